This is an optimization exercise on Yosys and OpenROAD, whose aim is small area, not a production implementation.
At most, simulation tests tie the RTL to the original design; equivalence was not proved.
The runs stand in the order in which they began. Some may have run side by side, so a run need not build on the results above it, and the first need not be the original design.
Some runs may be left out. An edit can pass the tests and still lose a function that they never use.
Only the layout flow was run in runs 3 to 8 and 12; the RTL was not checked for function there.
Power figures rest on the tool's default switching activity, not on a simulated workload.

**design.v**
```verilog
`timescale 1ns / 1ps
module pulse_generator(
    input clk,
    input reset,
    input src,
    output pulse
);
parameter INIT = 2'b00,
            GEN = 2'b01,
            WAIT = 2'b11;
reg [1:0] current_state;
reg [1:0] next_state;
assign pulse = (current_state == GEN) ? 1'b1 : 1'b0;
always @ (*)
begin
    if (src == 1) begin
        case (current_state)
        INIT :
            next_state = GEN;
        GEN :
            next_state = WAIT;
        WAIT :
            next_state = WAIT;
        default :
            next_state = INIT;
        endcase
    end else begin
        next_state = INIT;
    end
end
always @ (posedge clk or posedge reset)
begin
    if (reset) begin
        current_state <= INIT;
    end else begin
        current_state <= next_state;
    end
end
endmodule
`timescale 1ns / 1ps
module uart_byte_tx (
    input clk,
    input reset,
    input [19:0] speed,
    input [7:0] tx_data,
    input pulse,
    output reg tx,
    output reg tx_busy
);
localparam DATA_BIT = 4'd8;
reg [3:0] i;
reg [19:0] counter;
reg [DATA_BIT + 1:0] frame;
wire [19:0] COUNT_VALUE = 1000_000_00 / speed;
always @ (*)
begin
    frame = {1'b1, tx_data, 1'b0};
end
always @ (posedge clk or posedge reset)
begin
    if (reset) begin
        counter <= 1'b0;
        tx <= 1'b1;
        i <= 0;
        tx_busy <= 0;        
    end else begin
        if (pulse) begin
            tx_busy <= 1'b1;
        end else if (i == DATA_BIT + 3) begin
           tx_busy <= 1'b0;
           tx <= 1'b1;
           counter <= 0;
        end    
        if (tx_busy) begin
            if (counter == 0) begin
                if (i <= DATA_BIT + 1) begin
                    tx <= frame[i];
                end
                i <= i + 1;
                counter <= counter + 1;
            end else if (counter == COUNT_VALUE) begin
                counter <= 0;
            end else begin
                counter <= counter + 1;
            end
        end else begin
            i <= 0;
        end
    end
end
endmodule
`timescale 1ns / 1ps
module uart_rx (
    input clk,
    input reset,
    input [19:0] speed,
    input rx,
    input clr_buffer,
    output [7:0] rx_data,
    output reg rx_busy
);
localparam DATA_BIT = 4'd8;
reg [DATA_BIT:0] frame;
reg [19:0] counter;
reg [4:0] i;
wire [19:0] COUNT_VALUE = 1000_000_00 / speed;
assign rx_data = frame[DATA_BIT:1];
always @ (posedge clk or posedge reset)
begin
    if (reset) begin
        frame <= 0;
        counter <= 0;
        i <= 0;
        rx_busy <= 1'b0;
    end else begin
        if (clr_buffer) begin
            frame <= 0;
            counter <= 0;
            i <= 0;
            rx_busy <= 0;
        end else begin        
            if (rx_busy == 1'b0 && rx == 0) begin
                rx_busy <= 1'b1;
            end else if (rx_busy == 1'b1) begin
                if (counter == COUNT_VALUE / 2) begin
                    if (i <= DATA_BIT) frame[i] <= rx;    
                    i <= i + 1;
                    counter <= counter + 1;
                end else if (counter == COUNT_VALUE) begin
                    counter <= 0;
                    if (i == DATA_BIT + 1) begin
                        rx_busy <= 1'b0;
                        i <= 0;
                    end
                end else begin
                    counter <= counter + 1;
                end
            end
        end
    end
end
endmodule
`timescale 1ns / 1ps
module uart_8bytes_tx(
    input clk,
    input reset,
    input [19:0] speed,
    input [63:0] bytes2send,
    input [3:0] bytes_num,
    input pulse,
    output tx,
    output reg tx_busy_8bytes
);
localparam IDLE = 3'd0;
localparam READY = 3'd1;
localparam TRIGGER = 3'd2;
localparam XMIT = 3'd3;
reg send_byte;
reg [2:0] state, next_state;
reg [63:0] fifo;
reg signed [7:0] ptr;
reg [7:0] byte2send;
wire tx_busy_1byte;
reg [1:0] tx_busy_r;
uart_byte_tx uart_byte_tx(.clk(clk), .reset(reset), .speed(speed), .tx_data(byte2send), .pulse(send_byte), .tx(tx), .tx_busy(tx_busy_1byte));
always @ (*)
begin
    if (state == IDLE) begin
        if (pulse) begin
            next_state = READY;
        end else begin
            next_state = state;
        end
    end else if (state == READY) begin
        next_state = TRIGGER;
    end else if (state == TRIGGER) begin
        next_state = XMIT;
    end else if (state == XMIT) begin                
        if (tx_busy_r == 2'b10 && ptr > 0) begin
            next_state = TRIGGER;
        end else if (ptr == -1) begin
            next_state = IDLE;
        end else begin
            next_state = state;
        end
    end else begin
        next_state = IDLE;
    end
end
always @ (posedge clk or posedge reset)
begin
    if (reset) begin
        state <= IDLE;
    end else begin
        state <= next_state;
    end
end
always @ (posedge clk)
begin
    tx_busy_r <= {tx_busy_r[0], tx_busy_1byte};
end
always @ (posedge clk or posedge reset)
begin
    if (reset) begin
        send_byte <= 0;
        fifo <= 0;
        ptr <= 63;
        tx_busy_8bytes <= 0;
        byte2send <= 0;
    end else begin
        if (state == IDLE) begin
            send_byte <= 0;
            fifo <= 0;
            ptr <= 8 * bytes_num - 1;
            if (pulse) 
                tx_busy_8bytes <= 1;
            else
                tx_busy_8bytes <= 0;
        end else if (state == READY) begin
            fifo <= bytes2send;
        end else if (state == TRIGGER) begin
            if (ptr >= 7) 
                byte2send <= fifo[ptr -: 8];
            send_byte <= 1;
            ptr <= ptr - 8;
        end else if (state == XMIT) begin
            send_byte <= 0;
        end
    end
end
endmodule
`timescale 1ns / 1ps
module uart(
    input clk,
    input reset,
    input send,
    input [19:0] speed,  
    input [7:0] tx_data,
    input rx,
    output tx,
    output [7:0] rx_data
);
wire pulse;
pulse_generator pulse_generator(.clk(clk), .reset(reset), .src(send), .pulse(pulse));
uart_rx uart_rx(.clk(clk), .reset(reset), .speed(speed), .rx(rx), .rx_data(rx_data), .rx_busy(), .clr_buffer(1'b0));
uart_byte_tx uart_byte_tx(.clk(clk), .reset(reset), .speed(speed), .tx_data(tx_data), .pulse(pulse), .tx(tx));
endmodule
`timescale 1ns / 1ps
module console(
    input clk,
    input reset,
    input rx,
    output tx,
    output reg [1:0] mode,
    output reg [19:0] uart_speed,
    output reg [27:0] spi_speed,
    output reg spi_mode,
    output reg spi_cpol,
    output reg spi_cpha,
    output reg i2c_mode,
    output reg [23:0] i2c_speed
);
parameter UART = 2'd0;
parameter SPI = 2'd1;
parameter I2C = 2'd2;
parameter [19:0] SERIAL_SPEED = 115200;
localparam STANDBY = 2'd0;
localparam RESPOND = 2'd1;
localparam WAIT = 2'd2;
localparam CR = 8'h0d;
localparam LF = 8'h0a;
localparam [31:0] OK_RESPONSE = {"ok", CR, LF};
localparam [55:0] ERROR_RESPONSE = {"error", CR, LF};
localparam MAX_CMD_BITS = 8*20;
localparam SLAVE = 1'b0;
localparam MASTER = 1'b1;
reg clear_buffer;
wire rx_busy;
reg [1:0] rx_busy_r; 
always @ (posedge clk or posedge reset) 
begin 
    if (reset) begin
        rx_busy_r <= 0; 
    end else begin 
        rx_busy_r <= {rx_busy_r[0], rx_busy}; 
    end
end
wire rx_busy_fedge = (rx_busy_r == 2'b10);
wire [7:0] received_byte;
reg send;
reg [63:0] response;
reg [3:0] response_chars_num;
wire tx_busy;
reg [1:0] tx_busy_r;
wire tx_busy_fedge = (tx_busy_r == 2'b10);
always @ (posedge clk or posedge reset)
begin
    if (reset) begin
        tx_busy_r <= 0;
    end else begin
        tx_busy_r <= {tx_busy_r[0], tx_busy};
    end
end
reg [MAX_CMD_BITS:1] command;
uart_rx console_rx(.clk(clk), .reset(reset), .speed(SERIAL_SPEED), .rx(rx), .rx_data(received_byte), .rx_busy(rx_busy), .clr_buffer(clear_buffer));
uart_8bytes_tx console_tx(.clk(clk), .reset(reset), .speed(SERIAL_SPEED), .bytes2send(response), .bytes_num(response_chars_num), .pulse(send), .tx(tx), .tx_busy_8bytes(tx_busy));
reg [3:0] state, next_state;
always @ (*)
begin
    if (state == STANDBY) begin
        if (rx_busy_fedge && (received_byte == "\n"))
            next_state = RESPOND;
        else
            next_state = state;
    end else if (state == RESPOND) begin
        next_state = WAIT;
    end else if (state == WAIT) begin
        if (tx_busy_fedge)
            next_state = STANDBY;
        else
            next_state = state;        
    end else begin
        next_state = STANDBY;
    end
end
always @ (posedge clk or posedge reset)
begin
    if (reset) begin
        state <= STANDBY;
    end else begin
        state <= next_state;
    end
end
always @ (posedge clk or posedge reset)
begin
    if (reset) begin
        response <= 0;
        command <= 0;
        send <= 0;
        mode <= SPI;
        uart_speed <= 9600;
        spi_speed <= 1_000_000;
        i2c_speed <= 100_000; 
        spi_mode <= SLAVE;
        spi_cpol <= 0;
        spi_cpha <= 0;
        i2c_mode <= SLAVE;        
        response_chars_num <= 0;
        clear_buffer <= 0;
    end else begin
        if (state == STANDBY) begin
            send <= 0;
            if (rx_busy_fedge) begin
                command <= {command, received_byte};    
                clear_buffer <= 1;
            end else begin
                clear_buffer <= 0;
            end
        end else if (state == RESPOND) begin
            send <= 1;
            command <= 0;
            clear_buffer <= 0;            
            if (command == {"AT", CR, LF}) begin
                response <= OK_RESPONSE;
                response_chars_num <= 4;
            end else if (command == {"AT+MODE=UART", CR, LF}) begin
                response <= OK_RESPONSE;
                response_chars_num <= 4;
                mode <= UART;
            end else if (command == {"AT+MODE=SPI", CR, LF}) begin
                response <= OK_RESPONSE;
                response_chars_num <= 4;
                mode <= SPI;                    
            end else if (command == {"AT+MODE=I2C", CR, LF}) begin
                response <= OK_RESPONSE;
                response_chars_num <= 4;
                mode <= I2C;                
            end else if (command == {"AT+SPI=MASTER", CR, LF}) begin
                spi_mode <= MASTER;
                response <= OK_RESPONSE;
                response_chars_num <= 4;                
            end else if (command == {"AT+SPI=SLAVE", CR, LF}) begin
                spi_mode <= SLAVE;
                response <= OK_RESPONSE;
                response_chars_num <= 4;                
            end else if (command == {"AT+CPOL=1", CR, LF}) begin
                spi_cpol <= 1;
                response <= OK_RESPONSE;
                response_chars_num <= 4;                
            end else if (command == {"AT+CPOL=0", CR, LF}) begin
                spi_cpol <= 0;
                response <= OK_RESPONSE;
                response_chars_num <= 4;                
            end else if (command == {"AT+CPHA=1", CR, LF}) begin
                spi_cpha <= 1;
                response <= OK_RESPONSE;
                response_chars_num <= 4;                
            end else if (command == {"AT+CPHA=0", CR, LF}) begin
                spi_cpha <= 0;
                response <= OK_RESPONSE;
                response_chars_num <= 4;                           
            end else if (command == {"AT+I2C=MASTER", CR, LF}) begin
                i2c_mode <= MASTER;
                response <= OK_RESPONSE;
                response_chars_num <= 4;                
            end else if (command == {"AT+I2C=SLAVE", CR, LF}) begin
                i2c_mode <= SLAVE;
                response <= OK_RESPONSE;
                response_chars_num <= 4;                
            end else if (command[128 : 25] == "AT+UARTSPEED=") begin
                case (command[24 : 1])  
                    {"1", CR, LF} : begin
                        response <= OK_RESPONSE;
                        response_chars_num <= 4;
                        uart_speed <= 1200;     
                    end               
                    {"2", CR, LF} : begin
                        response <= OK_RESPONSE;
                        response_chars_num <= 4;
                        uart_speed <= 4800;
                    end
                    {"3", CR, LF} : begin
                        response <= OK_RESPONSE;
                        response_chars_num <= 4;
                        uart_speed <= 9600;                    
                    end
                    {"4", CR, LF} : begin
                        response <= OK_RESPONSE;
                        response_chars_num <= 4;
                        uart_speed <= 115200;                    
                    end
                    {"5", CR, LF} : begin
                        response <= OK_RESPONSE;
                        response_chars_num <= 4;
                        uart_speed <= 921600;
                    end
                    default : begin
                        response <= ERROR_RESPONSE;
                        response_chars_num <= 7;
                    end
                endcase
            end else if (command[120 : 25] == "AT+SPISPEED=") begin     
                case (command[24 : 1])  
                    {"1", CR, LF} : begin
                        response <= OK_RESPONSE;
                        response_chars_num <= 4;
                        spi_speed <= 100_000;
                    end
                    {"2", CR, LF} : begin
                        response <= OK_RESPONSE;
                        response_chars_num <= 4;       
                        spi_speed <= 500_000;     
                    end               
                    {"3", CR, LF} : begin
                        response <= OK_RESPONSE;
                        response_chars_num <= 4;   
                        spi_speed <= 1_000_000;                    
                    end
                    {"4", CR, LF} : begin
                        response <= OK_RESPONSE;
                        response_chars_num <= 4;       
                        spi_speed <= 10_000_000;
                    end
                    {"5", CR, LF} : begin
                        response <= OK_RESPONSE;
                        response_chars_num <= 4;   
                        spi_speed <= 50_000_000;
                    end
                    default : begin
                        response <= ERROR_RESPONSE;
                        response_chars_num <= 7;
                    end
                endcase                
            end else if (command[120 : 25] == "AT+I2CSPEED=") begin           
                case (command[24 : 1])  
                    {"1", CR, LF} : begin
                        response <= OK_RESPONSE;
                        response_chars_num <= 4;
                        i2c_speed <= 100_000;
                    end
                    {"2", CR, LF} : begin
                        response <= OK_RESPONSE;
                        response_chars_num <= 4;
                        i2c_speed <= 100_000;                    
                    end
                    {"3", CR, LF} : begin
                        response <= OK_RESPONSE;
                        response_chars_num <= 4;
                        i2c_speed <= 100_000;                    
                    end
                    {"4", CR, LF}: begin
                        response <= OK_RESPONSE;
                        response_chars_num <= 4;
                        i2c_speed <= 400_000; 
                    end
                   {"5", CR, LF} : begin
                        response <= OK_RESPONSE;
                        response_chars_num <= 4;       
                        i2c_speed <= 3_400_000;
                    end
                    default : begin
                        response <= ERROR_RESPONSE;
                        response_chars_num <= 7;
                    end
                endcase  
            end else begin
                response <= ERROR_RESPONSE;
                response_chars_num <= 7;
            end
        end else if (state == WAIT) begin
            send <= 0;
        end
    end
end     
endmodule
`timescale 1ns / 1ps
module spi_master(
    input clk,
    input reset,
    input pulse1,
    input pulse2,
    input [27:0] speed,
    input [7:0] data2send,
    input cpol,
    input cpha,
    input miso,
    output reg sclk,
    output reg cs1,
    output reg cs2,
    output reg mosi,
    output reg [7:0] data_received
);
localparam IDLE = 3'd0;
localparam CHIP1SELECT = 3'd1;
localparam CHIP2SELECT = 3'd2;
localparam CPHA0DELAY = 3'd3;
localparam CPHA1DELAY = 3'd4;
localparam CPHA0_DATA_PHASE = 3'd5;
localparam CPHA1_DATA_PHASE = 3'd6;
reg [7:0] counter;
reg signed [4:0] bit4tx;
reg signed [4:0] bit4rx;
reg [3:0] state, next_state;
reg activate_counter;
wire [11:0] COUNT_VALUE = (100_000_000 / speed) - 1;
wire [10:0] HALF_COUNT_VALUE = (COUNT_VALUE + 1) / 2 - 1;
wire full_counted = (counter == COUNT_VALUE);
wire half_counted = (counter == HALF_COUNT_VALUE);
always @ (*)
begin
    case (state)
        IDLE : begin
            if (pulse1)
                next_state = CHIP1SELECT;
            else if (pulse2)                
                next_state = CHIP2SELECT;                                      
            else
                next_state = state;
        end
        CHIP1SELECT, CHIP2SELECT : begin
            if (cpha == 0)
                next_state = CPHA0_DATA_PHASE;
            else
                next_state = CPHA1DELAY;
        end
        CPHA1DELAY : begin
            if (half_counted)
                next_state = CPHA1_DATA_PHASE;
            else 
                next_state = state;
        end
        CPHA0_DATA_PHASE, CPHA1_DATA_PHASE: begin
            if (bit4tx == -1) begin
                if (cpha == 0)
                    next_state = CPHA0DELAY;
                else if (cpha == 1)
                    next_state = IDLE;
                else
                    next_state = IDLE;
            end else begin
                next_state = state;
            end
        end
        CPHA0DELAY : begin
            if (half_counted)
                next_state = IDLE;
            else
                next_state = state;
        end
        default : begin
            next_state = IDLE;
        end
    endcase
end
always @ (posedge clk or posedge reset)
begin : COUNTING_PROGRAM
    if (reset) begin
        counter <= 0;
    end else begin
        if (activate_counter) begin
            if (counter == COUNT_VALUE)
                counter <= 0;
            else
                counter <= counter + 1;
         end else begin
            counter <= 0;
         end
    end
end
always @ (posedge clk or posedge reset)
begin : STATE_FF
    if (reset) begin
        state <= IDLE;
    end else begin
        state <= next_state;
    end
end
always @ (posedge clk or posedge reset)
begin : SCLK_GENERATOR
    if (reset) begin
        sclk <= 1'b0;
    end else begin
        if (state == IDLE) begin
            sclk <= cpol;
        end else if (state == CPHA0_DATA_PHASE && bit4tx >=0) begin
            if(half_counted || full_counted) begin
                sclk <= ~sclk;
            end
        end else if (state == CPHA1_DATA_PHASE && bit4tx >= 0) begin
            if (counter == 0 || half_counted) begin
                sclk <= ~ sclk;
            end
        end else begin
            sclk <= 0;
        end
    end
end
always @ (posedge clk or posedge reset)
begin : CS_MOSI_GENERATOR
    if (reset) begin
        bit4tx <= 7;
        cs1 <= 1;
        cs2 <= 1;
        activate_counter <= 0;
        mosi <= 1'b0;
    end else begin
        if (state == IDLE) begin
            cs1 <= 1;
            cs2 <= 1;
            mosi <= 1'b0;
            bit4tx <= 7;           
            activate_counter <= 0;
        end else if (state == CHIP1SELECT) begin
            cs1 <= 0;        
        end else if (state == CHIP2SELECT) begin
            cs2 <= 0;           
        end else if (state == CPHA1DELAY) begin
            mosi <= 0;
            activate_counter <= 1;
            if (half_counted)
                activate_counter <= 0; 
        end else if (state == CPHA0_DATA_PHASE || state == CPHA1_DATA_PHASE) begin
            activate_counter <= 1;
            if (counter == 0) begin
                if (bit4tx >= 0) begin
                    mosi <= data2send[bit4tx];                    
                end 
            end else if (full_counted) begin
                bit4tx <= bit4tx - 1;
                if (bit4tx == -1)
                    activate_counter <= 0;
            end            
        end else if (state == CPHA0DELAY) begin
            mosi <= 1'b0;
            activate_counter <= 1;
        end
    end
end
always @ (posedge clk or posedge reset)
begin
    if (reset) begin
        data_received <= 0;
        bit4rx <= 7;
    end else begin
        if (bit4rx != -1) begin
            if (state == CPHA0_DATA_PHASE || state == CPHA1_DATA_PHASE) begin
                if (half_counted) begin
                    data_received[bit4rx] <= miso;
                    bit4rx <= bit4rx - 1;
                end 
            end
        end else begin
            bit4rx <= 7;
        end         
    end
end
endmodule
`timescale 1ns / 1ps
module spi_slave(
    input clk,
    input reset,
    input cpol,
    input cpha,
    input sclk,
    input cs,
    input mosi,
    input [7:0] data2send,
    output reg miso,
    output reg [7:0] data_received
);
reg [1:0] sclkr;
reg [1:0] csr;
reg signed [4:0] bit4tx;
wire cs_fedge = (csr == 2'b10);
wire cs_redge = (csr == 2'b01);
wire time2sample = (cpha == 0) ? (sclkr == {cpol, !cpol}) : (sclkr == {!cpol, cpol});
wire time2send = (bit4tx != -1) && (cpha == 0 ? ((sclkr == {!cpol, cpol}) || cs_fedge) : (sclkr == {cpol, !cpol}));
reg [3:0] state, next_state;
localparam IDLE = 2'd0;
localparam DATA_PHASE = 2'd1;
always @ (posedge clk or posedge reset)
begin : DETECT_CS
    if (reset) begin
        csr <= 2'b11;
    end else begin
        csr <= {csr[0], cs};
    end
end
always @ (posedge clk or posedge reset)
begin : DETECT_EDGE
    if (reset) begin
        sclkr <= 2'b00;
    end else begin
        sclkr <= {sclkr[0], sclk};
    end
end
always @ (*)
begin : NEXT_STATE_TABLE
    case (state)
        IDLE : begin
            if (cs_fedge) begin
                next_state = DATA_PHASE;
            end else begin
                next_state = state;
            end
        end
        DATA_PHASE : begin
            if (cs_redge) begin
                next_state = IDLE;
            end else begin
                next_state = state;
            end
        end
        default : begin
            next_state = IDLE;
        end
    endcase
end
always @ (posedge clk or posedge reset)
begin : STATE_FF
    if (reset) begin
        state <= IDLE;
    end else begin
        state <= next_state;        
    end
end
always @ (posedge clk or posedge reset)
begin : SLAVE_MOSI
    if (reset) begin
        data_received <= 0;
    end else begin
        if (state == DATA_PHASE) begin
            if (time2sample ) begin
                data_received <= {data_received[6:0], mosi};
            end
        end
    end
end
always @ (posedge clk or posedge reset)
begin : SLAVE_MISO
    if (reset) begin
        bit4tx <= 7;
    end else begin
        if (state == IDLE) begin
            if (time2send) begin
                miso <= data2send[bit4tx];
                bit4tx <= bit4tx - 1;
            end else begin
                miso <= 1'b0; 
                bit4tx <= 7;
            end       
        end else if (state == DATA_PHASE) begin
            if (time2send) begin
                miso <=  data2send[bit4tx];
                bit4tx <= bit4tx - 1;
            end
        end
    end
end
endmodule
`timescale 1ns / 1ps
module spi(
    input clk, 
    input reset, 
    input mode,  
    input [27:0] speed,
    input cpol,
    input cpha,
    input [7:0] data2send, 
    input send1, 
    input send2, 
    input master_miso, 
    input slave_mosi, 
    input slave_sclk, 
    input slave_cs, 
    output [7:0] data_received, 
    output master_sclk, 
    output master_mosi, 
    output slave_miso, 
    output master_cs1, 
    output master_cs2 
);
localparam SLAVE = 1'b0;
localparam MASTER = 1'b1;
wire [7:0] slave_data_received, master_data_received;
wire pulse1, pulse2;
assign data_received = (mode == SLAVE ? slave_data_received : master_data_received);
pulse_generator pulse_generator1(.clk(clk), .reset(reset), .src(send1), .pulse(pulse1));
pulse_generator pulse_generator2(.clk(clk), .reset(reset), .src(send2), .pulse(pulse2));
spi_master spi_master(.clk(clk), .reset(reset), .pulse1(pulse1), .pulse2(pulse2), .data2send(data2send), .speed(speed), .cpol(cpol), .cpha(cpha),
                      .sclk(master_sclk), .cs1(master_cs1), .cs2(master_cs2), .mosi(master_mosi), .miso(master_miso), .data_received(master_data_received));
spi_slave spi_slave(.clk(clk), .reset(reset), .cpol(cpol), .cpha(cpha), .sclk(slave_sclk), .cs(slave_cs), .mosi(slave_mosi),
                    .miso(slave_miso), .data2send(data2send), .data_received(slave_data_received));
endmodule
`timescale 1ns / 1ps
module i2c_master #(parameter NUM_OF_FRAMES = 2) (
    input clk,
    input reset,
    input [23:0] speed,
    input [6:0] addr2send,
    input [7:0] data2send,
    input pulse,
    output scl,
    input sda_i,
    output sda_o,
    output sda_oe
);
parameter [6:0] SLAVE_ADDRESS = 7'h33;
parameter [3:0] IDLE = 0;
parameter [3:0] START = 1;
parameter [3:0] ADDR = 2;
parameter [3:0] RW = 3;
parameter [3:0] ADDR_ACK = 4;
parameter [3:0] DATA1 = 5;
parameter [3:0] DATA1_ACK = 6;
parameter [3:0] DATA2 = 7;
parameter [3:0] DATA2_ACK = 8;
parameter [3:0] STOP = 9;
wire [9:0] COUNT_VALUE = (100_000_000 / speed) - 1; 
wire [9:0] PERIOD_4Q = COUNT_VALUE;
wire [9:0] PERIOD_3Q =  3 * COUNT_VALUE / 4;
wire [8:0] PERIOD_2Q =   COUNT_VALUE / 2;
wire [7:0] PERIOD_1Q =  COUNT_VALUE / 4;
reg reg_sda;
reg reg_scl;
wire sda_in;
reg sda_driving;
reg scl_driving;
reg [11:0] counter;
reg [3:0] state, next_state;
reg signed [4:0] bit_idx;
reg addr_acknowledged;
reg data_acknowledged;
assign sda_o = reg_sda;
assign sda_oe = sda_driving;
assign scl = scl_driving ? reg_scl : 1'b1;
assign sda_in = sda_i;
always @ (*)
begin
    if (state == IDLE) begin
        if (pulse) begin
            next_state = START;
        end else begin
            next_state = state;
        end
    end else if (state == START) begin
        if (counter == PERIOD_4Q) begin
            next_state = ADDR;
        end else begin
            next_state = state;
        end
    end else if (state == ADDR) begin
        if (bit_idx == -1 && counter == PERIOD_4Q) begin
            next_state = RW;
        end else begin
            next_state =  state;
        end
    end else if (state == RW) begin
        if (counter == PERIOD_4Q) begin
            next_state = ADDR_ACK;
        end else begin
            next_state = state;
        end    
    end else if (state == ADDR_ACK) begin
        if (counter == PERIOD_4Q) begin
            if (addr_acknowledged == 1 && (NUM_OF_FRAMES > 1)) begin
                next_state = DATA1;
            end else begin
                next_state = STOP;
            end
        end else begin
            next_state = state;
        end
    end else if (state == DATA1) begin
        if (bit_idx == -1 && counter == PERIOD_4Q) begin
            next_state = DATA1_ACK;
        end else begin
            next_state = state;
        end    
    end else if (state == DATA1_ACK) begin
        if (counter == PERIOD_4Q) begin
            next_state = STOP;            
        end else begin
            next_state = state;
        end
    end else if (state == STOP) begin
        if (counter == PERIOD_4Q) begin
            next_state = IDLE;
        end else begin
            next_state = state;
        end
    end else begin
        next_state = IDLE;
    end
end
always @ (posedge clk or posedge reset)
begin
    if (reset) begin
        state <= IDLE;
    end else begin
        state <= next_state;
    end
end
always @ (posedge clk or posedge reset)
begin : COUNTER
    if (reset) begin
        counter <= 0;    
    end else begin
        if (state != IDLE) begin
            if (counter == PERIOD_4Q) begin
                counter <= 0;
            end else begin
                counter <= counter + 1;
            end
        end
    end
end
always @ (posedge clk or posedge reset)
begin : SCL_GENERATOR
    if (reset) begin
        reg_scl <= 0;
        scl_driving <= 0;
    end else begin
            if (state == IDLE) begin
                scl_driving <= 0;
            end else begin             
                if (state == START) begin
                    scl_driving <= 1;               
                    if (counter == 0) begin
                        reg_scl <= 1;
                    end else if (counter == PERIOD_2Q) begin
                        reg_scl <= 0;
                    end
                end else if (state ==  STOP) begin
                    scl_driving <= 0;
                end else begin
                    if (counter == PERIOD_1Q) begin
                        reg_scl <= 1;
                    end else if (counter == PERIOD_3Q) begin
                        reg_scl <= 0;
                    end
                end
            end
    end
end
always @ (posedge clk or posedge reset)
begin : SDA_GENERATOR
    if (reset) begin
        bit_idx <= 6;
        addr_acknowledged <= 0;
        data_acknowledged <= 0;
        sda_driving <= 0;
        reg_sda <= 0;
    end else begin        
        if (state == IDLE) begin
            sda_driving <= 0;
            reg_sda <= 0;
            addr_acknowledged <= 0;
            data_acknowledged <= 0;            
            bit_idx <= 6;
        end else if (state == START) begin
            sda_driving <= 1;
            if (counter == 0) begin
                reg_sda <= 0;
            end else if (counter == PERIOD_4Q) begin
                reg_sda <= addr2send[bit_idx];
                bit_idx <= bit_idx - 1;
            end
        end else if (state == ADDR) begin
            if (counter == PERIOD_4Q) begin
                reg_sda <= (bit_idx >= 0 ? addr2send[bit_idx] : 1'b0);  
                bit_idx <= bit_idx - 1;    
            end
        end else if (state == RW) begin
            if (counter == PERIOD_4Q) begin
                sda_driving <= 0;            
            end
        end else if (state == ADDR_ACK) begin
            if (counter == PERIOD_1Q) begin
                bit_idx <= 7;            
                if (sda_in == 0) begin
                    addr_acknowledged <= 1;
                end else begin
                    addr_acknowledged <= 0;
                end
            end else if (counter == PERIOD_4Q) begin
                sda_driving <= 1;
                reg_sda <= 1;
                reg_sda <= data2send[bit_idx];
                bit_idx <= bit_idx - 1;                
            end
        end else if (state == DATA1) begin
            sda_driving <= 1;
            if (counter == PERIOD_4Q) begin
                if (bit_idx >= 0) begin
                    reg_sda <= data2send[bit_idx];
                    bit_idx <= bit_idx - 1;
                end else begin
                    sda_driving <= 0;
                end
            end
        end else if (state == DATA1_ACK) begin
            if (counter == PERIOD_1Q) begin
                if (sda_in == 0) begin
                    data_acknowledged <= 1;
                end else begin
                    data_acknowledged <= 0;
                end
            end else if (counter == PERIOD_3Q) begin
                sda_driving <= 1;
                reg_sda <= 0;
            end
        end else if (state == STOP) begin
            if (counter == 0) begin
                reg_sda <= 0;
            end else if (counter == PERIOD_4Q) begin
                sda_driving <= 0;
            end
        end
    end
end    
endmodule
`timescale 1ns / 1ps
module i2c_slave(
    input clk,
    input reset,
    input scl,
    input sda_i,
    output sda_o,
    output sda_oe,
    output reg [7:0] data_received
);
parameter [6:0] SLAVE_ADDRESS = 7'h33;
parameter [3:0] IDLE = 0;
parameter [3:0] START = 1;
parameter [3:0] ADDR = 2;
parameter [3:0] RW = 3;
parameter [3:0] ADDR_ACK = 4;
parameter [3:0] DATA1 = 5;
parameter [3:0] DATA1_ACK = 6;
parameter [3:0] DATA2 = 7;
parameter [3:0] DATA2_ACK = 8;
parameter [3:0] STOP = 9;
localparam [3:0] MAX_BIT = 8;
reg [6:0] received_address;
reg r_or_w;
reg [1:0] sclr, sdar;
reg [3:0] state, next_state;
reg signed [4:0] bit_count;
wire scl_redge = (sclr == 2'b01);
wire scl_fedge = (sclr == 2'b10);
wire sda_redge = (sdar == 2'b01);
wire sda_fedge = (sdar == 2'b10);
wire addr_match = (received_address == SLAVE_ADDRESS);
reg sda_driving;
wire sda_in;
reg sda_out;
wire sda = sda_i;
assign sda_o = sda_out;
assign sda_oe = sda_driving;
assign sda_in = sda_i;
task toIdleState;
begin
    bit_count <= 7;     
    sda_driving <= 0;
    sda_out <= 0;
    received_address <= 0;
    r_or_w <= 0;
end
endtask
always @ (*)
begin
    if (scl && sda_redge) begin
        next_state = IDLE;
    end else begin
        if (state == IDLE) begin
            if (scl && sda_fedge)
                next_state = START;
            else
                next_state = state;
        end else if (state == START) begin
            if (scl_redge)
                next_state = ADDR;
            else
                next_state = state;
        end else if (state == ADDR) begin
            if (scl_redge && bit_count == 0)
                next_state = RW;
            else 
                next_state = state;
        end else if (state == RW) begin
            if (scl_redge && bit_count == -1)
                next_state = ADDR_ACK;
            else 
                next_state = state;        
        end else if (state == ADDR_ACK) begin
            if (scl_redge)
                next_state = DATA1;
            else
                next_state = state;
        end else if (state == DATA1) begin
            if (scl_redge && bit_count == 0)
                next_state = DATA1_ACK;
            else
                next_state = state;
        end else if (state == DATA1_ACK) begin
            if (scl && sda_redge)
                next_state = IDLE;
            else
                next_state = state;
        end else begin
            next_state = IDLE;
        end
    end
end
always @ (posedge clk or posedge reset)
begin
    if (reset) begin
        sclr <= 2'b11;
        sdar <= 2'b11;
    end else begin
        sclr <= {sclr[0], scl};
        sdar <= {sdar[0], sda};
    end
end
always @ (posedge clk or posedge reset)
begin
    if (reset) begin
        state <= IDLE; 
    end else begin
        state <= next_state;
    end
end
always @ (posedge clk or posedge reset)
begin
    if (reset) begin
        toIdleState;
        data_received <= 0;    
    end else begin
        if (state == IDLE) begin
            toIdleState;
        end else if (state == ADDR) begin
            if (scl_fedge) begin
                if (bit_count >= 0) begin
                    if (bit_count > 0) begin
                        received_address <= {received_address[6:0], sda};
                    end
                    bit_count <= bit_count - 1;
                end
            end
        end else if (state == RW) begin
            if (scl_fedge) begin
                r_or_w <= sda_in;
                bit_count <= bit_count - 1;
                sda_driving <= 1;
                sda_out <= ~addr_match;
            end
        end else if (state == ADDR_ACK) begin
            bit_count <= 8;
            if (scl_fedge) begin
                sda_driving <= 0;        
            end
        end else if (state == DATA1) begin
            if (scl_fedge) begin
                if (bit_count > 0) begin
                    if (bit_count == 1) begin
                        sda_driving <= 1;
                        sda_out <= 0;
                    end
                    data_received <= {data_received[6:0], sda};                       
                    bit_count <= bit_count - 1;
                end
            end
        end else if (state == DATA1_ACK) begin
            if (scl_fedge) begin
                sda_driving <= 0;
            end
        end   
    end
end
endmodule
`timescale 1ns / 1ps
module i2c(
    input clk,
    input reset,
    input [23:0] speed,
    input mode,
    input [6:0] addr2send,
    input [7:0] data2send,
    input send,
    input slave_scl,
    input slave_sda_i,
    output slave_sda_o,
    output slave_sda_oe,
    output master_scl,
    input master_sda_i,
    output master_sda_o,
    output master_sda_oe,
    output [7:0] data_received
);
parameter [6:0] SLAVE_ADDRESS = 7'h33;
parameter [3:0] IDLE = 0;
parameter [3:0] START = 1;
parameter [3:0] ADDR = 2;
parameter [3:0] RW = 3;
parameter [3:0] ADDR_ACK = 4;
parameter [3:0] DATA1 = 5;
parameter [3:0] DATA1_ACK = 6;
parameter [3:0] DATA2 = 7;
parameter [3:0] DATA2_ACK = 8;
parameter [3:0] STOP = 9;
wire pulse;
pulse_generator pulse_generator1(.clk(clk), .reset(reset), .src(send), .pulse(pulse));
i2c_master i2c_master(.clk(clk), .reset(reset), .speed(speed), .addr2send(addr2send), .data2send(data2send), .pulse(pulse), .scl(master_scl), .sda_i(master_sda_i), .sda_o(master_sda_o), .sda_oe(master_sda_oe));
i2c_slave i2c_slave(.clk(clk), .reset(reset), .scl(slave_scl), .sda_i(slave_sda_i), .sda_o(slave_sda_o), .sda_oe(slave_sda_oe), .data_received(data_received));
endmodule
`timescale 1ns / 1ps
module comms(
    input clk,
    input BTNC,
    input BTNU,
    input BTND,
    input BTNR,
    input BTNL,
    input[7:0] D_SW,
    output [7:0] LED,    
    output JA1,
    input JA2,
    output JA3,
    input JA4,
    output JB1,
    input JB2,
    output JB3,
    output JB7,
    output JB8,
    input JA7,
    output JA8,
    input JA9,
    input JA10,
    output JB9,
    input JB10_I,
    output JB10_O,
    output JB10_OE,
    input JC1_N,
    input JC1_P_I,
    output JC1_P_O,
    output JC1_P_OE
);
parameter UART = 2'd0;
parameter SPI = 2'd1;
parameter I2C = 2'd2;
parameter [19:0] SERIAL_SPEED = 115200;
localparam STANDBY = 2'd0;
localparam RESPOND = 2'd1;
localparam WAIT = 2'd2;
localparam CR = 8'h0d;
localparam LF = 8'h0a;
localparam [31:0] OK_RESPONSE = {"ok", CR, LF};
localparam [55:0] ERROR_RESPONSE = {"error", CR, LF};
localparam MAX_CMD_BITS = 8*20;
parameter [6:0] SLAVE_ADDRESS = 7'h33;
parameter [3:0] IDLE = 0;
parameter [3:0] START = 1;
parameter [3:0] ADDR = 2;
parameter [3:0] RW = 3;
parameter [3:0] ADDR_ACK = 4;
parameter [3:0] DATA1 = 5;
parameter [3:0] DATA1_ACK = 6;
parameter [3:0] DATA2 = 7;
parameter [3:0] DATA2_ACK = 8;
parameter [3:0] STOP = 9;
wire [1:0] mode;
wire [7:0] uart_data_received;
wire [19:0] uart_speed;
wire [7:0] spi_data_received;
wire spi_mode, cpol, cpha;
wire [27:0] spi_speed;
wire [7:0] i2c_data_received;
wire i2c_mode;
wire [23:0] i2c_speed;
assign LED = (mode == UART ? uart_data_received : (mode == SPI ? spi_data_received : i2c_data_received));
console console(.clk(clk), .reset(BTNC), .tx(JA1), .rx(JA2), .mode(mode), .uart_speed(uart_speed), .spi_speed(spi_speed), 
                 .spi_mode(spi_mode), .spi_cpol(cpol), .spi_cpha(cpha),
                 .i2c_mode(i2c_mode), .i2c_speed(i2c_speed));   
uart uart(.clk(clk), .reset(BTNC), .speed(uart_speed), .send(BTND), .tx_data(D_SW), .rx(JA4), .tx(JA3), .rx_data(uart_data_received));
spi spi(.clk(clk), .reset(BTNC), .mode(spi_mode), .speed(spi_speed), .cpol(cpol), .cpha(cpha), .data2send(D_SW), .data_received(spi_data_received), 
        .send1(BTNR), .send2(BTNL), .master_sclk(JB1), .master_miso(JB2), .master_mosi(JB3), .master_cs1(JB7), .master_cs2(JB8),
         .slave_sclk(JA7), .slave_miso(JA8), .slave_mosi(JA9), .slave_cs(JA10));
i2c i2c(.clk(clk), .reset(BTNC), .speed(i2c_speed), .mode(i2c_mode), .addr2send(D_SW[6:0]), .data2send(D_SW), .send(BTNU),
        .master_scl(JB9), .master_sda_i(JB10_I), .master_sda_o(JB10_O), .master_sda_oe(JB10_OE),
        .slave_scl(JC1_N), .slave_sda_i(JC1_P_I), .slave_sda_o(JC1_P_O), .slave_sda_oe(JC1_P_OE), .data_received(i2c_data_received));
endmodule
```
**run.sh**
```bash
#!/bin/bash
# synth_recipe.tcl (not shown) runs the flow's synth.tcl, then flattens the netlist and writes it again
# the make line also repeats each setting of config.mk as NAME=value (left out here)
make -C /OpenROAD-flow-scripts/flow DESIGN_CONFIG=/design/flow/config.mk WORK_HOME=/design/flow/orfs CLKGATE_MAP_FILE= SYNTH_SCRIPT=/design/flow/synth_recipe.tcl finish
```
**config.mk**
```make
export PLATFORM = sky130hd
export DESIGN_NAME = comms
export DESIGN_NICKNAME = comms
export VERILOG_FILES = /design/flow/design.v
export SDC_FILE = /design/flow/constraint.sdc
export NUM_CORES = 4
export LEC_CHECK = 0
export CAP_MARGIN = 20
export CORE_MARGIN = 2
export CORE_UTILIZATION = 40
export SLEW_MARGIN = 20
```
**constraint.sdc**
```tcl
create_clock -name core_clock -period 80.0 [get_ports {clk}]
set_input_delay 16.0000 -clock core_clock [delete_from_list [all_inputs] [get_ports {clk}]]
set_output_delay 16.0000 -clock core_clock [all_outputs]
set_load 0.01 [all_outputs]
```
==> impl_results.html, run 1 <==
<table>
<tr><th>Metric</th><th>Value</th></tr>
<tr><th colspan="2">Run status</th></tr>
<tr><td>Run status</td><td>timing/DRC/antenna clean</td></tr>
<tr><th colspan="2">Timing</th></tr>
<tr><td>Minimum clock period</td><td>73.85 ns</td></tr>
<tr><td>Number of setup violations in the final report</td><td>0</td></tr>
<tr><td>Fin Hold WS</td><td>0.361 ns</td></tr>
<tr><td>Final Max Slew Viols</td><td>0</td></tr>
<tr><td>Slew HR</td><td>17.7%</td></tr>
<tr><td>Layout Skew</td><td>0.0391 ns</td></tr>
<tr><td>Portion of the clock cycle consumed by the worst path in the final layout</td><td>92.3%</td></tr>
<tr><td>Maximum clock frequency</td><td>0.0135 GHz</td></tr>
<tr><td>Worst-Margin Slew</td><td>1.22 ns</td></tr>
<tr><td>Final count of hold timing violations</td><td>0</td></tr>
<tr><th colspan="2">Clock tree</th></tr>
<tr><td>Maximum clock path buffer count</td><td>3</td></tr>
<tr><td>Num CTS Buffers</td><td>53</td></tr>
<tr><td>Htree depth</td><td>2</td></tr>
<tr><td>Clock root cell</td><td>sky130_fd_sc_hd__clkbuf_16</td></tr>
<tr><td>Hold bufs inserted after CTS</td><td>0</td></tr>
<tr><td>Clock net sink count</td><td>465</td></tr>
<tr><td>CTS tree</td><td>yes</td></tr>
<tr><td>Clock latency on the worst-skew pair</td><td>0.66 ns</td></tr>
<tr><td>Clock-pin slew on the worst setup and hold paths</td><td>0.06 ns</td></tr>
<tr><th colspan="2">Floorplan</th></tr>
<tr><td>Row cnt</td><td>164</td></tr>
<tr><td>Effective utilization at floorplan</td><td>40.2%</td></tr>
<tr><td>Die Y-Extent</td><td>452 um</td></tr>
<tr><td>Placeable core region</td><td>199000 um^2</td></tr>
<tr><td>Number of top-level pins</td><td>43</td></tr>
<tr><td>Chip width</td><td>452 um</td></tr>
<tr><td>Die ar.</td><td>204000 um^2</td></tr>
<tr><th colspan="2">Synthesis</th></tr>
<tr><td>Most instantiated flip-flop cell in the synthesis netlist</td><td>sky130_fd_sc_hd__dfrtp_1</td></tr>
<tr><td>Synth Area per Inst</td><td>7.30 um^2</td></tr>
<tr><td>Asr flop ratio synth</td><td>99.4%</td></tr>
<tr><td>Number of flops mapped to enable cells by yosys</td><td>1</td></tr>
<tr><td>Synth Register Bits</td><td>465</td></tr>
<tr><td>Yosys warnings</td><td>9</td></tr>
<tr><td>Area of the mapped netlist</td><td>80100 um^2</td></tr>
<tr><td>Unique masters post-synth</td><td>133</td></tr>
<tr><td>Share of the yosys chip area belonging to registers</td><td>14.6%</td></tr>
<tr><td>Cells after synthesis</td><td>11000</td></tr>
<tr><th colspan="2">Setup path</th></tr>
<tr><td>Crit path DAT</td><td>74.40 ns</td></tr>
<tr><td>Crit-path max FO</td><td>25</td></tr>
<tr><td>Largest delay share family, worst path</td><td>compound AO/OA/AOI/OAI gates</td></tr>
<tr><td>Class of the most critical setup path</td><td>flip-flop to flip-flop</td></tr>
<tr><td>Capturing element type of the critical path</td><td>flip-flop</td></tr>
<tr><td>Max incr delay on CP</td><td>0.70 ns</td></tr>
<tr><td>Cell with the biggest individual delay on the critical path</td><td>sky130_fd_sc_hd__dfstp_4</td></tr>
<tr><td>CP startpoint kind</td><td>flip-flop</td></tr>
<tr><td>Number of buffers and inverters on the critical path</td><td>12</td></tr>
<tr><td>Critical path data required time</td><td>80.55 ns</td></tr>
<tr><th colspan="2">Cells and area</th></tr>
<tr><td>Net count, final</td><td>11800</td></tr>
<tr><td>Area growth from synthesis to layout</td><td>7.35%</td></tr>
<tr><td>Most common library cell in the layout ignoring fill and taps</td><td>sky130_fd_sc_hd__nand2_1</td></tr>
<tr><td>Top library cells by usage in the layout, fill and taps aside</td><td>sky130_fd_sc_hd__nand2_1, sky130_fd_sc_hd__nor2_1, sky130_fd_sc_hd__ha_1</td></tr>
<tr><td>Proportion of layout cells with a drive suffix above 1</td><td>7.34%</td></tr>
<tr><th colspan="2">Detailed routing</th></tr>
<tr><td>Met2 Wirelength</td><td>115 mm</td></tr>
<tr><td>Total wirelength of the detailed-routed design</td><td>246 mm</td></tr>
<tr><td>Post-DRT Antenna Nets</td><td>0</td></tr>
<tr><td>First-pass iteration count of the detailed router</td><td>6</td></tr>
<tr><td>Via count</td><td>80400</td></tr>
<tr><td>Routed len/inst</td><td>18.2 um</td></tr>
<tr><td>Post-route DRC violation count</td><td>0</td></tr>
<tr><td>Met3 wirelength from detailed routing</td><td>9.11 mm</td></tr>
<tr><td>Wl on met1</td><td>115 mm</td></tr>
<tr><td>Number of DRC violations after detailed-routing iteration 0</td><td>6006</td></tr>
<tr><td>Drt via density</td><td>5.93</td></tr>
<tr><td>Highest metal used</td><td>met4</td></tr>
<tr><th colspan="2">Place</th></tr>
<tr><td>Count of port buffers added during placement</td><td>42</td></tr>
<tr><td>Final RePlAce weighted congestion</td><td>0.915</td></tr>
<tr><td>Final HPWL from detailed placement</td><td>189 mm</td></tr>
<tr><th colspan="2">Global routing</th></tr>
<tr><td>Number of global-route vias before repair</td><td>76100</td></tr>
<tr><td>Wire length of the first global-routing pass</td><td>398 mm</td></tr>
<tr><td>Grt ovf</td><td>0</td></tr>
<tr><td>Global-route total usage across every layer</td><td>23.0%</td></tr>
<tr><td>Pin count of the biggest net entering global routing</td><td>274</td></tr>
<tr><td>Antenna violations before repair</td><td>4</td></tr>
<tr><th colspan="2">Worst hold path</th></tr>
<tr><td>Worst hold path type</td><td>flip-flop to flip-flop</td></tr>
<tr><th colspan="2">Flow run</th></tr>
<tr><td>Maxcap violations</td><td>0</td></tr>
</table>
[cell families (layout without fill, tap and decap cells)]
logic type	after synthesis	after routing	share of synthesized area, %
DFF	465	465	14.6
AOI/OAI and AO/OA	3463	3463	28.1
buffers and inverters	823	743	3.94
other	1	10	0.00468
and+or+nand+nor	4141	4142	25.2
adders and majority gates	914	914	14.3
muxes	368	368	5.10
xor gates and xnor gates	801	801	8.81
[flip-flops by register name (all words and copies together) (netlist names), 6 cells and up]
register                                 cells
console.uart_speed                           9
i2c.i2c_master.counter                      12
uart.uart_rx.counter                        20
uart.uart_byte_tx.counter                   20
console.console_tx.uart_byte_tx.counter     20
console.command                            160
console.console_tx.byte2send                 8
spi.spi_master.counter                       8
console.console_rx.frame                     8
uart.uart_rx.frame                           8
console.i2c_speed                            6
console.spi_speed                           15
spi.spi_slave.data_received                  8
console.console_rx.counter                  20
console.console_tx.ptr                       6
i2c.i2c_slave.received_address               7
spi.spi_master.data_received                 8
i2c.i2c_slave.data_received                  8
[final cells by class]
| cell class | count | area, um^2 |
|---|---|---|
| Tap cell | 2656 | 3320 |
| Fill cell | 20300 | 113000 |
| Multi-Input combinational cell | 9696 | 65800 |
| Timing Repair Buffer | 199 | 1700 |
| Clock inverter | 28 | 367 |
| Antenna cell | 2 | 5.00 |
| Sequential cell | 465 | 11700 |
| Clock buffer | 72 | 1470 |
| Inverter | 444 | 1680 |
[worst paths after layout]
check	start	depth (start not counted)	slack [ns]	end
worst max-delay path	console.i2c_speed[10]	420	6.15	i2c.i2c_master.sda_driving
worst min-delay path	console.console_tx.tx_busy_r[0]	0	0.36	console.console_tx.tx_busy_r[1]
worst max register to register	console.i2c_speed[10]	420	6.15	i2c.i2c_master.sda_driving
worst min register to register	console.console_tx.tx_busy_r[0]	0	0.36	console.console_tx.tx_busy_r[1]
max in group asynchronous	BTNC	5	61.39	i2c.i2c_slave.data_received[2]
min in group asynchronous	BTNC	2	15.96	console.console_tx.uart_byte_tx.tx_busy
[routing by layer]
layer,vias up,global-route usage (%)
li1,40000,-
met1,38400,31.2
met3,307,1.44
met5,-,0
met2,1701,39.2
met4,0,6.66
[cell usage after synthesis, types with 86 or more instances]
cell type                     n  area, um^2
sky130_fd_sc_hd__nand2_1   1267        4760
sky130_fd_sc_hd__nor2_1     969        3640
sky130_fd_sc_hd__ha_1       911       11400
sky130_fd_sc_hd__o21ai_0    898        4490
sky130_fd_sc_hd__a21oi_1    805        4030
sky130_fd_sc_hd__xnor2_1    483        4230
sky130_fd_sc_hd__inv_1      439        1650
sky130_fd_sc_hd__dfrtp_1    420       10500
sky130_fd_sc_hd__a21o_1     397        2980
sky130_fd_sc_hd__xor2_1     314        2750
sky130_fd_sc_hd__clkbuf_1   308        1160
sky130_fd_sc_hd__nor3_1     291        1460
sky130_fd_sc_hd__nand3_1    278        1390
sky130_fd_sc_hd__nand2b_1   262        1640
sky130_fd_sc_hd__o21a_1     238        1790
sky130_fd_sc_hd__mux2_2     219        2470
sky130_fd_sc_hd__o31ai_1    177        1330
sky130_fd_sc_hd__nor2b_1    156         976
sky130_fd_sc_hd__and3_1     154         963
sky130_fd_sc_hd__nand4_1    142         888
sky130_fd_sc_hd__mux2i_1    133        1330
sky130_fd_sc_hd__a31oi_1    121         757
sky130_fd_sc_hd__and2_1     120         751
sky130_fd_sc_hd__nor4_1     103         644
sky130_fd_sc_hd__a211oi_1    86         646
[metrics by stage]
step	instance area, um^2	TNS [ns]	setup slack [ns]	cells	utilization [%]
finish	86000	0	6.15	13600	43.1
detailed placement	83400	-8.55	-1.69	13400	41.8
CTS	85300	0	0.0700	13500	42.8
floorplan	80100	0	1.34	11000	-
global placement	83400	0	0.173	13400	41.8
global route	86000	-0.251	-0.251	13600	43.1
[repair_timing]
action / CTS / global route
endpoints found under the setup margin: 24 / 24
gates resized for setup: 19 / 115
cloned: 0 / 3
pin swaps: 2 / 19
buffers inserted: 7 / 35
Power of run 1 is left out: the tool's default activity adds up to more than one toggle a clock period on the data nets, which glitch-free logic cannot reach.
==> run 2, diff against run 1 <==
==> design.v (replaced) <==
module pulse_generator(
    input clk,
    input reset,
    input src,
    output pulse
);
reg q1, q2;
assign pulse = q1 & ~q2;
always @ (posedge clk or posedge reset)
begin
    if (reset) begin
        q1 <= 1'b0;
        q2 <= 1'b0;
    end else begin
        q1 <= src;
        q2 <= q1;
    end
end
endmodule
module uart_byte_tx #(parameter FIXED = 0, parameter CW = 20) (
    input clk,
    input reset,
    input [2:0] spd,
    input [7:0] tx_data,
    input pulse,
    output reg tx,
    output reg tx_busy
);
reg [3:0] i;
reg [CW-1:0] counter;
wire [9:0] frame = {1'b1, tx_data, 1'b0};
reg [16:0] cv;
always @ (*)
begin
    if (FIXED) cv = 17'd868;
    else case (spd)
        3'd1: cv = 17'd83333;
        3'd2: cv = 17'd20833;
        3'd3: cv = 17'd10416;
        3'd4: cv = 17'd868;
        default: cv = 17'd108;
    endcase
end
always @ (posedge clk or posedge reset)
begin
    if (reset) begin
        counter <= 0;
        tx <= 1'b1;
        i <= 0;
        tx_busy <= 0;
    end else begin
        if (pulse) begin
            tx_busy <= 1'b1;
        end else if (i == 4'd11) begin
           tx_busy <= 1'b0;
           tx <= 1'b1;
           counter <= 0;
        end
        if (tx_busy) begin
            if (counter == 0) begin
                if (i <= 4'd9) begin
                    tx <= frame[i];
                end
                i <= i + 1'b1;
                counter <= counter + 1'b1;
            end else if (counter == cv) begin
                counter <= 0;
            end else begin
                counter <= counter + 1'b1;
            end
        end else begin
            i <= 0;
        end
    end
end
endmodule
module uart_rx #(parameter FIXED = 0, parameter CW = 20, parameter IW = 5) (
    input clk,
    input reset,
    input [2:0] spd,
    input rx,
    input clr_buffer,
    output reg [7:0] rx_data,
    output reg rx_busy
);
reg [CW-1:0] counter;
reg [IW-1:0] i;
reg [16:0] cv, hv;
always @ (*)
begin
    if (FIXED) begin
        cv = 17'd868; hv = 17'd434;
    end else case (spd)
        3'd1: begin cv = 17'd83333; hv = 17'd41666; end
        3'd2: begin cv = 17'd20833; hv = 17'd10416; end
        3'd3: begin cv = 17'd10416; hv = 17'd5208; end
        3'd4: begin cv = 17'd868; hv = 17'd434; end
        default: begin cv = 17'd108; hv = 17'd54; end
    endcase
end
integer k;
always @ (posedge clk or posedge reset)
begin
    if (reset) begin
        rx_data <= 0;
        counter <= 0;
        i <= 0;
        rx_busy <= 1'b0;
    end else begin
        if (clr_buffer) begin
            rx_data <= 0;
            counter <= 0;
            i <= 0;
            rx_busy <= 0;
        end else begin
            if (rx_busy == 1'b0 && rx == 0) begin
                rx_busy <= 1'b1;
            end else if (rx_busy == 1'b1) begin
                if (counter == hv) begin
                    for (k = 1; k <= 8; k = k + 1)
                        if (i == k) rx_data[k-1] <= rx;
                    i <= i + 1'b1;
                    counter <= counter + 1'b1;
                end else if (counter == cv) begin
                    counter <= 0;
                    if (i == 9) begin
                        rx_busy <= 1'b0;
                        i <= 0;
                    end
                end else begin
                    counter <= counter + 1'b1;
                end
            end
        end
    end
end
endmodule
module uart_8bytes_tx(
    input clk,
    input reset,
    input err,
    input pulse,
    output tx,
    output reg tx_busy_8bytes
);
localparam IDLE = 2'd0;
localparam READY = 2'd1;
localparam TRIGGER = 2'd2;
localparam XMIT = 2'd3;
reg send_byte;
reg [1:0] state, next_state;
reg [2:0] k;
reg [2:0] code;
reg [7:0] byte2send;
reg [2:0] next_code;
wire tx_busy_1byte;
reg [1:0] tx_busy_r;
always @ (*)
begin
    case (code)
        3'd1: byte2send = 8'h0a;
        3'd2: byte2send = 8'h0d;
        3'd3: byte2send = "k";
        3'd4: byte2send = "o";
        3'd5: byte2send = "r";
        3'd6: byte2send = "e";
        default: byte2send = 8'h00;
    endcase
end
always @ (*)
begin
    case (k)
        3'd1: next_code = 3'd1;
        3'd2: next_code = 3'd2;
        3'd3: next_code = err ? 3'd5 : 3'd3;
        3'd4: next_code = 3'd4;
        3'd5, 3'd6: next_code = 3'd5;
        default: next_code = 3'd6;
    endcase
end
uart_byte_tx #(.FIXED(1), .CW(10)) uart_byte_tx(.clk(clk), .reset(reset), .spd(3'd0), .tx_data(byte2send), .pulse(send_byte), .tx(tx), .tx_busy(tx_busy_1byte));
always @ (*)
begin
    case (state)
        IDLE: next_state = pulse ? READY : IDLE;
        READY: next_state = TRIGGER;
        TRIGGER: next_state = XMIT;
        default: begin
            if (tx_busy_r == 2'b10 && k != 0)
                next_state = TRIGGER;
            else if (k == 0)
                next_state = IDLE;
            else
                next_state = XMIT;
        end
    endcase
end
always @ (posedge clk or posedge reset)
begin
    if (reset) begin
        state <= IDLE;
    end else begin
        state <= next_state;
    end
end
always @ (posedge clk)
begin
    tx_busy_r <= {tx_busy_r[0], tx_busy_1byte};
end
always @ (posedge clk or posedge reset)
begin
    if (reset) begin
        send_byte <= 0;
        k <= 0;
        tx_busy_8bytes <= 0;
        code <= 0;
    end else begin
        if (state == IDLE) begin
            send_byte <= 0;
            k <= err ? 3'd7 : 3'd4;
            tx_busy_8bytes <= pulse;
        end else if (state == READY) begin
        end else if (state == TRIGGER) begin
            if (k != 0)
                code <= next_code;
            send_byte <= 1;
            k <= k - 1'b1;
        end else begin
            send_byte <= 0;
        end
    end
end
endmodule
module uart(
    input clk,
    input reset,
    input send,
    input [2:0] spd,
    input [7:0] tx_data,
    input rx,
    output tx,
    output [7:0] rx_data
);
wire pulse;
pulse_generator pulse_generator(.clk(clk), .reset(reset), .src(send), .pulse(pulse));
uart_rx #(.FIXED(0), .CW(20), .IW(5)) uart_rx(.clk(clk), .reset(reset), .spd(spd), .rx(rx), .rx_data(rx_data), .rx_busy(), .clr_buffer(1'b0));
uart_byte_tx #(.FIXED(0), .CW(20)) uart_byte_tx(.clk(clk), .reset(reset), .spd(spd), .tx_data(tx_data), .pulse(pulse), .tx(tx), .tx_busy());
endmodule
module console(
    input clk,
    input reset,
    input rx,
    output tx,
    output reg [1:0] mode,
    output reg [2:0] uart_spd,
    output reg [2:0] spi_spd,
    output reg spi_mode,
    output reg spi_cpol,
    output reg spi_cpha,
    output reg i2c_mode,
    output reg [1:0] i2c_spd
);
localparam UART = 2'd0;
localparam SPI = 2'd1;
localparam I2C = 2'd2;
localparam STANDBY = 2'd0;
localparam RESPOND = 2'd1;
localparam WAIT = 2'd2;
localparam SLAVE = 1'b0;
localparam MASTER = 1'b1;
reg clear_buffer;
wire rx_busy;
reg [1:0] rx_busy_r;
always @ (posedge clk or posedge reset)
begin
    if (reset) begin
        rx_busy_r <= 0;
    end else begin
        rx_busy_r <= {rx_busy_r[0], rx_busy};
    end
end
wire rx_busy_fedge = (rx_busy_r == 2'b10);
wire [7:0] received_byte;
reg send;
reg resp_err;
wire tx_busy;
reg [1:0] tx_busy_r;
wire tx_busy_fedge = (tx_busy_r == 2'b10);
always @ (posedge clk or posedge reset)
begin
    if (reset) begin
        tx_busy_r <= 0;
    end else begin
        tx_busy_r <= {tx_busy_r[0], tx_busy};
    end
end
uart_rx #(.FIXED(1), .CW(10), .IW(4)) console_rx(.clk(clk), .reset(reset), .spd(3'd0), .rx(rx), .rx_data(received_byte), .rx_busy(rx_busy), .clr_buffer(clear_buffer));
uart_8bytes_tx console_tx(.clk(clk), .reset(reset), .err(resp_err), .pulse(send), .tx(tx), .tx_busy_8bytes(tx_busy));
reg [1:0] state, next_state;
reg [3:0] act;
localparam NW = 7;
localparam [NW-1:0] N_ROOT = 7'd0;
localparam [NW-1:0] N_A = 7'd1;
localparam [NW-1:0] N_AT = 7'd2;
localparam [NW-1:0] N_AT_CR = 7'd3;
localparam [NW-1:0] N_AT_ = 7'd4;
localparam [NW-1:0] N_AT_M = 7'd5;
localparam [NW-1:0] N_AT_MO = 7'd6;
localparam [NW-1:0] N_AT_MOD = 7'd7;
localparam [NW-1:0] N_AT_MODE = 7'd8;
localparam [NW-1:0] N_AT_MODE_ = 7'd9;
localparam [NW-1:0] N_AT_MODE_U = 7'd10;
localparam [NW-1:0] N_AT_MODE_UA = 7'd11;
localparam [NW-1:0] N_AT_MODE_UAR = 7'd12;
localparam [NW-1:0] N_AT_MODE_UART = 7'd13;
localparam [NW-1:0] N_AT_MODE_UART_CR = 7'd14;
localparam [NW-1:0] N_AT_MODE_S = 7'd15;
localparam [NW-1:0] N_AT_MODE_SP = 7'd16;
localparam [NW-1:0] N_AT_MODE_SPI = 7'd17;
localparam [NW-1:0] N_AT_MODE_SPI_CR = 7'd18;
localparam [NW-1:0] N_AT_MODE_I = 7'd19;
localparam [NW-1:0] N_AT_MODE_I2 = 7'd20;
localparam [NW-1:0] N_AT_MODE_I2C = 7'd21;
localparam [NW-1:0] N_AT_MODE_I2C_CR = 7'd22;
localparam [NW-1:0] N_AT_S = 7'd23;
localparam [NW-1:0] N_AT_SP = 7'd24;
localparam [NW-1:0] N_AT_SPI = 7'd25;
localparam [NW-1:0] N_AT_SPI_ = 7'd26;
localparam [NW-1:0] N_AT_SPI_M = 7'd27;
localparam [NW-1:0] N_AT_SPI_MA = 7'd28;
localparam [NW-1:0] N_AT_SPI_MAS = 7'd29;
localparam [NW-1:0] N_AT_SPI_MAST = 7'd30;
localparam [NW-1:0] N_AT_SPI_MASTE = 7'd31;
localparam [NW-1:0] N_AT_SPI_MASTER = 7'd32;
localparam [NW-1:0] N_AT_SPI_MASTER_CR = 7'd33;
localparam [NW-1:0] N_AT_SPI_S = 7'd34;
localparam [NW-1:0] N_AT_SPI_SL = 7'd35;
localparam [NW-1:0] N_AT_SPI_SLA = 7'd36;
localparam [NW-1:0] N_AT_SPI_SLAV = 7'd37;
localparam [NW-1:0] N_AT_SPI_SLAVE = 7'd38;
localparam [NW-1:0] N_AT_SPI_SLAVE_CR = 7'd39;
localparam [NW-1:0] N_AT_C = 7'd40;
localparam [NW-1:0] N_AT_CP = 7'd41;
localparam [NW-1:0] N_AT_CPO = 7'd42;
localparam [NW-1:0] N_AT_CPOL = 7'd43;
localparam [NW-1:0] N_AT_CPOL_ = 7'd44;
localparam [NW-1:0] N_AT_CPOL_V = 7'd45;
localparam [NW-1:0] N_AT_CPOL_V_CR = 7'd46;
localparam [NW-1:0] N_AT_CPH = 7'd47;
localparam [NW-1:0] N_AT_CPHA = 7'd48;
localparam [NW-1:0] N_AT_CPHA_ = 7'd49;
localparam [NW-1:0] N_AT_CPHA_V = 7'd50;
localparam [NW-1:0] N_AT_CPHA_V_CR = 7'd51;
localparam [NW-1:0] N_AT_I = 7'd52;
localparam [NW-1:0] N_AT_I2 = 7'd53;
localparam [NW-1:0] N_AT_I2C = 7'd54;
localparam [NW-1:0] N_AT_I2C_ = 7'd55;
localparam [NW-1:0] N_AT_I2C_M = 7'd56;
localparam [NW-1:0] N_AT_I2C_MA = 7'd57;
localparam [NW-1:0] N_AT_I2C_MAS = 7'd58;
localparam [NW-1:0] N_AT_I2C_MAST = 7'd59;
localparam [NW-1:0] N_AT_I2C_MASTE = 7'd60;
localparam [NW-1:0] N_AT_I2C_MASTER = 7'd61;
localparam [NW-1:0] N_AT_I2C_MASTER_CR = 7'd62;
localparam [NW-1:0] N_AT_I2C_S = 7'd63;
localparam [NW-1:0] N_AT_I2C_SL = 7'd64;
localparam [NW-1:0] N_AT_I2C_SLA = 7'd65;
localparam [NW-1:0] N_AT_I2C_SLAV = 7'd66;
localparam [NW-1:0] N_AT_I2C_SLAVE = 7'd67;
localparam [NW-1:0] N_AT_I2C_SLAVE_CR = 7'd68;
localparam [NW-1:0] N_AT_U = 7'd69;
localparam [NW-1:0] N_AT_UA = 7'd70;
localparam [NW-1:0] N_AT_UAR = 7'd71;
localparam [NW-1:0] N_AT_UART = 7'd72;
localparam [NW-1:0] N_AT_UARTS = 7'd73;
localparam [NW-1:0] N_AT_UARTSP = 7'd74;
localparam [NW-1:0] N_AT_UARTSPE = 7'd75;
localparam [NW-1:0] N_AT_UARTSPEE = 7'd76;
localparam [NW-1:0] N_AT_UARTSPEED = 7'd77;
localparam [NW-1:0] N_AT_UARTSPEED_ = 7'd78;
localparam [NW-1:0] N_AT_UARTSPEED_D = 7'd79;
localparam [NW-1:0] N_AT_UARTSPEED_D_CR = 7'd80;
localparam [NW-1:0] N_AT_SPIS = 7'd81;
localparam [NW-1:0] N_AT_SPISP = 7'd82;
localparam [NW-1:0] N_AT_SPISPE = 7'd83;
localparam [NW-1:0] N_AT_SPISPEE = 7'd84;
localparam [NW-1:0] N_AT_SPISPEED = 7'd85;
localparam [NW-1:0] N_AT_SPISPEED_ = 7'd86;
localparam [NW-1:0] N_AT_SPISPEED_D = 7'd87;
localparam [NW-1:0] N_AT_SPISPEED_D_CR = 7'd88;
localparam [NW-1:0] N_AT_I2CS = 7'd89;
localparam [NW-1:0] N_AT_I2CSP = 7'd90;
localparam [NW-1:0] N_AT_I2CSPE = 7'd91;
localparam [NW-1:0] N_AT_I2CSPEE = 7'd92;
localparam [NW-1:0] N_AT_I2CSPEED = 7'd93;
localparam [NW-1:0] N_AT_I2CSPEED_ = 7'd94;
localparam [NW-1:0] N_AT_I2CSPEED_D = 7'd95;
localparam [NW-1:0] N_AT_I2CSPEED_D_CR = 7'd96;
reg [NW-1:0] node, nn;
reg [4:0] zl, nz;
reg [2:0] val, nv;
reg hit, ends_a;
wire [7:0] c = received_byte;
always @ (*)
begin
    nn = N_ROOT; nz = zl; nv = val; hit = 1'b0; ends_a = 1'b0;
    case (node)
        N_ROOT: begin
            if (c == "A") begin nn = N_A; hit = 1'b1; end
        end
        N_A: begin
            if (c == "T") begin nn = N_AT; hit = 1'b1; end
        end
        N_AT: begin
            if (c == 8'h0d) begin nn = N_AT_CR; hit = 1'b1; end
            else if (c == "+") begin nn = N_AT_; hit = 1'b1; end
        end
        N_AT_: begin
            if (c == "M") begin nn = N_AT_M; hit = 1'b1; end
            else if (c == "S") begin nn = N_AT_S; hit = 1'b1; end
            else if (c == "C") begin nn = N_AT_C; hit = 1'b1; end
            else if (c == "I") begin nn = N_AT_I; hit = 1'b1; end
            else if (c == "U") begin nn = N_AT_U; hit = 1'b1; end
        end
        N_AT_M: begin
            if (c == "O") begin nn = N_AT_MO; hit = 1'b1; end
        end
        N_AT_MO: begin
            if (c == "D") begin nn = N_AT_MOD; hit = 1'b1; end
        end
        N_AT_MOD: begin
            if (c == "E") begin nn = N_AT_MODE; hit = 1'b1; end
        end
        N_AT_MODE: begin
            if (c == "=") begin nn = N_AT_MODE_; hit = 1'b1; end
        end
        N_AT_MODE_: begin
            if (c == "U") begin nn = N_AT_MODE_U; hit = 1'b1; end
            else if (c == "S") begin nn = N_AT_MODE_S; hit = 1'b1; end
            else if (c == "I") begin nn = N_AT_MODE_I; hit = 1'b1; end
        end
        N_AT_MODE_U: begin
            if (c == "A") begin nn = N_AT_MODE_UA; hit = 1'b1; end
        end
        N_AT_MODE_UA: begin
            ends_a = 1'b1;
            if (c == "R") begin nn = N_AT_MODE_UAR; hit = 1'b1; end
        end
        N_AT_MODE_UAR: begin
            if (c == "T") begin nn = N_AT_MODE_UART; hit = 1'b1; end
        end
        N_AT_MODE_UART: begin
            if (c == 8'h0d) begin nn = N_AT_MODE_UART_CR; hit = 1'b1; end
        end
        N_AT_MODE_S: begin
            if (c == "P") begin nn = N_AT_MODE_SP; hit = 1'b1; end
        end
        N_AT_MODE_SP: begin
            if (c == "I") begin nn = N_AT_MODE_SPI; hit = 1'b1; end
        end
        N_AT_MODE_SPI: begin
            if (c == 8'h0d) begin nn = N_AT_MODE_SPI_CR; hit = 1'b1; end
        end
        N_AT_MODE_I: begin
            if (c == "2") begin nn = N_AT_MODE_I2; hit = 1'b1; end
        end
        N_AT_MODE_I2: begin
            if (c == "C") begin nn = N_AT_MODE_I2C; hit = 1'b1; end
        end
        N_AT_MODE_I2C: begin
            if (c == 8'h0d) begin nn = N_AT_MODE_I2C_CR; hit = 1'b1; end
        end
        N_AT_S: begin
            if (c == "P") begin nn = N_AT_SP; hit = 1'b1; end
        end
        N_AT_SP: begin
            if (c == "I") begin nn = N_AT_SPI; hit = 1'b1; end
        end
        N_AT_SPI: begin
            if (c == "=") begin nn = N_AT_SPI_; hit = 1'b1; end
            else if (c == "S") begin nn = N_AT_SPIS; hit = 1'b1; end
        end
        N_AT_SPI_: begin
            if (c == "M") begin nn = N_AT_SPI_M; hit = 1'b1; end
            else if (c == "S") begin nn = N_AT_SPI_S; hit = 1'b1; end
        end
        N_AT_SPI_M: begin
            if (c == "A") begin nn = N_AT_SPI_MA; hit = 1'b1; end
        end
        N_AT_SPI_MA: begin
            ends_a = 1'b1;
            if (c == "S") begin nn = N_AT_SPI_MAS; hit = 1'b1; end
        end
        N_AT_SPI_MAS: begin
            if (c == "T") begin nn = N_AT_SPI_MAST; hit = 1'b1; end
        end
        N_AT_SPI_MAST: begin
            if (c == "E") begin nn = N_AT_SPI_MASTE; hit = 1'b1; end
        end
        N_AT_SPI_MASTE: begin
            if (c == "R") begin nn = N_AT_SPI_MASTER; hit = 1'b1; end
        end
        N_AT_SPI_MASTER: begin
            if (c == 8'h0d) begin nn = N_AT_SPI_MASTER_CR; hit = 1'b1; end
        end
        N_AT_SPI_S: begin
            if (c == "L") begin nn = N_AT_SPI_SL; hit = 1'b1; end
        end
        N_AT_SPI_SL: begin
            if (c == "A") begin nn = N_AT_SPI_SLA; hit = 1'b1; end
        end
        N_AT_SPI_SLA: begin
            ends_a = 1'b1;
            if (c == "V") begin nn = N_AT_SPI_SLAV; hit = 1'b1; end
        end
        N_AT_SPI_SLAV: begin
            if (c == "E") begin nn = N_AT_SPI_SLAVE; hit = 1'b1; end
        end
        N_AT_SPI_SLAVE: begin
            if (c == 8'h0d) begin nn = N_AT_SPI_SLAVE_CR; hit = 1'b1; end
        end
        N_AT_C: begin
            if (c == "P") begin nn = N_AT_CP; hit = 1'b1; end
        end
        N_AT_CP: begin
            if (c == "O") begin nn = N_AT_CPO; hit = 1'b1; end
            else if (c == "H") begin nn = N_AT_CPH; hit = 1'b1; end
        end
        N_AT_CPO: begin
            if (c == "L") begin nn = N_AT_CPOL; hit = 1'b1; end
        end
        N_AT_CPOL: begin
            if (c == "=") begin nn = N_AT_CPOL_; hit = 1'b1; end
        end
        N_AT_CPOL_: begin
            if (c == "0" || c == "1") begin nn = N_AT_CPOL_V; hit = 1'b1; nv = c[2:0]; end
        end
        N_AT_CPOL_V: begin
            if (c == 8'h0d) begin nn = N_AT_CPOL_V_CR; hit = 1'b1; end
        end
        N_AT_CPH: begin
            if (c == "A") begin nn = N_AT_CPHA; hit = 1'b1; end
        end
        N_AT_CPHA: begin
            ends_a = 1'b1;
            if (c == "=") begin nn = N_AT_CPHA_; hit = 1'b1; end
        end
        N_AT_CPHA_: begin
            if (c == "0" || c == "1") begin nn = N_AT_CPHA_V; hit = 1'b1; nv = c[2:0]; end
        end
        N_AT_CPHA_V: begin
            if (c == 8'h0d) begin nn = N_AT_CPHA_V_CR; hit = 1'b1; end
        end
        N_AT_I: begin
            if (c == "2") begin nn = N_AT_I2; hit = 1'b1; end
        end
        N_AT_I2: begin
            if (c == "C") begin nn = N_AT_I2C; hit = 1'b1; end
        end
        N_AT_I2C: begin
            if (c == "=") begin nn = N_AT_I2C_; hit = 1'b1; end
            else if (c == "S") begin nn = N_AT_I2CS; hit = 1'b1; end
        end
        N_AT_I2C_: begin
            if (c == "M") begin nn = N_AT_I2C_M; hit = 1'b1; end
            else if (c == "S") begin nn = N_AT_I2C_S; hit = 1'b1; end
        end
        N_AT_I2C_M: begin
            if (c == "A") begin nn = N_AT_I2C_MA; hit = 1'b1; end
        end
        N_AT_I2C_MA: begin
            ends_a = 1'b1;
            if (c == "S") begin nn = N_AT_I2C_MAS; hit = 1'b1; end
        end
        N_AT_I2C_MAS: begin
            if (c == "T") begin nn = N_AT_I2C_MAST; hit = 1'b1; end
        end
        N_AT_I2C_MAST: begin
            if (c == "E") begin nn = N_AT_I2C_MASTE; hit = 1'b1; end
        end
        N_AT_I2C_MASTE: begin
            if (c == "R") begin nn = N_AT_I2C_MASTER; hit = 1'b1; end
        end
        N_AT_I2C_MASTER: begin
            if (c == 8'h0d) begin nn = N_AT_I2C_MASTER_CR; hit = 1'b1; end
        end
        N_AT_I2C_S: begin
            if (c == "L") begin nn = N_AT_I2C_SL; hit = 1'b1; end
        end
        N_AT_I2C_SL: begin
            if (c == "A") begin nn = N_AT_I2C_SLA; hit = 1'b1; end
        end
        N_AT_I2C_SLA: begin
            ends_a = 1'b1;
            if (c == "V") begin nn = N_AT_I2C_SLAV; hit = 1'b1; end
        end
        N_AT_I2C_SLAV: begin
            if (c == "E") begin nn = N_AT_I2C_SLAVE; hit = 1'b1; end
        end
        N_AT_I2C_SLAVE: begin
            if (c == 8'h0d) begin nn = N_AT_I2C_SLAVE_CR; hit = 1'b1; end
        end
        N_AT_U: begin
            if (c == "A") begin nn = N_AT_UA; hit = 1'b1; end
        end
        N_AT_UA: begin
            ends_a = 1'b1;
            if (c == "R") begin nn = N_AT_UAR; hit = 1'b1; end
        end
        N_AT_UAR: begin
            if (c == "T") begin nn = N_AT_UART; hit = 1'b1; end
        end
        N_AT_UART: begin
            if (c == "S") begin nn = N_AT_UARTS; hit = 1'b1; end
        end
        N_AT_UARTS: begin
            if (c == "P") begin nn = N_AT_UARTSP; hit = 1'b1; end
        end
        N_AT_UARTSP: begin
            if (c == "E") begin nn = N_AT_UARTSPE; hit = 1'b1; end
        end
        N_AT_UARTSPE: begin
            if (c == "E") begin nn = N_AT_UARTSPEE; hit = 1'b1; end
        end
        N_AT_UARTSPEE: begin
            if (c == "D") begin nn = N_AT_UARTSPEED; hit = 1'b1; end
        end
        N_AT_UARTSPEED: begin
            if (c == "=") begin nn = N_AT_UARTSPEED_; hit = 1'b1; end
        end
        N_AT_UARTSPEED_: begin
            if (c >= "1" && c <= "5") begin nn = N_AT_UARTSPEED_D; hit = 1'b1; nv = c[2:0]; end
        end
        N_AT_UARTSPEED_D: begin
            if (c == 8'h0d) begin nn = N_AT_UARTSPEED_D_CR; hit = 1'b1; end
        end
        N_AT_SPIS: begin
            if (c == "P") begin nn = N_AT_SPISP; hit = 1'b1; end
        end
        N_AT_SPISP: begin
            if (c == "E") begin nn = N_AT_SPISPE; hit = 1'b1; end
        end
        N_AT_SPISPE: begin
            if (c == "E") begin nn = N_AT_SPISPEE; hit = 1'b1; end
        end
        N_AT_SPISPEE: begin
            if (c == "D") begin nn = N_AT_SPISPEED; hit = 1'b1; end
        end
        N_AT_SPISPEED: begin
            if (c == "=") begin nn = N_AT_SPISPEED_; hit = 1'b1; end
        end
        N_AT_SPISPEED_: begin
            if (c >= "1" && c <= "5") begin nn = N_AT_SPISPEED_D; hit = 1'b1; nv = c[2:0]; end
        end
        N_AT_SPISPEED_D: begin
            if (c == 8'h0d) begin nn = N_AT_SPISPEED_D_CR; hit = 1'b1; end
        end
        N_AT_I2CS: begin
            if (c == "P") begin nn = N_AT_I2CSP; hit = 1'b1; end
        end
        N_AT_I2CSP: begin
            if (c == "E") begin nn = N_AT_I2CSPE; hit = 1'b1; end
        end
        N_AT_I2CSPE: begin
            if (c == "E") begin nn = N_AT_I2CSPEE; hit = 1'b1; end
        end
        N_AT_I2CSPEE: begin
            if (c == "D") begin nn = N_AT_I2CSPEED; hit = 1'b1; end
        end
        N_AT_I2CSPEED: begin
            if (c == "=") begin nn = N_AT_I2CSPEED_; hit = 1'b1; end
        end
        N_AT_I2CSPEED_: begin
            if (c >= "1" && c <= "5") begin nn = N_AT_I2CSPEED_D; hit = 1'b1; nv = c[2:0]; end
        end
        N_AT_I2CSPEED_D: begin
            if (c == 8'h0d) begin nn = N_AT_I2CSPEED_D_CR; hit = 1'b1; end
        end
        default: ;
    endcase
    if (c == 8'h00) begin
        nn = N_ROOT;
        nz = (node == N_ROOT) ? (zl[4] ? zl : zl + 1'b1) : 5'd1;
    end else if (!hit) begin
        nz = 5'd0;
        if (c == "A") nn = N_A;
        else if (c == "T" && ends_a) nn = N_AT;
        else nn = N_ROOT;
    end
end
always @ (*)
begin
    act = 4'd0;
    case (node)
        N_AT_CR: if (zl[4]) act = 4'd1;  
        N_AT_MODE_UART_CR: if ((zl >= 5'd6)) act = 4'd2;  
        N_AT_MODE_SPI_CR: if ((zl >= 5'd7)) act = 4'd3;  
        N_AT_MODE_I2C_CR: if ((zl >= 5'd7)) act = 4'd4;  
        N_AT_SPI_MASTER_CR: if ((zl >= 5'd5)) act = 4'd5;  
        N_AT_SPI_SLAVE_CR: if ((zl >= 5'd6)) act = 4'd6;  
        N_AT_CPOL_V_CR: if ((zl >= 5'd9)) act = 4'd7;  
        N_AT_CPHA_V_CR: if ((zl >= 5'd9)) act = 4'd8;  
        N_AT_I2C_MASTER_CR: if ((zl >= 5'd5)) act = 4'd9;  
        N_AT_I2C_SLAVE_CR: if ((zl >= 5'd6)) act = 4'd10;  
        N_AT_UARTSPEED_D_CR: if (1'b1) act = 4'd11;  
        N_AT_SPISPEED_D_CR: if (1'b1) act = 4'd12;  
        N_AT_I2CSPEED_D_CR: if (1'b1) act = 4'd13;  
        default: ;
    endcase
end
localparam [3:0] A_AT = 4'd1;
localparam [3:0] A_MODE_UART = 4'd2;
localparam [3:0] A_MODE_SPI = 4'd3;
localparam [3:0] A_MODE_I2C = 4'd4;
localparam [3:0] A_SPI_MASTER = 4'd5;
localparam [3:0] A_SPI_SLAVE = 4'd6;
localparam [3:0] A_CPOL = 4'd7;
localparam [3:0] A_CPHA = 4'd8;
localparam [3:0] A_I2C_MASTER = 4'd9;
localparam [3:0] A_I2C_SLAVE = 4'd10;
localparam [3:0] A_UART_SPEED = 4'd11;
localparam [3:0] A_SPI_SPEED = 4'd12;
localparam [3:0] A_I2C_SPEED = 4'd13;
always @ (*)
begin
    case (state)
        STANDBY: next_state = (rx_busy_fedge && received_byte == 8'h0a) ? RESPOND : STANDBY;
        RESPOND: next_state = WAIT;
        WAIT: next_state = tx_busy_fedge ? STANDBY : WAIT;
        default: next_state = STANDBY;
    endcase
end
always @ (posedge clk or posedge reset)
begin
    if (reset) begin
        state <= STANDBY;
    end else begin
        state <= next_state;
    end
end
always @ (posedge clk or posedge reset)
begin
    if (reset) begin
        node <= N_ROOT;
        zl <= 5'd16;
        val <= 3'd0;
    end else begin
        if (state == STANDBY) begin
            if (rx_busy_fedge && received_byte != 8'h0a) begin
                node <= nn;
                zl <= nz;
                val <= nv;
            end
        end else if (state == RESPOND) begin
            node <= N_ROOT;
            zl <= 5'd16;
        end
    end
end
always @ (posedge clk or posedge reset)
begin
    if (reset) begin
        resp_err <= 0;
        send <= 0;
        mode <= SPI;
        uart_spd <= 3'd3;
        spi_spd <= 3'd3;
        i2c_spd <= 2'd0;
        spi_mode <= SLAVE;
        spi_cpol <= 0;
        spi_cpha <= 0;
        i2c_mode <= SLAVE;
        clear_buffer <= 0;
    end else begin
        if (state == STANDBY) begin
            send <= 0;
            clear_buffer <= rx_busy_fedge;
        end else if (state == RESPOND) begin
            send <= 1;
            clear_buffer <= 0;
            resp_err <= (act == 4'd0);
            case (act)
                A_MODE_UART: mode <= UART;
                A_MODE_SPI: mode <= SPI;
                A_MODE_I2C: mode <= I2C;
                A_SPI_MASTER: spi_mode <= MASTER;
                A_SPI_SLAVE: spi_mode <= SLAVE;
                A_CPOL: spi_cpol <= val[0];
                A_CPHA: spi_cpha <= val[0];
                A_I2C_MASTER: i2c_mode <= MASTER;
                A_I2C_SLAVE: i2c_mode <= SLAVE;
                A_UART_SPEED: uart_spd <= val;
                A_SPI_SPEED: spi_spd <= val;
                A_I2C_SPEED: i2c_spd <= (val == 3'd5) ? 2'd2 : (val == 3'd4) ? 2'd1 : 2'd0;
                default: ;
            endcase
        end else if (state == WAIT) begin
            send <= 0;
        end
    end
end
endmodule
module spi_master(
    input clk,
    input reset,
    input pulse1,
    input pulse2,
    input [2:0] spd,
    input [7:0] data2send,
    input cpol,
    input cpha,
    input miso,
    output reg sclk,
    output reg cs1,
    output reg cs2,
    output reg mosi,
    output reg [7:0] data_received
);
localparam IDLE = 3'd0;
localparam CHIP1SELECT = 3'd1;
localparam CHIP2SELECT = 3'd2;
localparam CPHA0DELAY = 3'd3;
localparam CPHA1DELAY = 3'd4;
localparam CPHA0_DATA_PHASE = 3'd5;
localparam CPHA1_DATA_PHASE = 3'd6;
reg [7:0] counter;
reg signed [3:0] bit4tx;
reg signed [3:0] bit4rx;
reg [2:0] state, next_state;
reg activate_counter;
reg full_counted, half_counted;
always @ (*)
begin
    case (spd)
        3'd2: begin full_counted = (counter == 8'd199); half_counted = (counter == 8'd99); end
        3'd3: begin full_counted = (counter == 8'd99); half_counted = (counter == 8'd49); end
        3'd4: begin full_counted = (counter == 8'd9); half_counted = (counter == 8'd4); end
        3'd5: begin full_counted = (counter == 8'd1); half_counted = (counter == 8'd0); end
        default: begin full_counted = 1'b0; half_counted = 1'b0; end
    endcase
end
wire data_phase = (state == CPHA0_DATA_PHASE) || (state == CPHA1_DATA_PHASE);
always @ (*)
begin
    case (state)
        IDLE : begin
            if (pulse1)
                next_state = CHIP1SELECT;
            else if (pulse2)
                next_state = CHIP2SELECT;
            else
                next_state = state;
        end
        CHIP1SELECT, CHIP2SELECT : begin
            if (cpha == 0)
                next_state = CPHA0_DATA_PHASE;
            else
                next_state = CPHA1DELAY;
        end
        CPHA1DELAY : begin
            if (half_counted)
                next_state = CPHA1_DATA_PHASE;
            else
                next_state = state;
        end
        CPHA0_DATA_PHASE, CPHA1_DATA_PHASE: begin
            if (bit4tx == -1) begin
                if (cpha == 0)
                    next_state = CPHA0DELAY;
                else
                    next_state = IDLE;
            end else begin
                next_state = state;
            end
        end
        CPHA0DELAY : begin
            if (half_counted)
                next_state = IDLE;
            else
                next_state = state;
        end
        default : begin
            next_state = IDLE;
        end
    endcase
end
always @ (posedge clk or posedge reset)
begin
    if (reset) begin
        counter <= 0;
    end else begin
        if (activate_counter) begin
            if (full_counted)
                counter <= 0;
            else
                counter <= counter + 1'b1;
         end else begin
            counter <= 0;
         end
    end
end
always @ (posedge clk or posedge reset)
begin
    if (reset) begin
        state <= IDLE;
    end else begin
        state <= next_state;
    end
end
always @ (posedge clk or posedge reset)
begin
    if (reset) begin
        sclk <= 1'b0;
    end else begin
        if (state == IDLE) begin
            sclk <= cpol;
        end else if (state == CPHA0_DATA_PHASE && bit4tx >= 0) begin
            if (half_counted || full_counted) begin
                sclk <= ~sclk;
            end
        end else if (state == CPHA1_DATA_PHASE && bit4tx >= 0) begin
            if (counter == 0 || half_counted) begin
                sclk <= ~sclk;
            end
        end else begin
            sclk <= 0;
        end
    end
end
always @ (posedge clk or posedge reset)
begin
    if (reset) begin
        bit4tx <= 7;
        cs1 <= 1;
        cs2 <= 1;
        activate_counter <= 0;
        mosi <= 1'b0;
    end else begin
        if (state == IDLE) begin
            cs1 <= 1;
            cs2 <= 1;
            mosi <= 1'b0;
            bit4tx <= 7;
            activate_counter <= 0;
        end else if (state == CHIP1SELECT) begin
            cs1 <= 0;
        end else if (state == CHIP2SELECT) begin
            cs2 <= 0;
        end else if (state == CPHA1DELAY) begin
            mosi <= 0;
            activate_counter <= !half_counted;
        end else if (data_phase) begin
            activate_counter <= 1;
            if (counter == 0) begin
                if (bit4tx >= 0) begin
                    mosi <= data2send[bit4tx[2:0]];
                end
            end else if (full_counted) begin
                bit4tx <= bit4tx - 1'b1;
                if (bit4tx == -1)
                    activate_counter <= 0;
            end
        end else if (state == CPHA0DELAY) begin
            mosi <= 1'b0;
            activate_counter <= 1;
        end
    end
end
always @ (posedge clk or posedge reset)
begin
    if (reset) begin
        data_received <= 0;
        bit4rx <= 7;
    end else begin
        if (bit4rx != -1) begin
            if (data_phase) begin
                if (half_counted) begin
                    data_received[bit4rx[2:0]] <= miso;
                    bit4rx <= bit4rx - 1'b1;
                end
            end
        end else begin
            bit4rx <= 7;
        end
    end
end
endmodule
module spi_slave(
    input clk,
    input reset,
    input cpol,
    input cpha,
    input sclk,
    input cs,
    input mosi,
    input [7:0] data2send,
    output reg miso,
    output reg [7:0] data_received
);
reg [1:0] sclkr;
reg [1:0] csr;
reg signed [3:0] bit4tx;
wire cs_fedge = (csr == 2'b10);
wire cs_redge = (csr == 2'b01);
wire time2sample = (cpha == 0) ? (sclkr == {cpol, !cpol}) : (sclkr == {!cpol, cpol});
wire time2send = (bit4tx != -1) && (cpha == 0 ? ((sclkr == {!cpol, cpol}) || cs_fedge) : (sclkr == {cpol, !cpol}));
reg state;
always @ (posedge clk or posedge reset)
begin
    if (reset) begin
        csr <= 2'b11;
        sclkr <= 2'b00;
        state <= 1'b0;
    end else begin
        csr <= {csr[0], cs};
        sclkr <= {sclkr[0], sclk};
        if (state == 1'b0)
            state <= cs_fedge;
        else
            state <= !cs_redge;
    end
end
always @ (posedge clk or posedge reset)
begin
    if (reset) begin
        data_received <= 0;
    end else begin
        if (state && time2sample)
            data_received <= {data_received[6:0], mosi};
    end
end
always @ (posedge clk)
begin
    if (time2send)
        miso <= data2send[bit4tx[2:0]];
    else if (!state)
        miso <= 1'b0;
end
always @ (posedge clk or posedge reset)
begin
    if (reset) begin
        bit4tx <= 7;
    end else begin
        if (time2send)
            bit4tx <= bit4tx - 1'b1;
        else if (!state)
            bit4tx <= 7;
    end
end
endmodule
module spi(
    input clk,
    input reset,
    input mode,  
    input [2:0] spd,
    input cpol,
    input cpha,
    input [7:0] data2send,
    input send1,
    input send2,
    input master_miso,
    input slave_mosi,
    input slave_sclk,
    input slave_cs,
    output [7:0] data_received,
    output master_sclk,
    output master_mosi,
    output slave_miso,
    output master_cs1,
    output master_cs2
);
localparam SLAVE = 1'b0;
wire [7:0] slave_data_received, master_data_received;
wire pulse1, pulse2;
assign data_received = (mode == SLAVE ? slave_data_received : master_data_received);
pulse_generator pulse_generator1(.clk(clk), .reset(reset), .src(send1), .pulse(pulse1));
pulse_generator pulse_generator2(.clk(clk), .reset(reset), .src(send2), .pulse(pulse2));
spi_master spi_master(.clk(clk), .reset(reset), .pulse1(pulse1), .pulse2(pulse2), .data2send(data2send), .spd(spd), .cpol(cpol), .cpha(cpha),
                      .sclk(master_sclk), .cs1(master_cs1), .cs2(master_cs2), .mosi(master_mosi), .miso(master_miso), .data_received(master_data_received));
spi_slave spi_slave(.clk(clk), .reset(reset), .cpol(cpol), .cpha(cpha), .sclk(slave_sclk), .cs(slave_cs), .mosi(slave_mosi),
                    .miso(slave_miso), .data2send(data2send), .data_received(slave_data_received));
endmodule
module i2c_master(
    input clk,
    input reset,
    input [1:0] spd,
    input [6:0] addr2send,
    input [7:0] data2send,
    input pulse,
    output scl,
    input sda_i,
    output sda_o,
    output sda_oe
);
localparam [2:0] IDLE = 0;
localparam [2:0] START = 1;
localparam [2:0] ADDR = 2;
localparam [2:0] RW = 3;
localparam [2:0] ADDR_ACK = 4;
localparam [2:0] DATA1 = 5;
localparam [2:0] DATA1_ACK = 6;
localparam [2:0] STOP = 7;
reg reg_sda;
reg reg_scl;
reg sda_driving;
reg scl_driving;
reg [11:0] counter;
reg [2:0] state, next_state;
reg signed [4:0] bit_idx;
reg addr_acknowledged;
reg is4q, is3q, is2q, is1q;
always @ (*)
begin
    case (spd)
        2'd0: begin is4q = counter == 12'd999; is3q = counter == 12'd749; is2q = counter == 12'd499; is1q = counter == 12'd249; end
        2'd1: begin is4q = counter == 12'd249; is3q = counter == 12'd186; is2q = counter == 12'd124; is1q = counter == 12'd62; end
        default: begin is4q = counter == 12'd28; is3q = counter == 12'd21; is2q = counter == 12'd14; is1q = counter == 12'd7; end
    endcase
end
assign sda_o = reg_sda;
assign sda_oe = sda_driving;
assign scl = scl_driving ? reg_scl : 1'b1;
always @ (*)
begin
    next_state = state;
    case (state)
        IDLE: if (pulse) next_state = START;
        START: if (is4q) next_state = ADDR;
        ADDR: if (bit_idx == -1 && is4q) next_state = RW;
        RW: if (is4q) next_state = ADDR_ACK;
        ADDR_ACK: if (is4q) next_state = addr_acknowledged ? DATA1 : STOP;
        DATA1: if (bit_idx == -1 && is4q) next_state = DATA1_ACK;
        DATA1_ACK: if (is4q) next_state = STOP;
        default: if (is4q) next_state = IDLE;
    endcase
end
always @ (posedge clk or posedge reset)
begin
    if (reset) begin
        state <= IDLE;
    end else begin
        state <= next_state;
    end
end
always @ (posedge clk or posedge reset)
begin
    if (reset) begin
        counter <= 0;
    end else begin
        if (state != IDLE) begin
            if (is4q) begin
                counter <= 0;
            end else begin
                counter <= counter + 1'b1;
            end
        end
    end
end
always @ (posedge clk or posedge reset)
begin
    if (reset) begin
        reg_scl <= 0;
        scl_driving <= 0;
    end else begin
        if (state == IDLE) begin
            scl_driving <= 0;
        end else if (state == START) begin
            scl_driving <= 1;
            if (counter == 0) begin
                reg_scl <= 1;
            end else if (is2q) begin
                reg_scl <= 0;
            end
        end else if (state == STOP) begin
            scl_driving <= 0;
        end else begin
            if (is1q) begin
                reg_scl <= 1;
            end else if (is3q) begin
                reg_scl <= 0;
            end
        end
    end
end
always @ (posedge clk or posedge reset)
begin
    if (reset) begin
        bit_idx <= 6;
        addr_acknowledged <= 0;
        sda_driving <= 0;
        reg_sda <= 0;
    end else begin
        case (state)
        IDLE: begin
            sda_driving <= 0;
            reg_sda <= 0;
            addr_acknowledged <= 0;
            bit_idx <= 6;
        end
        START: begin
            sda_driving <= 1;
            if (counter == 0) begin
                reg_sda <= 0;
            end else if (is4q) begin
                reg_sda <= addr2send[bit_idx];
                bit_idx <= bit_idx - 1'b1;
            end
        end
        ADDR: begin
            if (is4q) begin
                reg_sda <= (bit_idx >= 0 ? addr2send[bit_idx] : 1'b0);
                bit_idx <= bit_idx - 1'b1;
            end
        end
        RW: begin
            if (is4q) begin
                sda_driving <= 0;
            end
        end
        ADDR_ACK: begin
            if (is1q) begin
                bit_idx <= 7;
                addr_acknowledged <= (sda_i == 0);
            end else if (is4q) begin
                sda_driving <= 1;
                reg_sda <= data2send[bit_idx];
                bit_idx <= bit_idx - 1'b1;
            end
        end
        DATA1: begin
            sda_driving <= 1;
            if (is4q) begin
                if (bit_idx >= 0) begin
                    reg_sda <= data2send[bit_idx];
                    bit_idx <= bit_idx - 1'b1;
                end else begin
                    sda_driving <= 0;
                end
            end
        end
        DATA1_ACK: begin
            if (is1q) begin
            end else if (is3q) begin
                sda_driving <= 1;
                reg_sda <= 0;
            end
        end
        default: begin  
            if (counter == 0) begin
                reg_sda <= 0;
            end else if (is4q) begin
                sda_driving <= 0;
            end
        end
        endcase
    end
end
endmodule
module i2c_slave(
    input clk,
    input reset,
    input scl,
    input sda_i,
    output sda_o,
    output sda_oe,
    output reg [7:0] data_received
);
localparam [6:0] SLAVE_ADDRESS = 7'h33;
localparam [2:0] IDLE = 0;
localparam [2:0] START = 1;
localparam [2:0] ADDR = 2;
localparam [2:0] RW = 3;
localparam [2:0] ADDR_ACK = 4;
localparam [2:0] DATA1 = 5;
localparam [2:0] DATA1_ACK = 6;
reg [6:0] received_address;
reg [1:0] sclr, sdar;
reg [2:0] state, next_state;
reg signed [4:0] bit_count;
wire scl_redge = (sclr == 2'b01);
wire scl_fedge = (sclr == 2'b10);
wire sda_redge = (sdar == 2'b01);
wire sda_fedge = (sdar == 2'b10);
wire addr_match = (received_address == SLAVE_ADDRESS);
reg sda_driving;
reg sda_out;
assign sda_o = sda_out;
assign sda_oe = sda_driving;
always @ (*)
begin
    next_state = state;
    if (scl && sda_redge) begin
        next_state = IDLE;
    end else begin
        case (state)
            IDLE: if (scl && sda_fedge) next_state = START;
            START: if (scl_redge) next_state = ADDR;
            ADDR: if (scl_redge && bit_count == 0) next_state = RW;
            RW: if (scl_redge && bit_count == -1) next_state = ADDR_ACK;
            ADDR_ACK: if (scl_redge) next_state = DATA1;
            DATA1: if (scl_redge && bit_count == 0) next_state = DATA1_ACK;
            DATA1_ACK: ;
            default: next_state = IDLE;
        endcase
    end
end
always @ (posedge clk or posedge reset)
begin
    if (reset) begin
        sclr <= 2'b11;
        sdar <= 2'b11;
        state <= IDLE;
    end else begin
        sclr <= {sclr[0], scl};
        sdar <= {sdar[0], sda_i};
        state <= next_state;
    end
end
always @ (posedge clk or posedge reset)
begin
    if (reset) begin
        bit_count <= 7;
        sda_driving <= 0;
        sda_out <= 0;
        received_address <= 0;
        data_received <= 0;
    end else begin
        case (state)
        IDLE: begin
            bit_count <= 7;
            sda_driving <= 0;
            sda_out <= 0;
            received_address <= 0;
        end
        ADDR: begin
            if (scl_fedge) begin
                if (bit_count >= 0) begin
                    if (bit_count > 0) begin
                        received_address <= {received_address[5:0], sda_i};
                    end
                    bit_count <= bit_count - 1'b1;
                end
            end
        end
        RW: begin
            if (scl_fedge) begin
                bit_count <= bit_count - 1'b1;
                sda_driving <= 1;
                sda_out <= ~addr_match;
            end
        end
        ADDR_ACK: begin
            bit_count <= 8;
            if (scl_fedge) begin
                sda_driving <= 0;
            end
        end
        DATA1: begin
            if (scl_fedge) begin
                if (bit_count > 0) begin
                    if (bit_count == 1) begin
                        sda_driving <= 1;
                        sda_out <= 0;
                    end
                    data_received <= {data_received[6:0], sda_i};
                    bit_count <= bit_count - 1'b1;
                end
            end
        end
        DATA1_ACK: begin
            if (scl_fedge) begin
                sda_driving <= 0;
            end
        end
        default: ;
        endcase
    end
end
endmodule
module i2c(
    input clk,
    input reset,
    input [1:0] spd,
    input mode,
    input [6:0] addr2send,
    input [7:0] data2send,
    input send,
    input slave_scl,
    input slave_sda_i,
    output slave_sda_o,
    output slave_sda_oe,
    output master_scl,
    input master_sda_i,
    output master_sda_o,
    output master_sda_oe,
    output [7:0] data_received
);
wire pulse;
pulse_generator pulse_generator1(.clk(clk), .reset(reset), .src(send), .pulse(pulse));
i2c_master i2c_master(.clk(clk), .reset(reset), .spd(spd), .addr2send(addr2send), .data2send(data2send), .pulse(pulse), .scl(master_scl), .sda_i(master_sda_i), .sda_o(master_sda_o), .sda_oe(master_sda_oe));
i2c_slave i2c_slave(.clk(clk), .reset(reset), .scl(slave_scl), .sda_i(slave_sda_i), .sda_o(slave_sda_o), .sda_oe(slave_sda_oe), .data_received(data_received));
endmodule
module comms(
    input clk,
    input BTNC,
    input BTNU,
    input BTND,
    input BTNR,
    input BTNL,
    input[7:0] D_SW,
    output [7:0] LED,
    output JA1,
    input JA2,
    output JA3,
    input JA4,
    output JB1,
    input JB2,
    output JB3,
    output JB7,
    output JB8,
    input JA7,
    output JA8,
    input JA9,
    input JA10,
    output JB9,
    input JB10_I,
    output JB10_O,
    output JB10_OE,
    input JC1_N,
    input JC1_P_I,
    output JC1_P_O,
    output JC1_P_OE
);
localparam UART = 2'd0;
localparam SPI = 2'd1;
wire [1:0] mode;
wire [7:0] uart_data_received;
wire [2:0] uart_spd;
wire [7:0] spi_data_received;
wire spi_mode, cpol, cpha;
wire [2:0] spi_spd;
wire [7:0] i2c_data_received;
wire i2c_mode;
wire [1:0] i2c_spd;
assign LED = (mode == UART ? uart_data_received : (mode == SPI ? spi_data_received : i2c_data_received));
console console(.clk(clk), .reset(BTNC), .tx(JA1), .rx(JA2), .mode(mode), .uart_spd(uart_spd), .spi_spd(spi_spd),
                .spi_mode(spi_mode), .spi_cpol(cpol), .spi_cpha(cpha),
                .i2c_mode(i2c_mode), .i2c_spd(i2c_spd));
uart uart(.clk(clk), .reset(BTNC), .spd(uart_spd), .send(BTND), .tx_data(D_SW), .rx(JA4), .tx(JA3), .rx_data(uart_data_received));
spi spi(.clk(clk), .reset(BTNC), .mode(spi_mode), .spd(spi_spd), .cpol(cpol), .cpha(cpha), .data2send(D_SW), .data_received(spi_data_received),
        .send1(BTNR), .send2(BTNL), .master_sclk(JB1), .master_miso(JB2), .master_mosi(JB3), .master_cs1(JB7), .master_cs2(JB8),
        .slave_sclk(JA7), .slave_miso(JA8), .slave_mosi(JA9), .slave_cs(JA10));
i2c i2c(.clk(clk), .reset(BTNC), .spd(i2c_spd), .mode(i2c_mode), .addr2send(D_SW[6:0]), .data2send(D_SW), .send(BTNU),
        .master_scl(JB9), .master_sda_i(JB10_I), .master_sda_o(JB10_O), .master_sda_oe(JB10_OE),
        .slave_scl(JC1_N), .slave_sda_i(JC1_P_I), .slave_sda_o(JC1_P_O), .slave_sda_oe(JC1_P_OE), .data_received(i2c_data_received));
endmodule
==> impl_results.html, run 2 <==
<table>
<tr><th>Metric</th><th>Value</th></tr>
<tr><th colspan="2">Synthesis</th></tr>
<tr><td>Top post-synthesis cells by count</td><td>sky130_fd_sc_hd__dfrtp_1, sky130_fd_sc_hd__nor2_1, sky130_fd_sc_hd__nand2_1</td></tr>
<tr><td>Area of the mapped netlist</td><td>18000 um^2</td></tr>
<tr><td>Most instantiated flip-flop cell in the synthesis netlist</td><td>sky130_fd_sc_hd__dfrtp_1</td></tr>
<tr><td>Cells after synthesis</td><td>2147</td></tr>
<tr><td>Share of the yosys chip area belonging to registers</td><td>36.3%</td></tr>
<tr><td>Most repeated cell in the gate-level netlist after synthesis</td><td>sky130_fd_sc_hd__dfrtp_1</td></tr>
<tr><td>Synth Area per Inst</td><td>8.38 um^2</td></tr>
<tr><td>Asr flop ratio synth</td><td>98.8%</td></tr>
<tr><td>Synth Register Bits</td><td>260</td></tr>
<tr><td>Yosys warnings</td><td>11</td></tr>
<tr><td>Number of flops mapped to enable cells by yosys</td><td>1</td></tr>
<tr><td>Area share of the largest cell type after synthesis</td><td>31.6%</td></tr>
<tr><td>Cell type with the highest aggregate area in the netlist</td><td>sky130_fd_sc_hd__dfrtp_1</td></tr>
<tr><td>Most area-consuming cells after synthesis</td><td>sky130_fd_sc_hd__dfrtp_1, sky130_fd_sc_hd__o21ai_0, sky130_fd_sc_hd__nor2_1</td></tr>
<tr><td>Unique masters post-synth</td><td>90</td></tr>
<tr><th colspan="2">Detailed routing</th></tr>
<tr><td>Routed len/inst</td><td>19.2 um</td></tr>
<tr><td>First-pass iteration count of the detailed router</td><td>6</td></tr>
<tr><td>Post-DRT Antenna Nets</td><td>0</td></tr>
<tr><td>Drt via density</td><td>6.04</td></tr>
<tr><td>Total wirelength of the detailed-routed design</td><td>52.3 mm</td></tr>
<tr><td>Number of DRC violations after detailed-routing iteration 0</td><td>1665</td></tr>
<tr><td>Via count</td><td>16500</td></tr>
<tr><td>Post-route DRC violation count</td><td>0</td></tr>
<tr><th colspan="2">Setup path</th></tr>
<tr><td>Capturing element type of the critical path</td><td>async pin</td></tr>
<tr><td>Critical path data required time</td><td>80.54 ns</td></tr>
<tr><td>Worst reg2reg path endpoint</td><td>console.node[0]</td></tr>
<tr><td>Reg-to-reg critical path startpoint</td><td>console.node[2]</td></tr>
<tr><td>Setup slack of the worst register-to-register path</td><td>76.33 ns</td></tr>
<tr><td>CP startpoint kind</td><td>input port</td></tr>
<tr><td>Origin of the worst setup path</td><td>BTNC</td></tr>
<tr><td>Timing endpoint of the critical path</td><td>console.console_tx.tx_busy_8bytes</td></tr>
<tr><td>Crit-path max FO</td><td>112</td></tr>
<tr><td>Path depth of the worst reg2reg path</td><td>9</td></tr>
<tr><td>Crit path DAT</td><td>18.89 ns</td></tr>
<tr><td>Class of the most critical setup path</td><td>input port to async pin</td></tr>
<tr><th colspan="2">Timing</th></tr>
<tr><td>Portion of the clock cycle consumed by the worst path in the final layout</td><td>22.9%</td></tr>
<tr><td>Maximum clock frequency</td><td>0.0545 GHz</td></tr>
<tr><td>Slew HR</td><td>34.0%</td></tr>
<tr><td>Final Max Slew Viols</td><td>0</td></tr>
<tr><td>Worst-Margin Slew</td><td>0.977 ns</td></tr>
<tr><td>Unrepaired setup endpoints after global routing</td><td>no</td></tr>
<tr><td>Layout Skew</td><td>0.0198 ns</td></tr>
<tr><td>Setup TNS Final</td><td>0 ns</td></tr>
<tr><td>Minimum clock period</td><td>18.35 ns</td></tr>
<tr><td>Number of setup violations in the final report</td><td>0</td></tr>
<tr><td>Final count of hold timing violations</td><td>0</td></tr>
<tr><th colspan="2">Cells and area</th></tr>
<tr><td>Footprint of the flip-flops and latches</td><td>6540 um^2</td></tr>
<tr><td>Proportion of layout cells with a drive suffix above 1</td><td>9.47%</td></tr>
<tr><td>Area growth from synthesis to layout</td><td>10.5%</td></tr>
<tr><td>Most common library cell in the layout ignoring fill and taps</td><td>sky130_fd_sc_hd__dfrtp_1</td></tr>
<tr><td>Net count, final</td><td>2187</td></tr>
<tr><td>Multi-input logic area</td><td>10600 um^2</td></tr>
<tr><td>Filler cells</td><td>4285</td></tr>
<tr><td>Final cell count without fillers</td><td>2726</td></tr>
<tr><td>Top library cells by usage in the layout, fill and taps aside</td><td>sky130_fd_sc_hd__dfrtp_1, sky130_fd_sc_hd__nor2_1, sky130_fd_sc_hd__nand2_1</td></tr>
<tr><td>Largest registers in the final layout</td><td>uart.uart_byte_tx.counter: 20 flops, uart.uart_rx.counter: 20 flops, i2c.i2c_master.counter: 12 flops</td></tr>
<tr><td># diodes</td><td>0</td></tr>
<tr><th colspan="2">Place</th></tr>
<tr><td>Final RePlAce weighted congestion</td><td>1.01</td></tr>
<tr><td>Count of port buffers added during placement</td><td>42</td></tr>
<tr><td>Inst Count DP</td><td>2670</td></tr>
<tr><td>Final HPWL from detailed placement</td><td>37.3 mm</td></tr>
<tr><th colspan="2">Clock tree</th></tr>
<tr><td>CTS tree</td><td>yes</td></tr>
<tr><td>Clock-pin slew on the worst setup and hold paths</td><td>0.06 ns</td></tr>
<tr><td>Hold bufs inserted after CTS</td><td>0</td></tr>
<tr><td>Setup fix buffers added after clock tree synthesis</td><td>0</td></tr>
<tr><td>Clock latency on the worst-skew pair</td><td>0.56 ns</td></tr>
<tr><td>Clock root cell</td><td>sky130_fd_sc_hd__clkbuf_16</td></tr>
<tr><td>Clock net sink count</td><td>260</td></tr>
<tr><td>Htree depth</td><td>1</td></tr>
<tr><td>Maximum clock path buffer count</td><td>3</td></tr>
<tr><td>Num CTS Buffers</td><td>30</td></tr>
<tr><td>Resized cells post-CTS</td><td>0</td></tr>
<tr><th colspan="2">Floorplan</th></tr>
<tr><td>Die Y-Extent</td><td>216 um</td></tr>
<tr><td>Die ar.</td><td>46700 um^2</td></tr>
<tr><td>Effective utilization at floorplan</td><td>40.6%</td></tr>
<tr><td>Placeable core region</td><td>44300 um^2</td></tr>
<tr><td>Row cnt</td><td>77</td></tr>
<tr><td>Chip width</td><td>216 um</td></tr>
<tr><td>Number of top-level pins</td><td>43</td></tr>
<tr><th colspan="2">Pwr</th></tr>
<tr><td>Reported net switching power</td><td>169 uW</td></tr>
<tr><td>Peak supply drop</td><td>0.0174 mV</td></tr>
<tr><td>Sequential Power Share</td><td>41.6%</td></tr>
<tr><td>Clock share of power</td><td>31.6%</td></tr>
<tr><td>Switching part of the total</td><td>35.4%</td></tr>
<tr><td>Pwr per Cell Area</td><td>24.0 nW/um^2</td></tr>
<tr><td>Internal power consumption</td><td>308 uW</td></tr>
<tr><td>Part of the power in combinational logic</td><td>26.9%</td></tr>
<tr><td>Leakage power of the design</td><td>7.96 nW</td></tr>
<tr><th colspan="2">Global routing</th></tr>
<tr><td>Pin count of the biggest net entering global routing</td><td>113</td></tr>
<tr><td>Antenna violations before repair</td><td>0</td></tr>
<tr><td>Wire length of the first global-routing pass</td><td>84.6 mm</td></tr>
<tr><td>Global-route total usage across every layer</td><td>22.1%</td></tr>
<tr><td>Number of global-route vias before repair</td><td>15400</td></tr>
<tr><td>Grt ovf</td><td>0</td></tr>
<tr><th colspan="2">Worst hold path</th></tr>
<tr><td>Startpoint of the lowest-slack hold path</td><td>console.console_tx.tx_busy_r[0]</td></tr>
<tr><td>Worst hold path type</td><td>flip-flop to flip-flop</td></tr>
<tr><td>Number of instances on the worst hold path</td><td>0</td></tr>
<tr><th colspan="2">Flow run</th></tr>
<tr><td>Maxcap violations</td><td>0</td></tr>
<tr><th colspan="2">Run status</th></tr>
<tr><td>Run status</td><td>timing/DRC/antenna clean</td></tr>
</table>
==> run 2: cell types whose count changed after synthesis, sizes merged, moves of 388 or more <==
cell   delta
nand2  -1061
ha      -857
nor2    -750
o21ai   -747
a21oi   -705
xnor2   -451
a21o    -388
==> run 2: power by group through the flow <==
stage          combinational [mW]  sequential (mW)  clock (mW)
6_report                    0.128            0.198       0.150
5_1_grt                     0.147            0.204       0.161
4_1_cts                     0.129            0.198       0.154
3_5_place_dp                0.128            0.200           0
3_3_place_gp                0.125            0.199           0
2_1_floorplan               0.114            0.177           0
==> run 2: worst min-delay path by stage <==
stage                                            to  slack (ns)
finish              console.console_tx.tx_busy_r[1]        0.36
global route        console.console_tx.tx_busy_r[1]        0.38
CTS                 console.console_tx.tx_busy_r[1]        0.36
detailed placement  console.console_tx.tx_busy_r[1]        0.34
global placement    console.console_tx.tx_busy_r[1]        0.34
floorplan           console.console_tx.tx_busy_r[1]        0.33
==> run 2: final cells by class <==
cell class / instances / share of cell area [%]
Multi-Input combinational cell: 1668 / 53.2
Inverter: 87 / 1.68
Clock inverter: 19 / 1.28
Timing Repair Buffer: 63 / 2.91
Clock buffer: 37 / 4.27
Tap cell: 592 / 3.73
Sequential cell: 260 / 32.9
==> run 2: cell families (layout without fill, tap and decap cells) <==
group | after synthesis | after routing | synth area share [%]
simple gates | 934 | 934 | 27.1
compound gates | 527 | 527 | 19.0
flops | 260 | 260 | 36.3
buf+inv | 219 | 206 | 4.90
mux | 90 | 90 | 5.84
xor+xnor | 62 | 62 | 3.02
fa+ha+maj | 55 | 55 | 3.81
==> run 2: routing by layer <==
metal	vias to the layer above	share of wire, %	global-route usage [%]
li1	7793	-	-
met1	8035	45	30.4
met2	530	46	35.5
met3	113	5.7	3.00
met4	0	3.4	7.97
met5	-	0	0
==> run 2: critical path, stage by stage <==
cell	delay [ns]
sky130_fd_sc_hd__clkdlybuf4s50_1	0.49
sky130_fd_sc_hd__inv_8	0.54
sky130_fd_sc_hd__buf_4	0.81
sky130_fd_sc_hd__buf_4	0.89
==> run 2: through the flow <==
step / utilization [%] / total power [mW] / area [um^2] / setup slack, ns / hold WS [ns]
after detailed placement: 42.4 / 0.328 / 18800 / 60.87 / 0.343
after global routing: 44.9 / 0.511 / 19900 / 61.13 / 0.378
final: 44.9 / 0.477 / 19900 / 61.65 / 0.359
after global placement: 42.4 / 0.323 / 18800 / 60.92 / 0.342
after floorplan: - / 0.291 / 18000 / 56.98 / 0.326
after CTS: 44.9 / 0.481 / 19900 / 61.47 / 0.364
==> run 3, diff against run 2 <==
--- a/design.v
+++ b/design.v
@@ -18,5 +18,5 @@
 end
 endmodule
-module uart_byte_tx #(parameter FIXED = 0, parameter CW = 20) (
+module uart_byte_tx (
     input clk,
     input reset,
@@ -28,16 +28,16 @@
 );
 reg [3:0] i;
-reg [CW-1:0] counter;
+reg [19:0] counter;
 wire [9:0] frame = {1'b1, tx_data, 1'b0};
-reg [16:0] cv;
+reg [19:0] cv;
+wire [19:0] counter_inc = {counter[18:0], counter[19] ^ counter[2] ^ (counter[18:0] == 19'd0)};
 always @ (*)
 begin
-    if (FIXED) cv = 17'd868;
-    else case (spd)
-        3'd1: cv = 17'd83333;
-        3'd2: cv = 17'd20833;
-        3'd3: cv = 17'd10416;
-        3'd4: cv = 17'd868;
-        default: cv = 17'd108;
+    case (spd)
+        3'd1: cv = 20'h6acfe;    
+        3'd2: cv = 20'hd923f;    
+        3'd3: cv = 20'h2352e;    
+        3'd4: cv = 20'hc9fd5;    
+        default: cv = 20'hfc337;  
     endcase
 end
@@ -45,5 +45,5 @@
 begin
     if (reset) begin
-        counter <= 0;
+        counter <= 20'd0;
         tx <= 1'b1;
         i <= 0;
@@ -55,17 +55,64 @@
            tx_busy <= 1'b0;
            tx <= 1'b1;
-           counter <= 0;
+           counter <= 20'd0;
         end
         if (tx_busy) begin
-            if (counter == 0) begin
+            if (counter == 20'd0) begin
                 if (i <= 4'd9) begin
                     tx <= frame[i];
                 end
                 i <= i + 1'b1;
-                counter <= counter + 1'b1;
+                counter <= counter_inc;
             end else if (counter == cv) begin
-                counter <= 0;
+                counter <= 20'd0;
+            end else begin
+                counter <= counter_inc;
+            end
+        end else begin
+            i <= 0;
+        end
+    end
+end
+endmodule
+module uart_byte_tx_con (
+    input clk,
+    input reset,
+    input [7:0] tx_data,
+    input pulse,
+    output reg tx,
+    output reg tx_busy
+);
+localparam [9:0] C0 = 10'h001;
+localparam [9:0] C868 = 10'h280;
+reg [3:0] i;
+reg [9:0] counter;
+wire [9:0] frame = {1'b1, tx_data, 1'b0};
+wire [9:0] counter_inc = {counter[8:0], counter[9] ^ counter[2]};
+always @ (posedge clk or posedge reset)
+begin
+    if (reset) begin
+        counter <= C0;
+        tx <= 1'b1;
+        i <= 0;
+        tx_busy <= 0;
+    end else begin
+        if (pulse) begin
+            tx_busy <= 1'b1;
+        end else if (i == 4'd11) begin
+           tx_busy <= 1'b0;
+           tx <= 1'b1;
+           counter <= C0;
+        end
+        if (tx_busy) begin
+            if (counter == C0) begin
+                if (i <= 4'd9) begin
+                    tx <= frame[i];
+                end
+                i <= i + 1'b1;
+                counter <= counter_inc;
+            end else if (counter == C868) begin
+                counter <= C0;
             end else begin
-                counter <= counter + 1'b1;
+                counter <= counter_inc;
             end
         end else begin
@@ -75,26 +122,24 @@
 end
 endmodule
-module uart_rx #(parameter FIXED = 0, parameter CW = 20, parameter IW = 5) (
+module uart_rx (
     input clk,
     input reset,
     input [2:0] spd,
     input rx,
-    input clr_buffer,
-    output reg [7:0] rx_data,
-    output reg rx_busy
+    output reg [7:0] rx_data
 );
-reg [CW-1:0] counter;
-reg [IW-1:0] i;
-reg [16:0] cv, hv;
+reg [19:0] counter;
+reg [4:0] i;
+reg rx_busy;
+reg [19:0] cv, hv;
+wire [19:0] counter_inc = {counter[18:0], counter[19] ^ counter[2] ^ (counter[18:0] == 19'd0)};
 always @ (*)
 begin
-    if (FIXED) begin
-        cv = 17'd868; hv = 17'd434;
-    end else case (spd)
-        3'd1: begin cv = 17'd83333; hv = 17'd41666; end
-        3'd2: begin cv = 17'd20833; hv = 17'd10416; end
-        3'd3: begin cv = 17'd10416; hv = 17'd5208; end
-        3'd4: begin cv = 17'd868; hv = 17'd434; end
-        default: begin cv = 17'd108; hv = 17'd54; end
+    case (spd)
+        3'd1: begin cv = 20'h6acfe; hv = 20'h323df; end    
+        3'd2: begin cv = 20'hd923f; hv = 20'h2352e; end    
+        3'd3: begin cv = 20'h2352e; hv = 20'h688e5; end    
+        3'd4: begin cv = 20'hc9fd5; hv = 20'h91cff; end    
+        default: begin cv = 20'hfc337; hv = 20'h2ef2e; end  
     endcase
 end
@@ -104,5 +149,49 @@
     if (reset) begin
         rx_data <= 0;
-        counter <= 0;
+        counter <= 20'd0;
+        i <= 0;
+        rx_busy <= 1'b0;
+    end else begin
+        if (rx_busy == 1'b0 && rx == 0) begin
+            rx_busy <= 1'b1;
+        end else if (rx_busy == 1'b1) begin
+            if (counter == hv) begin
+                for (k = 1; k <= 8; k = k + 1)
+                    if (i == k) rx_data[k-1] <= rx;
+                i <= i + 1'b1;
+                counter <= counter_inc;
+            end else if (counter == cv) begin
+                counter <= 20'd0;
+                if (i == 9) begin
+                    rx_busy <= 1'b0;
+                    i <= 0;
+                end
+            end else begin
+                counter <= counter_inc;
+            end
+        end
+    end
+end
+endmodule
+module uart_rx_con (
+    input clk,
+    input reset,
+    input rx,
+    input clr_buffer,
+    output reg [7:0] rx_data,
+    output reg rx_busy
+);
+localparam [9:0] C0 = 10'h001;
+localparam [9:0] C434 = 10'h063;
+localparam [9:0] C868 = 10'h280;
+reg [9:0] counter;
+reg [3:0] i;
+wire [9:0] counter_inc = {counter[8:0], counter[9] ^ counter[2]};
+integer k;
+always @ (posedge clk or posedge reset)
+begin
+    if (reset) begin
+        rx_data <= 0;
+        counter <= C0;
         i <= 0;
         rx_busy <= 1'b0;
@@ -110,5 +199,5 @@
         if (clr_buffer) begin
             rx_data <= 0;
-            counter <= 0;
+            counter <= C0;
             i <= 0;
             rx_busy <= 0;
@@ -117,11 +206,11 @@
                 rx_busy <= 1'b1;
             end else if (rx_busy == 1'b1) begin
-                if (counter == hv) begin
+                if (counter == C434) begin
                     for (k = 1; k <= 8; k = k + 1)
                         if (i == k) rx_data[k-1] <= rx;
                     i <= i + 1'b1;
-                    counter <= counter + 1'b1;
-                end else if (counter == cv) begin
-                    counter <= 0;
+                    counter <= counter_inc;
+                end else if (counter == C868) begin
+                    counter <= C0;
                     if (i == 9) begin
                         rx_busy <= 1'b0;
@@ -129,5 +218,5 @@
                     end
                 end else begin
-                    counter <= counter + 1'b1;
+                    counter <= counter_inc;
                 end
             end
@@ -179,5 +268,5 @@
     endcase
 end
-uart_byte_tx #(.FIXED(1), .CW(10)) uart_byte_tx(.clk(clk), .reset(reset), .spd(3'd0), .tx_data(byte2send), .pulse(send_byte), .tx(tx), .tx_busy(tx_busy_1byte));
+uart_byte_tx_con uart_byte_tx(.clk(clk), .reset(reset), .tx_data(byte2send), .pulse(send_byte), .tx(tx), .tx_busy(tx_busy_1byte));
 always @ (*)
 begin
@@ -244,6 +333,6 @@
 wire pulse;
 pulse_generator pulse_generator(.clk(clk), .reset(reset), .src(send), .pulse(pulse));
-uart_rx #(.FIXED(0), .CW(20), .IW(5)) uart_rx(.clk(clk), .reset(reset), .spd(spd), .rx(rx), .rx_data(rx_data), .rx_busy(), .clr_buffer(1'b0));
-uart_byte_tx #(.FIXED(0), .CW(20)) uart_byte_tx(.clk(clk), .reset(reset), .spd(spd), .tx_data(tx_data), .pulse(pulse), .tx(tx), .tx_busy());
+uart_rx uart_rx(.clk(clk), .reset(reset), .spd(spd), .rx(rx), .rx_data(rx_data));
+uart_byte_tx uart_byte_tx(.clk(clk), .reset(reset), .spd(spd), .tx_data(tx_data), .pulse(pulse), .tx(tx), .tx_busy());
 endmodule
 module console(
@@ -295,396 +384,140 @@
     end
 end
-uart_rx #(.FIXED(1), .CW(10), .IW(4)) console_rx(.clk(clk), .reset(reset), .spd(3'd0), .rx(rx), .rx_data(received_byte), .rx_busy(rx_busy), .clr_buffer(clear_buffer));
+uart_rx_con console_rx(.clk(clk), .reset(reset), .rx(rx), .rx_data(received_byte), .rx_busy(rx_busy), .clr_buffer(clear_buffer));
 uart_8bytes_tx console_tx(.clk(clk), .reset(reset), .err(resp_err), .pulse(send), .tx(tx), .tx_busy_8bytes(tx_busy));
 reg [1:0] state, next_state;
 reg [3:0] act;
-localparam NW = 7;
-localparam [NW-1:0] N_ROOT = 7'd0;
-localparam [NW-1:0] N_A = 7'd1;
-localparam [NW-1:0] N_AT = 7'd2;
-localparam [NW-1:0] N_AT_CR = 7'd3;
-localparam [NW-1:0] N_AT_ = 7'd4;
-localparam [NW-1:0] N_AT_M = 7'd5;
-localparam [NW-1:0] N_AT_MO = 7'd6;
-localparam [NW-1:0] N_AT_MOD = 7'd7;
-localparam [NW-1:0] N_AT_MODE = 7'd8;
-localparam [NW-1:0] N_AT_MODE_ = 7'd9;
-localparam [NW-1:0] N_AT_MODE_U = 7'd10;
-localparam [NW-1:0] N_AT_MODE_UA = 7'd11;
-localparam [NW-1:0] N_AT_MODE_UAR = 7'd12;
-localparam [NW-1:0] N_AT_MODE_UART = 7'd13;
-localparam [NW-1:0] N_AT_MODE_UART_CR = 7'd14;
-localparam [NW-1:0] N_AT_MODE_S = 7'd15;
-localparam [NW-1:0] N_AT_MODE_SP = 7'd16;
-localparam [NW-1:0] N_AT_MODE_SPI = 7'd17;
-localparam [NW-1:0] N_AT_MODE_SPI_CR = 7'd18;
-localparam [NW-1:0] N_AT_MODE_I = 7'd19;
-localparam [NW-1:0] N_AT_MODE_I2 = 7'd20;
-localparam [NW-1:0] N_AT_MODE_I2C = 7'd21;
-localparam [NW-1:0] N_AT_MODE_I2C_CR = 7'd22;
-localparam [NW-1:0] N_AT_S = 7'd23;
-localparam [NW-1:0] N_AT_SP = 7'd24;
-localparam [NW-1:0] N_AT_SPI = 7'd25;
-localparam [NW-1:0] N_AT_SPI_ = 7'd26;
-localparam [NW-1:0] N_AT_SPI_M = 7'd27;
-localparam [NW-1:0] N_AT_SPI_MA = 7'd28;
-localparam [NW-1:0] N_AT_SPI_MAS = 7'd29;
-localparam [NW-1:0] N_AT_SPI_MAST = 7'd30;
-localparam [NW-1:0] N_AT_SPI_MASTE = 7'd31;
-localparam [NW-1:0] N_AT_SPI_MASTER = 7'd32;
-localparam [NW-1:0] N_AT_SPI_MASTER_CR = 7'd33;
-localparam [NW-1:0] N_AT_SPI_S = 7'd34;
-localparam [NW-1:0] N_AT_SPI_SL = 7'd35;
-localparam [NW-1:0] N_AT_SPI_SLA = 7'd36;
-localparam [NW-1:0] N_AT_SPI_SLAV = 7'd37;
-localparam [NW-1:0] N_AT_SPI_SLAVE = 7'd38;
-localparam [NW-1:0] N_AT_SPI_SLAVE_CR = 7'd39;
-localparam [NW-1:0] N_AT_C = 7'd40;
-localparam [NW-1:0] N_AT_CP = 7'd41;
-localparam [NW-1:0] N_AT_CPO = 7'd42;
-localparam [NW-1:0] N_AT_CPOL = 7'd43;
-localparam [NW-1:0] N_AT_CPOL_ = 7'd44;
-localparam [NW-1:0] N_AT_CPOL_V = 7'd45;
-localparam [NW-1:0] N_AT_CPOL_V_CR = 7'd46;
-localparam [NW-1:0] N_AT_CPH = 7'd47;
-localparam [NW-1:0] N_AT_CPHA = 7'd48;
-localparam [NW-1:0] N_AT_CPHA_ = 7'd49;
-localparam [NW-1:0] N_AT_CPHA_V = 7'd50;
-localparam [NW-1:0] N_AT_CPHA_V_CR = 7'd51;
-localparam [NW-1:0] N_AT_I = 7'd52;
-localparam [NW-1:0] N_AT_I2 = 7'd53;
-localparam [NW-1:0] N_AT_I2C = 7'd54;
-localparam [NW-1:0] N_AT_I2C_ = 7'd55;
-localparam [NW-1:0] N_AT_I2C_M = 7'd56;
-localparam [NW-1:0] N_AT_I2C_MA = 7'd57;
-localparam [NW-1:0] N_AT_I2C_MAS = 7'd58;
-localparam [NW-1:0] N_AT_I2C_MAST = 7'd59;
-localparam [NW-1:0] N_AT_I2C_MASTE = 7'd60;
-localparam [NW-1:0] N_AT_I2C_MASTER = 7'd61;
-localparam [NW-1:0] N_AT_I2C_MASTER_CR = 7'd62;
-localparam [NW-1:0] N_AT_I2C_S = 7'd63;
-localparam [NW-1:0] N_AT_I2C_SL = 7'd64;
-localparam [NW-1:0] N_AT_I2C_SLA = 7'd65;
-localparam [NW-1:0] N_AT_I2C_SLAV = 7'd66;
-localparam [NW-1:0] N_AT_I2C_SLAVE = 7'd67;
-localparam [NW-1:0] N_AT_I2C_SLAVE_CR = 7'd68;
-localparam [NW-1:0] N_AT_U = 7'd69;
-localparam [NW-1:0] N_AT_UA = 7'd70;
-localparam [NW-1:0] N_AT_UAR = 7'd71;
-localparam [NW-1:0] N_AT_UART = 7'd72;
-localparam [NW-1:0] N_AT_UARTS = 7'd73;
-localparam [NW-1:0] N_AT_UARTSP = 7'd74;
-localparam [NW-1:0] N_AT_UARTSPE = 7'd75;
-localparam [NW-1:0] N_AT_UARTSPEE = 7'd76;
-localparam [NW-1:0] N_AT_UARTSPEED = 7'd77;
-localparam [NW-1:0] N_AT_UARTSPEED_ = 7'd78;
-localparam [NW-1:0] N_AT_UARTSPEED_D = 7'd79;
-localparam [NW-1:0] N_AT_UARTSPEED_D_CR = 7'd80;
-localparam [NW-1:0] N_AT_SPIS = 7'd81;
-localparam [NW-1:0] N_AT_SPISP = 7'd82;
-localparam [NW-1:0] N_AT_SPISPE = 7'd83;
-localparam [NW-1:0] N_AT_SPISPEE = 7'd84;
-localparam [NW-1:0] N_AT_SPISPEED = 7'd85;
-localparam [NW-1:0] N_AT_SPISPEED_ = 7'd86;
-localparam [NW-1:0] N_AT_SPISPEED_D = 7'd87;
-localparam [NW-1:0] N_AT_SPISPEED_D_CR = 7'd88;
-localparam [NW-1:0] N_AT_I2CS = 7'd89;
-localparam [NW-1:0] N_AT_I2CSP = 7'd90;
-localparam [NW-1:0] N_AT_I2CSPE = 7'd91;
-localparam [NW-1:0] N_AT_I2CSPEE = 7'd92;
-localparam [NW-1:0] N_AT_I2CSPEED = 7'd93;
-localparam [NW-1:0] N_AT_I2CSPEED_ = 7'd94;
-localparam [NW-1:0] N_AT_I2CSPEED_D = 7'd95;
-localparam [NW-1:0] N_AT_I2CSPEED_D_CR = 7'd96;
-reg [NW-1:0] node, nn;
+localparam CW = 4;
+localparam PW = 4;
+reg [CW-1:0] cand, ncand;
+reg [PW-1:0] p, np;
 reg [4:0] zl, nz;
 reg [2:0] val, nv;
-reg hit, ends_a;
+reg [7:0] e;       
+reg wild01, wild15, ends_a;
 wire [7:0] c = received_byte;
 always @ (*)
 begin
-    nn = N_ROOT; nz = zl; nv = val; hit = 1'b0; ends_a = 1'b0;
-    case (node)
-        N_ROOT: begin
-            if (c == "A") begin nn = N_A; hit = 1'b1; end
-        end
-        N_A: begin
-            if (c == "T") begin nn = N_AT; hit = 1'b1; end
-        end
-        N_AT: begin
-            if (c == 8'h0d) begin nn = N_AT_CR; hit = 1'b1; end
-            else if (c == "+") begin nn = N_AT_; hit = 1'b1; end
-        end
-        N_AT_: begin
-            if (c == "M") begin nn = N_AT_M; hit = 1'b1; end
-            else if (c == "S") begin nn = N_AT_S; hit = 1'b1; end
-            else if (c == "C") begin nn = N_AT_C; hit = 1'b1; end
-            else if (c == "I") begin nn = N_AT_I; hit = 1'b1; end
-            else if (c == "U") begin nn = N_AT_U; hit = 1'b1; end
-        end
-        N_AT_M: begin
-            if (c == "O") begin nn = N_AT_MO; hit = 1'b1; end
-        end
-        N_AT_MO: begin
-            if (c == "D") begin nn = N_AT_MOD; hit = 1'b1; end
-        end
-        N_AT_MOD: begin
-            if (c == "E") begin nn = N_AT_MODE; hit = 1'b1; end
-        end
-        N_AT_MODE: begin
-            if (c == "=") begin nn = N_AT_MODE_; hit = 1'b1; end
-        end
-        N_AT_MODE_: begin
-            if (c == "U") begin nn = N_AT_MODE_U; hit = 1'b1; end
-            else if (c == "S") begin nn = N_AT_MODE_S; hit = 1'b1; end
-            else if (c == "I") begin nn = N_AT_MODE_I; hit = 1'b1; end
-        end
-        N_AT_MODE_U: begin
-            if (c == "A") begin nn = N_AT_MODE_UA; hit = 1'b1; end
-        end
-        N_AT_MODE_UA: begin
-            ends_a = 1'b1;
-            if (c == "R") begin nn = N_AT_MODE_UAR; hit = 1'b1; end
-        end
-        N_AT_MODE_UAR: begin
-            if (c == "T") begin nn = N_AT_MODE_UART; hit = 1'b1; end
-        end
-        N_AT_MODE_UART: begin
-            if (c == 8'h0d) begin nn = N_AT_MODE_UART_CR; hit = 1'b1; end
-        end
-        N_AT_MODE_S: begin
-            if (c == "P") begin nn = N_AT_MODE_SP; hit = 1'b1; end
-        end
-        N_AT_MODE_SP: begin
-            if (c == "I") begin nn = N_AT_MODE_SPI; hit = 1'b1; end
-        end
-        N_AT_MODE_SPI: begin
-            if (c == 8'h0d) begin nn = N_AT_MODE_SPI_CR; hit = 1'b1; end
-        end
-        N_AT_MODE_I: begin
-            if (c == "2") begin nn = N_AT_MODE_I2; hit = 1'b1; end
-        end
-        N_AT_MODE_I2: begin
-            if (c == "C") begin nn = N_AT_MODE_I2C; hit = 1'b1; end
-        end
-        N_AT_MODE_I2C: begin
-            if (c == 8'h0d) begin nn = N_AT_MODE_I2C_CR; hit = 1'b1; end
-        end
-        N_AT_S: begin
-            if (c == "P") begin nn = N_AT_SP; hit = 1'b1; end
-        end
-        N_AT_SP: begin
-            if (c == "I") begin nn = N_AT_SPI; hit = 1'b1; end
-        end
-        N_AT_SPI: begin
-            if (c == "=") begin nn = N_AT_SPI_; hit = 1'b1; end
-            else if (c == "S") begin nn = N_AT_SPIS; hit = 1'b1; end
-        end
-        N_AT_SPI_: begin
-            if (c == "M") begin nn = N_AT_SPI_M; hit = 1'b1; end
-            else if (c == "S") begin nn = N_AT_SPI_S; hit = 1'b1; end
-        end
-        N_AT_SPI_M: begin
-            if (c == "A") begin nn = N_AT_SPI_MA; hit = 1'b1; end
-        end
-        N_AT_SPI_MA: begin
-            ends_a = 1'b1;
-            if (c == "S") begin nn = N_AT_SPI_MAS; hit = 1'b1; end
-        end
-        N_AT_SPI_MAS: begin
-            if (c == "T") begin nn = N_AT_SPI_MAST; hit = 1'b1; end
-        end
-        N_AT_SPI_MAST: begin
-            if (c == "E") begin nn = N_AT_SPI_MASTE; hit = 1'b1; end
-        end
-        N_AT_SPI_MASTE: begin
-            if (c == "R") begin nn = N_AT_SPI_MASTER; hit = 1'b1; end
-        end
-        N_AT_SPI_MASTER: begin
-            if (c == 8'h0d) begin nn = N_AT_SPI_MASTER_CR; hit = 1'b1; end
-        end
-        N_AT_SPI_S: begin
-            if (c == "L") begin nn = N_AT_SPI_SL; hit = 1'b1; end
-        end
-        N_AT_SPI_SL: begin
-            if (c == "A") begin nn = N_AT_SPI_SLA; hit = 1'b1; end
-        end
-        N_AT_SPI_SLA: begin
-            ends_a = 1'b1;
-            if (c == "V") begin nn = N_AT_SPI_SLAV; hit = 1'b1; end
-        end
-        N_AT_SPI_SLAV: begin
-            if (c == "E") begin nn = N_AT_SPI_SLAVE; hit = 1'b1; end
-        end
-        N_AT_SPI_SLAVE: begin
-            if (c == 8'h0d) begin nn = N_AT_SPI_SLAVE_CR; hit = 1'b1; end
-        end
-        N_AT_C: begin
-            if (c == "P") begin nn = N_AT_CP; hit = 1'b1; end
-        end
-        N_AT_CP: begin
-            if (c == "O") begin nn = N_AT_CPO; hit = 1'b1; end
-            else if (c == "H") begin nn = N_AT_CPH; hit = 1'b1; end
-        end
-        N_AT_CPO: begin
-            if (c == "L") begin nn = N_AT_CPOL; hit = 1'b1; end
-        end
-        N_AT_CPOL: begin
-            if (c == "=") begin nn = N_AT_CPOL_; hit = 1'b1; end
-        end
-        N_AT_CPOL_: begin
-            if (c == "0" || c == "1") begin nn = N_AT_CPOL_V; hit = 1'b1; nv = c[2:0]; end
-        end
-        N_AT_CPOL_V: begin
-            if (c == 8'h0d) begin nn = N_AT_CPOL_V_CR; hit = 1'b1; end
-        end
-        N_AT_CPH: begin
-            if (c == "A") begin nn = N_AT_CPHA; hit = 1'b1; end
-        end
-        N_AT_CPHA: begin
-            ends_a = 1'b1;
-            if (c == "=") begin nn = N_AT_CPHA_; hit = 1'b1; end
-        end
-        N_AT_CPHA_: begin
-            if (c == "0" || c == "1") begin nn = N_AT_CPHA_V; hit = 1'b1; nv = c[2:0]; end
-        end
-        N_AT_CPHA_V: begin
-            if (c == 8'h0d) begin nn = N_AT_CPHA_V_CR; hit = 1'b1; end
-        end
-        N_AT_I: begin
-            if (c == "2") begin nn = N_AT_I2; hit = 1'b1; end
-        end
-        N_AT_I2: begin
-            if (c == "C") begin nn = N_AT_I2C; hit = 1'b1; end
-        end
-        N_AT_I2C: begin
-            if (c == "=") begin nn = N_AT_I2C_; hit = 1'b1; end
-            else if (c == "S") begin nn = N_AT_I2CS; hit = 1'b1; end
-        end
-        N_AT_I2C_: begin
-            if (c == "M") begin nn = N_AT_I2C_M; hit = 1'b1; end
-            else if (c == "S") begin nn = N_AT_I2C_S; hit = 1'b1; end
-        end
-        N_AT_I2C_M: begin
-            if (c == "A") begin nn = N_AT_I2C_MA; hit = 1'b1; end
-        end
-        N_AT_I2C_MA: begin
-            ends_a = 1'b1;
-            if (c == "S") begin nn = N_AT_I2C_MAS; hit = 1'b1; end
-        end
-        N_AT_I2C_MAS: begin
-            if (c == "T") begin nn = N_AT_I2C_MAST; hit = 1'b1; end
-        end
-        N_AT_I2C_MAST: begin
-            if (c == "E") begin nn = N_AT_I2C_MASTE; hit = 1'b1; end
-        end
-        N_AT_I2C_MASTE: begin
-            if (c == "R") begin nn = N_AT_I2C_MASTER; hit = 1'b1; end
-        end
-        N_AT_I2C_MASTER: begin
-            if (c == 8'h0d) begin nn = N_AT_I2C_MASTER_CR; hit = 1'b1; end
-        end
-        N_AT_I2C_S: begin
-            if (c == "L") begin nn = N_AT_I2C_SL; hit = 1'b1; end
-        end
-        N_AT_I2C_SL: begin
-            if (c == "A") begin nn = N_AT_I2C_SLA; hit = 1'b1; end
-        end
-        N_AT_I2C_SLA: begin
-            ends_a = 1'b1;
-            if (c == "V") begin nn = N_AT_I2C_SLAV; hit = 1'b1; end
-        end
-        N_AT_I2C_SLAV: begin
-            if (c == "E") begin nn = N_AT_I2C_SLAVE; hit = 1'b1; end
-        end
-        N_AT_I2C_SLAVE: begin
-            if (c == 8'h0d) begin nn = N_AT_I2C_SLAVE_CR; hit = 1'b1; end
-        end
-        N_AT_U: begin
-            if (c == "A") begin nn = N_AT_UA; hit = 1'b1; end
-        end
-        N_AT_UA: begin
-            ends_a = 1'b1;
-            if (c == "R") begin nn = N_AT_UAR; hit = 1'b1; end
-        end
-        N_AT_UAR: begin
-            if (c == "T") begin nn = N_AT_UART; hit = 1'b1; end
-        end
-        N_AT_UART: begin
-            if (c == "S") begin nn = N_AT_UARTS; hit = 1'b1; end
-        end
-        N_AT_UARTS: begin
-            if (c == "P") begin nn = N_AT_UARTSP; hit = 1'b1; end
-        end
-        N_AT_UARTSP: begin
-            if (c == "E") begin nn = N_AT_UARTSPE; hit = 1'b1; end
-        end
-        N_AT_UARTSPE: begin
-            if (c == "E") begin nn = N_AT_UARTSPEE; hit = 1'b1; end
-        end
-        N_AT_UARTSPEE: begin
-            if (c == "D") begin nn = N_AT_UARTSPEED; hit = 1'b1; end
-        end
-        N_AT_UARTSPEED: begin
-            if (c == "=") begin nn = N_AT_UARTSPEED_; hit = 1'b1; end
-        end
-        N_AT_UARTSPEED_: begin
-            if (c >= "1" && c <= "5") begin nn = N_AT_UARTSPEED_D; hit = 1'b1; nv = c[2:0]; end
-        end
-        N_AT_UARTSPEED_D: begin
-            if (c == 8'h0d) begin nn = N_AT_UARTSPEED_D_CR; hit = 1'b1; end
-        end
-        N_AT_SPIS: begin
-            if (c == "P") begin nn = N_AT_SPISP; hit = 1'b1; end
-        end
-        N_AT_SPISP: begin
-            if (c == "E") begin nn = N_AT_SPISPE; hit = 1'b1; end
-        end
-        N_AT_SPISPE: begin
-            if (c == "E") begin nn = N_AT_SPISPEE; hit = 1'b1; end
-        end
-        N_AT_SPISPEE: begin
-            if (c == "D") begin nn = N_AT_SPISPEED; hit = 1'b1; end
-        end
-        N_AT_SPISPEED: begin
-            if (c == "=") begin nn = N_AT_SPISPEED_; hit = 1'b1; end
-        end
-        N_AT_SPISPEED_: begin
-            if (c >= "1" && c <= "5") begin nn = N_AT_SPISPEED_D; hit = 1'b1; nv = c[2:0]; end
-        end
-        N_AT_SPISPEED_D: begin
-            if (c == 8'h0d) begin nn = N_AT_SPISPEED_D_CR; hit = 1'b1; end
-        end
-        N_AT_I2CS: begin
-            if (c == "P") begin nn = N_AT_I2CSP; hit = 1'b1; end
-        end
-        N_AT_I2CSP: begin
-            if (c == "E") begin nn = N_AT_I2CSPE; hit = 1'b1; end
-        end
-        N_AT_I2CSPE: begin
-            if (c == "E") begin nn = N_AT_I2CSPEE; hit = 1'b1; end
-        end
-        N_AT_I2CSPEE: begin
-            if (c == "D") begin nn = N_AT_I2CSPEED; hit = 1'b1; end
-        end
-        N_AT_I2CSPEED: begin
-            if (c == "=") begin nn = N_AT_I2CSPEED_; hit = 1'b1; end
-        end
-        N_AT_I2CSPEED_: begin
-            if (c >= "1" && c <= "5") begin nn = N_AT_I2CSPEED_D; hit = 1'b1; nv = c[2:0]; end
-        end
-        N_AT_I2CSPEED_D: begin
-            if (c == 8'h0d) begin nn = N_AT_I2CSPEED_D_CR; hit = 1'b1; end
-        end
+    e = 8'h0a; wild01 = 1'b0; wild15 = 1'b0; ends_a = 1'b0;
+    case ({cand, p})
+        {4'd0, 4'd0}: begin e = "A"; end
+        {4'd0, 4'd1}: begin e = "T"; end
+        {4'd0, 4'd2}: begin e = 8'h0d; end
+        {4'd1, 4'd3}: begin e = "M"; end
+        {4'd1, 4'd4}: begin e = "O"; end
+        {4'd1, 4'd5}: begin e = "D"; end
+        {4'd1, 4'd6}: begin e = "E"; end
+        {4'd1, 4'd7}: begin e = "="; end
+        {4'd1, 4'd8}: begin e = "U"; end
+        {4'd1, 4'd9}: begin e = "A"; end
+        {4'd1, 4'd10}: begin e = "R"; ends_a = 1'b1; end
+        {4'd1, 4'd11}: begin e = "T"; end
+        {4'd1, 4'd12}: begin e = 8'h0d; end
+        {4'd2, 4'd9}: begin e = "P"; end
+        {4'd2, 4'd10}: begin e = "I"; end
+        {4'd2, 4'd11}: begin e = 8'h0d; end
+        {4'd3, 4'd9}: begin e = "2"; end
+        {4'd3, 4'd10}: begin e = "C"; end
+        {4'd3, 4'd11}: begin e = 8'h0d; end
+        {4'd4, 4'd4}: begin e = "P"; end
+        {4'd4, 4'd5}: begin e = "I"; end
+        {4'd4, 4'd6}: begin e = "="; end
+        {4'd4, 4'd7}: begin e = "M"; end
+        {4'd4, 4'd8}: begin e = "A"; end
+        {4'd4, 4'd9}: begin e = "S"; ends_a = 1'b1; end
+        {4'd4, 4'd10}: begin e = "T"; end
+        {4'd4, 4'd11}: begin e = "E"; end
+        {4'd4, 4'd12}: begin e = "R"; end
+        {4'd4, 4'd13}: begin e = 8'h0d; end
+        {4'd5, 4'd8}: begin e = "L"; end
+        {4'd5, 4'd9}: begin e = "A"; end
+        {4'd5, 4'd10}: begin e = "V"; ends_a = 1'b1; end
+        {4'd5, 4'd11}: begin e = "E"; end
+        {4'd5, 4'd12}: begin e = 8'h0d; end
+        {4'd6, 4'd4}: begin e = "P"; end
+        {4'd6, 4'd5}: begin e = "O"; end
+        {4'd6, 4'd6}: begin e = "L"; end
+        {4'd6, 4'd7}: begin e = "="; end
+        {4'd6, 4'd8}: wild01 = 1'b1;
+        {4'd6, 4'd9}: begin e = 8'h0d; end
+        {4'd7, 4'd6}: begin e = "A"; end
+        {4'd7, 4'd7}: begin e = "="; ends_a = 1'b1; end
+        {4'd7, 4'd8}: wild01 = 1'b1;
+        {4'd7, 4'd9}: begin e = 8'h0d; end
+        {4'd8, 4'd4}: begin e = "2"; end
+        {4'd8, 4'd5}: begin e = "C"; end
+        {4'd8, 4'd6}: begin e = "="; end
+        {4'd8, 4'd7}: begin e = "M"; end
+        {4'd8, 4'd8}: begin e = "A"; end
+        {4'd8, 4'd9}: begin e = "S"; ends_a = 1'b1; end
+        {4'd8, 4'd10}: begin e = "T"; end
+        {4'd8, 4'd11}: begin e = "E"; end
+        {4'd8, 4'd12}: begin e = "R"; end
+        {4'd8, 4'd13}: begin e = 8'h0d; end
+        {4'd9, 4'd8}: begin e = "L"; end
+        {4'd9, 4'd9}: begin e = "A"; end
+        {4'd9, 4'd10}: begin e = "V"; ends_a = 1'b1; end
+        {4'd9, 4'd11}: begin e = "E"; end
+        {4'd9, 4'd12}: begin e = 8'h0d; end
+        {4'd10, 4'd4}: begin e = "A"; end
+        {4'd10, 4'd5}: begin e = "R"; ends_a = 1'b1; end
+        {4'd10, 4'd6}: begin e = "T"; end
+        {4'd10, 4'd7}: begin e = "S"; end
+        {4'd10, 4'd8}: begin e = "P"; end
+        {4'd10, 4'd9}: begin e = "E"; end
+        {4'd10, 4'd10}: begin e = "E"; end
+        {4'd10, 4'd11}: begin e = "D"; end
+        {4'd10, 4'd12}: begin e = "="; end
+        {4'd10, 4'd13}: wild15 = 1'b1;
+        {4'd10, 4'd14}: begin e = 8'h0d; end
+        {4'd11, 4'd7}: begin e = "P"; end
+        {4'd11, 4'd8}: begin e = "E"; end
+        {4'd11, 4'd9}: begin e = "E"; end
+        {4'd11, 4'd10}: begin e = "D"; end
+        {4'd11, 4'd11}: begin e = "="; end
+        {4'd11, 4'd12}: wild15 = 1'b1;
+        {4'd11, 4'd13}: begin e = 8'h0d; end
+        {4'd12, 4'd7}: begin e = "P"; end
+        {4'd12, 4'd8}: begin e = "E"; end
+        {4'd12, 4'd9}: begin e = "E"; end
+        {4'd12, 4'd10}: begin e = "D"; end
+        {4'd12, 4'd11}: begin e = "="; end
+        {4'd12, 4'd12}: wild15 = 1'b1;
+        {4'd12, 4'd13}: begin e = 8'h0d; end
         default: ;
     endcase
+end
+reg brh; reg [CW-1:0] bcand;
+always @ (*)
+begin
+    brh = 1'b0; bcand = cand;
+    if (cand == 4'd0 && p == 4'd2 && c == "+") begin brh = 1'b1; bcand = 4'd1; end
+    if (cand == 4'd1 && p == 4'd8 && c == "S") begin brh = 1'b1; bcand = 4'd2; end
+    if (cand == 4'd1 && p == 4'd8 && c == "I") begin brh = 1'b1; bcand = 4'd3; end
+    if (cand == 4'd1 && p == 4'd3 && c == "S") begin brh = 1'b1; bcand = 4'd4; end
+    if (cand == 4'd4 && p == 4'd7 && c == "S") begin brh = 1'b1; bcand = 4'd5; end
+    if (cand == 4'd1 && p == 4'd3 && c == "C") begin brh = 1'b1; bcand = 4'd6; end
+    if (cand == 4'd6 && p == 4'd5 && c == "H") begin brh = 1'b1; bcand = 4'd7; end
+    if (cand == 4'd1 && p == 4'd3 && c == "I") begin brh = 1'b1; bcand = 4'd8; end
+    if (cand == 4'd8 && p == 4'd7 && c == "S") begin brh = 1'b1; bcand = 4'd9; end
+    if (cand == 4'd1 && p == 4'd3 && c == "U") begin brh = 1'b1; bcand = 4'd10; end
+    if (cand == 4'd4 && p == 4'd6 && c == "S") begin brh = 1'b1; bcand = 4'd11; end
+    if (cand == 4'd8 && p == 4'd6 && c == "S") begin brh = 1'b1; bcand = 4'd12; end
+end
+wire m_ok = (c == e) || (wild01 && (c == "0" || c == "1")) || (wild15 && c >= "1" && c <= "5");
+always @ (*)
+begin
+    ncand = cand; np = p + 1'b1; nz = zl; nv = val;
     if (c == 8'h00) begin
-        nn = N_ROOT;
-        nz = (node == N_ROOT) ? (zl[4] ? zl : zl + 1'b1) : 5'd1;
-    end else if (!hit) begin
-        nz = 5'd0;
-        if (c == "A") nn = N_A;
-        else if (c == "T" && ends_a) nn = N_AT;
-        else nn = N_ROOT;
+        ncand = 0; np = 0;
+        nz = (p == 0) ? (zl[4] ? zl : zl + 1'b1) : 5'd1;
+    end else if (m_ok || brh) begin
+        ncand = brh ? bcand : cand;
+        if (wild01 || wild15) nv = c[2:0];
+    end else begin
+        ncand = 0; nz = 5'd0;
+        if (c == "A") np = 1;
+        else if (c == "T" && ends_a) np = 2;
+        else np = 0;
     end
 end
@@ -692,18 +525,18 @@
 begin
     act = 4'd0;
-    case (node)
-        N_AT_CR: if (zl[4]) act = 4'd1;  
-        N_AT_MODE_UART_CR: if ((zl >= 5'd6)) act = 4'd2;  
-        N_AT_MODE_SPI_CR: if ((zl >= 5'd7)) act = 4'd3;  
-        N_AT_MODE_I2C_CR: if ((zl >= 5'd7)) act = 4'd4;  
-        N_AT_SPI_MASTER_CR: if ((zl >= 5'd5)) act = 4'd5;  
-        N_AT_SPI_SLAVE_CR: if ((zl >= 5'd6)) act = 4'd6;  
-        N_AT_CPOL_V_CR: if ((zl >= 5'd9)) act = 4'd7;  
-        N_AT_CPHA_V_CR: if ((zl >= 5'd9)) act = 4'd8;  
-        N_AT_I2C_MASTER_CR: if ((zl >= 5'd5)) act = 4'd9;  
-        N_AT_I2C_SLAVE_CR: if ((zl >= 5'd6)) act = 4'd10;  
-        N_AT_UARTSPEED_D_CR: if (1'b1) act = 4'd11;  
-        N_AT_SPISPEED_D_CR: if (1'b1) act = 4'd12;  
-        N_AT_I2CSPEED_D_CR: if (1'b1) act = 4'd13;  
+    case ({cand, p})
+        {4'd0, 4'd3}: if (zl[4]) act = 4'd1;  
+        {4'd1, 4'd13}: if ((zl >= 5'd6)) act = 4'd2;  
+        {4'd2, 4'd12}: if ((zl >= 5'd7)) act = 4'd3;  
+        {4'd3, 4'd12}: if ((zl >= 5'd7)) act = 4'd4;  
+        {4'd4, 4'd14}: if ((zl >= 5'd5)) act = 4'd5;  
+        {4'd5, 4'd13}: if ((zl >= 5'd6)) act = 4'd6;  
+        {4'd6, 4'd10}: if ((zl >= 5'd9)) act = 4'd7;  
+        {4'd7, 4'd10}: if ((zl >= 5'd9)) act = 4'd8;  
+        {4'd8, 4'd14}: if ((zl >= 5'd5)) act = 4'd9;  
+        {4'd9, 4'd13}: if ((zl >= 5'd6)) act = 4'd10;  
+        {4'd10, 4'd15}: if (1'b1) act = 4'd11;  
+        {4'd11, 4'd14}: if (1'b1) act = 4'd12;  
+        {4'd12, 4'd14}: if (1'b1) act = 4'd13;  
         default: ;
     endcase
@@ -742,5 +575,6 @@
 begin
     if (reset) begin
-        node <= N_ROOT;
+        cand <= 0;
+        p <= 0;
         zl <= 5'd16;
         val <= 3'd0;
@@ -748,10 +582,12 @@
         if (state == STANDBY) begin
             if (rx_busy_fedge && received_byte != 8'h0a) begin
-                node <= nn;
+                cand <= ncand;
+                p <= np;
                 zl <= nz;
                 val <= nv;
             end
         end else if (state == RESPOND) begin
-            node <= N_ROOT;
+            cand <= 0;
+            p <= 0;
             zl <= 5'd16;
         end
@@ -825,4 +661,5 @@
 localparam CPHA1_DATA_PHASE = 3'd6;
 reg [7:0] counter;
+wire [7:0] counter_inc = {counter[6:0], counter[7] ^ counter[6] ^ counter[1] ^ counter[0] ^ (counter[6:0] == 7'd0)};
 reg signed [3:0] bit4tx;
 reg signed [3:0] bit4rx;
@@ -833,8 +670,8 @@
 begin
     case (spd)
-        3'd2: begin full_counted = (counter == 8'd199); half_counted = (counter == 8'd99); end
-        3'd3: begin full_counted = (counter == 8'd99); half_counted = (counter == 8'd49); end
-        3'd4: begin full_counted = (counter == 8'd9); half_counted = (counter == 8'd4); end
-        3'd5: begin full_counted = (counter == 8'd1); half_counted = (counter == 8'd0); end
+        3'd2: begin full_counted = (counter == 8'h54); half_counted = (counter == 8'hff); end  
+        3'd3: begin full_counted = (counter == 8'hff); half_counted = (counter == 8'h38); end  
+        3'd4: begin full_counted = (counter == 8'hb5); half_counted = (counter == 8'h0d); end  
+        3'd5: begin full_counted = (counter == 8'h01); half_counted = (counter == 8'h00); end  
         default: begin full_counted = 1'b0; half_counted = 1'b0; end
     endcase
@@ -894,5 +731,5 @@
                 counter <= 0;
             else
-                counter <= counter + 1'b1;
+                counter <= counter_inc;
          end else begin
             counter <= 0;
@@ -1106,4 +943,5 @@
 reg scl_driving;
 reg [11:0] counter;
+wire [11:0] counter_inc = {counter[10:0], counter[11] ^ counter[7] ^ counter[1] ^ counter[0] ^ (counter[10:0] == 11'd0)};
 reg [2:0] state, next_state;
 reg signed [4:0] bit_idx;
@@ -1113,7 +951,7 @@
 begin
     case (spd)
-        2'd0: begin is4q = counter == 12'd999; is3q = counter == 12'd749; is2q = counter == 12'd499; is1q = counter == 12'd249; end
-        2'd1: begin is4q = counter == 12'd249; is3q = counter == 12'd186; is2q = counter == 12'd124; is1q = counter == 12'd62; end
-        default: begin is4q = counter == 12'd28; is3q = counter == 12'd21; is2q = counter == 12'd14; is1q = counter == 12'd7; end
+        2'd0: begin is4q = counter == 12'h468; is3q = counter == 12'h085; is2q = counter == 12'h946; is1q = counter == 12'h1a1; end
+        2'd1: begin is4q = counter == 12'h1a1; is3q = counter == 12'h8c4; is2q = counter == 12'ha8c; is1q = counter == 12'hb42; end
+        default: begin is4q = counter == 12'hfa3; is3q = counter == 12'h8bf; is2q = counter == 12'h6f1; is1q = counter == 12'h06d; end
     endcase
 end
@@ -1152,5 +990,5 @@
                 counter <= 0;
             end else begin
-                counter <= counter + 1'b1;
+                counter <= counter_inc;
             end
         end
--- a/config.mk
+++ b/config.mk
@@ -9,3 +9,4 @@
 export CORE_MARGIN = 2
 export CORE_UTILIZATION = 40
+export CTS_BUF_LIST = sky130_fd_sc_hd__clkbuf_4
 export SLEW_MARGIN = 20
==> impl_results.html, run 3 <==
<table>
<tr><th>Metric</th><th>Value</th></tr>
<tr><th colspan="2">Run status</th></tr>
<tr><td>Run status</td><td>timing/DRC/antenna clean</td></tr>
<tr><th colspan="2">Floorplan</th></tr>
<tr><td>Number of top-level pins</td><td>43</td></tr>
<tr><td>Placeable core region</td><td>42800 um^2</td></tr>
<tr><td>Chip width</td><td>212 um</td></tr>
<tr><td>Die ar.</td><td>44800 um^2</td></tr>
<tr><td>Row cnt</td><td>76</td></tr>
<tr><td>Effective utilization at floorplan</td><td>40.3%</td></tr>
<tr><td>Die Y-Extent</td><td>212 um</td></tr>
<tr><th colspan="2">Cells and area</th></tr>
<tr><td>Top library cells by usage in the layout, fill and taps aside</td><td>sky130_fd_sc_hd__nand2_1, sky130_fd_sc_hd__dfrtp_1, sky130_fd_sc_hd__o21ai_0</td></tr>
<tr><td>Largest registers in the final layout</td><td>uart.uart_byte_tx.counter: 20 flops, uart.uart_rx.counter: 20 flops, i2c.i2c_master.counter: 12 flops</td></tr>
<tr><td>Proportion of layout cells with a drive suffix above 1</td><td>12.8%</td></tr>
<tr><td>Filler cells</td><td>4212</td></tr>
<tr><td>Post-route cell area</td><td>18900 um^2</td></tr>
<tr><td>Area growth from synthesis to layout</td><td>9.76%</td></tr>
<tr><td>Most common library cell in the layout ignoring fill and taps</td><td>sky130_fd_sc_hd__nand2_1</td></tr>
<tr><td>Net count, final</td><td>2065</td></tr>
<tr><th colspan="2">Timing</th></tr>
<tr><td>Final Max Slew Viols</td><td>0</td></tr>
<tr><td>Worst-Margin Slew</td><td>1.10 ns</td></tr>
<tr><td>Setup TNS Final</td><td>0 ns</td></tr>
<tr><td>Minimum clock period</td><td>18.67 ns</td></tr>
<tr><td>Unrepaired setup endpoints after global routing</td><td>no</td></tr>
<tr><td>Final count of hold timing violations</td><td>0</td></tr>
<tr><td>Layout Skew</td><td>0.0771 ns</td></tr>
<tr><td>Slew HR</td><td>25.7%</td></tr>
<tr><td>Portion of the clock cycle consumed by the worst path in the final layout</td><td>23.3%</td></tr>
<tr><td>Maximum clock frequency</td><td>0.0536 GHz</td></tr>
<tr><td>Number of setup violations in the final report</td><td>0</td></tr>
<tr><th colspan="2">Detailed routing</th></tr>
<tr><td>Drt via density</td><td>5.80</td></tr>
<tr><td>First-pass iteration count of the detailed router</td><td>6</td></tr>
<tr><td>Number of DRC violations after detailed-routing iteration 0</td><td>1714</td></tr>
<tr><td>Routed len/inst</td><td>17.1 um</td></tr>
<tr><td>Post-route DRC violation count</td><td>0</td></tr>
<tr><td>Total wirelength of the detailed-routed design</td><td>44.2 mm</td></tr>
<tr><td>Post-DRT Antenna Nets</td><td>0</td></tr>
<tr><td>Via count</td><td>15000</td></tr>
<tr><th colspan="2">Global routing</th></tr>
<tr><td>Pin count of the biggest net entering global routing</td><td>110</td></tr>
<tr><td>Grt ovf</td><td>0</td></tr>
<tr><td>Wire length of the first global-routing pass</td><td>73.1 mm</td></tr>
<tr><td>Antenna violations before repair</td><td>2</td></tr>
<tr><td>Global-route total usage across every layer</td><td>19.8%</td></tr>
<tr><td>Number of global-route vias before repair</td><td>14300</td></tr>
<tr><th colspan="2">Clock tree</th></tr>
<tr><td>Hold bufs inserted after CTS</td><td>0</td></tr>
<tr><td>Clock latency on the worst-skew pair</td><td>0.83 ns</td></tr>
<tr><td>Setup fix buffers added after clock tree synthesis</td><td>0</td></tr>
<tr><td>Clock root cell</td><td>sky130_fd_sc_hd__clkbuf_4</td></tr>
<tr><td>Htree depth</td><td>3</td></tr>
<tr><td>Num CTS Buffers</td><td>75</td></tr>
<tr><td>Clock-pin slew on the worst setup and hold paths</td><td>0.06 ns</td></tr>
<tr><td>Resized cells post-CTS</td><td>0</td></tr>
<tr><td>CTS tree</td><td>yes</td></tr>
<tr><td>Maximum clock path buffer count</td><td>3</td></tr>
<tr><td>Clock net sink count</td><td>261</td></tr>
<tr><th colspan="2">Setup path</th></tr>
<tr><td>Path depth of the worst reg2reg path</td><td>12</td></tr>
<tr><td>Crit path DAT</td><td>2.67 ns</td></tr>
<tr><td>Reg-to-reg critical path startpoint</td><td>console.p[1]</td></tr>
<tr><td>CP startpoint kind</td><td>flip-flop</td></tr>
<tr><td>Cell with the biggest individual delay on the critical path</td><td>sky130_fd_sc_hd__dfrtp_1</td></tr>
<tr><td>Levels on crit path</td><td>5</td></tr>
<tr><td>Number of buffers and inverters on the critical path</td><td>1</td></tr>
<tr><td>Setup slack of the worst register-to-register path</td><td>75.37 ns</td></tr>
<tr><td>Critical path data required time</td><td>64.00 ns</td></tr>
<tr><td>Largest delay share family, worst path</td><td>flip-flops</td></tr>
<tr><td>Most prevalent standard cell on the critical path</td><td>sky130_fd_sc_hd__o21ai_0</td></tr>
<tr><td>Class of the most critical setup path</td><td>flip-flop to output pin</td></tr>
<tr><td>Timing endpoint of the critical path</td><td>LED[0]</td></tr>
<tr><td>Origin of the worst setup path</td><td>console.spi_mode</td></tr>
<tr><td>Max incr delay on CP</td><td>0.67 ns</td></tr>
<tr><td>Chain of cells forming the critical path</td><td>mux2i_1 &gt; nand2_1 &gt; o21ai_0 &gt; o21ai_0 &gt; clkdlybuf4s50_1</td></tr>
<tr><td>Capturing element type of the critical path</td><td>output pin</td></tr>
<tr><td>Worst reg2reg path endpoint</td><td>console.val[1]</td></tr>
<tr><td>Crit-path max FO</td><td>10</td></tr>
<tr><th colspan="2">Synthesis</th></tr>
<tr><td>Synth Area per Inst</td><td>8.70 um^2</td></tr>
<tr><td>Area share of the largest cell type after synthesis</td><td>32.8%</td></tr>
<tr><td>Most repeated cell in the gate-level netlist after synthesis</td><td>sky130_fd_sc_hd__nand2_1</td></tr>
<tr><td>Unique masters post-synth</td><td>106</td></tr>
<tr><td>Asr flop ratio synth</td><td>98.9%</td></tr>
<tr><td>Share of the yosys chip area belonging to registers</td><td>38.1%</td></tr>
<tr><td>Area of the mapped netlist</td><td>17200 um^2</td></tr>
<tr><td>Cells after synthesis</td><td>1982</td></tr>
<tr><td>Top post-synthesis cells by count</td><td>sky130_fd_sc_hd__nand2_1, sky130_fd_sc_hd__dfrtp_1, sky130_fd_sc_hd__o21ai_0</td></tr>
<tr><td>Synth Register Bits</td><td>261</td></tr>
<tr><td>Cell type with the highest aggregate area in the netlist</td><td>sky130_fd_sc_hd__dfrtp_1</td></tr>
<tr><td>Most area-consuming cells after synthesis</td><td>sky130_fd_sc_hd__dfrtp_1, sky130_fd_sc_hd__nand2_1, sky130_fd_sc_hd__dfstp_2</td></tr>
<tr><td>Number of flops mapped to enable cells by yosys</td><td>1</td></tr>
<tr><td>Yosys warnings</td><td>11</td></tr>
<tr><td>Most instantiated flip-flop cell in the synthesis netlist</td><td>sky130_fd_sc_hd__dfrtp_1</td></tr>
<tr><th colspan="2">Pwr</th></tr>
<tr><td>Peak supply drop</td><td>0.0104 mV</td></tr>
<tr><td>Pwr per Cell Area</td><td>21.9 nW/um^2</td></tr>
<tr><td>Leakage power of the design</td><td>7.80 nW</td></tr>
<tr><th colspan="2">Place</th></tr>
<tr><td>Count of port buffers added during placement</td><td>42</td></tr>
<tr><td>Final HPWL from detailed placement</td><td>29.6 mm</td></tr>
<tr><td>Final RePlAce weighted congestion</td><td>0.923</td></tr>
<tr><td>Placed instance area</td><td>17900 um^2</td></tr>
<tr><th colspan="2">Flow run</th></tr>
<tr><td>Maxcap violations</td><td>0</td></tr>
<tr><th colspan="2">Worst hold path</th></tr>
<tr><td>Worst hold path type</td><td>flip-flop to flip-flop</td></tr>
</table>
## run 3: how the worst min path moves through the flow
stage	cells after the start	slack, ns	endpoint	from
after floorplan	0	0.33	console.console_tx.tx_busy_r[1]	console.console_tx.tx_busy_r[0]
after global placement	0	0.34	console.console_tx.tx_busy_r[1]	console.console_tx.tx_busy_r[0]
after detailed placement	0	0.34	console.console_tx.tx_busy_r[1]	console.console_tx.tx_busy_r[0]
after CTS	0	0.35	console.console_tx.tx_busy_r[1]	console.console_tx.tx_busy_r[0]
after global routing	0	0.37	console.console_tx.tx_busy_r[1]	console.console_tx.tx_busy_r[0]
final	0	0.35	console.console_tx.tx_busy_r[1]	console.console_tx.tx_busy_r[0]
## run 3: cell families after synthesis
group,Yosys count,share of synthesized area [%]
DFF,261,38.1
AOI/OAI and AO/OA,526,20.5
adders and majority gates,60,4.33
buffers and inverters,227,5.49
muxes,95,6.42
xor gates and xnor gates,49,2.53
and+or+nand+nor,764,22.6
## run 3: cell type report
class | count | area [um^2] | area share [%]
Inverter | 96 | 369 | 1.95
Tap cell | 546 | 683 | 3.61
Multi-Input combinational cell | 1494 | 9730 | 51.4
Clock inverter | 21 | 160 | 0.846
Antenna cell | 4 | 10.0 | 0.0529
Sequential cell | 261 | 6570 | 34.7
Clock buffer | 114 | 856 | 4.52
Timing Repair Buffer | 56 | 546 | 2.88
## run 3: power breakdown
| part | total [mW] | leakage [nW] | switching (mW) | internal [mW] |
|---|---|---|---|---|
| clock | 0.133 | 0.599 | 0.0609 | 0.0719 |
| sequential | 0.188 | 3.19 | 0.0343 | 0.154 |
| combinational | 0.0940 | 4.01 | 0.0472 | 0.0468 |
## run 3: worst reg2reg max path: cells and delay by family, from the launching register on
kind | cells | cell delay [ns]
adders and majority gates | 2 | 0.98
DFF | 1 | 0.75
AOI/OAI and AO/OA | 4 | 1.14
muxes | 1 | 0.38
and+or+nand+nor | 3 | 0.87
xor gates and xnor gates | 1 | 0.30
buffers and inverters | 1 | 0.11
## run 3: routing by layer
layer  vias up  GRT usage, %  share of wire [%]
li1       7278             -                  -
met1      7192          26.6                 45
met2       470          30.9                 46
met3        85          4.32                6.2
met4         0          8.35                2.6
met5         -             0                  0
## run 3: metrics by stage
stage	util, %	power [mW]	setup slack [ns]	std cells	hold WS (ns)
3_5_place_dp	41.8	0.284	61.83	2452	0.340
5_1_grt	44.2	0.445	61.15	2590	0.366
6_report	44.2	0.415	61.33	2592	0.351
4_1_cts	44.1	0.420	61.27	2587	0.352
3_3_place_gp	41.8	0.282	61.85	2452	0.341
2_1_floorplan	-	0.258	56.95	1982	0.326
==> run 4, diff against run 3 <==
--- a/config.mk
+++ b/config.mk
@@ -9,4 +9,4 @@
 export CORE_MARGIN = 2
 export CORE_UTILIZATION = 40
-export CTS_BUF_LIST = sky130_fd_sc_hd__clkbuf_4
+export CTS_BUF_LIST = sky130_fd_sc_hd__clkbuf_2
 export SLEW_MARGIN = 20
==> impl_results.html, run 4 <==
<table>
<tr><th>Metric</th><th>Value</th></tr>
<tr><th colspan="2">Synthesis</th></tr>
<tr><td>Number of flops mapped to enable cells by yosys</td><td>1</td></tr>
<tr><td>Most repeated cell in the gate-level netlist after synthesis</td><td>sky130_fd_sc_hd__nand2_1</td></tr>
<tr><td>Unique masters post-synth</td><td>106</td></tr>
<tr><td>Area of the mapped netlist</td><td>17200 um^2</td></tr>
<tr><td>Yosys warnings</td><td>11</td></tr>
<tr><td>Share of the yosys chip area belonging to registers</td><td>38.1%</td></tr>
<tr><td>Top post-synthesis cells by count</td><td>sky130_fd_sc_hd__nand2_1, sky130_fd_sc_hd__dfrtp_1, sky130_fd_sc_hd__o21ai_0</td></tr>
<tr><td>Asr flop ratio synth</td><td>98.9%</td></tr>
<tr><td>Area share of the largest cell type after synthesis</td><td>32.8%</td></tr>
<tr><td>Most instantiated flip-flop cell in the synthesis netlist</td><td>sky130_fd_sc_hd__dfrtp_1</td></tr>
<tr><td>Cells after synthesis</td><td>1982</td></tr>
<tr><td>Cell type with the highest aggregate area in the netlist</td><td>sky130_fd_sc_hd__dfrtp_1</td></tr>
<tr><td>Most area-consuming cells after synthesis</td><td>sky130_fd_sc_hd__dfrtp_1, sky130_fd_sc_hd__nand2_1, sky130_fd_sc_hd__dfstp_2</td></tr>
<tr><td>Synth Area per Inst</td><td>8.70 um^2</td></tr>
<tr><td>Synth Register Bits</td><td>261</td></tr>
<tr><th colspan="2">Clock tree</th></tr>
<tr><td>Htree depth</td><td>3</td></tr>
<tr><td>Num CTS Buffers</td><td>72</td></tr>
<tr><td>Hold bufs inserted after CTS</td><td>0</td></tr>
<tr><td>Clock latency on the worst-skew pair</td><td>1.01 ns</td></tr>
<tr><td>CTS tree</td><td>yes</td></tr>
<tr><td>Resized cells post-CTS</td><td>0</td></tr>
<tr><td>Clock-pin slew on the worst setup and hold paths</td><td>0.10 ns</td></tr>
<tr><td>Clock net sink count</td><td>261</td></tr>
<tr><td>Setup fix buffers added after clock tree synthesis</td><td>0</td></tr>
<tr><td>Maximum clock path buffer count</td><td>3</td></tr>
<tr><td>Clock root cell</td><td>sky130_fd_sc_hd__clkbuf_2</td></tr>
<tr><th colspan="2">Setup path</th></tr>
<tr><td>Origin of the worst setup path</td><td>console.spi_mode</td></tr>
<tr><td>Cell with the biggest individual delay on the critical path</td><td>sky130_fd_sc_hd__dfrtp_1</td></tr>
<tr><td>Max incr delay on CP</td><td>0.68 ns</td></tr>
<tr><td>Most prevalent standard cell on the critical path</td><td>sky130_fd_sc_hd__o21ai_0</td></tr>
<tr><td>Crit path DAT</td><td>2.83 ns</td></tr>
<tr><td>Class of the most critical setup path</td><td>flip-flop to output pin</td></tr>
<tr><td>Number of buffers and inverters on the critical path</td><td>1</td></tr>
<tr><td>Chain of cells forming the critical path</td><td>mux2i_1 &gt; nand2_1 &gt; o21ai_0 &gt; o21ai_0 &gt; clkdlybuf4s50_1</td></tr>
<tr><td>Crit-path max FO</td><td>10</td></tr>
<tr><td>Largest delay share family, worst path</td><td>flip-flops</td></tr>
<tr><td>Critical path data required time</td><td>64.00 ns</td></tr>
<tr><td>CP startpoint kind</td><td>flip-flop</td></tr>
<tr><td>Reg-to-reg critical path startpoint</td><td>console.p[1]</td></tr>
<tr><td>Capturing element type of the critical path</td><td>output pin</td></tr>
<tr><th colspan="2">Timing</th></tr>
<tr><td>Unrepaired setup endpoints after global routing</td><td>no</td></tr>
<tr><td>Final count of hold timing violations</td><td>0</td></tr>
<tr><td>Number of setup violations in the final report</td><td>0</td></tr>
<tr><td>Worst-Margin Slew</td><td>1.11 ns</td></tr>
<tr><td>Maximum clock frequency</td><td>0.0531 GHz</td></tr>
<tr><td>Layout Skew</td><td>0.102 ns</td></tr>
<tr><td>Minimum clock period</td><td>18.83 ns</td></tr>
<tr><td>Portion of the clock cycle consumed by the worst path in the final layout</td><td>23.5%</td></tr>
<tr><td>Setup TNS Final</td><td>0 ns</td></tr>
<tr><td>Final Max Slew Viols</td><td>0</td></tr>
<tr><td>Slew HR</td><td>24.9%</td></tr>
<tr><th colspan="2">Floorplan</th></tr>
<tr><td>Chip width</td><td>212 um</td></tr>
<tr><td>Effective utilization at floorplan</td><td>40.3%</td></tr>
<tr><td>Die Y-Extent</td><td>212 um</td></tr>
<tr><td>Die ar.</td><td>44800 um^2</td></tr>
<tr><td>Row cnt</td><td>76</td></tr>
<tr><td>Placeable core region</td><td>42800 um^2</td></tr>
<tr><td>Number of top-level pins</td><td>43</td></tr>
<tr><th colspan="2">Cells and area</th></tr>
<tr><td>Final cell count without fillers</td><td>2585</td></tr>
<tr><td>Largest registers in the final layout</td><td>uart.uart_byte_tx.counter: 20 flops, uart.uart_rx.counter: 20 flops, i2c.i2c_master.counter: 12 flops</td></tr>
<tr><td>Fraction of the core area covered by cells at the end of the flow</td><td>43.4%</td></tr>
<tr><td>Footprint of the flip-flops and latches</td><td>6570 um^2</td></tr>
<tr><td>Top library cells by usage in the layout, fill and taps aside</td><td>sky130_fd_sc_hd__nand2_1, sky130_fd_sc_hd__dfrtp_1, sky130_fd_sc_hd__o21ai_0</td></tr>
<tr><td>Multi-input logic area</td><td>9730 um^2</td></tr>
<tr><td>Most common library cell in the layout ignoring fill and taps</td><td>sky130_fd_sc_hd__nand2_1</td></tr>
<tr><td>Filler cells</td><td>4261</td></tr>
<tr><td>Net count, final</td><td>2062</td></tr>
<tr><td>Proportion of layout cells with a drive suffix above 1</td><td>12.4%</td></tr>
<tr><td>Area growth from synthesis to layout</td><td>7.81%</td></tr>
<tr><th colspan="2">Detailed routing</th></tr>
<tr><td>Drt via density</td><td>5.82</td></tr>
<tr><td>Post-DRT Antenna Nets</td><td>0</td></tr>
<tr><td>Routed len/inst</td><td>17.1 um</td></tr>
<tr><td>First-pass iteration count of the detailed router</td><td>5</td></tr>
<tr><td>Total wirelength of the detailed-routed design</td><td>44.2 mm</td></tr>
<tr><td>Number of DRC violations after detailed-routing iteration 0</td><td>1689</td></tr>
<tr><td>Via count</td><td>15000</td></tr>
<tr><td>Post-route DRC violation count</td><td>0</td></tr>
<tr><th colspan="2">Pwr</th></tr>
<tr><td>Peak supply drop</td><td>0.00909 mV</td></tr>
<tr><td>Overall power</td><td>384 uW</td></tr>
<tr><td>Pwr per Cell Area</td><td>20.6 nW/um^2</td></tr>
<tr><td>Leakage power of the design</td><td>7.73 nW</td></tr>
<tr><th colspan="2">Worst hold path</th></tr>
<tr><td>Worst hold path type</td><td>flip-flop to flip-flop</td></tr>
<tr><td>Startpoint of the lowest-slack hold path</td><td>console.rx_busy_r[0]</td></tr>
<tr><th colspan="2">Global routing</th></tr>
<tr><td>Met1 Track Usage GR</td><td>26.5%</td></tr>
<tr><td>Wire length of the first global-routing pass</td><td>72.9 mm</td></tr>
<tr><td>Met3 global-route usage</td><td>4.32%</td></tr>
<tr><td>Busiest grt layer</td><td>met2</td></tr>
<tr><td>Grt ovf</td><td>0</td></tr>
<tr><td>Pin count of the biggest net entering global routing</td><td>110</td></tr>
<tr><td>Global-route total usage across every layer</td><td>19.8%</td></tr>
<tr><td>Fraction of met2 tracks used by global routing</td><td>30.8%</td></tr>
<tr><td>Number of global-route vias before repair</td><td>14300</td></tr>
<tr><td>Antenna violations before repair</td><td>1</td></tr>
<tr><th colspan="2">Place</th></tr>
<tr><td>Count of port buffers added during placement</td><td>42</td></tr>
<tr><td>Final HPWL from detailed placement</td><td>29.6 mm</td></tr>
<tr><td>Final RePlAce weighted congestion</td><td>0.923</td></tr>
<tr><td>Inst Count DP</td><td>2452</td></tr>
<tr><th colspan="2">Flow run</th></tr>
<tr><td>Maxcap violations</td><td>0</td></tr>
<tr><th colspan="2">Run status</th></tr>
<tr><td>Run status</td><td>timing/DRC/antenna clean</td></tr>
</table>
## run 4: cell count changes in the layout (fill, tap and decap cells not counted)
cell,change
sky130_fd_sc_hd__diode_2,-3
sky130_fd_sc_hd__inv_6,-1
sky130_fd_sc_hd__clkinv_4,-1
sky130_fd_sc_hd__clkinv_2,-4
sky130_fd_sc_hd__clkinv_1,+6
sky130_fd_sc_hd__clkinvlp_4,-2
sky130_fd_sc_hd__clkbuf_2,+109
sky130_fd_sc_hd__inv_2,+3
sky130_fd_sc_hd__clkbuf_4,-114
## run 4: routing by layer
layer,vias up,routed length (um)
li1,7279,-
met1,7182,19900
met2,488,20300
met3,98,2820
met4,0,1210
met5,-,0
## run 4: per-stage QoR
step	setup WS (ns)	hold slack, ns	area (um^2)
floorplan	56.95	0.326	17200
global placement	61.85	0.341	17900
detailed placement	61.83	0.340	17900
CTS	61.05	0.359	18600
global route	60.95	0.374	18600
finish	61.17	0.339	18600
## run 4: area by class of cell
| type | instances | share of cell area (%) |
|---|---|---|
| clock buffer | 109 | 2.93 |
| timing repair buffer | 56 | 2.93 |
| clock inverter | 22 | 0.761 |
| tap | 546 | 3.68 |
| inverter | 96 | 1.99 |
| multi-input combinational | 1494 | 52.4 |
| sequential | 261 | 35.3 |
| antenna | 1 | 0.0135 |
## run 4: worst paths after layout
path / end / slack (ns) / cells past startpoint
max in group asynchronous: uart.uart_rx.counter[10] / 62.92 / 3
worst max-delay path: LED[0] / 61.17 / 5
worst max register to register: console.val[1] / 75.35 / 12
min in group asynchronous: console.console_rx.rx_data[3] / 15.57 / 2
worst min-delay path: console.rx_busy_r[1] / 0.34 / 0
worst min register to register: console.rx_busy_r[1] / 0.34 / 0
## run 4: cell families (layout without fill, tap and decap cells)
group | count (synthesis) | in the layout | share of synthesized area (%)
DFF | 261 | 261 | 38.1
AOI/OAI and AO/OA | 526 | 526 | 20.5
xor gates and xnor gates | 49 | 49 | 2.53
muxes | 95 | 95 | 6.42
other | 0 | 1 | 0
adders and majority gates | 60 | 60 | 4.33
and+or+nand+nor | 764 | 764 | 22.6
buffers and inverters | 227 | 283 | 5.49
## run 4: power by group
| part | switching (mW) | total (mW) | leakage [nW] | internal (mW) |
|---|---|---|---|---|
| Sequential | 0.0340 | 0.188 | 3.19 | 0.154 |
| Clock | 0.0589 | 0.102 | 0.525 | 0.0428 |
| Combinational | 0.0473 | 0.0941 | 4.01 | 0.0468 |
==> run 5, diff against run 4 <==
--- a/design.v
+++ b/design.v
@@ -240,30 +240,16 @@
 reg [1:0] state, next_state;
 reg [2:0] k;
-reg [2:0] code;
 reg [7:0] byte2send;
-reg [2:0] next_code;
 wire tx_busy_1byte;
 reg [1:0] tx_busy_r;
 always @ (*)
 begin
-    case (code)
-        3'd1: byte2send = 8'h0a;
-        3'd2: byte2send = 8'h0d;
-        3'd3: byte2send = "k";
-        3'd4: byte2send = "o";
-        3'd5: byte2send = "r";
-        3'd6: byte2send = "e";
-        default: byte2send = 8'h00;
-    endcase
-end
-always @ (*)
-begin
     case (k)
-        3'd1: next_code = 3'd1;
-        3'd2: next_code = 3'd2;
-        3'd3: next_code = err ? 3'd5 : 3'd3;
-        3'd4: next_code = 3'd4;
-        3'd5, 3'd6: next_code = 3'd5;
-        default: next_code = 3'd6;
+        3'd0: byte2send = 8'h0a;
+        3'd1: byte2send = 8'h0d;
+        3'd2: byte2send = err ? "r" : "k";
+        3'd3: byte2send = "o";
+        3'd4, 3'd5: byte2send = "r";
+        default: byte2send = "e";
     endcase
 end
@@ -299,21 +285,21 @@
 always @ (posedge clk or posedge reset)
 begin
+    if (reset)
+        k <= 3'd0;
+    else if (state == TRIGGER)
+        k <= (k == 3'd0) ? (err ? 3'd6 : 3'd3) : k - 1'b1;
+end
+always @ (posedge clk or posedge reset)
+begin
     if (reset) begin
         send_byte <= 0;
-        k <= 0;
         tx_busy_8bytes <= 0;
-        code <= 0;
     end else begin
         if (state == IDLE) begin
             send_byte <= 0;
-            k <= err ? 3'd7 : 3'd4;
             tx_busy_8bytes <= pulse;
-        end else if (state == READY) begin
         end else if (state == TRIGGER) begin
-            if (k != 0)
-                code <= next_code;
             send_byte <= 1;
-            k <= k - 1'b1;
-        end else begin
+        end else if (state == XMIT) begin
             send_byte <= 0;
         end
@@ -356,4 +342,5 @@
 localparam RESPOND = 2'd1;
 localparam WAIT = 2'd2;
+localparam WAIT1 = 2'd3;    
 localparam SLAVE = 1'b0;
 localparam MASTER = 1'b1;
@@ -371,5 +358,5 @@
 wire rx_busy_fedge = (rx_busy_r == 2'b10);
 wire [7:0] received_byte;
-reg send;
+wire send;
 reg resp_err;
 wire tx_busy;
@@ -394,95 +381,95 @@
 reg [4:0] zl, nz;
 reg [2:0] val, nv;
-reg [7:0] e;       
+reg m_e;           
 reg wild01, wild15, ends_a;
 wire [7:0] c = received_byte;
 always @ (*)
 begin
-    e = 8'h0a; wild01 = 1'b0; wild15 = 1'b0; ends_a = 1'b0;
+    m_e = 1'b0; wild01 = 1'b0; wild15 = 1'b0; ends_a = 1'b0;
     case ({cand, p})
-        {4'd0, 4'd0}: begin e = "A"; end
-        {4'd0, 4'd1}: begin e = "T"; end
-        {4'd0, 4'd2}: begin e = 8'h0d; end
-        {4'd1, 4'd3}: begin e = "M"; end
-        {4'd1, 4'd4}: begin e = "O"; end
-        {4'd1, 4'd5}: begin e = "D"; end
-        {4'd1, 4'd6}: begin e = "E"; end
-        {4'd1, 4'd7}: begin e = "="; end
-        {4'd1, 4'd8}: begin e = "U"; end
-        {4'd1, 4'd9}: begin e = "A"; end
-        {4'd1, 4'd10}: begin e = "R"; ends_a = 1'b1; end
-        {4'd1, 4'd11}: begin e = "T"; end
-        {4'd1, 4'd12}: begin e = 8'h0d; end
-        {4'd2, 4'd9}: begin e = "P"; end
-        {4'd2, 4'd10}: begin e = "I"; end
-        {4'd2, 4'd11}: begin e = 8'h0d; end
-        {4'd3, 4'd9}: begin e = "2"; end
-        {4'd3, 4'd10}: begin e = "C"; end
-        {4'd3, 4'd11}: begin e = 8'h0d; end
-        {4'd4, 4'd4}: begin e = "P"; end
-        {4'd4, 4'd5}: begin e = "I"; end
-        {4'd4, 4'd6}: begin e = "="; end
-        {4'd4, 4'd7}: begin e = "M"; end
-        {4'd4, 4'd8}: begin e = "A"; end
-        {4'd4, 4'd9}: begin e = "S"; ends_a = 1'b1; end
-        {4'd4, 4'd10}: begin e = "T"; end
-        {4'd4, 4'd11}: begin e = "E"; end
-        {4'd4, 4'd12}: begin e = "R"; end
-        {4'd4, 4'd13}: begin e = 8'h0d; end
-        {4'd5, 4'd8}: begin e = "L"; end
-        {4'd5, 4'd9}: begin e = "A"; end
-        {4'd5, 4'd10}: begin e = "V"; ends_a = 1'b1; end
-        {4'd5, 4'd11}: begin e = "E"; end
-        {4'd5, 4'd12}: begin e = 8'h0d; end
-        {4'd6, 4'd4}: begin e = "P"; end
-        {4'd6, 4'd5}: begin e = "O"; end
-        {4'd6, 4'd6}: begin e = "L"; end
-        {4'd6, 4'd7}: begin e = "="; end
+        {4'd0, 4'd0}: begin m_e = (c == "A"); end
+        {4'd0, 4'd1}: begin m_e = (c == "T"); end
+        {4'd0, 4'd2}: begin m_e = (c == 8'h0d); end
+        {4'd1, 4'd3}: begin m_e = (c == "M"); end
+        {4'd1, 4'd4}: begin m_e = (c == "O"); end
+        {4'd1, 4'd5}: begin m_e = (c == "D"); end
+        {4'd1, 4'd6}: begin m_e = (c == "E"); end
+        {4'd1, 4'd7}: begin m_e = (c == "="); end
+        {4'd1, 4'd8}: begin m_e = (c == "U"); end
+        {4'd1, 4'd9}: begin m_e = (c == "A"); end
+        {4'd1, 4'd10}: begin m_e = (c == "R"); ends_a = 1'b1; end
+        {4'd1, 4'd11}: begin m_e = (c == "T"); end
+        {4'd1, 4'd12}: begin m_e = (c == 8'h0d); end
+        {4'd2, 4'd9}: begin m_e = (c == "P"); end
+        {4'd2, 4'd10}: begin m_e = (c == "I"); end
+        {4'd2, 4'd11}: begin m_e = (c == 8'h0d); end
+        {4'd3, 4'd9}: begin m_e = (c == "2"); end
+        {4'd3, 4'd10}: begin m_e = (c == "C"); end
+        {4'd3, 4'd11}: begin m_e = (c == 8'h0d); end
+        {4'd4, 4'd4}: begin m_e = (c == "P"); end
+        {4'd4, 4'd5}: begin m_e = (c == "I"); end
+        {4'd4, 4'd6}: begin m_e = (c == "="); end
+        {4'd4, 4'd7}: begin m_e = (c == "M"); end
+        {4'd4, 4'd8}: begin m_e = (c == "A"); end
+        {4'd4, 4'd9}: begin m_e = (c == "S"); ends_a = 1'b1; end
+        {4'd4, 4'd10}: begin m_e = (c == "T"); end
+        {4'd4, 4'd11}: begin m_e = (c == "E"); end
+        {4'd4, 4'd12}: begin m_e = (c == "R"); end
+        {4'd4, 4'd13}: begin m_e = (c == 8'h0d); end
+        {4'd5, 4'd8}: begin m_e = (c == "L"); end
+        {4'd5, 4'd9}: begin m_e = (c == "A"); end
+        {4'd5, 4'd10}: begin m_e = (c == "V"); ends_a = 1'b1; end
+        {4'd5, 4'd11}: begin m_e = (c == "E"); end
+        {4'd5, 4'd12}: begin m_e = (c == 8'h0d); end
+        {4'd6, 4'd4}: begin m_e = (c == "P"); end
+        {4'd6, 4'd5}: begin m_e = (c == "O"); end
+        {4'd6, 4'd6}: begin m_e = (c == "L"); end
+        {4'd6, 4'd7}: begin m_e = (c == "="); end
         {4'd6, 4'd8}: wild01 = 1'b1;
-        {4'd6, 4'd9}: begin e = 8'h0d; end
-        {4'd7, 4'd6}: begin e = "A"; end
-        {4'd7, 4'd7}: begin e = "="; ends_a = 1'b1; end
+        {4'd6, 4'd9}: begin m_e = (c == 8'h0d); end
+        {4'd7, 4'd6}: begin m_e = (c == "A"); end
+        {4'd7, 4'd7}: begin m_e = (c == "="); ends_a = 1'b1; end
         {4'd7, 4'd8}: wild01 = 1'b1;
-        {4'd7, 4'd9}: begin e = 8'h0d; end
-        {4'd8, 4'd4}: begin e = "2"; end
-        {4'd8, 4'd5}: begin e = "C"; end
-        {4'd8, 4'd6}: begin e = "="; end
-        {4'd8, 4'd7}: begin e = "M"; end
-        {4'd8, 4'd8}: begin e = "A"; end
-        {4'd8, 4'd9}: begin e = "S"; ends_a = 1'b1; end
-        {4'd8, 4'd10}: begin e = "T"; end
-        {4'd8, 4'd11}: begin e = "E"; end
-        {4'd8, 4'd12}: begin e = "R"; end
-        {4'd8, 4'd13}: begin e = 8'h0d; end
-        {4'd9, 4'd8}: begin e = "L"; end
-        {4'd9, 4'd9}: begin e = "A"; end
-        {4'd9, 4'd10}: begin e = "V"; ends_a = 1'b1; end
-        {4'd9, 4'd11}: begin e = "E"; end
-        {4'd9, 4'd12}: begin e = 8'h0d; end
-        {4'd10, 4'd4}: begin e = "A"; end
-        {4'd10, 4'd5}: begin e = "R"; ends_a = 1'b1; end
-        {4'd10, 4'd6}: begin e = "T"; end
-        {4'd10, 4'd7}: begin e = "S"; end
-        {4'd10, 4'd8}: begin e = "P"; end
-        {4'd10, 4'd9}: begin e = "E"; end
-        {4'd10, 4'd10}: begin e = "E"; end
-        {4'd10, 4'd11}: begin e = "D"; end
-        {4'd10, 4'd12}: begin e = "="; end
+        {4'd7, 4'd9}: begin m_e = (c == 8'h0d); end
+        {4'd8, 4'd4}: begin m_e = (c == "2"); end
+        {4'd8, 4'd5}: begin m_e = (c == "C"); end
+        {4'd8, 4'd6}: begin m_e = (c == "="); end
+        {4'd8, 4'd7}: begin m_e = (c == "M"); end
+        {4'd8, 4'd8}: begin m_e = (c == "A"); end
+        {4'd8, 4'd9}: begin m_e = (c == "S"); ends_a = 1'b1; end
+        {4'd8, 4'd10}: begin m_e = (c == "T"); end
+        {4'd8, 4'd11}: begin m_e = (c == "E"); end
+        {4'd8, 4'd12}: begin m_e = (c == "R"); end
+        {4'd8, 4'd13}: begin m_e = (c == 8'h0d); end
+        {4'd9, 4'd8}: begin m_e = (c == "L"); end
+        {4'd9, 4'd9}: begin m_e = (c == "A"); end
+        {4'd9, 4'd10}: begin m_e = (c == "V"); ends_a = 1'b1; end
+        {4'd9, 4'd11}: begin m_e = (c == "E"); end
+        {4'd9, 4'd12}: begin m_e = (c == 8'h0d); end
+        {4'd10, 4'd4}: begin m_e = (c == "A"); end
+        {4'd10, 4'd5}: begin m_e = (c == "R"); ends_a = 1'b1; end
+        {4'd10, 4'd6}: begin m_e = (c == "T"); end
+        {4'd10, 4'd7}: begin m_e = (c == "S"); end
+        {4'd10, 4'd8}: begin m_e = (c == "P"); end
+        {4'd10, 4'd9}: begin m_e = (c == "E"); end
+        {4'd10, 4'd10}: begin m_e = (c == "E"); end
+        {4'd10, 4'd11}: begin m_e = (c == "D"); end
+        {4'd10, 4'd12}: begin m_e = (c == "="); end
         {4'd10, 4'd13}: wild15 = 1'b1;
-        {4'd10, 4'd14}: begin e = 8'h0d; end
-        {4'd11, 4'd7}: begin e = "P"; end
-        {4'd11, 4'd8}: begin e = "E"; end
-        {4'd11, 4'd9}: begin e = "E"; end
-        {4'd11, 4'd10}: begin e = "D"; end
-        {4'd11, 4'd11}: begin e = "="; end
+        {4'd10, 4'd14}: begin m_e = (c == 8'h0d); end
+        {4'd11, 4'd7}: begin m_e = (c == "P"); end
+        {4'd11, 4'd8}: begin m_e = (c == "E"); end
+        {4'd11, 4'd9}: begin m_e = (c == "E"); end
+        {4'd11, 4'd10}: begin m_e = (c == "D"); end
+        {4'd11, 4'd11}: begin m_e = (c == "="); end
         {4'd11, 4'd12}: wild15 = 1'b1;
-        {4'd11, 4'd13}: begin e = 8'h0d; end
-        {4'd12, 4'd7}: begin e = "P"; end
-        {4'd12, 4'd8}: begin e = "E"; end
-        {4'd12, 4'd9}: begin e = "E"; end
-        {4'd12, 4'd10}: begin e = "D"; end
-        {4'd12, 4'd11}: begin e = "="; end
+        {4'd11, 4'd13}: begin m_e = (c == 8'h0d); end
+        {4'd12, 4'd7}: begin m_e = (c == "P"); end
+        {4'd12, 4'd8}: begin m_e = (c == "E"); end
+        {4'd12, 4'd9}: begin m_e = (c == "E"); end
+        {4'd12, 4'd10}: begin m_e = (c == "D"); end
+        {4'd12, 4'd11}: begin m_e = (c == "="); end
         {4'd12, 4'd12}: wild15 = 1'b1;
-        {4'd12, 4'd13}: begin e = 8'h0d; end
+        {4'd12, 4'd13}: begin m_e = (c == 8'h0d); end
         default: ;
     endcase
@@ -505,5 +492,5 @@
     if (cand == 4'd8 && p == 4'd6 && c == "S") begin brh = 1'b1; bcand = 4'd12; end
 end
-wire m_ok = (c == e) || (wild01 && (c == "0" || c == "1")) || (wild15 && c >= "1" && c <= "5");
+wire m_ok = m_e || (wild01 && (c == "0" || c == "1")) || (wild15 && c >= "1" && c <= "5");
 always @ (*)
 begin
@@ -559,7 +546,6 @@
     case (state)
         STANDBY: next_state = (rx_busy_fedge && received_byte == 8'h0a) ? RESPOND : STANDBY;
-        RESPOND: next_state = WAIT;
-        WAIT: next_state = tx_busy_fedge ? STANDBY : WAIT;
-        default: next_state = STANDBY;
+        RESPOND: next_state = WAIT1;
+        default: next_state = tx_busy_fedge ? STANDBY : WAIT;
     endcase
 end
@@ -572,4 +558,10 @@
     end
 end
+assign send = (state == WAIT1);
+always @ (posedge clk)
+begin
+    if (state == STANDBY && rx_busy_fedge && received_byte != 8'h0a)
+        val <= nv;
+end
 always @ (posedge clk or posedge reset)
 begin
@@ -578,5 +570,4 @@
         p <= 0;
         zl <= 5'd16;
-        val <= 3'd0;
     end else begin
         if (state == STANDBY) begin
@@ -585,5 +576,4 @@
                 p <= np;
                 zl <= nz;
-                val <= nv;
             end
         end else if (state == RESPOND) begin
@@ -598,5 +588,4 @@
     if (reset) begin
         resp_err <= 0;
-        send <= 0;
         mode <= SPI;
         uart_spd <= 3'd3;
@@ -610,8 +599,6 @@
     end else begin
         if (state == STANDBY) begin
-            send <= 0;
             clear_buffer <= rx_busy_fedge;
         end else if (state == RESPOND) begin
-            send <= 1;
             clear_buffer <= 0;
             resp_err <= (act == 4'd0);
@@ -631,6 +618,4 @@
                 default: ;
             endcase
-        end else if (state == WAIT) begin
-            send <= 0;
         end
     end
@@ -722,17 +707,13 @@
     endcase
 end
-always @ (posedge clk or posedge reset)
+always @ (posedge clk)
 begin
-    if (reset) begin
-        counter <= 0;
-    end else begin
-        if (activate_counter) begin
-            if (full_counted)
-                counter <= 0;
-            else
-                counter <= counter_inc;
-         end else begin
+    if (activate_counter) begin
+        if (full_counted)
             counter <= 0;
-         end
+        else
+            counter <= counter_inc;
+    end else begin
+        counter <= 0;
     end
 end
@@ -842,5 +823,5 @@
 wire time2sample = (cpha == 0) ? (sclkr == {cpol, !cpol}) : (sclkr == {!cpol, cpol});
 wire time2send = (bit4tx != -1) && (cpha == 0 ? ((sclkr == {!cpol, cpol}) || cs_fedge) : (sclkr == {cpol, !cpol}));
-reg state;
+wire state = !csr[1];
 always @ (posedge clk or posedge reset)
 begin
@@ -848,12 +829,7 @@
         csr <= 2'b11;
         sclkr <= 2'b00;
-        state <= 1'b0;
     end else begin
         csr <= {csr[0], cs};
         sclkr <= {sclkr[0], sclk};
-        if (state == 1'b0)
-            state <= cs_fedge;
-        else
-            state <= !cs_redge;
     end
 end
@@ -945,5 +921,5 @@
 wire [11:0] counter_inc = {counter[10:0], counter[11] ^ counter[7] ^ counter[1] ^ counter[0] ^ (counter[10:0] == 11'd0)};
 reg [2:0] state, next_state;
-reg signed [4:0] bit_idx;
+reg signed [3:0] bit_idx;    
 reg addr_acknowledged;
 reg is4q, is3q, is2q, is1q;
@@ -1112,13 +1088,14 @@
 localparam [2:0] DATA1 = 5;
 localparam [2:0] DATA1_ACK = 6;
-reg [6:0] received_address;
+reg addr_ok;
 reg [1:0] sclr, sdar;
 reg [2:0] state, next_state;
-reg signed [4:0] bit_count;
+reg [3:0] b;
 wire scl_redge = (sclr == 2'b01);
 wire scl_fedge = (sclr == 2'b10);
 wire sda_redge = (sdar == 2'b01);
 wire sda_fedge = (sdar == 2'b10);
-wire addr_match = (received_address == SLAVE_ADDRESS);
+wire addr_match = addr_ok;
+wire [2:0] abit = b[2:0] - 2'd2;
 reg sda_driving;
 reg sda_out;
@@ -1134,8 +1111,8 @@
             IDLE: if (scl && sda_fedge) next_state = START;
             START: if (scl_redge) next_state = ADDR;
-            ADDR: if (scl_redge && bit_count == 0) next_state = RW;
-            RW: if (scl_redge && bit_count == -1) next_state = ADDR_ACK;
+            ADDR: if (scl_redge && b == 4'd1) next_state = RW;
+            RW: if (scl_redge && b == 4'd0) next_state = ADDR_ACK;
             ADDR_ACK: if (scl_redge) next_state = DATA1;
-            DATA1: if (scl_redge && bit_count == 0) next_state = DATA1_ACK;
+            DATA1: if (scl_redge && b == 4'd1) next_state = DATA1_ACK;
             DATA1_ACK: ;
             default: next_state = IDLE;
@@ -1158,24 +1135,24 @@
 begin
     if (reset) begin
-        bit_count <= 7;
+        b <= 4'd8;
         sda_driving <= 0;
         sda_out <= 0;
-        received_address <= 0;
+        addr_ok <= 1'b1;
         data_received <= 0;
     end else begin
         case (state)
         IDLE: begin
-            bit_count <= 7;
+            b <= 4'd8;
             sda_driving <= 0;
             sda_out <= 0;
-            received_address <= 0;
+            addr_ok <= 1'b1;
         end
         ADDR: begin
             if (scl_fedge) begin
-                if (bit_count >= 0) begin
-                    if (bit_count > 0) begin
-                        received_address <= {received_address[5:0], sda_i};
+                if (b != 4'd0) begin
+                    if (b >= 4'd2) begin
+                        addr_ok <= addr_ok & (sda_i == SLAVE_ADDRESS[abit]);
                     end
-                    bit_count <= bit_count - 1'b1;
+                    b <= b - 1'b1;
                 end
             end
@@ -1183,5 +1160,5 @@
         RW: begin
             if (scl_fedge) begin
-                bit_count <= bit_count - 1'b1;
+                b <= b - 1'b1;
                 sda_driving <= 1;
                 sda_out <= ~addr_match;
@@ -1189,5 +1166,5 @@
         end
         ADDR_ACK: begin
-            bit_count <= 8;
+            b <= 4'd9;
             if (scl_fedge) begin
                 sda_driving <= 0;
@@ -1196,11 +1173,11 @@
         DATA1: begin
             if (scl_fedge) begin
-                if (bit_count > 0) begin
-                    if (bit_count == 1) begin
+                if (b >= 4'd2) begin
+                    if (b == 4'd2) begin
                         sda_driving <= 1;
                         sda_out <= 0;
                     end
                     data_received <= {data_received[6:0], sda_i};
-                    bit_count <= bit_count - 1'b1;
+                    b <= b - 1'b1;
                 end
             end
--- a/config.mk
+++ b/config.mk
@@ -9,4 +9,6 @@
 export CORE_MARGIN = 2
 export CORE_UTILIZATION = 40
-export CTS_BUF_LIST = sky130_fd_sc_hd__clkbuf_2
+export CTS_BUF_LIST = sky130_fd_sc_hd__clkbuf_4
+export CTS_CLUSTER_DIAMETER = 50
+export CTS_CLUSTER_SIZE = 10
 export SLEW_MARGIN = 20
==> impl_results.html, run 5 <==
<table>
<tr><th>Metric</th><th>Value</th></tr>
<tr><th colspan="2">Clock tree</th></tr>
<tr><td>Maximum clock path buffer count</td><td>3</td></tr>
<tr><td>CTS tree</td><td>yes</td></tr>
<tr><td>Clock-pin slew on the worst setup and hold paths</td><td>0.12 ns</td></tr>
<tr><td>Clock latency on the worst-skew pair</td><td>0.76 ns</td></tr>
<tr><td>Clock root cell</td><td>sky130_fd_sc_hd__clkbuf_4</td></tr>
<tr><td>Hold bufs inserted after CTS</td><td>0</td></tr>
<tr><td>Num CTS Buffers</td><td>38</td></tr>
<tr><td>Resized cells post-CTS</td><td>0</td></tr>
<tr><td>Htree depth</td><td>2</td></tr>
<tr><td>Setup fix buffers added after clock tree synthesis</td><td>0</td></tr>
<tr><td>Clock net sink count</td><td>248</td></tr>
<tr><th colspan="2">Timing</th></tr>
<tr><td>Layout Skew</td><td>0.0472 ns</td></tr>
<tr><td>Slew HR</td><td>28.4%</td></tr>
<tr><td>Worst-Margin Slew</td><td>1.07 ns</td></tr>
<tr><td>Unrepaired setup endpoints after global routing</td><td>no</td></tr>
<tr><td>Post-layout worst setup margin</td><td>61.52 ns</td></tr>
<tr><td>Final Max Slew Viols</td><td>0</td></tr>
<tr><td>Portion of the clock cycle consumed by the worst path in the final layout</td><td>23.1%</td></tr>
<tr><td>Setup TNS Final</td><td>0 ns</td></tr>
<tr><td>Final count of hold timing violations</td><td>0</td></tr>
<tr><td>Minimum clock period</td><td>18.48 ns</td></tr>
<tr><td>Maximum clock frequency</td><td>0.0541 GHz</td></tr>
<tr><td>Number of setup violations in the final report</td><td>0</td></tr>
<tr><th colspan="2">Global routing</th></tr>
<tr><td>Busiest grt layer</td><td>met2</td></tr>
<tr><td>Pin count of the biggest net entering global routing</td><td>87</td></tr>
<tr><td>Met1 Track Usage GR</td><td>27.1%</td></tr>
<tr><td>Number of global-route vias before repair</td><td>12300</td></tr>
<tr><td>Global-route total usage across every layer</td><td>18.9%</td></tr>
<tr><td>Grt ovf</td><td>0</td></tr>
<tr><td>Fraction of met2 tracks used by global routing</td><td>28.6%</td></tr>
<tr><td>Wire length of the first global-routing pass</td><td>63.8 mm</td></tr>
<tr><td>Antenna violations before repair</td><td>2</td></tr>
<tr><td>Met3 global-route usage</td><td>3.81%</td></tr>
<tr><th colspan="2">Pwr</th></tr>
<tr><td>Pwr per Cell Area</td><td>26.7 nW/um^2</td></tr>
<tr><td>Leakage power of the design</td><td>6.85 nW</td></tr>
<tr><td>Overall power</td><td>444 uW</td></tr>
<tr><td>Peak supply drop</td><td>0.0148 mV</td></tr>
<tr><th colspan="2">Setup path</th></tr>
<tr><td>Worst reg2reg path endpoint</td><td>console.val[0]</td></tr>
<tr><td>Largest delay share family, worst path</td><td>flip-flops</td></tr>
<tr><td>Cell with the biggest individual delay on the critical path</td><td>sky130_fd_sc_hd__dfrtp_1</td></tr>
<tr><td>Crit-path max FO</td><td>10</td></tr>
<tr><td>Number of buffers and inverters on the critical path</td><td>1</td></tr>
<tr><td>Setup slack of the worst register-to-register path</td><td>75.75 ns</td></tr>
<tr><td>Path depth of the worst reg2reg path</td><td>9</td></tr>
<tr><td>Most prevalent standard cell on the critical path</td><td>sky130_fd_sc_hd__o21ai_0</td></tr>
<tr><td>Reg-to-reg critical path startpoint</td><td>console.cand[1]</td></tr>
<tr><td>Max incr delay on CP</td><td>0.65 ns</td></tr>
<tr><td>CP startpoint kind</td><td>flip-flop</td></tr>
<tr><td>Crit path DAT</td><td>2.48 ns</td></tr>
<tr><td>Critical path data required time</td><td>64.00 ns</td></tr>
<tr><td>Class of the most critical setup path</td><td>flip-flop to output pin</td></tr>
<tr><td>Capturing element type of the critical path</td><td>output pin</td></tr>
<tr><td>Chain of cells forming the critical path</td><td>mux2i_1 &gt; nand2_1 &gt; o21ai_0 &gt; o21ai_0 &gt; clkdlybuf4s50_1</td></tr>
<tr><th colspan="2">Worst hold path</th></tr>
<tr><td>Worst hold path type</td><td>flip-flop to flip-flop</td></tr>
<tr><td>Startpoint of the lowest-slack hold path</td><td>spi.spi_slave.csr[0]</td></tr>
<tr><td>Number of instances on the worst hold path</td><td>0</td></tr>
<tr><td>Worst Hold Endpoint</td><td>spi.spi_slave.csr[1]</td></tr>
<tr><th colspan="2">Cells and area</th></tr>
<tr><td>Proportion of layout cells with a drive suffix above 1</td><td>10.5%</td></tr>
<tr><td>Most common library cell in the layout ignoring fill and taps</td><td>sky130_fd_sc_hd__dfrtp_1</td></tr>
<tr><td>Area growth from synthesis to layout</td><td>7.91%</td></tr>
<tr><td>Fraction of the core area covered by cells at the end of the flow</td><td>44.0%</td></tr>
<tr><td>Net count, final</td><td>1789</td></tr>
<tr><td>Largest registers in the final layout</td><td>uart.uart_byte_tx.counter: 20 flops, uart.uart_rx.counter: 20 flops, i2c.i2c_master.counter: 12 flops</td></tr>
<tr><td>Top library cells by usage in the layout, fill and taps aside</td><td>sky130_fd_sc_hd__dfrtp_1, sky130_fd_sc_hd__nand2_1, sky130_fd_sc_hd__nor2_1</td></tr>
<tr><th colspan="2">Floorplan</th></tr>
<tr><td>Chip width</td><td>200 um</td></tr>
<tr><td>Effective utilization at floorplan</td><td>40.7%</td></tr>
<tr><td>Die Y-Extent</td><td>200 um</td></tr>
<tr><td>Row cnt</td><td>71</td></tr>
<tr><td>Number of top-level pins</td><td>43</td></tr>
<tr><td>Placeable core region</td><td>37800 um^2</td></tr>
<tr><td>Die ar.</td><td>40100 um^2</td></tr>
<tr><th colspan="2">Detailed routing</th></tr>
<tr><td>Routed len/inst</td><td>16.9 um</td></tr>
<tr><td>Number of DRC violations after detailed-routing iteration 0</td><td>1095</td></tr>
<tr><td>Total wirelength of the detailed-routed design</td><td>38.3 mm</td></tr>
<tr><td>Drt via density</td><td>5.78</td></tr>
<tr><td>Post-DRT Antenna Nets</td><td>0</td></tr>
<tr><td>First-pass iteration count of the detailed router</td><td>5</td></tr>
<tr><td>Post-route DRC violation count</td><td>0</td></tr>
<tr><td>Via count</td><td>13100</td></tr>
<tr><th colspan="2">Synthesis</th></tr>
<tr><td>Area share of the largest cell type after synthesis</td><td>32.9%</td></tr>
<tr><td>Asr flop ratio synth</td><td>94.4%</td></tr>
<tr><td>Top post-synthesis cells by count</td><td>sky130_fd_sc_hd__dfrtp_1, sky130_fd_sc_hd__nand2_1, sky130_fd_sc_hd__nor2_1</td></tr>
<tr><td>Synth Area per Inst</td><td>8.89 um^2</td></tr>
<tr><td>Yosys warnings</td><td>11</td></tr>
<tr><td>Most area-consuming cells after synthesis</td><td>sky130_fd_sc_hd__dfrtp_1, sky130_fd_sc_hd__dfstp_2, sky130_fd_sc_hd__nand2_1</td></tr>
<tr><td>Most repeated cell in the gate-level netlist after synthesis</td><td>sky130_fd_sc_hd__dfrtp_1</td></tr>
<tr><td>Most instantiated flip-flop cell in the synthesis netlist</td><td>sky130_fd_sc_hd__dfrtp_1</td></tr>
<tr><td>Number of flops mapped to enable cells by yosys</td><td>4</td></tr>
<tr><td>Area of the mapped netlist</td><td>15400 um^2</td></tr>
<tr><td>Cells after synthesis</td><td>1734</td></tr>
<tr><td>Cell type with the highest aggregate area in the netlist</td><td>sky130_fd_sc_hd__dfrtp_1</td></tr>
<tr><td>Unique masters post-synth</td><td>93</td></tr>
<tr><td>Share of the yosys chip area belonging to registers</td><td>40.3%</td></tr>
<tr><td>Synth Register Bits</td><td>248</td></tr>
<tr><th colspan="2">Place</th></tr>
<tr><td>Final RePlAce weighted congestion</td><td>0.938</td></tr>
<tr><td>Final HPWL from detailed placement</td><td>26.5 mm</td></tr>
<tr><td>Setup slack after placement</td><td>61.00 ns</td></tr>
<tr><td>Count of port buffers added during placement</td><td>42</td></tr>
<tr><th colspan="2">Run status</th></tr>
<tr><td>Run status</td><td>timing/DRC/antenna clean</td></tr>
<tr><th colspan="2">Flow run</th></tr>
<tr><td>Maxcap violations</td><td>0</td></tr>
</table>
run 5: cell types whose count changed in the layout (fill, tap and decap cells not counted), moves of 9 or more:
cell	change
sky130_fd_sc_hd__dfrtp_1	-23
sky130_fd_sc_hd__nand2b_1	-13
sky130_fd_sc_hd__mux2_2	-11
sky130_fd_sc_hd__a21oi_1	-11
sky130_fd_sc_hd__nand3_1	-23
sky130_fd_sc_hd__nand2_1	-57
sky130_fd_sc_hd__clkbuf_2	-109
sky130_fd_sc_hd__o22ai_1	+9
sky130_fd_sc_hd__ha_1	-11
sky130_fd_sc_hd__o21ai_0	-29
sky130_fd_sc_hd__clkbuf_4	+48
sky130_fd_sc_hd__nand4b_1	-9
sky130_fd_sc_hd__clkinv_1	-10
run 5: cell families (layout without fill, tap and decap cells):
group           Yosys count  count (layout)  synth area share, %
fa+ha+maj                48              48                 3.88
compound gates          455             455                 19.6
simple gates            654             654                 21.8
xor+xnor                 48              48                 2.73
mux                      82              82                 6.39
other cells               0               3                    0
buf+inv                 199             213                 5.23
flops                   248             248                 40.3
run 5: worst max-delay path by stage:
stage | from | endpoint | cells after the start
detailed placement | BTNC | i2c.i2c_slave.data_received[2] | 4
CTS | console.spi_mode | LED[7] | 5
global route | console.spi_mode | LED[5] | 5
finish | console.spi_mode | LED[7] | 5
floorplan | BTNC | console.cand[0] | 1
global placement | BTNC | uart.uart_rx.counter[18] | 4
run 5: final cells by class:
class,instances,area (um^2)
antenna,3,7.51
clock buffer,48,360
clock inverter,21,148
fill,3780,21200
inverter,90,345
multi-input combinational,1287,8410
sequential,248,6210
tap,511,639
timing repair buffer,54,514
run 5: per-stage QoR:
step / instances / hold slack (ns) / cell area [um^2]
2_1_floorplan: 1734 / 0.332 / 15400
3_3_place_gp: 2190 / 0.341 / 16100
3_5_place_dp: 2190 / 0.345 / 16100
4_1_cts: 2259 / 0.362 / 16600
5_1_grt: 2262 / 0.366 / 16600
6_report: 2262 / 0.359 / 16600
run 5: metal layers:
layer | up-vias | share of wire (%)
met4 | 0 | 2.5
met2 | 402 | 44
met1 | 6302 | 47
li1 | 6306 | -
met5 | - | 0
met3 | 74 | 6.0
run 5: worst register-to-register path, delay by kind of cell, from the launching register on:
family / cells / cell delay [ns]
and+or+nand+nor: 5 / 1.54
DFF: 1 / 0.95
xor gates and xnor gates: 1 / 0.12
AOI/OAI and AO/OA: 3 / 1.38
run 5: power breakdown:
group | switching [mW] | internal [mW] | total (mW)
clock | 0.0509 | 0.0332 | 0.0841
sequential | 0.0575 | 0.161 | 0.219
combinational | 0.0712 | 0.0698 | 0.141
==> run 6, diff against run 5 <==
--- a/config.mk
+++ b/config.mk
@@ -9,6 +9,6 @@
 export CORE_MARGIN = 2
 export CORE_UTILIZATION = 40
-export CTS_BUF_LIST = sky130_fd_sc_hd__clkbuf_4
-export CTS_CLUSTER_DIAMETER = 50
-export CTS_CLUSTER_SIZE = 10
+export CTS_BUF_LIST = sky130_fd_sc_hd__clkbuf_8
+export CTS_CLUSTER_DIAMETER = 60
+export CTS_CLUSTER_SIZE = 20
 export SLEW_MARGIN = 20
==> impl_results.html, run 6 <==
<table>
<tr><th>Metric</th><th>Value</th></tr>
<tr><th colspan="2">Clock tree</th></tr>
<tr><td>Setup fix buffers added after clock tree synthesis</td><td>0</td></tr>
<tr><td>Clock root cell</td><td>sky130_fd_sc_hd__clkbuf_8</td></tr>
<tr><td>Maximum clock path buffer count</td><td>3</td></tr>
<tr><td>CTS tree</td><td>yes</td></tr>
<tr><td>Clock net sink count</td><td>248</td></tr>
<tr><td>Num CTS Buffers</td><td>27</td></tr>
<tr><td>Hold bufs inserted after CTS</td><td>0</td></tr>
<tr><td>Clock-pin slew on the worst setup and hold paths</td><td>0.11 ns</td></tr>
<tr><td>Resized cells post-CTS</td><td>0</td></tr>
<tr><td>Clock latency on the worst-skew pair</td><td>0.62 ns</td></tr>
<tr><td>Htree depth</td><td>1</td></tr>
<tr><th colspan="2">Setup path</th></tr>
<tr><td>Reg-to-reg critical path startpoint</td><td>console.cand[1]</td></tr>
<tr><td>Critical path data required time</td><td>64.00 ns</td></tr>
<tr><td>Origin of the worst setup path</td><td>console.spi_mode</td></tr>
<tr><td>Crit path DAT</td><td>2.37 ns</td></tr>
<tr><td>Crit-path max FO</td><td>10</td></tr>
<tr><td>Class of the most critical setup path</td><td>flip-flop to output pin</td></tr>
<tr><td>Capturing element type of the critical path</td><td>output pin</td></tr>
<tr><td>CP startpoint kind</td><td>flip-flop</td></tr>
<tr><th colspan="2">Worst hold path</th></tr>
<tr><td>Worst hold path type</td><td>flip-flop to flip-flop</td></tr>
<tr><td>Startpoint of the lowest-slack hold path</td><td>console.console_tx.tx_busy_r[0]</td></tr>
<tr><th colspan="2">Synthesis</th></tr>
<tr><td>Top post-synthesis cells by count</td><td>sky130_fd_sc_hd__dfrtp_1, sky130_fd_sc_hd__nand2_1, sky130_fd_sc_hd__nor2_1</td></tr>
<tr><td>Most instantiated flip-flop cell in the synthesis netlist</td><td>sky130_fd_sc_hd__dfrtp_1</td></tr>
<tr><td>Number of flops mapped to enable cells by yosys</td><td>4</td></tr>
<tr><td>Share of the yosys chip area belonging to registers</td><td>40.3%</td></tr>
<tr><td>Cell type with the highest aggregate area in the netlist</td><td>sky130_fd_sc_hd__dfrtp_1</td></tr>
<tr><td>Cells after synthesis</td><td>1734</td></tr>
<tr><td>Synth Area per Inst</td><td>8.89 um^2</td></tr>
<tr><td>Most area-consuming cells after synthesis</td><td>sky130_fd_sc_hd__dfrtp_1, sky130_fd_sc_hd__dfstp_2, sky130_fd_sc_hd__nand2_1</td></tr>
<tr><td>Yosys warnings</td><td>11</td></tr>
<tr><td>Unique masters post-synth</td><td>93</td></tr>
<tr><td>Area of the mapped netlist</td><td>15400 um^2</td></tr>
<tr><td>Synth Register Bits</td><td>248</td></tr>
<tr><td>Area share of the largest cell type after synthesis</td><td>32.9%</td></tr>
<tr><td>Most repeated cell in the gate-level netlist after synthesis</td><td>sky130_fd_sc_hd__dfrtp_1</td></tr>
<tr><td>Asr flop ratio synth</td><td>94.4%</td></tr>
<tr><th colspan="2">Cells and area</th></tr>
<tr><td>Most common library cell in the layout ignoring fill and taps</td><td>sky130_fd_sc_hd__dfrtp_1</td></tr>
<tr><td># diodes</td><td>0</td></tr>
<tr><td>Final cell count without fillers</td><td>2240</td></tr>
<tr><td>Proportion of layout cells with a drive suffix above 1</td><td>9.77%</td></tr>
<tr><td>Net count, final</td><td>1778</td></tr>
<tr><td>Largest registers in the final layout</td><td>uart.uart_byte_tx.counter: 20 flops, uart.uart_rx.counter: 20 flops, i2c.i2c_master.counter: 12 flops</td></tr>
<tr><td>Filler cells</td><td>3750</td></tr>
<tr><td>Top library cells by usage in the layout, fill and taps aside</td><td>sky130_fd_sc_hd__dfrtp_1, sky130_fd_sc_hd__nand2_1, sky130_fd_sc_hd__nor2_1</td></tr>
<tr><td>Area growth from synthesis to layout</td><td>8.59%</td></tr>
<tr><th colspan="2">Timing</th></tr>
<tr><td>Portion of the clock cycle consumed by the worst path in the final layout</td><td>23.0%</td></tr>
<tr><td>Final count of hold timing violations</td><td>0</td></tr>
<tr><td>Final Max Slew Viols</td><td>0</td></tr>
<tr><td>Unrepaired setup endpoints after global routing</td><td>no</td></tr>
<tr><td>Worst-Margin Slew</td><td>1.12 ns</td></tr>
<tr><td>Maximum clock frequency</td><td>0.0544 GHz</td></tr>
<tr><td>Slew HR</td><td>25.1%</td></tr>
<tr><td>Minimum clock period</td><td>18.37 ns</td></tr>
<tr><td>Setup TNS Final</td><td>0 ns</td></tr>
<tr><td>Post-layout worst setup margin</td><td>61.63 ns</td></tr>
<tr><td>Number of setup violations in the final report</td><td>0</td></tr>
<tr><td>Layout Skew</td><td>0.0359 ns</td></tr>
<tr><th colspan="2">Global routing</th></tr>
<tr><td>Pin count of the biggest net entering global routing</td><td>87</td></tr>
<tr><td>Wire length of the first global-routing pass</td><td>63.4 mm</td></tr>
<tr><td>Number of global-route vias before repair</td><td>12200</td></tr>
<tr><td>Antenna violations before repair</td><td>0</td></tr>
<tr><td>Grt ovf</td><td>0</td></tr>
<tr><td>Global-route total usage across every layer</td><td>18.5%</td></tr>
<tr><th colspan="2">Floorplan</th></tr>
<tr><td>Die ar.</td><td>40100 um^2</td></tr>
<tr><td>Die Y-Extent</td><td>200 um</td></tr>
<tr><td>Placeable core region</td><td>37800 um^2</td></tr>
<tr><td>Effective utilization at floorplan</td><td>40.7%</td></tr>
<tr><td>Row cnt</td><td>71</td></tr>
<tr><td>Number of top-level pins</td><td>43</td></tr>
<tr><td>Chip width</td><td>200 um</td></tr>
<tr><th colspan="2">Detailed routing</th></tr>
<tr><td>Routed len/inst</td><td>16.9 um</td></tr>
<tr><td>Number of DRC violations after detailed-routing iteration 0</td><td>1068</td></tr>
<tr><td>Post-DRT Antenna Nets</td><td>0</td></tr>
<tr><td>First-pass iteration count of the detailed router</td><td>5</td></tr>
<tr><td>Total wirelength of the detailed-routed design</td><td>37.9 mm</td></tr>
<tr><td>Drt via density</td><td>5.80</td></tr>
<tr><td>Post-route DRC violation count</td><td>0</td></tr>
<tr><td>Via count</td><td>13000</td></tr>
<tr><th colspan="2">Pwr</th></tr>
<tr><td>Sequential Power Share</td><td>48.1%</td></tr>
<tr><td>Pwr per Cell Area</td><td>27.2 nW/um^2</td></tr>
<tr><td>Peak supply drop</td><td>0.0170 mV</td></tr>
<tr><td>Internal power consumption</td><td>271 uW</td></tr>
<tr><td>Leakage power of the design</td><td>6.88 nW</td></tr>
<tr><td>Clock share of power</td><td>21.0%</td></tr>
<tr><td>Part of the power in combinational logic</td><td>31.0%</td></tr>
<tr><td>Switching part of the total</td><td>40.5%</td></tr>
<tr><td>Reported net switching power</td><td>184 uW</td></tr>
<tr><th colspan="2">Place</th></tr>
<tr><td>Inst Count DP</td><td>2190</td></tr>
<tr><td>Final RePlAce weighted congestion</td><td>0.938</td></tr>
<tr><td>Setup slack after placement</td><td>61.00 ns</td></tr>
<tr><td>Count of port buffers added during placement</td><td>42</td></tr>
<tr><td>Final HPWL from detailed placement</td><td>26.5 mm</td></tr>
<tr><th colspan="2">Run status</th></tr>
<tr><td>Run status</td><td>timing/DRC/antenna clean</td></tr>
<tr><th colspan="2">Flow run</th></tr>
<tr><td>Maxcap violations</td><td>0</td></tr>
</table>
## run 6: cell counts after synthesis
No cell type changed its count.
## run 6: worst max-delay path, stage by stage (launching register included)
cell and delay, ns:
sky130_fd_sc_hd__dfrtp_1 0.65, sky130_fd_sc_hd__mux2i_1 0.14, sky130_fd_sc_hd__nand2_1 0.07, sky130_fd_sc_hd__o21ai_0 0.10, sky130_fd_sc_hd__o21ai_0 0.21, sky130_fd_sc_hd__clkdlybuf4s50_1 0.57
## run 6: area by class of cell
class / count / area [um^2] / area share (%)
Multi-Input combinational cell: 1287 / 8410 / 50.2
Timing Repair Buffer: 54 / 514 / 3.07
Inverter: 90 / 345 / 2.06
Tap cell: 511 / 639 / 3.82
Clock inverter: 23 / 249 / 1.49
Clock buffer: 27 / 372 / 2.22
Sequential cell: 248 / 6210 / 37.1
## run 6: per-stage QoR
step	utilization [%]	power (mW)	hold WS (ns)	area, um^2
finish	44.3	0.455	0.357	16700
global route	44.3	0.492	0.349	16700
CTS	44.2	0.459	0.346	16700
detailed placement	42.6	0.361	0.345	16100
global placement	42.6	0.356	0.341	16100
floorplan	-	0.319	0.332	15400
## run 6: metal layers
| layer | wire, um | vias up | share of wire, % | GRT usage [%] |
|---|---|---|---|---|
| li1 | - | 6256 | - | - |
| met1 | 18200 | 6305 | 48 | 27.1 |
| met2 | 16800 | 358 | 44 | 28.5 |
| met3 | 2070 | 65 | 5.4 | 2.70 |
| met4 | 866 | 0 | 2.3 | 5.21 |
| met5 | 0 | - | 0 | 0 |
## run 6: kinds of logic (layout without fill, tap and decap cells)
group / Yosys count / in the layout / synth area share [%]
and+or+nand+nor: 654 / 654 / 21.8
buffers and inverters: 199 / 194 / 5.23
adders and majority gates: 48 / 48 / 3.88
DFF: 248 / 248 / 40.3
AOI/OAI and AO/OA: 455 / 455 / 19.6
xor gates and xnor gates: 48 / 48 / 2.73
muxes: 82 / 82 / 6.39
## run 6: power by group through the flow
stage               clock (mW)  sequential, mW  combinational, mW
floorplan                    0           0.188              0.131
global placement             0           0.219              0.137
detailed placement           0           0.220              0.141
CTS                     0.0998           0.218              0.142
global route             0.105           0.227              0.160
finish                  0.0954           0.219              0.141
## run 6: worst paths after layout
| check | to | slack, ns | cells past startpoint |
|---|---|---|---|
| min in group asynchronous | i2c.i2c_master.counter[0] | 15.87 | 2 |
| worst min register to register | console.console_tx.tx_busy_r[1] | 0.36 | 0 |
| worst min-delay path | console.console_tx.tx_busy_r[1] | 0.36 | 0 |
| worst max register to register | console.val[0] | 75.68 | 9 |
| max in group asynchronous | spi.spi_master.data_received[6] | 62.13 | 4 |
| worst max-delay path | LED[7] | 61.63 | 5 |
==> run 7, diff against run 6 <==
==> flow/run.sh (new file) <==
#!/bin/bash
# Layout flow: the standard ORFS flow (standard synthesis unchanged) with
# two changes to how the layout is made:
#  - ports are buffered with sky130_fd_sc_hd__buf_1 instead of the default
#    buffer_ports choice (every input and output port still gets a buffer);
#  - clock tree synthesis uses clkbuf_4 leaf clusters of at most 10 sinks
#    and inserts no dummy loads.
# ORFS writes each step's full log under orfs/logs/; make's own output goes
# to standard.log in this folder.
set -euo pipefail
export BUFFER_PORTS_ARGS="-buffer_cell sky130_fd_sc_hd__buf_1"
export CTS_ARGS="-sink_clustering_enable -repair_clock_nets -buf_list sky130_fd_sc_hd__clkbuf_4 -sink_clustering_size 10 -sink_clustering_max_diameter 50 -dont_use_dummy_load"
bash standard.sh finish > standard.log 2>&1
==> standard.sh (new file) <==
#!/bin/bash
# synth_recipe.tcl (not shown) runs the flow's synth.tcl, then flattens the netlist and writes it again
# the make line also repeats each setting of config.mk as NAME=value (left out here)
make -C /OpenROAD-flow-scripts/flow DESIGN_CONFIG=/design/flow/config.mk WORK_HOME=/design/flow/orfs CLKGATE_MAP_FILE= SYNTH_SCRIPT=/design/flow/synth_recipe.tcl "${@:-finish}"
--- a/config.mk
+++ b/config.mk
@@ -9,6 +9,6 @@
 export CORE_MARGIN = 2
 export CORE_UTILIZATION = 40
-export CTS_BUF_LIST = sky130_fd_sc_hd__clkbuf_8
-export CTS_CLUSTER_DIAMETER = 60
-export CTS_CLUSTER_SIZE = 20
+export CTS_BUF_LIST = sky130_fd_sc_hd__clkbuf_4
+export CTS_CLUSTER_DIAMETER = 50
+export CTS_CLUSTER_SIZE = 10
 export SLEW_MARGIN = 20
removed: run.sh
==> impl_results.html, run 7 <==
<table>
<tr><th>Metric</th><th>Value</th></tr>
<tr><th colspan="2">Timing</th></tr>
<tr><td>Layout Skew</td><td>0.0545 ns</td></tr>
<tr><td>Unrepaired setup endpoints after global routing</td><td>no</td></tr>
<tr><td>Worst-Margin Slew</td><td>1.06 ns</td></tr>
<tr><td>Final count of hold timing violations</td><td>0</td></tr>
<tr><td>Maximum clock frequency</td><td>0.0556 GHz</td></tr>
<tr><td>Setup TNS Final</td><td>0 ns</td></tr>
<tr><td>Final Max Slew Viols</td><td>0</td></tr>
<tr><td>Slew HR</td><td>28.8%</td></tr>
<tr><td>Minimum clock period</td><td>17.98 ns</td></tr>
<tr><td>Portion of the clock cycle consumed by the worst path in the final layout</td><td>22.5%</td></tr>
<tr><td>Number of setup violations in the final report</td><td>0</td></tr>
<tr><th colspan="2">Synthesis</th></tr>
<tr><td>Unique masters post-synth</td><td>93</td></tr>
<tr><td>Number of flops mapped to enable cells by yosys</td><td>4</td></tr>
<tr><td>Most area-consuming cells after synthesis</td><td>sky130_fd_sc_hd__dfrtp_1, sky130_fd_sc_hd__dfstp_2, sky130_fd_sc_hd__nand2_1</td></tr>
<tr><td>Most instantiated flip-flop cell in the synthesis netlist</td><td>sky130_fd_sc_hd__dfrtp_1</td></tr>
<tr><td>Post-synthesis share of cell area spent on and, or, nand and nor gates</td><td>21.8%</td></tr>
<tr><td>Synth Register Bits</td><td>248</td></tr>
<tr><td>Cells after synthesis</td><td>1734</td></tr>
<tr><td>Synthesized-area fraction occupied by ao, oa, aoi and oai cells</td><td>19.6%</td></tr>
<tr><td>Synth Area in Adders</td><td>3.88%</td></tr>
<tr><td>Post-synthesis share of cell area spent on xor and xnor gates</td><td>2.73%</td></tr>
<tr><td>Cell type with the highest aggregate area in the netlist</td><td>sky130_fd_sc_hd__dfrtp_1</td></tr>
<tr><td>Post-synthesis mux area share</td><td>6.39%</td></tr>
<tr><td>Asr flop ratio synth</td><td>94.4%</td></tr>
<tr><td>Synth Area per Inst</td><td>8.89 um^2</td></tr>
<tr><td>Most repeated cell in the gate-level netlist after synthesis</td><td>sky130_fd_sc_hd__dfrtp_1</td></tr>
<tr><td>Top post-synthesis cells by count</td><td>sky130_fd_sc_hd__dfrtp_1, sky130_fd_sc_hd__nand2_1, sky130_fd_sc_hd__nor2_1</td></tr>
<tr><td>Share of the yosys chip area belonging to registers</td><td>40.3%</td></tr>
<tr><td>Area share of the largest cell type after synthesis</td><td>32.9%</td></tr>
<tr><td>Largest family of logic cells by synthesized area</td><td>simple AND/OR/NAND/NOR gates</td></tr>
<tr><td>Yosys warnings</td><td>11</td></tr>
<tr><td>Area of the mapped netlist</td><td>15400 um^2</td></tr>
<tr><th colspan="2">Setup path</th></tr>
<tr><td>CP startpoint kind</td><td>flip-flop</td></tr>
<tr><td>Most prevalent standard cell on the critical path</td><td>sky130_fd_sc_hd__o21ai_0</td></tr>
<tr><td>Max incr delay on CP</td><td>0.64 ns</td></tr>
<tr><td>Crit path DAT</td><td>1.98 ns</td></tr>
<tr><td>Setup slack of the worst register-to-register path</td><td>75.73 ns</td></tr>
<tr><td>Critical path data required time</td><td>64.00 ns</td></tr>
<tr><td>Class of the most critical setup path</td><td>flip-flop to output pin</td></tr>
<tr><td>Cell with the biggest individual delay on the critical path</td><td>sky130_fd_sc_hd__dfrtp_1</td></tr>
<tr><td>Crit-path max FO</td><td>10</td></tr>
<tr><td>Chain of cells forming the critical path</td><td>mux2i_1 &gt; nand2_1 &gt; o21ai_0 &gt; o21ai_0 &gt; buf_1</td></tr>
<tr><td>Capturing element type of the critical path</td><td>output pin</td></tr>
<tr><th colspan="2">Cells and area</th></tr>
<tr><td>Net count, final</td><td>1787</td></tr>
<tr><td>Post-route cell area</td><td>16100 um^2</td></tr>
<tr><td>Proportion of layout cells with a drive suffix above 1</td><td>9.04%</td></tr>
<tr><td>Most common library cell in the layout ignoring fill and taps</td><td>sky130_fd_sc_hd__dfrtp_1</td></tr>
<tr><td>Top library cells by usage in the layout, fill and taps aside</td><td>sky130_fd_sc_hd__dfrtp_1, sky130_fd_sc_hd__nand2_1, sky130_fd_sc_hd__nor2_1</td></tr>
<tr><td>Largest registers in the final layout</td><td>uart.uart_byte_tx.counter: 20 flops, uart.uart_rx.counter: 20 flops, i2c.i2c_master.counter: 12 flops</td></tr>
<tr><td>Area growth from synthesis to layout</td><td>4.61%</td></tr>
<tr><th colspan="2">Clock tree</th></tr>
<tr><td>Clock net sink count</td><td>248</td></tr>
<tr><td>Clock root cell</td><td>sky130_fd_sc_hd__clkbuf_4</td></tr>
<tr><td>Setup fix buffers added after clock tree synthesis</td><td>0</td></tr>
<tr><td>Maximum clock path buffer count</td><td>3</td></tr>
<tr><td>CTS tree</td><td>yes</td></tr>
<tr><td>Num CTS Buffers</td><td>36</td></tr>
<tr><td>Hold bufs inserted after CTS</td><td>0</td></tr>
<tr><td>Clock-pin slew on the worst setup and hold paths</td><td>0.10 ns</td></tr>
<tr><td>Clock latency on the worst-skew pair</td><td>0.68 ns</td></tr>
<tr><td>Resized cells post-CTS</td><td>0</td></tr>
<tr><td>Htree depth</td><td>2</td></tr>
<tr><th colspan="2">Detailed routing</th></tr>
<tr><td>Via count</td><td>13100</td></tr>
<tr><td>Drt via density</td><td>5.86</td></tr>
<tr><td>Total wirelength of the detailed-routed design</td><td>37.9 mm</td></tr>
<tr><td>Number of DRC violations after detailed-routing iteration 0</td><td>1205</td></tr>
<tr><td>Routed len/inst</td><td>17.0 um</td></tr>
<tr><td>Post-DRT Antenna Nets</td><td>0</td></tr>
<tr><td>Post-route DRC violation count</td><td>0</td></tr>
<tr><td>First-pass iteration count of the detailed router</td><td>6</td></tr>
<tr><th colspan="2">Floorplan</th></tr>
<tr><td>Row cnt</td><td>71</td></tr>
<tr><td>Die ar.</td><td>40100 um^2</td></tr>
<tr><td>Die Y-Extent</td><td>200 um</td></tr>
<tr><td>Number of top-level pins</td><td>43</td></tr>
<tr><td>Chip width</td><td>200 um</td></tr>
<tr><td>Placeable core region</td><td>37800 um^2</td></tr>
<tr><td>Effective utilization at floorplan</td><td>40.7%</td></tr>
<tr><th colspan="2">Worst hold path</th></tr>
<tr><td>Worst hold path type</td><td>flip-flop to flip-flop</td></tr>
<tr><th colspan="2">Pwr</th></tr>
<tr><td>Overall power</td><td>417 uW</td></tr>
<tr><td>Peak supply drop</td><td>0.0147 mV</td></tr>
<tr><td>Pwr per Cell Area</td><td>25.9 nW/um^2</td></tr>
<tr><td>Leakage power of the design</td><td>6.61 nW</td></tr>
<tr><th colspan="2">Global routing</th></tr>
<tr><td>Met3 global-route usage</td><td>3.17%</td></tr>
<tr><td>Wire length of the first global-routing pass</td><td>63.5 mm</td></tr>
<tr><td>Met1 Track Usage GR</td><td>27.1%</td></tr>
<tr><td>Busiest grt layer</td><td>met2</td></tr>
<tr><td>Grt ovf</td><td>0</td></tr>
<tr><td>Fraction of met2 tracks used by global routing</td><td>28.4%</td></tr>
<tr><td>Global-route total usage across every layer</td><td>18.6%</td></tr>
<tr><td>Number of global-route vias before repair</td><td>12300</td></tr>
<tr><td>Antenna violations before repair</td><td>1</td></tr>
<tr><td>Pin count of the biggest net entering global routing</td><td>97</td></tr>
<tr><th colspan="2">Run status</th></tr>
<tr><td>Run status</td><td>timing/DRC/antenna clean</td></tr>
<tr><th colspan="2">Place</th></tr>
<tr><td>Placed instance area</td><td>15900 um^2</td></tr>
<tr><td>Final RePlAce weighted congestion</td><td>0.947</td></tr>
<tr><td>Count of port buffers added during placement</td><td>42</td></tr>
<tr><td>Final HPWL from detailed placement</td><td>26.5 mm</td></tr>
<tr><th colspan="2">Flow run</th></tr>
<tr><td>Maxcap violations</td><td>0</td></tr>
</table>
==> run 7: critical path, delay by kind of cell, from the launching register on <==
kind,cells,cell delay [ns]
flops,1,0.64
mux,1,0.24
compound gates,2,0.22
buf+inv,1,0.16
simple gates,1,0.06
==> run 7: layout make-up <==
type	count	area [um^2]
Fill cell	3750	21700
Antenna cell	2	5.00
Timing Repair Buffer	54	248
Clock buffer	36	270
Sequential cell	248	6210
Multi-Input combinational cell	1287	8410
Inverter	90	345
Tap cell	511	639
==> run 7: cells by family after synthesis <==
logic type,after synthesis
xor gates and xnor gates,48
buffers and inverters,199
AOI/OAI and AO/OA,455
DFF,248
muxes,82
and+or+nand+nor,654
adders and majority gates,48
==> run 7: stage by stage <==
stage	util [%]	hold WS, ns	worst slack (ns)	cells
2_1_floorplan	-	0.332	57.63	1734
3_3_place_gp	41.9	0.336	62.36	2190
3_5_place_dp	41.9	0.338	62.34	2190
4_1_cts	42.6	0.365	61.95	2226
5_1_grt	42.6	0.380	61.85	2228
6_report	42.6	0.364	62.02	2228
==> run 7: layer usage <==
layer,wire [um],vias up
li1,-,6266
met1,18100,6274
met2,16500,431
met3,2400,85
met4,918,0
met5,0,-
==> run 7: report_power, final <==
| group | internal, mW | total, mW | switching [mW] |
|---|---|---|---|
| combinational | 0.0656 | 0.136 | 0.0709 |
| clock | 0.0208 | 0.0626 | 0.0418 |
| sequential | 0.161 | 0.218 | 0.0572 |
| total | 0.248 | 0.417 | 0.170 |
==> run 7: worst paths after layout <==
check,from,endpoint,cells after the start
min in group asynchronous,BTNC,spi.spi_master.state[2],2
max,console.spi_mode,LED[7],5
min,i2c.i2c_slave.sdar[0],i2c.i2c_slave.sdar[1],0
min reg2reg,i2c.i2c_slave.sdar[0],i2c.i2c_slave.sdar[1],0
max reg2reg,console.cand[1],console.val[0],9
max in group asynchronous,BTNC,console.console_rx.i[0],3
==> run 8, diff against run 7 <==
--- a/flow/run.sh
+++ b/flow/run.sh
@@ -10,4 +10,4 @@
 set -euo pipefail
 export BUFFER_PORTS_ARGS="-buffer_cell sky130_fd_sc_hd__buf_1"
-export CTS_ARGS="-sink_clustering_enable -repair_clock_nets -buf_list sky130_fd_sc_hd__clkbuf_4 -sink_clustering_size 10 -sink_clustering_max_diameter 50 -dont_use_dummy_load"
+export CTS_ARGS="-sink_clustering_enable -repair_clock_nets -buf_list sky130_fd_sc_hd__clkbuf_2 -dont_use_dummy_load"
 bash standard.sh finish > standard.log 2>&1
==> impl_results.html, run 8 <==
<table>
<tr><th>Metric</th><th>Value</th></tr>
<tr><th colspan="2">Pwr</th></tr>
<tr><td>Peak supply drop</td><td>0.0151 mV</td></tr>
<tr><td>Pwr per Cell Area</td><td>26.2 nW/um^2</td></tr>
<tr><td>Leakage power of the design</td><td>6.73 nW</td></tr>
<tr><th colspan="2">Synthesis</th></tr>
<tr><td>Number of flops mapped to enable cells by yosys</td><td>4</td></tr>
<tr><td>Synth Area in Adders</td><td>3.88%</td></tr>
<tr><td>Most repeated cell in the gate-level netlist after synthesis</td><td>sky130_fd_sc_hd__dfrtp_1</td></tr>
<tr><td>Most instantiated flip-flop cell in the synthesis netlist</td><td>sky130_fd_sc_hd__dfrtp_1</td></tr>
<tr><td>Yosys warnings</td><td>11</td></tr>
<tr><td>Post-synthesis share of cell area spent on and, or, nand and nor gates</td><td>21.8%</td></tr>
<tr><td>Unique masters post-synth</td><td>93</td></tr>
<tr><td>Post-synthesis mux area share</td><td>6.39%</td></tr>
<tr><td>Share of the yosys chip area belonging to registers</td><td>40.3%</td></tr>
<tr><td>Area share of the largest cell type after synthesis</td><td>32.9%</td></tr>
<tr><td>Synth Register Bits</td><td>248</td></tr>
<tr><td>Area of the mapped netlist</td><td>15400 um^2</td></tr>
<tr><td>Asr flop ratio synth</td><td>94.4%</td></tr>
<tr><td>Top post-synthesis cells by count</td><td>sky130_fd_sc_hd__dfrtp_1, sky130_fd_sc_hd__nand2_1, sky130_fd_sc_hd__nor2_1</td></tr>
<tr><td>Post-synthesis share of cell area spent on xor and xnor gates</td><td>2.73%</td></tr>
<tr><td>Largest family of logic cells by synthesized area</td><td>simple AND/OR/NAND/NOR gates</td></tr>
<tr><td>Synth Area per Inst</td><td>8.89 um^2</td></tr>
<tr><td>Cell type with the highest aggregate area in the netlist</td><td>sky130_fd_sc_hd__dfrtp_1</td></tr>
<tr><td>Most area-consuming cells after synthesis</td><td>sky130_fd_sc_hd__dfrtp_1, sky130_fd_sc_hd__dfstp_2, sky130_fd_sc_hd__nand2_1</td></tr>
<tr><td>Cells after synthesis</td><td>1734</td></tr>
<tr><td>Synthesized-area fraction occupied by ao, oa, aoi and oai cells</td><td>19.6%</td></tr>
<tr><th colspan="2">Clock tree</th></tr>
<tr><td>Htree depth</td><td>3</td></tr>
<tr><td>CTS tree</td><td>yes</td></tr>
<tr><td>Resized cells post-CTS</td><td>0</td></tr>
<tr><td>Hold bufs inserted after CTS</td><td>0</td></tr>
<tr><td>Clock latency on the worst-skew pair</td><td>0.89 ns</td></tr>
<tr><td>Maximum clock path buffer count</td><td>3</td></tr>
<tr><td>Setup fix buffers added after clock tree synthesis</td><td>0</td></tr>
<tr><td>Clock root cell</td><td>sky130_fd_sc_hd__clkbuf_2</td></tr>
<tr><td>Num CTS Buffers</td><td>69</td></tr>
<tr><td>Clock-pin slew on the worst setup and hold paths</td><td>0.08 ns</td></tr>
<tr><td>Clock net sink count</td><td>248</td></tr>
<tr><th colspan="2">Setup path</th></tr>
<tr><td>Number of buffers and inverters on the critical path</td><td>1</td></tr>
<tr><td>Class of the most critical setup path</td><td>flip-flop to output pin</td></tr>
<tr><td>Largest delay share family, worst path</td><td>flip-flops</td></tr>
<tr><td>Crit-path max FO</td><td>10</td></tr>
<tr><td>Cell with the biggest individual delay on the critical path</td><td>sky130_fd_sc_hd__dfrtp_1</td></tr>
<tr><td>Most prevalent standard cell on the critical path</td><td>sky130_fd_sc_hd__o21ai_0</td></tr>
<tr><td>Origin of the worst setup path</td><td>console.spi_mode</td></tr>
<tr><td>Critical path data required time</td><td>64.00 ns</td></tr>
<tr><td>CP startpoint kind</td><td>flip-flop</td></tr>
<tr><td>Crit path DAT</td><td>2.17 ns</td></tr>
<tr><td>Capturing element type of the critical path</td><td>output pin</td></tr>
<tr><td>Max incr delay on CP</td><td>0.63 ns</td></tr>
<tr><td>Chain of cells forming the critical path</td><td>mux2i_1 &gt; nand2_1 &gt; o21ai_0 &gt; o21ai_0 &gt; buf_1</td></tr>
<tr><td>Reg-to-reg critical path startpoint</td><td>console.cand[3]</td></tr>
<tr><th colspan="2">Global routing</th></tr>
<tr><td>Met1 Track Usage GR</td><td>26.9%</td></tr>
<tr><td>Number of global-route vias before repair</td><td>12700</td></tr>
<tr><td>Busiest grt layer</td><td>met2</td></tr>
<tr><td>Antenna violations before repair</td><td>1</td></tr>
<tr><td>Wire length of the first global-routing pass</td><td>64.4 mm</td></tr>
<tr><td>Fraction of met2 tracks used by global routing</td><td>28.4%</td></tr>
<tr><td>Grt ovf</td><td>0</td></tr>
<tr><td>Global-route total usage across every layer</td><td>19.0%</td></tr>
<tr><td>Pin count of the biggest net entering global routing</td><td>97</td></tr>
<tr><td>Met3 global-route usage</td><td>3.81%</td></tr>
<tr><th colspan="2">Timing</th></tr>
<tr><td>Portion of the clock cycle consumed by the worst path in the final layout</td><td>22.7%</td></tr>
<tr><td>Final count of hold timing violations</td><td>0</td></tr>
<tr><td>Layout Skew</td><td>0.0887 ns</td></tr>
<tr><td>Worst-Margin Slew</td><td>1.07 ns</td></tr>
<tr><td>Slew HR</td><td>28.6%</td></tr>
<tr><td>Number of setup violations in the final report</td><td>0</td></tr>
<tr><td>Final Max Slew Viols</td><td>0</td></tr>
<tr><td>Unrepaired setup endpoints after global routing</td><td>no</td></tr>
<tr><td>Fin Hold WS</td><td>0.321 ns</td></tr>
<tr><td>Minimum clock period</td><td>18.17 ns</td></tr>
<tr><td>Setup TNS Final</td><td>0 ns</td></tr>
<tr><td>Maximum clock frequency</td><td>0.0550 GHz</td></tr>
<tr><th colspan="2">Detailed routing</th></tr>
<tr><td>First-pass iteration count of the detailed router</td><td>5</td></tr>
<tr><td>Total wirelength of the detailed-routed design</td><td>38.2 mm</td></tr>
<tr><td>Via count</td><td>13100</td></tr>
<tr><td>Number of DRC violations after detailed-routing iteration 0</td><td>1146</td></tr>
<tr><td>Drt via density</td><td>5.79</td></tr>
<tr><td>Routed len/inst</td><td>16.9 um</td></tr>
<tr><td>Post-DRT Antenna Nets</td><td>0</td></tr>
<tr><td>Post-route DRC violation count</td><td>0</td></tr>
<tr><th colspan="2">Cells and area</th></tr>
<tr><td>Most common library cell in the layout ignoring fill and taps</td><td>sky130_fd_sc_hd__dfrtp_1</td></tr>
<tr><td>Filler cells</td><td>3763</td></tr>
<tr><td>Top library cells by usage in the layout, fill and taps aside</td><td>sky130_fd_sc_hd__dfrtp_1, sky130_fd_sc_hd__nand2_1, sky130_fd_sc_hd__nor2_1</td></tr>
<tr><td>Net count, final</td><td>1820</td></tr>
<tr><td>Proportion of layout cells with a drive suffix above 1</td><td>10.8%</td></tr>
<tr><td>Area growth from synthesis to layout</td><td>5.08%</td></tr>
<tr><td>Largest registers in the final layout</td><td>uart.uart_byte_tx.counter: 20 flops, uart.uart_rx.counter: 20 flops, i2c.i2c_master.counter: 12 flops</td></tr>
<tr><th colspan="2">Place</th></tr>
<tr><td>Final HPWL from detailed placement</td><td>26.5 mm</td></tr>
<tr><td>Count of port buffers added during placement</td><td>42</td></tr>
<tr><td>Final RePlAce weighted congestion</td><td>0.947</td></tr>
<tr><th colspan="2">Floorplan</th></tr>
<tr><td>Number of top-level pins</td><td>43</td></tr>
<tr><td>Die ar.</td><td>40100 um^2</td></tr>
<tr><td>Row cnt</td><td>71</td></tr>
<tr><td>Effective utilization at floorplan</td><td>40.7%</td></tr>
<tr><td>Die Y-Extent</td><td>200 um</td></tr>
<tr><td>Placeable core region</td><td>37800 um^2</td></tr>
<tr><td>Chip width</td><td>200 um</td></tr>
<tr><th colspan="2">Worst hold path</th></tr>
<tr><td>Startpoint of the lowest-slack hold path</td><td>console.console_tx.tx_busy_r[0]</td></tr>
<tr><td>Worst hold path type</td><td>flip-flop to flip-flop</td></tr>
<tr><th colspan="2">Run status</th></tr>
<tr><td>Run status</td><td>timing/DRC/antenna clean</td></tr>
<tr><th colspan="2">Flow run</th></tr>
<tr><td>Maxcap violations</td><td>0</td></tr>
</table>
==> run 8: worst reg2reg max path, cell delays in order (launching register included) <==
cell and delay, ns:
sky130_fd_sc_hd__dfrtp_1 0.98, sky130_fd_sc_hd__xor2_1 0.62, sky130_fd_sc_hd__a31oi_1 0.19, sky130_fd_sc_hd__nor4_2 0.55, sky130_fd_sc_hd__nor3_1 0.15, sky130_fd_sc_hd__nand4_1 0.14, sky130_fd_sc_hd__a41oi_1 0.11, sky130_fd_sc_hd__nand4b_1 0.26
sky130_fd_sc_hd__o31ai_4 0.61, sky130_fd_sc_hd__o211a_1 0.33
==> run 8: cell type report <==
cell class / count / area [um^2] / area share, %
tap: 511 / 639 / 3.95
antenna: 1 / 2.50 / 0.0154
timing repair buffer: 54 / 248 / 1.53
sequential: 248 / 6210 / 38.4
multi-input combinational: 1287 / 8410 / 51.9
inverter: 90 / 345 / 2.13
clock buffer: 69 / 345 / 2.13
==> run 8: path summary, 6_finish.rpt <==
path,to,slack (ns),cells after the start
worst min-delay path,console.console_tx.tx_busy_r[1],0.32,0
worst max-delay path,LED[7],61.83,5
max in group asynchronous,console.console_tx.uart_byte_tx.counter[5],63.34,3
min in group asynchronous,spi.spi_slave.sclkr[1],15.22,2
worst min register to register,console.console_tx.tx_busy_r[1],0.32,0
worst max register to register,console.val[2],75.80,9
==> run 8: logic make-up after synthesis <==
| logic type | count (synthesis) |
|---|---|
| and+or+nand+nor | 654 |
| AOI/OAI and AO/OA | 455 |
| DFF | 248 |
| buffers and inverters | 199 |
| muxes | 82 |
| xor gates and xnor gates | 48 |
| adders and majority gates | 48 |
==> run 8: stage by stage <==
step	utilization (%)	std cells	power [mW]	setup WS (ns)	cell area [um^2]
floorplan	-	1734	0.319	57.63	15400
global placement	41.9	2190	0.352	62.36	15900
detailed placement	41.9	2190	0.357	62.34	15900
CTS	42.8	2259	0.430	61.70	16200
global route	42.8	2260	0.464	61.65	16200
finish	42.8	2260	0.425	61.83	16200
==> run 8: metal layers <==
layer	routed length (um)	vias to the layer above
met5	0	-
met4	1170	0
met3	2380	93
met2	16500	428
met1	18200	6242
li1	-	6328
==> run 8: power by group <==
| part | switching, mW | leakage [nW] | internal, mW |
|---|---|---|---|
| logic | 0.0708 | 3.47 | 0.0656 |
| clock network | 0.0476 | 0.287 | 0.0224 |
| registers | 0.0575 | 2.97 | 0.161 |
| total | 0.176 | 6.73 | 0.249 |
==> run 9, diff against run 8 <==
--- a/design.v
+++ b/design.v
@@ -153,7 +153,9 @@
         rx_busy <= 1'b0;
     end else begin
-        if (rx_busy == 1'b0 && rx == 0) begin
-            rx_busy <= 1'b1;
-        end else if (rx_busy == 1'b1) begin
+        if (rx_busy == 1'b0) begin
+            counter <= 20'd0;
+            if (rx == 0)
+                rx_busy <= 1'b1;
+        end else begin
             if (counter == hv) begin
                 for (k = 1; k <= 8; k = k + 1)
@@ -203,7 +205,9 @@
             rx_busy <= 0;
         end else begin
-            if (rx_busy == 1'b0 && rx == 0) begin
-                rx_busy <= 1'b1;
-            end else if (rx_busy == 1'b1) begin
+            if (rx_busy == 1'b0) begin
+                counter <= C0;
+                if (rx == 0)
+                    rx_busy <= 1'b1;
+            end else begin
                 if (counter == C434) begin
                     for (k = 1; k <= 8; k = k + 1)
@@ -962,10 +966,8 @@
         counter <= 0;
     end else begin
-        if (state != IDLE) begin
-            if (is4q) begin
-                counter <= 0;
-            end else begin
-                counter <= counter_inc;
-            end
+        if (state == IDLE || is4q) begin
+            counter <= 0;
+        end else begin
+            counter <= counter_inc;
         end
     end
--- a/flow/run.sh
+++ b/flow/run.sh
@@ -10,4 +10,4 @@
 set -euo pipefail
 export BUFFER_PORTS_ARGS="-buffer_cell sky130_fd_sc_hd__buf_1"
-export CTS_ARGS="-sink_clustering_enable -repair_clock_nets -buf_list sky130_fd_sc_hd__clkbuf_2 -dont_use_dummy_load"
+export CTS_ARGS="-sink_clustering_enable -repair_clock_nets -buf_list sky130_fd_sc_hd__clkbuf_4 -sink_clustering_size 10 -sink_clustering_max_diameter 50 -dont_use_dummy_load"
 bash standard.sh finish > standard.log 2>&1
==> impl_results.html, run 9 <==
<table>
<tr><th>Metric</th><th>Value</th></tr>
<tr><th colspan="2">Synthesis</th></tr>
<tr><td>Synth Register Bits</td><td>248</td></tr>
<tr><td>Most area-consuming cells after synthesis</td><td>sky130_fd_sc_hd__dfrtp_1, sky130_fd_sc_hd__dfstp_2, sky130_fd_sc_hd__o21ai_0</td></tr>
<tr><td>Post-synthesis share of cell area spent on and, or, nand and nor gates</td><td>23.7%</td></tr>
<tr><td>Most repeated cell in the gate-level netlist after synthesis</td><td>sky130_fd_sc_hd__dfrtp_1</td></tr>
<tr><td>Post-synthesis mux area share</td><td>5.92%</td></tr>
<tr><td>Unique masters post-synth</td><td>98</td></tr>
<tr><td>Yosys warnings</td><td>11</td></tr>
<tr><td>Area share of the largest cell type after synthesis</td><td>33.4%</td></tr>
<tr><td>Cells after synthesis</td><td>1701</td></tr>
<tr><td>Share of the yosys chip area belonging to registers</td><td>40.9%</td></tr>
<tr><td>Largest family of logic cells by synthesized area</td><td>simple AND/OR/NAND/NOR gates</td></tr>
<tr><td>Asr flop ratio synth</td><td>94.4%</td></tr>
<tr><td>Area of the mapped netlist</td><td>15200 um^2</td></tr>
<tr><td>Most instantiated flip-flop cell in the synthesis netlist</td><td>sky130_fd_sc_hd__dfrtp_1</td></tr>
<tr><td>Synthesized-area fraction occupied by ao, oa, aoi and oai cells</td><td>18.3%</td></tr>
<tr><td>Synth Area in Adders</td><td>3.85%</td></tr>
<tr><td>Synth Area per Inst</td><td>8.94 um^2</td></tr>
<tr><td>Cell type with the highest aggregate area in the netlist</td><td>sky130_fd_sc_hd__dfrtp_1</td></tr>
<tr><td>Post-synthesis share of cell area spent on xor and xnor gates</td><td>2.48%</td></tr>
<tr><td>Number of flops mapped to enable cells by yosys</td><td>4</td></tr>
<tr><td>Top post-synthesis cells by count</td><td>sky130_fd_sc_hd__dfrtp_1, sky130_fd_sc_hd__nand2_1, sky130_fd_sc_hd__nor2_1</td></tr>
<tr><th colspan="2">Setup path</th></tr>
<tr><td>Crit path DAT</td><td>1.95 ns</td></tr>
<tr><td>Class of the most critical setup path</td><td>flip-flop to output pin</td></tr>
<tr><td>Crit-path max FO</td><td>10</td></tr>
<tr><td>CP startpoint kind</td><td>flip-flop</td></tr>
<tr><td>Critical path data required time</td><td>64.00 ns</td></tr>
<tr><td>Capturing element type of the critical path</td><td>output pin</td></tr>
<tr><th colspan="2">Run status</th></tr>
<tr><td>Run status</td><td>timing/DRC/antenna clean</td></tr>
<tr><th colspan="2">Cells and area</th></tr>
<tr><td>Most common library cell in the layout ignoring fill and taps</td><td>sky130_fd_sc_hd__dfrtp_1</td></tr>
<tr><td>Largest registers in the final layout</td><td>uart.uart_byte_tx.counter: 20 flops, uart.uart_rx.counter: 20 flops, i2c.i2c_master.counter: 12 flops</td></tr>
<tr><td>Area growth from synthesis to layout</td><td>4.60%</td></tr>
<tr><td>Top library cells by usage in the layout, fill and taps aside</td><td>sky130_fd_sc_hd__dfrtp_1, sky130_fd_sc_hd__nand2_1, sky130_fd_sc_hd__nor2_1</td></tr>
<tr><td>Fraction of the core area covered by cells at the end of the flow</td><td>42.3%</td></tr>
<tr><td>Proportion of layout cells with a drive suffix above 1</td><td>8.96%</td></tr>
<tr><td>Final cell count without fillers</td><td>2198</td></tr>
<tr><td>Net count, final</td><td>1757</td></tr>
<tr><th colspan="2">Timing</th></tr>
<tr><td>Unrepaired setup endpoints after global routing</td><td>no</td></tr>
<tr><td>Slew HR</td><td>25.0%</td></tr>
<tr><td>Final count of hold timing violations</td><td>0</td></tr>
<tr><td>Setup TNS Final</td><td>0 ns</td></tr>
<tr><td>Layout Skew</td><td>0.148 ns</td></tr>
<tr><td>Worst-Margin Slew</td><td>1.12 ns</td></tr>
<tr><td>Maximum clock frequency</td><td>0.0557 GHz</td></tr>
<tr><td>Minimum clock period</td><td>17.95 ns</td></tr>
<tr><td>Number of setup violations in the final report</td><td>0</td></tr>
<tr><td>Portion of the clock cycle consumed by the worst path in the final layout</td><td>22.4%</td></tr>
<tr><td>Final Max Slew Viols</td><td>0</td></tr>
<tr><th colspan="2">Detailed routing</th></tr>
<tr><td>Post-route DRC violation count</td><td>0</td></tr>
<tr><td>Post-DRT Antenna Nets</td><td>0</td></tr>
<tr><td>Drt via density</td><td>5.80</td></tr>
<tr><td>Routed len/inst</td><td>16.4 um</td></tr>
<tr><td>Number of DRC violations after detailed-routing iteration 0</td><td>1010</td></tr>
<tr><td>Total wirelength of the detailed-routed design</td><td>36.0 mm</td></tr>
<tr><td>First-pass iteration count of the detailed router</td><td>5</td></tr>
<tr><td>Via count</td><td>12700</td></tr>
<tr><th colspan="2">Clock tree</th></tr>
<tr><td>Clock root cell</td><td>sky130_fd_sc_hd__clkbuf_4</td></tr>
<tr><td>Num CTS Buffers</td><td>37</td></tr>
<tr><td>Maximum clock path buffer count</td><td>3</td></tr>
<tr><td>Clock latency on the worst-skew pair</td><td>0.72 ns</td></tr>
<tr><td>Setup fix buffers added after clock tree synthesis</td><td>0</td></tr>
<tr><td>CTS tree</td><td>yes</td></tr>
<tr><td>Hold bufs inserted after CTS</td><td>0</td></tr>
<tr><td>Clock-pin slew on the worst setup and hold paths</td><td>0.11 ns</td></tr>
<tr><td>Htree depth</td><td>2</td></tr>
<tr><td>Clock net sink count</td><td>248</td></tr>
<tr><td>Resized cells post-CTS</td><td>0</td></tr>
<tr><th colspan="2">Global routing</th></tr>
<tr><td>Wire length of the first global-routing pass</td><td>60.8 mm</td></tr>
<tr><td>Number of global-route vias before repair</td><td>12100</td></tr>
<tr><td>Grt ovf</td><td>0</td></tr>
<tr><td>Global-route total usage across every layer</td><td>18.5%</td></tr>
<tr><td>Antenna violations before repair</td><td>1</td></tr>
<tr><td>Pin count of the biggest net entering global routing</td><td>118</td></tr>
<tr><th colspan="2">Pwr</th></tr>
<tr><td>Leakage power of the design</td><td>6.49 nW</td></tr>
<tr><td>Peak supply drop</td><td>0.0139 mV</td></tr>
<tr><td>Pwr per Cell Area</td><td>23.3 nW/um^2</td></tr>
<tr><th colspan="2">Place</th></tr>
<tr><td>Inst Count DP</td><td>2159</td></tr>
<tr><td>Count of port buffers added during placement</td><td>42</td></tr>
<tr><td>Final RePlAce weighted congestion</td><td>0.927</td></tr>
<tr><td>Final HPWL from detailed placement</td><td>25.1 mm</td></tr>
<tr><th colspan="2">Floorplan</th></tr>
<tr><td>Row cnt</td><td>71</td></tr>
<tr><td>Die Y-Extent</td><td>199 um</td></tr>
<tr><td>Die ar.</td><td>39600 um^2</td></tr>
<tr><td>Effective utilization at floorplan</td><td>40.5%</td></tr>
<tr><td>Chip width</td><td>199 um</td></tr>
<tr><td>Number of top-level pins</td><td>43</td></tr>
<tr><td>Placeable core region</td><td>37600 um^2</td></tr>
<tr><th colspan="2">Worst hold path</th></tr>
<tr><td>Worst hold path type</td><td>flip-flop to flip-flop</td></tr>
<tr><th colspan="2">Flow run</th></tr>
<tr><td>Maxcap violations</td><td>0</td></tr>
</table>
==> run 9: final cells by class <==
type                            count  area (um^2)
Tap cell                          511          639
Sequential cell                   248         6210
Timing Repair Buffer               48          199
Clock buffer                       37          278
Fill cell                        3697        21700
Antenna cell                        1         2.50
Multi-Input combinational cell   1269         8250
Inverter                           84          323
==> run 9: final timing paths <==
kind,start,depth (start not counted),slack [ns],endpoint
hold / removal,spi.pulse_generator1.q1,0,0.31,spi.pulse_generator1.q2
min in group asynchronous,BTNC,2,15.47,uart.uart_byte_tx.i[1]
hold reg to reg,spi.pulse_generator1.q1,0,0.31,spi.pulse_generator1.q2
max in group asynchronous,BTNC,3,62.99,spi.spi_master.data_received[3]
setup / recovery,console.spi_mode,5,62.05,LED[0]
setup reg to reg,console.cand[1],10,76.00,console.cand[2]
==> run 9: through the flow <==
stage          setup slack, ns  total power, mW  hold slack [ns]  instance area, um^2
2_1_floorplan            57.63            0.280            0.326                15200
4_1_cts                  61.98            0.375            0.319                15900
3_5_place_dp             62.30            0.309            0.344                15600
5_1_grt                  61.82            0.402            0.325                15900
6_report                 62.05            0.370            0.309                15900
3_3_place_gp             62.32            0.306            0.337                15600
==> run 9: where the power goes <==
part / leakage [nW] / internal, mW / switching (mW)
clock network: 0.170 / 0.0213 / 0.0415
registers: 2.98 / 0.155 / 0.0430
logic: 3.34 / 0.0535 / 0.0559
total: 6.49 / 0.230 / 0.140
==> run 9: logic make-up (layout without fill, tap and decap cells) <==
| family | after synthesis | count (layout) |
|---|---|---|
| AND/OR/NAND/NOR | 685 | 685 |
| AO/OA/AOI/OAI | 418 | 418 |
| flip-flops | 248 | 248 |
| buffers and inverters | 184 | 169 |
| multiplexers | 76 | 76 |
| adder cells (fa/ha/maj) | 47 | 47 |
| XOR/XNOR | 43 | 43 |
| other | 0 | 1 |
==> run 9: critical path, cell delays in order, from the launching register on <==
cell and delay [ns]:
sky130_fd_sc_hd__dfrtp_1 0.64, sky130_fd_sc_hd__mux2i_1 0.26, sky130_fd_sc_hd__nand2_1 0.06, sky130_fd_sc_hd__o21ai_0 0.11, sky130_fd_sc_hd__o21ai_0 0.11, sky130_fd_sc_hd__buf_1 0.15
==> run 9: routing by layer <==
metal  global-route usage [%]  part of all wire, %  vias to the layer above
met5                        0                    0                        -
met4                     5.94                  2.5                        0
met3                     2.97                  5.2                       77
met2                     28.4                   45                      357
met1                     26.6                   48                     6125
li1                         -                    -                     6183
==> run 10, diff against run 9 <==
--- a/flow/run.sh
+++ b/flow/run.sh
@@ -10,4 +10,4 @@
 set -euo pipefail
 export BUFFER_PORTS_ARGS="-buffer_cell sky130_fd_sc_hd__buf_1"
-export CTS_ARGS="-sink_clustering_enable -repair_clock_nets -buf_list sky130_fd_sc_hd__clkbuf_4 -sink_clustering_size 10 -sink_clustering_max_diameter 50 -dont_use_dummy_load"
+export CTS_ARGS="-sink_clustering_enable -repair_clock_nets -buf_list sky130_fd_sc_hd__clkbuf_8 -sink_clustering_size 20 -sink_clustering_max_diameter 60 -dont_use_dummy_load"
 bash standard.sh finish > standard.log 2>&1
==> impl_results.html, run 10 <==
<table>
<tr><th>Metric</th><th>Value</th></tr>
<tr><th colspan="2">Setup path</th></tr>
<tr><td>Crit-path max FO</td><td>10</td></tr>
<tr><td>Crit path DAT</td><td>1.89 ns</td></tr>
<tr><td>Class of the most critical setup path</td><td>flip-flop to output pin</td></tr>
<tr><td>Critical path data required time</td><td>64.00 ns</td></tr>
<tr><td>Cell with the biggest individual delay on the critical path</td><td>sky130_fd_sc_hd__dfrtp_1</td></tr>
<tr><td>Capturing element type of the critical path</td><td>output pin</td></tr>
<tr><td>Setup slack of the worst register-to-register path</td><td>75.96 ns</td></tr>
<tr><td>CP startpoint kind</td><td>flip-flop</td></tr>
<tr><td>Chain of cells forming the critical path</td><td>mux2i_1 &gt; nand2_1 &gt; o21ai_0 &gt; o21ai_0 &gt; buf_1</td></tr>
<tr><td>Most prevalent standard cell on the critical path</td><td>sky130_fd_sc_hd__o21ai_0</td></tr>
<tr><td>Max incr delay on CP</td><td>0.64 ns</td></tr>
<tr><th colspan="2">Clock tree</th></tr>
<tr><td>Clock-pin slew on the worst setup and hold paths</td><td>0.09 ns</td></tr>
<tr><td>Hold bufs inserted after CTS</td><td>0</td></tr>
<tr><td>CTS tree</td><td>yes</td></tr>
<tr><td>Clock net sink count</td><td>248</td></tr>
<tr><td>Resized cells post-CTS</td><td>0</td></tr>
<tr><td>Maximum clock path buffer count</td><td>3</td></tr>
<tr><td>Clock latency on the worst-skew pair</td><td>0.60 ns</td></tr>
<tr><td>Num CTS Buffers</td><td>27</td></tr>
<tr><td>Htree depth</td><td>1</td></tr>
<tr><td>Setup fix buffers added after clock tree synthesis</td><td>0</td></tr>
<tr><td>Clock root cell</td><td>sky130_fd_sc_hd__clkbuf_8</td></tr>
<tr><th colspan="2">Cells and area</th></tr>
<tr><td>Area growth from synthesis to layout</td><td>5.20%</td></tr>
<tr><td>Final cell count without fillers</td><td>2187</td></tr>
<tr><td>Filler cells</td><td>3664</td></tr>
<tr><td>Most common library cell in the layout ignoring fill and taps</td><td>sky130_fd_sc_hd__dfrtp_1</td></tr>
<tr><td>Net count, final</td><td>1747</td></tr>
<tr><td>Largest registers in the final layout</td><td>uart.uart_byte_tx.counter: 20 flops, uart.uart_rx.counter: 20 flops, i2c.i2c_master.counter: 12 flops</td></tr>
<tr><td>Proportion of layout cells with a drive suffix above 1</td><td>8.41%</td></tr>
<tr><td># diodes</td><td>0</td></tr>
<tr><td>Top library cells by usage in the layout, fill and taps aside</td><td>sky130_fd_sc_hd__dfrtp_1, sky130_fd_sc_hd__nand2_1, sky130_fd_sc_hd__nor2_1</td></tr>
<tr><th colspan="2">Global routing</th></tr>
<tr><td>Wire length of the first global-routing pass</td><td>60.7 mm</td></tr>
<tr><td>Grt ovf</td><td>0</td></tr>
<tr><td>Number of global-route vias before repair</td><td>12000</td></tr>
<tr><td>Global-route total usage across every layer</td><td>18.4%</td></tr>
<tr><td>Antenna violations before repair</td><td>0</td></tr>
<tr><td>Pin count of the biggest net entering global routing</td><td>118</td></tr>
<tr><th colspan="2">Synthesis</th></tr>
<tr><td>Synth Area per Inst</td><td>8.94 um^2</td></tr>
<tr><td>Area share of the largest cell type after synthesis</td><td>33.4%</td></tr>
<tr><td>Most repeated cell in the gate-level netlist after synthesis</td><td>sky130_fd_sc_hd__dfrtp_1</td></tr>
<tr><td>Asr flop ratio synth</td><td>94.4%</td></tr>
<tr><td>Cells after synthesis</td><td>1701</td></tr>
<tr><td>Yosys warnings</td><td>11</td></tr>
<tr><td>Synth Area in Adders</td><td>3.85%</td></tr>
<tr><td>Area of the mapped netlist</td><td>15200 um^2</td></tr>
<tr><td>Post-synthesis share of cell area spent on and, or, nand and nor gates</td><td>23.7%</td></tr>
<tr><td>Synthesized-area fraction occupied by ao, oa, aoi and oai cells</td><td>18.3%</td></tr>
<tr><td>Post-synthesis share of cell area spent on xor and xnor gates</td><td>2.48%</td></tr>
<tr><td>Largest family of logic cells by synthesized area</td><td>simple AND/OR/NAND/NOR gates</td></tr>
<tr><td>Cell type with the highest aggregate area in the netlist</td><td>sky130_fd_sc_hd__dfrtp_1</td></tr>
<tr><td>Synth Register Bits</td><td>248</td></tr>
<tr><td>Post-synthesis mux area share</td><td>5.92%</td></tr>
<tr><td>Most area-consuming cells after synthesis</td><td>sky130_fd_sc_hd__dfrtp_1, sky130_fd_sc_hd__dfstp_2, sky130_fd_sc_hd__o21ai_0</td></tr>
<tr><td>Unique masters post-synth</td><td>98</td></tr>
<tr><td>Top post-synthesis cells by count</td><td>sky130_fd_sc_hd__dfrtp_1, sky130_fd_sc_hd__nand2_1, sky130_fd_sc_hd__nor2_1</td></tr>
<tr><td>Share of the yosys chip area belonging to registers</td><td>40.9%</td></tr>
<tr><td>Most instantiated flip-flop cell in the synthesis netlist</td><td>sky130_fd_sc_hd__dfrtp_1</td></tr>
<tr><td>Number of flops mapped to enable cells by yosys</td><td>4</td></tr>
<tr><th colspan="2">Detailed routing</th></tr>
<tr><td>Total wirelength of the detailed-routed design</td><td>36.0 mm</td></tr>
<tr><td>Post-route DRC violation count</td><td>0</td></tr>
<tr><td>Number of DRC violations after detailed-routing iteration 0</td><td>968</td></tr>
<tr><td>Post-DRT Antenna Nets</td><td>0</td></tr>
<tr><td>Routed len/inst</td><td>16.5 um</td></tr>
<tr><td>Drt via density</td><td>5.80</td></tr>
<tr><td>Via count</td><td>12700</td></tr>
<tr><td>First-pass iteration count of the detailed router</td><td>6</td></tr>
<tr><th colspan="2">Floorplan</th></tr>
<tr><td>Placeable core region</td><td>37600 um^2</td></tr>
<tr><td>Die ar.</td><td>39600 um^2</td></tr>
<tr><td>Effective utilization at floorplan</td><td>40.5%</td></tr>
<tr><td>Die Y-Extent</td><td>199 um</td></tr>
<tr><td>Number of top-level pins</td><td>43</td></tr>
<tr><td>Row cnt</td><td>71</td></tr>
<tr><td>Chip width</td><td>199 um</td></tr>
<tr><th colspan="2">Timing</th></tr>
<tr><td>Setup TNS Final</td><td>0 ns</td></tr>
<tr><td>Final Max Slew Viols</td><td>0</td></tr>
<tr><td>Worst-Margin Slew</td><td>1.15 ns</td></tr>
<tr><td>Layout Skew</td><td>0.0819 ns</td></tr>
<tr><td>Fin Hold WS</td><td>0.358 ns</td></tr>
<tr><td>Minimum clock period</td><td>17.89 ns</td></tr>
<tr><td>Slew HR</td><td>22.5%</td></tr>
<tr><td>Portion of the clock cycle consumed by the worst path in the final layout</td><td>22.4%</td></tr>
<tr><td>Number of setup violations in the final report</td><td>0</td></tr>
<tr><td>Unrepaired setup endpoints after global routing</td><td>no</td></tr>
<tr><td>Maximum clock frequency</td><td>0.0559 GHz</td></tr>
<tr><td>Final count of hold timing violations</td><td>0</td></tr>
<tr><th colspan="2">Pwr</th></tr>
<tr><td>Peak supply drop</td><td>0.0159 mV</td></tr>
<tr><td>Leakage power of the design</td><td>6.52 nW</td></tr>
<tr><td>Pwr per Cell Area</td><td>23.7 nW/um^2</td></tr>
<tr><th colspan="2">Run status</th></tr>
<tr><td>Run status</td><td>timing/DRC/antenna clean</td></tr>
<tr><th colspan="2">Flow run</th></tr>
<tr><td>Maxcap violations</td><td>0</td></tr>
<tr><th colspan="2">Place</th></tr>
<tr><td>Final RePlAce weighted congestion</td><td>0.927</td></tr>
<tr><td>Inst Count DP</td><td>2159</td></tr>
<tr><td>Count of port buffers added during placement</td><td>42</td></tr>
<tr><td>Final HPWL from detailed placement</td><td>25.1 mm</td></tr>
<tr><th colspan="2">Worst hold path</th></tr>
<tr><td>Worst hold path type</td><td>flip-flop to flip-flop</td></tr>
</table>
run 10: per-layer routing:
metal | global-route usage (%) | part of all wire, %
met2 | 28.5 | 45
met5 | 0 | 0
met1 | 26.7 | 48
met3 | 2.66 | 5.0
met4 | 5.14 | 2.3
run 10: logic make-up (layout without fill, tap and decap cells):
group	Yosys count	count (layout)
simple gates	685	685
flops	248	248
fa+ha+maj	47	47
mux	76	76
buf+inv	184	159
compound gates	418	418
xor+xnor	43	43
run 10: power by group:
group / switching [mW] / internal (mW) / leakage [nW] / total (mW)
Sequential: 0.0430 / 0.155 / 2.98 / 0.198
Combinational: 0.0559 / 0.0535 / 3.34 / 0.109
Clock: 0.0422 / 0.0298 / 0.194 / 0.0721
Total: 0.141 / 0.238 / 6.52 / 0.380
run 10: worst max-delay path: cells and delay by family, from the launching register on:
| kind | cells | cell delay [ns] |
|---|---|---|
| AOI/OAI and AO/OA | 2 | 0.22 |
| buffers and inverters | 1 | 0.15 |
| muxes | 1 | 0.26 |
| DFF | 1 | 0.64 |
| and+or+nand+nor | 1 | 0.06 |
run 10: final timing paths:
path                                            startpoint                              end  cells past startpoint
max                                       console.spi_mode                           LED[0]                      5
max in group asynchronous                             BTNC  spi.spi_master.data_received[6]                      3
min reg2reg                console.console_tx.tx_busy_r[0]  console.console_tx.tx_busy_r[1]                      0
min                        console.console_tx.tx_busy_r[0]  console.console_tx.tx_busy_r[1]                      0
min in group asynchronous                             BTNC           uart.uart_byte_tx.i[0]                      2
max reg2reg                                   console.p[2]                  console.cand[2]                     10
run 10: stage by stage:
stage	area, um^2	power [mW]	utilization [%]	worst slack (ns)
after floorplan	15200	0.280	-	57.63
after global placement	15600	0.306	41.6	62.32
after detailed placement	15600	0.309	41.6	62.30
after CTS	16000	0.384	42.6	62.05
after global routing	16000	0.411	42.6	61.90
final	16000	0.380	42.6	62.11
run 10: cell type report:
| class | count | area, um^2 | share of cell area, % |
|---|---|---|---|
| well taps | 511 | 639 | 4.00 |
| clock buffers | 27 | 372 | 2.32 |
| repair buffers | 48 | 199 | 1.24 |
| flip-flops and latches | 248 | 6210 | 38.8 |
| multi-input cells | 1269 | 8250 | 51.6 |
| inverters | 84 | 323 | 2.02 |
==> run 11, diff against run 10 <==
--- a/design.v
+++ b/design.v
@@ -42,34 +42,35 @@
     endcase
 end
+wire eq0 = (counter == 20'd0);
+wire eqcv = (counter == cv);
+always @ (posedge clk)
+begin
+    if (tx_busy) begin
+        if (!eq0 && eqcv)
+            counter <= 20'd0;
+        else
+            counter <= counter_inc;
+        if (eq0)
+            i <= i + 1'b1;
+    end else begin
+        if (!pulse)
+            counter <= 20'd0;
+        i <= 4'd0;
+    end
+end
 always @ (posedge clk or posedge reset)
 begin
     if (reset) begin
-        counter <= 20'd0;
         tx <= 1'b1;
-        i <= 0;
         tx_busy <= 0;
     end else begin
-        if (pulse) begin
+        if (pulse)
             tx_busy <= 1'b1;
-        end else if (i == 4'd11) begin
-           tx_busy <= 1'b0;
-           tx <= 1'b1;
-           counter <= 20'd0;
-        end
-        if (tx_busy) begin
-            if (counter == 20'd0) begin
-                if (i <= 4'd9) begin
-                    tx <= frame[i];
-                end
-                i <= i + 1'b1;
-                counter <= counter_inc;
-            end else if (counter == cv) begin
-                counter <= 20'd0;
-            end else begin
-                counter <= counter_inc;
-            end
-        end else begin
-            i <= 0;
-        end
+        else if (i == 4'd11)
+            tx_busy <= 1'b0;
+        if (!pulse && i == 4'd11)
+            tx <= 1'b1;
+        else if (tx_busy && eq0 && i <= 4'd9)
+            tx <= frame[i];
     end
 end
@@ -89,34 +90,35 @@
 wire [9:0] frame = {1'b1, tx_data, 1'b0};
 wire [9:0] counter_inc = {counter[8:0], counter[9] ^ counter[2]};
+wire eq0 = (counter == C0);
+wire eqcv = (counter == C868);
+always @ (posedge clk)
+begin
+    if (tx_busy) begin
+        if (!eq0 && eqcv)
+            counter <= C0;
+        else
+            counter <= counter_inc;
+        if (eq0)
+            i <= i + 1'b1;
+    end else begin
+        if (!pulse)
+            counter <= C0;
+        i <= 4'd0;
+    end
+end
 always @ (posedge clk or posedge reset)
 begin
     if (reset) begin
-        counter <= C0;
         tx <= 1'b1;
-        i <= 0;
         tx_busy <= 0;
     end else begin
-        if (pulse) begin
+        if (pulse)
             tx_busy <= 1'b1;
-        end else if (i == 4'd11) begin
-           tx_busy <= 1'b0;
-           tx <= 1'b1;
-           counter <= C0;
-        end
-        if (tx_busy) begin
-            if (counter == C0) begin
-                if (i <= 4'd9) begin
-                    tx <= frame[i];
-                end
-                i <= i + 1'b1;
-                counter <= counter_inc;
-            end else if (counter == C868) begin
-                counter <= C0;
-            end else begin
-                counter <= counter_inc;
-            end
-        end else begin
-            i <= 0;
-        end
+        else if (i == 4'd11)
+            tx_busy <= 1'b0;
+        if (!pulse && i == 4'd11)
+            tx <= 1'b1;
+        else if (tx_busy && eq0 && i <= 4'd9)
+            tx <= frame[i];
     end
 end
@@ -144,4 +146,18 @@
     endcase
 end
+wire hit_h = rx_busy && (counter == hv);
+wire hit_c = rx_busy && !hit_h && (counter == cv);
+wire done = hit_c && (i == 5'd9);
+always @ (posedge clk)
+begin
+    if (!rx_busy || hit_c)
+        counter <= 20'd0;
+    else
+        counter <= counter_inc;
+    if (!rx_busy || done)
+        i <= 5'd0;
+    else if (hit_h)
+        i <= i + 1'b1;
+end
 integer k;
 always @ (posedge clk or posedge reset)
@@ -149,26 +165,15 @@
     if (reset) begin
         rx_data <= 0;
-        counter <= 20'd0;
-        i <= 0;
         rx_busy <= 1'b0;
     end else begin
         if (rx_busy == 1'b0) begin
-            counter <= 20'd0;
             if (rx == 0)
                 rx_busy <= 1'b1;
         end else begin
-            if (counter == hv) begin
+            if (hit_h) begin
                 for (k = 1; k <= 8; k = k + 1)
                     if (i == k) rx_data[k-1] <= rx;
-                i <= i + 1'b1;
-                counter <= counter_inc;
-            end else if (counter == cv) begin
-                counter <= 20'd0;
-                if (i == 9) begin
-                    rx_busy <= 1'b0;
-                    i <= 0;
-                end
-            end else begin
-                counter <= counter_inc;
+            end else if (done) begin
+                rx_busy <= 1'b0;
             end
         end
@@ -190,40 +195,34 @@
 reg [3:0] i;
 wire [9:0] counter_inc = {counter[8:0], counter[9] ^ counter[2]};
+wire hit_h = rx_busy && (counter == C434);
+wire hit_c = rx_busy && !hit_h && (counter == C868);
+wire done = hit_c && (i == 4'd9);
 integer k;
+always @ (posedge clk)
+begin
+    if (clr_buffer || !rx_busy || hit_c)
+        counter <= C0;
+    else
+        counter <= counter_inc;
+    if (clr_buffer || !rx_busy || done)
+        i <= 4'd0;
+    else if (hit_h)
+        i <= i + 1'b1;
+    if (clr_buffer)
+        rx_data <= 8'd0;
+    else if (hit_h) begin
+        for (k = 1; k <= 8; k = k + 1)
+            if (i == k) rx_data[k-1] <= rx;
+    end
+end
 always @ (posedge clk or posedge reset)
 begin
     if (reset) begin
-        rx_data <= 0;
-        counter <= C0;
-        i <= 0;
         rx_busy <= 1'b0;
     end else begin
-        if (clr_buffer) begin
-            rx_data <= 0;
-            counter <= C0;
-            i <= 0;
-            rx_busy <= 0;
-        end else begin
-            if (rx_busy == 1'b0) begin
-                counter <= C0;
-                if (rx == 0)
-                    rx_busy <= 1'b1;
-            end else begin
-                if (counter == C434) begin
-                    for (k = 1; k <= 8; k = k + 1)
-                        if (i == k) rx_data[k-1] <= rx;
-                    i <= i + 1'b1;
-                    counter <= counter_inc;
-                end else if (counter == C868) begin
-                    counter <= C0;
-                    if (i == 9) begin
-                        rx_busy <= 1'b0;
-                        i <= 0;
-                    end
-                end else begin
-                    counter <= counter_inc;
-                end
-            end
-        end
+        if (clr_buffer || done)
+            rx_busy <= 1'b0;
+        else if (rx_busy == 1'b0 && rx == 0)
+            rx_busy <= 1'b1;
     end
 end
@@ -287,7 +286,7 @@
     tx_busy_r <= {tx_busy_r[0], tx_busy_1byte};
 end
-always @ (posedge clk or posedge reset)
+always @ (posedge clk)
 begin
-    if (reset)
+    if (state == IDLE)
         k <= 3'd0;
     else if (state == TRIGGER)
@@ -750,8 +749,14 @@
     end
 end
+always @ (posedge clk)
+begin
+    if (state == IDLE)
+        bit4tx <= 7;
+    else if (data_phase && counter != 0 && full_counted)
+        bit4tx <= bit4tx - 1'b1;
+end
 always @ (posedge clk or posedge reset)
 begin
     if (reset) begin
-        bit4tx <= 7;
         cs1 <= 1;
         cs2 <= 1;
@@ -763,5 +768,4 @@
             cs2 <= 1;
             mosi <= 1'b0;
-            bit4tx <= 7;
             activate_counter <= 0;
         end else if (state == CHIP1SELECT) begin
@@ -779,5 +783,4 @@
                 end
             end else if (full_counted) begin
-                bit4tx <= bit4tx - 1'b1;
                 if (bit4tx == -1)
                     activate_counter <= 0;
@@ -961,15 +964,37 @@
     end
 end
-always @ (posedge clk or posedge reset)
+always @ (posedge clk)
 begin
-    if (reset) begin
+    if (state == IDLE || is4q) begin
         counter <= 0;
     end else begin
-        if (state == IDLE || is4q) begin
-            counter <= 0;
-        end else begin
-            counter <= counter_inc;
-        end
+        counter <= counter_inc;
+    end
+end
+always @ (posedge clk)
+begin
+    case (state)
+    IDLE: begin
+        addr_acknowledged <= 0;
+        bit_idx <= 6;
     end
+    START, ADDR: begin
+        if (is4q)
+            bit_idx <= bit_idx - 1'b1;
+    end
+    ADDR_ACK: begin
+        if (is1q) begin
+            bit_idx <= 7;
+            addr_acknowledged <= (sda_i == 0);
+        end else if (is4q) begin
+            bit_idx <= bit_idx - 1'b1;
+        end
+    end
+    DATA1: begin
+        if (is4q && bit_idx >= 0)
+            bit_idx <= bit_idx - 1'b1;
+    end
+    default: ;
+    endcase
 end
 always @ (posedge clk or posedge reset)
@@ -1002,6 +1027,4 @@
 begin
     if (reset) begin
-        bit_idx <= 6;
-        addr_acknowledged <= 0;
         sda_driving <= 0;
         reg_sda <= 0;
@@ -1011,6 +1034,4 @@
             sda_driving <= 0;
             reg_sda <= 0;
-            addr_acknowledged <= 0;
-            bit_idx <= 6;
         end
         START: begin
@@ -1020,5 +1041,4 @@
             end else if (is4q) begin
                 reg_sda <= addr2send[bit_idx];
-                bit_idx <= bit_idx - 1'b1;
             end
         end
@@ -1026,5 +1046,4 @@
             if (is4q) begin
                 reg_sda <= (bit_idx >= 0 ? addr2send[bit_idx] : 1'b0);
-                bit_idx <= bit_idx - 1'b1;
             end
         end
@@ -1036,10 +1055,7 @@
         ADDR_ACK: begin
             if (is1q) begin
-                bit_idx <= 7;
-                addr_acknowledged <= (sda_i == 0);
             end else if (is4q) begin
                 sda_driving <= 1;
                 reg_sda <= data2send[bit_idx];
-                bit_idx <= bit_idx - 1'b1;
             end
         end
@@ -1049,5 +1065,4 @@
                 if (bit_idx >= 0) begin
                     reg_sda <= data2send[bit_idx];
-                    bit_idx <= bit_idx - 1'b1;
                 end else begin
                     sda_driving <= 0;
@@ -1134,33 +1149,46 @@
     end
 end
+always @ (posedge clk)
+begin
+    case (state)
+    IDLE: begin
+        b <= 4'd8;
+        addr_ok <= 1'b1;
+    end
+    ADDR: begin
+        if (scl_fedge && b != 4'd0) begin
+            if (b >= 4'd2)
+                addr_ok <= addr_ok & (sda_i == SLAVE_ADDRESS[abit]);
+            b <= b - 1'b1;
+        end
+    end
+    RW: begin
+        if (scl_fedge)
+            b <= b - 1'b1;
+    end
+    ADDR_ACK: begin
+        b <= 4'd9;
+    end
+    DATA1: begin
+        if (scl_fedge && b >= 4'd2)
+            b <= b - 1'b1;
+    end
+    default: ;
+    endcase
+end
 always @ (posedge clk or posedge reset)
 begin
     if (reset) begin
-        b <= 4'd8;
         sda_driving <= 0;
         sda_out <= 0;
-        addr_ok <= 1'b1;
         data_received <= 0;
     end else begin
         case (state)
         IDLE: begin
-            b <= 4'd8;
             sda_driving <= 0;
             sda_out <= 0;
-            addr_ok <= 1'b1;
-        end
-        ADDR: begin
-            if (scl_fedge) begin
-                if (b != 4'd0) begin
-                    if (b >= 4'd2) begin
-                        addr_ok <= addr_ok & (sda_i == SLAVE_ADDRESS[abit]);
-                    end
-                    b <= b - 1'b1;
-                end
-            end
         end
         RW: begin
             if (scl_fedge) begin
-                b <= b - 1'b1;
                 sda_driving <= 1;
                 sda_out <= ~addr_match;
@@ -1168,5 +1196,4 @@
         end
         ADDR_ACK: begin
-            b <= 4'd9;
             if (scl_fedge) begin
                 sda_driving <= 0;
@@ -1181,5 +1208,4 @@
                     end
                     data_received <= {data_received[6:0], sda_i};
-                    b <= b - 1'b1;
                 end
             end
--- a/flow/run.sh
+++ b/flow/run.sh
@@ -10,4 +10,4 @@
 set -euo pipefail
 export BUFFER_PORTS_ARGS="-buffer_cell sky130_fd_sc_hd__buf_1"
-export CTS_ARGS="-sink_clustering_enable -repair_clock_nets -buf_list sky130_fd_sc_hd__clkbuf_8 -sink_clustering_size 20 -sink_clustering_max_diameter 60 -dont_use_dummy_load"
+export CTS_ARGS="-sink_clustering_enable -repair_clock_nets -buf_list sky130_fd_sc_hd__clkbuf_4 -sink_clustering_size 10 -sink_clustering_max_diameter 50 -dont_use_dummy_load"
 bash standard.sh finish > standard.log 2>&1
==> impl_results.html, run 11 <==
<table>
<tr><th>Metric</th><th>Value</th></tr>
<tr><th colspan="2">Setup path</th></tr>
<tr><td>Path depth of the worst reg2reg path</td><td>10</td></tr>
<tr><td>Capturing element type of the critical path</td><td>output pin</td></tr>
<tr><td>Setup slack of the worst register-to-register path</td><td>75.55 ns</td></tr>
<tr><td>Worst reg2reg path endpoint</td><td>console.val[0]</td></tr>
<tr><td>Crit path DAT</td><td>1.97 ns</td></tr>
<tr><td>Crit-path max FO</td><td>10</td></tr>
<tr><td>Class of the most critical setup path</td><td>flip-flop to output pin</td></tr>
<tr><td>Reg-to-reg critical path startpoint</td><td>console.cand[2]</td></tr>
<tr><td>CP startpoint kind</td><td>flip-flop</td></tr>
<tr><td>Critical path data required time</td><td>64.00 ns</td></tr>
<tr><th colspan="2">Place</th></tr>
<tr><td>Final HPWL from detailed placement</td><td>25.9 mm</td></tr>
<tr><td>Final RePlAce weighted congestion</td><td>0.903</td></tr>
<tr><td>Count of port buffers added during placement</td><td>42</td></tr>
<tr><td>Placed instance area</td><td>15400 um^2</td></tr>
<tr><th colspan="2">Global routing</th></tr>
<tr><td>Wire length of the first global-routing pass</td><td>60.5 mm</td></tr>
<tr><td>Grt ovf</td><td>0</td></tr>
<tr><td>Number of global-route vias before repair</td><td>12000</td></tr>
<tr><td>Antenna violations before repair</td><td>2</td></tr>
<tr><td>Global-route total usage across every layer</td><td>18.6%</td></tr>
<tr><td>Pin count of the biggest net entering global routing</td><td>78</td></tr>
<tr><th colspan="2">Clock tree</th></tr>
<tr><td>Hold bufs inserted after CTS</td><td>0</td></tr>
<tr><td>Clock-pin slew on the worst setup and hold paths</td><td>0.10 ns</td></tr>
<tr><td>Htree depth</td><td>2</td></tr>
<tr><td>Clock latency on the worst-skew pair</td><td>0.64 ns</td></tr>
<tr><td>Maximum clock path buffer count</td><td>3</td></tr>
<tr><td>Resized cells post-CTS</td><td>0</td></tr>
<tr><td>CTS tree</td><td>yes</td></tr>
<tr><td>Clock net sink count</td><td>248</td></tr>
<tr><td>Setup fix buffers added after clock tree synthesis</td><td>0</td></tr>
<tr><td>Num CTS Buffers</td><td>38</td></tr>
<tr><td>Clock root cell</td><td>sky130_fd_sc_hd__clkbuf_4</td></tr>
<tr><th colspan="2">Synthesis</th></tr>
<tr><td>Synth Area per Inst</td><td>8.83 um^2</td></tr>
<tr><td>Most repeated cell in the gate-level netlist after synthesis</td><td>sky130_fd_sc_hd__nand2_1</td></tr>
<tr><td>Unique masters post-synth</td><td>100</td></tr>
<tr><td>Area share of the largest cell type after synthesis</td><td>16.3%</td></tr>
<tr><td>Most area-consuming cells after synthesis</td><td>sky130_fd_sc_hd__dfrtp_1, sky130_fd_sc_hd__dfxtp_1, sky130_fd_sc_hd__edfxtp_1</td></tr>
<tr><td>Asr flop ratio synth</td><td>48.4%</td></tr>
<tr><td>Most instantiated flip-flop cell in the synthesis netlist</td><td>sky130_fd_sc_hd__dfrtp_1</td></tr>
<tr><td>Area of the mapped netlist</td><td>15000 um^2</td></tr>
<tr><td>Top post-synthesis cells by count</td><td>sky130_fd_sc_hd__nand2_1, sky130_fd_sc_hd__nor2_1, sky130_fd_sc_hd__o21ai_0</td></tr>
<tr><td>Cell type with the highest aggregate area in the netlist</td><td>sky130_fd_sc_hd__dfrtp_1</td></tr>
<tr><td>Cells after synthesis</td><td>1701</td></tr>
<tr><td>Yosys warnings</td><td>11</td></tr>
<tr><td>Share of the yosys chip area belonging to registers</td><td>40.2%</td></tr>
<tr><td>Number of flops mapped to enable cells by yosys</td><td>44</td></tr>
<tr><td>Synth Register Bits</td><td>248</td></tr>
<tr><th colspan="2">Timing</th></tr>
<tr><td>Unrepaired setup endpoints after global routing</td><td>no</td></tr>
<tr><td>Maximum clock frequency</td><td>0.0556 GHz</td></tr>
<tr><td>Worst-Margin Slew</td><td>1.03 ns</td></tr>
<tr><td>Layout Skew</td><td>0.0880 ns</td></tr>
<tr><td>Number of setup violations in the final report</td><td>0</td></tr>
<tr><td>Minimum clock period</td><td>17.97 ns</td></tr>
<tr><td>Setup TNS Final</td><td>0 ns</td></tr>
<tr><td>Final Max Slew Viols</td><td>0</td></tr>
<tr><td>Portion of the clock cycle consumed by the worst path in the final layout</td><td>22.5%</td></tr>
<tr><td>Final count of hold timing violations</td><td>0</td></tr>
<tr><td>Slew HR</td><td>30.1%</td></tr>
<tr><th colspan="2">Detailed routing</th></tr>
<tr><td>Post-DRT Antenna Nets</td><td>0</td></tr>
<tr><td>Number of DRC violations after detailed-routing iteration 0</td><td>790</td></tr>
<tr><td>Post-route DRC violation count</td><td>0</td></tr>
<tr><td>Via count</td><td>12500</td></tr>
<tr><td>First-pass iteration count of the detailed router</td><td>5</td></tr>
<tr><td>Total wirelength of the detailed-routed design</td><td>36.2 mm</td></tr>
<tr><td>Routed len/inst</td><td>16.7 um</td></tr>
<tr><td>Drt via density</td><td>5.78</td></tr>
<tr><th colspan="2">Pwr</th></tr>
<tr><td>Peak supply drop</td><td>0.00756 mV</td></tr>
<tr><td>Pwr per Cell Area</td><td>23.1 nW/um^2</td></tr>
<tr><td>Leakage power of the design</td><td>5.93 nW</td></tr>
<tr><th colspan="2">Floorplan</th></tr>
<tr><td>Placeable core region</td><td>36800 um^2</td></tr>
<tr><td>Chip width</td><td>198 um</td></tr>
<tr><td>Effective utilization at floorplan</td><td>40.8%</td></tr>
<tr><td>Row cnt</td><td>70</td></tr>
<tr><td>Die ar.</td><td>39100 um^2</td></tr>
<tr><td>Number of top-level pins</td><td>43</td></tr>
<tr><td>Die Y-Extent</td><td>198 um</td></tr>
<tr><th colspan="2">Run status</th></tr>
<tr><td>Run status</td><td>timing/DRC/antenna clean</td></tr>
<tr><th colspan="2">Flow run</th></tr>
<tr><td>Maxcap violations</td><td>0</td></tr>
<tr><th colspan="2">Cells and area</th></tr>
<tr><td>Post-route cell area</td><td>15700 um^2</td></tr>
<tr><td>Top library cells by usage in the layout, fill and taps aside</td><td>sky130_fd_sc_hd__nand2_1, sky130_fd_sc_hd__nor2_1, sky130_fd_sc_hd__o21ai_0</td></tr>
<tr><td>Most common library cell in the layout ignoring fill and taps</td><td>sky130_fd_sc_hd__nand2_1</td></tr>
<tr><td>Filler cells</td><td>3679</td></tr>
<tr><td>Area growth from synthesis to layout</td><td>4.70%</td></tr>
<tr><td>Net count, final</td><td>1765</td></tr>
<tr><td>Proportion of layout cells with a drive suffix above 1</td><td>8.85%</td></tr>
<tr><td>Largest registers in the final layout</td><td>uart.uart_byte_tx.counter: 20 flops, uart.uart_rx.counter: 20 flops, i2c.i2c_master.counter: 12 flops</td></tr>
<tr><th colspan="2">Worst hold path</th></tr>
<tr><td>Worst Hold Endpoint</td><td>console.console_tx.tx_busy_r[1]</td></tr>
<tr><td>Number of instances on the worst hold path</td><td>0</td></tr>
<tr><td>Startpoint of the lowest-slack hold path</td><td>console.console_tx.tx_busy_r[0]</td></tr>
<tr><td>Worst hold path type</td><td>flip-flop to flip-flop</td></tr>
</table>
## run 11: cell types whose count changed in the layout (fill, tap and decap cells not counted), sizes merged, moves of 10 or more
cell,change
nand3,+16
dfrtp,-105
edfxtp,+40
a32oi,+11
clkbuf,+10
nand4,-10
a31oi,-15
and2,+49
a22o,-30
and3,-13
dfxtp,+74
nor2,-11
nand2,+28
nor3,-10
## run 11: stage by stage
stage	utilization [%]	power, mW	instances	setup slack, ns	hold slack, ns
3_5_place_dp	41.9	0.303	2124	62.53	0.345
4_1_cts	42.7	0.368	2162	61.91	0.356
6_report	42.8	0.364	2164	62.03	0.357
2_1_floorplan	-	0.273	1701	60.85	0.331
5_1_grt	42.8	0.393	2164	61.77	0.368
3_3_place_gp	41.9	0.301	2123	62.53	0.344
## run 11: worst max path at each step
stage	from	end	slack [ns]	depth (start not counted)
after global placement	BTNC	uart.uart_rx.rx_busy	62.53	3
after detailed placement	BTNC	uart.uart_rx.rx_busy	62.53	3
after global routing	console.spi_mode	LED[1]	61.77	5
final	console.spi_mode	LED[0]	62.03	5
after floorplan	BTNC	console.cand[0]	60.85	1
after CTS	console.spi_mode	LED[0]	61.91	5
## run 11: kinds of logic (layout without fill, tap and decap cells)
| logic type | count (synthesis) | in the layout | synth area share (%) |
|---|---|---|---|
| other cells | 0 | 2 | 0 |
| buf+inv | 170 | 163 | 4.67 |
| fa+ha+maj | 46 | 46 | 3.83 |
| mux | 74 | 74 | 5.82 |
| flops | 248 | 248 | 40.2 |
| xor+xnor | 42 | 42 | 2.45 |
| simple gates | 749 | 749 | 26.8 |
| compound gates | 372 | 372 | 16.3 |
## run 11: cell type report
class	count	area, um^2	area share [%]
multi-input combinational	1283	8320	52.9
clock buffer	38	285	1.81
antenna	2	5.00	0.0318
timing repair buffer	49	208	1.32
sequential	248	6030	38.4
tap	468	586	3.72
inverter	76	290	1.85
## run 11: critical path, cell delays in order (launching register included)
cell and delay (ns):
sky130_fd_sc_hd__dfrtp_1 0.67, sky130_fd_sc_hd__mux2i_1 0.14, sky130_fd_sc_hd__nand2_1 0.08, sky130_fd_sc_hd__o21ai_0 0.07, sky130_fd_sc_hd__o21ai_0 0.20, sky130_fd_sc_hd__buf_1 0.18
## run 11: routing by layer
layer / share of wire (%) / global-route usage, % / vias to the layer above
met3: 5.1 / 2.84 / 75
met1: 47 / 25.2 / 5977
met2: 45 / 30.2 / 318
met4: 3.0 / 6.82 / 0
li1: - / - / 6134
met5: 0 / 0 / -
## run 11: power by group
| group | switching [mW] | internal [mW] |
|---|---|---|
| logic | 0.0511 | 0.0484 |
| clock network | 0.0405 | 0.0218 |
| registers | 0.0407 | 0.161 |
| total | 0.132 | 0.232 |
==> run 12, diff against run 11 <==
--- a/design.v
+++ b/design.v
@@ -293,13 +293,16 @@
         k <= (k == 3'd0) ? (err ? 3'd6 : 3'd3) : k - 1'b1;
 end
+always @ (posedge clk)
+begin
+    if (state == IDLE)
+        tx_busy_8bytes <= pulse;
+end
 always @ (posedge clk or posedge reset)
 begin
     if (reset) begin
         send_byte <= 0;
-        tx_busy_8bytes <= 0;
     end else begin
         if (state == IDLE) begin
             send_byte <= 0;
-            tx_busy_8bytes <= pulse;
         end else if (state == TRIGGER) begin
             send_byte <= 1;
@@ -566,4 +569,6 @@
     if (state == STANDBY && rx_busy_fedge && received_byte != 8'h0a)
         val <= nv;
+    if (state == RESPOND)
+        resp_err <= (act == 4'd0);
 end
 always @ (posedge clk or posedge reset)
@@ -590,5 +595,4 @@
 begin
     if (reset) begin
-        resp_err <= 0;
         mode <= SPI;
         uart_spd <= 3'd3;
@@ -605,5 +609,4 @@
         end else if (state == RESPOND) begin
             clear_buffer <= 0;
-            resp_err <= (act == 4'd0);
             case (act)
                 A_MODE_UART: mode <= UART;
@@ -729,22 +732,18 @@
     end
 end
-always @ (posedge clk or posedge reset)
+always @ (posedge clk)
 begin
-    if (reset) begin
-        sclk <= 1'b0;
-    end else begin
-        if (state == IDLE) begin
-            sclk <= cpol;
-        end else if (state == CPHA0_DATA_PHASE && bit4tx >= 0) begin
-            if (half_counted || full_counted) begin
-                sclk <= ~sclk;
-            end
-        end else if (state == CPHA1_DATA_PHASE && bit4tx >= 0) begin
-            if (counter == 0 || half_counted) begin
-                sclk <= ~sclk;
-            end
-        end else begin
-            sclk <= 0;
+    if (state == IDLE) begin
+        sclk <= cpol;
+    end else if (state == CPHA0_DATA_PHASE && bit4tx >= 0) begin
+        if (half_counted || full_counted) begin
+            sclk <= ~sclk;
+        end
+    end else if (state == CPHA1_DATA_PHASE && bit4tx >= 0) begin
+        if (counter == 0 || half_counted) begin
+            sclk <= ~sclk;
         end
+    end else begin
+        sclk <= 0;
     end
 end
@@ -756,12 +755,7 @@
         bit4tx <= bit4tx - 1'b1;
 end
-always @ (posedge clk or posedge reset)
+always @ (posedge clk)
 begin
-    if (reset) begin
-        cs1 <= 1;
-        cs2 <= 1;
-        activate_counter <= 0;
-        mosi <= 1'b0;
-    end else begin
+    begin
         if (state == IDLE) begin
             cs1 <= 1;
@@ -998,10 +992,7 @@
     endcase
 end
-always @ (posedge clk or posedge reset)
+always @ (posedge clk)
 begin
-    if (reset) begin
-        reg_scl <= 0;
-        scl_driving <= 0;
-    end else begin
+    begin
         if (state == IDLE) begin
             scl_driving <= 0;
@@ -1024,10 +1015,7 @@
     end
 end
-always @ (posedge clk or posedge reset)
+always @ (posedge clk)
 begin
-    if (reset) begin
-        sda_driving <= 0;
-        reg_sda <= 0;
-    end else begin
+    begin
         case (state)
         IDLE: begin
==> impl_results.html, run 12 <==
<table>
<tr><th>Metric</th><th>Value</th></tr>
<tr><th colspan="2">Cells and area</th></tr>
<tr><td>Area growth from synthesis to layout</td><td>4.50%</td></tr>
<tr><td>Net count, final</td><td>1749</td></tr>
<tr><td>Top library cells by usage in the layout, fill and taps aside</td><td>sky130_fd_sc_hd__nand2_1, sky130_fd_sc_hd__nor2_1, sky130_fd_sc_hd__o21ai_0</td></tr>
<tr><td>Fraction of the core area covered by cells at the end of the flow</td><td>42.2%</td></tr>
<tr><td>Filler cells</td><td>3718</td></tr>
<tr><td>Largest registers in the final layout</td><td>uart.uart_byte_tx.counter: 20 flops, uart.uart_rx.counter: 20 flops, i2c.i2c_master.counter: 12 flops</td></tr>
<tr><td>Final cell count without fillers</td><td>2186</td></tr>
<tr><td>Most common library cell in the layout ignoring fill and taps</td><td>sky130_fd_sc_hd__nand2_1</td></tr>
<tr><td>Proportion of layout cells with a drive suffix above 1</td><td>8.12%</td></tr>
<tr><th colspan="2">Detailed routing</th></tr>
<tr><td>Drt via density</td><td>5.80</td></tr>
<tr><td>First-pass iteration count of the detailed router</td><td>7</td></tr>
<tr><td>Number of DRC violations after detailed-routing iteration 0</td><td>870</td></tr>
<tr><td>Post-DRT Antenna Nets</td><td>0</td></tr>
<tr><td>Routed len/inst</td><td>16.9 um</td></tr>
<tr><td>Post-route DRC violation count</td><td>0</td></tr>
<tr><td>Total wirelength of the detailed-routed design</td><td>37.0 mm</td></tr>
<tr><td>Via count</td><td>12700</td></tr>
<tr><th colspan="2">Worst hold path</th></tr>
<tr><td>Worst hold path type</td><td>flip-flop to flip-flop</td></tr>
<tr><td>Number of instances on the worst hold path</td><td>0</td></tr>
<tr><th colspan="2">Setup path</th></tr>
<tr><td>Critical path data required time</td><td>64.00 ns</td></tr>
<tr><td>Class of the most critical setup path</td><td>flip-flop to output pin</td></tr>
<tr><td>Crit-path max FO</td><td>10</td></tr>
<tr><td>Crit path DAT</td><td>2.03 ns</td></tr>
<tr><td>CP startpoint kind</td><td>flip-flop</td></tr>
<tr><td>Capturing element type of the critical path</td><td>output pin</td></tr>
<tr><td>Path depth of the worst reg2reg path</td><td>8</td></tr>
<tr><th colspan="2">Timing</th></tr>
<tr><td>Setup TNS Final</td><td>0 ns</td></tr>
<tr><td>Final count of hold timing violations</td><td>0</td></tr>
<tr><td>Maximum clock frequency</td><td>0.0555 GHz</td></tr>
<tr><td>Final Max Slew Viols</td><td>0</td></tr>
<tr><td>Fin Hold WS</td><td>0.356 ns</td></tr>
<tr><td>Layout Skew</td><td>0.0900 ns</td></tr>
<tr><td>Slew HR</td><td>30.3%</td></tr>
<tr><td>Number of setup violations in the final report</td><td>0</td></tr>
<tr><td>Minimum clock period</td><td>18.03 ns</td></tr>
<tr><td>Portion of the clock cycle consumed by the worst path in the final layout</td><td>22.5%</td></tr>
<tr><td>Worst-Margin Slew</td><td>1.05 ns</td></tr>
<tr><td>Post-layout worst setup margin</td><td>61.97 ns</td></tr>
<tr><td>Unrepaired setup endpoints after global routing</td><td>no</td></tr>
<tr><th colspan="2">Synthesis</th></tr>
<tr><td>Synth Register Bits</td><td>248</td></tr>
<tr><td>Number of flops mapped to enable cells by yosys</td><td>50</td></tr>
<tr><td>Share of the yosys chip area belonging to registers</td><td>40.0%</td></tr>
<tr><td>Synth Area per Inst</td><td>8.88 um^2</td></tr>
<tr><td>Cell type with the highest aggregate area in the netlist</td><td>sky130_fd_sc_hd__dfrtp_1</td></tr>
<tr><td>Most area-consuming cells after synthesis</td><td>sky130_fd_sc_hd__dfrtp_1, sky130_fd_sc_hd__dfxtp_1, sky130_fd_sc_hd__edfxtp_1</td></tr>
<tr><td>Asr flop ratio synth</td><td>44.0%</td></tr>
<tr><td>Cells after synthesis</td><td>1699</td></tr>
<tr><td>Unique masters post-synth</td><td>88</td></tr>
<tr><td>Top post-synthesis cells by count</td><td>sky130_fd_sc_hd__nand2_1, sky130_fd_sc_hd__nor2_1, sky130_fd_sc_hd__o21ai_0</td></tr>
<tr><td>Area of the mapped netlist</td><td>15100 um^2</td></tr>
<tr><td>Yosys warnings</td><td>11</td></tr>
<tr><td>Most instantiated flip-flop cell in the synthesis netlist</td><td>sky130_fd_sc_hd__dfxtp_1</td></tr>
<tr><td>Area share of the largest cell type after synthesis</td><td>14.8%</td></tr>
<tr><td>Most repeated cell in the gate-level netlist after synthesis</td><td>sky130_fd_sc_hd__nand2_1</td></tr>
<tr><th colspan="2">Global routing</th></tr>
<tr><td>Antenna violations before repair</td><td>2</td></tr>
<tr><td>Global-route total usage across every layer</td><td>19.0%</td></tr>
<tr><td>Number of global-route vias before repair</td><td>12100</td></tr>
<tr><td>Fraction of met2 tracks used by global routing</td><td>29.9%</td></tr>
<tr><td>Grt ovf</td><td>0</td></tr>
<tr><td>Wire length of the first global-routing pass</td><td>62.2 mm</td></tr>
<tr><td>Busiest grt layer</td><td>met2</td></tr>
<tr><td>Met3 global-route usage</td><td>3.19%</td></tr>
<tr><td>Pin count of the biggest net entering global routing</td><td>65</td></tr>
<tr><td>Met1 Track Usage GR</td><td>26.6%</td></tr>
<tr><th colspan="2">Clock tree</th></tr>
<tr><td>Hold bufs inserted after CTS</td><td>0</td></tr>
<tr><td>Num CTS Buffers</td><td>34</td></tr>
<tr><td>Clock root cell</td><td>sky130_fd_sc_hd__clkbuf_4</td></tr>
<tr><td>Setup fix buffers added after clock tree synthesis</td><td>0</td></tr>
<tr><td>Maximum clock path buffer count</td><td>3</td></tr>
<tr><td>CTS tree</td><td>yes</td></tr>
<tr><td>Clock latency on the worst-skew pair</td><td>0.65 ns</td></tr>
<tr><td>Clock net sink count</td><td>248</td></tr>
<tr><td>Htree depth</td><td>2</td></tr>
<tr><td>Resized cells post-CTS</td><td>0</td></tr>
<tr><td>Clock-pin slew on the worst setup and hold paths</td><td>0.09 ns</td></tr>
<tr><th colspan="2">Floorplan</th></tr>
<tr><td>Die ar.</td><td>39300 um^2</td></tr>
<tr><td>Chip width</td><td>198 um</td></tr>
<tr><td>Number of top-level pins</td><td>43</td></tr>
<tr><td>Placeable core region</td><td>37400 um^2</td></tr>
<tr><td>Effective utilization at floorplan</td><td>40.4%</td></tr>
<tr><td>Die Y-Extent</td><td>198 um</td></tr>
<tr><td>Row cnt</td><td>71</td></tr>
<tr><th colspan="2">Flow run</th></tr>
<tr><td>Maxcap violations</td><td>0</td></tr>
<tr><th colspan="2">Pwr</th></tr>
<tr><td>Pwr per Cell Area</td><td>22.3 nW/um^2</td></tr>
<tr><td>Peak supply drop</td><td>0.0127 mV</td></tr>
<tr><td>Leakage power of the design</td><td>5.83 nW</td></tr>
<tr><th colspan="2">Run status</th></tr>
<tr><td>Run status</td><td>timing/DRC/antenna clean</td></tr>
<tr><th colspan="2">Place</th></tr>
<tr><td>Count of port buffers added during placement</td><td>42</td></tr>
<tr><td>Setup slack after placement</td><td>62.55 ns</td></tr>
<tr><td>Final RePlAce weighted congestion</td><td>0.878</td></tr>
<tr><td>Inst Count DP</td><td>2151</td></tr>
<tr><td>Final HPWL from detailed placement</td><td>26.1 mm</td></tr>
</table>
## run 12: cell count changes after synthesis, sizes merged, moves of 9 or more
cell,change
clkbuf,+16
and2,-29
dfrtp,-9
nand2,-34
and3,+27
inv,-11
nand3,-25
## run 12: where the power goes
group          switching, mW  internal, mW  total [mW]  leakage [nW]
logic                 0.0480        0.0452      0.0932          3.13
registers             0.0373         0.160       0.197          2.54
clock network         0.0408        0.0197      0.0605         0.156
## run 12: per-stage QoR
step | area (um^2) | power, mW
global route | 15800 | 0.379
finish | 15800 | 0.351
global placement | 15500 | 0.290
floorplan | 15100 | 0.266
detailed placement | 15500 | 0.293
CTS | 15800 | 0.355
## run 12: kinds of logic (layout without fill, tap and decap cells)
group,count (synthesis),in the layout,synth area share [%]
flip-flops,248,248,40.0
XOR/XNOR,40,40,2.32
AND/OR/NAND/NOR,717,717,25.9
multiplexers,78,78,6.11
buffers and inverters,173,148,4.56
other,0,1,0
adder cells (fa/ha/maj),51,51,4.21
AO/OA/AOI/OAI,392,392,16.9
## run 12: cell type report
class	instances	area (um^2)	share of cell area, %
inverters	65	246	1.56
multi-input cells	1278	8380	53.1
diodes	1	2.50	0.0159
repair buffers	49	210	1.33
flip-flops and latches	248	6040	38.3
clock buffers	34	255	1.62
well taps	511	639	4.05
## run 12: routing by layer
layer	wire length (um)	part of all wire, %
met2	16700	45
met1	17400	47
met5	0	0
met4	943	2.5
met3	2020	5.5
## run 12: final timing paths
kind	start	endpoint	slack [ns]
max	console.spi_mode	LED[7]	61.97
min in group asynchronous	BTNC	console.console_tx.state[0]	15.44
max in group asynchronous	BTNC	spi.spi_master.bit4rx[3]	63.28
max reg2reg	console.cand[1]	console.val[2]	75.41
min	console.console_tx.tx_busy_8bytes	console.tx_busy_r[0]	0.36
min reg2reg	console.console_tx.tx_busy_8bytes	console.tx_busy_r[0]	0.36
## run 12: critical path, cell delays in order (launching register included)
cell and delay [ns]:
sky130_fd_sc_hd__dfrtp_1 0.67, sky130_fd_sc_hd__mux2i_1 0.14, sky130_fd_sc_hd__nand2_1 0.08, sky130_fd_sc_hd__o21ai_0 0.08, sky130_fd_sc_hd__o21ai_0 0.23, sky130_fd_sc_hd__buf_1 0.20
==> run 13, diff against run 12 <==
--- a/design.v
+++ b/design.v
@@ -293,16 +293,13 @@
         k <= (k == 3'd0) ? (err ? 3'd6 : 3'd3) : k - 1'b1;
 end
-always @ (posedge clk)
-begin
-    if (state == IDLE)
-        tx_busy_8bytes <= pulse;
-end
 always @ (posedge clk or posedge reset)
 begin
     if (reset) begin
         send_byte <= 0;
+        tx_busy_8bytes <= 0;
     end else begin
         if (state == IDLE) begin
             send_byte <= 0;
+            tx_busy_8bytes <= pulse;
         end else if (state == TRIGGER) begin
             send_byte <= 1;
@@ -569,6 +566,4 @@
     if (state == STANDBY && rx_busy_fedge && received_byte != 8'h0a)
         val <= nv;
-    if (state == RESPOND)
-        resp_err <= (act == 4'd0);
 end
 always @ (posedge clk or posedge reset)
@@ -595,4 +590,5 @@
 begin
     if (reset) begin
+        resp_err <= 0;
         mode <= SPI;
         uart_spd <= 3'd3;
@@ -609,4 +605,5 @@
         end else if (state == RESPOND) begin
             clear_buffer <= 0;
+            resp_err <= (act == 4'd0);
             case (act)
                 A_MODE_UART: mode <= UART;
@@ -992,7 +989,10 @@
     endcase
 end
-always @ (posedge clk)
+always @ (posedge clk or posedge reset)
 begin
-    begin
+    if (reset) begin
+        reg_scl <= 0;
+        scl_driving <= 0;
+    end else begin
         if (state == IDLE) begin
             scl_driving <= 0;
@@ -1015,7 +1015,10 @@
     end
 end
-always @ (posedge clk)
+always @ (posedge clk or posedge reset)
 begin
-    begin
+    if (reset) begin
+        sda_driving <= 0;
+        reg_sda <= 0;
+    end else begin
         case (state)
         IDLE: begin
==> impl_results.html, run 13 <==
<table>
<tr><th>Metric</th><th>Value</th></tr>
<tr><th colspan="2">Clock tree</th></tr>
<tr><td>Clock root cell</td><td>sky130_fd_sc_hd__clkbuf_4</td></tr>
<tr><td>Htree depth</td><td>2</td></tr>
<tr><td>Setup fix buffers added after clock tree synthesis</td><td>0</td></tr>
<tr><td>Num CTS Buffers</td><td>35</td></tr>
<tr><td>Clock latency on the worst-skew pair</td><td>0.67 ns</td></tr>
<tr><td>Clock-pin slew on the worst setup and hold paths</td><td>0.11 ns</td></tr>
<tr><td>Resized cells post-CTS</td><td>0</td></tr>
<tr><td>Clock net sink count</td><td>248</td></tr>
<tr><td>Hold bufs inserted after CTS</td><td>0</td></tr>
<tr><td>CTS tree</td><td>yes</td></tr>
<tr><td>Maximum clock path buffer count</td><td>3</td></tr>
<tr><th colspan="2">Worst hold path</th></tr>
<tr><td>Number of instances on the worst hold path</td><td>0</td></tr>
<tr><td>Worst Hold Endpoint</td><td>i2c.i2c_slave.sdar[1]</td></tr>
<tr><td>Worst hold path type</td><td>flip-flop to flip-flop</td></tr>
<tr><td>Startpoint of the lowest-slack hold path</td><td>i2c.i2c_slave.sdar[0]</td></tr>
<tr><th colspan="2">Setup path</th></tr>
<tr><td>Setup slack of the worst register-to-register path</td><td>76.01 ns</td></tr>
<tr><td>Cell with the biggest individual delay on the critical path</td><td>sky130_fd_sc_hd__dfrtp_1</td></tr>
<tr><td>Worst reg2reg path endpoint</td><td>uart.uart_rx.rx_busy</td></tr>
<tr><td>Critical path data required time</td><td>64.00 ns</td></tr>
<tr><td>Reg-to-reg critical path startpoint</td><td>console.uart_spd[0]</td></tr>
<tr><td>CP startpoint kind</td><td>flip-flop</td></tr>
<tr><td>Crit-path max FO</td><td>10</td></tr>
<tr><td>Max incr delay on CP</td><td>0.67 ns</td></tr>
<tr><td>Path depth of the worst reg2reg path</td><td>7</td></tr>
<tr><td>Crit path DAT</td><td>2.00 ns</td></tr>
<tr><td>Most prevalent standard cell on the critical path</td><td>sky130_fd_sc_hd__o21ai_0</td></tr>
<tr><td>Class of the most critical setup path</td><td>flip-flop to output pin</td></tr>
<tr><td>Chain of cells forming the critical path</td><td>mux2i_1 &gt; nand2_1 &gt; o21ai_0 &gt; o21ai_0 &gt; buf_1</td></tr>
<tr><td>Capturing element type of the critical path</td><td>output pin</td></tr>
<tr><th colspan="2">Global routing</th></tr>
<tr><td>Wire length of the first global-routing pass</td><td>57.1 mm</td></tr>
<tr><td>Global-route total usage across every layer</td><td>17.7%</td></tr>
<tr><td>Antenna violations before repair</td><td>1</td></tr>
<tr><td>Grt ovf</td><td>0</td></tr>
<tr><td>Number of global-route vias before repair</td><td>11400</td></tr>
<tr><td>Pin count of the biggest net entering global routing</td><td>73</td></tr>
<tr><th colspan="2">Synthesis</th></tr>
<tr><td>Synth Register Bits</td><td>248</td></tr>
<tr><td>Top post-synthesis cells by count</td><td>sky130_fd_sc_hd__nand2_1, sky130_fd_sc_hd__nor2_1, sky130_fd_sc_hd__o21ai_0</td></tr>
<tr><td>Area of the mapped netlist</td><td>14700 um^2</td></tr>
<tr><td>Most instantiated flip-flop cell in the synthesis netlist</td><td>sky130_fd_sc_hd__dfrtp_1</td></tr>
<tr><td>Asr flop ratio synth</td><td>46.4%</td></tr>
<tr><td>Cell type with the highest aggregate area in the netlist</td><td>sky130_fd_sc_hd__dfrtp_1</td></tr>
<tr><td>Cells after synthesis</td><td>1658</td></tr>
<tr><td>Area share of the largest cell type after synthesis</td><td>16.1%</td></tr>
<tr><td>Most area-consuming cells after synthesis</td><td>sky130_fd_sc_hd__dfrtp_1, sky130_fd_sc_hd__dfxtp_1, sky130_fd_sc_hd__edfxtp_1</td></tr>
<tr><td>Share of the yosys chip area belonging to registers</td><td>40.9%</td></tr>
<tr><td>Number of flops mapped to enable cells by yosys</td><td>45</td></tr>
<tr><td>Unique masters post-synth</td><td>95</td></tr>
<tr><td>Most repeated cell in the gate-level netlist after synthesis</td><td>sky130_fd_sc_hd__nand2_1</td></tr>
<tr><td>Yosys warnings</td><td>11</td></tr>
<tr><td>Synth Area per Inst</td><td>8.88 um^2</td></tr>
<tr><th colspan="2">Floorplan</th></tr>
<tr><td>Row cnt</td><td>70</td></tr>
<tr><td>Number of top-level pins</td><td>43</td></tr>
<tr><td>Placeable core region</td><td>36400 um^2</td></tr>
<tr><td>Chip width</td><td>196 um</td></tr>
<tr><td>Die Y-Extent</td><td>196 um</td></tr>
<tr><td>Effective utilization at floorplan</td><td>40.4%</td></tr>
<tr><td>Die ar.</td><td>38400 um^2</td></tr>
<tr><th colspan="2">Place</th></tr>
<tr><td>Inst Count DP</td><td>2088</td></tr>
<tr><td>Final RePlAce weighted congestion</td><td>0.873</td></tr>
<tr><td>Setup slack after placement</td><td>62.48 ns</td></tr>
<tr><td>Count of port buffers added during placement</td><td>42</td></tr>
<tr><td>Final HPWL from detailed placement</td><td>24.2 mm</td></tr>
<tr><th colspan="2">Cells and area</th></tr>
<tr><td>Net count, final</td><td>1726</td></tr>
<tr><td>Area growth from synthesis to layout</td><td>4.71%</td></tr>
<tr><td>Most common library cell in the layout ignoring fill and taps</td><td>sky130_fd_sc_hd__nand2_1</td></tr>
<tr><td>Proportion of layout cells with a drive suffix above 1</td><td>8.16%</td></tr>
<tr><td>Top library cells by usage in the layout, fill and taps aside</td><td>sky130_fd_sc_hd__nand2_1, sky130_fd_sc_hd__nor2_1, sky130_fd_sc_hd__o21ai_0</td></tr>
<tr><td>Final cell count without fillers</td><td>2125</td></tr>
<tr><td>Largest registers in the final layout</td><td>uart.uart_byte_tx.counter: 20 flops, uart.uart_rx.counter: 20 flops, i2c.i2c_master.counter: 12 flops</td></tr>
<tr><th colspan="2">Timing</th></tr>
<tr><td>Final count of hold timing violations</td><td>0</td></tr>
<tr><td>Portion of the clock cycle consumed by the worst path in the final layout</td><td>22.5%</td></tr>
<tr><td>Post-layout worst setup margin</td><td>62.00 ns</td></tr>
<tr><td>Setup TNS Final</td><td>0 ns</td></tr>
<tr><td>Fin Hold WS</td><td>0.374 ns</td></tr>
<tr><td>Layout Skew</td><td>0.0663 ns</td></tr>
<tr><td>Number of setup violations in the final report</td><td>0</td></tr>
<tr><td>Slew HR</td><td>33.7%</td></tr>
<tr><td>Maximum clock frequency</td><td>0.0556 GHz</td></tr>
<tr><td>Worst-Margin Slew</td><td>0.980 ns</td></tr>
<tr><td>Minimum clock period</td><td>18.00 ns</td></tr>
<tr><td>Final Max Slew Viols</td><td>0</td></tr>
<tr><td>Unrepaired setup endpoints after global routing</td><td>no</td></tr>
<tr><th colspan="2">Detailed routing</th></tr>
<tr><td>Drt via density</td><td>5.75</td></tr>
<tr><td>Post-DRT Antenna Nets</td><td>0</td></tr>
<tr><td>Routed len/inst</td><td>16.0 um</td></tr>
<tr><td>Number of DRC violations after detailed-routing iteration 0</td><td>896</td></tr>
<tr><td>Post-route DRC violation count</td><td>0</td></tr>
<tr><td>Total wirelength of the detailed-routed design</td><td>34.0 mm</td></tr>
<tr><td>First-pass iteration count of the detailed router</td><td>5</td></tr>
<tr><td>Via count</td><td>12200</td></tr>
<tr><th colspan="2">Pwr</th></tr>
<tr><td>Pwr per Cell Area</td><td>24.2 nW/um^2</td></tr>
<tr><td>Leakage power of the design</td><td>5.74 nW</td></tr>
<tr><td>Peak supply drop</td><td>0.0152 mV</td></tr>
<tr><th colspan="2">Flow run</th></tr>
<tr><td>Maxcap violations</td><td>0</td></tr>
<tr><th colspan="2">Run status</th></tr>
<tr><td>Run status</td><td>timing/DRC/antenna clean</td></tr>
</table>
## run 13: metrics by stage
stage | power [mW] | instance area [um^2] | utilization (%)
after global placement | 0.310 | 15100 | 41.6
after CTS | 0.377 | 15400 | 42.3
final | 0.373 | 15400 | 42.3
after floorplan | 0.283 | 14700 | -
after detailed placement | 0.314 | 15100 | 41.6
after global routing | 0.404 | 15400 | 42.3
## run 13: kinds of logic after synthesis
kind of cell / after synthesis / synth area share, %
compound gates: 361 / 16.1
simple gates: 727 / 25.9
mux: 79 / 6.31
xor+xnor: 46 / 2.79
flops: 248 / 40.9
buf+inv: 151 / 4.09
fa+ha+maj: 46 / 3.91
## run 13: worst max path at each step
stage	startpoint	endpoint	slack, ns	cells past startpoint
floorplan	BTNC	console.cand[0]	60.99	1
global placement	BTNC	i2c.i2c_master.reg_sda	62.53	3
detailed placement	BTNC	i2c.i2c_master.reg_sda	62.48	3
CTS	console.spi_mode	LED[0]	61.92	5
global route	console.spi_mode	LED[3]	61.81	5
finish	console.spi_mode	LED[0]	62.00	5
## run 13: power by group
| part | switching (mW) | total (mW) | internal, mW |
|---|---|---|---|
| clock | 0.0412 | 0.0613 | 0.0202 |
| sequential | 0.0375 | 0.199 | 0.162 |
| combinational | 0.0607 | 0.113 | 0.0518 |
## run 13: per-layer routing
layer,vias to the layer above,wire [um],track usage (%)
met4,0,955,5.53
met1,5734,16300,25.1
met5,-,0,0
met3,87,2070,3.16
li1,6003,-,-
met2,397,14700,27.4
## run 13: cell type report
type                       count  area, um^2
multi-input combinational   1259        8100
sequential                   248        6020
inverter                      67         254
timing repair buffer          46         188
tap                          468         586
fill                        3581       21000
antenna                        2        5.00
clock buffer                  35         263
## run 13: worst max-delay path, delay by kind of cell (launching register included)
kind / cells / cell delay [ns]
multiplexers: 1 / 0.27
AND/OR/NAND/NOR: 1 / 0.07
buffers and inverters: 1 / 0.15
flip-flops: 1 / 0.67
AO/OA/AOI/OAI: 2 / 0.19
==> run 14, diff against run 13 <==
--- a/flow/run.sh
+++ b/flow/run.sh
@@ -10,4 +10,4 @@
 set -euo pipefail
 export BUFFER_PORTS_ARGS="-buffer_cell sky130_fd_sc_hd__buf_1"
-export CTS_ARGS="-sink_clustering_enable -repair_clock_nets -buf_list sky130_fd_sc_hd__clkbuf_4 -sink_clustering_size 10 -sink_clustering_max_diameter 50 -dont_use_dummy_load"
+export CTS_ARGS="-sink_clustering_enable -repair_clock_nets -buf_list {sky130_fd_sc_hd__clkbuf_2 sky130_fd_sc_hd__clkbuf_4} -sink_clustering_size 10 -sink_clustering_max_diameter 50 -dont_use_dummy_load"
 bash standard.sh finish > standard.log 2>&1
==> impl_results.html, run 14 <==
<table>
<tr><th>Metric</th><th>Value</th></tr>
<tr><th colspan="2">Run status</th></tr>
<tr><td>Run status</td><td>timing/DRC/antenna clean</td></tr>
<tr><th colspan="2">Clock tree</th></tr>
<tr><td>Htree depth</td><td>2</td></tr>
<tr><td>Clock net sink count</td><td>248</td></tr>
<tr><td>Clock root cell</td><td>sky130_fd_sc_hd__clkbuf_4</td></tr>
<tr><td>CTS tree</td><td>yes</td></tr>
<tr><td>Hold bufs inserted after CTS</td><td>0</td></tr>
<tr><td>Num CTS Buffers</td><td>35</td></tr>
<tr><td>Maximum clock path buffer count</td><td>3</td></tr>
<tr><td>Clock latency on the worst-skew pair</td><td>0.67 ns</td></tr>
<tr><td>Setup fix buffers added after clock tree synthesis</td><td>0</td></tr>
<tr><td>Clock-pin slew on the worst setup and hold paths</td><td>0.11 ns</td></tr>
<tr><td>Resized cells post-CTS</td><td>0</td></tr>
<tr><th colspan="2">Setup path</th></tr>
<tr><td>Capturing element type of the critical path</td><td>output pin</td></tr>
<tr><td>Class of the most critical setup path</td><td>flip-flop to output pin</td></tr>
<tr><td>CP startpoint kind</td><td>flip-flop</td></tr>
<tr><td>Worst reg2reg path endpoint</td><td>uart.uart_rx.rx_busy</td></tr>
<tr><td>Critical path data required time</td><td>64.00 ns</td></tr>
<tr><td>Crit-path max FO</td><td>10</td></tr>
<tr><td>Setup slack of the worst register-to-register path</td><td>76.01 ns</td></tr>
<tr><td>Reg-to-reg critical path startpoint</td><td>console.uart_spd[0]</td></tr>
<tr><td>Crit path DAT</td><td>2.00 ns</td></tr>
<tr><td>Path depth of the worst reg2reg path</td><td>7</td></tr>
<tr><th colspan="2">Global routing</th></tr>
<tr><td>Antenna violations before repair</td><td>1</td></tr>
<tr><td>Grt ovf</td><td>0</td></tr>
<tr><td>Number of global-route vias before repair</td><td>11400</td></tr>
<tr><td>Wire length of the first global-routing pass</td><td>57.1 mm</td></tr>
<tr><td>Global-route total usage across every layer</td><td>17.7%</td></tr>
<tr><td>Pin count of the biggest net entering global routing</td><td>73</td></tr>
<tr><th colspan="2">Synthesis</th></tr>
<tr><td>Share of the yosys chip area belonging to registers</td><td>40.9%</td></tr>
<tr><td>Unique masters post-synth</td><td>95</td></tr>
<tr><td>Cells after synthesis</td><td>1658</td></tr>
<tr><td>Most instantiated flip-flop cell in the synthesis netlist</td><td>sky130_fd_sc_hd__dfrtp_1</td></tr>
<tr><td>Asr flop ratio synth</td><td>46.4%</td></tr>
<tr><td>Area of the mapped netlist</td><td>14700 um^2</td></tr>
<tr><td>Synth Register Bits</td><td>248</td></tr>
<tr><td>Synth Area per Inst</td><td>8.88 um^2</td></tr>
<tr><td>Yosys warnings</td><td>11</td></tr>
<tr><td>Most repeated cell in the gate-level netlist after synthesis</td><td>sky130_fd_sc_hd__nand2_1</td></tr>
<tr><td>Number of flops mapped to enable cells by yosys</td><td>45</td></tr>
<tr><td>Top post-synthesis cells by count</td><td>sky130_fd_sc_hd__nand2_1, sky130_fd_sc_hd__nor2_1, sky130_fd_sc_hd__o21ai_0</td></tr>
<tr><td>Area share of the largest cell type after synthesis</td><td>16.1%</td></tr>
<tr><td>Cell type with the highest aggregate area in the netlist</td><td>sky130_fd_sc_hd__dfrtp_1</td></tr>
<tr><td>Most area-consuming cells after synthesis</td><td>sky130_fd_sc_hd__dfrtp_1, sky130_fd_sc_hd__dfxtp_1, sky130_fd_sc_hd__edfxtp_1</td></tr>
<tr><th colspan="2">Pwr</th></tr>
<tr><td>Pwr per Cell Area</td><td>24.2 nW/um^2</td></tr>
<tr><td>Peak supply drop</td><td>0.0152 mV</td></tr>
<tr><td>Leakage power of the design</td><td>5.74 nW</td></tr>
<tr><td>Overall power</td><td>373 uW</td></tr>
<tr><th colspan="2">Floorplan</th></tr>
<tr><td>Row cnt</td><td>70</td></tr>
<tr><td>Chip width</td><td>196 um</td></tr>
<tr><td>Effective utilization at floorplan</td><td>40.4%</td></tr>
<tr><td>Die Y-Extent</td><td>196 um</td></tr>
<tr><td>Placeable core region</td><td>36400 um^2</td></tr>
<tr><td>Number of top-level pins</td><td>43</td></tr>
<tr><td>Die ar.</td><td>38400 um^2</td></tr>
<tr><th colspan="2">Place</th></tr>
<tr><td>Final RePlAce weighted congestion</td><td>0.873</td></tr>
<tr><td>Setup slack after placement</td><td>62.48 ns</td></tr>
<tr><td>Inst Count DP</td><td>2088</td></tr>
<tr><td>Placed instance area</td><td>15100 um^2</td></tr>
<tr><td>Count of port buffers added during placement</td><td>42</td></tr>
<tr><td>Final HPWL from detailed placement</td><td>24.2 mm</td></tr>
<tr><th colspan="2">Timing</th></tr>
<tr><td>Setup TNS Final</td><td>0 ns</td></tr>
<tr><td>Slew HR</td><td>33.7%</td></tr>
<tr><td>Minimum clock period</td><td>18.00 ns</td></tr>
<tr><td>Worst-Margin Slew</td><td>0.980 ns</td></tr>
<tr><td>Layout Skew</td><td>0.0663 ns</td></tr>
<tr><td>Maximum clock frequency</td><td>0.0556 GHz</td></tr>
<tr><td>Number of setup violations in the final report</td><td>0</td></tr>
<tr><td>Post-layout worst setup margin</td><td>62.00 ns</td></tr>
<tr><td>Fin Hold WS</td><td>0.374 ns</td></tr>
<tr><td>Unrepaired setup endpoints after global routing</td><td>no</td></tr>
<tr><td>Final count of hold timing violations</td><td>0</td></tr>
<tr><td>Portion of the clock cycle consumed by the worst path in the final layout</td><td>22.5%</td></tr>
<tr><td>Final Max Slew Viols</td><td>0</td></tr>
<tr><th colspan="2">Cells and area</th></tr>
<tr><td>Post-route cell area</td><td>15400 um^2</td></tr>
<tr><td>Final cell count without fillers</td><td>2125</td></tr>
<tr><td>Largest registers in the final layout</td><td>uart.uart_byte_tx.counter: 20 flops, uart.uart_rx.counter: 20 flops, i2c.i2c_master.counter: 12 flops</td></tr>
<tr><td>Area growth from synthesis to layout</td><td>4.71%</td></tr>
<tr><td>Top library cells by usage in the layout, fill and taps aside</td><td>sky130_fd_sc_hd__nand2_1, sky130_fd_sc_hd__nor2_1, sky130_fd_sc_hd__o21ai_0</td></tr>
<tr><td>Most common library cell in the layout ignoring fill and taps</td><td>sky130_fd_sc_hd__nand2_1</td></tr>
<tr><td>Proportion of layout cells with a drive suffix above 1</td><td>8.16%</td></tr>
<tr><td>Net count, final</td><td>1726</td></tr>
<tr><td>Fraction of the core area covered by cells at the end of the flow</td><td>42.3%</td></tr>
<tr><th colspan="2">Detailed routing</th></tr>
<tr><td>Drt via density</td><td>5.75</td></tr>
<tr><td>Post-DRT Antenna Nets</td><td>0</td></tr>
<tr><td>Post-route DRC violation count</td><td>0</td></tr>
<tr><td>Number of DRC violations after detailed-routing iteration 0</td><td>896</td></tr>
<tr><td>Routed len/inst</td><td>16.0 um</td></tr>
<tr><td>Total wirelength of the detailed-routed design</td><td>34.0 mm</td></tr>
<tr><td>First-pass iteration count of the detailed router</td><td>5</td></tr>
<tr><td>Via count</td><td>12200</td></tr>
<tr><th colspan="2">Flow run</th></tr>
<tr><td>Maxcap violations</td><td>0</td></tr>
<tr><th colspan="2">Worst hold path</th></tr>
<tr><td>Worst Hold Endpoint</td><td>i2c.i2c_slave.sdar[1]</td></tr>
<tr><td>Worst hold path type</td><td>flip-flop to flip-flop</td></tr>
<tr><td>Startpoint of the lowest-slack hold path</td><td>i2c.i2c_slave.sdar[0]</td></tr>
<tr><td>Number of instances on the worst hold path</td><td>0</td></tr>
</table>
-- run 14: cell counts in the layout (fill, tap and decap cells not counted) --
Identical to the previous run, type by type.
-- run 14: per-layer routing --
layer  track usage, %  share of wire, %
met5                0                 0
met2             27.4                43
met4             5.53               2.8
met1             25.1                48
met3             3.16               6.1
-- run 14: worst max-delay path, cell delays in order, from the launching register on --
cell                      delay [ns]
sky130_fd_sc_hd__dfrtp_1        0.67
sky130_fd_sc_hd__mux2i_1        0.27
sky130_fd_sc_hd__nand2_1        0.07
sky130_fd_sc_hd__o21ai_0        0.09
sky130_fd_sc_hd__o21ai_0        0.10
sky130_fd_sc_hd__buf_1          0.15
-- run 14: worst max-delay path by stage --
stage / to / from / depth (start not counted)
after floorplan: console.cand[0] / BTNC / 1
after global placement: i2c.i2c_master.reg_sda / BTNC / 3
after detailed placement: i2c.i2c_master.reg_sda / BTNC / 3
after CTS: LED[0] / console.spi_mode / 5
after global routing: LED[3] / console.spi_mode / 5
final: LED[0] / console.spi_mode / 5
-- run 14: kinds of logic after synthesis --
group / Yosys count / synth area share [%]
fa+ha+maj: 46 / 3.91
mux: 79 / 6.31
flops: 248 / 40.9
simple gates: 727 / 25.9
compound gates: 361 / 16.1
xor+xnor: 46 / 2.79
buf+inv: 151 / 4.09
-- run 14: layout make-up --
class / instances / area (um^2)
Sequential cell: 248 / 6020
Fill cell: 3581 / 21000
Clock buffer: 35 / 263
Inverter: 67 / 254
Multi-Input combinational cell: 1259 / 8100
Antenna cell: 2 / 5.00
Timing Repair Buffer: 46 / 188
Tap cell: 468 / 586
-- run 14: power breakdown --
part           internal, mW  switching [mW]  total, mW  leakage (nW)
clock                0.0202          0.0412     0.0613         0.161
combinational        0.0518          0.0607      0.113          3.00
sequential            0.162          0.0375      0.199          2.58

[afterwards: timing with drivers on the ports]
In the flow no input, the clock included, has a driving cell. The finished layouts below were timed again as built, in two steps.
Step 1 sets driving cells, clkbuf_16 on the clock port and buf_2 on the other inputs (assumed; they add their load-dependent delay and slew).
Step 2 moves the port delays by t, midway between the first and last clock arrival at a register: inputs arrive t later, outputs are due t later. That takes back most of the time a late clock gives input paths.
Slacks: ideal ports / drivers / drivers and shift; pairs: ideal ports / drivers.
run	shift t [ns]	setup WS [ns]	latest minus earliest clock arrival (ns)	cell pins on the clock port's net
run 1	0.718	6.153 / 6.153 / 6.153	0.043 / 0.043	1
run 2	0.611	61.651 / 61.656 / 61.077	0.021 / 0.021	1
run 3	0.839	61.332 / 61.280 / 61.973	0.081 / 0.080	1
run 4	1.008	61.174 / 61.118 / 61.943	0.117 / 0.117	1
run 5	0.777	61.516 / 61.473 / 61.525	0.055 / 0.054	1
run 6	0.653	61.631 / 61.587 / 61.499	0.043 / 0.043	1
run 7	0.696	62.020 / 61.971 / 62.462	0.066 / 0.066	1
run 8	0.894	61.835 / 61.789 / 62.462	0.097 / 0.097	1
run 9	0.687	62.053 / 62.007 / 62.324	0.147 / 0.148	1
run 10	0.610	62.115 / 62.069 / 62.356	0.115 / 0.115	1
run 11	0.645	62.028 / 61.979 / 62.624	0.111 / 0.111	1
run 12	0.650	61.966 / 61.921 / 62.571	0.094 / 0.094	1
run 13	0.681	62.003 / 61.956 / 62.588	0.066 / 0.066	1
run 14	0.681	62.003 / 61.956 / 62.588	0.066 / 0.066	1
After both steps every run listed still meets setup and hold. The setup slack of run 2, which loses most, moves by +0.005 ns with the drivers and by -0.574 ns with both steps. Setup slack includes reset recovery checks.
